What follows belongs to an exercise in optimizing a design on an open flow for small area and a short achievable clock period; a production flow would make more cautious choices. Where RTL was checked, it was by simulation tests only, not by an equivalence proof against the original. Order is by start time. A run may have started before the one above it ended, and the first run may already hold edits. Not every run is shown, and edits may drop behaviour that the tests do not exercise. The RTL of runs 3, 4, 12 to 15, 17, 19, 20, 22 to 24 and 38 was laid out without a check of its function.

==> design.v <==
module my_fir
#(parameter F=10)
(
input logic                clk,
input logic                rst,
input logic signed  [15:0] filter_in,
output logic signed [31:0] filter_out
    );
logic signed [15:0] shift_regs [0:16];
logic signed [15:0] coes       [0:16];
logic signed [31:0] mults      [0:16];
logic signed [31:0] psum       [0: 3];
logic signed [31:0] sum;
logic signed [31:0] mult16_d;    
always@(posedge clk,posedge rst)
  if(rst)
    for(int i=0;i<=16;i++)
     shift_regs[i]<=0;
  else
  begin
     shift_regs[0]<=filter_in;
     for(int i=0;i<16;i++)
       shift_regs[i+1]<=shift_regs[i];
  end
assign coes[0]= -17;
assign coes[1]=  62;
assign coes[2]=  456;
assign coes[3]=  1482;
assign coes[4]=  3367;
assign coes[5]=  6013;
assign coes[6]=  8880;
assign coes[7]=  11129;
assign coes[8]=  11983;
assign coes[9]=  11129;
assign coes[10]= 8880;
assign coes[11]= 6013;
assign coes[12]= 3367;
assign coes[13]= 1482;
assign coes[14]= 456;
assign coes[15]= 62;
assign coes[16]= -17;
always@(posedge clk,posedge rst)
  if(rst)
    for(int i=0;i<=16;i++)
      mults[i]<=0;
  else
  begin
    for(int i=0;i<=16;i++)
      mults[i]<=coes[i]*shift_regs[i]; 
  end
always@(posedge clk,posedge rst)
  if(rst)
     for(int i=0;i<4;i++)
       psum[i]<=0;
  else
       for(int i=0;i<4;i++)
        psum[i]<=mults[4*i]+mults[4*i+1]+mults[4*i+2]+mults[4*i+3];
always@(posedge clk,posedge rst)
  if(rst)
     mult16_d<=0;
  else
     mult16_d<=mults[16];
always@(posedge clk,posedge rst)
  if(rst)
     sum<=0;
  else
    sum<=psum[0]+psum[1]+psum[2]+psum[3]+mult16_d;
assign filter_out=(sum>>>F);
endmodule
==> run.sh <==
#!/bin/bash
# synth_recipe.tcl (not shown) runs the flow's synth.tcl, then flattens the netlist and writes it again
# the make line also repeats each setting of config.mk as NAME=value (left out here)
make -C /OpenROAD-flow-scripts/flow DESIGN_CONFIG=/design/flow/config.mk WORK_HOME=/design/flow/orfs CLKGATE_MAP_FILE= SYNTH_SCRIPT=/design/flow/synth_recipe.tcl finish
==> config.mk <==
export PLATFORM = sky130hd
export DESIGN_NAME = my_fir
export DESIGN_NICKNAME = my_fir
export VERILOG_FILES = /design/flow/design.v
export SDC_FILE = /design/flow/constraint.sdc
export NUM_CORES = 4
export LEC_CHECK = 0
export CAP_MARGIN = 20
export CORE_MARGIN = 2
export CORE_UTILIZATION = 40
export PLACE_DENSITY = 0.6
export SLEW_MARGIN = 20
==> constraint.sdc <==
create_clock -name core_clock -period 6.5 [get_ports {clk}]
set_input_delay 1.3000 -clock core_clock [delete_from_list [all_inputs] [get_ports {clk}]]
set_output_delay 1.3000 -clock core_clock [all_outputs]
set_load 0.01 [all_outputs]
==> out/results.ini, run 1 <==
[run_status]
status=no timing/DRC/antenna violations

[synthesis]
synth_ff_type=dfrtp_1
synth_edf_count=0
synth_cell_types=77
yosys_warnings=5
syn_area_um2=94000
postSynthAreaPerCell_um2=10.8
async_flop_share_pct=100
synth-seq-cells=867
syn_inst=8668
yosysSeqAreaShare_pct=23.1

[sta]
period_minus_slack_ps=6230
hold_viol_final=0
clock.fmax_mhz=160
slew_headroom_pct=39.6
grt_setup_unrepaired=yes
worst_pin_slew_ps=883
drv_slew=0
fin_crit_sh_pct=95.9
finalSetupViolCount=0
fin_skew_ps=46.1

[critical_path]
reg2reg_slack_ps=270
critPathKind=reg -> reg
path_max_fanout=6
endpoint_kind=register
crit_arrival_ps=6860
rr_worst_depth=19
r2r_start=shift_regs[11][4]$_DFF_PP0_
startpoint_type=register
required_ps=7120
r2r_end=mults[11][28]$_DFF_PP0_

[cells_and_area]
nNetsFinal=11843
area_delta_synth_final_pct=9.51
drive_gt1_share_pct=4.07
stdcell_count=12130
fill_cells=21690
layout_commonest_cell=inv_1
mostFrequentLayoutCells=inv_1, ha_1, fa_1

[die]
die_area_um2=239000
die_w_um=489
die_h_um=489
coreArea_um2=233000
top_level_ports=50
rows=177
start_util_pct=40.3

[grt]
grt_pass1_wl_um=361000
grt_antenna_before_repair=12
grt_start_max_net_pins=156
grt_pass1_vias=63466
grt_usage_pct=19.5
grt-ovfl-total=0

[place]
place.port_buffers=49
gp_congestion=0.894
place.detailed.hpwl_um=190000
dpl.cell_count=11930

[clock_tree]
cts_tree=done
cts_buffer_depth=3
h-tree-depth=3
cts_root_buf=clkbuf_16
numCtsBuffers=106
clk_transition_reported_paths_ps=60
clk_latency_ps=750
cts.sinks=867

[detailed_routing]
ant_nets=0
via_per_inst=4.82
num_vias=58508
wirelength_um=225000
drtIter0Drc=3339
drt-wirelength-per-cell_um=18.5
firstDrtPassIters=6
drc=0

[flow_run]
cap_violations=0

[min_path]
min_to=mult16_d[4]$_DFF_PP0_
hold_path_depth=0
min_from=mults[16][4]$_DFF_PP0_
hold_class=reg -> reg

cells in the mapped netlist (7+ instances only):
cell | n | share of area (%)
inv_1 | 2221 | 8.9
ha_1 | 1524 | 20
fa_1 | 1392 | 30
dfrtp_1 | 867 | 23
xnor2_1 | 435 | 4.1
a21oi_1 | 405 | 2.2
nor2_1 | 269 | 1.1
o21ai_0 | 198 | 1.1
nand2_1 | 182 | 0.73
a21o_1 | 174 | 1.4
xor2_1 | 156 | 1.5
o21bai_1 | 82 | 0.65
nand3_1 | 73 | 0.39
nor3_1 | 70 | 0.37
o21a_1 | 63 | 0.50
nand2b_1 | 55 | 0.37
nor2b_1 | 45 | 0.30
and3_1 | 41 | 0.27
a211oi_1 | 38 | 0.30
a31oi_1 | 37 | 0.25
or2_2 | 34 | 0.23
or3_1 | 24 | 0.16
o211ai_1 | 20 | 0.16
nand4_1 | 19 | 0.13
a21boi_0 | 16 | 0.13
and2_1 | 15 | 0.10
mux2i_1 | 15 | 0.16
o31a_1 | 14 | 0.13
a31o_2 | 12 | 0.11
clkbuf_1 | 12 | 0.048
o31ai_1 | 11 | 0.088
buf_4 | 10 | 0.080
a2111oi_0 | 9 | 0.084
a221oi_1 | 7 | 0.065
a311oi_1 | 7 | 0.065
a41oi_1 | 7 | 0.065
o2111ai_1 | 7 | 0.065
metrics by stage:
stage               setup slack, ps  hold WS [ps]  area, um2  util [%]  setup TNS [ps]
floorplan                     -6720           331      94000         -        -5824420
global placement                140           335      99100      42.5               0
detailed placement              105           336      99200      42.5               0
CTS                            62.1           338     103000      44.1               0
global route                  -29.4           334     103000      44.1           -29.4
finish                          266           337     103000      44.1               0
how the worst max path moves through the flow:
stage	start	endpoint	cells after the start
floorplan	rst	mult16_d[0]$_DFF_PP0_	1
global placement	shift_regs[11][5]$_DFF_PP0_	mults[11][28]$_DFF_PP0_	22
detailed placement	shift_regs[11][5]$_DFF_PP0_	mults[11][28]$_DFF_PP0_	24
CTS	shift_regs[11][5]$_DFF_PP0_	mults[11][28]$_DFF_PP0_	24
global route	shift_regs[11][4]$_DFF_PP0_	mults[11][28]$_DFF_PP0_	22
finish	shift_regs[11][4]$_DFF_PP0_	mults[11][28]$_DFF_PP0_	19
registers in the layout (all words and copies together) (netlist names):
name and cells:
mults 425, shift_regs 272, psum 126, mult16_d 22, sum 22
worst max-delay path: stages, from the launching register on:
cell and delay (ps):
dfrtp_2 480, fa_1 480, buf_4 160, fa_1 500
fa_1 580, fa_1 450, fa_1 490, inv_1 50
fa_1 470, inv_1 40, ha_1 330, and3_1 200
a21boi_1 150, o41a_1 400, o31a_1 290, a311o_1 360
a21o_1 200, and4_1 210, mux2i_1 140, o211ai_1 100
timing repair:
action                                  in CTS  in global routing
hold buffers                                 0                  0
setup buffers                                0                  3
resized for setup                            0                 23
endpoints found under the setup margin       0                  7
routing by layer:
layer	routed length, um	GRT usage [%]
met2	109000	33.2
met1	104000	27.3
met3	6290	1.62
met4	4620	3.85
met5	13	0
final cells by class:
cell class	count	area, um2	share of cell area [%]
antenna	3	7.51	0.00729
clock buffer	135	2910	2.83
multi-input combinational	5556	63900	62.1
clock inverter	59	764	0.743
sequential	867	21700	21.1
tap	3132	3920	3.81
timing repair buffer	156	1390	1.35
inverter	2222	8340	8.11
cells by family (layout without fill, tap and decap cells):
| kind of cell | after synthesis | after routing | share of synthesized area, % |
|---|---|---|---|
| DFF | 867 | 867 | 23.1 |
| xor gates and xnor gates | 591 | 591 | 5.51 |
| buffers and inverters | 2245 | 2572 | 9.01 |
| AOI/OAI and AO/OA | 1174 | 1174 | 7.91 |
| other | 0 | 3 | 0 |
| and+or+nand+nor | 858 | 858 | 4.38 |
| muxes | 17 | 17 | 0.184 |
| adders and majority gates | 2916 | 2916 | 49.9 |
Power of run 1 is left out: the tool's default activity adds up to more than one toggle a clock period on the data nets, which glitch-free logic cannot reach.
==> run 2, diff against run 1 <==
==> design.v (replaced) <==
module my_fir
#(parameter F=10)
(
input logic                clk,
input logic                rst,
input logic signed  [15:0] filter_in,
output logic signed [31:0] filter_out
    );
logic signed [15:0] d [0:16];
logic r1_2670;
logic r1_2671;
logic r1_2672;
logic r1_2673;
logic r1_2674;
logic r1_2675;
logic r1_2676;
logic r1_2677;
logic r1_2678;
logic r1_2679;
logic r1_2680;
logic r1_2681;
logic r1_2682;
logic r1_2683;
logic r1_2684;
logic r1_2685;
logic r1_2686;
logic r1_2687;
logic r1_2688;
logic r1_2689;
logic r1_2690;
logic r1_2691;
logic r1_2692;
logic r1_2693;
logic r1_2694;
logic r1_2695;
logic r1_2696;
logic r1_2697;
logic r1_2698;
logic r1_2699;
logic r1_2700;
logic r1_2701;
logic r1_2702;
logic r1_2703;
logic r1_2704;
logic r1_2705;
logic r1_2706;
logic r1_2707;
logic r1_2708;
logic r1_2709;
logic r1_2710;
logic r1_2711;
logic r1_2712;
logic r1_2713;
logic r1_2714;
logic r1_2715;
logic r1_2716;
logic r1_2717;
logic r1_2718;
logic r1_2719;
logic r1_2720;
logic r1_2721;
logic r1_2722;
logic r1_2723;
logic r1_2724;
logic r1_2725;
logic r1_2726;
logic r1_2727;
logic r1_2728;
logic r1_2729;
logic r1_2730;
logic r1_2731;
logic r1_2732;
logic r1_2733;
logic r1_2734;
logic r1_2735;
logic r1_2736;
logic r1_2737;
logic r1_2738;
logic r1_2739;
logic r1_2740;
logic r1_2741;
logic r1_2742;
logic r1_2743;
logic r1_2744;
logic r1_2745;
logic r1_2746;
logic r1_2747;
logic r1_2748;
logic r1_2749;
logic r1_2750;
logic r1_2751;
logic r1_2752;
logic r1_2753;
logic r1_2754;
logic r1_2755;
logic r1_2756;
logic r1_2757;
logic r1_2758;
logic r1_2759;
logic r1_2760;
logic r1_2761;
logic r1_2762;
logic r1_2763;
logic r1_2764;
logic r1_2765;
logic r1_2766;
logic r1_2767;
logic r1_2768;
logic r1_2769;
logic r1_2770;
logic r1_2771;
logic r1_2772;
logic r1_2773;
logic r1_2774;
logic r1_2775;
logic r1_2776;
logic r1_2777;
logic r1_2778;
logic r1_2779;
logic r1_2780;
logic r1_2781;
logic r1_2782;
logic r1_2783;
logic r1_2784;
logic r1_2785;
logic r1_2786;
logic r1_2787;
logic r1_2788;
logic r1_2789;
logic r1_2790;
logic r1_2791;
logic r1_2792;
logic r1_2793;
logic r1_2794;
logic r1_2795;
logic r1_2796;
logic r1_2797;
logic r1_2798;
logic r1_2799;
logic r1_2800;
logic r1_2801;
logic r1_2802;
logic r1_2803;
logic r1_2804;
logic r1_2805;
logic r1_2806;
logic r1_2807;
logic r1_2808;
logic r1_2809;
logic r1_2810;
logic r1_2811;
logic r1_2812;
logic r1_2813;
logic r1_2814;
logic r1_2815;
logic r1_2816;
logic r1_2817;
logic r1_2818;
logic r1_2819;
logic r1_2820;
logic r1_2821;
logic h_3641;
logic h_3642;
logic h_3643;
logic h_3644;
logic h_3645;
logic h_3646;
logic h_3647;
logic h_3648;
logic h_3649;
logic h_3650;
logic h_3651;
logic h_3652;
logic h_3653;
logic h_3654;
logic h_3655;
logic h_3656;
logic h_3657;
logic h_3658;
logic h_3659;
logic h_3660;
logic h_3661;
logic h_3662;
logic h_3663;
logic h_3664;
logic h_3665;
logic h_3666;
logic h_3667;
logic h_3668;
logic h_3669;
logic h_3670;
logic h_3671;
logic h_3672;
logic h_3673;
logic h_3674;
logic h_3675;
logic h_3676;
logic h_3677;
logic h_3678;
logic h_3679;
logic h_3680;
logic h_3681;
logic h_3682;
logic h_3683;
logic h_3684;
logic h_3685;
logic h_3686;
logic h_3687;
logic h_3688;
logic h_3689;
logic h_3690;
logic h_3691;
logic h_3692;
logic h_3693;
logic h_3694;
logic h_3695;
logic h_3696;
logic h_3697;
logic h_3698;
logic h_3699;
logic h_3700;
logic h_3701;
logic h_3702;
logic h_3703;
logic h_3704;
logic [21:0] q;
always @(posedge clk, posedge rst)
  if (rst) begin
    for (int i = 0; i < 17; i++) d[i] <= '0;
    pr0 <= 17'd0;
    pr1 <= 17'd0;
    pr2 <= 17'd0;
    pr3 <= 17'd0;
    pr4 <= 17'd0;
    pr5 <= 17'd0;
    pr6 <= 17'd0;
    r1_2670 <= 1'b0;
    r1_2671 <= 1'b1;
    r1_2672 <= 1'b1;
    r1_2673 <= 1'b0;
    r1_2674 <= 1'b0;
    r1_2675 <= 1'b1;
    r1_2676 <= 1'b0;
    r1_2677 <= 1'b0;
    r1_2678 <= 1'b0;
    r1_2679 <= 1'b0;
    r1_2680 <= 1'b1;
    r1_2681 <= 1'b0;
    r1_2682 <= 1'b0;
    r1_2683 <= 1'b0;
    r1_2684 <= 1'b1;
    r1_2685 <= 1'b0;
    r1_2686 <= 1'b1;
    r1_2687 <= 1'b0;
    r1_2688 <= 1'b1;
    r1_2689 <= 1'b0;
    r1_2690 <= 1'b0;
    r1_2691 <= 1'b1;
    r1_2692 <= 1'b0;
    r1_2693 <= 1'b0;
    r1_2694 <= 1'b1;
    r1_2695 <= 1'b0;
    r1_2696 <= 1'b0;
    r1_2697 <= 1'b0;
    r1_2698 <= 1'b1;
    r1_2699 <= 1'b0;
    r1_2700 <= 1'b1;
    r1_2701 <= 1'b0;
    r1_2702 <= 1'b1;
    r1_2703 <= 1'b0;
    r1_2704 <= 1'b0;
    r1_2705 <= 1'b0;
    r1_2706 <= 1'b1;
    r1_2707 <= 1'b1;
    r1_2708 <= 1'b1;
    r1_2709 <= 1'b0;
    r1_2710 <= 1'b0;
    r1_2711 <= 1'b0;
    r1_2712 <= 1'b0;
    r1_2713 <= 1'b0;
    r1_2714 <= 1'b0;
    r1_2715 <= 1'b1;
    r1_2716 <= 1'b0;
    r1_2717 <= 1'b0;
    r1_2718 <= 1'b0;
    r1_2719 <= 1'b0;
    r1_2720 <= 1'b0;
    r1_2721 <= 1'b1;
    r1_2722 <= 1'b1;
    r1_2723 <= 1'b1;
    r1_2724 <= 1'b0;
    r1_2725 <= 1'b0;
    r1_2726 <= 1'b0;
    r1_2727 <= 1'b0;
    r1_2728 <= 1'b0;
    r1_2729 <= 1'b1;
    r1_2730 <= 1'b0;
    r1_2731 <= 1'b1;
    r1_2732 <= 1'b0;
    r1_2733 <= 1'b0;
    r1_2734 <= 1'b0;
    r1_2735 <= 1'b0;
    r1_2736 <= 1'b1;
    r1_2737 <= 1'b0;
    r1_2738 <= 1'b0;
    r1_2739 <= 1'b0;
    r1_2740 <= 1'b0;
    r1_2741 <= 1'b1;
    r1_2742 <= 1'b0;
    r1_2743 <= 1'b0;
    r1_2744 <= 1'b0;
    r1_2745 <= 1'b0;
    r1_2746 <= 1'b0;
    r1_2747 <= 1'b0;
    r1_2748 <= 1'b0;
    r1_2749 <= 1'b0;
    r1_2750 <= 1'b0;
    r1_2751 <= 1'b0;
    r1_2752 <= 1'b0;
    r1_2753 <= 1'b1;
    r1_2754 <= 1'b1;
    r1_2755 <= 1'b0;
    r1_2756 <= 1'b0;
    r1_2757 <= 1'b0;
    r1_2758 <= 1'b0;
    r1_2759 <= 1'b0;
    r1_2760 <= 1'b1;
    r1_2761 <= 1'b0;
    r1_2762 <= 1'b1;
    r1_2763 <= 1'b0;
    r1_2764 <= 1'b0;
    r1_2765 <= 1'b0;
    r1_2766 <= 1'b0;
    r1_2767 <= 1'b1;
    r1_2768 <= 1'b0;
    r1_2769 <= 1'b1;
    r1_2770 <= 1'b0;
    r1_2771 <= 1'b1;
    r1_2772 <= 1'b0;
    r1_2773 <= 1'b0;
    r1_2774 <= 1'b0;
    r1_2775 <= 1'b0;
    r1_2776 <= 1'b1;
    r1_2777 <= 1'b1;
    r1_2778 <= 1'b0;
    r1_2779 <= 1'b0;
    r1_2780 <= 1'b0;
    r1_2781 <= 1'b1;
    r1_2782 <= 1'b0;
    r1_2783 <= 1'b0;
    r1_2784 <= 1'b0;
    r1_2785 <= 1'b1;
    r1_2786 <= 1'b0;
    r1_2787 <= 1'b0;
    r1_2788 <= 1'b0;
    r1_2789 <= 1'b1;
    r1_2790 <= 1'b0;
    r1_2791 <= 1'b0;
    r1_2792 <= 1'b0;
    r1_2793 <= 1'b0;
    r1_2794 <= 1'b0;
    r1_2795 <= 1'b0;
    r1_2796 <= 1'b0;
    r1_2797 <= 1'b0;
    r1_2798 <= 1'b1;
    r1_2799 <= 1'b0;
    r1_2800 <= 1'b1;
    r1_2801 <= 1'b0;
    r1_2802 <= 1'b1;
    r1_2803 <= 1'b1;
    r1_2804 <= 1'b0;
    r1_2805 <= 1'b0;
    r1_2806 <= 1'b0;
    r1_2807 <= 1'b0;
    r1_2808 <= 1'b0;
    r1_2809 <= 1'b1;
    r1_2810 <= 1'b0;
    r1_2811 <= 1'b0;
    r1_2812 <= 1'b0;
    r1_2813 <= 1'b1;
    r1_2814 <= 1'b0;
    r1_2815 <= 1'b1;
    r1_2816 <= 1'b0;
    r1_2817 <= 1'b0;
    r1_2818 <= 1'b1;
    r1_2819 <= 1'b1;
    r1_2820 <= 1'b0;
    r1_2821 <= 1'b0;
    pr2822 <= 17'd0;
    h_3641 <= 1'b0;
    h_3642 <= 1'b1;
    h_3643 <= 1'b0;
    h_3644 <= 1'b1;
    h_3645 <= 1'b1;
    h_3646 <= 1'b1;
    h_3647 <= 1'b0;
    h_3648 <= 1'b0;
    h_3649 <= 1'b0;
    h_3650 <= 1'b0;
    h_3651 <= 1'b0;
    h_3652 <= 1'b0;
    h_3653 <= 1'b1;
    h_3654 <= 1'b1;
    h_3655 <= 1'b0;
    h_3656 <= 1'b0;
    h_3657 <= 1'b1;
    h_3658 <= 1'b1;
    h_3659 <= 1'b0;
    h_3660 <= 1'b1;
    h_3661 <= 1'b0;
    h_3662 <= 1'b1;
    h_3663 <= 1'b1;
    h_3664 <= 1'b1;
    h_3665 <= 1'b0;
    h_3666 <= 1'b1;
    h_3667 <= 1'b0;
    h_3668 <= 1'b1;
    h_3669 <= 1'b0;
    h_3670 <= 1'b1;
    h_3671 <= 1'b1;
    h_3672 <= 1'b1;
    h_3673 <= 1'b0;
    h_3674 <= 1'b0;
    h_3675 <= 1'b0;
    h_3676 <= 1'b1;
    h_3677 <= 1'b0;
    h_3678 <= 1'b1;
    h_3679 <= 1'b0;
    h_3680 <= 1'b0;
    h_3681 <= 1'b1;
    h_3682 <= 1'b1;
    h_3683 <= 1'b1;
    h_3684 <= 1'b1;
    h_3685 <= 1'b0;
    h_3686 <= 1'b1;
    h_3687 <= 1'b0;
    h_3688 <= 1'b1;
    h_3689 <= 1'b0;
    h_3690 <= 1'b1;
    h_3691 <= 1'b1;
    h_3692 <= 1'b0;
    h_3693 <= 1'b0;
    h_3694 <= 1'b1;
    h_3695 <= 1'b0;
    h_3696 <= 1'b1;
    h_3697 <= 1'b0;
    h_3698 <= 1'b1;
    h_3699 <= 1'b1;
    h_3700 <= 1'b0;
    h_3701 <= 1'b0;
    h_3702 <= 1'b1;
    h_3703 <= 1'b0;
    h_3704 <= 1'b1;
    q <= '0;
  end else begin
    d[0] <= filter_in;
    for (int i = 1; i < 17; i++) d[i] <= d[i-1];
    pr0 <= pr0_d;
    pr1 <= pr1_d;
    pr2 <= pr2_d;
    pr3 <= pr3_d;
    pr4 <= pr4_d;
    pr5 <= pr5_d;
    pr6 <= pr6_d;
    r1_2670 <= x7[0];
    r1_2671 <= s662;
    r1_2672 <= s674;
    r1_2673 <= s686;
    r1_2674 <= s690;
    r1_2675 <= s718;
    r1_2676 <= c719;
    r1_2677 <= s754;
    r1_2678 <= c747;
    r1_2679 <= s790;
    r1_2680 <= c755;
    r1_2681 <= s794;
    r1_2682 <= s838;
    r1_2683 <= c795;
    r1_2684 <= s846;
    r1_2685 <= s898;
    r1_2686 <= s902;
    r1_2687 <= c847;
    r1_2688 <= s906;
    r1_2689 <= c907;
    r1_2690 <= s974;
    r1_2691 <= s978;
    r1_2692 <= s1046;
    r1_2693 <= c975;
    r1_2694 <= s1054;
    r1_2695 <= c979;
    r1_2696 <= s1058;
    r1_2697 <= s1134;
    r1_2698 <= s1138;
    r1_2699 <= c1055;
    r1_2700 <= s1146;
    r1_2701 <= c1059;
    r1_2702 <= s1142;
    r1_2703 <= c1147;
    r1_2704 <= c1143;
    r1_2705 <= s1234;
    r1_2706 <= s1238;
    r1_2707 <= s1242;
    r1_2708 <= s1334;
    r1_2709 <= c1235;
    r1_2710 <= s1338;
    r1_2711 <= c1239;
    r1_2712 <= s1342;
    r1_2713 <= c1243;
    r1_2714 <= s1346;
    r1_2715 <= s1442;
    r1_2716 <= c1339;
    r1_2717 <= c1343;
    r1_2718 <= c1347;
    r1_2719 <= s1450;
    r1_2720 <= s1454;
    r1_2721 <= s1458;
    r1_2722 <= s1558;
    r1_2723 <= s1562;
    r1_2724 <= c1451;
    r1_2725 <= c1455;
    r1_2726 <= s1566;
    r1_2727 <= s1570;
    r1_2728 <= c1459;
    r1_2729 <= s1574;
    r1_2730 <= c1563;
    r1_2731 <= s1682;
    r1_2732 <= c1567;
    r1_2733 <= c1571;
    r1_2734 <= c1575;
    r1_2735 <= s1686;
    r1_2736 <= s1690;
    r1_2737 <= s1694;
    r1_2738 <= c1687;
    r1_2739 <= c1691;
    r1_2740 <= s1802;
    r1_2741 <= s1806;
    r1_2742 <= c1695;
    r1_2743 <= s1810;
    r1_2744 <= s1814;
    r1_2745 <= c1803;
    r1_2746 <= c1807;
    r1_2747 <= s1914;
    r1_2748 <= c1811;
    r1_2749 <= s1918;
    r1_2750 <= s1922;
    r1_2751 <= s1926;
    r1_2752 <= c1815;
    r1_2753 <= s2010;
    r1_2754 <= s2018;
    r1_2755 <= c1915;
    r1_2756 <= c1919;
    r1_2757 <= c1923;
    r1_2758 <= s2022;
    r1_2759 <= s2026;
    r1_2760 <= s2030;
    r1_2761 <= c1927;
    r1_2762 <= s2114;
    r1_2763 <= s2118;
    r1_2764 <= c2023;
    r1_2765 <= c2027;
    r1_2766 <= c2031;
    r1_2767 <= s2122;
    r1_2768 <= s2126;
    r1_2769 <= s2130;
    r1_2770 <= s2198;
    r1_2771 <= s2206;
    r1_2772 <= c2123;
    r1_2773 <= c2127;
    r1_2774 <= s2210;
    r1_2775 <= c2131;
    r1_2776 <= s2214;
    r1_2777 <= s2218;
    r1_2778 <= c2211;
    r1_2779 <= c2215;
    r1_2780 <= c2219;
    r1_2781 <= s2294;
    r1_2782 <= s2298;
    r1_2783 <= s2302;
    r1_2784 <= s2366;
    r1_2785 <= s2370;
    r1_2786 <= c2295;
    r1_2787 <= c2299;
    r1_2788 <= s2374;
    r1_2789 <= s2378;
    r1_2790 <= c2303;
    r1_2791 <= c2375;
    r1_2792 <= c2379;
    r1_2793 <= s2438;
    r1_2794 <= s2442;
    r1_2795 <= s2446;
    r1_2796 <= c2439;
    r1_2797 <= c2443;
    r1_2798 <= c2447;
    r1_2799 <= s2498;
    r1_2800 <= s2502;
    r1_2801 <= c2495;
    r1_2802 <= c2499;
    r1_2803 <= s2550;
    r1_2804 <= s2546;
    r1_2805 <= c2503;
    r1_2806 <= s2586;
    r1_2807 <= c2551;
    r1_2808 <= c2547;
    r1_2809 <= s2590;
    r1_2810 <= c2587;
    r1_2811 <= c2591;
    r1_2812 <= s2622;
    r1_2813 <= s2642;
    r1_2814 <= s2646;
    r1_2815 <= c2623;
    r1_2816 <= c2647;
    r1_2817 <= s2662;
    r1_2818 <= c2659;
    r1_2819 <= s2666;
    r1_2820 <= c2663;
    r1_2821 <= c2667;
    pr2822 <= pr2822_d;
    h_3641 <= pr2822[0];
    h_3642 <= s3026;
    h_3643 <= s3030;
    h_3644 <= c3027;
    h_3645 <= c3031;
    h_3646 <= s3034;
    h_3647 <= s3038;
    h_3648 <= c3035;
    h_3649 <= s3042;
    h_3650 <= s3046;
    h_3651 <= c3047;
    h_3652 <= s3058;
    h_3653 <= c3059;
    h_3654 <= s3070;
    h_3655 <= c3071;
    h_3656 <= s3086;
    h_3657 <= s3098;
    h_3658 <= s3102;
    h_3659 <= c3103;
    h_3660 <= s3122;
    h_3661 <= c3123;
    h_3662 <= s3146;
    h_3663 <= s3166;
    h_3664 <= s3170;
    h_3665 <= c3171;
    h_3666 <= s3198;
    h_3667 <= c3199;
    h_3668 <= s3226;
    h_3669 <= s3258;
    h_3670 <= c3227;
    h_3671 <= c3259;
    h_3672 <= s3290;
    h_3673 <= c3291;
    h_3674 <= s3322;
    h_3675 <= c3323;
    h_3676 <= s3354;
    h_3677 <= s3390;
    h_3678 <= c3355;
    h_3679 <= s3422;
    h_3680 <= s3426;
    h_3681 <= c3427;
    h_3682 <= s3458;
    h_3683 <= s3486;
    h_3684 <= c3459;
    h_3685 <= c3487;
    h_3686 <= s3514;
    h_3687 <= c3515;
    h_3688 <= s3538;
    h_3689 <= c3539;
    h_3690 <= s3558;
    h_3691 <= s3578;
    h_3692 <= c3559;
    h_3693 <= c3579;
    h_3694 <= s3594;
    h_3695 <= c3595;
    h_3696 <= s3606;
    h_3697 <= s3618;
    h_3698 <= c3607;
    h_3699 <= c3619;
    h_3700 <= s3626;
    h_3701 <= s3634;
    h_3702 <= c3627;
    h_3703 <= c3635;
    h_3704 <= s3638;
    q <= acc_[31:10];
  end
wire [16:0] pr0_d = {d[0][15], d[0]} + {d[14][15], d[14]};
logic [16:0] pr0;
wire [16:0] pr1_d = {d[1][15], d[1]} + {d[13][15], d[13]};
logic [16:0] pr1;
wire [16:0] pr2_d = {d[2][15], d[2]} + {d[12][15], d[12]};
logic [16:0] pr2;
wire [16:0] pr3_d = {d[3][15], d[3]} + {d[11][15], d[11]};
logic [16:0] pr3;
wire [16:0] pr4_d = {d[4][15], d[4]} + {d[10][15], d[10]};
logic [16:0] pr4;
wire [16:0] pr5_d = {d[5][15], d[5]} + {d[9][15], d[9]};
logic [16:0] pr5;
wire [16:0] pr6_d = {d[6][15], d[6]} + {d[8][15], d[8]};
logic [16:0] pr6;
wire [15:0] x7 = d[8];
wire s662, c663;
fa_ us662 (~pr3[0], pr4[0], pr6[0], s662, c663);
wire s666, c667;
fa_ us666 (pr0[0], pr3[1], x7[1], s666, c667);
wire s670, c671;
fa_ us670 (pr2[0], pr4[1], pr6[1], s670, c671);
wire s674, c675;
fa_ us674 (c663, ~s666, s670, s674, c675);
wire s678, c679;
fa_ us678 (pr0[1], pr3[2], pr4[0], s678, c679);
wire s682, c683;
fa_ us682 (pr2[1], pr4[2], pr6[2], s682, c683);
wire s686, c687;
fa_ us686 (x7[2], c667, s678, s686, c687);
wire s690, c691;
fa_ us690 (c671, s682, c675, s690, c691);
wire s694, c695;
fa_ us694 (pr0[2], pr3[3], pr4[1], s694, c695);
wire s698, c699;
fa_ us698 (pr1[0], pr2[2], pr2[0], s698, c699);
wire s702, c703;
fa_ us702 (pr3[0], pr4[3], pr6[3], s702, c703);
wire s706, c707;
fa_ us706 (pr6[0], x7[3], c679, s706, c707);
wire s710, c711;
fa_ us710 (c683, s698, s702, s710, c711);
wire s714, c715;
fa_ us714 (s694, c687, s706, s714, c715);
wire s718, c719;
fa_ us718 (s710, c691, ~s714, s718, c719);
wire s722, c723;
fa_ us722 (pr0[3], pr3[4], pr4[2], s722, c723);
wire s726, c727;
fa_ us726 (pr1[1], pr2[3], pr2[1], s726, c727);
wire s730, c731;
fa_ us730 (pr3[1], pr4[4], pr6[4], s730, c731);
wire s734, c735;
fa_ us734 (pr5[0], pr6[1], x7[4], s734, c735);
wire s738, c739;
fa_ us738 (x7[0], c699, c703, s738, c739);
wire s742, c743;
fa_ us742 (c695, s722, s734, s742, c743);
wire s746, c747;
fa_ us746 (s726, s730, c711, s746, c747);
wire s750, c751;
fa_ us750 (c707, ~s738, s742, s750, c751);
wire s754, c755;
fa_ us754 (c715, ~s746, s750, s754, c755);
wire s758, c759;
fa_ us758 (1'b1, pr1[2], pr2[4], s758, c759);
wire s762, c763;
fa_ us762 (pr0[4], pr3[5], pr4[3], s762, c763);
wire s766, c767;
fa_ us766 (pr2[2], pr3[2], pr3[0], s766, c767);
wire s770, c771;
fa_ us770 (pr4[5], pr6[5], x7[1], s770, c771);
wire s774, c775;
fa_ us774 (pr5[1], pr6[2], x7[5], s774, c775);
wire s778, c779;
fa_ us778 (c723, c735, s762, s778, c779);
wire s782, c783;
fa_ us782 (c727, c731, s758, s782, c783);
wire s786, c787;
fa_ us786 (s766, s770, ~s774, s786, c787);
wire s790, c791;
fa_ us790 (c739, s782, s786, s790, c791);
wire s794, c795;
fa_ us794 (c743, s778, c751, s794, c795);
wire s798, c799;
fa_ us798 (pr0[5], pr1[0], pr2[0], s798, c799);
wire s802, c803;
fa_ us802 (pr0[0], pr1[3], pr2[5], s802, c803);
wire s806, c807;
fa_ us806 (pr2[3], pr3[3], pr3[1], s806, c807);
wire s810, c811;
fa_ us810 (pr3[6], pr4[4], pr5[2], s810, c811);
wire s814, c815;
fa_ us814 (pr4[6], pr6[6], x7[2], s814, c815);
wire s818, c819;
fa_ us818 (pr5[0], pr6[3], x7[6], s818, c819);
wire s822, c823;
fa_ us822 (x7[0], c763, c775, s822, c823);
wire s826, c827;
fa_ us826 (c759, c767, c771, s826, c827);
wire s830, c831;
fa_ us830 (s798, s810, s818, s830, c831);
wire s834, c835;
fa_ us834 (s802, s806, s814, s834, c835);
wire s838, c839;
fa_ us838 (c779, s822, s830, s838, c839);
wire s842, c843;
fa_ us842 (c783, s826, c787, s842, c843);
wire s846, c847;
fa_ us846 (s834, c791, s842, s846, c847);
wire s850, c851;
fa_ us850 (pr0[6], pr1[1], pr2[1], s850, c851);
wire s854, c855;
fa_ us854 (pr0[1], pr1[4], pr2[6], s854, c855);
wire s858, c859;
fa_ us858 (pr2[4], pr3[4], pr3[2], s858, c859);
wire s862, c863;
fa_ us862 (pr3[7], pr4[5], pr4[0], s862, c863);
wire s866, c867;
fa_ us866 (pr4[7], pr6[7], x7[3], s866, c867);
wire s870, c871;
fa_ us870 (pr5[3], pr5[1], pr6[4], s870, c871);
wire s874, c875;
fa_ us874 (pr6[0], x7[7], x7[1], s874, c875);
wire s878, c879;
fa_ us878 (c799, c811, c819, s878, c879);
wire s882, c883;
fa_ us882 (c803, c807, c815, s882, c883);
wire s886, c887;
fa_ us886 (s850, s862, s870, s886, c887);
wire s890, c891;
fa_ us890 (s854, s858, s866, s890, c891);
wire s894, c895;
fa_ us894 (s874, c823, c831, s894, c895);
wire s898, c899;
fa_ us898 (c827, c835, s882, s898, c899);
wire s902, c903;
fa_ us902 (s878, s886, ~s890, s902, c903);
wire s906, c907;
fa_ us906 (~c843, c839, s894, s906, c907);
wire s910, c911;
fa_ us910 (pr0[7], pr1[2], pr2[2], s910, c911);
wire s914, c915;
fa_ us914 (pr0[2], pr1[5], pr2[7], s914, c915);
wire s918, c919;
fa_ us918 (pr2[5], pr3[5], pr3[3], s918, c919);
wire s922, c923;
fa_ us922 (pr3[8], pr4[6], pr4[1], s922, c923);
wire s926, c927;
fa_ us926 (pr3[0], pr4[8], pr6[8], s926, c927);
wire s930, c931;
fa_ us930 (pr5[4], pr5[2], pr5[0], s930, c931);
wire s934, c935;
fa_ us934 (pr6[5], pr6[1], x7[8], s934, c935);
wire s938, c939;
fa_ us938 (~x7[4], x7[2], x7[0], s938, c939);
wire s942, c943;
fa_ us942 (c851, c863, c871, s942, c943);
wire s946, c947;
fa_ us946 (c855, c859, c867, s946, c947);
wire s950, c951;
fa_ us950 (c875, s910, s922, s950, c951);
wire s954, c955;
fa_ us954 (s914, s918, s926, s954, c955);
wire s958, c959;
fa_ us958 (s930, s934, s938, s958, c959);
wire s962, c963;
fa_ us962 (c879, c887, s942, s962, c963);
wire s966, c967;
fa_ us966 (c883, c891, s946, s966, c967);
wire s970, c971;
fa_ us970 (s950, ~s954, s958, s970, c971);
wire s974, c975;
fa_ us974 (c895, s962, c903, s974, c975);
wire s978, c979;
fa_ us978 (c899, s966, ~s970, s978, c979);
wire s982, c983;
fa_ us982 (1'b1, pr0[3], pr1[6], s982, c983);
wire s986, c987;
fa_ us986 (pr0[8], pr1[3], pr2[3], s986, c987);
wire s990, c991;
fa_ us990 (pr1[0], pr2[8], pr2[6], s990, c991);
wire s994, c995;
fa_ us994 (pr2[0], pr3[9], pr4[7], s994, c995);
wire s998, c999;
fa_ us998 (pr3[6], pr3[4], pr3[1], s998, c999);
wire s1002, c1003;
fa_ us1002 (pr4[9], pr6[9], x7[5], s1002, c1003);
wire s1006, c1007;
fa_ us1006 (pr4[2], pr5[5], pr5[3], s1006, c1007);
wire s1010, c1011;
fa_ us1010 (pr5[1], pr6[6], pr6[2], s1010, c1011);
wire s1014, c1015;
fa_ us1014 (x7[9], x7[3], x7[1], s1014, c1015);
wire s1018, c1019;
fa_ us1018 (c911, c923, c931, s1018, c1019);
wire s1022, c1023;
fa_ us1022 (c915, c919, c927, s1022, c1023);
wire s1026, c1027;
fa_ us1026 (c935, c939, s986, s1026, c1027);
wire s1030, c1031;
fa_ us1030 (s982, s990, s998, s1030, c1031);
wire s1034, c1035;
fa_ us1034 (s994, s1006, s1010, s1034, c1035);
wire s1038, c1039;
fa_ us1038 (s1002, c947, c955, s1038, c1039);
wire s1042, c1043;
fa_ us1042 (s1014, c943, c951, s1042, c1043);
wire s1046, c1047;
fa_ us1046 (s1018, c959, s1026, s1046, c1047);
wire s1050, c1051;
fa_ us1050 (s1022, s1030, ~s1034, s1050, c1051);
wire s1054, c1055;
fa_ us1054 (c963, s1042, c971, s1054, c1055);
wire s1058, c1059;
fa_ us1058 (c967, s1038, s1050, s1058, c1059);
wire s1062, c1063;
fa_ us1062 (1'b1, pr0[4], pr1[7], s1062, c1063);
wire s1066, c1067;
fa_ us1066 (pr0[9], pr1[4], pr2[4], s1066, c1067);
wire s1070, c1071;
fa_ us1070 (pr1[1], pr2[9], pr2[7], s1070, c1071);
wire s1074, c1075;
fa_ us1074 (pr2[1], pr3[10], pr3[0], s1074, c1075);
wire s1078, c1079;
fa_ us1078 (pr3[7], pr3[5], pr3[2], s1078, c1079);
wire s1082, c1083;
fa_ us1082 (pr4[10], pr5[0], pr6[10], s1082, c1083);
wire s1086, c1087;
fa_ us1086 (pr4[8], pr4[3], pr5[6], s1086, c1087);
wire s1090, c1091;
fa_ us1090 (pr5[4], pr5[2], pr6[7], s1090, c1091);
wire s1094, c1095;
fa_ us1094 (pr6[3], pr6[0], x7[10], s1094, c1095);
wire s1098, c1099;
fa_ us1098 (~x7[6], x7[4], x7[2], s1098, c1099);
wire s1102, c1103;
fa_ us1102 (c983, c991, c999, s1102, c1103);
wire s1106, c1107;
fa_ us1106 (c987, c995, c1007, s1106, c1107);
wire s1110, c1111;
fa_ us1110 (c1003, s1062, s1070, s1110, c1111);
wire s1114, c1115;
fa_ us1114 (c1011, c1015, s1066, s1114, c1115);
wire s1118, c1119;
fa_ us1118 (s1074, s1086, s1090, s1118, c1119);
wire s1122, c1123;
fa_ us1122 (s1078, s1082, ~s1094, s1122, c1123);
wire s1126, c1127;
fa_ us1126 (s1098, c1019, c1027, s1126, c1127);
wire s1130, c1131;
fa_ us1130 (c1023, c1031, s1102, s1130, c1131);
wire s1134, c1135;
fa_ us1134 (c1035, s1106, s1114, s1134, c1135);
wire s1138, c1139;
fa_ us1138 (s1110, ~s1118, s1122, s1138, c1139);
wire s1142, c1143;
fa_ us1142 (c1039, s1130, c1051, s1142, c1143);
wire s1146, c1147;
fa_ us1146 (c1043, c1047, s1126, s1146, c1147);
wire s1150, c1151;
fa_ us1150 (pr0[10], pr1[5], pr2[5], s1150, c1151);
wire s1154, c1155;
fa_ us1154 (pr0[5], pr1[8], pr1[2], s1154, c1155);
wire s1158, c1159;
fa_ us1158 (pr2[10], pr2[8], pr2[0], s1158, c1159);
wire s1162, c1163;
fa_ us1162 (pr2[2], pr3[11], pr3[1], s1162, c1163);
wire s1166, c1167;
fa_ us1166 (pr3[8], pr3[6], pr3[3], s1166, c1167);
wire s1170, c1171;
fa_ us1170 (pr4[11], pr5[1], pr6[11], s1170, c1171);
wire s1174, c1175;
fa_ us1174 (pr4[9], pr4[4], pr4[0], s1174, c1175);
wire s1178, c1179;
fa_ us1178 (pr5[7], pr5[5], pr5[3], s1178, c1179);
wire s1182, c1183;
fa_ us1182 (pr6[8], pr6[4], pr6[1], s1182, c1183);
wire s1186, c1187;
fa_ us1186 (x7[11], x7[5], x7[3], s1186, c1187);
wire s1190, c1191;
fa_ us1190 (x7[7], c1063, c1071, s1190, c1191);
wire s1194, c1195;
fa_ us1194 (c1067, c1075, c1087, s1194, c1195);
wire s1198, c1199;
fa_ us1198 (c1079, c1083, s1154, s1198, c1199);
wire s1202, c1203;
fa_ us1202 (c1091, c1095, c1099, s1202, c1203);
wire s1206, c1207;
fa_ us1206 (s1150, s1162, s1174, s1206, c1207);
wire s1210, c1211;
fa_ us1210 (s1158, s1166, s1170, s1210, c1211);
wire s1214, c1215;
fa_ us1214 (s1178, s1182, s1186, s1214, c1215);
wire s1218, c1219;
fa_ us1218 (c1103, c1111, s1190, s1218, c1219);
wire s1222, c1223;
fa_ us1222 (c1107, c1115, c1119, s1222, c1223);
wire s1226, c1227;
fa_ us1226 (s1194, s1202, s1206, s1226, c1227);
wire s1230, c1231;
fa_ us1230 (c1123, s1198, s1210, s1230, c1231);
wire s1234, c1235;
fa_ us1234 (s1214, c1127, c1135, s1234, c1235);
wire s1238, c1239;
fa_ us1238 (c1131, s1218, c1139, s1238, c1239);
wire s1242, c1243;
fa_ us1242 (s1222, s1226, ~s1230, s1242, c1243);
wire s1246, c1247;
fa_ us1246 (1'b1, pr0[6], pr1[9], s1246, c1247);
wire s1250, c1251;
fa_ us1250 (pr0[11], pr1[6], pr2[6], s1250, c1251);
wire s1254, c1255;
fa_ us1254 (pr1[3], pr2[11], pr2[9], s1254, c1255);
wire s1258, c1259;
fa_ us1258 (pr2[3], pr3[12], pr3[2], s1258, c1259);
wire s1262, c1263;
fa_ us1262 (pr2[1], pr3[9], pr3[7], s1262, c1263);
wire s1266, c1267;
fa_ us1266 (pr3[4], pr3[0], pr4[12], s1266, c1267);
wire s1270, c1271;
fa_ us1270 (pr4[10], pr4[5], pr4[1], s1270, c1271);
wire s1274, c1275;
fa_ us1274 (pr5[8], pr5[6], pr5[4], s1274, c1275);
wire s1278, c1279;
fa_ us1278 (pr5[2], pr6[12], x7[8], s1278, c1279);
wire s1282, c1283;
fa_ us1282 (pr6[9], pr6[5], pr6[2], s1282, c1283);
wire s1286, c1287;
fa_ us1286 (pr6[0], x7[12], x7[6], s1286, c1287);
wire s1290, c1291;
fa_ us1290 (x7[4], x7[0], c1151, s1290, c1291);
wire s1294, c1295;
fa_ us1294 (c1155, c1159, c1167, s1294, c1295);
wire s1298, c1299;
fa_ us1298 (c1163, c1175, c1179, s1298, c1299);
wire s1302, c1303;
fa_ us1302 (c1171, s1246, s1254, s1302, c1303);
wire s1306, c1307;
fa_ us1306 (c1183, c1187, s1250, s1306, c1307);
wire s1310, c1311;
fa_ us1310 (s1258, s1270, s1274, s1310, c1311);
wire s1314, c1315;
fa_ us1314 (s1262, s1266, s1278, s1314, c1315);
wire s1318, c1319;
fa_ us1318 (s1282, s1286, c1195, s1318, c1319);
wire s1322, c1323;
fa_ us1322 (c1191, c1199, c1211, s1322, c1323);
wire s1326, c1327;
fa_ us1326 (c1203, c1207, c1215, s1326, c1327);
wire s1330, c1331;
fa_ us1330 (s1290, s1298, s1306, s1330, c1331);
wire s1334, c1335;
fa_ us1334 (s1294, s1302, s1314, s1334, c1335);
wire s1338, c1339;
fa_ us1338 (s1310, c1223, s1318, s1338, c1339);
wire s1342, c1343;
fa_ us1342 (c1219, c1231, s1322, s1342, c1343);
wire s1346, c1347;
fa_ us1346 (c1227, s1326, s1330, s1346, c1347);
wire s1350, c1351;
fa_ us1350 (1'b1, pr0[7], pr1[10], s1350, c1351);
wire s1354, c1355;
fa_ us1354 (pr0[12], pr1[7], pr2[7], s1354, c1355);
wire s1358, c1359;
fa_ us1358 (pr1[4], pr2[12], pr2[10], s1358, c1359);
wire s1362, c1363;
fa_ us1362 (pr2[4], pr3[13], pr3[3], s1362, c1363);
wire s1366, c1367;
fa_ us1366 (pr2[2], pr3[10], pr3[8], s1366, c1367);
wire s1370, c1371;
fa_ us1370 (pr3[5], pr3[1], pr4[13], s1370, c1371);
wire s1374, c1375;
fa_ us1374 (pr4[11], pr4[6], pr4[2], s1374, c1375);
wire s1378, c1379;
fa_ us1378 (pr4[0], pr5[3], pr5[0], s1378, c1379);
wire s1382, c1383;
fa_ us1382 (pr5[9], pr5[7], pr5[5], s1382, c1383);
wire s1386, c1387;
fa_ us1386 (~pr6[13], pr6[10], pr6[6], s1386, c1387);
wire s1390, c1391;
fa_ us1390 (pr6[3], pr6[1], x7[13], s1390, c1391);
wire s1394, c1395;
fa_ us1394 (~x7[9], x7[7], x7[5], s1394, c1395);
wire s1398, c1399;
fa_ us1398 (x7[1], c1251, c1259, s1398, c1399);
wire s1402, c1403;
fa_ us1402 (c1247, c1255, c1263, s1402, c1403);
wire s1406, c1407;
fa_ us1406 (c1267, c1279, s1350, s1406, c1407);
wire s1410, c1411;
fa_ us1410 (c1271, c1275, c1283, s1410, c1411);
wire s1414, c1415;
fa_ us1414 (c1287, s1354, s1362, s1414, c1415);
wire s1418, c1419;
fa_ us1418 (s1358, s1366, s1370, s1418, c1419);
wire s1422, c1423;
fa_ us1422 (s1374, s1382, s1390, s1422, c1423);
wire s1426, c1427;
fa_ us1426 (~s1378, s1386, s1394, s1426, c1427);
wire s1430, c1431;
fa_ us1430 (c1291, c1299, c1307, s1430, c1431);
wire s1434, c1435;
fa_ us1434 (c1295, c1303, c1315, s1434, c1435);
wire s1438, c1439;
fa_ us1438 (c1311, s1398, s1410, s1438, c1439);
wire s1442, c1443;
fa_ us1442 (s1402, s1406, s1418, s1442, c1443);
wire s1446, c1447;
fa_ us1446 (s1414, s1422, s1426, s1446, c1447);
wire s1450, c1451;
fa_ us1450 (c1319, c1327, c1331, s1450, c1451);
wire s1454, c1455;
fa_ us1454 (c1323, c1335, s1434, s1454, c1455);
wire s1458, c1459;
fa_ us1458 (s1430, s1438, s1446, s1458, c1459);
wire s1462, c1463;
fa_ us1462 (pr0[13], pr1[8], pr2[8], s1462, c1463);
wire s1466, c1467;
fa_ us1466 (pr0[8], pr1[11], pr1[5], s1466, c1467);
wire s1470, c1471;
fa_ us1470 (pr2[13], pr2[11], pr2[3], s1470, c1471);
wire s1474, c1475;
fa_ us1474 (pr2[5], pr3[14], pr3[4], s1474, c1475);
wire s1478, c1479;
fa_ us1478 (pr3[11], pr3[9], pr3[6], s1478, c1479);
wire s1482, c1483;
fa_ us1482 (pr3[2], pr4[14], pr4[1], s1482, c1483);
wire s1486, c1487;
fa_ us1486 (pr4[12], pr4[7], pr4[3], s1486, c1487);
wire s1490, c1491;
fa_ us1490 (pr5[10], pr5[8], pr5[6], s1490, c1491);
wire s1494, c1495;
fa_ us1494 (pr5[4], pr5[1], pr6[14], s1494, c1495);
wire s1498, c1499;
fa_ us1498 (pr6[11], pr6[7], pr6[4], s1498, c1499);
wire s1502, c1503;
fa_ us1502 (pr6[2], x7[14], x7[8], s1502, c1503);
wire s1506, c1507;
fa_ us1506 (pr6[0], x7[10], x7[0], s1506, c1507);
wire s1510, c1511;
fa_ us1510 (x7[6], x7[2], c1355, s1510, c1511);
wire s1514, c1515;
fa_ us1514 (c1351, c1359, c1367, s1514, c1515);
wire s1518, c1519;
fa_ us1518 (c1363, c1375, c1383, s1518, c1519);
wire s1522, c1523;
fa_ us1522 (c1371, c1379, s1466, s1522, c1523);
wire s1526, c1527;
fa_ us1526 (c1391, c1387, c1395, s1526, c1527);
wire s1530, c1531;
fa_ us1530 (s1462, s1474, s1486, s1530, c1531);
wire s1534, c1535;
fa_ us1534 (s1470, s1478, s1482, s1534, c1535);
wire s1538, c1539;
fa_ us1538 (s1490, s1498, s1502, s1538, c1539);
wire s1542, c1543;
fa_ us1542 (s1494, s1506, c1403, s1542, c1543);
wire s1546, c1547;
fa_ us1546 (c1399, c1411, c1415, s1546, c1547);
wire s1550, c1551;
fa_ us1550 (c1407, c1419, s1514, s1550, c1551);
wire s1554, c1555;
fa_ us1554 (c1423, s1510, s1518, s1554, c1555);
wire s1558, c1559;
fa_ us1558 (c1427, s1526, s1530, s1558, c1559);
wire s1562, c1563;
fa_ us1562 (s1522, s1534, ~s1538, s1562, c1563);
wire s1566, c1567;
fa_ us1566 (c1431, c1439, s1546, s1566, c1567);
wire s1570, c1571;
fa_ us1570 (c1435, s1542, c1443, s1570, c1571);
wire s1574, c1575;
fa_ us1574 (~s1550, s1554, c1447, s1574, c1575);
wire s1578, c1579;
fa_ us1578 (1'b1, pr0[9], pr1[12], s1578, c1579);
wire s1582, c1583;
fa_ us1582 (pr0[14], pr1[9], pr2[9], s1582, c1583);
wire s1586, c1587;
fa_ us1586 (pr1[6], pr2[14], pr2[12], s1586, c1587);
wire s1590, c1591;
fa_ us1590 (pr2[6], pr3[15], pr3[5], s1590, c1591);
wire s1594, c1595;
fa_ us1594 (pr2[4], pr3[12], pr3[10], s1594, c1595);
wire s1598, c1599;
fa_ us1598 (pr3[7], pr3[3], pr4[15], s1598, c1599);
wire s1602, c1603;
fa_ us1602 (pr4[13], pr4[8], pr4[4], s1602, c1603);
wire s1606, c1607;
fa_ us1606 (pr4[2], pr5[5], pr5[2], s1606, c1607);
wire s1610, c1611;
fa_ us1610 (pr5[11], pr5[9], pr5[7], s1610, c1611);
wire s1614, c1615;
fa_ us1614 (pr6[15], pr6[1], x7[15], s1614, c1615);
wire s1618, c1619;
fa_ us1618 (pr6[12], pr6[8], pr6[5], s1618, c1619);
wire s1622, c1623;
fa_ us1622 (pr6[3], x7[9], x7[7], s1622, c1623);
wire s1626, c1627;
fa_ us1626 (x7[11], ~x7[3], x7[1], s1626, c1627);
wire s1630, c1631;
fa_ us1630 (c1463, c1475, c1487, s1630, c1631);
wire s1634, c1635;
fa_ us1634 (c1467, c1471, c1479, s1634, c1635);
wire s1638, c1639;
fa_ us1638 (c1483, c1495, c1507, s1638, c1639);
wire s1642, c1643;
fa_ us1642 (c1491, c1499, c1503, s1642, c1643);
wire s1646, c1647;
fa_ us1646 (s1578, s1586, s1594, s1646, c1647);
wire s1650, c1651;
fa_ us1650 (s1582, s1590, s1602, s1650, c1651);
wire s1654, c1655;
fa_ us1654 (s1598, s1606, s1614, s1654, c1655);
wire s1658, c1659;
fa_ us1658 (s1610, s1618, s1622, s1658, c1659);
wire s1662, c1663;
fa_ us1662 (s1626, c1515, c1523, s1662, c1663);
wire s1666, c1667;
fa_ us1666 (c1511, c1519, c1527, s1666, c1667);
wire s1670, c1671;
fa_ us1670 (c1531, c1539, s1630, s1670, c1671);
wire s1674, c1675;
fa_ us1674 (c1535, s1634, s1638, s1674, c1675);
wire s1678, c1679;
fa_ us1678 (s1642, s1650, s1658, s1678, c1679);
wire s1682, c1683;
fa_ us1682 (s1646, s1654, c1543, s1682, c1683);
wire s1686, c1687;
fa_ us1686 (c1547, c1555, c1559, s1686, c1687);
wire s1690, c1691;
fa_ us1690 (c1551, s1662, s1674, s1690, c1691);
wire s1694, c1695;
fa_ us1694 (s1666, s1670, s1678, s1694, c1695);
wire s1698, c1699;
fa_ us1698 (pr0[15], pr1[10], pr2[10], s1698, c1699);
wire s1702, c1703;
fa_ us1702 (pr0[10], pr1[13], pr1[7], s1702, c1703);
wire s1706, c1707;
fa_ us1706 (pr2[15], pr2[13], pr2[5], s1706, c1707);
wire s1710, c1711;
fa_ us1710 (pr2[7], pr3[6], pr4[16], s1710, c1711);
wire s1714, c1715;
fa_ us1714 (pr3[16], pr3[13], pr3[11], s1714, c1715);
wire s1718, c1719;
fa_ us1718 (pr3[8], pr3[4], pr4[3], s1718, c1719);
wire s1722, c1723;
fa_ us1722 (pr4[14], pr4[9], pr4[5], s1722, c1723);
wire s1726, c1727;
fa_ us1726 (pr5[12], pr5[10], pr5[8], s1726, c1727);
wire s1730, c1731;
fa_ us1730 (pr5[6], pr5[3], pr6[2], s1730, c1731);
wire s1734, c1735;
fa_ us1734 (pr6[16], pr6[13], pr6[9], s1734, c1735);
wire s1738, c1739;
fa_ us1738 (pr6[6], pr6[4], x7[10], s1738, c1739);
wire s1742, c1743;
fa_ us1742 (~x7[12], x7[8], x7[4], s1742, c1743);
wire s1746, c1747;
fa_ us1746 (x7[2], c1579, c1587, s1746, c1747);
wire s1750, c1751;
fa_ us1750 (c1583, c1591, c1603, s1750, c1751);
wire s1754, c1755;
fa_ us1754 (c1595, c1599, c1607, s1754, c1755);
wire s1758, c1759;
fa_ us1758 (c1611, c1619, c1623, s1758, c1759);
wire s1762, c1763;
fa_ us1762 (c1615, c1627, s1702, s1762, c1763);
wire s1766, c1767;
fa_ us1766 (s1698, s1710, s1722, s1766, c1767);
wire s1770, c1771;
fa_ us1770 (s1706, s1714, s1718, s1770, c1771);
wire s1774, c1775;
fa_ us1774 (s1726, s1734, s1738, s1774, c1775);
wire s1778, c1779;
fa_ us1778 (s1730, c1635, c1639, s1778, c1779);
wire s1782, c1783;
fa_ us1782 (s1742, c1631, c1643, s1782, c1783);
wire s1786, c1787;
fa_ us1786 (c1647, c1655, s1746, s1786, c1787);
wire s1790, c1791;
fa_ us1790 (c1651, c1659, s1750, s1790, c1791);
wire s1794, c1795;
fa_ us1794 (s1754, s1762, s1770, s1794, c1795);
wire s1798, c1799;
fa_ us1798 (s1758, s1766, s1774, s1798, c1799);
wire s1802, c1803;
fa_ us1802 (c1663, c1675, s1778, s1802, c1803);
wire s1806, c1807;
fa_ us1806 (c1667, c1671, s1782, s1806, c1807);
wire s1810, c1811;
fa_ us1810 (c1679, s1790, s1798, s1810, c1811);
wire s1814, c1815;
fa_ us1814 (s1786, s1794, c1683, s1814, c1815);
wire s1818, c1819;
fa_ us1818 (pr0[16], pr0[11], pr1[14], s1818, c1819);
wire s1822, c1823;
fa_ us1822 (pr1[11], pr2[16], pr2[11], s1822, c1823);
wire s1826, c1827;
fa_ us1826 (pr1[8], pr2[14], pr2[6], s1826, c1827);
wire s1830, c1831;
fa_ us1830 (pr2[8], pr3[7], pr4[15], s1830, c1831);
wire s1834, c1835;
fa_ us1834 (pr3[14], pr3[12], pr3[9], s1834, c1835);
wire s1838, c1839;
fa_ us1838 (pr3[5], pr4[4], pr5[7], s1838, c1839);
wire s1842, c1843;
fa_ us1842 (pr4[10], pr4[6], pr5[13], s1842, c1843);
wire s1846, c1847;
fa_ us1846 (pr5[11], pr5[9], pr6[14], s1846, c1847);
wire s1850, c1851;
fa_ us1850 (pr5[4], pr6[3], x7[13], s1850, c1851);
wire s1854, c1855;
fa_ us1854 (pr6[10], pr6[7], pr6[5], s1854, c1855);
wire s1858, c1859;
fa_ us1858 (x7[11], x7[9], x7[5], s1858, c1859);
wire s1862, c1863;
fa_ us1862 (x7[3], c1703, c1707, s1862, c1863);
wire s1866, c1867;
fa_ us1866 (c1699, c1711, c1723, s1866, c1867);
wire s1870, c1871;
fa_ us1870 (c1715, c1719, c1731, s1870, c1871);
wire s1874, c1875;
fa_ us1874 (c1727, c1735, c1739, s1874, c1875);
wire s1878, c1879;
fa_ us1878 (c1743, s1822, s1830, s1878, c1879);
wire s1882, c1883;
fa_ us1882 (s1818, s1826, s1834, s1882, c1883);
wire s1886, c1887;
fa_ us1886 (~s1838, s1842, s1846, s1886, c1887);
wire s1890, c1891;
fa_ us1890 (~s1850, s1854, s1858, s1890, c1891);
wire s1894, c1895;
fa_ us1894 (c1747, c1755, c1763, s1894, c1895);
wire s1898, c1899;
fa_ us1898 (c1751, c1759, c1767, s1898, c1899);
wire s1902, c1903;
fa_ us1902 (c1771, s1862, s1870, s1902, c1903);
wire s1906, c1907;
fa_ us1906 (c1775, s1866, s1874, s1906, c1907);
wire s1910, c1911;
fa_ us1910 (s1878, s1886, s1890, s1910, c1911);
wire s1914, c1915;
fa_ us1914 (s1882, c1779, c1787, s1914, c1915);
wire s1918, c1919;
fa_ us1918 (c1783, c1791, c1799, s1918, c1919);
wire s1922, c1923;
fa_ us1922 (c1795, s1894, s1902, s1922, c1923);
wire s1926, c1927;
fa_ us1926 (s1898, s1906, s1910, s1926, c1927);
wire s1930, c1931;
fa_ us1930 (1'b1, pr0[12], pr1[15], s1930, c1931);
wire s1934, c1935;
fa_ us1934 (pr1[12], pr2[12], pr2[9], s1934, c1935);
wire s1938, c1939;
fa_ us1938 (pr1[9], pr2[15], pr2[7], s1938, c1939);
wire s1942, c1943;
fa_ us1942 (pr3[15], pr3[13], pr3[10], s1942, c1943);
wire s1946, c1947;
fa_ us1946 (pr3[8], pr4[11], pr4[7], s1946, c1947);
wire s1950, c1951;
fa_ us1950 (pr3[6], pr4[16], pr4[5], s1950, c1951);
wire s1954, c1955;
fa_ us1954 (pr5[14], pr5[12], pr5[10], s1954, c1955);
wire s1958, c1959;
fa_ us1958 (pr5[8], pr5[5], pr6[4], s1958, c1959);
wire s1962, c1963;
fa_ us1962 (pr6[15], pr6[11], pr6[8], s1962, c1963);
wire s1966, c1967;
fa_ us1966 (pr6[6], x7[12], x7[10], s1966, c1967);
wire s1970, c1971;
fa_ us1970 (x7[14], ~x7[6], x7[4], s1970, c1971);
wire s1974, c1975;
fa_ us1974 (c1819, c1827, c1835, s1974, c1975);
wire s1978, c1979;
fa_ us1978 (c1823, c1831, c1843, s1978, c1979);
wire s1982, c1983;
fa_ us1982 (c1839, c1851, s1930, s1982, c1983);
wire s1986, c1987;
fa_ us1986 (c1847, c1855, c1859, s1986, c1987);
wire s1990, c1991;
fa_ us1990 (s1934, s1946, s1954, s1990, c1991);
wire s1994, c1995;
fa_ us1994 (s1938, s1942, s1950, s1994, c1995);
wire s1998, c1999;
fa_ us1998 (~s1958, s1962, s1966, s1998, c1999);
wire s2002, c2003;
fa_ us2002 (s1970, c1863, c1871, s2002, c2003);
wire s2006, c2007;
fa_ us2006 (c1867, c1875, c1879, s2006, c2007);
wire s2010, c2011;
fa_ us2010 (c1883, s1974, s1982, s2010, c2011);
wire s2014, c2015;
fa_ us2014 (s1978, s1986, c1887, s2014, c2015);
wire s2018, c2019;
fa_ us2018 (c1891, s1990, s1998, s2018, c2019);
wire s2022, c2023;
fa_ us2022 (s1994, c1895, c1903, s2022, c2023);
wire s2026, c2027;
fa_ us2026 (c1899, c1907, s2006, s2026, c2027);
wire s2030, c2031;
fa_ us2030 (~s2002, c1911, s2014, s2030, c2031);
wire s2034, c2035;
fa_ us2034 (1'b1, pr0[13], pr1[10], s2034, c2035);
wire s2038, c2039;
fa_ us2038 (pr1[16], pr1[13], pr2[16], s2038, c2039);
wire s2042, c2043;
fa_ us2042 (pr2[13], pr2[10], pr3[16], s2042, c2043);
wire s2046, c2047;
fa_ us2046 (pr2[8], pr3[14], pr3[11], s2046, c2047);
wire s2050, c2051;
fa_ us2050 (pr3[9], pr4[12], pr4[8], s2050, c2051);
wire s2054, c2055;
fa_ us2054 (pr3[7], pr4[6], pr5[9], s2054, c2055);
wire s2058, c2059;
fa_ us2058 (pr5[15], pr5[13], pr5[11], s2058, c2059);
wire s2062, c2063;
fa_ us2062 (pr5[6], pr6[16], pr6[5], s2062, c2063);
wire s2066, c2067;
fa_ us2066 (pr6[12], pr6[9], pr6[7], s2066, c2067);
wire s2070, c2071;
fa_ us2070 (x7[15], x7[13], x7[11], s2070, c2071);
wire s2074, c2075;
fa_ us2074 (x7[7], c1935, c1947, s2074, c2075);
wire s2078, c2079;
fa_ us2078 (x7[5], c1931, c1939, s2078, c2079);
wire s2082, c2083;
fa_ us2082 (c1943, c1951, c1959, s2082, c2083);
wire s2086, c2087;
fa_ us2086 (c1955, c1963, c1967, s2086, c2087);
wire s2090, c2091;
fa_ us2090 (c1971, s2034, s2046, s2090, c2091);
wire s2094, c2095;
fa_ us2094 (s2038, s2042, s2050, s2094, c2095);
wire s2098, c2099;
fa_ us2098 (s2054, ~s2058, s2062, s2098, c2099);
wire s2102, c2103;
fa_ us2102 (s2066, s2070, c1979, s2102, c2103);
wire s2106, c2107;
fa_ us2106 (c1975, c1983, c1995, s2106, c2107);
wire s2110, c2111;
fa_ us2110 (c1987, c1991, s2074, s2110, c2111);
wire s2114, c2115;
fa_ us2114 (s2078, s2082, s2090, s2114, c2115);
wire s2118, c2119;
fa_ us2118 (s2086, c1999, s2094, s2118, c2119);
wire s2122, c2123;
fa_ us2122 (s2098, c2003, c2011, s2122, c2123);
wire s2126, c2127;
fa_ us2126 (c2007, s2102, c2015, s2126, c2127);
wire s2130, c2131;
fa_ us2130 (~s2106, s2110, c2019, s2130, c2131);
wire s2134, c2135;
fa_ us2134 (1'b1, pr0[14], pr1[11], s2134, c2135);
wire s2138, c2139;
fa_ us2138 (pr1[14], pr2[14], pr2[11], s2138, c2139);
wire s2142, c2143;
fa_ us2142 (pr2[9], pr3[15], pr3[12], s2142, c2143);
wire s2146, c2147;
fa_ us2146 (pr3[10], pr4[13], pr4[9], s2146, c2147);
wire s2150, c2151;
fa_ us2150 (pr3[8], pr4[7], pr5[16], s2150, c2151);
wire s2154, c2155;
fa_ us2154 (pr5[14], pr5[12], pr6[13], s2154, c2155);
wire s2158, c2159;
fa_ us2158 (pr5[10], pr5[7], pr6[6], s2158, c2159);
wire s2162, c2163;
fa_ us2162 (pr6[10], pr6[8], x7[14], s2162, c2163);
wire s2166, c2167;
fa_ us2166 (x7[12], x7[8], ~x7[6], s2166, c2167);
wire s2170, c2171;
fa_ us2170 (c2035, c2047, c2055, s2170, c2171);
wire s2174, c2175;
fa_ us2174 (c2039, c2043, c2051, s2174, c2175);
wire s2178, c2179;
fa_ us2178 (c2059, c2067, c2071, s2178, c2179);
wire s2182, c2183;
fa_ us2182 (c2063, s2134, s2142, s2182, c2183);
wire s2186, c2187;
fa_ us2186 (s2138, s2146, s2154, s2186, c2187);
wire s2190, c2191;
fa_ us2190 (s2150, s2158, ~s2162, s2190, c2191);
wire s2194, c2195;
fa_ us2194 (s2166, c2075, c2087, s2194, c2195);
wire s2198, c2199;
fa_ us2198 (c2079, c2083, c2091, s2198, c2199);
wire s2202, c2203;
fa_ us2202 (c2095, s2174, s2178, s2202, c2203);
wire s2206, c2207;
fa_ us2206 (s2170, c2099, s2182, s2206, c2207);
wire s2210, c2211;
fa_ us2210 (s2186, c2103, c2111, s2210, c2211);
wire s2214, c2215;
fa_ us2214 (s2190, c2107, c2115, s2214, c2215);
wire s2218, c2219;
fa_ us2218 (s2194, c2119, s2202, s2218, c2219);
wire s2222, c2223;
fa_ us2222 (1'b1, pr0[15], pr1[12], s2222, c2223);
wire s2226, c2227;
fa_ us2226 (pr1[15], pr2[15], pr2[12], s2226, c2227);
wire s2230, c2231;
fa_ us2230 (pr2[10], pr3[13], pr3[9], s2230, c2231);
wire s2234, c2235;
fa_ us2234 (pr3[16], pr3[11], pr4[14], s2234, c2235);
wire s2238, c2239;
fa_ us2238 (pr4[10], pr5[15], pr5[13], s2238, c2239);
wire s2242, c2243;
fa_ us2242 (pr4[8], pr5[11], pr5[8], s2242, c2243);
wire s2246, c2247;
fa_ us2246 (pr6[14], pr6[11], pr6[9], s2246, c2247);
wire s2250, c2251;
fa_ us2250 (pr6[7], x7[15], x7[7], s2250, c2251);
wire s2254, c2255;
fa_ us2254 (x7[13], x7[9], c2139, s2254, c2255);
wire s2258, c2259;
fa_ us2258 (c2135, c2143, c2151, s2258, c2259);
wire s2262, c2263;
fa_ us2262 (c2147, c2155, c2163, s2262, c2263);
wire s2266, c2267;
fa_ us2266 (c2159, s2222, s2230, s2266, c2267);
wire s2270, c2271;
fa_ us2270 (c2167, s2226, s2234, s2270, c2271);
wire s2274, c2275;
fa_ us2274 (s2238, ~s2242, s2246, s2274, c2275);
wire s2278, c2279;
fa_ us2278 (s2250, c2171, c2183, s2278, c2279);
wire s2282, c2283;
fa_ us2282 (c2175, c2179, c2187, s2282, c2283);
wire s2286, c2287;
fa_ us2286 (s2254, s2262, s2270, s2286, c2287);
wire s2290, c2291;
fa_ us2290 (s2258, c2191, s2266, s2290, c2291);
wire s2294, c2295;
fa_ us2294 (s2274, c2195, c2203, s2294, c2295);
wire s2298, c2299;
fa_ us2298 (c2199, c2207, s2278, s2298, c2299);
wire s2302, c2303;
fa_ us2302 (s2282, s2286, ~s2290, s2302, c2303);
wire s2306, c2307;
fa_ us2306 (1'b1, pr1[16], pr1[13], s2306, c2307);
wire s2310, c2311;
fa_ us2310 (pr0[16], pr2[13], pr3[12], s2310, c2311);
wire s2314, c2315;
fa_ us2314 (pr2[16], pr2[11], pr3[14], s2314, c2315);
wire s2318, c2319;
fa_ us2318 (pr3[10], pr4[9], pr5[16], s2318, c2319);
wire s2322, c2323;
fa_ us2322 (pr4[15], pr4[11], pr5[14], s2322, c2323);
wire s2326, c2327;
fa_ us2326 (pr5[12], pr5[9], pr6[8], s2326, c2327);
wire s2330, c2331;
fa_ us2330 (pr6[15], pr6[12], pr6[10], s2330, c2331);
wire s2334, c2335;
fa_ us2334 (x7[14], x7[10], ~x7[8], s2334, c2335);
wire s2338, c2339;
fa_ us2338 (c2223, c2231, c2243, s2338, c2339);
wire s2342, c2343;
fa_ us2342 (c2227, c2235, c2239, s2342, c2343);
wire s2346, c2347;
fa_ us2346 (c2247, s2310, s2322, s2346, c2347);
wire s2350, c2351;
fa_ us2350 (c2251, s2306, s2314, s2350, c2351);
wire s2354, c2355;
fa_ us2354 (s2318, s2326, ~s2330, s2354, c2355);
wire s2358, c2359;
fa_ us2358 (s2334, c2255, c2263, s2358, c2359);
wire s2362, c2363;
fa_ us2362 (c2259, c2267, s2338, s2362, c2363);
wire s2366, c2367;
fa_ us2366 (c2271, s2342, c2275, s2366, c2367);
wire s2370, c2371;
fa_ us2370 (~s2346, s2350, s2354, s2370, c2371);
wire s2374, c2375;
fa_ us2374 (c2279, c2291, s2362, s2374, c2375);
wire s2378, c2379;
fa_ us2378 (c2283, s2358, c2287, s2378, c2379);
wire s2382, c2383;
fa_ us2382 (1'b1, pr1[14], pr2[12], s2382, c2383);
wire s2386, c2387;
fa_ us2386 (pr2[14], pr3[13], pr4[12], s2386, c2387);
wire s2390, c2391;
fa_ us2390 (pr3[15], pr3[11], pr4[16], s2390, c2391);
wire s2394, c2395;
fa_ us2394 (pr4[10], pr5[13], pr5[10], s2394, c2395);
wire s2398, c2399;
fa_ us2398 (pr5[15], pr6[13], pr6[11], s2398, c2399);
wire s2402, c2403;
fa_ us2402 (pr6[16], pr6[9], x7[15], s2402, c2403);
wire s2406, c2407;
fa_ us2406 (x7[11], c2311, c2323, s2406, c2407);
wire s2410, c2411;
fa_ us2410 (x7[9], c2307, c2315, s2410, c2411);
wire s2414, c2415;
fa_ us2414 (c2319, c2327, s2382, s2414, c2415);
wire s2418, c2419;
fa_ us2418 (c2331, c2335, s2386, s2418, c2419);
wire s2422, c2423;
fa_ us2422 (s2390, s2394, s2402, s2422, c2423);
wire s2426, c2427;
fa_ us2426 (s2398, c2343, c2347, s2426, c2427);
wire s2430, c2431;
fa_ us2430 (c2339, c2351, s2410, s2430, c2431);
wire s2434, c2435;
fa_ us2434 (~s2406, c2355, s2414, s2434, c2435);
wire s2438, c2439;
fa_ us2438 (s2418, c2359, c2367, s2438, c2439);
wire s2442, c2443;
fa_ us2442 (s2422, c2363, s2430, s2442, c2443);
wire s2446, c2447;
fa_ us2446 (~s2426, c2371, s2434, s2446, c2447);
wire s2450, c2451;
fa_ us2450 (pr1[15], pr2[13], pr3[12], s2450, c2451);
wire s2454, c2455;
fa_ us2454 (pr2[15], pr3[16], pr3[14], s2454, c2455);
wire s2458, c2459;
fa_ us2458 (pr4[13], pr6[14], pr6[12], s2458, c2459);
wire s2462, c2463;
fa_ us2462 (pr4[11], pr5[16], pr5[14], s2462, c2463);
wire s2466, c2467;
fa_ us2466 (pr5[11], pr6[10], x7[10], s2466, c2467);
wire s2470, c2471;
fa_ us2470 (x7[12], c2387, c2399, s2470, c2471);
wire s2474, c2475;
fa_ us2474 (c2383, c2391, c2395, s2474, c2475);
wire s2478, c2479;
fa_ us2478 (c2403, s2450, s2462, s2478, c2479);
wire s2482, c2483;
fa_ us2482 (s2454, s2458, ~s2466, s2482, c2483);
wire s2486, c2487;
fa_ us2486 (c2407, c2419, s2470, s2486, c2487);
wire s2490, c2491;
fa_ us2490 (c2411, c2415, c2423, s2490, c2491);
wire s2494, c2495;
fa_ us2494 (s2474, s2478, ~s2482, s2494, c2495);
wire s2498, c2499;
fa_ us2498 (~c2427, c2431, c2435, s2498, c2499);
wire s2502, c2503;
fa_ us2502 (~s2486, s2490, s2494, s2502, c2503);
wire s2506, c2507;
fa_ us2506 (1'b1, pr2[16], pr2[14], s2506, c2507);
wire s2510, c2511;
fa_ us2510 (pr1[16], pr3[15], pr4[14], s2510, c2511);
wire s2514, c2515;
fa_ us2514 (pr3[13], pr4[12], pr5[15], s2514, c2515);
wire s2518, c2519;
fa_ us2518 (pr5[12], pr6[11], x7[11], s2518, c2519);
wire s2522, c2523;
fa_ us2522 (pr6[15], pr6[13], x7[13], s2522, c2523);
wire s2526, c2527;
fa_ us2526 (c2451, c2463, c2467, s2526, c2527);
wire s2530, c2531;
fa_ us2530 (c2455, c2459, s2510, s2530, c2531);
wire s2534, c2535;
fa_ us2534 (s2506, s2514, s2518, s2534, c2535);
wire s2538, c2539;
fa_ us2538 (s2522, c2471, c2483, s2538, c2539);
wire s2542, c2543;
fa_ us2542 (c2475, c2479, s2526, s2542, c2543);
wire s2546, c2547;
fa_ us2546 (s2530, c2487, s2538, s2546, c2547);
wire s2550, c2551;
fa_ us2550 (s2534, c2491, s2542, s2550, c2551);
wire s2554, c2555;
fa_ us2554 (pr2[15], pr3[16], pr3[14], s2554, c2555);
wire s2558, c2559;
fa_ us2558 (pr4[15], pr5[16], pr6[14], s2558, c2559);
wire s2562, c2563;
fa_ us2562 (pr4[13], pr5[13], pr6[16], s2562, c2563);
wire s2566, c2567;
fa_ us2566 (pr6[12], ~x7[14], x7[12], s2566, c2567);
wire s2570, c2571;
fa_ us2570 (c2507, c2515, c2519, s2570, c2571);
wire s2574, c2575;
fa_ us2574 (c2511, c2523, s2558, s2574, c2575);
wire s2578, c2579;
fa_ us2578 (s2554, s2562, s2566, s2578, c2579);
wire s2582, c2583;
fa_ us2582 (c2527, c2535, s2570, s2582, c2583);
wire s2586, c2587;
fa_ us2586 (c2531, s2574, ~s2578, s2586, c2587);
wire s2590, c2591;
fa_ us2590 (c2543, ~c2539, s2582, s2590, c2591);
wire s2594, c2595;
fa_ us2594 (~pr2[16], pr3[15], pr4[16], s2594, c2595);
wire s2598, c2599;
fa_ us2598 (pr4[14], pr5[14], pr6[13], s2598, c2599);
wire s2602, c2603;
fa_ us2602 (~pr6[15], x7[15], x7[13], s2602, c2603);
wire s2606, c2607;
fa_ us2606 (c2555, c2563, c2567, s2606, c2607);
wire s2610, c2611;
fa_ us2610 (~c2559, s2598, s2594, s2610, c2611);
wire s2614, c2615;
fa_ us2614 (s2602, c2571, c2579, s2614, c2615);
wire s2618, c2619;
fa_ us2618 (~c2575, s2606, s2610, s2618, c2619);
wire s2622, c2623;
fa_ us2622 (c2583, s2614, s2618, s2622, c2623);
wire s2626, c2627;
fa_ us2626 (1'b1, pr4[15], pr5[15], s2626, c2627);
wire s2630, c2631;
fa_ us2630 (~pr3[16], pr6[16], pr6[14], s2630, c2631);
wire s2634, c2635;
fa_ us2634 (x7[14], c2599, c2595, s2634, c2635);
wire s2638, c2639;
fa_ us2638 (c2603, s2626, s2630, s2638, c2639);
wire s2642, c2643;
fa_ us2642 (c2607, c2611, s2634, s2642, c2643);
wire s2646, c2647;
fa_ us2646 (s2638, c2615, c2619, s2646, c2647);
wire s2650, c2651;
fa_ us2650 (pr4[16], pr5[16], x7[15], s2650, c2651);
wire s2654, c2655;
fa_ us2654 (pr6[15], c2627, c2631, s2654, c2655);
wire s2658, c2659;
fa_ us2658 (~s2650, c2635, c2639, s2658, c2659);
wire s2662, c2663;
fa_ us2662 (s2654, c2643, s2658, s2662, c2663);
wire s2666, c2667;
fa_ us2666 (pr6[16], c2651, ~c2655, s2666, c2667);
wire [16:0] pr2822_d = {d[0][15], d[0]} + {d[16][15], d[16]};
logic [16:0] pr2822;
wire s3026, c3027;
fa_ us3026 (1'b1, ~r1_2670, r1_2671, s3026, c3027);
wire s3030 = r1_2672 ^ ~pr2822[1];
wire c3031 = r1_2672 & ~pr2822[1];
wire s3034, c3035;
fa_ us3034 (r1_2673, ~r1_2674, pr2822[2], s3034, c3035);
wire s3038 = r1_2675 ^ ~pr2822[3];
wire c3039 = r1_2675 & ~pr2822[3];
wire s3042, c3043;
fa_ us3042 (1'b1, r1_2676, ~r1_2677, s3042, c3043);
wire s3046, c3047;
fa_ us3046 (pr2822[4], pr2822[0], ~c3039, s3046, c3047);
wire s3050, c3051;
fa_ us3050 (r1_2678, r1_2679, ~r1_2680, s3050, c3051);
wire s3054, c3055;
fa_ us3054 (r1_2681, pr2822[5], pr2822[1], s3054, c3055);
wire s3058, c3059;
fa_ us3058 (c3043, ~s3054, s3050, s3058, c3059);
wire s3062, c3063;
fa_ us3062 (r1_2682, r1_2683, pr2822[6], s3062, c3063);
wire s3066, c3067;
fa_ us3066 (~r1_2684, pr2822[2], c3055, s3066, c3067);
wire s3070, c3071;
fa_ us3070 (~c3051, s3062, s3066, s3070, c3071);
wire s3074, c3075;
fa_ us3074 (r1_2685, ~r1_2686, r1_2687, s3074, c3075);
wire s3078, c3079;
fa_ us3078 (r1_2688, pr2822[7], pr2822[3], s3078, c3079);
wire s3082, c3083;
fa_ us3082 (c3063, s3078, ~s3074, s3082, c3083);
wire s3086 = ~c3067 ^ ~s3082;
wire c3087 = ~c3067 & ~s3082;
wire s3090, c3091;
fa_ us3090 (r1_2689, r1_2690, pr2822[8], s3090, c3091);
wire s3094, c3095;
fa_ us3094 (~r1_2691, pr2822[4], c3079, s3094, c3095);
wire s3098, c3099;
fa_ us3098 (~c3075, s3090, s3094, s3098, c3099);
wire s3102 = ~c3083 ^ c3087;
wire c3103 = ~c3083 & c3087;
wire s3106, c3107;
fa_ us3106 (r1_2692, r1_2693, r1_2694, s3106, c3107);
wire s3110, c3111;
fa_ us3110 (r1_2695, r1_2696, ~pr2822[9], s3110, c3111);
wire s3114, c3115;
fa_ us3114 (pr2822[5], c3091, s3106, s3114, c3115);
wire s3118, c3119;
fa_ us3118 (~s3110, c3095, s3114, s3118, c3119);
wire s3122 = ~c3099 ^ ~s3118;
wire c3123 = ~c3099 & ~s3118;
wire s3126, c3127;
fa_ us3126 (r1_2697, r1_2699, r1_2700, s3126, c3127);
wire s3130, c3131;
fa_ us3130 (r1_2698, r1_2701, r1_2702, s3130, c3131);
wire s3134, c3135;
fa_ us3134 (pr2822[10], pr2822[6], c3107, s3134, c3135);
wire s3138, c3139;
fa_ us3138 (c3111, ~s3126, s3130, s3138, c3139);
wire s3142, c3143;
fa_ us3142 (c3115, s3134, ~s3138, s3142, c3143);
wire s3146 = ~c3119 ^ ~s3142;
wire c3147 = ~c3119 & ~s3142;
wire s3150, c3151;
fa_ us3150 (r1_2703, r1_2705, r1_2707, s3150, c3151);
wire s3154, c3155;
fa_ us3154 (r1_2704, r1_2706, ~pr2822[11], s3154, c3155);
wire s3158, c3159;
fa_ us3158 (pr2822[7], c3127, s3150, s3158, c3159);
wire s3162, c3163;
fa_ us3162 (c3131, s3154, c3139, s3162, c3163);
wire s3166, c3167;
fa_ us3166 (c3135, s3158, c3143, s3166, c3167);
wire s3170 = s3162 ^ c3147;
wire c3171 = s3162 & c3147;
wire s3174, c3175;
fa_ us3174 (r1_2708, r1_2711, r1_2712, s3174, c3175);
wire s3178, c3179;
fa_ us3178 (r1_2709, r1_2710, r1_2713, s3178, c3179);
wire s3182, c3183;
fa_ us3182 (r1_2714, pr2822[12], pr2822[8], s3182, c3183);
wire s3186, c3187;
fa_ us3186 (c3151, s3178, s3182, s3186, c3187);
wire s3190, c3191;
fa_ us3190 (c3155, s3174, ~c3159, s3190, c3191);
wire s3194, c3195;
fa_ us3194 (~s3186, c3163, s3190, s3194, c3195);
wire s3198 = ~c3167 ^ s3194;
wire c3199 = ~c3167 & s3194;
wire s3202, c3203;
fa_ us3202 (r1_2715, r1_2717, r1_2720, s3202, c3203);
wire s3206, c3207;
fa_ us3206 (r1_2716, r1_2718, r1_2719, s3206, c3207);
wire s3210, c3211;
fa_ us3210 (r1_2721, pr2822[13], pr2822[9], s3210, c3211);
wire s3214, c3215;
fa_ us3214 (~c3175, c3179, c3183, s3214, c3215);
wire s3218, c3219;
fa_ us3218 (~s3202, s3206, s3210, s3218, c3219);
wire s3222, c3223;
fa_ us3222 (c3187, s3214, s3218, s3222, c3223);
wire s3226, c3227;
fa_ us3226 (c3191, ~s3222, c3195, s3226, c3227);
wire s3230, c3231;
fa_ us3230 (r1_2722, r1_2724, r1_2726, s3230, c3231);
wire s3234, c3235;
fa_ us3234 (r1_2723, r1_2725, r1_2727, s3234, c3235);
wire s3238, c3239;
fa_ us3238 (r1_2728, r1_2729, pr2822[14], s3238, c3239);
wire s3242, c3243;
fa_ us3242 (pr2822[10], c3207, c3211, s3242, c3243);
wire s3246, c3247;
fa_ us3246 (c3203, ~s3230, s3234, s3246, c3247);
wire s3250, c3251;
fa_ us3250 (s3238, c3215, s3242, s3250, c3251);
wire s3254, c3255;
fa_ us3254 (c3219, s3250, c3223, s3254, c3255);
wire s3258 = s3246 ^ ~s3254;
wire c3259 = s3246 & ~s3254;
wire s3262, c3263;
fa_ us3262 (r1_2730, r1_2731, r1_2733, s3262, c3263);
wire s3266, c3267;
fa_ us3266 (r1_2732, r1_2734, r1_2735, s3266, c3267);
wire s3270, c3271;
fa_ us3270 (~r1_2736, r1_2737, pr2822[15], s3270, c3271);
wire s3274, c3275;
fa_ us3274 (pr2822[11], c3231, c3239, s3274, c3275);
wire s3278, c3279;
fa_ us3278 (c3235, s3262, ~s3266, s3278, c3279);
wire s3282, c3283;
fa_ us3282 (s3270, c3243, s3274, s3282, c3283);
wire s3286, c3287;
fa_ us3286 (c3247, s3278, ~c3251, s3286, c3287);
wire s3290, c3291;
fa_ us3290 (s3282, c3255, ~s3286, s3290, c3291);
wire s3294, c3295;
fa_ us3294 (1'b1, r1_2739, r1_2740, s3294, c3295);
wire s3298, c3299;
fa_ us3298 (r1_2738, r1_2741, r1_2742, s3298, c3299);
wire s3302, c3303;
fa_ us3302 (~r1_2743, r1_2744, pr2822[16], s3302, c3303);
wire s3306, c3307;
fa_ us3306 (pr2822[12], c3267, c3271, s3306, c3307);
wire s3310, c3311;
fa_ us3310 (c3263, s3294, s3302, s3310, c3311);
wire s3314, c3315;
fa_ us3314 (s3298, c3275, s3306, s3314, c3315);
wire s3318, c3319;
fa_ us3318 (c3279, s3310, ~c3283, s3318, c3319);
wire s3322, c3323;
fa_ us3322 (~s3314, c3287, s3318, s3322, c3323);
wire s3326, c3327;
fa_ us3326 (1'b1, r1_2745, r1_2747, s3326, c3327);
wire s3330, c3331;
fa_ us3330 (r1_2746, r1_2748, r1_2749, s3330, c3331);
wire s3334, c3335;
fa_ us3334 (r1_2750, ~r1_2751, r1_2752, s3334, c3335);
wire s3338, c3339;
fa_ us3338 (pr2822[13], c3299, s3330, s3338, c3339);
wire s3342, c3343;
fa_ us3342 (c3295, c3303, s3326, s3342, c3343);
wire s3346, c3347;
fa_ us3346 (s3334, c3311, s3342, s3346, c3347);
wire s3350, c3351;
fa_ us3350 (c3307, s3338, c3315, s3350, c3351);
wire s3354, c3355;
fa_ us3354 (s3346, c3319, ~s3350, s3354, c3355);
wire s3358, c3359;
fa_ us3358 (1'b1, r1_2753, r1_2755, s3358, c3359);
wire s3362, c3363;
fa_ us3362 (r1_2754, r1_2756, r1_2759, s3362, c3363);
wire s3366, c3367;
fa_ us3366 (r1_2757, r1_2758, ~r1_2760, s3366, c3367);
wire s3370, c3371;
fa_ us3370 (r1_2761, pr2822[14], c3331, s3370, c3371);
wire s3374, c3375;
fa_ us3374 (c3327, c3335, s3358, s3374, c3375);
wire s3378, c3379;
fa_ us3378 (s3362, c3339, s3370, s3378, c3379);
wire s3382, c3383;
fa_ us3382 (s3366, c3343, s3374, s3382, c3383);
wire s3386, c3387;
fa_ us3386 (c3347, ~s3378, s3382, s3386, c3387);
wire s3390 = ~c3351 ^ s3386;
wire c3391 = ~c3351 & s3386;
wire s3394, c3395;
fa_ us3394 (1'b1, r1_2762, r1_2764, s3394, c3395);
wire s3398, c3399;
fa_ us3398 (r1_2763, r1_2765, r1_2766, s3398, c3399);
wire s3402, c3403;
fa_ us3402 (~r1_2767, r1_2768, r1_2769, s3402, c3403);
wire s3406, c3407;
fa_ us3406 (pr2822[15], c3363, s3398, s3406, c3407);
wire s3410, c3411;
fa_ us3410 (c3359, c3367, s3394, s3410, c3411);
wire s3414, c3415;
fa_ us3414 (s3402, c3371, s3406, s3414, c3415);
wire s3418, c3419;
fa_ us3418 (c3375, s3410, c3383, s3418, c3419);
wire s3422, c3423;
fa_ us3422 (c3379, s3414, ~c3387, s3422, c3423);
wire s3426 = s3418 ^ c3391;
wire c3427 = s3418 & c3391;
wire s3430, c3431;
fa_ us3430 (r1_2770, r1_2771, r1_2772, s3430, c3431);
wire s3434, c3435;
fa_ us3434 (r1_2773, r1_2774, r1_2775, s3434, c3435);
wire s3438, c3439;
fa_ us3438 (r1_2776, ~r1_2777, pr2822[16], s3438, c3439);
wire s3442, c3443;
fa_ us3442 (c3395, s3430, s3438, s3442, c3443);
wire s3446, c3447;
fa_ us3446 (c3399, c3403, s3434, s3446, c3447);
wire s3450, c3451;
fa_ us3450 (c3407, ~c3411, s3446, s3450, c3451);
wire s3454, c3455;
fa_ us3454 (~s3442, c3415, s3450, s3454, c3455);
wire s3458, c3459;
fa_ us3458 (~c3419, s3454, c3423, s3458, c3459);
wire s3462, c3463;
fa_ us3462 (1'b1, r1_2779, r1_2782, s3462, c3463);
wire s3466, c3467;
fa_ us3466 (r1_2778, r1_2780, r1_2781, s3466, c3467);
wire s3470, c3471;
fa_ us3470 (r1_2783, c3435, s3466, s3470, c3471);
wire s3474, c3475;
fa_ us3474 (c3431, c3439, s3462, s3474, c3475);
wire s3478, c3479;
fa_ us3478 (c3447, ~c3443, s3470, s3478, c3479);
wire s3482, c3483;
fa_ us3482 (~s3474, c3451, s3478, s3482, c3483);
wire s3486 = ~c3455 ^ ~s3482;
wire c3487 = ~c3455 & ~s3482;
wire s3490, c3491;
fa_ us3490 (1'b1, r1_2785, r1_2787, s3490, c3491);
wire s3494, c3495;
fa_ us3494 (r1_2784, r1_2786, r1_2789, s3494, c3495);
wire s3498, c3499;
fa_ us3498 (r1_2788, c3463, s3490, s3498, c3499);
wire s3502, c3503;
fa_ us3502 (r1_2790, c3467, s3494, s3502, c3503);
wire s3506, c3507;
fa_ us3506 (~c3471, c3475, s3498, s3506, c3507);
wire s3510, c3511;
fa_ us3510 (s3502, c3479, ~s3506, s3510, c3511);
wire s3514 = ~c3483 ^ ~s3510;
wire c3515 = ~c3483 & ~s3510;
wire s3518, c3519;
fa_ us3518 (1'b1, r1_2791, r1_2794, s3518, c3519);
wire s3522, c3523;
fa_ us3522 (r1_2792, r1_2793, ~r1_2795, s3522, c3523);
wire s3526, c3527;
fa_ us3526 (c3491, ~c3495, s3518, s3526, c3527);
wire s3530, c3531;
fa_ us3530 (s3522, ~c3499, c3503, s3530, c3531);
wire s3534, c3535;
fa_ us3534 (s3526, c3507, ~s3530, s3534, c3535);
wire s3538 = ~c3511 ^ s3534;
wire c3539 = ~c3511 & s3534;
wire s3542, c3543;
fa_ us3542 (1'b1, r1_2797, r1_2798, s3542, c3543);
wire s3546, c3547;
fa_ us3546 (~r1_2796, r1_2799, r1_2800, s3546, c3547);
wire s3550, c3551;
fa_ us3550 (c3519, s3542, s3546, s3550, c3551);
wire s3554, c3555;
fa_ us3554 (~c3523, c3527, s3550, s3554, c3555);
wire s3558, c3559;
fa_ us3558 (~c3531, s3554, c3535, s3558, c3559);
wire s3562, c3563;
fa_ us3562 (1'b1, r1_2801, r1_2802, s3562, c3563);
wire s3566, c3567;
fa_ us3566 (r1_2803, ~r1_2804, r1_2805, s3566, c3567);
wire s3570, c3571;
fa_ us3570 (c3543, c3547, s3562, s3570, c3571);
wire s3574, c3575;
fa_ us3574 (s3566, c3551, s3570, s3574, c3575);
wire s3578 = c3555 ^ s3574;
wire c3579 = c3555 & s3574;
wire s3582, c3583;
fa_ us3582 (1'b1, r1_2807, r1_2809, s3582, c3583);
wire s3586, c3587;
fa_ us3586 (r1_2806, r1_2808, ~c3563, s3586, c3587);
wire s3590, c3591;
fa_ us3590 (c3567, s3582, c3571, s3590, c3591);
wire s3594, c3595;
fa_ us3594 (~s3586, c3575, s3590, s3594, c3595);
wire s3598, c3599;
fa_ us3598 (1'b1, r1_2811, r1_2812, s3598, c3599);
wire s3602, c3603;
fa_ us3602 (~r1_2810, c3583, s3598, s3602, c3603);
wire s3606, c3607;
fa_ us3606 (~c3587, s3602, c3591, s3606, c3607);
wire s3610, c3611;
fa_ us3610 (1'b1, r1_2813, r1_2814, s3610, c3611);
wire s3614, c3615;
fa_ us3614 (r1_2815, c3599, s3610, s3614, c3615);
wire s3618 = c3603 ^ s3614;
wire c3619 = c3603 & s3614;
wire s3622, c3623;
fa_ us3622 (1'b1, r1_2816, r1_2817, s3622, c3623);
wire s3626, c3627;
fa_ us3626 (c3611, s3622, c3615, s3626, c3627);
wire s3630, c3631;
fa_ us3630 (1'b1, r1_2818, r1_2820, s3630, c3631);
wire s3634, c3635;
fa_ us3634 (~r1_2819, c3623, s3630, s3634, c3635);
wire s3638, c3639;
fa_ us3638 (1'b1, ~r1_2821, c3631, s3638, c3639);
wire [31:0] acc_ = {h_3703, h_3701, h_3699, h_3697, h_3695, h_3693, h_3691, h_3689, h_3687, h_3685, h_3683, h_3681, ~h_3679, h_3677, h_3675, ~h_3673, h_3671, h_3669, h_3667, h_3665, ~h_3663, h_3661, h_3659, ~h_3657, ~h_3655, h_3653, ~h_3651, h_3649, h_3647, h_3645, h_3643, ~h_3641} + {h_3704, h_3702, h_3700, h_3698, h_3696, h_3694, h_3692, h_3690, h_3688, h_3686, ~h_3684, ~h_3682, h_3680, h_3678, h_3676, h_3674, ~h_3672, h_3670, h_3668, h_3666, h_3664, h_3662, h_3660, h_3658, h_3656, ~h_3654, h_3652, ~h_3650, ~h_3648, ~h_3646, h_3644, h_3642};
assign filter_out = {{10{q[21]}}, q};
endmodule
module fa_ (input logic a, input logic b, input logic c, output logic s, output logic co);
assign s = a ^ b ^ c;
assign co = (a & b) | (a & c) | (b & c);
endmodule
--- a/config.mk
+++ b/config.mk
@@ -10,3 +10,4 @@
 export CORE_UTILIZATION = 40
 export PLACE_DENSITY = 0.6
 export SLEW_MARGIN = 20
+export SYNTH_HIERARCHICAL = 1
==> out/results.ini, run 2 <==
[cells_and_area]
layout_commonest_cell=fa_1
regMostFlops=d
drive_gt1_share_pct=8.81
mostFrequentLayoutCells=fa_1, dfrtp_1, inv_1, ha_1, a21oi_1
nNetsFinal=3383
fill_cells=7882
final_core_util_pct=45.4
top_regs=d x272, q x22
largest_register_ffs=272
area_delta_synth_final_pct=12.6

[synthesis]
yosys-top-cells-count=fa_1, dfrtp_1, inv_1, ha_1, a21oi_1
synthTopCellsByArea=dfrtp_1, fa_1, ha_1
synth_cell_types=74
yosys_warnings=8
syn_inst=2400
async_flop_share_pct=100
synth_edf_count=0
synth_ff_type=dfrtp_1
yosys.area.top_type_share_pct=38.5
yosysSeqAreaShare_pct=44.0
syn_area_um2=36900
yosys.area.top_type=dfrtp_1
synth-seq-cells=645
yosysMostFrequentCell=fa_1
postSynthAreaPerCell_um2=15.4

[place]
place.port_buffers=49
gp_congestion=0.955
post-place-ws_ps=3110
place.detailed.hpwl_um=80200

[sta]
period_minus_slack_ps=3340
fin_skew_ps=40.7
fin_setup_tns_ps=0
clock.fmax_mhz=300
fin_crit_sh_pct=51.3
slew_headroom_pct=37.3
hold_ws_ps=346
finalSetupViolCount=0
setup_slack_ps=3160
hold_viol_final=0
grt_setup_unrepaired=no
worst_pin_slew_ps=940
drv_slew=0

[detailed_routing]
drt-wirelength-per-cell_um=26.4
firstDrtPassIters=7
drc=0
wirelength_um=100000
via_per_inst=5.20
ant_nets=0
drtIter0Drc=1569
num_vias=19699

[die]
die_h_um=308
start_util_pct=40.3
rows=111
coreArea_um2=91500
die_area_um2=94700
top_level_ports=50
die_w_um=308

[clock_tree]
clk_transition_reported_paths_ps=60
h-tree-depth=3
cts.sinks=645
clk_latency_ps=650
cts_resized=0
cts_hold_buf=0
cts_tree=done
cts_buffer_depth=3
cts_root_buf=clkbuf_16
cts_setup_buffers=0
numCtsBuffers=71

[grt]
grt_pass1_vias=22559
grt-ovfl-total=0
grt_pass1_wl_um=150000
grt_start_max_net_pins=163
grt_usage_pct=22.2
grt_antenna_before_repair=4

[run_status]
status=no timing/DRC/antenna violations

[critical_path]
crit_arrival_ps=3830
path_max_fanout=7
critPathKind=reg -> reg
endpoint_kind=register
required_ps=6990
startpoint_type=register

[min_path]
hold_class=reg -> reg

[flow_run]
cap_violations=0

run 2: cell types whose count changed after synthesis, sizes merged, moves of 197 or more:
cell,delta
inv,-2046
ha,-1350
fa,-744
xnor2,-351
a21oi,-303
dfrtp,-299
nor2,-197
run 2: per-layer routing:
metal	routed length [um]	part of all wire, %	track usage [%]	vias to the layer above
met5	0	0	0	-
met2	46500	46	35.1	712
met3	6640	6.6	4.26	182
li1	-	-	-	8183
met4	3500	3.5	7.86	0
met1	43400	43	30.8	10622
run 2: cell families after synthesis:
family                     share of synthesized area, %
adders and majority gates                          41.1
DFF                                                44.0
AOI/OAI and AO/OA                                  6.57
and+or+nand+nor                                    3.44
buffers and inverters                              2.11
xor gates and xnor gates                           2.78
other                                            0.0102
muxes                                            0.0271
run 2: stage by stage:
| step | cell area, um2 | cells |
|---|---|---|
| 6_report | 41500 | 3787 |
| 3_5_place_dp | 39000 | 3656 |
| 3_3_place_gp | 39000 | 3656 |
| 4_1_cts | 41500 | 3786 |
| 5_1_grt | 41500 | 3786 |
| 2_1_floorplan | 37000 | 2430 |
run 2: path summary, 6_finish.rpt:
kind	from	to	slack [ps]	cells past startpoint
worst max register to register	d[8][0]$_DFF_PP0_	pr6[14]$_DFF_PP0_	3160	9
worst min register to register	d[7][11]$_DFF_PP0_	d[8][11]$_DFF_PP0_	350	0
worst max-delay path	d[8][0]$_DFF_PP0_	pr6[14]$_DFF_PP0_	3160	9
max in group asynchronous	rst	d[8][15]$_DFF_PP0_	3950	3
min in group asynchronous	rst	q[0]$_DFF_PP0_	1180	2
worst min-delay path	d[7][11]$_DFF_PP0_	d[8][11]$_DFF_PP0_	350	0
run 2: modules after synthesis (local to each module, per instance):
| module | times used | cells | flip-flops and latches | cell area, um2 |
|---|---|---|---|---|
| fa_ | 640 | 1 | 0 | 20.0 |
| my_fir | 1 | 1760 | 645 | 24100 |
run 2: layout make-up:
cell class | count | area [um2] | area share [%]
well taps | 1186 | 1480 | 3.57
inverters | 175 | 661 | 1.59
diodes | 1 | 2.50 | 0.00602
clock buffers | 106 | 2050 | 4.93
multi-input cells | 1590 | 20000 | 48.1
clock inverters | 24 | 488 | 1.17
repair buffers | 60 | 623 | 1.50
flip-flops and latches | 645 | 16200 | 39.1
run 2: critical path: stages, from the launching register on:
cell	delay, ps
dfrtp_1	610
ha_1	330
fa_1	400
a21o_1	200
a21o_1	190
a21oi_1	510
o21ba_2	230
o21ai_0	120
a2111oi_0	460
nor3_1	120
Power of run 2 is not shown: the default activity estimate is doubtful for this run.
--- run 3: outline of the changes from run 2 ---
design.v: 2019 -> 2180 lines; modules unchanged: 1
  my_fir: edited, 2015 -> 2176 lines, shown in part
==> module my_fir as of run 3, first 114 of 2176 lines <==
module my_fir
#(parameter F=10)
(
input logic                clk,
input logic                rst,
input logic signed  [15:0] filter_in,
output logic signed [31:0] filter_out
    );
logic signed [15:0] d [0:16];
logic r1_2935;
logic r1_2936;
logic r1_2937;
logic r1_2938;
logic r1_2939;
logic r1_2940;
logic r1_2941;
logic r1_2942;
logic r1_2943;
logic r1_2944;
logic r1_2945;
logic r1_2946;
logic r1_2947;
logic r1_2948;
logic r1_2949;
logic r1_2950;
logic r1_2951;
logic r1_2952;
logic r1_2953;
logic r1_2954;
logic r1_2955;
logic r1_2956;
logic r1_2957;
logic r1_2958;
logic r1_2959;
logic r1_2960;
logic r1_2961;
logic r1_2962;
logic r1_2963;
logic r1_2964;
logic r1_2965;
logic r1_2966;
logic r1_2967;
logic r1_2968;
logic r1_2969;
logic r1_2970;
logic r1_2971;
logic r1_2972;
logic r1_2973;
logic r1_2974;
logic r1_2975;
logic r1_2976;
logic r1_2977;
logic r1_2978;
logic r1_2979;
logic r1_2980;
logic r1_2981;
logic r1_2982;
logic r1_2983;
logic r1_2984;
logic r1_2985;
logic r1_2986;
logic r1_2987;
logic r1_2988;
logic r1_2989;
logic r1_2990;
logic r1_2991;
logic r1_2992;
logic r1_2993;
logic r1_2994;
logic r1_2995;
logic r1_2996;
logic r1_2997;
logic r1_2998;
logic r1_2999;
logic r1_3000;
logic r1_3001;
logic r1_3002;
logic r1_3003;
logic r1_3004;
logic r1_3005;
logic r1_3006;
logic r1_3007;
logic r1_3008;
logic r1_3009;
logic r1_3010;
logic r1_3011;
logic r1_3012;
logic r1_3013;
logic r1_3014;
logic r1_3015;
logic r1_3016;
logic r1_3017;
logic r1_3018;
logic r1_3019;
logic r1_3020;
logic r1_3021;
logic r1_3022;
logic r1_3023;
logic r1_3024;
logic r1_3025;
logic r1_3026;
logic r1_3027;
logic r1_3028;
logic r1_3029;
logic r1_3030;
logic r1_3031;
logic r1_3032;
logic r1_3033;
logic r1_3034;
logic r1_3035;
logic r1_3036;
logic r1_3037;
logic r1_3038;
logic r1_3039;
--- a/config.mk
+++ b/config.mk
@@ -5,6 +5,7 @@
 export SDC_FILE = /design/flow/constraint.sdc
 export NUM_CORES = 4
 export LEC_CHECK = 0
+export ABC_CLOCK_PERIOD_IN_PS = 2700
 export CAP_MARGIN = 20
 export CORE_MARGIN = 2
 export CORE_UTILIZATION = 40
==> out/results.ini, run 3 <==
[clock_tree]
numCtsBuffers=70
cts_resized=0
cts.sinks=624
h-tree-depth=3
clk_transition_reported_paths_ps=60
cts_root_buf=clkbuf_16
cts_hold_buf=0
cts_buffer_depth=3
cts_setup_buffers=0
clk_latency_ps=660
cts_tree=done

[run_status]
status=no timing/DRC/antenna violations

[synthesis]
synth_cell_types=67
synth_ff_type=dfrtp_1
yosys_warnings=8
synth_edf_count=0
yosysSeqAreaShare_pct=42.8
postSynthAreaPerCell_um2=15.6
yosys.area.top_type_share_pct=42.8
syn_area_um2=36500
async_flop_share_pct=100
synthTopCellsByArea=dfrtp_1, fa_1, ha_1
yosys-top-cells-count=fa_1, dfrtp_1, inv_1, ha_1, a21oi_1
synth-seq-cells=624
yosysMostFrequentCell=fa_1
yosys.area.top_type=dfrtp_1
syn_inst=2336

[critical_path]
required_ps=7000
reg2reg_slack_ps=3080
r2r_start=d[1][15]$_DFF_PP0_
cp_common_cell=fa_1
rr_worst_depth=8
critPathKind=reg -> reg
max_stage_delay_ps=680
path_max_fanout=6
startpoint_type=register
crit_arrival_ps=3920
cp-startpoint=d[1][15]$_DFF_PP0_
endpoint=h_4020$_DFF_PP0_
endpoint_kind=register
crit_chain=fa_1 -> fa_1 -> fa_1 -> fa_1 -> inv_1 -> fa_1 -> inv_1 -> ha_1
cpMaxStageDelayCell=dfrtp_1
r2r_end=h_4020$_DFF_PP0_

[grt]
grt_antenna_before_repair=3
grt-ovfl-total=0
grt_usage_pct=22.6
grt_pass1_wl_um=150000
grt_start_max_net_pins=143
grt_pass1_vias=22069

[min_path]
min_from=d[14][4]$_DFF_PP0_
hold_class=reg -> reg

[detailed_routing]
drc=0
drt-wirelength-per-cell_um=27.3
firstDrtPassIters=5
ant_nets=0
via_per_inst=5.18
num_vias=19230
drtIter0Drc=1554
wirelength_um=101000

[sta]
drv_slew=0
hold_viol_final=0
fin_skew_ps=49.0
slew_headroom_pct=29.8
finalSetupViolCount=0
fin_crit_sh_pct=52.6
fin_setup_tns_ps=0
period_minus_slack_ps=3420
grt_setup_unrepaired=no
worst_pin_slew_ps=1050
clock.fmax_mhz=292

[cells_and_area]
nNetsFinal=3353
top_regs=d x272, q x22
largest_register_ffs=272
fill_cells=7781
stdcell_count=3714
antenna_cells=0
drive_gt1_share_pct=6.23
layout_commonest_cell=fa_1
area_delta_synth_final_pct=12.7
regMostFlops=d
mostFrequentLayoutCells=fa_1, dfrtp_1, inv_1

[die]
coreArea_um2=90100
die_area_um2=93600
top_level_ports=50
rows=110
start_util_pct=40.5
die_w_um=306
die_h_um=306

[place]
dpl.cell_count=3588
place.detailed.hpwl_um=79000
gp_congestion=0.966
place.port_buffers=49

[flow_run]
cap_violations=0

## run 3: cell types whose count changed after synthesis, sizes merged, moves of 10 or more
cell,change
nor3,-10
o211ai,-10
dfrtp,+56
xor2,-11
nand2,-12
fa,+60
inv,+80
o21ai,-19
a21oi,-18
ha,-31
dfstp,-77
xnor2,-10
a21o,-10
## run 3: worst min-delay path by stage
| stage | endpoint | slack [ps] | depth (start not counted) |
|---|---|---|---|
| floorplan | d[15][0]$_DFF_PP0_ | 330 | 0 |
| global placement | d[8][5]$_DFF_PP0_ | 330 | 0 |
| detailed placement | d[15][5]$_DFF_PP0_ | 330 | 0 |
| CTS | d[15][12]$_DFF_PP0_ | 330 | 0 |
| global route | d[15][4]$_DFF_PP0_ | 340 | 0 |
| finish | d[15][4]$_DFF_PP0_ | 330 | 0 |
## run 3: layout make-up
class                   instances  area, um2  area share (%)
multi-input cells            1470      19900            48.4
flip-flops and latches        624      15600            38.0
clock buffers                  88       1920            4.67
well taps                    1176       1470            3.58
inverters                     255        961            2.34
repair buffers                 63        658            1.60
clock inverters                38        573            1.39
## run 3: per-layer routing
| metal | track usage, % | vias up | part of all wire [%] |
|---|---|---|---|
| met5 | 0 | - | 0 |
| met4 | 7.76 | 0 | 3.5 |
| met3 | 4.11 | 154 | 6.2 |
| met2 | 35.8 | 658 | 48 |
| met1 | 31.7 | 10676 | 43 |
| li1 | - | 7742 | - |
## run 3: kinds of logic after synthesis
| group | share of synthesized area, % |
|---|---|
| multiplexers | 0.110 |
| buffers and inverters | 2.94 |
| AO/OA/AOI/OAI | 5.50 |
| XOR/XNOR | 2.31 |
| other | 0.0206 |
| adder cells (fa/ha/maj) | 43.8 |
| AND/OR/NAND/NOR | 2.53 |
| flip-flops | 42.8 |
## run 3: critical path: cells and delay by family (launching register included)
kind	cells	cell delay [ps]
DFF	1	680
adders and majority gates	6	2470
buffers and inverters	2	120
## run 3: stage by stage
step	setup WS (ps)	cell area (um2)	hold WS, ps	utilization [%]
floorplan	-3320	36600	331	-
global placement	3110	38600	332	42.8
detailed placement	3120	38600	335	42.8
CTS	3050	41100	332	45.6
global route	2970	41100	337	45.6
finish	3080	41100	334	45.6
## run 3: modules after synthesis, one instance, submodules excluded
module	flops+latches	cells	times used	area [um2]
my_fir	624	1634	1	22400
fa_	0	1	702	20.0
Power of run 3 is not shown: the default activity estimate is doubtful for this run.
==> run 4, diff against run 3 <==
--- a/config.mk
+++ b/config.mk
@@ -10,5 +10,6 @@
 export CORE_MARGIN = 2
 export CORE_UTILIZATION = 40
 export PLACE_DENSITY = 0.6
+export SETUP_SLACK_MARGIN = 3.8
 export SLEW_MARGIN = 20
 export SYNTH_HIERARCHICAL = 1
==> out/results.ini, run 4 <==
[sta]
hold_viol_final=0
period_minus_slack_ps=3150
drv_slew=0
finalSetupViolCount=0
grt_setup_unrepaired=yes
fin_skew_ps=32.7
fin_crit_sh_pct=48.5
clock.fmax_mhz=317
worst_pin_slew_ps=835
slew_headroom_pct=44.3

[clock_tree]
clk_transition_reported_paths_ps=60
cts_buffer_depth=3
clk_latency_ps=660
cts_tree=done
h-tree-depth=3
cts_root_buf=clkbuf_16
cts.sinks=624
cts_hold_buf=0
numCtsBuffers=72

[synthesis]
yosys.area.top_type=dfrtp_1
yosysMostFrequentCell=fa_1
syn_inst=2336
synth_edf_count=0
synthTopCellsByArea=dfrtp_1, fa_1, ha_1
synth_ff_type=dfrtp_1
yosysSeqAreaShare_pct=42.8
syn_area_um2=36500
yosys.area.top_type_share_pct=42.8
yosys-top-cells-count=fa_1, dfrtp_1, inv_1, ha_1, a21oi_1
synth_cell_types=67
synth-seq-cells=624
yosys_warnings=8
postSynthAreaPerCell_um2=15.6
async_flop_share_pct=100

[run_status]
status=no timing/DRC/antenna violations

[critical_path]
crit_arrival_ps=3720
required_ps=7070
cpMaxStageDelayCell=fa_1
path_max_fanout=1
rr_worst_depth=7
endpoint_kind=register
startpoint_type=register
critPathKind=reg -> reg
crit_chain=fa_1 -> fa_1 -> fa_2 -> inv_2 -> fa_1 -> fa_2 -> fa_2
max_stage_delay_ps=560

[detailed_routing]
drtIter0Drc=1621
drc=0
num_vias=19719
ant_nets=0
drt-wirelength-per-cell_um=27.0
firstDrtPassIters=7
wl_met1_um=42700
via_per_inst=5.08
wirelength_um=105000
wl_met3_um=7640
dr_wl_met2_um=49300
top_layer=met5

[min_path]
hold_path_depth=0
hold_class=reg -> reg

[die]
die_area_um2=93600
start_util_pct=40.5
rows=110
coreArea_um2=90100
die_h_um=306
top_level_ports=50
die_w_um=306

[cells_and_area]
antenna_cells=0
area_delta_synth_final_pct=21.4
drive_gt1_share_pct=31.0
mostFrequentLayoutCells=dfrtp_1, fa_1, fa_2
largest_register_ffs=272
multiInputGateArea_um2=21200
top_regs=d x272, q x22
nNetsFinal=3519
seq_area_um2=15900
regMostFlops=d
fill_cells=7466
layout_commonest_cell=dfrtp_1
stdcell_count=3879

[flow_run]
cap_violations=0

[grt]
grt_usage_pct=23.3
grt_pass1_wl_um=154000
grt_antenna_before_repair=4
grt_start_max_net_pins=155
grt-ovfl-total=0
grt_pass1_vias=22715

[place]
place.port_buffers=49
place.detailed.hpwl_um=78500
gp_congestion=0.981
dpl.cell_count=3583

## run 4: cells by family after synthesis
family	synth area share, %
buffers and inverters	2.94
multiplexers	0.110
AND/OR/NAND/NOR	2.53
AO/OA/AOI/OAI	5.50
other	0.0206
adder cells (fa/ha/maj)	43.8
XOR/XNOR	2.31
flip-flops	42.8
## run 4: worst max-delay path: cells and delay by family (launching register included)
| family | cells | cell delay, ps |
|---|---|---|
| buffers and inverters | 1 | 60 |
| DFF | 1 | 390 |
| adders and majority gates | 6 | 2640 |
## run 4: area by class of cell
type,instances,share of cell area (%)
Inverter,255,2.17
Timing Repair Buffer,227,4.91
Tap cell,1176,3.32
Multi-Input combinational cell,1470,47.8
Clock inverter,31,1.11
Sequential cell,624,36.0
Clock buffer,96,4.61
## run 4: per-module statistics from Yosys (local to each module, per instance)
module,cell area [um2],times used,cells,flip-flops and latches
fa_,20.0,702,1,0
my_fir,22400,1,1634,624
## run 4: repair_timing
action | CTS | global route
setup endpoints to repair | 246 | 212
gates resized for setup | 571 | 153
pin swaps | 163 | 115
gates cloned | 0 | 0
buffers inserted | 116 | 53
hold endpoints to repair | 0 | 0
## run 4: final timing paths
kind	start	endpoint	slack, ps
worst max-delay path	r1_3032$_DFF_PP0_	h_4024$_DFF_PP0_	3350
worst min-delay path	d[14][14]$_DFF_PP0_	d[15][14]$_DFF_PP0_	340
worst max register to register	r1_3032$_DFF_PP0_	h_4024$_DFF_PP0_	3350
worst min register to register	d[14][14]$_DFF_PP0_	d[15][14]$_DFF_PP0_	340
max in group asynchronous	rst	d[8][0]$_DFF_PP0_	3980
min in group asynchronous	rst	d[16][13]$_DFF_PP0_	1160
## run 4: per-layer routing
metal  track usage (%)  vias to the layer above
met5                 0                        -
li1                  -                     8068
met4              11.2                        2
met3              6.01                      217
met1              30.7                    10712
met2              36.3                      720
## run 4: metrics by stage
step | hold WS [ps] | util, % | setup TNS [ps] | setup WS, ps | instance area [um2]
2_1_floorplan | 331 | - | -2071010 | -3320 | 36600
3_3_place_gp | 331 | 42.8 | 0 | 3080 | 38500
3_5_place_dp | 335 | 42.8 | 0 | 3100 | 38500
4_1_cts | 329 | 48.1 | 0 | 3340 | 43300
5_1_grt | 352 | 49.1 | 0 | 3270 | 44300
6_report | 340 | 49.1 | 0 | 3350 | 44300
Power of run 4 is not shown: the default activity estimate is doubtful for this run.
--- run 5: outline of the changes from run 4 ---
design.v: 2180 -> 2465 lines; modules unchanged: 1
  my_fir: edited, 2176 -> 2461 lines, shown in part
==> module my_fir as of run 5, first 114 of 2461 lines <==
module my_fir
#(parameter F=10)
(
input logic                clk,
input logic                rst,
input logic signed  [15:0] filter_in,
output logic signed [31:0] filter_out
    );
logic signed [15:0] d [0:15];
logic r0_2971;
logic r0_2972;
logic r0_2973;
logic r0_2974;
logic r0_2975;
logic r0_2976;
logic r0_2977;
logic r0_2978;
logic r0_2979;
logic r0_2980;
logic r0_2981;
logic r0_2982;
logic r0_2983;
logic r0_2984;
logic r0_2985;
logic r0_2986;
logic r0_2987;
logic r0_2988;
logic r0_2989;
logic r0_2990;
logic r0_2991;
logic r0_2992;
logic r0_2993;
logic r0_2994;
logic r0_2995;
logic r0_2996;
logic r0_2997;
logic r0_2998;
logic r0_2999;
logic r0_3000;
logic r0_3001;
logic r0_3002;
logic r0_3003;
logic r0_3004;
logic r0_3005;
logic r0_3006;
logic r0_3007;
logic r0_3008;
logic r0_3009;
logic r0_3010;
logic r0_3011;
logic r0_3012;
logic r0_3013;
logic r0_3014;
logic r0_3015;
logic r0_3016;
logic r0_3017;
logic r0_3018;
logic r0_3019;
logic r0_3020;
logic r0_3021;
logic r0_3022;
logic r0_3023;
logic r0_3024;
logic r0_3025;
logic r0_3026;
logic r0_3027;
logic r0_3028;
logic r0_3029;
logic r0_3030;
logic r0_3031;
logic r0_3032;
logic r0_3033;
logic r0_3034;
logic r0_3035;
logic r0_3036;
logic r0_3037;
logic r0_3038;
logic r0_3039;
logic r0_3040;
logic r0_3041;
logic r0_3042;
logic r0_3043;
logic r0_3044;
logic r0_3045;
logic r0_3046;
logic r0_3047;
logic r0_3048;
logic r0_3049;
logic r0_3050;
logic r0_3051;
logic r0_3052;
logic r0_3053;
logic r0_3054;
logic r0_3055;
logic r0_3056;
logic r0_3057;
logic r0_3058;
logic r0_3059;
logic r0_3060;
logic r0_3061;
logic r0_3062;
logic r0_3063;
logic r0_3064;
logic r0_3065;
logic r0_3066;
logic r0_3067;
logic r0_3068;
logic r0_3069;
logic r0_3070;
logic r0_3071;
logic r0_3072;
logic r0_3073;
logic r0_3074;
logic r0_3075;
--- a/config.mk
+++ b/config.mk
@@ -5,11 +5,10 @@
 export SDC_FILE = /design/flow/constraint.sdc
 export NUM_CORES = 4
 export LEC_CHECK = 0
-export ABC_CLOCK_PERIOD_IN_PS = 2700
+export ABC_CLOCK_PERIOD_IN_PS = 2600
 export CAP_MARGIN = 20
 export CORE_MARGIN = 2
 export CORE_UTILIZATION = 40
 export PLACE_DENSITY = 0.6
-export SETUP_SLACK_MARGIN = 3.8
 export SLEW_MARGIN = 20
 export SYNTH_HIERARCHICAL = 1
==> out/results.ini, run 5 <==
[die]
coreArea_um2=93300
rows=112
die_h_um=311
die_area_um2=96600
top_level_ports=50
start_util_pct=40.3
die_w_um=311

[clock_tree]
cts_buffer_depth=3
cts.sinks=659
clk_latency_ps=640
cts_setup_buffers=0
cts_tree=done
cts_hold_buf=0
clk_transition_reported_paths_ps=80
h-tree-depth=3
numCtsBuffers=73
cts_root_buf=clkbuf_16
cts_resized=0

[grt]
use_met1_pct=30.8
use_met3_pct=5.33
grt_antenna_before_repair=5
grt_start_max_net_pins=189
use_met2_pct=36.5
grt_usage_pct=22.6
grt_pass1_vias=22473
grt-ovfl-total=0
grt_pass1_wl_um=154000
busiest_layer=met2

[detailed_routing]
via_per_inst=5.06
drtIter0Drc=1583
drc=0
ant_nets=0
num_vias=19296
wirelength_um=105000
drt-wirelength-per-cell_um=27.5
firstDrtPassIters=6

[sta]
hold_viol_final=0
slew_headroom_pct=30.1
finalSetupViolCount=0
drv_slew=0
fin_crit_sh_pct=50.5
period_minus_slack_ps=3280
fin_skew_ps=25.7
hold_ws_ps=326
setup_slack_ps=3220
worst_pin_slew_ps=1050
clock.fmax_mhz=305
grt_setup_unrepaired=no

[synthesis]
yosysSeqAreaShare_pct=43.8
synth-seq-cells=659
yosys_warnings=8
syn_area_um2=37600
yosys.area.top_type=dfrtp_1
synth_cell_types=67
synthTopCellsByArea=dfrtp_1, fa_1, ha_1
synth_edf_count=0
yosys.area.top_type_share_pct=43.8
postSynthAreaPerCell_um2=16.0
synth_ff_type=dfrtp_1
yosys-top-cells-count=fa_1, dfrtp_1, inv_1, ha_1, a21oi_1
syn_inst=2357
async_flop_share_pct=100
yosysMostFrequentCell=fa_1

[cells_and_area]
fill_cells=8149
layout_commonest_cell=fa_1
mostFrequentLayoutCells=fa_1, dfrtp_1, inv_1
nNetsFinal=3391
seq_area_um2=16500
top_regs=d x256, q x22
multiInputGateArea_um2=20100
drive_gt1_share_pct=5.71
area_delta_synth_final_pct=12.3
largest_register_ffs=256
regMostFlops=d

[critical_path]
crit_arrival_ps=3800
crit_chain=fa_1 -> fa_1 -> fa_1 -> fa_1 -> inv_1
critPathKind=reg -> reg
cpMaxStageDelayCell=dfrtp_1
critPathTopFamily=adder cells
endpoint_kind=register
path_max_fanout=8
cp-startpoint=d[7][7]$_DFF_PP0_
max_stage_delay_ps=1030
critPathBufInv=1
r2r_start=d[7][7]$_DFF_PP0_
required_ps=7020
cp_common_cell=fa_1
startpoint_type=register

[min_path]
hold_class=reg -> reg
min_from=d[12][4]$_DFF_PP0_

[place]
place.port_buffers=49
place.detailed.hpwl_um=82700
post-place-ws_ps=3260
gp_congestion=0.978

[flow_run]
cap_violations=0

[run_status]
status=no timing/DRC/antenna violations

run 5: cell count changes after synthesis, moves of 6 or more:
cell | before | now
fa_1 | 708 | 750
dfrtp_1 | 624 | 659
inv_1 | 255 | 284
nor2_1 | 70 | 48
ha_1 | 143 | 123
o21ai_0 | 42 | 23
xnor2_1 | 74 | 58
o21ai_1 | 7 | 15
a211oi_1 | 10 | 4
run 5: cell families after synthesis:
family | after synthesis | synth area share (%)
AO/OA/AOI/OAI | 258 | 4.75
XOR/XNOR | 83 | 1.93
adder cells (fa/ha/maj) | 873 | 44.0
buffers and inverters | 305 | 3.17
flip-flops | 659 | 43.8
multiplexers | 1 | 0.0266
other | 2 | 0.0199
AND/OR/NAND/NOR | 176 | 2.33
run 5: final timing paths:
kind | slack [ps] | cells after the start | to
worst max-delay path | 3220 | 5 | r0_3043$_DFF_PP0_
worst min-delay path | 330 | 0 | d[13][4]$_DFF_PP0_
worst max register to register | 3220 | 5 | r0_3043$_DFF_PP0_
worst min register to register | 330 | 0 | d[13][4]$_DFF_PP0_
max in group asynchronous | 3950 | 4 | d[13][2]$_DFF_PP0_
min in group asynchronous | 1140 | 2 | q[11]$_DFF_PP0_
run 5: through the flow:
stage | instances | instance area, um2 | util (%) | TNS, ps
2_1_floorplan | 2385 | 37800 | - | -2509800
3_3_place_gp | 3678 | 39800 | 42.7 | 0
3_5_place_dp | 3678 | 39800 | 42.7 | 0
4_1_cts | 3808 | 42300 | 45.3 | 0
5_1_grt | 3809 | 42300 | 45.3 | 0
6_report | 3810 | 42300 | 45.3 | 0
run 5: layer usage:
metal	vias up	wire, um
met5	-	0
met4	0	2610
met3	136	7380
met2	664	50700
met1	10768	44300
li1	7728	-
run 5: area by class of cell:
cell class / count / area share (%)
antenna: 1 / 0.00592
clock buffer: 106 / 5.02
clock inverter: 24 / 0.761
inverter: 284 / 2.53
multi-input combinational: 1421 / 47.5
sequential: 659 / 39.0
tap: 1254 / 3.71
timing repair buffer: 61 / 1.51
run 5: per-module statistics from Yosys (local to each module, per instance):
module	flops+latches	copies in the design	cell area, um2	cells
my_fir	659	1	22700	1612
fa_	0	745	20.0	1
Power of run 5 is not shown: the default activity estimate is doubtful for this run.
==> run 6, diff against run 5 <==
--- a/config.mk
+++ b/config.mk
@@ -10,5 +10,6 @@
 export CORE_MARGIN = 2
 export CORE_UTILIZATION = 40
 export PLACE_DENSITY = 0.6
+export SETUP_SLACK_MARGIN = 3.9
 export SLEW_MARGIN = 20
 export SYNTH_HIERARCHICAL = 1
==> out/results.ini, run 6 <==
[clock_tree]
cts.sinks=659
cts_hold_buf=0
cts_buffer_depth=3
cts_root_buf=clkbuf_16
clk_latency_ps=650
cts_tree=done
clk_transition_reported_paths_ps=70
numCtsBuffers=76
h-tree-depth=3

[cells_and_area]
drive_gt1_share_pct=31.7
nNetsFinal=3581
final_core_util_pct=49.3
regMostFlops=d
top_regs=d x256, q x22
area_delta_synth_final_pct=22.3
layout_commonest_cell=dfrtp_1
mostFrequentLayoutCells=dfrtp_1, fa_1, fa_2
largest_register_ffs=256

[grt]
busiest_layer=met2
grt_antenna_before_repair=7
grt_start_max_net_pins=193
grt_usage_pct=23.6
grt_pass1_wl_um=161000
grt-ovfl-total=0
use_met2_pct=38.2
grt_pass1_vias=22974
use_met1_pct=33.0
use_met3_pct=3.70

[sta]
fin_crit_sh_pct=44.3
period_minus_slack_ps=2880
setup_slack_ps=3620
finalSetupViolCount=0
clock.fmax_mhz=347
drv_slew=0
hold_ws_ps=346
worst_pin_slew_ps=897
slew_headroom_pct=40.2
grt_setup_unrepaired=yes
hold_viol_final=0
fin_skew_ps=34.1

[synthesis]
syn_inst=2357
yosys_warnings=8
synth_cell_types=67
yosys-top-cells-count=fa_1, dfrtp_1, inv_1, ha_1, a21oi_1
synthTopCellsByArea=dfrtp_1, fa_1, ha_1
postSynthAreaPerCell_um2=16.0
synth_edf_count=0
yosys.area.top_type=dfrtp_1
synth-seq-cells=659
synth_ff_type=dfrtp_1
syn_area_um2=37600
yosysMostFrequentCell=fa_1
async_flop_share_pct=100
yosys.area.top_type_share_pct=43.8
yosysSeqAreaShare_pct=43.8

[run_status]
status=no timing/DRC/antenna violations

[min_path]
hold_class=reg -> reg

[detailed_routing]
num_vias=20182
drc=0
wirelength_um=111000
ant_nets=0
drt-wirelength-per-cell_um=27.7
drtIter0Drc=1601
via_per_inst=5.04
firstDrtPassIters=5

[die]
top_level_ports=50
rows=112
coreArea_um2=93300
start_util_pct=40.3
die_w_um=311
die_h_um=311
die_area_um2=96600

[critical_path]
required_ps=7020
cp_common_cell=fa_2
crit_arrival_ps=3400
max_stage_delay_ps=570
endpoint_kind=register
cpMaxStageDelayCell=dfrtp_4
crit_chain=buf_12 -> fa_2 -> fa_2 -> fa_2 -> fa_2
startpoint_type=register
path_max_fanout=5
critPathKind=reg -> reg

[place]
gp_congestion=0.975
post-place-ws_ps=2970
place.port_buffers=49
place.detailed.hpwl_um=85100

[flow_run]
cap_violations=0

run 6: critical path: cells and delay by family, from the launching register on:
| family | cells | cell delay, ps |
|---|---|---|
| fa+ha+maj | 4 | 2000 |
| flops | 1 | 570 |
| buf+inv | 1 | 170 |
run 6: path summary, 6_finish.rpt:
path                                     from            endpoint  slack [ps]  cells past startpoint
max reg2reg                  pr8[8]$_DFF_PP0_   r0_3095$_DFF_PP0_        3620                      5
max                          pr8[8]$_DFF_PP0_   r0_3095$_DFF_PP0_        3620                      5
min                        d[12][5]$_DFF_PP0_  d[13][5]$_DFF_PP0_         350                      0
max in group asynchronous                 rst   d[1][3]$_DFF_PP0_        4080                      3
min reg2reg                d[12][5]$_DFF_PP0_  d[13][5]$_DFF_PP0_         350                      0
min in group asynchronous                 rst    h_4361$_DFF_PP0_        1120                      2
run 6: final cells by class:
type,count,area [um2]
timing repair buffer,247,2630
clock inverter,37,576
clock buffer,104,2130
timing repair inverter,1,5.00
fill,7894,47300
inverter,284,1070
multi-input combinational,1421,21200
tap,1254,1570
antenna,1,2.50
sequential,659,16900
run 6: stage by stage:
stage / TNS [ps] / std cells / area (um2)
after CTS: 0 / 3940 / 44900
after global routing: 0 / 4007 / 46000
after floorplan: -2509800 / 2385 / 37800
final: 0 / 4008 / 46000
after global placement: 0 / 3677 / 39800
after detailed placement: 0 / 3677 / 39800
run 6: timing repair:
action,in CTS,in global routing
endpoints found under the setup margin,295,422
gates resized for setup,593,171
cloned,0,2
setup buffers,122,64
pin swaps,112,142
run 6: cells by family after synthesis:
| group | count (synthesis) | synth area share, % |
|---|---|---|
| fa+ha+maj | 873 | 44.0 |
| flops | 659 | 43.8 |
| buf+inv | 305 | 3.17 |
| compound gates | 258 | 4.75 |
| simple gates | 176 | 2.33 |
| xor+xnor | 83 | 1.93 |
| other cells | 2 | 0.0199 |
| mux | 1 | 0.0266 |
run 6: per-layer routing:
| layer | routed length, um | up-vias |
|---|---|---|
| met5 | 0 | - |
| met4 | 3840 | 0 |
| met2 | 53800 | 632 |
| met1 | 47400 | 11285 |
| li1 | - | 8093 |
| met3 | 5950 | 172 |
run 6: Yosys stat by module (local to each module, per instance):
module / times used / flops+latches / cells inside
my_fir: 1 / 659 / 1612
fa_: 745 / 0 / 1
Power of run 6 is not shown: the default activity estimate is doubtful for this run.
==> run 7, diff against run 6 <==
--- a/config.mk
+++ b/config.mk
@@ -10,6 +10,6 @@
 export CORE_MARGIN = 2
 export CORE_UTILIZATION = 40
 export PLACE_DENSITY = 0.6
-export SETUP_SLACK_MARGIN = 3.9
+export SETUP_SLACK_MARGIN = 3.6
 export SLEW_MARGIN = 20
 export SYNTH_HIERARCHICAL = 1
==> out/results.ini, run 7 <==
[run_status]
status=no timing/DRC/antenna violations

[detailed_routing]
drc=0
drtIter0Drc=1527
ant_nets=0
num_vias=19483
drt-wirelength-per-cell_um=27.3
wirelength_um=105000
firstDrtPassIters=5
via_per_inst=5.05

[critical_path]
startpoint_type=register
critPathTopFamily=buffers and inverters
path_max_fanout=11
reg2reg_slack_ps=3600
max_stage_delay_ps=570
required_ps=5200
critPathKind=reg -> out
cpMaxStageDelayCell=clkdlybuf4s50_1
crit_arrival_ps=1640
critPathBufInv=1
endpoint_kind=output port
crit_chain=clkdlybuf4s50_1

[place]
place.port_buffers=49
place.detailed.hpwl_um=82700
gp_congestion=0.978

[synthesis]
syn_inst=2357
synthSimpleGateAreaFrac_pct=2.33
synthTopCellsByArea=dfrtp_1, fa_1, ha_1
synthMuxAreaShare_pct=0.0266
yosys_warnings=8
yosys-top-cells-count=fa_1, dfrtp_1, inv_1, ha_1, a21oi_1
synth_top_family_by_area=adder cells
synth_compound_area_share_pct=4.75
yosys.area.top_type_share_pct=43.8
syn_area_um2=37600
synth-seq-cells=659
yosysMostFrequentCell=fa_1
synth_cell_types=67
synth_ff_type=dfrtp_1
synth_xor_area_share_pct=1.93
yosysSeqAreaShare_pct=43.8
synthAdderAreaFrac_pct=44.0
yosys.area.top_type=dfrtp_1
async_flop_share_pct=100
postSynthAreaPerCell_um2=16.0
synth_edf_count=0

[die]
die_w_um=311
die_area_um2=96600
top_level_ports=50
coreArea_um2=93300
start_util_pct=40.3
die_h_um=311
rows=112

[clock_tree]
cts_buffer_depth=3
clk_latency_ps=640
clk_transition_reported_paths_ps=80
cts.sinks=659
cts_root_buf=clkbuf_16
h-tree-depth=3
numCtsBuffers=73
cts_tree=done

[cells_and_area]
layout_commonest_cell=fa_1
area_delta_synth_final_pct=14.2
drive_gt1_share_pct=12.6
top_regs=d x256, q x22
regMostFlops=d
mostFrequentLayoutCells=fa_1, dfrtp_1, inv_1
nNetsFinal=3439
largest_register_ffs=256

[grt]
grt_pass1_vias=22501
grt_pass1_wl_um=155000
grt_antenna_before_repair=5
grt-ovfl-total=0
grt_start_max_net_pins=189
grt_usage_pct=22.6

[sta]
period_minus_slack_ps=2940
hold_viol_final=0
worst_pin_slew_ps=811
finalSetupViolCount=0
clock.fmax_mhz=341
fin_skew_ps=26.0
grt_setup_unrepaired=yes
fin_crit_sh_pct=45.2
hold_ws_ps=326
slew_headroom_pct=45.9
drv_slew=0

[min_path]
hold_class=reg -> reg

[flow_run]
cap_violations=0

==> run 7: final timing paths <==
path,from,to,depth (start not counted)
worst min-delay path,d[12][4]$_DFF_PP0_,d[13][4]$_DFF_PP0_,0
min in group asynchronous,rst,q[11]$_DFF_PP0_,2
worst max register to register,pr6[5]$_DFF_PP0_,r0_3032$_DFF_PP0_,5
worst max-delay path,q[21]$_DFF_PP0_,filter_out[28],1
worst min register to register,d[12][4]$_DFF_PP0_,d[13][4]$_DFF_PP0_,0
max in group asynchronous,rst,d[1][6]$_DFF_PP0_,4
==> run 7: area by class of cell <==
class | count | area (um2)
diodes | 1 | 2.50
clock buffers | 106 | 2120
clock inverters | 24 | 322
fillers | 8094 | 50300
inverters | 284 | 1070
multi-input cells | 1421 | 20100
flip-flops and latches | 659 | 16700
well taps | 1254 | 1570
repair buffers | 109 | 1070
==> run 7: per-stage QoR <==
step	area (um2)	instances	setup slack, ps	TNS [ps]	util [%]
6_report	43000	3858	3560	0	46.1
5_1_grt	43000	3857	3490	0	46.1
4_1_cts	42500	3812	3510	0	45.5
3_5_place_dp	39800	3678	3260	0	42.7
3_3_place_gp	39800	3678	3180	0	42.7
2_1_floorplan	37800	2385	-3810	-2509800	-
==> run 7: timing repair <==
| item | 4_1_cts | 5_1_grt |
|---|---|---|
| setup endpoints to repair | 137 | 38 |
| pin swaps | 0 | 9 |
| resized for setup | 118 | 49 |
| cloned | 0 | 0 |
| hold buffers | 0 | 0 |
| setup buffers | 4 | 44 |
==> run 7: Yosys stat by module (local to each module, per instance) <==
module | cells inside | times used
my_fir | 1612 | 1
fa_ | 1 | 745
==> run 7: per-layer routing <==
layer	vias up	GRT usage (%)	wire (um)
li1	7824	-	-
met1	10860	30.8	44000
met2	664	36.6	51000
met3	135	5.45	7990
met4	0	5.85	2460
met5	-	0	0
==> run 7: kinds of logic (layout without fill, tap and decap cells) <==
family / count (synthesis) / count (layout)
multiplexers: 1 / 1
AO/OA/AOI/OAI: 258 / 258
XOR/XNOR: 83 / 83
other: 2 / 31
adder cells (fa/ha/maj): 873 / 873
flip-flops: 659 / 659
AND/OR/NAND/NOR: 176 / 176
buffers and inverters: 305 / 523
Power of run 7 is not shown: the default activity estimate is doubtful for this run.
==> run 8, diff against run 7 <==
--- a/config.mk
+++ b/config.mk
@@ -9,6 +9,7 @@
 export CAP_MARGIN = 20
 export CORE_MARGIN = 2
 export CORE_UTILIZATION = 40
+export CTS_BUF_LIST = sky130_fd_sc_hd__clkbuf_4 sky130_fd_sc_hd__clkbuf_8
 export PLACE_DENSITY = 0.6
 export SETUP_SLACK_MARGIN = 3.6
 export SLEW_MARGIN = 20
==> out/results.ini, run 8 <==
[sta]
fin_crit_sh_pct=44.4
drv_slew=0
hold_viol_final=0
period_minus_slack_ps=2880
clock.fmax_mhz=347
worst_pin_slew_ps=809
hold_ws_ps=325
slew_headroom_pct=46.0
setup_slack_ps=3620
finalSetupViolCount=0
grt_setup_unrepaired=yes
fin_skew_ps=51.9

[critical_path]
crit_chain=fa_1 -> inv_1 -> fa_1 -> fa_1 -> fa_1 -> inv_1
required_ps=7150
critPathKind=reg -> reg
path_max_fanout=6
reg2reg_slack_ps=3620
critPathBufInv=2
crit_arrival_ps=3530
cpMaxStageDelayCell=fa_1
max_stage_delay_ps=610
startpoint_type=register
cp_common_cell=fa_1
critPathTopFamily=adder cells
endpoint_kind=register

[synthesis]
synth_compound_area_share_pct=4.75
yosysSeqAreaShare_pct=43.8
yosys-top-cells-count=fa_1, dfrtp_1, inv_1, ha_1, a21oi_1
yosys.area.top_type_share_pct=43.8
async_flop_share_pct=100
synth-seq-cells=659
postSynthAreaPerCell_um2=16.0
yosysMostFrequentCell=fa_1
yosys.area.top_type=dfrtp_1
syn_area_um2=37600
syn_inst=2357
synth_edf_count=0
yosys_warnings=8
synthAdderAreaFrac_pct=44.0
synth_ff_type=dfrtp_1
synth_cell_types=67
synthMuxAreaShare_pct=0.0266
synth_xor_area_share_pct=1.93
synth_top_family_by_area=adder cells
synthSimpleGateAreaFrac_pct=2.33
synthTopCellsByArea=dfrtp_1, fa_1, ha_1

[cells_and_area]
largest_register_ffs=256
stdcell_count=3929
final_core_util_pct=46.1
drive_gt1_share_pct=15.5
nNetsFinal=3479
mostFrequentLayoutCells=fa_1, dfrtp_1, inv_1
layout_commonest_cell=fa_1
regMostFlops=d
area_delta_synth_final_pct=14.4
top_regs=d x256, q x22

[grt]
grt_pass1_wl_um=155000
grt_pass1_vias=22838
grt_usage_pct=22.7
grt_antenna_before_repair=8
grt_start_max_net_pins=189
grt-ovfl-total=0

[detailed_routing]
num_vias=19871
wirelength_um=106000
ant_nets=0
drt-wirelength-per-cell_um=26.9
firstDrtPassIters=5
drtIter0Drc=1616
drc=0
via_per_inst=5.06

[clock_tree]
cts_hold_buf=0
numCtsBuffers=109
h-tree-depth=3
clk_transition_reported_paths_ps=80
cts_root_buf=clkbuf_8
cts.sinks=659
cts_tree=done
cts_buffer_depth=3
clk_latency_ps=770

[die]
die_area_um2=96600
coreArea_um2=93300
rows=112
top_level_ports=50
die_w_um=311
die_h_um=311
start_util_pct=40.3

[place]
place.port_buffers=49
post-place-ws_ps=3260
dpl.cell_count=3678
gp_congestion=0.978
place.detailed.hpwl_um=82700

[min_path]
hold_class=reg -> reg

[flow_run]
cap_violations=0

[run_status]
status=no timing/DRC/antenna violations

==> run 8: final cells by class <==
type	count	area, um2
fill	8163	50300
multi-input combinational	1421	20100
sequential	659	16700
clock buffer	165	2070
tap	1254	1570
timing repair buffer	113	1100
inverter	284	1070
clock inverter	31	388
antenna	2	5.00
==> run 8: final timing paths <==
check | start | end | depth (start not counted)
hold / removal | d[12][4]$_DFF_PP0_ | d[13][4]$_DFF_PP0_ | 0
hold reg to reg | d[12][4]$_DFF_PP0_ | d[13][4]$_DFF_PP0_ | 0
min in group asynchronous | rst | q[17]$_DFF_PP0_ | 2
setup reg to reg | pr8[9]$_DFF_PP0_ | r0_3069$_DFF_PP0_ | 6
max in group asynchronous | rst | pr6[4]$_DFF_PP0_ | 4
setup / recovery | pr8[9]$_DFF_PP0_ | r0_3069$_DFF_PP0_ | 6
==> run 8: stage by stage <==
stage | cell area [um2] | TNS [ps]
floorplan | 37800 | -2509800
global route | 43100 | 0
CTS | 42500 | 0
detailed placement | 39800 | 0
global placement | 39800 | 0
finish | 43100 | 0
==> run 8: repair_timing <==
item	4_1_cts	5_1_grt
pin swaps	0	5
endpoints found under the setup margin	162	29
hold endpoints to repair	0	0
resized for setup	167	42
buffers inserted	6	46
==> run 8: logic make-up after synthesis <==
logic type,after synthesis
adder cells (fa/ha/maj),873
flip-flops,659
buffers and inverters,305
AO/OA/AOI/OAI,258
AND/OR/NAND/NOR,176
XOR/XNOR,83
other,2
multiplexers,1
==> run 8: per-module statistics from Yosys, one instance, submodules excluded <==
module  copies in the design  cells inside
fa_                      745             1
my_fir                     1          1612
==> run 8: layer usage <==
metal	global-route usage, %	wire, um
met5	0	0
met4	7.37	3240
met3	5.88	8180
met2	36.2	50700
met1	30.5	43700
Power of run 8 is not shown: the default activity estimate is doubtful for this run.
==> run 9, diff against run 8 <==
--- a/config.mk
+++ b/config.mk
@@ -8,9 +8,8 @@
 export ABC_CLOCK_PERIOD_IN_PS = 2600
 export CAP_MARGIN = 20
 export CORE_MARGIN = 2
-export CORE_UTILIZATION = 40
-export CTS_BUF_LIST = sky130_fd_sc_hd__clkbuf_4 sky130_fd_sc_hd__clkbuf_8
-export PLACE_DENSITY = 0.6
+export CORE_UTILIZATION = 60
+export PLACE_DENSITY = 0.75
 export SETUP_SLACK_MARGIN = 3.6
 export SLEW_MARGIN = 20
 export SYNTH_HIERARCHICAL = 1
==> out/results.ini, run 9 <==
[critical_path]
max_stage_delay_ps=570
crit_arrival_ps=1630
cpMaxStageDelayCell=clkdlybuf4s50_1
required_ps=5200
critPathTopFamily=buffers and inverters
path_max_fanout=11
critPathBufInv=1
startpoint_type=register
critPathKind=reg -> out
crit_chain=clkdlybuf4s50_1
endpoint_kind=output port

[clock_tree]
numCtsBuffers=71
clk_latency_ps=620
cts_buffer_depth=3
h-tree-depth=3
cts_root_buf=clkbuf_16
cts_hold_buf=0
cts_tree=done
clk_transition_reported_paths_ps=60
cts.sinks=659

[sta]
worst_pin_slew_ps=939
clock.fmax_mhz=341
setup_slack_ps=3570
period_minus_slack_ps=2930
drv_slew=0
grt_setup_unrepaired=yes
finalSetupViolCount=0
fin_skew_ps=34.5
slew_headroom_pct=37.2
fin_crit_sh_pct=45.1
hold_viol_final=0

[die]
top_level_ports=50
start_util_pct=60.9
die_w_um=254
die_h_um=254
coreArea_um2=61800
rows=91
die_area_um2=64800

[synthesis]
postSynthAreaPerCell_um2=16.0
syn_inst=2357
yosysMostFrequentCell=fa_1
yosys_warnings=8
syn_area_um2=37600
synth_edf_count=0
yosys.area.top_type=dfrtp_1
synth-seq-cells=659
yosys.area.top_type_share_pct=43.8
synth_ff_type=dfrtp_1
synthTopCellsByArea=dfrtp_1, fa_1, ha_1
yosysSeqAreaShare_pct=43.8
synth_cell_types=67
yosys-top-cells-count=fa_1, dfrtp_1, inv_1, ha_1, a21oi_1
async_flop_share_pct=100

[grt]
grt_usage_pct=33.7
grt_pass1_vias=22300
grt-ovfl-total=0
grt_antenna_before_repair=2
grt_start_max_net_pins=166
grt_pass1_wl_um=149000

[cells_and_area]
layout_commonest_cell=fa_1
multiInputGateArea_um2=20100
nNetsFinal=3400
area_delta_synth_final_pct=11.7
regMostFlops=d
seq_area_um2=16700
largest_register_ffs=256
drive_gt1_share_pct=11.1
top_regs=d x256, q x22
fill_cells=4121
mostFrequentLayoutCells=fa_1, dfrtp_1, inv_1

[run_status]
status=no timing/DRC/antenna violations

[detailed_routing]
via_per_inst=5.74
firstDrtPassIters=7
ant_nets=0
wirelength_um=101000
drc=0
drtIter0Drc=1785
num_vias=19528
drt-wirelength-per-cell_um=29.7

[min_path]
hold_class=reg -> reg

[place]
place.detailed.hpwl_um=78100
post-place-ws_ps=3230
gp_congestion=1.02
place.port_buffers=49

[flow_run]
cap_violations=0

==> run 9: cell counts after synthesis <==
Identical to the previous run, type by type.
==> run 9: area by class of cell <==
type | count | area share (%)
multi-input cells | 1421 | 47.8
flip-flops and latches | 659 | 39.6
clock buffers | 96 | 4.78
inverters | 284 | 2.54
well taps | 837 | 2.49
repair buffers | 72 | 1.80
clock inverters | 31 | 0.952
diodes | 2 | 0.0119
==> run 9: kinds of logic after synthesis <==
group,count (synthesis),share of synthesized area [%]
buffers and inverters,305,3.17
other,2,0.0199
adders and majority gates,873,44.0
xor gates and xnor gates,83,1.93
muxes,1,0.0266
DFF,659,43.8
and+or+nand+nor,176,2.33
AOI/OAI and AO/OA,258,4.75
==> run 9: worst paths after layout <==
path                                     end         startpoint  depth (start not counted)  slack (ps)
min reg2reg                d[7][2]$_DFF_PP0_  d[6][2]$_DFF_PP0_                          0         350
min in group asynchronous    q[17]$_DFF_PP0_                rst                          2        1240
max in group asynchronous   pr8[5]$_DFF_PP0_                rst                          3        3860
max                           filter_out[22]    q[21]$_DFF_PP0_                          1        3570
min                        d[7][2]$_DFF_PP0_  d[6][2]$_DFF_PP0_                          0         350
max reg2reg                r0_3069$_DFF_PP0_   pr8[9]$_DFF_PP0_                          6        3630
==> run 9: per-module statistics from Yosys (local to each module, per instance) <==
module | area [um2] | cells inside | flip-flops and latches | copies in the design
my_fir | 22700 | 1612 | 659 | 1
fa_ | 20.0 | 1 | 0 | 745
==> run 9: timing repair <==
| item | CTS | global route |
|---|---|---|
| gates resized for setup | 104 | 37 |
| setup buffers | 6 | 9 |
| endpoints found under the setup margin | 126 | 45 |
| pin swaps | 0 | 2 |
| hold endpoints to repair | 0 | 0 |
==> run 9: stage by stage <==
stage                     hold slack, ps  setup TNS, ps  instances  utilization, %  cell area [um2]
final                                346              0       3402            68.0            42100
after global routing                 356              0       3400            68.0            42100
after CTS                            348              0       3391            67.7            41900
after detailed placement             335              0       3258            63.5            39300
after global placement               331              0       3258            63.5            39300
after floorplan                      331       -2509800       2385               -            37800
==> run 9: metal layers <==
layer / global-route usage, % / routed length, um / vias up
met5: 0 / 0 / -
met4: 12.1 / 3770 / 0
met3: 10.3 / 10400 / 194
met2: 51.0 / 47000 / 911
met1: 47.3 / 40100 / 10694
li1: - / - / 7729
Power of run 9 is not shown: the default activity estimate is doubtful for this run.
==> run 10, diff against run 9 <==
--- a/config.mk
+++ b/config.mk
@@ -9,6 +9,8 @@
 export CAP_MARGIN = 20
 export CORE_MARGIN = 2
 export CORE_UTILIZATION = 60
+export CTS_CLUSTER_DIAMETER = 100
+export CTS_CLUSTER_SIZE = 22
 export PLACE_DENSITY = 0.75
 export SETUP_SLACK_MARGIN = 3.6
 export SLEW_MARGIN = 20
==> out/results.ini, run 10 <==
[run_status]
status=no timing/DRC/antenna violations

[grt]
grt-ovfl-total=0
grt_start_max_net_pins=166
grt_pass1_wl_um=146000
grt_pass1_vias=21734
grt_usage_pct=33.1
grt_antenna_before_repair=2

[sta]
hold_viol_final=0
worst_pin_slew_ps=997
grt_setup_unrepaired=yes
drv_slew=0
slew_headroom_pct=33.5
finalSetupViolCount=0
period_minus_slack_ps=2920
clock.fmax_mhz=342
hold_ws_ps=349
fin_crit_sh_pct=44.9
fin_skew_ps=23.1

[critical_path]
crit_chain=fa_1 -> fa_1 -> fa_1 -> fa_1 -> inv_1
cpMaxStageDelayCell=dfrtp_1
startpoint_type=register
max_stage_delay_ps=630
crit_arrival_ps=3410
path_max_fanout=4
required_ps=6990
endpoint_kind=register
reg2reg_slack_ps=3580
critPathKind=reg -> reg
cp_common_cell=fa_1

[cells_and_area]
nNetsFinal=3366
top_regs=d x256, q x22
largest_register_ffs=256
layout_commonest_cell=fa_1
antenna_cells=0
area_delta_synth_final_pct=8.18
regMostFlops=d
mostFrequentLayoutCells=fa_1, dfrtp_1, inv_1
drive_gt1_share_pct=8.77
fill_cells=4287

[synthesis]
yosysMostFrequentCell=fa_1
synth_ff_type=dfrtp_1
yosys-top-cells-count=fa_1, dfrtp_1, inv_1, ha_1, a21oi_1
async_flop_share_pct=100
syn_area_um2=37600
synth_edf_count=0
syn_inst=2357
postSynthAreaPerCell_um2=16.0
synthTopCellsByArea=dfrtp_1, fa_1, ha_1
synth_cell_types=67
yosys.area.top_type=dfrtp_1
synth-seq-cells=659
yosysSeqAreaShare_pct=43.8
yosys.area.top_type_share_pct=43.8
yosys_warnings=8

[detailed_routing]
drc=0
wl_met1_um=39900
top_layer=met5
num_vias=19316
dr_wl_met2_um=45800
drt-wirelength-per-cell_um=30.0
drtIter0Drc=1776
firstDrtPassIters=5
via_per_inst=5.81
wirelength_um=99600
wl_met3_um=10000
ant_nets=0

[clock_tree]
h-tree-depth=2
numCtsBuffers=38
cts.sinks=659
clk_transition_reported_paths_ps=90
cts_hold_buf=0
clk_latency_ps=600
cts_root_buf=clkbuf_16
cts_tree=done
cts_buffer_depth=3

[place]
place.port_buffers=49
place.detailed.hpwl_um=78100
gp_congestion=1.02

[die]
start_util_pct=60.9
die_area_um2=64800
die_h_um=254
die_w_um=254
top_level_ports=50
coreArea_um2=61800
rows=91

[min_path]
hold_class=reg -> reg

[flow_run]
cap_violations=0

[run 10: path summary, 6_finish.rpt]
path,startpoint,endpoint,cells past startpoint
max,d[13][6]$_DFF_PP0_,r0_3041$_DFF_PP0_,5
min,r0_2976$_DFF_PP0_,r1_3750$_DFF_PP0_,0
max reg2reg,d[13][6]$_DFF_PP0_,r0_3041$_DFF_PP0_,5
min reg2reg,r0_2976$_DFF_PP0_,r1_3750$_DFF_PP0_,0
max in group asynchronous,rst,pr7[5]$_DFF_PP0_,3
min in group asynchronous,rst,q[17]$_DFF_PP0_,2
[run 10: cell families (layout without fill, tap and decap cells)]
family / count (synthesis) / after routing / synth area share (%)
adders and majority gates: 873 / 873 / 44.0
DFF: 659 / 659 / 43.8
buffers and inverters: 305 / 406 / 3.17
AOI/OAI and AO/OA: 258 / 258 / 4.75
and+or+nand+nor: 176 / 176 / 2.33
xor gates and xnor gates: 83 / 83 / 1.93
other: 2 / 30 / 0.0199
muxes: 1 / 1 / 0.0266
[run 10: routing by layer]
metal  up-vias  GRT usage [%]
li1       7639              -
met3       203           10.2
met1     10573           47.1
met2       899           49.8
met5         -              0
met4         2           10.8
[run 10: layout make-up]
cell class	instances	area, um2	area share (%)
Multi-Input combinational cell	1421	20100	49.4
Sequential cell	659	16700	40.9
Inverter	284	1070	2.63
Tap cell	837	1050	2.57
Clock buffer	42	996	2.45
Timing Repair Buffer	71	724	1.78
Clock inverter	9	114	0.280
[run 10: per-module statistics from Yosys (local to each module, per instance)]
| module | cells | times used | cell area (um2) |
|---|---|---|---|
| my_fir | 1612 | 1 | 22700 |
| fa_ | 1 | 745 | 20.0 |
[run 10: what timing repair did]
item / in CTS / in global routing
resized for setup: 112 / 38
pin swaps: 0 / 1
endpoints found under the setup margin: 132 / 34
setup buffers: 8 / 6
gates cloned: 0 / 0
[run 10: stage by stage]
stage	instances	setup TNS, ps	setup WS, ps	utilization [%]	instance area (um2)
finish	3323	0	3580	65.9	40700
floorplan	2385	-2509800	-3810	-	37800
global route	3323	0	3570	65.9	40700
CTS	3317	0	3550	65.7	40600
global placement	3258	0	3280	63.5	39300
detailed placement	3258	0	3230	63.5	39300
[run 10: critical path, delay by kind of cell (launching register included)]
family,cells,cell delay (ps)
buffers and inverters,1,50
flip-flops,1,630
adder cells (fa/ha/maj),4,2110
Power of run 10 is not shown: the default activity estimate is doubtful for this run.
==> run 11, diff against run 10 <==
--- a/config.mk
+++ b/config.mk
@@ -9,8 +9,8 @@
 export CAP_MARGIN = 20
 export CORE_MARGIN = 2
 export CORE_UTILIZATION = 60
-export CTS_CLUSTER_DIAMETER = 100
-export CTS_CLUSTER_SIZE = 22
+export CTS_CLUSTER_DIAMETER = 80
+export CTS_CLUSTER_SIZE = 18
 export PLACE_DENSITY = 0.75
 export SETUP_SLACK_MARGIN = 3.6
 export SLEW_MARGIN = 20
==> out/results.ini, run 11 <==
[sta]
fin_crit_sh_pct=44.4
worst_pin_slew_ps=953
fin_skew_ps=21.8
hold_viol_final=0
period_minus_slack_ps=2890
drv_slew=0
clock.fmax_mhz=346
hold_ws_ps=345
finalSetupViolCount=0
slew_headroom_pct=36.5
grt_setup_unrepaired=yes

[synthesis]
syn_inst=2357
synth_ff_type=dfrtp_1
yosys-top-cells-count=fa_1, dfrtp_1, inv_1, ha_1, a21oi_1
synthAdderAreaFrac_pct=44.0
synth_compound_area_share_pct=4.75
synth_xor_area_share_pct=1.93
synthSimpleGateAreaFrac_pct=2.33
yosys.area.top_type_share_pct=43.8
synthTopCellsByArea=dfrtp_1, fa_1, ha_1
yosys.area.top_type=dfrtp_1
postSynthAreaPerCell_um2=16.0
syn_area_um2=37600
yosysMostFrequentCell=fa_1
synth-seq-cells=659
synthMuxAreaShare_pct=0.0266
yosysSeqAreaShare_pct=43.8
synth_cell_types=67
yosys_warnings=8
async_flop_share_pct=100
synth_edf_count=0
synth_top_family_by_area=adder cells

[cells_and_area]
largest_register_ffs=256
seq_area_um2=16700
area_delta_synth_final_pct=8.66
mostFrequentLayoutCells=fa_1, dfrtp_1, inv_1
antenna_cells=0
regMostFlops=d
final_core_util_pct=66.2
layout_commonest_cell=fa_1
drive_gt1_share_pct=8.90
multiInputGateArea_um2=20100
fill_cells=4278
nNetsFinal=3373
top_regs=d x256, q x22
post-route-cell-area_um2=40900

[clock_tree]
cts_tree=done
clk_latency_ps=620
cts_root_buf=clkbuf_16
cts_buffer_depth=3
cts.sinks=659
cts_hold_buf=0
numCtsBuffers=45
clk_transition_reported_paths_ps=80
h-tree-depth=2

[detailed_routing]
ant_nets=0
drc=0
num_vias=19247
firstDrtPassIters=7
drt-wirelength-per-cell_um=29.9
drtIter0Drc=1725
via_per_inst=5.78
wirelength_um=99500

[critical_path]
rr_worst_depth=5
crit_chain=fa_1 -> fa_1 -> fa_1 -> fa_1 -> inv_1
crit_arrival_ps=3390
endpoint_kind=register
startpoint_type=register
max_stage_delay_ps=590
path_max_fanout=7
required_ps=7000
cp_common_cell=fa_1
cpMaxStageDelayCell=fa_1
critPathKind=reg -> reg

[min_path]
hold_path_depth=0
hold_class=reg -> reg

[flow_run]
cap_violations=0

[die]
coreArea_um2=61800
rows=91
die_h_um=254
die_w_um=254
start_util_pct=60.9
top_level_ports=50
die_area_um2=64800

[place]
place.detailed.hpwl_um=78100
dpl_cell_area_um2=39300
place.port_buffers=49
gp_congestion=1.02

[grt]
grt_usage_pct=33.1
grt_start_max_net_pins=166
grt_pass1_vias=21786
grt-ovfl-total=0
grt_antenna_before_repair=1
grt_pass1_wl_um=146000

[run_status]
status=no timing/DRC/antenna violations

## run 11: what timing repair did
action / in CTS / in global routing
endpoints found under the hold margin: 0 / 0
gates resized for setup: 112 / 35
pin swaps: 0 / 2
setup buffers: 8 / 6
setup endpoints to repair: 128 / 30
## run 11: cell families after synthesis
| logic type | after synthesis |
|---|---|
| compound gates | 258 |
| xor+xnor | 83 |
| fa+ha+maj | 873 |
| buf+inv | 305 |
| flops | 659 |
| mux | 1 |
| other cells | 2 |
| simple gates | 176 |
## run 11: final timing paths
| path | startpoint | end | slack, ps |
|---|---|---|---|
| max reg2reg | d[1][6]$_DFF_PP0_ | r0_3041$_DFF_PP0_ | 3610 |
| min reg2reg | r0_2977$_DFF_PP0_ | r1_3751$_DFF_PP0_ | 350 |
| min in group asynchronous | rst | q[17]$_DFF_PP0_ | 1230 |
| max in group asynchronous | rst | d[7][4]$_DFF_PP0_ | 3770 |
| min | r0_2977$_DFF_PP0_ | r1_3751$_DFF_PP0_ | 350 |
| max | d[1][6]$_DFF_PP0_ | r0_3041$_DFF_PP0_ | 3610 |
## run 11: layer usage
layer / GRT usage, % / routed length [um] / up-vias
met5: 0 / 0 / -
met4: 10.6 / 3520 / 0
met3: 10.3 / 9670 / 174
met2: 49.6 / 46100 / 809
met1: 47.1 / 40200 / 10619
li1: - / - / 7645
## run 11: per-module statistics from Yosys, one instance, submodules excluded
| module | cells | flip-flops and latches | copies in the design |
|---|---|---|---|
| fa_ | 1 | 0 | 745 |
| my_fir | 1612 | 659 | 1 |
## run 11: worst max-delay path: cells and delay by family, from the launching register on
family	cells	cell delay [ps]
adders and majority gates	4	2140
DFF	1	570
buffers and inverters	1	50
## run 11: metrics by stage
step	TNS (ps)	instances	setup slack, ps
after floorplan	-2509800	2385	-3810
after global placement	0	3258	3280
after detailed placement	0	3258	3230
after CTS	0	3326	3540
after global routing	0	3332	3560
final	0	3332	3610
## run 11: final cells by class
type	instances	share of cell area, %
sequential	659	40.7
tap	837	2.56
clock buffer	51	2.86
multi-input combinational	1421	49.1
timing repair buffer	71	1.77
clock inverter	9	0.324
inverter	284	2.62
Power of run 11 is not shown: the default activity estimate is doubtful for this run.
--- run 12: outline of the changes from run 11 ---
design.v: 2465 -> 2564 lines; modules unchanged: 1
  my_fir: edited, 2461 -> 2560 lines, shown in part
==> module my_fir as of run 12, first 114 of 2560 lines <==
module my_fir
#(parameter F=10)
(
input logic                clk,
input logic                rst,
input logic signed  [15:0] filter_in,
output logic signed [31:0] filter_out
    );
logic signed [15:0] d [0:15];
logic r0_1971;
logic r0_1972;
logic r0_1973;
logic r0_1974;
logic r0_1975;
logic r0_1976;
logic r0_1977;
logic r0_1978;
logic r0_1979;
logic r0_1980;
logic r0_1981;
logic r0_1982;
logic r0_1983;
logic r0_1984;
logic r0_1985;
logic r0_1986;
logic r0_1987;
logic r0_1988;
logic r0_1989;
logic r0_1990;
logic r0_1991;
logic r0_1992;
logic r0_1993;
logic r0_1994;
logic r0_1995;
logic r0_1996;
logic r0_1997;
logic r0_1998;
logic r0_1999;
logic r0_2000;
logic r0_2001;
logic r0_2002;
logic r0_2003;
logic r0_2004;
logic r0_2005;
logic r0_2006;
logic r0_2007;
logic r0_2008;
logic r0_2009;
logic r0_2010;
logic r0_2011;
logic r0_2012;
logic r0_2013;
logic r0_2014;
logic r0_2015;
logic r0_2016;
logic r0_2017;
logic r0_2018;
logic r0_2019;
logic r0_2020;
logic r0_2021;
logic r0_2022;
logic r0_2023;
logic r0_2024;
logic r0_2025;
logic r0_2026;
logic r0_2027;
logic r0_2028;
logic r0_2029;
logic r0_2030;
logic r0_2031;
logic r0_2032;
logic r0_2033;
logic r0_2034;
logic r0_2035;
logic r0_2036;
logic r0_2037;
logic r0_2038;
logic r0_2039;
logic r0_2040;
logic r0_2041;
logic r0_2042;
logic r0_2043;
logic r0_2044;
logic r0_2045;
logic r0_2046;
logic r0_2047;
logic r0_2048;
logic r0_2049;
logic r0_2050;
logic r0_2051;
logic r0_2052;
logic r0_2053;
logic r0_2054;
logic r0_2055;
logic r0_2056;
logic r0_2057;
logic r0_2058;
logic r0_2059;
logic r0_2060;
logic r0_2061;
logic r0_2062;
logic r0_2063;
logic r0_2064;
logic r0_2065;
logic r0_2066;
logic r0_2067;
logic r0_2068;
logic r0_2069;
logic r0_2070;
logic r0_2071;
logic r0_2072;
logic r0_2073;
logic r0_2074;
logic r0_2075;
==> config.mk (replaced) <==
export PLATFORM = sky130hd
export DESIGN_NAME = my_fir
export DESIGN_NICKNAME = my_fir
export VERILOG_FILES = /design/flow/design.v
export SDC_FILE = /design/flow/constraint.sdc
export NUM_CORES = 4
export LEC_CHECK = 0
export CAP_MARGIN = 20
export CORE_MARGIN = 2
export CORE_UTILIZATION = 60
export CTS_CLUSTER_DIAMETER = 80
export CTS_CLUSTER_SIZE = 18
export PLACE_DENSITY = 0.75
export SETUP_SLACK_MARGIN = 3.7
export SLEW_MARGIN = 20
export SYNTH_HIERARCHICAL = 1
==> out/results.ini, run 12 <==
[sta]
fin_skew_ps=19.9
finalSetupViolCount=0
worst_pin_slew_ps=917
drv_slew=0
slew_headroom_pct=38.9
setup_slack_ps=3670
hold_viol_final=0
fin_crit_sh_pct=43.6
clock.fmax_mhz=353
period_minus_slack_ps=2830
grt_setup_unrepaired=yes

[synthesis]
synthMuxAreaShare_pct=0.0258
yosysSeqAreaShare_pct=47.7
synth_ff_type=dfrtp_1
yosys_warnings=8
synth_compound_area_share_pct=3.63
syn_inst=2455
yosysMostFrequentCell=dfrtp_1
synth_cell_types=61
yosys-top-cells-count=dfrtp_1, fa_1, inv_1, ha_1, a21oi_1
postSynthAreaPerCell_um2=15.8
synth_edf_count=0
yosys.area.top_type=dfrtp_1
synthTopCellsByArea=dfrtp_1, fa_1, ha_1
synthSimpleGateAreaFrac_pct=2.41
syn_area_um2=38800
synth_top_family_by_area=adder cells
yosys.area.top_type_share_pct=47.7
synthAdderAreaFrac_pct=40.2
synth-seq-cells=739
async_flop_share_pct=100
synth_xor_area_share_pct=2.08

[run_status]
status=no timing/DRC/antenna violations

[critical_path]
rr_worst_depth=12
endpoint_kind=register
crit_arrival_ps=3360
reg2reg_slack_ps=3670
cpMaxStageDelayCell=dfrtp_1
r2r_start=h_4247$_DFF_PP0_
startpoint_type=register
crit_chain=ha_4 -> nor4b_4 -> o41ai_4 -> or3_4 -> a211oi_4 -> buf_6 -> nor2_4 -> o22ai_4 -> o41ai_4 -> buf_6 -> o31ai_4 -> xnor2_1
required_ps=7030
critPathTopFamily=compound AO/OA/AOI/OAI gates
critPathKind=reg -> reg
path_max_fanout=4
r2r_end=q[21]$_DFF_PP0_
critPathBufInv=2
max_stage_delay_ps=400

[place]
dpl_cell_area_um2=40400
dpl.cell_count=3358
place.detailed.hpwl_um=73700
post-place-ws_ps=3000
gp_congestion=0.972
place.port_buffers=49

[clock_tree]
numCtsBuffers=49
cts.sinks=739
clk_latency_ps=610
clk_transition_reported_paths_ps=80
h-tree-depth=2
cts_tree=done
cts_buffer_depth=3
cts_hold_buf=0
cts_root_buf=clkbuf_16

[min_path]
hold_path_depth=0
min_from=d[6][5]$_DFF_PP0_
hold_class=reg -> reg
min_to=d[7][5]$_DFF_PP0_

[grt]
grt_pass1_vias=22559
grt_start_max_net_pins=146
grt_usage_pct=29.8
grt-ovfl-total=0
grt_antenna_before_repair=5
grt_pass1_wl_um=142000

[detailed_routing]
firstDrtPassIters=5
ant_nets=0
drt-wirelength-per-cell_um=27.1
drtIter0Drc=1530
drc=0
via_per_inst=5.63
num_vias=19443
wirelength_um=93600

[cells_and_area]
fill_cells=4443
regMostFlops=d
largest_register_ffs=256
top_regs=d x256, q x22
final_core_util_pct=66.2
nNetsFinal=3442
layout_commonest_cell=dfrtp_1
mostFrequentLayoutCells=dfrtp_1, fa_1, inv_1
drive_gt1_share_pct=7.78
area_delta_synth_final_pct=9.52
post-route-cell-area_um2=42500
stdcell_count=3453

[die]
start_util_pct=60.5
top_level_ports=50
coreArea_um2=64100
die_area_um2=66700
die_h_um=258
rows=93
die_w_um=258

[flow_run]
cap_violations=0

run 12: cell types whose count changed after synthesis, sizes merged, moves of 7 or more:
cell,change
inv,+103
dfrtp,+80
fa,-67
ha,+30
nand2,-15
nand3,+13
o21ai,-12
a21o,-11
o211ai,-9
clkbuf,-7
run 12: what timing repair did:
action                     4_1_cts  5_1_grt
resized for setup               95       36
setup buffers                   25        8
pin swaps                       32       27
setup endpoints to repair       66       38
run 12: metal layers:
metal	GRT usage [%]	up-vias	part of all wire (%)
met5	0	-	0
met4	10.9	0	4.3
met3	5.82	209	6.7
met2	46.1	701	47
met1	43.4	10690	42
li1	-	7843	-
run 12: modules after synthesis, one instance, submodules excluded:
module,area (um2),cells inside,copies in the design,flops+latches
fa_,20.0,1,677,0
my_fir,25200,1778,1,739
run 12: kinds of logic (layout without fill, tap and decap cells):
kind of cell | after synthesis | in the layout
flip-flops | 739 | 739
AO/OA/AOI/OAI | 211 | 211
AND/OR/NAND/NOR | 177 | 177
multiplexers | 1 | 1
other | 0 | 1
XOR/XNOR | 92 | 92
adder cells (fa/ha/maj) | 836 | 836
buffers and inverters | 399 | 541
run 12: layout make-up:
class | instances | area, um2 | area share (%)
timing repair buffer | 94 | 891 | 2.10
sequential | 739 | 18500 | 43.6
clock inverter | 8 | 98.8 | 0.233
clock buffer | 52 | 1280 | 3.01
multi-input combinational | 1317 | 19100 | 45.1
antenna | 1 | 2.50 | 0.00589
inverter | 387 | 1460 | 3.43
tap | 855 | 1070 | 2.52
run 12: through the flow:
step,TNS (ps),hold WS [ps]
2_1_floorplan,-3641420,331
3_3_place_gp,0,332
3_5_place_dp,0,335
4_1_cts,0,331
5_1_grt,0,331
6_report,0,333
run 12: how the worst max path moves through the flow:
stage / endpoint / depth (start not counted) / startpoint / slack, ps
3_5_place_dp: pr6[14]$_DFF_PP0_ / 11 / d[5][0]$_DFF_PP0_ / 3000
4_1_cts: pr6[14]$_DFF_PP0_ / 12 / d[7][0]$_DFF_PP0_ / 3690
5_1_grt: q[21]$_DFF_PP0_ / 12 / h_4247$_DFF_PP0_ / 3570
6_report: q[21]$_DFF_PP0_ / 12 / h_4247$_DFF_PP0_ / 3670
2_1_floorplan: d[0][0]$_DFF_PP0_ / 1 / rst / -4930
3_3_place_gp: pr6[16]$_DFF_PP0_ / 11 / d[5][0]$_DFF_PP0_ / 3120
Power of run 12 is not shown: the default activity estimate is doubtful for this run.
==> run 13, diff against run 12 <==
--- a/config.mk
+++ b/config.mk
@@ -11,6 +11,6 @@
 export CTS_CLUSTER_DIAMETER = 80
 export CTS_CLUSTER_SIZE = 18
 export PLACE_DENSITY = 0.75
-export SETUP_SLACK_MARGIN = 3.7
+export SETUP_SLACK_MARGIN = 3.85
 export SLEW_MARGIN = 20
 export SYNTH_HIERARCHICAL = 1
==> out/results.ini, run 13 <==
[cells_and_area]
top_regs=d x256, q x22
largest_register_ffs=256
area_delta_synth_final_pct=10.4
drive_gt1_share_pct=10.3
mostFrequentLayoutCells=dfrtp_1, fa_1, inv_1
layout_commonest_cell=dfrtp_1
fill_cells=4341
multiInputGateArea_um2=19300
regMostFlops=d
nNetsFinal=3458
final_core_util_pct=66.7
seq_area_um2=18500

[sta]
grt_setup_unrepaired=yes
slew_headroom_pct=39.4
fin_crit_sh_pct=42.8
worst_pin_slew_ps=908
period_minus_slack_ps=2780
clock.fmax_mhz=359
drv_slew=0
fin_skew_ps=23.6
finalSetupViolCount=0
hold_viol_final=0

[synthesis]
synth_edf_count=0
synth_compound_area_share_pct=3.63
synthMuxAreaShare_pct=0.0258
yosys_warnings=8
postSynthAreaPerCell_um2=15.8
synth_ff_type=dfrtp_1
synthSimpleGateAreaFrac_pct=2.41
synth_top_family_by_area=adder cells
yosys.area.top_type=dfrtp_1
yosys-top-cells-count=dfrtp_1, fa_1, inv_1, ha_1, a21oi_1
syn_inst=2455
synth_xor_area_share_pct=2.08
synth-seq-cells=739
yosys.area.top_type_share_pct=47.7
synth_cell_types=61
synthTopCellsByArea=dfrtp_1, fa_1, ha_1
syn_area_um2=38800
async_flop_share_pct=100
yosysMostFrequentCell=dfrtp_1
yosysSeqAreaShare_pct=47.7
synthAdderAreaFrac_pct=40.2

[critical_path]
crit_chain=ha_1 -> a21o_1 -> a21oi_2 -> o21bai_2 -> a2111oi_4 -> buf_4 -> o31ai_4 -> nor4_2 -> nor4b_2 -> o21ai_1 -> a31o_2
cpMaxStageDelayCell=dfrtp_4
critPathKind=reg -> reg
path_max_fanout=3
required_ps=7010
crit_arrival_ps=3290
max_stage_delay_ps=480
endpoint_kind=register
startpoint_type=register

[clock_tree]
cts.sinks=739
numCtsBuffers=48
cts_buffer_depth=3
h-tree-depth=2
cts_root_buf=clkbuf_16
clk_transition_reported_paths_ps=80
clk_latency_ps=630
cts_tree=done

[grt]
grt_pass1_wl_um=143000
grt_usage_pct=30.1
grt_antenna_before_repair=1
grt_pass1_vias=22349
grt_start_max_net_pins=185
grt-ovfl-total=0

[run_status]
status=no timing/DRC/antenna violations

[flow_run]
cap_violations=0

[place]
gp_congestion=0.986
place.detailed.hpwl_um=73600
place.port_buffers=49

[die]
start_util_pct=60.5
die_h_um=258
rows=93
die_area_um2=66700
die_w_um=258
coreArea_um2=64100
top_level_ports=50

[detailed_routing]
wirelength_um=94800
firstDrtPassIters=5
num_vias=19440
drt-wirelength-per-cell_um=27.3
drtIter0Drc=1625
via_per_inst=5.60
ant_nets=0
drc=0

[min_path]
hold_class=reg -> reg

==> run 13: cell counts after synthesis <==
Identical to the previous run, type by type.
==> run 13: worst max-delay path: cells and delay by family (launching register included) <==
kind	cells	cell delay, ps
compound gates	7	1190
fa+ha+maj	1	380
buf+inv	1	170
flops	1	480
simple gates	2	430
==> run 13: area by class of cell <==
cell class / count / area share [%]
inverter: 387 / 3.40
tap: 855 / 2.50
antenna: 1 / 0.00585
clock inverter: 8 / 0.325
multi-input combinational: 1317 / 45.2
clock buffer: 51 / 2.88
timing repair buffer: 111 / 2.35
sequential: 739 / 43.3
==> run 13: metal layers <==
layer | track usage (%) | up-vias | routed length, um
met3 | 6.72 | 195 | 6870
met1 | 43.9 | 10670 | 39700
met5 | 0 | - | 0
li1 | - | 7881 | -
met2 | 46.6 | 694 | 44600
met4 | 9.41 | 0 | 3620
==> run 13: cell families after synthesis <==
group           Yosys count
simple gates            177
mux                       1
flops                   739
compound gates          211
fa+ha+maj               836
buf+inv                 399
xor+xnor                 92
==> run 13: path summary, 6_finish.rpt <==
kind	start	to	slack, ps	depth (start not counted)
min reg2reg	d[6][3]$_DFF_PP0_	d[7][3]$_DFF_PP0_	350	0
min in group asynchronous	rst	d[1][14]$_DFF_PP0_	1230	2
max reg2reg	d[8][2]$_DFF_PP0_	pr5[16]$_DFF_PP0_	3720	11
max in group asynchronous	rst	d[1][0]$_DFF_PP0_	3880	3
min	d[6][3]$_DFF_PP0_	d[7][3]$_DFF_PP0_	350	0
max	d[8][2]$_DFF_PP0_	pr5[16]$_DFF_PP0_	3720	11
==> run 13: timing repair <==
item | 4_1_cts | 5_1_grt
cloned | 0 | 2
gates resized for setup | 173 | 58
hold buffers | 0 | 0
endpoints found under the setup margin | 103 | 196
pin swaps | 55 | 36
setup buffers | 41 | 11
==> run 13: per-stage QoR <==
stage | cells | TNS, ps | hold slack [ps] | area [um2] | setup slack, ps
after floorplan | 2455 | -3641420 | 331 | 38800 | -4930
after global placement | 3355 | 0 | 333 | 40400 | 3030
after detailed placement | 3355 | 0 | 335 | 40400 | 3000
after CTS | 3455 | 0 | 348 | 42400 | 3700
after global routing | 3468 | 0 | 355 | 42800 | 3600
final | 3469 | 0 | 349 | 42800 | 3720
==> run 13: modules after synthesis (local to each module, per instance) <==
module  area (um2)  cells  flops+latches  times used
fa_           20.0      1              0         677
my_fir       25200   1778            739           1
Power of run 13 is not shown: the default activity estimate is doubtful for this run.
==> run 14, diff against run 13 <==
--- a/config.mk
+++ b/config.mk
@@ -5,12 +5,13 @@
 export SDC_FILE = /design/flow/constraint.sdc
 export NUM_CORES = 4
 export LEC_CHECK = 0
+export ABC_CLOCK_PERIOD_IN_PS = 2400
 export CAP_MARGIN = 20
 export CORE_MARGIN = 2
 export CORE_UTILIZATION = 60
 export CTS_CLUSTER_DIAMETER = 80
 export CTS_CLUSTER_SIZE = 18
 export PLACE_DENSITY = 0.75
-export SETUP_SLACK_MARGIN = 3.85
+export SETUP_SLACK_MARGIN = 3.95
 export SLEW_MARGIN = 20
 export SYNTH_HIERARCHICAL = 1
==> out/results.ini, run 14 <==
[grt]
grt_pass1_vias=22696
use_met2_pct=47.5
use_met1_pct=43.8
grt_usage_pct=30.4
grt_start_max_net_pins=166
use_met3_pct=5.40
grt_pass1_wl_um=144000
grt_antenna_before_repair=2
busiest_layer=met2
grt-ovfl-total=0

[clock_tree]
numCtsBuffers=48
clk_transition_reported_paths_ps=80
cts_root_buf=clkbuf_16
clk_latency_ps=620
cts_tree=done
cts_hold_buf=0
cts.sinks=739
h-tree-depth=2
cts_buffer_depth=3

[critical_path]
endpoint_kind=register
crit_chain=ha_1 -> a21o_1 -> a21oi_2 -> o21bai_2 -> a2111oi_4 -> o31ai_4 -> buf_4 -> buf_6 -> o21a_1 -> nor2_2 -> xnor2_1
cpMaxStageDelayCell=dfrtp_2
crit_arrival_ps=3340
critPathKind=reg -> reg
critPathTopFamily=compound AO/OA/AOI/OAI gates
required_ps=7040
path_max_fanout=8
max_stage_delay_ps=600
startpoint_type=register
critPathBufInv=2

[synthesis]
synth_cell_types=61
yosys_warnings=8
yosysSeqAreaShare_pct=47.7
async_flop_share_pct=100
yosysMostFrequentCell=dfrtp_1
postSynthAreaPerCell_um2=15.8
yosys.area.top_type=dfrtp_1
synth-seq-cells=739
synth_edf_count=0
syn_inst=2455
synth_ff_type=dfrtp_1
synthTopCellsByArea=dfrtp_1, fa_1, ha_1
yosys.area.top_type_share_pct=47.7
yosys-top-cells-count=dfrtp_1, fa_1, inv_1, ha_1, a21oi_1
syn_area_um2=38800

[sta]
drv_slew=0
slew_headroom_pct=46.2
worst_pin_slew_ps=807
hold_viol_final=0
fin_skew_ps=23.3
clock.fmax_mhz=357
grt_setup_unrepaired=yes
setup_slack_ps=3700
period_minus_slack_ps=2800
fin_crit_sh_pct=43.1
finalSetupViolCount=0
fin_setup_tns_ps=0

[cells_and_area]
nNetsFinal=3478
area_delta_synth_final_pct=11.4
top_regs=d x256, q x22
largest_register_ffs=256
fill_cells=4253
final_core_util_pct=67.4
regMostFlops=d
layout_commonest_cell=dfrtp_1
mostFrequentLayoutCells=dfrtp_1, fa_1, inv_1
drive_gt1_share_pct=13.5

[die]
top_level_ports=50
die_area_um2=66700
coreArea_um2=64100
start_util_pct=60.5
die_h_um=258
die_w_um=258
rows=93

[detailed_routing]
num_vias=19759
wirelength_um=95800
firstDrtPassIters=7
drc=0
ant_nets=0
drt-wirelength-per-cell_um=27.4
drtIter0Drc=1543
via_per_inst=5.66

[flow_run]
cap_violations=0

[place]
post-place-ws_ps=2820
gp_congestion=0.963
place.detailed.hpwl_um=74400
place.port_buffers=49

[min_path]
hold_class=reg -> reg

[run_status]
status=no timing/DRC/antenna violations

==> run 14: cell counts after synthesis <==
No cell type changed its count.
==> run 14: cells by family (layout without fill, tap and decap cells) <==
group                    count (synthesis)  after routing  synth area share [%]
buffers and inverters                  399            577                  3.96
other                                    0              2                     0
AND/OR/NAND/NOR                        177            177                  2.41
XOR/XNOR                                92             92                  2.08
adder cells (fa/ha/maj)                836            836                  40.2
flip-flops                             739            739                  47.7
multiplexers                             1              1                0.0258
AO/OA/AOI/OAI                          211            211                  3.63
==> run 14: worst reg2reg max path, stage by stage, from the launching register on <==
cell and delay [ps]:
dfrtp_2 600, ha_1 350, a21o_1 230, a21oi_2 170, o21bai_2 110, a2111oi_4 450
o31ai_4 140, buf_4 180, buf_6 120, o21a_1 170, nor2_2 100, xnor2_1 120
==> run 14: worst paths after layout <==
check / slack, ps / endpoint / startpoint / depth (start not counted)
worst min-delay path: 340 / d[13][15]$_DFF_PP0_ / d[12][15]$_DFF_PP0_ / 0
max in group asynchronous: 4200 / pr5[2]$_DFF_PP0_ / rst / 5
worst max register to register: 3700 / pr5[12]$_DFF_PP0_ / d[8][2]$_DFF_PP0_ / 11
worst min register to register: 340 / d[13][15]$_DFF_PP0_ / d[12][15]$_DFF_PP0_ / 0
min in group asynchronous: 1310 / r0_2076$_DFF_PP0_ / rst / 2
worst max-delay path: 3700 / pr5[12]$_DFF_PP0_ / d[8][2]$_DFF_PP0_ / 11
==> run 14: final cells by class <==
class	instances	area, um2	area share [%]
timing repair buffer	130	1250	2.90
clock inverter	6	80.1	0.185
antenna	2	5.00	0.0116
sequential	739	18600	43.0
clock buffer	53	1260	2.92
timing repair inverter	1	5.00	0.0116
multi-input combinational	1317	19500	45.1
inverter	387	1460	3.37
tap	855	1070	2.48
==> run 14: what timing repair did <==
| action | CTS | global route |
|---|---|---|
| buffers inserted | 36 | 32 |
| resized for setup | 254 | 84 |
| cloned | 0 | 2 |
| hold endpoints to repair | 0 | 0 |
| pin swaps | 85 | 65 |
| endpoints found under the setup margin | 191 | 492 |
==> run 14: through the flow <==
step / hold slack, ps / instance area [um2] / std cells
global route: 356 / 43200 / 3488
finish: 344 / 43200 / 3490
CTS: 346 / 42600 / 3454
global placement: 334 / 40400 / 3359
floorplan: 331 / 38800 / 2455
detailed placement: 335 / 40400 / 3359
==> run 14: per-module statistics from Yosys, one instance, submodules excluded <==
module | copies in the design | cell area [um2] | flops+latches
my_fir | 1 | 25200 | 739
fa_ | 677 | 20.0 | 0
==> run 14: layer usage <==
| metal | vias to the layer above | wire (um) | part of all wire (%) |
|---|---|---|---|
| met5 | - | 0 | 0 |
| met4 | 0 | 4240 | 4.4 |
| met3 | 218 | 6270 | 6.5 |
| met2 | 669 | 45500 | 48 |
| met1 | 10960 | 39700 | 41 |
| li1 | 7912 | - | - |
Power of run 14 is not shown: the default activity estimate is doubtful for this run.
==> run 15, diff against run 14 <==
--- a/config.mk
+++ b/config.mk
@@ -12,6 +12,6 @@
 export CTS_CLUSTER_DIAMETER = 80
 export CTS_CLUSTER_SIZE = 18
 export PLACE_DENSITY = 0.75
-export SETUP_SLACK_MARGIN = 3.95
+export SETUP_SLACK_MARGIN = 3.85
 export SLEW_MARGIN = 20
 export SYNTH_HIERARCHICAL = 1
==> out/results.ini, run 15 <==
[die]
rows=93
start_util_pct=60.5
top_level_ports=50
coreArea_um2=64100
die_w_um=258
die_h_um=258
die_area_um2=66700

[critical_path]
startpoint_type=register
required_ps=7010
r2r_start=d[8][2]$_DFF_PP0_
path_max_fanout=3
critPathKind=reg -> reg
reg2reg_slack_ps=3720
r2r_end=pr5[16]$_DFF_PP0_
rr_worst_depth=11
crit_arrival_ps=3290
endpoint_kind=register

[clock_tree]
cts_hold_buf=0
numCtsBuffers=48
cts_buffer_depth=3
h-tree-depth=2
cts.sinks=739
clk_latency_ps=630
clk_transition_reported_paths_ps=80
cts_root_buf=clkbuf_16
cts_tree=done

[synthesis]
async_flop_share_pct=100
yosys_warnings=8
yosys.area.top_type_share_pct=47.7
synth_ff_type=dfrtp_1
yosysSeqAreaShare_pct=47.7
yosys-top-cells-count=dfrtp_1, fa_1, inv_1, ha_1, a21oi_1
synth-seq-cells=739
synth_cell_types=61
yosys.area.top_type=dfrtp_1
yosysMostFrequentCell=dfrtp_1
syn_area_um2=38800
synth_edf_count=0
postSynthAreaPerCell_um2=15.8
syn_inst=2455
synthTopCellsByArea=dfrtp_1, fa_1, ha_1

[grt]
grt_pass1_wl_um=143000
grt_antenna_before_repair=1
grt_start_max_net_pins=185
grt_pass1_vias=22349
grt-ovfl-total=0
grt_usage_pct=30.1

[sta]
fin_crit_sh_pct=42.8
hold_ws_ps=349
worst_pin_slew_ps=908
clock.fmax_mhz=359
drv_slew=0
hold_viol_final=0
grt_setup_unrepaired=yes
finalSetupViolCount=0
slew_headroom_pct=39.4
period_minus_slack_ps=2780
fin_skew_ps=23.6

[cells_and_area]
layout_commonest_cell=dfrtp_1
top_regs=d x256, q x22
mostFrequentLayoutCells=dfrtp_1, fa_1, inv_1
nNetsFinal=3458
area_delta_synth_final_pct=10.4
largest_register_ffs=256
regMostFlops=d
drive_gt1_share_pct=10.3

[min_path]
hold_path_depth=0
min_to=d[7][3]$_DFF_PP0_
min_from=d[6][3]$_DFF_PP0_
hold_class=reg -> reg

[run_status]
status=no timing/DRC/antenna violations

[detailed_routing]
drtIter0Drc=1625
firstDrtPassIters=5
drc=0
num_vias=19440
wirelength_um=94800
drt-wirelength-per-cell_um=27.3
via_per_inst=5.60
ant_nets=0

[place]
gp_congestion=0.986
place.detailed.hpwl_um=73600
place.port_buffers=49

[flow_run]
cap_violations=0

run 15: cell counts after synthesis:
No cell type changed its count.
run 15: per-module statistics from Yosys (local to each module, per instance):
module / flops+latches / times used / cells inside / cell area (um2)
fa_: 0 / 677 / 1 / 20.0
my_fir: 739 / 1 / 1778 / 25200
run 15: cells by family after synthesis:
logic type,count (synthesis),share of synthesized area [%]
muxes,1,0.0258
DFF,739,47.7
and+or+nand+nor,177,2.41
AOI/OAI and AO/OA,211,3.63
adders and majority gates,836,40.2
buffers and inverters,399,3.96
xor gates and xnor gates,92,2.08
run 15: worst max path at each step:
| stage | start | endpoint | slack, ps |
|---|---|---|---|
| final | d[8][2]$_DFF_PP0_ | pr5[16]$_DFF_PP0_ | 3720 |
| after global routing | h_4237$_DFF_PP0_ | q[15]$_DFF_PP0_ | 3600 |
| after CTS | h_4247$_DFF_PP0_ | q[21]$_DFF_PP0_ | 3700 |
| after detailed placement | d[8][0]$_DFF_PP0_ | pr5[14]$_DFF_PP0_ | 3000 |
| after global placement | d[8][0]$_DFF_PP0_ | pr5[16]$_DFF_PP0_ | 3030 |
| after floorplan | rst | d[0][0]$_DFF_PP0_ | -4930 |
run 15: layout make-up:
type                       count  area (um2)
clock inverter                 8         139
tap                          855        1070
antenna                        1        2.50
inverter                     387        1460
sequential                   739       18500
timing repair buffer         111        1010
clock buffer                  51        1230
multi-input combinational   1317       19300
fill                        4341       21300
run 15: metrics by stage:
stage	std cells	TNS (ps)	utilization, %	setup WS (ps)	area (um2)
after floorplan	2455	-3641420	-	-4930	38800
after global placement	3355	0	63.0	3030	40400
after detailed placement	3355	0	63.0	3000	40400
after CTS	3455	0	66.2	3700	42400
after global routing	3468	0	66.7	3600	42800
final	3469	0	66.7	3720	42800
run 15: what timing repair did:
action / 4_1_cts / 5_1_grt
gates resized for setup: 173 / 58
pin swaps: 55 / 36
setup endpoints to repair: 103 / 196
setup buffers: 41 / 11
cloned: 0 / 2
run 15: metal layers:
| metal | routed length (um) | GRT usage (%) |
|---|---|---|
| met3 | 6870 | 6.72 |
| met2 | 44600 | 46.6 |
| met4 | 3620 | 9.41 |
| met5 | 0 | 0 |
| met1 | 39700 | 43.9 |
run 15: critical path: stages (launching register included):
cell       delay [ps]
dfrtp_4           480
ha_1              380
a21o_1            190
a21oi_2            70
o21bai_2          190
a2111oi_4         100
buf_4             170
o31ai_4           270
nor4_2             80
nor4b_2           350
o21ai_1           130
a31o_2            240
Power of run 15 is not shown: the default activity estimate is doubtful for this run.
==> run 16, diff against run 15 <==
==> design.v: back to that of run 5 <==
==> config.mk (replaced) <==
export PLATFORM = sky130hd
export DESIGN_NAME = my_fir
export DESIGN_NICKNAME = my_fir
export VERILOG_FILES = /design/flow/design.v
export SDC_FILE = /design/flow/constraint.sdc
export NUM_CORES = 4
export LEC_CHECK = 0
export ABC_CLOCK_PERIOD_IN_PS = 2600
export CAP_MARGIN = 20
export CORE_MARGIN = 2
export CORE_UTILIZATION = 60
export CTS_CLUSTER_DIAMETER = 80
export CTS_CLUSTER_SIZE = 18
export PLACE_DENSITY = 0.75
export SETUP_SLACK_MARGIN = 3.7
export SLEW_MARGIN = 20
export SYNTH_HIERARCHICAL = 1
==> out/results.ini, run 16 <==
[synthesis]
synthTopCellsByArea=dfrtp_1, fa_1, ha_1
syn_area_um2=37600
synth_ff_type=dfrtp_1
yosysSeqAreaShare_pct=43.8
synth-seq-cells=659
yosys_warnings=8
syn_inst=2357
yosysMostFrequentCell=fa_1
postSynthAreaPerCell_um2=16.0
synth_cell_types=67
yosys.area.top_type_share_pct=43.8
yosys.area.top_type=dfrtp_1
async_flop_share_pct=100
yosys-top-cells-count=fa_1, dfrtp_1, inv_1, ha_1, a21oi_1
synth_edf_count=0

[clock_tree]
cts_root_buf=clkbuf_16
cts_tree=done
h-tree-depth=2
cts.sinks=659
numCtsBuffers=45
clk_latency_ps=620
cts_buffer_depth=3
clk_transition_reported_paths_ps=70

[critical_path]
startpoint_type=register
crit_chain=clkdlybuf4s50_1
required_ps=5200
cpMaxStageDelayCell=clkdlybuf4s50_1
critPathBufInv=1
crit_arrival_ps=1630
path_max_fanout=11
critPathKind=reg -> out
max_stage_delay_ps=580
endpoint_kind=output port
critPathTopFamily=buffers and inverters

[die]
die_w_um=254
die_h_um=254
rows=91
coreArea_um2=61800
start_util_pct=60.9
top_level_ports=50
die_area_um2=64800

[flow_run]
cap_violations=0

[grt]
use_met2_pct=49.7
busiest_layer=met2
grt_pass1_wl_um=147000
use_met1_pct=47.4
use_met3_pct=9.78
grt_start_max_net_pins=166
grt_pass1_vias=22034
grt_antenna_before_repair=1
grt-ovfl-total=0
grt_usage_pct=33.2

[sta]
fin_crit_sh_pct=45.0
clock.fmax_mhz=342
drv_slew=0
setup_slack_ps=3570
finalSetupViolCount=0
grt_setup_unrepaired=yes
fin_skew_ps=24.8
slew_headroom_pct=40.4
hold_viol_final=0
hold_ws_ps=346
worst_pin_slew_ps=894
period_minus_slack_ps=2930

[detailed_routing]
wirelength_um=100000
via_per_inst=5.75
firstDrtPassIters=5
num_vias=19608
ant_nets=0
drt-wirelength-per-cell_um=29.4
drtIter0Drc=1718
drc=0

[cells_and_area]
mostFrequentLayoutCells=fa_1, dfrtp_1, inv_1
layout_commonest_cell=fa_1
top_regs=d x256, q x22
fill_cells=4176
regMostFlops=d
area_delta_synth_final_pct=11.6
seq_area_um2=16800
largest_register_ffs=256
multiInputGateArea_um2=20300
nNetsFinal=3452
drive_gt1_share_pct=14.5

[place]
post-place-ws_ps=3230
place.detailed.hpwl_um=78100
gp_congestion=1.02
place.port_buffers=49

[run_status]
status=no timing/DRC/antenna violations

[min_path]
hold_class=reg -> reg

[run 16: cell count changes after synthesis, moves of 5 or more]
cell      previous run  this run
dfrtp_1            739       659
nand2_1             22        37
a31oi_1              6        11
ha_1               153       123
inv_1              387       284
nand3_1             26        13
and3_1               4        10
o21ai_1              1        15
o211ai_1             0         9
fa_1               683       750
xor2_1              31        25
clkbuf_1             1         8
a21o_1              31        43
[run 16: cells by family after synthesis]
family	synth area share, %
fa+ha+maj	44.0
flops	43.8
buf+inv	3.17
compound gates	4.75
simple gates	2.33
xor+xnor	1.93
other cells	0.0199
mux	0.0266
[run 16: stage by stage]
stage | utilization (%) | cells | instance area [um2] | TNS, ps
after floorplan | - | 2385 | 37800 | -2509800
after global placement | 63.5 | 3258 | 39300 | 0
after detailed placement | 63.5 | 3258 | 39300 | 0
after CTS | 66.8 | 3361 | 41300 | 0
after global routing | 67.9 | 3411 | 42000 | 0
final | 67.9 | 3412 | 42000 | 0
[run 16: cell type report]
cell class                      instances  area share, %
Multi-Input combinational cell       1421           48.2
Sequential cell                       659           40.0
Timing Repair Buffer                  149           3.66
Clock buffer                           51           2.78
Inverter                              284           2.55
Tap cell                              837           2.49
Clock inverter                          9          0.316
Timing Repair inverter                  1         0.0119
Antenna cell                            1        0.00596
[run 16: per-module statistics from Yosys, one instance, submodules excluded]
module / flip-flops and latches / cells inside
my_fir: 659 / 1612
fa_: 0 / 1
[run 16: what timing repair did]
item                                    4_1_cts  5_1_grt
pin swaps                                    21       36
gates cloned                                  0        1
hold buffers                                  0        0
endpoints found under the setup margin      168      173
resized for setup                           186       83
buffers inserted                             43       49
[run 16: metal layers]
layer,part of all wire [%],vias up
met3,10,199
met2,46,859
met5,0.0080,-
met1,40,10753
li1,-,7795
met4,3.8,2
[run 16: path summary, 6_finish.rpt]
path | slack, ps | depth (start not counted) | from | to
min in group asynchronous | 1210 | 2 | rst | q[13]$_DFF_PP0_
setup reg to reg | 3650 | 6 | pr4[9]$_DFF_PP0_ | r0_3026$_DFF_PP0_
hold / removal | 350 | 0 | r0_2977$_DFF_PP0_ | r1_3751$_DFF_PP0_
hold reg to reg | 350 | 0 | r0_2977$_DFF_PP0_ | r1_3751$_DFF_PP0_
setup / recovery | 3570 | 1 | q[21]$_DFF_PP0_ | filter_out[24]
max in group asynchronous | 3930 | 3 | rst | pr8[6]$_DFF_PP0_
Power of run 16 is not shown: the default activity estimate is doubtful for this run.
--- run 17: outline of the changes from run 16 ---
design.v: 2465 -> 2525 lines; modules unchanged: 1
  my_fir: edited, 2461 -> 2505 lines, shown in part
  anb_: new, 3 lines
  ha_: new, 4 lines
  or2_: new, 3 lines
  orn_: new, 3 lines
  x2_: new, 3 lines
==> module my_fir, changes in run 17, first 85 of 1938 lines <==
@@ -297,14 +297,6 @@
 logic h_4378;
 logic h_4379;
 logic h_4380;
-logic h_4381;
-logic h_4382;
-logic h_4383;
-logic h_4384;
-logic h_4385;
-logic h_4386;
-logic h_4387;
-logic h_4388;
 logic [21:0] q;
 always @(posedge clk, posedge rst)
   if (rst) begin
@@ -604,14 +596,6 @@
     h_4378 <= 1'b0;
     h_4379 <= 1'b0;
     h_4380 <= 1'b0;
-    h_4381 <= 1'b0;
-    h_4382 <= 1'b0;
-    h_4383 <= 1'b0;
-    h_4384 <= 1'b0;
-    h_4385 <= 1'b0;
-    h_4386 <= 1'b0;
-    h_4387 <= 1'b0;
-    h_4388 <= 1'b0;
     q <= '0;
   end else begin
     d[0] <= filter_in;
@@ -621,7 +605,7 @@
     pr6 <= pr6_d;
     pr7 <= pr7_d;
     pr8 <= pr8_d;
-    r0_2971 <= ~s739;
+    r0_2971 <= g739;
     r0_2972 <= s743;
     r0_2973 <= ~s759;
     r0_2974 <= c760;
@@ -629,24 +613,24 @@
     r0_2976 <= s807;
     r0_2977 <= s811;
     r0_2978 <= s851;
-    r0_2979 <= ~s855;
-    r0_2980 <= c812;
-    r0_2981 <= c856;
-    r0_2982 <= ~s903;
+    r0_2979 <= c812;
+    r0_2980 <= ~s855;
+    r0_2981 <= ~s903;
+    r0_2982 <= c856;
     r0_2983 <= s907;
-    r0_2984 <= s959;
-    r0_2985 <= s967;
+    r0_2984 <= s967;
+    r0_2985 <= ~s963;
     r0_2986 <= c904;
-    r0_2987 <= ~c908;
-    r0_2988 <= s971;
-    r0_2989 <= s1031;
-    r0_2990 <= ~c968;
-    r0_2991 <= ~c972;
-    r0_2992 <= ~s1039;
+    r0_2987 <= ~s971;
+    r0_2988 <= ~c908;
+    r0_2989 <= c964;
+    r0_2990 <= s1031;
+    r0_2991 <= s1039;
+    r0_2992 <= c972;
     r0_2993 <= s1043;
     r0_2994 <= c1036;
     r0_2995 <= s1111;
-    r0_2996 <= c1040;
+    r0_2996 <= ~c1040;
     r0_2997 <= s1119;
     r0_2998 <= c1044;
     r0_2999 <= ~s1123;
@@ -656,88 +640,88 @@
     r0_3003 <= s1211;
     r0_3004 <= ~s1215;
     r0_3005 <= c1124;
-    r0_3006 <= s1303;
+    r0_3006 <= c1208;
     r0_3007 <= c1212;
-    r0_3008 <= c1216;
==> module anb_ as of run 17 <==
module anb_ (input logic a, input logic b, output logic y);
assign y = ~a & b;
endmodule
==> module ha_ as of run 17 <==
module ha_ (input logic a, input logic b, output logic s, output logic co);
assign s = a ^ b;
assign co = a & b;
endmodule
==> module or2_ as of run 17 <==
module or2_ (input logic a, input logic b, output logic y);
assign y = a | b;
endmodule
==> module orn_ as of run 17 <==
module orn_ (input logic a, input logic b, output logic y);
assign y = ~a | b;
endmodule
==> module x2_ as of run 17 <==
module x2_ (input logic a, input logic b, output logic y);
assign y = a ^ b;
endmodule
--- a/config.mk
+++ b/config.mk
@@ -12,6 +12,6 @@
 export CTS_CLUSTER_DIAMETER = 80
 export CTS_CLUSTER_SIZE = 18
 export PLACE_DENSITY = 0.75
-export SETUP_SLACK_MARGIN = 3.7
+export SETUP_SLACK_MARGIN = 3.6
 export SLEW_MARGIN = 20
 export SYNTH_HIERARCHICAL = 1
==> out/results.ini, run 17 <==
[clock_tree]
cts_hold_buf=0
cts_tree=done
cts_root_buf=clkbuf_16
clk_transition_reported_paths_ps=80
cts_buffer_depth=3
clk_latency_ps=640
h-tree-depth=2
cts.sinks=652
numCtsBuffers=47

[critical_path]
path_max_fanout=2
required_ps=7060
critPathKind=reg -> reg
crit_chain=ha_2 -> fa_2 -> a21o_1 -> a21oi_2 -> nor2_1 -> o21a_1 -> o41ai_4 -> buf_4 -> o31ai_1 -> a2111oi_1 -> a21o_1
max_stage_delay_ps=450
critPathBufInv=1
endpoint_kind=register
crit_arrival_ps=3490
cp_common_cell=a21o_1
critPathTopFamily=compound AO/OA/AOI/OAI gates
startpoint_type=register
cpMaxStageDelayCell=dfrtp_2

[cells_and_area]
layout_commonest_cell=fa_1
seq_area_um2=16600
drive_gt1_share_pct=12.4
nNetsFinal=3271
regMostFlops=d
fill_cells=4115
largest_register_ffs=256
antenna_cells=0
multiInputGateArea_um2=19300
final_core_util_pct=67.2
stdcell_count=3219
area_delta_synth_final_pct=11.0
post-route-cell-area_um2=40600
top_regs=d x256, q x22
mostFrequentLayoutCells=fa_1, dfrtp_1, inv_1

[detailed_routing]
wirelength_um=103000
drc=0
drtIter0Drc=1465
firstDrtPassIters=6
ant_nets=0
drt-wirelength-per-cell_um=31.9
via_per_inst=5.83
num_vias=18780

[sta]
clock.fmax_mhz=342
finalSetupViolCount=0
fin_crit_sh_pct=45.0
fin_skew_ps=33.1
worst_pin_slew_ps=958
period_minus_slack_ps=2930
grt_setup_unrepaired=yes
slew_headroom_pct=36.1
fin_setup_tns_ps=0
hold_viol_final=0
drv_slew=0

[run_status]
status=no timing/DRC/antenna violations

[synthesis]
syn_area_um2=36600
yosysSeqAreaShare_pct=44.6
synthTopCellsByArea=dfrtp_1, fa_1, ha_1
yosys.area.top_type_share_pct=44.6
yosys-top-cells-count=fa_1, dfrtp_1, inv_1, ha_1, xor2_1
async_flop_share_pct=100
synth_ff_type=dfrtp_1
syn_inst=2250
yosysMostFrequentCell=fa_1
yosys_warnings=8
synth_cell_types=56
synth_edf_count=0
synth-seq-cells=652
postSynthAreaPerCell_um2=16.3
yosys.area.top_type=dfrtp_1

[grt]
grt_usage_pct=34.9
grt_pass1_vias=21406
grt_pass1_wl_um=149000
grt_antenna_before_repair=5
grt_start_max_net_pins=129
grt-ovfl-total=0

[place]
gp_congestion=0.994
place.detailed.hpwl_um=79600
dpl_cell_area_um2=38100
place.port_buffers=49
dpl.cell_count=3082

[die]
coreArea_um2=60400
die_h_um=251
rows=90
start_util_pct=60.6
top_level_ports=50
die_w_um=251
die_area_um2=62900

[min_path]
hold_class=reg -> reg

[flow_run]
cap_violations=0

-- run 17: cell count changes in the layout (fill, tap and decap cells not counted), sizes merged, moves of 16 or more --
cell / delta
xor2: +42
conb: -30
fa: -23
inv: -22
or2: +20
buf: -18
ha: -18
nand2: -16
o21ai: -16
-- run 17: cell type report --
type | instances | area share (%)
multi-input cells | 1327 | 47.6
flip-flops and latches | 652 | 40.8
repair buffers | 131 | 3.12
clock buffers | 52 | 2.97
inverters | 261 | 2.42
well taps | 782 | 2.41
clock inverters | 13 | 0.626
repair inverters | 1 | 0.0123
-- run 17: path summary, 6_finish.rpt --
path                                    start  slack [ps]  depth (start not counted)                 end
setup / recovery            d[2][0]$_DFF_PP0_        3570                         11   pr5[16]$_DFF_PP0_
hold / removal             d[6][13]$_DFF_PP0_         340                          0  d[7][13]$_DFF_PP0_
setup reg to reg            d[2][0]$_DFF_PP0_        3570                         11   pr5[16]$_DFF_PP0_
hold reg to reg            d[6][13]$_DFF_PP0_         340                          0  d[7][13]$_DFF_PP0_
max in group asynchronous                 rst        3860                          4  d[1][15]$_DFF_PP0_
min in group asynchronous                 rst        1110                          2      q[7]$_DFF_PP0_
-- run 17: Yosys stat by module, one instance, submodules excluded --
module | cell area, um2 | copies in the design | flip-flops and latches
fa_ | 20.0 | 722 | 0
ha_ | 12.5 | 3 | 0
my_fir | 21600 | 1 | 652
x2_ | 8.76 | 34 | 0
anb_ | 13.8 | 1 | 0
or2_ | 6.26 | 25 | 0
orn_ | 6.26 | 7 | 0
-- run 17: layer usage --
layer / global-route usage [%] / wire [um] / vias up
met5: 0 / 13 / -
met4: 9.91 / 3370 / 2
met3: 9.92 / 9930 / 176
met2: 51.6 / 46700 / 818
met1: 51.9 / 42800 / 10449
li1: - / - / 7335
-- run 17: logic make-up after synthesis --
| group | count (synthesis) | synth area share [%] |
|---|---|---|
| adders and majority gates | 832 | 43.4 |
| DFF | 652 | 44.6 |
| buffers and inverters | 271 | 2.88 |
| AOI/OAI and AO/OA | 201 | 3.69 |
| and+or+nand+nor | 170 | 2.44 |
| xor gates and xnor gates | 124 | 2.97 |
-- run 17: per-stage QoR --
stage	hold slack (ps)	worst slack [ps]
floorplan	331	-3710
global placement	332	3160
finish	338	3570
detailed placement	335	3040
CTS	342	3520
global route	356	3480
-- run 17: what timing repair did --
action | 4_1_cts | 5_1_grt
cloned | 0 | 1
hold endpoints to repair | 0 | 0
setup buffers | 20 | 51
pin swaps | 12 | 21
endpoints found under the setup margin | 151 | 87
resized for setup | 142 | 65
Power of run 17 is not shown: the default activity estimate is doubtful for this run.
==> run 18, diff against run 17 <==
--- a/design.v
+++ b/design.v
@@ -895,21 +895,26 @@
     h_4378 <= g4318;
     h_4379 <= ~g4319;
     h_4380 <= g4322;
-    q <= acc_[31:10];
+    q <= acc_[21:0];
   end
 wire [15:0] x0 = d[15];
 wire [15:0] x1 = d[14];
 wire [15:0] x2 = d[1];
 wire [15:0] x3 = d[13];
-wire [16:0] pr4_d = {d[1][15], d[1]} + {d[11][15], d[11]};
+wire [16:0] pr4_d;
+padd_ upr4_d (d[1], d[11], pr4_d);
 logic [16:0] pr4;
-wire [16:0] pr5_d = {d[2][15], d[2]} + {d[10][15], d[10]};
+wire [16:0] pr5_d;
+padd_ upr5_d (d[2], d[10], pr5_d);
 logic [16:0] pr5;
-wire [16:0] pr6_d = {d[3][15], d[3]} + {d[9][15], d[9]};
+wire [16:0] pr6_d;
+padd_ upr6_d (d[3], d[9], pr6_d);
 logic [16:0] pr6;
-wire [16:0] pr7_d = {d[4][15], d[4]} + {d[8][15], d[8]};
+wire [16:0] pr7_d;
+padd_ upr7_d (d[4], d[8], pr7_d);
 logic [16:0] pr7;
-wire [16:0] pr8_d = {d[5][15], d[5]} + {d[7][15], d[7]};
+wire [16:0] pr8_d;
+padd_ upr8_d (d[5], d[7], pr8_d);
 logic [16:0] pr8;
 wire [15:0] x9 = d[7];
 wire g739;
@@ -2500,7 +2505,8 @@
 x2_ ug4322 (r1_3806, r1_3807, g4322);
 wire g4323;
 orn_ ug4323 (r1_3806, r1_3807, g4323);
-wire [31:0] acc_ = {~h_4379, ~h_4377, h_4375, ~h_4374, h_4372, ~h_4370, ~h_4369, h_4367, ~h_4365, ~h_4364, ~h_4362, ~h_4360, ~h_4359, ~h_4357, h_4355, h_4353, h_4351, ~h_4349, ~h_4348, h_4346, ~h_4344, h_4342, h_4340, ~h_4338, ~h_4336, ~h_4335, h_4333, ~h_4332, ~h_4330, ~h_4328, ~h_4327, ~h_4325} + {h_4380, h_4378, ~h_4376, 1'b0, ~h_4373, h_4371, 1'b0, ~h_4368, h_4366, 1'b0, h_4363, h_4361, 1'b0, h_4358, ~h_4356, ~h_4354, ~h_4352, h_4350, 1'b0, ~h_4347, h_4345, ~h_4343, ~h_4341, h_4339, h_4337, 1'b0, ~h_4334, 1'b0, h_4331, h_4329, 1'b0, ~h_4326};
+wire [21:0] acc_;
+cpa_ ucpa_ ({h_4380, h_4378, h_4376, h_4373, h_4371, h_4368, h_4366, h_4363, h_4361, h_4358, h_4356, h_4354, h_4352, h_4350, h_4347, h_4345, h_4343, h_4341, h_4339, h_4337, h_4334, h_4331, h_4329, h_4326, h_4379, h_4377, h_4375, h_4374, h_4372, h_4370, h_4369, h_4367, h_4365, h_4364, h_4362, h_4360, h_4359, h_4357, h_4355, h_4353, h_4351, h_4349, h_4348, h_4346, h_4344, h_4342, h_4340, h_4338, h_4336, h_4335, h_4333, h_4332, h_4330, h_4328, h_4327, h_4325}, acc_);
 assign filter_out = {{10{q[21]}}, q};
 endmodule
 module fa_ (input logic a, input logic b, input logic c, output logic s, output logic co);
@@ -2520,6 +2526,231 @@
 module orn_ (input logic a, input logic b, output logic y);
 assign y = ~a | b;
 endmodule
+module padd_ (input logic [15:0] a, input logic [15:0] b, output logic [16:0] p);
+wire p__g0_0 = a[0] & b[0];
+wire p__p0_0 = a[0] ^ b[0];
+wire p__g1_1 = a[1] & b[1];
+wire p__p1_1 = a[1] ^ b[1];
+wire p__g2_2 = a[2] & b[2];
+wire p__p2_2 = a[2] ^ b[2];
+wire p__g3_3 = a[3] & b[3];
+wire p__p3_3 = a[3] ^ b[3];
+wire p__g4_4 = a[4] & b[4];
+wire p__p4_4 = a[4] ^ b[4];
+wire p__g5_5 = a[5] & b[5];
+wire p__p5_5 = a[5] ^ b[5];
+wire p__g6_6 = a[6] & b[6];
+wire p__p6_6 = a[6] ^ b[6];
+wire p__g7_7 = a[7] & b[7];
+wire p__p7_7 = a[7] ^ b[7];
+wire p__g8_8 = a[8] & b[8];
+wire p__p8_8 = a[8] ^ b[8];
+wire p__g9_9 = a[9] & b[9];
+wire p__p9_9 = a[9] ^ b[9];
+wire p__g10_10 = a[10] & b[10];
+wire p__p10_10 = a[10] ^ b[10];
+wire p__g11_11 = a[11] & b[11];
+wire p__p11_11 = a[11] ^ b[11];
+wire p__g12_12 = a[12] & b[12];
+wire p__p12_12 = a[12] ^ b[12];
+wire p__g13_13 = a[13] & b[13];
+wire p__p13_13 = a[13] ^ b[13];
+wire p__g14_14 = a[14] & b[14];
+wire p__p14_14 = a[14] ^ b[14];
+wire p__g15_15 = a[15] & b[15];
+wire p__p15_15 = a[15] ^ b[15];
+wire p__g16_16 = a[15] & b[15];
+wire p__p16_16 = a[15] ^ b[15];
+wire p__g1_0 = p__g1_1 | (p__p1_1 & p__g0_0);
+wire p__g3_2 = p__g3_3 | (p__p3_3 & p__g2_2);
+wire p__p3_2 = p__p3_3 & p__p2_2;
+wire p__g5_4 = p__g5_5 | (p__p5_5 & p__g4_4);
+wire p__p5_4 = p__p5_5 & p__p4_4;
+wire p__g7_6 = p__g7_7 | (p__p7_7 & p__g6_6);
+wire p__p7_6 = p__p7_7 & p__p6_6;
+wire p__g9_8 = p__g9_9 | (p__p9_9 & p__g8_8);
+wire p__p9_8 = p__p9_9 & p__p8_8;
+wire p__g11_10 = p__g11_11 | (p__p11_11 & p__g10_10);
+wire p__p11_10 = p__p11_11 & p__p10_10;
+wire p__g13_12 = p__g13_13 | (p__p13_13 & p__g12_12);
+wire p__p13_12 = p__p13_13 & p__p12_12;
+wire p__g15_14 = p__g15_15 | (p__p15_15 & p__g14_14);
+wire p__p15_14 = p__p15_15 & p__p14_14;
+wire p__g3_0 = p__g3_2 | (p__p3_2 & p__g1_0);
+wire p__g7_4 = p__g7_6 | (p__p7_6 & p__g5_4);
+wire p__p7_4 = p__p7_6 & p__p5_4;
+wire p__g11_8 = p__g11_10 | (p__p11_10 & p__g9_8);
+wire p__p11_8 = p__p11_10 & p__p9_8;
+wire p__g15_12 = p__g15_14 | (p__p15_14 & p__g13_12);
+wire p__p15_12 = p__p15_14 & p__p13_12;
+wire p__g7_0 = p__g7_4 | (p__p7_4 & p__g3_0);
+wire p__g15_8 = p__g15_12 | (p__p15_12 & p__g11_8);
+wire p__p15_8 = p__p15_12 & p__p11_8;
+wire p__g15_0 = p__g15_8 | (p__p15_8 & p__g7_0);
+wire p__g11_0 = p__g11_8 | (p__p11_8 & p__g7_0);
+wire p__g5_0 = p__g5_4 | (p__p5_4 & p__g3_0);
+wire p__g9_0 = p__g9_8 | (p__p9_8 & p__g7_0);
+wire p__g13_0 = p__g13_12 | (p__p13_12 & p__g11_0);
+wire p__g2_0 = p__g2_2 | (p__p2_2 & p__g1_0);
+wire p__g4_0 = p__g4_4 | (p__p4_4 & p__g3_0);
+wire p__g6_0 = p__g6_6 | (p__p6_6 & p__g5_0);
+wire p__g8_0 = p__g8_8 | (p__p8_8 & p__g7_0);
+wire p__g10_0 = p__g10_10 | (p__p10_10 & p__g9_0);
+wire p__g12_0 = p__g12_12 | (p__p12_12 & p__g11_0);
+wire p__g14_0 = p__g14_14 | (p__p14_14 & p__g13_0);
+wire p__g16_0 = p__g16_16 | (p__p16_16 & p__g15_0);
+assign p = {p__p16_16 ^ p__g15_0, p__p15_15 ^ p__g14_0, p__p14_14 ^ p__g13_0, p__p13_13 ^ p__g12_0, p__p12_12 ^ p__g11_0, p__p11_11 ^ p__g10_0, p__p10_10 ^ p__g9_0, p__p9_9 ^ p__g8_0, p__p8_8 ^ p__g7_0, p__p7_7 ^ p__g6_0, p__p6_6 ^ p__g5_0, p__p5_5 ^ p__g4_0, p__p4_4 ^ p__g3_0, p__p3_3 ^ p__g2_0, p__p2_2 ^ p__g1_0, p__p1_1 ^ p__g0_0, p__p0_0};
+endmodule
 module x2_ (input logic a, input logic b, output logic y);
 assign y = a ^ b;
 endmodule
+module cpa_ (input logic [55:0] i, output logic [21:0] y);
+wire g0_0 = ~i[0] & ~i[32];
+wire p0_0 = ~i[0] ^ ~i[32];
+wire g1_1 = ~i[1] & 1'b0;
+wire p1_1 = ~i[1] ^ 1'b0;
+wire g2_2 = ~i[2] & i[33];
+wire p2_2 = ~i[2] ^ i[33];
+wire g3_3 = ~i[3] & i[34];
+wire p3_3 = ~i[3] ^ i[34];
+wire g4_4 = ~i[4] & 1'b0;
+wire p4_4 = ~i[4] ^ 1'b0;
+wire g5_5 = i[5] & ~i[35];
+wire p5_5 = i[5] ^ ~i[35];
+wire g6_6 = ~i[6] & 1'b0;
+wire p6_6 = ~i[6] ^ 1'b0;
+wire g7_7 = ~i[7] & i[36];
+wire p7_7 = ~i[7] ^ i[36];
+wire g8_8 = ~i[8] & i[37];
+wire p8_8 = ~i[8] ^ i[37];
+wire g9_9 = i[9] & ~i[38];
+wire p9_9 = i[9] ^ ~i[38];
+wire g10_10 = i[10] & ~i[39];
+wire p10_10 = i[10] ^ ~i[39];
+wire g11_11 = ~i[11] & i[40];
+wire p11_11 = ~i[11] ^ i[40];
+wire g12_12 = i[12] & ~i[41];
+wire p12_12 = i[12] ^ ~i[41];
+wire g13_13 = ~i[13] & 1'b0;
+wire p13_13 = ~i[13] ^ 1'b0;
+wire g14_14 = ~i[14] & i[42];
+wire p14_14 = ~i[14] ^ i[42];
+wire g15_15 = i[15] & ~i[43];
+wire p15_15 = i[15] ^ ~i[43];
+wire g16_16 = i[16] & ~i[44];
+wire p16_16 = i[16] ^ ~i[44];
+wire g17_17 = i[17] & ~i[45];
+wire p17_17 = i[17] ^ ~i[45];
+wire g18_18 = ~i[18] & i[46];
+wire p18_18 = ~i[18] ^ i[46];
+wire g19_19 = ~i[19] & 1'b0;
+wire p19_19 = ~i[19] ^ 1'b0;
+wire g20_20 = ~i[20] & i[47];
+wire p20_20 = ~i[20] ^ i[47];
+wire g21_21 = ~i[21] & i[48];
+wire p21_21 = ~i[21] ^ i[48];
+wire g22_22 = ~i[22] & 1'b0;
+wire p22_22 = ~i[22] ^ 1'b0;
+wire g23_23 = ~i[23] & i[49];
+wire p23_23 = ~i[23] ^ i[49];
+wire g24_24 = i[24] & ~i[50];
+wire p24_24 = i[24] ^ ~i[50];
+wire g25_25 = ~i[25] & 1'b0;
+wire p25_25 = ~i[25] ^ 1'b0;
+wire g26_26 = ~i[26] & i[51];
+wire p26_26 = ~i[26] ^ i[51];
+wire g27_27 = i[27] & ~i[52];
+wire p27_27 = i[27] ^ ~i[52];
+wire g28_28 = ~i[28] & 1'b0;
+wire p28_28 = ~i[28] ^ 1'b0;
+wire g29_29 = i[29] & ~i[53];
+wire p29_29 = i[29] ^ ~i[53];
+wire g30_30 = ~i[30] & i[54];
+wire p30_30 = ~i[30] ^ i[54];
+wire g31_31 = ~i[31] & i[55];
+wire p31_31 = ~i[31] ^ i[55];
+wire g1_0 = g1_1 | (p1_1 & g0_0);
+wire g3_2 = g3_3 | (p3_3 & g2_2);
+wire p3_2 = p3_3 & p2_2;
+wire g5_4 = g5_5 | (p5_5 & g4_4);
+wire p5_4 = p5_5 & p4_4;
+wire g7_6 = g7_7 | (p7_7 & g6_6);
+wire p7_6 = p7_7 & p6_6;
+wire g9_8 = g9_9 | (p9_9 & g8_8);
+wire p9_8 = p9_9 & p8_8;
+wire g11_10 = g11_11 | (p11_11 & g10_10);
+wire p11_10 = p11_11 & p10_10;
+wire g13_12 = g13_13 | (p13_13 & g12_12);
+wire p13_12 = p13_13 & p12_12;
+wire g15_14 = g15_15 | (p15_15 & g14_14);
+wire p15_14 = p15_15 & p14_14;
+wire g17_16 = g17_17 | (p17_17 & g16_16);
+wire p17_16 = p17_17 & p16_16;
+wire g19_18 = g19_19 | (p19_19 & g18_18);
+wire p19_18 = p19_19 & p18_18;
+wire g21_20 = g21_21 | (p21_21 & g20_20);
+wire p21_20 = p21_21 & p20_20;
+wire g23_22 = g23_23 | (p23_23 & g22_22);
+wire p23_22 = p23_23 & p22_22;
+wire g25_24 = g25_25 | (p25_25 & g24_24);
+wire p25_24 = p25_25 & p24_24;
+wire g27_26 = g27_27 | (p27_27 & g26_26);
+wire p27_26 = p27_27 & p26_26;
+wire g29_28 = g29_29 | (p29_29 & g28_28);
+wire p29_28 = p29_29 & p28_28;
+wire g31_30 = g31_31 | (p31_31 & g30_30);
+wire p31_30 = p31_31 & p30_30;
+wire g3_0 = g3_2 | (p3_2 & g1_0);
+wire g7_4 = g7_6 | (p7_6 & g5_4);
+wire p7_4 = p7_6 & p5_4;
+wire g11_8 = g11_10 | (p11_10 & g9_8);
+wire p11_8 = p11_10 & p9_8;
+wire g15_12 = g15_14 | (p15_14 & g13_12);
+wire p15_12 = p15_14 & p13_12;
+wire g19_16 = g19_18 | (p19_18 & g17_16);
+wire p19_16 = p19_18 & p17_16;
+wire g23_20 = g23_22 | (p23_22 & g21_20);
+wire p23_20 = p23_22 & p21_20;
+wire g27_24 = g27_26 | (p27_26 & g25_24);
+wire p27_24 = p27_26 & p25_24;
+wire g31_28 = g31_30 | (p31_30 & g29_28);
+wire p31_28 = p31_30 & p29_28;
+wire g7_0 = g7_4 | (p7_4 & g3_0);
+wire g15_8 = g15_12 | (p15_12 & g11_8);
+wire p15_8 = p15_12 & p11_8;
+wire g23_16 = g23_20 | (p23_20 & g19_16);
+wire p23_16 = p23_20 & p19_16;
+wire g31_24 = g31_28 | (p31_28 & g27_24);
+wire p31_24 = p31_28 & p27_24;
+wire g15_0 = g15_8 | (p15_8 & g7_0);
+wire g31_16 = g31_24 | (p31_24 & g23_16);
+wire p31_16 = p31_24 & p23_16;
+wire g31_0 = g31_16 | (p31_16 & g15_0);
+wire g23_0 = g23_16 | (p23_16 & g15_0);
+wire g11_0 = g11_8 | (p11_8 & g7_0);
+wire g19_0 = g19_16 | (p19_16 & g15_0);
+wire g27_0 = g27_24 | (p27_24 & g23_0);
+wire g5_0 = g5_4 | (p5_4 & g3_0);
+wire g9_0 = g9_8 | (p9_8 & g7_0);
+wire g13_0 = g13_12 | (p13_12 & g11_0);
+wire g17_0 = g17_16 | (p17_16 & g15_0);
+wire g21_0 = g21_20 | (p21_20 & g19_0);
+wire g25_0 = g25_24 | (p25_24 & g23_0);
+wire g29_0 = g29_28 | (p29_28 & g27_0);
+wire g2_0 = g2_2 | (p2_2 & g1_0);
+wire g4_0 = g4_4 | (p4_4 & g3_0);
+wire g6_0 = g6_6 | (p6_6 & g5_0);
+wire g8_0 = g8_8 | (p8_8 & g7_0);
+wire g10_0 = g10_10 | (p10_10 & g9_0);
+wire g12_0 = g12_12 | (p12_12 & g11_0);
+wire g14_0 = g14_14 | (p14_14 & g13_0);
+wire g16_0 = g16_16 | (p16_16 & g15_0);
+wire g18_0 = g18_18 | (p18_18 & g17_0);
+wire g20_0 = g20_20 | (p20_20 & g19_0);
+wire g22_0 = g22_22 | (p22_22 & g21_0);
+wire g24_0 = g24_24 | (p24_24 & g23_0);
+wire g26_0 = g26_26 | (p26_26 & g25_0);
+wire g28_0 = g28_28 | (p28_28 & g27_0);
+wire g30_0 = g30_30 | (p30_30 & g29_0);
+assign y = {p31_31 ^ g30_0, p30_30 ^ g29_0, p29_29 ^ g28_0, p28_28 ^ g27_0, p27_27 ^ g26_0, p26_26 ^ g25_0, p25_25 ^ g24_0, p24_24 ^ g23_0, p23_23 ^ g22_0, p22_22 ^ g21_0, p21_21 ^ g20_0, p20_20 ^ g19_0, p19_19 ^ g18_0, p18_18 ^ g17_0, p17_17 ^ g16_0, p16_16 ^ g15_0, p15_15 ^ g14_0, p14_14 ^ g13_0, p13_13 ^ g12_0, p12_12 ^ g11_0, p11_11 ^ g10_0, p10_10 ^ g9_0};
+endmodule
--- a/config.mk
+++ b/config.mk
@@ -12,6 +12,6 @@
 export CTS_CLUSTER_DIAMETER = 80
 export CTS_CLUSTER_SIZE = 18
 export PLACE_DENSITY = 0.75
-export SETUP_SLACK_MARGIN = 3.6
+export SETUP_SLACK_MARGIN = 3.7
 export SLEW_MARGIN = 20
 export SYNTH_HIERARCHICAL = 1
==> out/results.ini, run 18 <==
[synthesis]
yosysSeqAreaShare_pct=44.6
yosys-top-cells-count=fa_1, dfrtp_1, inv_1, ha_1, xor2_1
synthTopCellsByArea=dfrtp_1, fa_1, ha_1
synth_ff_type=dfrtp_1
yosysMostFrequentCell=fa_1
synth_edf_count=0
syn_inst=2184
yosys.area.top_type=dfrtp_1
syn_area_um2=36600
postSynthAreaPerCell_um2=16.7
async_flop_share_pct=100
yosys.area.top_type_share_pct=44.6
yosys_warnings=9
synth_cell_types=44
synth-seq-cells=652

[cells_and_area]
mostFrequentLayoutCells=fa_1, dfrtp_1, inv_1
drive_gt1_share_pct=17.6
antenna_cells=0
largest_register_ffs=256
area_delta_synth_final_pct=12.2
fill_cells=4029
regMostFlops=d
multiInputGateArea_um2=19200
seq_area_um2=16600
layout_commonest_cell=fa_1
top_regs=d x256, q x22
final_core_util_pct=68.0
nNetsFinal=3287

[min_path]
hold_class=reg -> reg
min_from=d[12][10]$_DFF_PP0_
min_to=d[13][10]$_DFF_PP0_
hold_path_depth=0

[die]
die_h_um=251
top_level_ports=50
die_area_um2=62900
rows=90
coreArea_um2=60400
start_util_pct=60.6
die_w_um=251

[grt]
grt_pass1_vias=21174
grt_usage_pct=33.9
grt-ovfl-total=0
grt_start_max_net_pins=163
grt_pass1_wl_um=146000
grt_antenna_before_repair=3

[critical_path]
crit_arrival_ps=3350
critPathKind=reg -> reg
reg2reg_slack_ps=3650
r2r_end=r0_3070$_DFF_PP0_
required_ps=7000
path_max_fanout=3
endpoint_kind=register
rr_worst_depth=7
r2r_start=pr7[7]$_DFF_PP0_
startpoint_type=register

[clock_tree]
cts_root_buf=clkbuf_16
cts_tree=done
clk_latency_ps=620
h-tree-depth=2
cts.sinks=652
cts_buffer_depth=3
numCtsBuffers=46
clk_transition_reported_paths_ps=80

[sta]
fin_setup_tns_ps=0
worst_pin_slew_ps=888
setup_slack_ps=3650
hold_viol_final=0
drv_slew=0
slew_headroom_pct=40.8
fin_skew_ps=30.2
grt_setup_unrepaired=yes
finalSetupViolCount=0
period_minus_slack_ps=2850
clock.fmax_mhz=351
fin_crit_sh_pct=43.9

[detailed_routing]
via_per_inst=5.74
drc=0
wirelength_um=99600
num_vias=18329
ant_nets=0
drtIter0Drc=1893
drt-wirelength-per-cell_um=31.2
firstDrtPassIters=5

[place]
place.detailed.hpwl_um=78200
place.port_buffers=49
post-place-ws_ps=3310
gp_congestion=1.04

[run_status]
status=no timing/DRC/antenna violations

[flow_run]
cap_violations=0

## run 18: how the worst max path moves through the flow
| stage | startpoint | end | slack [ps] | depth (start not counted) |
|---|---|---|---|---|
| 2_1_floorplan | rst | d[0][0]$_DFF_PP0_ | -3710 | 1 |
| 3_3_place_gp | rst | r0_3138$_DFF_PP0_ | 3350 | 3 |
| 3_5_place_dp | rst | r0_3141$_DFF_PP0_ | 3310 | 3 |
| 4_1_cts | pr5[9]$_DFF_PP0_ | r0_3070$_DFF_PP0_ | 3660 | 5 |
| 5_1_grt | pr7[7]$_DFF_PP0_ | r0_3070$_DFF_PP0_ | 3600 | 7 |
| 6_report | pr7[7]$_DFF_PP0_ | r0_3070$_DFF_PP0_ | 3650 | 7 |
## run 18: critical path, cell delays in order (launching register included)
cell and delay [ps]:
dfrtp_2 480, fa_1 560, inv_1 60, fa_1 550, inv_1 80, fa_1 480, fa_1 490, inv_1 30
## run 18: per-stage QoR
stage          std cells  hold slack, ps  cell area [um2]
2_1_floorplan       2184             331            36600
4_1_cts             3137             346            40300
3_5_place_dp        3010             335            38100
3_3_place_gp        3010             332            38100
6_report            3193             343            41000
5_1_grt             3193             352            41000
## run 18: kinds of logic after synthesis
logic type	Yosys count	share of synthesized area, %
xor gates and xnor gates	81	1.94
and+or+nand+nor	124	1.95
buffers and inverters	339	3.63
DFF	652	44.6
adders and majority gates	872	45.7
AOI/OAI and AO/OA	116	2.21
## run 18: metal layers
| layer | routed length, um | track usage, % | part of all wire (%) | up-vias |
|---|---|---|---|---|
| met3 | 11300 | 11.4 | 11 | 162 |
| met4 | 2730 | 8.59 | 2.7 | 0 |
| met5 | 0 | 0 | 0 | - |
| met1 | 39800 | 49.7 | 40 | 10268 |
| met2 | 45800 | 50.3 | 46 | 886 |
| li1 | - | - | - | 7013 |
## run 18: timing repair
action | 4_1_cts | 5_1_grt
buffers inserted | 65 | 56
gates resized for setup | 198 | 89
pin swaps | 19 | 36
hold buffers | 0 | 0
hold endpoints to repair | 0 | 0
setup endpoints to repair | 175 | 66
## run 18: layout make-up
class | count | share of cell area (%)
Multi-Input combinational cell | 1193 | 46.7
Sequential cell | 652 | 40.4
Timing Repair Buffer | 180 | 4.24
Inverter | 324 | 2.97
Clock buffer | 50 | 2.94
Tap cell | 782 | 2.38
Clock inverter | 12 | 0.326
## run 18: Yosys stat by module, one instance, submodules excluded
| module | times used | flops+latches | cell area [um2] |
|---|---|---|---|
| my_fir | 1 | 652 | 17200 |
| cpa_ | 1 | 0 | 1030 |
| padd_ | 5 | 0 | 669 |
| fa_ | 722 | 0 | 20.0 |
| anb_ | 1 | 0 | 13.8 |
| ha_ | 3 | 0 | 12.5 |
| x2_ | 34 | 0 | 8.76 |
| or2_ | 25 | 0 | 6.26 |
| orn_ | 7 | 0 | 6.26 |
Power of run 18 is not shown: the default activity estimate is doubtful for this run.
==> run 19: too many edits to list; what changed since run 18 <==
design.v: 2756 -> 2882 lines; modules unchanged: 7
  my_fir: edited, 2511 -> 2637 lines, shown in part
  cpa_: edited, 150 -> 150 lines, not shown
==> module my_fir as of run 19, first 114 of 2637 lines <==
module my_fir
#(parameter F=10)
(
input logic                clk,
input logic                rst,
input logic signed  [15:0] filter_in,
output logic signed [31:0] filter_out
    );
logic signed [15:0] d [0:15];
logic r0_1971;
logic r0_1972;
logic r0_1973;
logic r0_1974;
logic r0_1975;
logic r0_1976;
logic r0_1977;
logic r0_1978;
logic r0_1979;
logic r0_1980;
logic r0_1981;
logic r0_1982;
logic r0_1983;
logic r0_1984;
logic r0_1985;
logic r0_1986;
logic r0_1987;
logic r0_1988;
logic r0_1989;
logic r0_1990;
logic r0_1991;
logic r0_1992;
logic r0_1993;
logic r0_1994;
logic r0_1995;
logic r0_1996;
logic r0_1997;
logic r0_1998;
logic r0_1999;
logic r0_2000;
logic r0_2001;
logic r0_2002;
logic r0_2003;
logic r0_2004;
logic r0_2005;
logic r0_2006;
logic r0_2007;
logic r0_2008;
logic r0_2009;
logic r0_2010;
logic r0_2011;
logic r0_2012;
logic r0_2013;
logic r0_2014;
logic r0_2015;
logic r0_2016;
logic r0_2017;
logic r0_2018;
logic r0_2019;
logic r0_2020;
logic r0_2021;
logic r0_2022;
logic r0_2023;
logic r0_2024;
logic r0_2025;
logic r0_2026;
logic r0_2027;
logic r0_2028;
logic r0_2029;
logic r0_2030;
logic r0_2031;
logic r0_2032;
logic r0_2033;
logic r0_2034;
logic r0_2035;
logic r0_2036;
logic r0_2037;
logic r0_2038;
logic r0_2039;
logic r0_2040;
logic r0_2041;
logic r0_2042;
logic r0_2043;
logic r0_2044;
logic r0_2045;
logic r0_2046;
logic r0_2047;
logic r0_2048;
logic r0_2049;
logic r0_2050;
logic r0_2051;
logic r0_2052;
logic r0_2053;
logic r0_2054;
logic r0_2055;
logic r0_2056;
logic r0_2057;
logic r0_2058;
logic r0_2059;
logic r0_2060;
logic r0_2061;
logic r0_2062;
logic r0_2063;
logic r0_2064;
logic r0_2065;
logic r0_2066;
logic r0_2067;
logic r0_2068;
logic r0_2069;
logic r0_2070;
logic r0_2071;
logic r0_2072;
logic r0_2073;
logic r0_2074;
logic r0_2075;
--- a/config.mk
+++ b/config.mk
@@ -12,6 +12,6 @@
 export CTS_CLUSTER_DIAMETER = 80
 export CTS_CLUSTER_SIZE = 18
 export PLACE_DENSITY = 0.75
-export SETUP_SLACK_MARGIN = 3.7
+export SETUP_SLACK_MARGIN = 3.75
 export SLEW_MARGIN = 20
 export SYNTH_HIERARCHICAL = 1
==> out/results.ini, run 19 <==
[run_status]
status=no timing/DRC/antenna violations

[synthesis]
synth-seq-cells=739
synth_cell_types=39
yosysSeqAreaShare_pct=47.8
async_flop_share_pct=100
yosys-top-cells-count=dfrtp_1, fa_1, inv_1, ha_1, xor2_1
syn_inst=2332
yosys.area.top_type=dfrtp_1
yosys_warnings=9
synthTopCellsByArea=dfrtp_1, fa_1, ha_1
synth_edf_count=0
yosysMostFrequentCell=dfrtp_1
synth_ff_type=dfrtp_1
yosys.area.top_type_share_pct=47.8
syn_area_um2=38700
postSynthAreaPerCell_um2=16.6

[clock_tree]
cts_buffer_depth=3
clk_transition_reported_paths_ps=80
cts.sinks=739
h-tree-depth=2
numCtsBuffers=48
clk_latency_ps=600
cts_root_buf=clkbuf_16
cts_tree=done
cts_hold_buf=0

[die]
die_h_um=258
top_level_ports=50
die_area_um2=66600
start_util_pct=60.4
die_w_um=258
coreArea_um2=64100
rows=93

[place]
place.port_buffers=49
gp_congestion=0.963
dpl_cell_area_um2=40300
place.detailed.hpwl_um=72900

[cells_and_area]
top_regs=d x256, q x22
mostFrequentLayoutCells=fa_1, dfrtp_1, inv_1
regMostFlops=d
area_delta_synth_final_pct=8.07
fill_cells=4428
nNetsFinal=3307
antenna_cells=0
layout_commonest_cell=fa_1
drive_gt1_share_pct=6.10
post-route-cell-area_um2=41800
largest_register_ffs=256

[sta]
fin_skew_ps=23.7
hold_viol_final=0
period_minus_slack_ps=2840
slew_headroom_pct=37.8
fin_crit_sh_pct=43.6
worst_pin_slew_ps=933
clock.fmax_mhz=353
grt_setup_unrepaired=yes
drv_slew=0
finalSetupViolCount=0

[critical_path]
required_ps=6990
max_stage_delay_ps=400
critPathBufInv=1
crit_arrival_ps=3320
cpMaxStageDelayCell=dfrtp_1
crit_chain=ha_4 -> nor2b_1 -> a221oi_4 -> nor4_4 -> buf_6 -> o21ai_4 -> a41oi_4 -> a31oi_4 -> fa_2 -> xnor2_2 -> xnor2_1
critPathKind=reg -> reg
endpoint_kind=register
path_max_fanout=3
critPathTopFamily=compound AO/OA/AOI/OAI gates
startpoint_type=register

[detailed_routing]
drtIter0Drc=1498
via_per_inst=5.60
firstDrtPassIters=5
drc=0
wirelength_um=91700
num_vias=18461
drt-wirelength-per-cell_um=27.8
ant_nets=0

[min_path]
hold_class=reg -> reg

[grt]
grt_pass1_vias=21494
grt_pass1_wl_um=138000
grt-ovfl-total=0
grt_usage_pct=29.5
grt_antenna_before_repair=1
grt_start_max_net_pins=142

[flow_run]
cap_violations=0

run 19: cell types whose count changed in the layout (fill, tap and decap cells not counted), sizes merged, moves of 5 or more:
cell           previous run  this run
buf                     131        24
dfrtp                   652       739
fa                      771       733
inv                     329       366
ha                      101       116
clkdlybuf4s15             3        11
nand2                    18        25
dlymetal6s2s              6         0
a21oi                    39        44
run 19: cell families after synthesis:
| group | share of synthesized area, % |
|---|---|
| adder cells (fa/ha/maj) | 41.7 |
| AND/OR/NAND/NOR | 2.21 |
| AO/OA/AOI/OAI | 2.49 |
| flip-flops | 47.8 |
| buffers and inverters | 3.85 |
| XOR/XNOR | 2.01 |
run 19: layout make-up:
class,count,area [um2],area share (%)
clock inverters,4,43.8,0.105
clock buffers,50,1230,2.94
repair inverters,1,5.00,0.0120
flip-flops and latches,739,18500,44.3
inverters,365,1370,3.28
repair buffers,73,733,1.75
well taps,855,1070,2.56
multi-input cells,1212,18900,45.1
run 19: final timing paths:
kind	slack, ps	cells after the start	startpoint	end
min in group asynchronous	1270	3	rst	q[13]$_DFF_PP0_
min reg2reg	350	0	d[12][11]$_DFF_PP0_	d[13][11]$_DFF_PP0_
max in group asynchronous	4250	4	rst	d[8][12]$_DFF_PP0_
max	3660	11	h_4239$_DFF_PP0_	q[21]$_DFF_PP0_
max reg2reg	3660	11	h_4239$_DFF_PP0_	q[21]$_DFF_PP0_
min	350	0	d[12][11]$_DFF_PP0_	d[13][11]$_DFF_PP0_
run 19: per-layer routing:
layer / GRT usage [%] / part of all wire (%)
met2: 46.2 / 48
met1: 42.6 / 41
met5: 0 / 0
met3: 5.43 / 6.6
met4: 10.5 / 4.1
run 19: per-module statistics from Yosys (local to each module, per instance):
module  times used  cells inside  cell area, um2
my_fir           1           989           19500
anb_             8             1            13.8
padd_            6            77             669
cpa_             1           134            1090
ha_              2             1            12.5
or2_            26             1            6.26
fa_            676             1            20.0
x2_             35             1            8.76
run 19: through the flow:
| stage | util (%) | worst slack (ps) | hold WS (ps) | TNS (ps) | instances |
|---|---|---|---|---|---|
| after global routing | 65.2 | 3530 | 352 | 0 | 3299 |
| after floorplan | - | -4930 | 331 | -3641420 | 2332 |
| final | 65.2 | 3660 | 347 | 0 | 3299 |
| after global placement | 62.9 | 3330 | 332 | 0 | 3233 |
| after detailed placement | 62.9 | 3270 | 335 | 0 | 3233 |
| after CTS | 65.0 | 3620 | 344 | 0 | 3291 |
run 19: repair_timing:
item | CTS | global route
gates cloned | 0 | 1
pin swaps | 6 | 8
endpoints found under the setup margin | 59 | 115
resized for setup | 57 | 29
buffers inserted | 4 | 7
run 19: worst register-to-register path: stages (launching register included):
cell      delay (ps)
dfrtp_1          400
ha_4             290
nor2b_1          250
a221oi_4         120
nor4_4           240
buf_6            160
o21ai_4          100
a41oi_4          350
a31oi_4          150
fa_2             390
xnor2_2          150
xnor2_1          120
Power of run 19 is not shown: the default activity estimate is doubtful for this run.
==> run 20, diff against run 19 <==
--- a/config.mk
+++ b/config.mk
@@ -12,6 +12,6 @@
 export CTS_CLUSTER_DIAMETER = 80
 export CTS_CLUSTER_SIZE = 18
 export PLACE_DENSITY = 0.75
-export SETUP_SLACK_MARGIN = 3.75
+export SETUP_SLACK_MARGIN = 3.85
 export SLEW_MARGIN = 20
 export SYNTH_HIERARCHICAL = 1
==> out/results.ini, run 20 <==
[detailed_routing]
drtIter0Drc=1579
ant_nets=0
drc=0
drt-wirelength-per-cell_um=27.8
wirelength_um=92300
num_vias=18481
via_per_inst=5.56
firstDrtPassIters=5

[critical_path]
max_stage_delay_ps=510
critPathKind=reg -> reg
rr_worst_depth=9
path_max_fanout=4
crit_arrival_ps=3280
startpoint_type=register
critPathBufInv=0
r2r_end=q[21]$_DFF_PP0_
reg2reg_slack_ps=3700
endpoint_kind=register
critPathTopFamily=adder cells
crit_chain=ha_1 -> nand2_1 -> nor4_1 -> o21ai_4 -> a41oi_4 -> a31oi_4 -> fa_2 -> xnor2_2 -> xnor2_1
endpoint=q[21]$_DFF_PP0_
cp-startpoint=h_4263$_DFF_PP0_
cp.depth=9
cpMaxStageDelayCell=nor4_1
required_ps=6990
r2r_start=h_4263$_DFF_PP0_

[cells_and_area]
mostFrequentLayoutCells=fa_1, dfrtp_1, inv_1
drive_gt1_share_pct=8.92
nNetsFinal=3330
area_delta_synth_final_pct=8.72
layout_commonest_cell=fa_1
regMostFlops=d
top_regs=d x256, q x22
fill_cells=4410
antenna_cells=0
multiInputGateArea_um2=18900
largest_register_ffs=256
seq_area_um2=18600

[grt]
grt_antenna_before_repair=0
grt_pass1_wl_um=138000
grt_usage_pct=29.5
grt_pass1_vias=21528
grt-ovfl-total=0
grt_start_max_net_pins=142

[synthesis]
synth-seq-cells=739
yosys.area.top_type=dfrtp_1
syn_area_um2=38700
yosys-top-cells-count=dfrtp_1, fa_1, inv_1, ha_1, xor2_1
yosys.area.top_type_share_pct=47.8
yosys_warnings=9
synthTopCellsByArea=dfrtp_1, fa_1, ha_1
synth_ff_type=dfrtp_1
synth_edf_count=0
async_flop_share_pct=100
yosysMostFrequentCell=dfrtp_1
postSynthAreaPerCell_um2=16.6
syn_inst=2332
yosysSeqAreaShare_pct=47.8
synth_cell_types=39

[clock_tree]
clk_latency_ps=600
cts_root_buf=clkbuf_16
cts_tree=done
clk_transition_reported_paths_ps=80
numCtsBuffers=48
h-tree-depth=2
cts.sinks=739
cts_buffer_depth=3

[die]
die_area_um2=66600
die_w_um=258
start_util_pct=60.4
top_level_ports=50
die_h_um=258
rows=93
coreArea_um2=64100

[sta]
clock.fmax_mhz=358
grt_setup_unrepaired=yes
fin_skew_ps=23.4
worst_pin_slew_ps=886
period_minus_slack_ps=2800
hold_ws_ps=349
slew_headroom_pct=40.6
fin_crit_sh_pct=43.0
finalSetupViolCount=0
drv_slew=0
hold_viol_final=0

[min_path]
hold_class=reg -> reg
min_from=d[12][11]$_DFF_PP0_
hold_path_depth=0

[place]
place.port_buffers=49
place.detailed.hpwl_um=72900
gp_congestion=0.963

[flow_run]
cap_violations=0

[run_status]
status=no timing/DRC/antenna violations

-- run 20: cell counts after synthesis --
Identical to the previous run, type by type.
-- run 20: worst register-to-register path, stage by stage (launching register included) --
cell and delay, ps:
dfrtp_1 370, ha_1 370, nand2_1 90, nor4_1 510, o21ai_4 200, a41oi_4 350
a31oi_4 150, fa_2 390, xnor2_2 140, xnor2_1 130
-- run 20: kinds of logic after synthesis --
| logic type | count (synthesis) | synth area share [%] |
|---|---|---|
| adders and majority gates | 849 | 41.7 |
| DFF | 739 | 47.8 |
| buffers and inverters | 381 | 3.85 |
| AOI/OAI and AO/OA | 137 | 2.49 |
| and+or+nand+nor | 137 | 2.21 |
| xor gates and xnor gates | 89 | 2.01 |
-- run 20: metrics by stage --
| stage | cells | instance area, um2 | util, % | setup TNS [ps] | setup slack, ps |
|---|---|---|---|---|---|
| after floorplan | 2332 | 38700 | - | -3641420 | -4930 |
| after global placement | 3233 | 40300 | 62.9 | 0 | 3330 |
| after detailed placement | 3233 | 40300 | 62.9 | 0 | 3270 |
| after CTS | 3293 | 41700 | 65.1 | 0 | 3690 |
| after global routing | 3322 | 42100 | 65.6 | 0 | 3530 |
| final | 3322 | 42100 | 65.6 | 0 | 3700 |
-- run 20: metal layers --
layer / up-vias / global-route usage (%) / part of all wire [%] / routed length (um)
met2: 632 / 46.5 / 48 / 44400
met1: 10358 / 42.6 / 42 / 38400
li1: 7296 / - / - / -
met5: - / 0 / 0 / 0
met4: 0 / 10.1 / 4.1 / 3780
met3: 195 / 5.44 / 6.2 / 5760
-- run 20: how the worst min path moves through the flow --
stage | endpoint
floorplan | d[13][0]$_DFF_PP0_
global placement | d[13][6]$_DFF_PP0_
detailed placement | d[13][11]$_DFF_PP0_
CTS | d[13][11]$_DFF_PP0_
global route | d[13][11]$_DFF_PP0_
finish | d[13][11]$_DFF_PP0_
-- run 20: modules after synthesis, one instance, submodules excluded --
| module | copies in the design | area (um2) | flops+latches |
|---|---|---|---|
| padd_ | 6 | 669 | 0 |
| cpa_ | 1 | 1090 | 0 |
| anb_ | 8 | 13.8 | 0 |
| x2_ | 35 | 8.76 | 0 |
| fa_ | 676 | 20.0 | 0 |
| my_fir | 1 | 19500 | 739 |
| ha_ | 2 | 12.5 | 0 |
| or2_ | 26 | 6.26 | 0 |
-- run 20: layout make-up --
class	count	share of cell area (%)
sequential	739	44.1
inverter	365	3.26
clock inverter	4	0.104
timing repair buffer	96	2.05
tap	855	2.54
clock buffer	50	2.92
timing repair inverter	1	0.0119
multi-input combinational	1212	45.0
-- run 20: repair_timing --
action	4_1_cts	5_1_grt
gates resized for setup	111	40
endpoints found under the hold margin	0	0
hold buffers	0	0
gates cloned	0	1
setup endpoints to repair	93	295
setup buffers	6	28
pin swaps	7	13
Power of run 20 is not shown: the default activity estimate is doubtful for this run.
==> run 21, diff against run 20 <==
==> design.v: back to that of run 18 <==
--- a/config.mk
+++ b/config.mk
@@ -12,6 +12,6 @@
 export CTS_CLUSTER_DIAMETER = 80
 export CTS_CLUSTER_SIZE = 18
 export PLACE_DENSITY = 0.75
-export SETUP_SLACK_MARGIN = 3.85
+export SETUP_SLACK_MARGIN = 3.6
 export SLEW_MARGIN = 20
 export SYNTH_HIERARCHICAL = 1
==> out/results.ini, run 21 <==
[critical_path]
reg2reg_slack_ps=3620
crit_chain=fa_1 -> fa_1 -> fa_1 -> fa_1
rr_worst_depth=4
required_ps=6970
r2r_start=pr6[1]$_DFF_PP0_
cp_common_cell=fa_1
critPathKind=reg -> reg
crit_arrival_ps=3340
path_max_fanout=5
cp-startpoint=pr6[1]$_DFF_PP0_
startpoint_type=register
r2r_end=r0_3016$_DFF_PP0_
critPathBufInv=0
endpoint_kind=register
endpoint=r0_3016$_DFF_PP0_
cp.depth=4
max_stage_delay_ps=720
critPathTopFamily=adder cells
cpMaxStageDelayCell=dfrtp_1

[synthesis]
synth_cell_types=44
synth_ff_type=dfrtp_1
async_flop_share_pct=100
yosys-top-cells-count=fa_1, dfrtp_1, inv_1, ha_1, xor2_1
synth-seq-cells=652
yosysMostFrequentCell=fa_1
yosysSeqAreaShare_pct=44.6
syn_area_um2=36600
synth_edf_count=0
syn_inst=2184
yosys_warnings=9
yosys.area.top_type=dfrtp_1
yosys.area.top_type_share_pct=44.6
synthTopCellsByArea=dfrtp_1, fa_1, ha_1
postSynthAreaPerCell_um2=16.7

[die]
die_h_um=251
start_util_pct=60.6
top_level_ports=50
die_area_um2=62900
coreArea_um2=60400
rows=90
die_w_um=251

[cells_and_area]
area_delta_synth_final_pct=9.87
top_regs=d x256, q x22
mostFrequentLayoutCells=fa_1, dfrtp_1, inv_1
fill_cells=4101
drive_gt1_share_pct=12.2
layout_commonest_cell=fa_1
nNetsFinal=3226
regMostFlops=d
largest_register_ffs=256

[clock_tree]
clk_latency_ps=620
cts_root_buf=clkbuf_16
cts_tree=done
cts_hold_buf=0
cts_buffer_depth=3
clk_transition_reported_paths_ps=80
cts.sinks=652
h-tree-depth=2
numCtsBuffers=46

[detailed_routing]
drc=0
firstDrtPassIters=5
via_per_inst=5.77
wirelength_um=98500
drtIter0Drc=1908
drt-wirelength-per-cell_um=31.4
num_vias=18073
ant_nets=0

[grt]
grt_usage_pct=33.6
grt_pass1_vias=20886
grt_antenna_before_repair=6
grt_pass1_wl_um=145000
grt_start_max_net_pins=163
grt-ovfl-total=0

[sta]
worst_pin_slew_ps=889
fin_crit_sh_pct=44.3
drv_slew=0
grt_setup_unrepaired=yes
finalSetupViolCount=0
hold_viol_final=0
slew_headroom_pct=40.7
clock.fmax_mhz=348
period_minus_slack_ps=2880
fin_skew_ps=26.2
fin_setup_tns_ps=0

[place]
place.detailed.hpwl_um=78200
gp_congestion=1.04
place.port_buffers=49

[min_path]
min_from=d[12][12]$_DFF_PP0_
hold_class=reg -> reg

[run_status]
status=no timing/DRC/antenna violations

[flow_run]
cap_violations=0

==> run 21: cell types whose count changed after synthesis, sizes merged, moves of 5 or more <==
cell	before	now
a21oi	44	39
dfrtp	739	652
fa	733	771
ha	116	101
inv	365	324
nand2	25	18
==> run 21: layout make-up <==
class	instances	area, um2	share of cell area, %
clock inverter	12	134	0.333
inverter	324	1220	3.04
tap	782	978	2.43
antenna	2	5.00	0.0125
sequential	652	16500	41.1
clock buffer	50	1210	3.00
multi-input combinational	1193	19000	47.2
timing repair buffer	119	1160	2.89
==> run 21: cell families (layout without fill, tap and decap cells) <==
logic type      after synthesis  after routing  synth area share (%)
xor+xnor                     81             81                  1.94
simple gates                124            124                  1.95
other cells                   0              2                     0
fa+ha+maj                   872            872                  45.7
flops                       652            652                  44.6
compound gates              116            116                  2.21
buf+inv                     339            505                  3.63
==> run 21: modules after synthesis (local to each module, per instance), excerpt <==
module	cells inside	flops+latches	copies in the design	cell area, um2
cpa_	131	0	1	1030
padd_	77	0	5	669
ha_	1	0	3	12.5
anb_	1	0	1	13.8
orn_	1	0	7	6.26
or2_	1	0	25	6.26
==> run 21: worst min path at each step <==
stage	cells after the start	slack, ps	end
after global routing	0	350	d[13][11]$_DFF_PP0_
final	0	340	d[13][12]$_DFF_PP0_
after global placement	0	330	d[7][5]$_DFF_PP0_
after detailed placement	0	330	d[13][12]$_DFF_PP0_
after CTS	0	350	d[13][12]$_DFF_PP0_
after floorplan	0	330	d[13][0]$_DFF_PP0_
==> run 21: stage by stage <==
stage | instance area, um2 | worst slack [ps] | hold WS (ps) | instances | utilization, %
2_1_floorplan | 36600 | -3710 | 331 | 2184 | -
6_report | 40200 | 3620 | 344 | 3134 | 66.6
3_3_place_gp | 38100 | 3350 | 332 | 3010 | 63.1
3_5_place_dp | 38100 | 3310 | 335 | 3010 | 63.1
4_1_cts | 39600 | 3500 | 346 | 3077 | 65.6
5_1_grt | 40200 | 3560 | 352 | 3132 | 66.6
==> run 21: metal layers <==
| layer | vias to the layer above | global-route usage, % | wire length (um) |
|---|---|---|---|
| li1 | 6901 | - | - |
| met1 | 10148 | 49.5 | 39800 |
| met2 | 845 | 49.6 | 45300 |
| met3 | 175 | 11.3 | 10700 |
| met4 | 4 | 8.76 | 2640 |
| met5 | - | 0 | 22 |
==> run 21: timing repair <==
action / 4_1_cts / 5_1_grt
endpoints found under the hold margin: 0 / 0
buffers inserted: 5 / 55
pin swaps: 2 / 8
resized for setup: 115 / 47
setup endpoints to repair: 135 / 40
==> run 21: worst reg2reg max path, stage by stage (launching register included) <==
cell and delay (ps):
dfrtp_1 720, fa_1 570, fa_1 440, fa_1 500, fa_1 500
Power of run 21 is not shown: the default activity estimate is doubtful for this run.
==> run 22: too many edits to list; what changed since run 21 <==
design.v: 2756 -> 2893 lines; modules unchanged: 7
  my_fir: edited, 2511 -> 2648 lines, shown in part
  cpa_: edited, 150 -> 150 lines, not shown
==> module my_fir, changes in run 22, first 110 of 4159 lines <==
@@ -7,6 +7,166 @@
 output logic signed [31:0] filter_out
     );
 logic signed [15:0] d [0:15];
+logic r0_2811;
+logic r0_2812;
+logic r0_2813;
+logic r0_2814;
+logic r0_2815;
+logic r0_2816;
+logic r0_2817;
+logic r0_2818;
+logic r0_2819;
+logic r0_2820;
+logic r0_2821;
+logic r0_2822;
+logic r0_2823;
+logic r0_2824;
+logic r0_2825;
+logic r0_2826;
+logic r0_2827;
+logic r0_2828;
+logic r0_2829;
+logic r0_2830;
+logic r0_2831;
+logic r0_2832;
+logic r0_2833;
+logic r0_2834;
+logic r0_2835;
+logic r0_2836;
+logic r0_2837;
+logic r0_2838;
+logic r0_2839;
+logic r0_2840;
+logic r0_2841;
+logic r0_2842;
+logic r0_2843;
+logic r0_2844;
+logic r0_2845;
+logic r0_2846;
+logic r0_2847;
+logic r0_2848;
+logic r0_2849;
+logic r0_2850;
+logic r0_2851;
+logic r0_2852;
+logic r0_2853;
+logic r0_2854;
+logic r0_2855;
+logic r0_2856;
+logic r0_2857;
+logic r0_2858;
+logic r0_2859;
+logic r0_2860;
+logic r0_2861;
+logic r0_2862;
+logic r0_2863;
+logic r0_2864;
+logic r0_2865;
+logic r0_2866;
+logic r0_2867;
+logic r0_2868;
+logic r0_2869;
+logic r0_2870;
+logic r0_2871;
+logic r0_2872;
+logic r0_2873;
+logic r0_2874;
+logic r0_2875;
+logic r0_2876;
+logic r0_2877;
+logic r0_2878;
+logic r0_2879;
+logic r0_2880;
+logic r0_2881;
+logic r0_2882;
+logic r0_2883;
+logic r0_2884;
+logic r0_2885;
+logic r0_2886;
+logic r0_2887;
+logic r0_2888;
+logic r0_2889;
+logic r0_2890;
+logic r0_2891;
+logic r0_2892;
+logic r0_2893;
+logic r0_2894;
+logic r0_2895;
+logic r0_2896;
+logic r0_2897;
+logic r0_2898;
+logic r0_2899;
+logic r0_2900;
+logic r0_2901;
+logic r0_2902;
+logic r0_2903;
+logic r0_2904;
+logic r0_2905;
+logic r0_2906;
+logic r0_2907;
+logic r0_2908;
+logic r0_2909;
+logic r0_2910;
+logic r0_2911;
+logic r0_2912;
+logic r0_2913;
+logic r0_2914;
+logic r0_2915;
+logic r0_2916;
--- a/config.mk
+++ b/config.mk
@@ -12,6 +12,6 @@
 export CTS_CLUSTER_DIAMETER = 80
 export CTS_CLUSTER_SIZE = 18
 export PLACE_DENSITY = 0.75
-export SETUP_SLACK_MARGIN = 3.6
+export SETUP_SLACK_MARGIN = 3.75
 export SLEW_MARGIN = 20
 export SYNTH_HIERARCHICAL = 1
==> out/results.ini, run 22 <==
[synthesis]
synth_cell_types=54
synthMuxAreaShare_pct=0
yosysMostFrequentCell=fa_1
synth-seq-cells=699
yosysSeqAreaShare_pct=46.1
postSynthAreaPerCell_um2=17.0
synth_compound_area_share_pct=2.34
synth_edf_count=0
synthSimpleGateAreaFrac_pct=2.15
yosys.area.top_type=dfrtp_1
async_flop_share_pct=100
synth_ff_type=dfrtp_1
syn_inst=2236
synth_top_family_by_area=adder cells
synth_xor_area_share_pct=1.82
synthAdderAreaFrac_pct=44.1
yosys.area.top_type_share_pct=46.1
syn_area_um2=37900
yosys-top-cells-count=fa_1, dfrtp_1, inv_1, ha_1, xor2_1
synthTopCellsByArea=dfrtp_1, fa_1, ha_1
yosys_warnings=9

[sta]
setup_slack_ps=3700
grt_setup_unrepaired=yes
worst_pin_slew_ps=843
fin_skew_ps=29.6
clock.fmax_mhz=357
finalSetupViolCount=0
fin_crit_sh_pct=43.1
drv_slew=0
hold_ws_ps=350
period_minus_slack_ps=2800
fin_setup_tns_ps=0
hold_viol_final=0
slew_headroom_pct=43.8

[die]
top_level_ports=50
start_util_pct=60.4
coreArea_um2=62700
rows=92
die_w_um=255
die_h_um=255
die_area_um2=65200

[place]
place.port_buffers=49
place.detailed.hpwl_um=78700
post-place-ws_ps=3380
gp_congestion=0.985
dpl_cell_area_um2=39500

[critical_path]
cp_common_cell=inv_1
reg2reg_slack_ps=3700
required_ps=7010
max_stage_delay_ps=540
critPathBufInv=4
endpoint_kind=register
cpMaxStageDelayCell=fa_2
critPathTopFamily=adder cells
crit_arrival_ps=3310
path_max_fanout=4
crit_chain=inv_1 -> ha_1 -> and4bb_4 -> nand4_1 -> a2111oi_4 -> or2_4 -> buf_4 -> buf_6 -> a31oi_4 -> fa_2 -> inv_1
critPathKind=reg -> reg
startpoint_type=register

[clock_tree]
numCtsBuffers=48
clk_transition_reported_paths_ps=70
clk_latency_ps=640
cts_hold_buf=0
cts.sinks=699
cts_root_buf=clkbuf_16
cts_buffer_depth=3
cts_tree=done
h-tree-depth=2

[detailed_routing]
drc=0
wirelength_um=101000
drtIter0Drc=1493
num_vias=18397
via_per_inst=5.69
firstDrtPassIters=5
drt-wirelength-per-cell_um=31.1
wl_met3_um=9240
top_layer=met4
ant_nets=0
dr_wl_met2_um=47400
wl_met1_um=40900

[grt]
grt-ovfl-total=0
grt_start_max_net_pins=151
grt_usage_pct=33.0
grt_antenna_before_repair=5
grt_pass1_vias=21879
grt_pass1_wl_um=149000

[cells_and_area]
nNetsFinal=3264
post-route-cell-area_um2=41600
drive_gt1_share_pct=12.8
mostFrequentLayoutCells=fa_1, dfrtp_1, inv_1
area_delta_synth_final_pct=9.65
largest_register_ffs=256
top_regs=d x256, q x22
regMostFlops=d
layout_commonest_cell=fa_1

[run_status]
status=no timing/DRC/antenna violations

[min_path]
hold_class=reg -> reg

[flow_run]
cap_violations=0

==> run 22: routing by layer <==
metal,vias up,track usage (%)
met4,0,9.23
met3,170,9.99
met1,10437,47.1
met5,-,0
li1,7057,-
met2,733,50.5
==> run 22: cells by family after synthesis <==
kind of cell	count (synthesis)
adders and majority gates	875
and+or+nand+nor	130
xor gates and xnor gates	79
buffers and inverters	332
AOI/OAI and AO/OA	121
DFF	699
==> run 22: per-module statistics from Yosys (local to each module, per instance) <==
module	cell area, um2	cells
anb_	13.8	1
padd_	669	77
x2_	8.76	1
fa_	20.0	1
my_fir	18300	916
ha_	12.5	1
orn_	6.26	1
or2_	6.26	1
cpa_	1200	145
==> run 22: per-stage QoR <==
step	utilization (%)	std cells
6_report	66.3	3232
5_1_grt	66.3	3228
4_1_cts	65.8	3203
3_5_place_dp	63.0	3129
3_3_place_gp	63.0	3129
2_1_floorplan	-	2236
==> run 22: area by class of cell <==
cell class,count,area (um2)
Tap cell,846,1060
Clock buffer,49,1210
Sequential cell,699,17700
Multi-Input combinational cell,1205,19300
Clock inverter,12,193
Antenna cell,4,10.0
Timing Repair Buffer,100,872
Fill cell,4233,21200
Inverter,317,1190
==> run 22: repair_timing <==
item,CTS,global route
buffers inserted,13,25
resized for setup,163,64
endpoints found under the hold margin,0,0
pin swaps,5,6
setup endpoints to repair,126,57
cloned,0,0
==> run 22: path summary, 6_finish.rpt <==
kind                                        start                end  cells past startpoint
min in group asynchronous                     rst    q[13]$_DFF_PP0_                      2
max in group asynchronous                     rst  d[1][5]$_DFF_PP0_                      3
worst min register to register  d[6][5]$_DFF_PP0_  d[7][5]$_DFF_PP0_                      0
worst min-delay path            d[6][5]$_DFF_PP0_  d[7][5]$_DFF_PP0_                      0
worst max-delay path             h_4428$_DFF_PP0_     q[8]$_DFF_PP0_                     11
worst max register to register   h_4428$_DFF_PP0_     q[8]$_DFF_PP0_                     11
Power of run 22 is not shown: the default activity estimate is doubtful for this run.
==> run 23: too many edits to list; what changed since run 22 <==
design.v: 2893 -> 2846 lines; modules unchanged: 7
  my_fir: edited, 2648 -> 2630 lines, shown in part
  cpa_: edited, 150 -> 121 lines, not shown
==> module my_fir, changes in run 23, first 88 of 1379 lines <==
@@ -287,6 +287,7 @@
 logic r1_3867;
 logic r1_3868;
 logic r1_3869;
+logic lc_;
 logic h_4417;
 logic h_4418;
 logic h_4419;
@@ -334,16 +335,6 @@
 logic h_4461;
 logic h_4462;
 logic h_4463;
-logic h_4464;
-logic h_4465;
-logic h_4466;
-logic h_4467;
-logic h_4468;
-logic h_4469;
-logic h_4470;
-logic h_4471;
-logic h_4472;
-logic h_4473;
 logic [21:0] q;
 always @(posedge clk, posedge rst)
   if (rst) begin
@@ -355,7 +346,7 @@
     pr8 <= 17'd0;
     r0_2811 <= 1'b0;
     r0_2812 <= 1'b0;
-    r0_2813 <= 1'b0;
+    r0_2813 <= 1'b1;
     r0_2814 <= 1'b0;
     r0_2815 <= 1'b0;
     r0_2816 <= 1'b0;
@@ -368,13 +359,13 @@
     r0_2823 <= 1'b0;
     r0_2824 <= 1'b0;
     r0_2825 <= 1'b0;
-    r0_2826 <= 1'b0;
-    r0_2827 <= 1'b0;
+    r0_2826 <= 1'b1;
+    r0_2827 <= 1'b1;
     r0_2828 <= 1'b0;
     r0_2829 <= 1'b0;
     r0_2830 <= 1'b0;
     r0_2831 <= 1'b0;
-    r0_2832 <= 1'b0;
+    r0_2832 <= 1'b1;
     r0_2833 <= 1'b0;
     r0_2834 <= 1'b0;
     r0_2835 <= 1'b0;
@@ -386,12 +377,12 @@
     r0_2841 <= 1'b0;
     r0_2842 <= 1'b0;
     r0_2843 <= 1'b0;
-    r0_2844 <= 1'b0;
-    r0_2845 <= 1'b0;
+    r0_2844 <= 1'b1;
+    r0_2845 <= 1'b1;
     r0_2846 <= 1'b0;
     r0_2847 <= 1'b0;
     r0_2848 <= 1'b0;
-    r0_2849 <= 1'b0;
+    r0_2849 <= 1'b1;
     r0_2850 <= 1'b0;
     r0_2851 <= 1'b0;
     r0_2852 <= 1'b0;
@@ -402,7 +393,7 @@
     r0_2857 <= 1'b0;
     r0_2858 <= 1'b0;
     r0_2859 <= 1'b0;
-    r0_2860 <= 1'b0;
+    r0_2860 <= 1'b1;
     r0_2861 <= 1'b0;
     r0_2862 <= 1'b0;
     r0_2863 <= 1'b0;
@@ -413,7 +404,7 @@
     r0_2868 <= 1'b0;
     r0_2869 <= 1'b0;
     r0_2870 <= 1'b0;
-    r0_2871 <= 1'b0;
+    r0_2871 <= 1'b1;
     r0_2872 <= 1'b0;
     r0_2873 <= 1'b0;
     r0_2874 <= 1'b0;
@@ -428,17 +419,17 @@
     r0_2883 <= 1'b0;
     r0_2884 <= 1'b0;
==> out/results.ini, run 23 <==
[run_status]
status=no timing/DRC/antenna violations

[sta]
grt_setup_unrepaired=no
fin_crit_sh_pct=42.1
finalSetupViolCount=0
hold_viol_final=0
hold_ws_ps=350
worst_pin_slew_ps=737
drv_slew=0
fin_skew_ps=27.7
clock.fmax_mhz=365
slew_headroom_pct=50.9
period_minus_slack_ps=2740

[critical_path]
reg2reg_slack_ps=3760
endpoint_kind=register
path_max_fanout=6
startpoint_type=register
required_ps=7000
crit_arrival_ps=3240
critPathKind=reg -> reg

[clock_tree]
h-tree-depth=2
clk_transition_reported_paths_ps=80
numCtsBuffers=48
cts_tree=done
cts_buffer_depth=3
cts.sinks=691
cts_root_buf=clkbuf_16
cts_hold_buf=0
clk_latency_ps=630

[cells_and_area]
top_regs=d x256, q x22
nNetsFinal=3190
mostFrequentLayoutCells=fa_1, dfrtp_1, inv_1
layout_commonest_cell=fa_1
drive_gt1_share_pct=12.8
area_delta_synth_final_pct=8.87
largest_register_ffs=256
stdcell_count=3167
regMostFlops=d

[synthesis]
yosys_warnings=9
synthSimpleGateAreaFrac_pct=2.14
async_flop_share_pct=100
synth_top_family_by_area=adder cells
postSynthAreaPerCell_um2=17.2
synthMuxAreaShare_pct=0
synth_ff_type=dfrtp_1
synthTopCellsByArea=dfrtp_1, fa_1, dfstp_2
synth-seq-cells=691
synth_xor_area_share_pct=1.94
yosys-top-cells-count=fa_1, dfrtp_1, inv_1, ha_1, xor2_1
yosysMostFrequentCell=fa_1
yosysSeqAreaShare_pct=46.3
syn_area_um2=37500
synth_cell_types=44
synth_compound_area_share_pct=2.22
yosys.area.top_type=dfrtp_1
yosys.area.top_type_share_pct=42.3
synth_edf_count=0
synthAdderAreaFrac_pct=44.4
syn_inst=2183

[grt]
grt_pass1_vias=21079
grt_start_max_net_pins=133
grt_antenna_before_repair=2
grt-ovfl-total=0
grt_usage_pct=31.0
grt_pass1_wl_um=138000

[die]
coreArea_um2=61700
die_h_um=254
top_level_ports=50
rows=91
die_w_um=254
start_util_pct=60.8
die_area_um2=64500

[detailed_routing]
drc=0
wirelength_um=92000
via_per_inst=5.72
drt-wirelength-per-cell_um=29.1
drtIter0Drc=1514
ant_nets=0
num_vias=18108
firstDrtPassIters=7

[place]
gp_congestion=1.02
place.port_buffers=49
dpl.cell_count=3065
place.detailed.hpwl_um=71600

[flow_run]
cap_violations=0

[min_path]
hold_class=reg -> reg

[run 23: per-module statistics from Yosys (local to each module, per instance), a selection]
module / times used / cells
anb_: 2 / 1
cpa_: 1 / 135
fa_: 721 / 1
ha_: 2 / 1
my_fir: 1 / 869
or2_: 27 / 1
padd_: 5 / 77
x2_: 36 / 1
[run 23: area by class of cell]
type                       count  area [um2]
tap                          837        1050
multi-input combinational   1208       19100
sequential                   691       17500
antenna                        2        5.00
inverter                     269        1010
fill                        4215       20900
timing repair buffer          83         751
clock inverter                13         176
clock buffer                  64        1260
[run 23: path summary, 6_finish.rpt]
check	startpoint	end	cells past startpoint
min in group asynchronous	rst	q[9]$_DFF_PP0_	2
max reg2reg	pr4[16]$_DFF_PP0_	r0_2945$_DFF_PP0_	4
min	r0_2811$_DFF_PP0_	r1_3801$_DFF_PP0_	0
max	pr4[16]$_DFF_PP0_	r0_2945$_DFF_PP0_	4
min reg2reg	r0_2811$_DFF_PP0_	r1_3801$_DFF_PP0_	0
max in group asynchronous	rst	d[7][0]$_DFF_PP0_	4
[run 23: cells by family (layout without fill, tap and decap cells)]
family	after synthesis	count (layout)
simple gates	136	136
compound gates	118	118
buf+inv	284	429
flops	691	691
xor+xnor	83	83
other cells	0	2
fa+ha+maj	871	871
[run 23: worst max-delay path, cell delays in order, from the launching register on]
cell	delay, ps
dfrtp_1	580
fa_1	680
fa_1	460
fa_1	440
fa_1	440
[run 23: what timing repair did]
item	in CTS	in global routing
hold endpoints to repair	0	0
resized for setup	135	39
endpoints found under the setup margin	153	45
pin swaps	0	2
buffers inserted	10	13
[run 23: metal layers]
layer / vias up / share of wire, % / GRT usage [%]
met5: - / 0.014 / 0
met4: 2 / 4.2 / 10.3
met3: 235 / 11 / 10.9
met2: 933 / 46 / 46.7
met1: 10027 / 38 / 43.2
li1: 6911 / - / -
[run 23: stage by stage]
stage	utilization [%]	cell area (um2)	setup TNS [ps]	setup slack, ps
after floorplan	-	37500	-2756870	-4210
after global placement	63.3	39100	0	3130
after detailed placement	63.3	39100	0	3090
after CTS	66.0	40700	0	3710
after global routing	66.2	40800	0	3750
final	66.2	40800	0	3760
Power of run 23 is not shown: the default activity estimate is doubtful for this run.
==> run 24, diff against run 23 <==
--- a/config.mk
+++ b/config.mk
@@ -12,6 +12,6 @@
 export CTS_CLUSTER_DIAMETER = 80
 export CTS_CLUSTER_SIZE = 18
 export PLACE_DENSITY = 0.75
-export SETUP_SLACK_MARGIN = 3.75
+export SETUP_SLACK_MARGIN = 3.85
 export SLEW_MARGIN = 20
 export SYNTH_HIERARCHICAL = 1
==> out/results.ini, run 24 <==
[detailed_routing]
firstDrtPassIters=5
via_per_inst=5.65
drtIter0Drc=1567
ant_nets=0
num_vias=18180
wirelength_um=93200
drt-wirelength-per-cell_um=28.9
drc=0

[sta]
grt_setup_unrepaired=yes
fin_skew_ps=26.0
worst_pin_slew_ps=734
clock.fmax_mhz=370
hold_viol_final=0
slew_headroom_pct=51.1
period_minus_slack_ps=2700
finalSetupViolCount=0
fin_crit_sh_pct=41.5
drv_slew=0

[grt]
grt_antenna_before_repair=3
grt-ovfl-total=0
grt_pass1_vias=21269
grt_usage_pct=31.3
grt_start_max_net_pins=133
grt_pass1_wl_um=139000

[critical_path]
r2r_end=lc_$_DFF_PP1_
critPathKind=reg -> reg
crit_arrival_ps=3230
reg2reg_slack_ps=3800
endpoint_kind=register
cp-startpoint=d[1][4]$_DFF_PP0_
rr_worst_depth=7
r2r_start=d[1][4]$_DFF_PP0_
required_ps=7030
path_max_fanout=6
endpoint=lc_$_DFF_PP1_
startpoint_type=register

[clock_tree]
cts_tree=done
cts_buffer_depth=3
cts_hold_buf=0
clk_transition_reported_paths_ps=70
cts_root_buf=clkbuf_16
cts.sinks=691
h-tree-depth=2
numCtsBuffers=48
clk_latency_ps=630

[die]
die_w_um=254
coreArea_um2=61700
top_level_ports=50
die_area_um2=64500
start_util_pct=60.8
die_h_um=254
rows=91

[synthesis]
synth_edf_count=0
yosysSeqAreaShare_pct=46.3
synth-seq-cells=691
syn_area_um2=37500
async_flop_share_pct=100
synth_ff_type=dfrtp_1
syn_inst=2183
postSynthAreaPerCell_um2=17.2
yosys.area.top_type=dfrtp_1
yosys-top-cells-count=fa_1, dfrtp_1, inv_1, ha_1, xor2_1
synth_cell_types=44
yosys_warnings=9
synthTopCellsByArea=dfrtp_1, fa_1, dfstp_2
yosysMostFrequentCell=fa_1
yosys.area.top_type_share_pct=42.3

[min_path]
hold_class=reg -> reg

[flow_run]
cap_violations=0

[place]
gp_congestion=1.02
place.detailed.hpwl_um=71600
place.port_buffers=49

[cells_and_area]
final_core_util_pct=67.5
fill_cells=4133
top_regs=d x256, q x22
area_delta_synth_final_pct=11.0
regMostFlops=d
nNetsFinal=3242
largest_register_ffs=256
mostFrequentLayoutCells=fa_1, dfrtp_1, inv_1
drive_gt1_share_pct=18.2
layout_commonest_cell=fa_1

[run_status]
status=no timing/DRC/antenna violations

==> run 24: cell count changes in the layout (fill, tap and decap cells not counted), sizes merged <==
cell           before  now
buf                34   96
clkbuf             72   65
clkdlybuf4s15       3    0
diode               2    1
==> run 24: modules after synthesis (local to each module, per instance), a selection <==
| module | copies in the design | flip-flops and latches | cells | cell area, um2 |
|---|---|---|---|---|
| my_fir | 1 | 691 | 869 | 18100 |
| cpa_ | 1 | 0 | 135 | 1040 |
| padd_ | 5 | 0 | 77 | 669 |
| fa_ | 721 | 0 | 1 | 20.0 |
| ha_ | 2 | 0 | 1 | 12.5 |
| or2_ | 27 | 0 | 1 | 6.26 |
==> run 24: through the flow <==
stage               area, um2  hold WS (ps)  TNS [ps]  worst slack [ps]  cells
floorplan               37500           331  -2756870             -4210   2183
global placement        39100           331         0              3130   3065
detailed placement      39100           335         0              3090   3065
CTS                     41100           352         0              3710   3180
global route            41700           356         0              3740   3217
finish                  41700           350         0              3800   3218
==> run 24: how the worst min path moves through the flow <==
| stage | from | end | slack (ps) | depth (start not counted) |
|---|---|---|---|---|
| finish | r0_2811$_DFF_PP0_ | r1_3801$_DFF_PP0_ | 350 | 0 |
| floorplan | d[12][0]$_DFF_PP0_ | d[13][0]$_DFF_PP0_ | 330 | 0 |
| detailed placement | d[12][12]$_DFF_PP0_ | d[13][12]$_DFF_PP0_ | 330 | 0 |
| global placement | d[0][0]$_DFF_PP0_ | d[1][0]$_DFF_PP0_ | 330 | 0 |
| global route | d[6][6]$_DFF_PP0_ | d[7][6]$_DFF_PP0_ | 360 | 0 |
| CTS | d[12][6]$_DFF_PP0_ | d[13][6]$_DFF_PP0_ | 350 | 0 |
==> run 24: cell type report <==
class | instances | area, um2 | share of cell area [%]
clock buffer | 64 | 1260 | 3.03
tap | 837 | 1050 | 2.51
timing repair buffer | 135 | 1300 | 3.11
clock inverter | 13 | 176 | 0.423
sequential | 691 | 17600 | 42.3
inverter | 269 | 1010 | 2.43
multi-input combinational | 1208 | 19200 | 46.2
antenna | 1 | 2.50 | 0.00601
==> run 24: layer usage <==
layer	wire length, um	global-route usage, %
met1	35600	43.1
met2	43000	47.0
met3	10100	10.8
met4	4400	11.7
met5	42	0
==> run 24: what timing repair did <==
action,4_1_cts,5_1_grt
gates resized for setup,231,85
pin swaps,13,16
setup buffers,38,37
endpoints found under the setup margin,198,228
==> run 24: worst max-delay path, cell delays in order, from the launching register on <==
cell	delay (ps)
dfrtp_4	590
ha_4	200
fa_1	440
fa_1	500
inv_1	50
ha_1	290
and4bb_1	210
a221o_1	320
==> run 24: logic make-up (layout without fill, tap and decap cells) <==
group,after synthesis,after routing,synth area share (%)
other,0,1,0
AND/OR/NAND/NOR,136,136,2.14
AO/OA/AOI/OAI,118,118,2.22
buffers and inverters,284,481,2.99
adder cells (fa/ha/maj),871,871,44.4
flip-flops,691,691,46.3
XOR/XNOR,83,83,1.94
Power of run 24 is not shown: the default activity estimate is doubtful for this run.
## Run 25: large edit since run 24, in outline
design.v: 2846 -> 2828 lines; modules unchanged: 7
  my_fir: edited, 2630 -> 2620 lines, shown in part
  cpa_: edited, 121 -> 113 lines, not shown
==> module my_fir as of run 25, first 114 of 2620 lines <==
module my_fir
#(parameter F=10)
(
input logic                clk,
input logic                rst,
input logic signed  [15:0] filter_in,
output logic signed [31:0] filter_out
    );
logic signed [15:0] d [0:15];
logic r0_1971;
logic r0_1972;
logic r0_1973;
logic r0_1974;
logic r0_1975;
logic r0_1976;
logic r0_1977;
logic r0_1978;
logic r0_1979;
logic r0_1980;
logic r0_1981;
logic r0_1982;
logic r0_1983;
logic r0_1984;
logic r0_1985;
logic r0_1986;
logic r0_1987;
logic r0_1988;
logic r0_1989;
logic r0_1990;
logic r0_1991;
logic r0_1992;
logic r0_1993;
logic r0_1994;
logic r0_1995;
logic r0_1996;
logic r0_1997;
logic r0_1998;
logic r0_1999;
logic r0_2000;
logic r0_2001;
logic r0_2002;
logic r0_2003;
logic r0_2004;
logic r0_2005;
logic r0_2006;
logic r0_2007;
logic r0_2008;
logic r0_2009;
logic r0_2010;
logic r0_2011;
logic r0_2012;
logic r0_2013;
logic r0_2014;
logic r0_2015;
logic r0_2016;
logic r0_2017;
logic r0_2018;
logic r0_2019;
logic r0_2020;
logic r0_2021;
logic r0_2022;
logic r0_2023;
logic r0_2024;
logic r0_2025;
logic r0_2026;
logic r0_2027;
logic r0_2028;
logic r0_2029;
logic r0_2030;
logic r0_2031;
logic r0_2032;
logic r0_2033;
logic r0_2034;
logic r0_2035;
logic r0_2036;
logic r0_2037;
logic r0_2038;
logic r0_2039;
logic r0_2040;
logic r0_2041;
logic r0_2042;
logic r0_2043;
logic r0_2044;
logic r0_2045;
logic r0_2046;
logic r0_2047;
logic r0_2048;
logic r0_2049;
logic r0_2050;
logic r0_2051;
logic r0_2052;
logic r0_2053;
logic r0_2054;
logic r0_2055;
logic r0_2056;
logic r0_2057;
logic r0_2058;
logic r0_2059;
logic r0_2060;
logic r0_2061;
logic r0_2062;
logic r0_2063;
logic r0_2064;
logic r0_2065;
logic r0_2066;
logic r0_2067;
logic r0_2068;
logic r0_2069;
logic r0_2070;
logic r0_2071;
logic r0_2072;
logic r0_2073;
logic r0_2074;
logic r0_2075;
==> out/results.ini, run 25 <==
[run_status]
status=no timing/DRC/antenna violations

[min_path]
hold_class=reg -> reg

[flow_run]
cap_violations=0

[cells_and_area]
top_regs=d x256, q x22
largest_register_ffs=256
regMostFlops=d
area_delta_synth_final_pct=7.89
nNetsFinal=3234
layout_commonest_cell=fa_1
mostFrequentLayoutCells=fa_1, dfrtp_1, inv_1
drive_gt1_share_pct=9.56
final_core_util_pct=65.7

[detailed_routing]
firstDrtPassIters=5
wirelength_um=91500
num_vias=18185
via_per_inst=5.61
drc=0
drtIter0Drc=1511
drt-wirelength-per-cell_um=28.2
ant_nets=0

[synthesis]
postSynthAreaPerCell_um2=17.0
yosys_warnings=9
yosys.area.top_type_share_pct=42.7
synthTopCellsByArea=dfrtp_1, fa_1, dfstp_2
yosysMostFrequentCell=fa_1
syn_area_um2=38500
synth_ff_type=dfrtp_1
syn_inst=2268
yosys-top-cells-count=fa_1, dfrtp_1, inv_1, ha_1, dfstp_2
synth-seq-cells=734
yosys.area.top_type=dfrtp_1
synth_cell_types=46
yosysSeqAreaShare_pct=48.0
async_flop_share_pct=100
synth_edf_count=0

[sta]
drv_slew=0
fin_skew_ps=17.3
finalSetupViolCount=0
grt_setup_unrepaired=yes
hold_viol_final=0
worst_pin_slew_ps=977
clock.fmax_mhz=370
period_minus_slack_ps=2700
fin_crit_sh_pct=41.6
slew_headroom_pct=34.9

[critical_path]
crit_chain=buf_12 -> clkdlybuf4s15_1
max_stage_delay_ps=430
path_max_fanout=6
crit_arrival_ps=1400
required_ps=5200
critPathKind=reg -> out
endpoint_kind=output port
cpMaxStageDelayCell=dfrtp_2
startpoint_type=register

[place]
place.detailed.hpwl_um=71200
gp_congestion=0.948
place.port_buffers=49

[grt]
grt_start_max_net_pins=190
grt_pass1_wl_um=138000
grt_pass1_vias=21205
grt-ovfl-total=0
grt_antenna_before_repair=4
grt_usage_pct=29.5

[clock_tree]
cts_root_buf=clkbuf_16
cts_tree=done
h-tree-depth=2
cts_buffer_depth=3
numCtsBuffers=48
cts.sinks=734
cts_hold_buf=0
clk_latency_ps=620
clk_transition_reported_paths_ps=70

[die]
die_h_um=257
die_w_um=257
start_util_pct=60.9
rows=92
top_level_ports=50
die_area_um2=66200
coreArea_um2=63200

## run 25: cell count changes after synthesis, moves of 5 or more
cell,change
fa_1,-35
inv_1,+23
dfrtp_1,+22
dfstp_2,+21
ha_1,+13
a21oi_1,+5
xor2_1,+5
## run 25: worst paths after layout
check / slack [ps] / from / endpoint / cells after the start
min in group asynchronous: 1150 / rst / r0_2064$_DFF_PP0_ / 2
worst min register to register: 350 / d[12][5]$_DFF_PP0_ / d[13][5]$_DFF_PP0_ / 0
max in group asynchronous: 3950 / rst / d[8][7]$_DFF_PP0_ / 3
worst max register to register: 3860 / pr4[4]$_DFF_PP0_ / r0_2056$_DFF_PP1_ / 3
worst min-delay path: 350 / d[12][5]$_DFF_PP0_ / d[13][5]$_DFF_PP0_ / 0
worst max-delay path: 3800 / q[21]$_DFF_PP0_ / filter_out[27] / 2
## run 25: what timing repair did
action                                  in CTS  in global routing
endpoints found under the setup margin      54                176
resized for setup                           78                 19
pin swaps                                    1                  0
buffers inserted                             4                  1
cloned                                       0                  1
## run 25: kinds of logic (layout without fill, tap and decap cells)
group                      count (synthesis)  count (layout)  synth area share, %
and+or+nand+nor                          151             151                 2.31
adders and majority gates                849             849                 41.9
xor gates and xnor gates                  89              89                 2.03
AOI/OAI and AO/OA                        136             136                 2.55
buffers and inverters                    309             437                 3.17
DFF                                      734             734                 48.0
other                                      0               1                    0
## run 25: modules after synthesis (local to each module, per instance)
module	flops+latches	cells	copies in the design
anb_	0	1	6
ha_	0	1	2
padd_	0	77	6
or2_	0	1	25
x2_	0	1	35
cpa_	0	137	1
my_fir	734	922	1
orn_	0	1	3
fa_	0	1	676
## run 25: final cells by class
cell class	instances	area, um2
fillers	4276	21700
multi-input cells	1225	18800
flip-flops and latches	734	18500
clock buffers	73	1330
inverters	293	1100
well taps	846	1060
repair buffers	65	636
clock inverters	6	58.8
diodes	1	2.50
## run 25: per-stage QoR
step	instances	hold slack (ps)	setup WS (ps)	area, um2	TNS [ps]
floorplan	2268	331	-4790	38500	-3297380
global route	3242	356	3750	41500	0
finish	3243	351	3800	41500	0
global placement	3156	332	3330	40000	0
detailed placement	3156	335	3280	40000	0
CTS	3239	352	3720	41400	0
## run 25: metal layers
layer | share of wire, % | track usage (%)
met5 | 0 | 0
met2 | 47 | 45.0
met1 | 42 | 43.8
met3 | 6.8 | 5.81
met4 | 4.0 | 10.1
## run 25: worst max-delay path, delay by kind of cell (launching register included)
family / cells / cell delay [ps]
buf+inv: 2 / 360
flops: 1 / 430
Power of run 25 is not shown: the default activity estimate is doubtful for this run.
==> run 26, diff against run 25 <==
--- a/config.mk
+++ b/config.mk
@@ -12,6 +12,6 @@
 export CTS_CLUSTER_DIAMETER = 80
 export CTS_CLUSTER_SIZE = 18
 export PLACE_DENSITY = 0.75
-export SETUP_SLACK_MARGIN = 3.85
+export SETUP_SLACK_MARGIN = 3.95
 export SLEW_MARGIN = 20
 export SYNTH_HIERARCHICAL = 1
==> out/results.ini, run 26 <==
[place]
place.detailed.hpwl_um=71200
gp_congestion=0.948
post-place-ws_ps=3280
place.port_buffers=49

[sta]
clock.fmax_mhz=383
drv_slew=0
fin_crit_sh_pct=40.2
hold_viol_final=0
worst_pin_slew_ps=899
fin_skew_ps=15.4
finalSetupViolCount=0
grt_setup_unrepaired=yes
slew_headroom_pct=40.1
setup_slack_ps=3890
hold_ws_ps=351
period_minus_slack_ps=2610

[detailed_routing]
drt-wirelength-per-cell_um=28.3
num_vias=18201
ant_nets=0
drtIter0Drc=1433
via_per_inst=5.61
drc=0
wirelength_um=91800
firstDrtPassIters=7

[grt]
grt_start_max_net_pins=156
grt_antenna_before_repair=6
grt-ovfl-total=0
grt_pass1_wl_um=138000
grt_pass1_vias=21177
grt_usage_pct=29.7

[synthesis]
postSynthAreaPerCell_um2=17.0
synth_ff_type=dfrtp_1
synth-seq-cells=734
synth_edf_count=0
yosys_warnings=9
yosysMostFrequentCell=fa_1
synth_cell_types=46
yosys-top-cells-count=fa_1, dfrtp_1, inv_1, ha_1, dfstp_2
yosysSeqAreaShare_pct=48.0
syn_area_um2=38500
async_flop_share_pct=100
synthTopCellsByArea=dfrtp_1, fa_1, dfstp_2
syn_inst=2268
yosys.area.top_type=dfrtp_1
yosys.area.top_type_share_pct=42.7

[critical_path]
r2r_end=r0_2047$_DFF_PP1_
reg2reg_slack_ps=3950
required_ps=5200
r2r_start=pr2[5]$_DFF_PP0_
path_max_fanout=5
endpoint_kind=output port
rr_worst_depth=4
critPathKind=reg -> out
startpoint_type=register
crit_arrival_ps=1310

[die]
rows=92
coreArea_um2=63200
die_w_um=257
top_level_ports=50
die_h_um=257
start_util_pct=60.9
die_area_um2=66200

[clock_tree]
cts_root_buf=clkbuf_16
clk_transition_reported_paths_ps=80
h-tree-depth=2
numCtsBuffers=48
cts_tree=done
cts_buffer_depth=3
cts.sinks=734
cts_hold_buf=0
clk_latency_ps=620

[cells_and_area]
regMostFlops=d
area_delta_synth_final_pct=8.44
layout_commonest_cell=fa_1
drive_gt1_share_pct=11.8
mostFrequentLayoutCells=fa_1, dfrtp_1, inv_1
nNetsFinal=3237
final_core_util_pct=66.0
top_regs=d x256, q x22
largest_register_ffs=256

[min_path]
min_to=h_4282$_DFF_PP0_
hold_class=reg -> reg
min_from=r1_3776$_DFF_PP0_
hold_path_depth=0

[flow_run]
cap_violations=0

[run_status]
status=no timing/DRC/antenna violations

## run 26: worst max-delay path by stage
stage	cells past startpoint	startpoint	end	slack, ps
CTS	2	q[21]$_DFF_PP0_	filter_out[27]	3870
global placement	3	rst	d[13][1]$_DFF_PP0_	3330
finish	2	q[21]$_DFF_PP0_	filter_out[23]	3890
global route	3	rst	d[1][0]$_DFF_PP0_	3840
floorplan	1	rst	d[0][0]$_DFF_PP0_	-4790
detailed placement	3	rst	d[5][3]$_DFF_PP0_	3280
## run 26: area by class of cell
| cell class | count | area (um2) |
|---|---|---|
| fillers | 4242 | 21500 |
| multi-input cells | 1225 | 18900 |
| flip-flops and latches | 734 | 18500 |
| clock buffers | 73 | 1330 |
| inverters | 293 | 1100 |
| well taps | 846 | 1060 |
| repair buffers | 68 | 708 |
| clock inverters | 6 | 58.8 |
| diodes | 1 | 2.50 |
## run 26: cell families after synthesis
| family | synth area share (%) |
|---|---|
| AND/OR/NAND/NOR | 2.31 |
| adder cells (fa/ha/maj) | 41.9 |
| AO/OA/AOI/OAI | 2.55 |
| flip-flops | 48.0 |
| buffers and inverters | 3.17 |
| XOR/XNOR | 2.03 |
## run 26: Yosys stat by module, one instance, submodules excluded, excerpt
module / copies in the design / area [um2] / cells
my_fir: 1 / 19300 / 922
anb_: 6 / 13.8 / 1
padd_: 6 / 669 / 77
or2_: 25 / 6.26 / 1
x2_: 35 / 8.76 / 1
orn_: 3 / 6.26 / 1
ha_: 2 / 12.5 / 1
## run 26: worst max-delay path, cell delays in order (launching register included)
cell	delay [ps]
dfrtp_2	440
buf_6	130
buf_2	130
## run 26: repair_timing
item                                    4_1_cts  5_1_grt
buffers inserted                              5        4
pin swaps                                     1        4
resized for setup                           144       48
endpoints found under the setup margin      215      332
gates cloned                                  1        0
## run 26: per-stage QoR
step / std cells / area, um2 / TNS, ps
2_1_floorplan: 2268 / 38500 / -3297380
3_3_place_gp: 3156 / 40000 / 0
3_5_place_dp: 3156 / 40000 / 0
4_1_cts: 3241 / 41600 / 0
5_1_grt: 3245 / 41700 / 0
6_report: 3246 / 41700 / 0
## run 26: metal layers
layer / wire (um) / track usage [%]
met4: 3420 / 9.66
met3: 6320 / 5.99
met2: 43400 / 45.6
met1: 38600 / 43.8
met5: 12 / 0
Power of run 26 is not shown: the default activity estimate is doubtful for this run.
==> run 27, diff against run 26 <==
==> flow/run.sh (new file) <==
#!/bin/bash
# Standard layout, but the port buffers inserted before placement are plain
# buffers (buf_2) instead of the resizer's default delay cell; everything
# else is the standard flow (standard.sh).
export BUFFER_PORTS_ARGS="-buffer_cell sky130_fd_sc_hd__buf_2"
bash standard.sh > standard.log 2>&1
status=$?
cp standard.sh my_standard_copy.sh.txt 2>/dev/null
exit $status
==> standard.sh (new file) <==
#!/bin/bash
# synth_recipe.tcl (not shown) runs the flow's synth.tcl, then flattens the netlist and writes it again
# the make line also repeats each setting of config.mk as NAME=value (left out here)
make -C /OpenROAD-flow-scripts/flow DESIGN_CONFIG=/design/flow/config.mk WORK_HOME=/design/flow/orfs CLKGATE_MAP_FILE= SYNTH_SCRIPT=/design/flow/synth_recipe.tcl "${@:-finish}"
removed: run.sh
==> out/results.ini, run 27 <==
[sta]
worst_pin_slew_ps=963
drv_slew=0
fin_setup_tns_ps=0
grt_setup_unrepaired=yes
fin_crit_sh_pct=39.5
slew_headroom_pct=35.8
clock.fmax_mhz=390
setup_slack_ps=3930
hold_viol_final=0
fin_skew_ps=32.2
period_minus_slack_ps=2570
finalSetupViolCount=0

[synthesis]
synth_cell_types=46
synth-seq-cells=734
yosys-top-cells-count=fa_1, dfrtp_1, inv_1, ha_1, dfstp_2
syn_inst=2268
syn_area_um2=38500
synth_ff_type=dfrtp_1
async_flop_share_pct=100
yosys_warnings=9
yosysMostFrequentCell=fa_1
yosys.area.top_type_share_pct=42.7
synth_edf_count=0
postSynthAreaPerCell_um2=17.0
yosysSeqAreaShare_pct=48.0
synthTopCellsByArea=dfrtp_1, fa_1, dfstp_2
yosys.area.top_type=dfrtp_1

[grt]
grt_pass1_wl_um=136000
grt_antenna_before_repair=5
grt_usage_pct=29.2
grt_start_max_net_pins=175
grt_pass1_vias=21266
grt-ovfl-total=0

[cells_and_area]
top_regs=d x256, q x22
area_delta_synth_final_pct=7.87
layout_commonest_cell=fa_1
drive_gt1_share_pct=12.8
antenna_cells=0
largest_register_ffs=256
regMostFlops=d
final_core_util_pct=65.7
fill_cells=4305
mostFrequentLayoutCells=fa_1, dfrtp_1, inv_1
nNetsFinal=3238
stdcell_count=3246

[clock_tree]
clk_transition_reported_paths_ps=80
h-tree-depth=2
numCtsBuffers=48
cts_tree=done
cts_root_buf=clkbuf_16
cts.sinks=734
clk_latency_ps=620
cts_buffer_depth=3

[detailed_routing]
drtIter0Drc=1576
ant_nets=0
via_per_inst=5.57
num_vias=18094
drt-wirelength-per-cell_um=27.7
drc=0
firstDrtPassIters=5
wirelength_um=89900

[die]
die_area_um2=66200
rows=92
die_w_um=257
coreArea_um2=63200
die_h_um=257
top_level_ports=50
start_util_pct=60.9

[critical_path]
crit_arrival_ps=3040
startpoint_type=register
path_max_fanout=1
required_ps=6980
endpoint_kind=register
critPathKind=reg -> reg

[flow_run]
cap_violations=0

[place]
gp_congestion=0.950
place.port_buffers=49
dpl.cell_count=3157
post-place-ws_ps=3350
place.detailed.hpwl_um=71100

[min_path]
hold_class=reg -> reg

[run_status]
status=no timing/DRC/antenna violations

[run 27: cell count changes in the layout (fill, tap and decap cells not counted), sizes merged, moves of 3 or more]
cell,before,now
buf,29,68
clkbuf,79,74
clkdlybuf4s15,15,0
clkdlybuf4s50,17,0
clkinv,1,4
inv,297,293
[run 27: repair_timing]
item	in CTS	in global routing
hold buffers	0	0
pin swaps	1	8
endpoints found under the hold margin	0	0
buffers inserted	2	7
gates cloned	0	1
setup endpoints to repair	74	246
gates resized for setup	31	45
[run 27: modules after synthesis, one instance, submodules excluded, excerpt]
| module | area (um2) | cells inside | flip-flops and latches | times used |
|---|---|---|---|---|
| my_fir | 19300 | 922 | 734 | 1 |
| or2_ | 6.26 | 1 | 0 | 25 |
| padd_ | 669 | 77 | 0 | 6 |
| fa_ | 20.0 | 1 | 0 | 676 |
| orn_ | 6.26 | 1 | 0 | 3 |
| cpa_ | 1070 | 137 | 0 | 1 |
[run 27: worst paths after layout]
check / startpoint / endpoint / slack (ps) / depth (start not counted)
setup / recovery: r0_2060$_DFF_PP0_ / r1_3717$_DFF_PP0_ / 3930 / 5
hold / removal: d[6][14]$_DFF_PP0_ / d[7][14]$_DFF_PP0_ / 350 / 0
setup reg to reg: r0_2060$_DFF_PP0_ / r1_3717$_DFF_PP0_ / 3930 / 5
hold reg to reg: d[6][14]$_DFF_PP0_ / d[7][14]$_DFF_PP0_ / 350 / 0
max in group asynchronous: rst / d[8][7]$_DFF_PP0_ / 4230 / 4
min in group asynchronous: rst / r1_3747$_DFF_PP0_ / 690 / 2
[run 27: critical path: stages, from the launching register on]
cell and delay (ps):
dfrtp_1 390, fa_1 590, fa_1 480, fa_1 500, inv_1 50, fa_1 440
[run 27: per-layer routing]
| metal | GRT usage [%] | vias up | wire length, um |
|---|---|---|---|
| met5 | 0 | - | 13 |
| met4 | 10.4 | 2 | 3820 |
| met3 | 8.13 | 182 | 7290 |
| met2 | 44.7 | 632 | 42600 |
| met1 | 41.0 | 10127 | 36200 |
| li1 | - | 7151 | - |
[run 27: layout make-up]
class                   instances  area [um2]  area share, %
clock buffers                  73        1340           3.22
well taps                     846        1060           2.55
repair buffers                 69         465           1.12
flip-flops and latches        734       18500           44.6
clock inverters                 6        65.1          0.157
multi-input cells            1225       18900           45.6
inverters                     293        1100           2.66
[run 27: logic make-up after synthesis]
group	Yosys count	synth area share, %
adder cells (fa/ha/maj)	849	41.9
flip-flops	734	48.0
buffers and inverters	309	3.17
AND/OR/NAND/NOR	151	2.31
AO/OA/AOI/OAI	136	2.55
XOR/XNOR	89	2.03
[run 27: metrics by stage]
step           hold slack [ps]  cell area (um2)
2_1_floorplan              331            38500
3_3_place_gp               331            39800
3_5_place_dp               335            39800
4_1_cts                    353            41200
5_1_grt                    358            41500
6_report                   350            41500
Power of run 27 is not shown: the default activity estimate is doubtful for this run.
==> run 28, diff against run 27 <==
--- a/config.mk
+++ b/config.mk
@@ -12,6 +12,6 @@
 export CTS_CLUSTER_DIAMETER = 80
 export CTS_CLUSTER_SIZE = 18
 export PLACE_DENSITY = 0.75
-export SETUP_SLACK_MARGIN = 3.95
+export SETUP_SLACK_MARGIN = 4.05
 export SLEW_MARGIN = 20
 export SYNTH_HIERARCHICAL = 1
==> out/results.ini, run 28 <==
[min_path]
hold_path_depth=0
min_to=d[7][14]$_DFF_PP0_
min_from=d[6][14]$_DFF_PP0_
hold_class=reg -> reg

[synthesis]
yosysMostFrequentCell=fa_1
yosys-top-cells-count=fa_1, dfrtp_1, inv_1, ha_1, dfstp_2
synth-seq-cells=734
syn_inst=2268
synthTopCellsByArea=dfrtp_1, fa_1, dfstp_2
synth_ff_type=dfrtp_1
yosys.area.top_type_share_pct=42.7
async_flop_share_pct=100
yosys.area.top_type=dfrtp_1
yosys_warnings=9
syn_area_um2=38500
yosysSeqAreaShare_pct=48.0
synth_cell_types=46
postSynthAreaPerCell_um2=17.0
synth_edf_count=0

[grt]
grt_usage_pct=29.2
grt-ovfl-total=0
grt_antenna_before_repair=3
grt_pass1_wl_um=136000
grt_pass1_vias=21320
grt_start_max_net_pins=175

[detailed_routing]
firstDrtPassIters=5
drt-wirelength-per-cell_um=27.7
drtIter0Drc=1647
via_per_inst=5.54
wirelength_um=90200
dr_wl_met2_um=42400
ant_nets=0
wl_met1_um=36200
num_vias=18040
top_layer=met5
drc=0
wl_met3_um=7570

[die]
die_w_um=257
top_level_ports=50
die_area_um2=66200
start_util_pct=60.9
die_h_um=257
rows=92
coreArea_um2=63200

[sta]
slew_headroom_pct=38.6
clock.fmax_mhz=385
fin_crit_sh_pct=40.0
worst_pin_slew_ps=921
period_minus_slack_ps=2600
drv_slew=0
fin_setup_tns_ps=0
grt_setup_unrepaired=yes
finalSetupViolCount=0
fin_skew_ps=35.1
hold_viol_final=0

[flow_run]
cap_violations=0

[cells_and_area]
largest_register_ffs=256
top_regs=d x256, q x22
antenna_cells=0
drive_gt1_share_pct=16.2
nNetsFinal=3247
regMostFlops=d
stdcell_count=3255
multiInputGateArea_um2=19100
post-route-cell-area_um2=41800
mostFrequentLayoutCells=fa_1, dfrtp_1, inv_1
area_delta_synth_final_pct=8.60
layout_commonest_cell=fa_1
seq_area_um2=18600
fill_cells=4278
final_core_util_pct=66.1

[clock_tree]
cts_root_buf=clkbuf_16
cts_hold_buf=0
clk_latency_ps=620
cts_tree=done
numCtsBuffers=48
cts.sinks=734
clk_transition_reported_paths_ps=80
h-tree-depth=2
cts_buffer_depth=3

[critical_path]
critPathKind=reg -> reg
rr_worst_depth=5
r2r_end=r1_3717$_DFF_PP0_
endpoint_kind=register
r2r_start=r0_2060$_DFF_PP0_
startpoint_type=register
crit_chain=fa_1 -> fa_2 -> fa_1 -> inv_2 -> fa_2
required_ps=7040
path_max_fanout=1
max_stage_delay_ps=600
crit_arrival_ps=3130
cpMaxStageDelayCell=fa_1
reg2reg_slack_ps=3900

[place]
place.detailed.hpwl_um=71100
gp_congestion=0.950
dpl_cell_area_um2=39800
dpl.cell_count=3157
place.port_buffers=49

[run_status]
status=no timing/DRC/antenna violations

## run 28: through the flow
stage	setup slack, ps	hold slack [ps]
after floorplan	-4790	331
after global placement	3410	331
after detailed placement	3350	335
after CTS	3920	353
after global routing	3860	358
final	3900	350
## run 28: modules after synthesis, one instance, submodules excluded
module	flops+latches	times used	area (um2)
or2_	0	25	6.26
orn_	0	3	6.26
x2_	0	35	8.76
padd_	0	6	669
fa_	0	676	20.0
ha_	0	2	12.5
anb_	0	6	13.8
my_fir	734	1	19300
cpa_	0	1	1070
## run 28: how the worst max path moves through the flow
stage | start | to | slack, ps | cells past startpoint
2_1_floorplan | rst | d[0][0]$_DFF_PP0_ | -4790 | 1
3_3_place_gp | rst | d[6][8]$_DFF_PP0_ | 3410 | 4
3_5_place_dp | rst | d[6][8]$_DFF_PP0_ | 3350 | 4
4_1_cts | r0_2060$_DFF_PP0_ | r1_3717$_DFF_PP0_ | 3920 | 5
5_1_grt | r0_2060$_DFF_PP0_ | r1_3717$_DFF_PP0_ | 3860 | 5
6_report | r0_2060$_DFF_PP0_ | r1_3717$_DFF_PP0_ | 3900 | 5
## run 28: cell type report
cell class                 instances  share of cell area, %
tap                              846                   2.53
clock buffer                      73                   3.20
multi-input combinational       1225                   45.7
clock inverter                     6                  0.156
sequential                       734                   44.5
timing repair buffer              78                   1.28
inverter                         293                   2.64
## run 28: cells by family (layout without fill, tap and decap cells)
kind of cell | after synthesis | after routing | synth area share, %
buffers and inverters | 309 | 450 | 3.17
DFF | 734 | 734 | 48.0
xor gates and xnor gates | 89 | 89 | 2.03
adders and majority gates | 849 | 849 | 41.9
and+or+nand+nor | 151 | 151 | 2.31
AOI/OAI and AO/OA | 136 | 136 | 2.55
## run 28: metal layers
metal / up-vias / global-route usage, %
met4: 2 / 10.3
met2: 634 / 44.9
met3: 195 / 7.75
met5: - / 0
li1: 7170 / -
met1: 10039 / 41.3
## run 28: worst max-delay path, delay by kind of cell, from the launching register on
kind | cells | cell delay [ps]
buffers and inverters | 1 | 40
adders and majority gates | 4 | 2110
DFF | 1 | 390
## run 28: repair_timing
item	CTS	global route
pin swaps	8	15
setup endpoints to repair	232	260
buffers inserted	8	10
gates cloned	0	1
gates resized for setup	94	68
Power of run 28 is not shown: the default activity estimate is doubtful for this run.
==> run 29, diff against run 28 <==
--- a/config.mk
+++ b/config.mk
@@ -9,9 +9,9 @@
 export CAP_MARGIN = 20
 export CORE_MARGIN = 2
 export CORE_UTILIZATION = 60
-export CTS_CLUSTER_DIAMETER = 80
-export CTS_CLUSTER_SIZE = 18
+export CTS_CLUSTER_DIAMETER = 100
+export CTS_CLUSTER_SIZE = 24
 export PLACE_DENSITY = 0.75
-export SETUP_SLACK_MARGIN = 4.05
+export SETUP_SLACK_MARGIN = 3.95
 export SLEW_MARGIN = 20
 export SYNTH_HIERARCHICAL = 1
==> out/results.ini, run 29 <==
[sta]
slew_headroom_pct=36.5
grt_setup_unrepaired=yes
fin_skew_ps=26.4
fin_crit_sh_pct=39.6
finalSetupViolCount=0
hold_viol_final=0
drv_slew=0
clock.fmax_mhz=388
worst_pin_slew_ps=953
period_minus_slack_ps=2580

[synthesis]
yosys-top-cells-count=fa_1, dfrtp_1, inv_1, ha_1, dfstp_2
synth_cell_types=46
yosys.area.top_type_share_pct=42.7
syn_area_um2=38500
async_flop_share_pct=100
synthTopCellsByArea=dfrtp_1, fa_1, dfstp_2
yosys_warnings=9
postSynthAreaPerCell_um2=17.0
synth_edf_count=0
yosys.area.top_type=dfrtp_1
syn_inst=2268
yosysMostFrequentCell=fa_1
synth-seq-cells=734
yosysSeqAreaShare_pct=48.0
synth_ff_type=dfrtp_1

[die]
rows=92
die_area_um2=66200
die_h_um=257
top_level_ports=50
die_w_um=257
coreArea_um2=63200
start_util_pct=60.9

[grt]
grt_pass1_vias=21130
grt-ovfl-total=0
grt_usage_pct=29.1
grt_pass1_wl_um=135000
use_met2_pct=44.6
use_met3_pct=8.21
grt_start_max_net_pins=175
use_met1_pct=40.8
grt_antenna_before_repair=3
busiest_layer=met2

[detailed_routing]
via_per_inst=5.60
drt-wirelength-per-cell_um=27.8
num_vias=18048
drc=0
drtIter0Drc=1534
wirelength_um=89600
ant_nets=0
firstDrtPassIters=5

[place]
place.detailed.hpwl_um=71100
place.port_buffers=49
gp_congestion=0.950

[critical_path]
startpoint_type=register
path_max_fanout=1
required_ps=6960
critPathKind=reg -> reg
crit_arrival_ps=3030
endpoint_kind=register

[clock_tree]
cts_hold_buf=0
cts_tree=done
numCtsBuffers=37
h-tree-depth=2
cts_root_buf=clkbuf_16
clk_latency_ps=600
clk_transition_reported_paths_ps=90
cts.sinks=734
cts_buffer_depth=3

[cells_and_area]
mostFrequentLayoutCells=fa_1, dfrtp_1, inv_1
layout_commonest_cell=fa_1
antenna_cells=0
area_delta_synth_final_pct=6.99
seq_area_um2=18500
fill_cells=4353
top_regs=d x256, q x22
final_core_util_pct=65.1
drive_gt1_share_pct=12.4
multiInputGateArea_um2=18900
regMostFlops=d
nNetsFinal=3224
largest_register_ffs=256

[min_path]
hold_class=reg -> reg

[flow_run]
cap_violations=0

[run_status]
status=no timing/DRC/antenna violations

[run 29: worst paths after layout]
path | startpoint | slack (ps) | depth (start not counted) | endpoint
max | r0_2060$_DFF_PP0_ | 3920 | 5 | r1_3717$_DFF_PP0_
min | d[12][6]$_DFF_PP0_ | 350 | 0 | d[13][6]$_DFF_PP0_
max reg2reg | r0_2060$_DFF_PP0_ | 3920 | 5 | r1_3717$_DFF_PP0_
min reg2reg | d[12][6]$_DFF_PP0_ | 350 | 0 | d[13][6]$_DFF_PP0_
max in group asynchronous | rst | 4220 | 4 | d[8][7]$_DFF_PP0_
min in group asynchronous | rst | 710 | 2 | r1_3731$_DFF_PP0_
[run 29: routing by layer]
metal,vias to the layer above,share of wire (%)
met3,171,8.5
met5,-,0
met4,0,4.2
met2,633,47
met1,10124,40
li1,7120,-
[run 29: kinds of logic (layout without fill, tap and decap cells)]
family,after synthesis,in the layout,share of synthesized area (%)
DFF,734,734,48.0
AOI/OAI and AO/OA,136,136,2.55
buffers and inverters,309,419,3.17
xor gates and xnor gates,89,89,2.03
adders and majority gates,849,849,41.9
and+or+nand+nor,151,151,2.31
[run 29: modules after synthesis, one instance, submodules excluded]
module | cells inside | times used | flip-flops and latches
anb_ | 1 | 6 | 0
cpa_ | 137 | 1 | 0
fa_ | 1 | 676 | 0
ha_ | 1 | 2 | 0
my_fir | 922 | 1 | 734
or2_ | 1 | 25 | 0
orn_ | 1 | 3 | 0
padd_ | 77 | 6 | 0
x2_ | 1 | 35 | 0
[run 29: layout make-up]
class	instances	share of cell area (%)
Multi-Input combinational cell	1225	46.0
Inverter	293	2.68
Timing Repair Buffer	66	1.08
Sequential cell	734	45.0
Clock buffer	54	2.51
Tap cell	846	2.57
Clock inverter	6	0.134
[run 29: what timing repair did]
action,4_1_cts,5_1_grt
setup buffers,2,4
cloned,0,1
gates resized for setup,37,44
pin swaps,1,7
endpoints found under the setup margin,80,256
[run 29: stage by stage]
| step | setup TNS [ps] | setup WS [ps] | instance area [um2] | instances | hold WS (ps) |
|---|---|---|---|---|---|
| 6_report | 0 | 3920 | 41200 | 3224 | 353 |
| 5_1_grt | 0 | 3850 | 41200 | 3224 | 362 |
| 4_1_cts | 0 | 3890 | 40900 | 3219 | 355 |
| 3_5_place_dp | 0 | 3350 | 39800 | 3157 | 335 |
| 3_3_place_gp | 0 | 3410 | 39800 | 3157 | 331 |
| 2_1_floorplan | -3297380 | -4790 | 38500 | 2268 | 331 |
[run 29: worst max-delay path, stage by stage (launching register included)]
cell and delay, ps:
dfrtp_1 390, fa_1 600, fa_1 480, fa_1 500, inv_1 50, fa_1 440
Power of run 29 is not shown: the default activity estimate is doubtful for this run.
==> run 30, diff against run 29 <==
--- a/config.mk
+++ b/config.mk
@@ -9,8 +9,8 @@
 export CAP_MARGIN = 20
 export CORE_MARGIN = 2
 export CORE_UTILIZATION = 60
-export CTS_CLUSTER_DIAMETER = 100
-export CTS_CLUSTER_SIZE = 24
+export CTS_CLUSTER_DIAMETER = 110
+export CTS_CLUSTER_SIZE = 28
 export PLACE_DENSITY = 0.75
 export SETUP_SLACK_MARGIN = 3.95
 export SLEW_MARGIN = 20
==> out/results.ini, run 30 <==
[grt]
grt_antenna_before_repair=3
grt_pass1_wl_um=135000
grt-ovfl-total=0
grt_start_max_net_pins=175
grt_pass1_vias=21161
grt_usage_pct=28.8

[critical_path]
cpMaxStageDelayCell=fa_1
max_stage_delay_ps=600
endpoint_kind=register
r2r_end=r1_3717$_DFF_PP0_
required_ps=7020
endpoint=r1_3717$_DFF_PP0_
startpoint_type=register
rr_worst_depth=5
critPathKind=reg -> reg
reg2reg_slack_ps=3920
path_max_fanout=1
crit_arrival_ps=3110
cp_common_cell=fa_1
crit_chain=fa_1 -> fa_1 -> fa_1 -> inv_1 -> fa_1
r2r_start=r0_2060$_DFF_PP0_
cp-startpoint=r0_2060$_DFF_PP0_

[synthesis]
yosysMostFrequentCell=fa_1
synth_cell_types=46
yosys_warnings=9
synthMuxAreaShare_pct=0
yosys.area.top_type_share_pct=42.7
synth_xor_area_share_pct=2.03
synth_edf_count=0
synthTopCellsByArea=dfrtp_1, fa_1, dfstp_2
yosys-top-cells-count=fa_1, dfrtp_1, inv_1, ha_1, dfstp_2
syn_area_um2=38500
synth-seq-cells=734
yosysSeqAreaShare_pct=48.0
synth_ff_type=dfrtp_1
postSynthAreaPerCell_um2=17.0
syn_inst=2268
async_flop_share_pct=100
synthSimpleGateAreaFrac_pct=2.31
yosys.area.top_type=dfrtp_1
synthAdderAreaFrac_pct=41.9
synth_compound_area_share_pct=2.55
synth_top_family_by_area=adder cells

[sta]
period_minus_slack_ps=2580
clock.fmax_mhz=387
grt_setup_unrepaired=yes
worst_pin_slew_ps=938
finalSetupViolCount=0
fin_crit_sh_pct=39.7
fin_skew_ps=15.4
hold_viol_final=0
drv_slew=0
slew_headroom_pct=37.5

[detailed_routing]
via_per_inst=5.53
num_vias=17817
wirelength_um=89200
drt-wirelength-per-cell_um=27.7
drtIter0Drc=1526
ant_nets=0
drc=0
firstDrtPassIters=5

[clock_tree]
h-tree-depth=1
cts_tree=done
cts_hold_buf=0
clk_transition_reported_paths_ps=110
cts.sinks=734
cts_root_buf=clkbuf_16
numCtsBuffers=30
cts_buffer_depth=3
clk_latency_ps=650

[cells_and_area]
layout_commonest_cell=fa_1
top_regs=d x256, q x22
nNetsFinal=3217
stdcell_count=3220
area_delta_synth_final_pct=6.49
antenna_cells=0
largest_register_ffs=256
drive_gt1_share_pct=11.9
mostFrequentLayoutCells=fa_1, dfrtp_1, inv_1
regMostFlops=d

[place]
gp_congestion=0.950
place.detailed.hpwl_um=71100
place.port_buffers=49
dpl.cell_count=3157

[flow_run]
cap_violations=0

[die]
die_area_um2=66200
coreArea_um2=63200
start_util_pct=60.9
die_h_um=257
top_level_ports=50
die_w_um=257
rows=92

[run_status]
status=no timing/DRC/antenna violations

[min_path]
hold_class=reg -> reg

run 30: per-layer routing:
metal / track usage [%] / vias to the layer above / part of all wire, %
li1: - / 7102 / -
met1: 40.8 / 9927 / 40
met2: 44.6 / 615 / 47
met3: 7.35 / 173 / 8.4
met4: 9.84 / 0 / 4.3
met5: 0 / - / 0
run 30: cell type report:
type	count	area [um2]
Inverter	293	1100
Multi-Input combinational cell	1225	18900
Clock inverter	3	26.3
Clock buffer	53	868
Fill cell	4398	22200
Timing Repair Buffer	66	443
Tap cell	846	1060
Sequential cell	734	18500
run 30: worst min path at each step:
stage                        startpoint  cells past startpoint                   to  slack, ps
floorplan            d[12][0]$_DFF_PP0_                      0   d[13][0]$_DFF_PP0_        330
global placement    d[12][14]$_DFF_PP0_                      0  d[13][14]$_DFF_PP0_        330
detailed placement   d[12][1]$_DFF_PP0_                      0   d[13][1]$_DFF_PP0_        330
CTS                  d[12][9]$_DFF_PP0_                      0   d[13][9]$_DFF_PP0_        350
global route         d[12][1]$_DFF_PP0_                      0   d[13][1]$_DFF_PP0_        370
finish              d[12][13]$_DFF_PP0_                      0  d[13][13]$_DFF_PP0_        360
run 30: what timing repair did:
action / 4_1_cts / 5_1_grt
gates cloned: 0 / 1
endpoints found under the setup margin: 75 / 169
setup buffers: 2 / 4
resized for setup: 38 / 39
hold endpoints to repair: 0 / 0
pin swaps: 1 / 5
run 30: cell families after synthesis:
logic type                 count (synthesis)
DFF                                      734
xor gates and xnor gates                  89
buffers and inverters                    309
adders and majority gates                849
and+or+nand+nor                          151
AOI/OAI and AO/OA                        136
run 30: modules after synthesis (local to each module, per instance), excerpt:
module,area (um2),cells inside,flops+latches,copies in the design
orn_,6.26,1,0,3
anb_,13.8,1,0,6
ha_,12.5,1,0,2
padd_,669,77,0,6
my_fir,19300,922,734,1
x2_,8.76,1,0,35
or2_,6.26,1,0,25
run 30: through the flow:
stage	setup slack (ps)	util (%)	area, um2	setup TNS (ps)	hold WS [ps]
4_1_cts	3900	64.5	40800	0	355
2_1_floorplan	-4790	-	38500	-3297380	331
3_5_place_dp	3350	62.9	39800	0	335
3_3_place_gp	3410	62.9	39800	0	331
6_report	3920	64.8	41000	0	356
5_1_grt	3860	64.8	41000	0	366
run 30: worst max-delay path, delay by kind of cell, from the launching register on:
family / cells / cell delay, ps
buffers and inverters: 1 / 50
DFF: 1 / 400
adders and majority gates: 4 / 2020
Power of run 30 is not shown: the default activity estimate is doubtful for this run.
==> run 31, diff against run 30 <==
--- a/config.mk
+++ b/config.mk
@@ -8,10 +8,10 @@
 export ABC_CLOCK_PERIOD_IN_PS = 2600
 export CAP_MARGIN = 20
 export CORE_MARGIN = 2
-export CORE_UTILIZATION = 60
-export CTS_CLUSTER_DIAMETER = 110
-export CTS_CLUSTER_SIZE = 28
-export PLACE_DENSITY = 0.75
+export CORE_UTILIZATION = 70
+export CTS_CLUSTER_DIAMETER = 100
+export CTS_CLUSTER_SIZE = 24
+export PLACE_DENSITY = 0.82
 export SETUP_SLACK_MARGIN = 3.95
 export SLEW_MARGIN = 20
 export SYNTH_HIERARCHICAL = 1
==> out/results.ini, run 31 <==
[min_path]
hold_class=reg -> reg
hold_path_depth=0
min_from=d[12][12]$_DFF_PP0_
min_to=d[13][12]$_DFF_PP0_

[detailed_routing]
via_per_inst=5.90
drtIter0Drc=1471
drc=0
num_vias=18156
wirelength_um=90900
firstDrtPassIters=5
drt-wirelength-per-cell_um=29.6
ant_nets=0

[critical_path]
cp.depth=4
max_stage_delay_ps=570
cp-startpoint=r0_2062$_DFF_PP1_
critPathBufInv=0
endpoint_kind=register
r2r_end=r1_3717$_DFF_PP0_
crit_chain=fa_1 -> fa_1 -> fa_1 -> fa_1
crit_arrival_ps=3040
startpoint_type=register
critPathKind=reg -> reg
required_ps=6960
critPathTopFamily=adder cells
cp_common_cell=fa_1
cpMaxStageDelayCell=fa_1
r2r_start=r0_2062$_DFF_PP1_
reg2reg_slack_ps=3920
path_max_fanout=1
rr_worst_depth=4

[grt]
grt_start_max_net_pins=144
grt_antenna_before_repair=3
grt_pass1_vias=21228
grt_pass1_wl_um=135000
grt_usage_pct=34.7
grt-ovfl-total=0

[sta]
fin_setup_tns_ps=0
fin_crit_sh_pct=39.7
period_minus_slack_ps=2580
drv_slew=0
finalSetupViolCount=0
grt_setup_unrepaired=yes
slew_headroom_pct=44.5
clock.fmax_mhz=388
worst_pin_slew_ps=833
hold_viol_final=0
setup_slack_ps=3920
fin_skew_ps=23.3

[synthesis]
yosys_warnings=9
postSynthAreaPerCell_um2=17.0
yosys.area.top_type_share_pct=42.7
synth_cell_types=46
synthAdderAreaFrac_pct=41.9
yosys-top-cells-count=fa_1, dfrtp_1, inv_1, ha_1, dfstp_2
synth_edf_count=0
syn_inst=2268
synthTopCellsByArea=dfrtp_1, fa_1, dfstp_2
synthMuxAreaShare_pct=0
synth_compound_area_share_pct=2.55
yosys.area.top_type=dfrtp_1
synthSimpleGateAreaFrac_pct=2.31
yosysSeqAreaShare_pct=48.0
yosysMostFrequentCell=fa_1
syn_area_um2=38500
synth-seq-cells=734
synth_top_family_by_area=adder cells
async_flop_share_pct=100
synth_ff_type=dfrtp_1
synth_xor_area_share_pct=2.03

[place]
place.detailed.hpwl_um=71000
gp_congestion=0.987
post-place-ws_ps=3290
place.port_buffers=49
dpl_cell_area_um2=39600

[die]
die_area_um2=56800
top_level_ports=50
start_util_pct=71.2
die_h_um=238
rows=85
coreArea_um2=54000
die_w_um=238

[clock_tree]
clk_transition_reported_paths_ps=100
cts_root_buf=clkbuf_16
clk_latency_ps=590
numCtsBuffers=36
cts_tree=done
h-tree-depth=2
cts_buffer_depth=3
cts.sinks=734

[cells_and_area]
layout_commonest_cell=fa_1
largest_register_ffs=256
seq_area_um2=18500
multiInputGateArea_um2=19000
nNetsFinal=3228
regMostFlops=d
final_core_util_pct=76.0
area_delta_synth_final_pct=6.71
top_regs=d x256, q x22
antenna_cells=0
mostFrequentLayoutCells=fa_1, dfrtp_1, inv_1
fill_cells=3057
drive_gt1_share_pct=12.8
post-route-cell-area_um2=41000

[run_status]
status=no timing/DRC/antenna violations

[flow_run]
cap_violations=0

## run 31: cell count changes in the layout (fill, tap and decap cells not counted), sizes merged
cell / before / now
clkinvlp: 3 / 2
buf: 65 / 70
inv: 293 / 294
clkbuf: 54 / 53
bufinv: 0 / 2
## run 31: metrics by stage
step	hold slack [ps]	std cells
6_report	354	3076
3_5_place_dp	335	3005
3_3_place_gp	332	3005
5_1_grt	343	3076
4_1_cts	348	3069
2_1_floorplan	331	2268
## run 31: cell type report
cell class	instances	share of cell area [%]
clock buffer	53	2.43
clock inverter	4	0.189
inverter	293	2.69
multi-input combinational	1225	46.2
sequential	734	45.2
tap	696	2.12
timing repair buffer	70	1.15
timing repair inverter	1	0.0183
## run 31: worst max path at each step
stage	endpoint	slack, ps
2_1_floorplan	d[0][0]$_DFF_PP0_	-4790
3_3_place_gp	r1_3679$_DFF_PP0_	3400
3_5_place_dp	r1_3677$_DFF_PP0_	3290
4_1_cts	q[11]$_DFF_PP0_	3940
5_1_grt	q[19]$_DFF_PP0_	3890
6_report	r1_3717$_DFF_PP0_	3920
## run 31: per-layer routing
layer	vias to the layer above	share of wire [%]	track usage (%)
met2	791	47	52.7
met3	203	10	11.2
met5	-	0.014	0
met4	2	4.3	12.8
li1	7109	-	-
met1	10051	39	48.6
## run 31: worst register-to-register path, cell delays in order, from the launching register on
cell	delay (ps)
dfstp_2	540
fa_1	440
fa_1	570
fa_1	450
fa_1	440
## run 31: per-module statistics from Yosys (local to each module, per instance)
module  cells inside  area, um2
anb_               1       13.8
cpa_             137       1070
fa_                1       20.0
ha_                1       12.5
my_fir           922      19300
or2_               1       6.26
orn_               1       6.26
padd_             77        669
x2_                1       8.76
## run 31: what timing repair did
action | 4_1_cts | 5_1_grt
pin swaps | 10 | 9
endpoints found under the setup margin | 127 | 75
setup buffers | 6 | 7
hold buffers | 0 | 0
gates cloned | 1 | 0
gates resized for setup | 46 | 46
## run 31: cell families after synthesis
group | Yosys count
flops | 734
xor+xnor | 89
buf+inv | 309
compound gates | 136
simple gates | 151
fa+ha+maj | 849
Power of run 31 is not shown: the default activity estimate is doubtful for this run.
## Run 32: large edit since run 31, in outline
design.v: 2828 -> 2868 lines; modules unchanged: 7
  my_fir: edited, 2620 -> 2660 lines, shown in part
  cpa_: edited, 113 -> 113 lines, not shown
==> module my_fir as of run 32, first 114 of 2660 lines <==
module my_fir
#(parameter F=10)
(
input logic                clk,
input logic                rst,
input logic signed  [15:0] filter_in,
output logic signed [31:0] filter_out
    );
logic signed [15:0] d [0:15];
logic r0_2540;
logic r0_2541;
logic r0_2542;
logic r0_2543;
logic r0_2544;
logic r0_2545;
logic r0_2546;
logic r0_2547;
logic r0_2548;
logic r0_2549;
logic r0_2550;
logic r0_2551;
logic r0_2552;
logic r0_2553;
logic r0_2554;
logic r0_2555;
logic r0_2556;
logic r0_2557;
logic r0_2558;
logic r0_2559;
logic r0_2560;
logic r0_2561;
logic r0_2562;
logic r0_2563;
logic r0_2564;
logic r0_2565;
logic r0_2566;
logic r0_2567;
logic r0_2568;
logic r0_2569;
logic r0_2570;
logic r0_2571;
logic r0_2572;
logic r0_2573;
logic r0_2574;
logic r0_2575;
logic r0_2576;
logic r0_2577;
logic r0_2578;
logic r0_2579;
logic r0_2580;
logic r0_2581;
logic r0_2582;
logic r0_2583;
logic r0_2584;
logic r0_2585;
logic r0_2586;
logic r0_2587;
logic r0_2588;
logic r0_2589;
logic r0_2590;
logic r0_2591;
logic r0_2592;
logic r0_2593;
logic r0_2594;
logic r0_2595;
logic r0_2596;
logic r0_2597;
logic r0_2598;
logic r0_2599;
logic r0_2600;
logic r0_2601;
logic r0_2602;
logic r0_2603;
logic r0_2604;
logic r0_2605;
logic r0_2606;
logic r0_2607;
logic r0_2608;
logic r0_2609;
logic r0_2610;
logic r0_2611;
logic r0_2612;
logic r0_2613;
logic r0_2614;
logic r0_2615;
logic r0_2616;
logic r0_2617;
logic r0_2618;
logic r0_2619;
logic r0_2620;
logic r0_2621;
logic r0_2622;
logic r0_2623;
logic r0_2624;
logic r0_2625;
logic r0_2626;
logic r0_2627;
logic r0_2628;
logic r0_2629;
logic r0_2630;
logic r0_2631;
logic r0_2632;
logic r0_2633;
logic r0_2634;
logic r0_2635;
logic r0_2636;
logic r0_2637;
logic r0_2638;
logic r0_2639;
logic r0_2640;
logic r0_2641;
logic r0_2642;
logic r0_2643;
logic r0_2644;
--- a/config.mk
+++ b/config.mk
@@ -8,10 +8,10 @@
 export ABC_CLOCK_PERIOD_IN_PS = 2600
 export CAP_MARGIN = 20
 export CORE_MARGIN = 2
-export CORE_UTILIZATION = 70
+export CORE_UTILIZATION = 60
 export CTS_CLUSTER_DIAMETER = 100
 export CTS_CLUSTER_SIZE = 24
-export PLACE_DENSITY = 0.82
-export SETUP_SLACK_MARGIN = 3.95
+export PLACE_DENSITY = 0.75
+export SETUP_SLACK_MARGIN = 4.1
 export SLEW_MARGIN = 20
 export SYNTH_HIERARCHICAL = 1
==> out/results.ini, run 32 <==
[synthesis]
synthMuxAreaShare_pct=0
yosys-top-cells-count=fa_1, dfrtp_1, inv_1, ha_1, dfstp_2
yosysMostFrequentCell=fa_1
synth_ff_type=dfrtp_1
synth_xor_area_share_pct=2.02
synth_compound_area_share_pct=2.31
synth_edf_count=0
synthTopCellsByArea=dfrtp_1, fa_1, dfstp_2
postSynthAreaPerCell_um2=17.1
synthSimpleGateAreaFrac_pct=2.16
yosysSeqAreaShare_pct=48.7
syn_area_um2=38500
synth-seq-cells=746
synth_cell_types=45
syn_inst=2249
synthAdderAreaFrac_pct=41.9
async_flop_share_pct=100
yosys.area.top_type=dfrtp_1
yosys_warnings=9
synth_top_family_by_area=adder cells
yosys.area.top_type_share_pct=43.8

[sta]
period_minus_slack_ps=2510
drv_slew=0
finalSetupViolCount=0
hold_ws_ps=348
setup_slack_ps=3990
grt_setup_unrepaired=yes
fin_crit_sh_pct=38.6
fin_skew_ps=39.2
worst_pin_slew_ps=882
clock.fmax_mhz=398
hold_viol_final=0
slew_headroom_pct=41.2

[critical_path]
max_stage_delay_ps=460
r2r_end=r0_2671$_DFF_PP0_
critPathKind=reg -> out
required_ps=5200
rr_worst_depth=3
path_max_fanout=11
startpoint_type=register
cpMaxStageDelayCell=dfrtp_2
r2r_start=pr5[9]$_DFF_PP0_
critPathTopFamily=flip-flops
crit_arrival_ps=1210
crit_chain=buf_2
cp.depth=1
endpoint_kind=output port
reg2reg_slack_ps=4100
critPathBufInv=1

[die]
die_h_um=257
coreArea_um2=63300
rows=92
top_level_ports=50
die_area_um2=66300
start_util_pct=60.9
die_w_um=257

[clock_tree]
cts_tree=done
clk_transition_reported_paths_ps=90
clk_latency_ps=610
cts_root_buf=clkbuf_16
cts_buffer_depth=3
cts_hold_buf=0
cts.sinks=746
h-tree-depth=2
numCtsBuffers=38

[cells_and_area]
antenna_cells=0
top_regs=d x256, q x22
area_delta_synth_final_pct=8.08
drive_gt1_share_pct=15.9
largest_register_ffs=256
mostFrequentLayoutCells=fa_1, dfrtp_1, inv_1
nNetsFinal=3231
regMostFlops=d
layout_commonest_cell=fa_1

[flow_run]
cap_violations=0

[detailed_routing]
drtIter0Drc=1622
ant_nets=0
num_vias=18374
drt-wirelength-per-cell_um=29.7
drc=0
firstDrtPassIters=5
via_per_inst=5.69
wirelength_um=95900

[place]
post-place-ws_ps=3570
place.port_buffers=49
gp_congestion=0.991
place.detailed.hpwl_um=75800

[grt]
grt-ovfl-total=0
grt_pass1_wl_um=142000
grt_usage_pct=30.9
grt_start_max_net_pins=174
grt_antenna_before_repair=5
grt_pass1_vias=21495

[min_path]
min_to=d[14][14]$_DFF_PP0_
hold_class=reg -> reg
min_from=d[13][14]$_DFF_PP0_
hold_path_depth=0

[run_status]
status=no timing/DRC/antenna violations

==> run 32: routing by layer <==
layer	GRT usage [%]	up-vias	part of all wire (%)	routed length, um
met1	43.5	10250	40	38200
li1	-	7121	-	-
met2	46.1	794	46	44100
met3	11.6	205	11	10300
met5	0	-	0.028	27
met4	9.07	4	3.4	3300
==> run 32: per-stage QoR <==
step / instance area [um2] / TNS, ps / instances / util [%]
CTS: 41300 / 0 / 3214 / 65.3
finish: 41600 / 0 / 3232 / 65.8
global placement: 39900 / 0 / 3139 / 63.0
global route: 41600 / 0 / 3232 / 65.8
detailed placement: 39900 / 0 / 3139 / 63.0
floorplan: 38500 / -3497150 / 2249 / -
==> run 32: how the worst max path moves through the flow <==
stage | start | to | slack (ps)
after floorplan | rst | d[0][0]$_DFF_PP0_ | -4970
after CTS | q[21]$_DFF_PP0_ | filter_out[21] | 3950
after global routing | q[21]$_DFF_PP0_ | filter_out[30] | 3920
final | q[21]$_DFF_PP0_ | filter_out[21] | 3990
after detailed placement | rst | d[6][2]$_DFF_PP0_ | 3570
after global placement | rst | d[5][2]$_DFF_PP0_ | 3620
==> run 32: what timing repair did <==
action / in CTS / in global routing
resized for setup: 127 / 57
endpoints found under the setup margin: 214 / 435
pin swaps: 7 / 16
gates cloned: 0 / 1
setup buffers: 13 / 17
==> run 32: kinds of logic after synthesis <==
kind of cell	after synthesis
AOI/OAI and AO/OA	132
buffers and inverters	285
DFF	746
adders and majority gates	849
xor gates and xnor gates	89
and+or+nand+nor	148
==> run 32: cell type report <==
cell class	count	area [um2]
timing repair buffer	90	643
clock buffer	55	1020
multi-input combinational	1218	18900
clock inverter	7	82.6
sequential	746	18900
tap	846	1060
inverter	269	1010
fill	4326	21700
timing repair inverter	1	5.00
==> run 32: Yosys stat by module, one instance, submodules excluded <==
module	area (um2)	cells inside	times used	flip-flops and latches
x2_	8.76	1	34	0
anb_	13.8	1	2	0
fa_	20.0	1	680	0
my_fir	19500	912	1	746
padd_	661	78	6	0
or2_	6.26	1	28	0
cpa_	948	120	1	0
orn_	6.26	1	3	0
ha_	12.5	1	2	0
Power of run 32 is not shown: the default activity estimate is doubtful for this run.
==> run 33, diff against run 32 <==
--- a/config.mk
+++ b/config.mk
@@ -12,6 +12,6 @@
 export CTS_CLUSTER_DIAMETER = 100
 export CTS_CLUSTER_SIZE = 24
 export PLACE_DENSITY = 0.75
-export SETUP_SLACK_MARGIN = 4.1
+export SETUP_SLACK_MARGIN = 4.0
 export SLEW_MARGIN = 20
 export SYNTH_HIERARCHICAL = 1
==> out/results.ini, run 33 <==
[run_status]
status=no timing/DRC/antenna violations

[detailed_routing]
drt-wirelength-per-cell_um=29.6
ant_nets=0
num_vias=18157
drtIter0Drc=1659
via_per_inst=5.65
wirelength_um=95000
firstDrtPassIters=5
drc=0

[synthesis]
yosys.area.top_type_share_pct=43.8
yosysSeqAreaShare_pct=48.7
postSynthAreaPerCell_um2=17.1
yosysMostFrequentCell=fa_1
yosys.area.top_type=dfrtp_1
synth_ff_type=dfrtp_1
synthTopCellsByArea=dfrtp_1, fa_1, dfstp_2
yosys_warnings=9
yosys-top-cells-count=fa_1, dfrtp_1, inv_1, ha_1, dfstp_2
async_flop_share_pct=100
synth-seq-cells=746
synth_edf_count=0
syn_area_um2=38500
synth_cell_types=45
syn_inst=2249

[sta]
hold_viol_final=0
period_minus_slack_ps=2510
grt_setup_unrepaired=yes
fin_crit_sh_pct=38.6
finalSetupViolCount=0
worst_pin_slew_ps=864
clock.fmax_mhz=399
fin_skew_ps=38.9
slew_headroom_pct=42.1
drv_slew=0
setup_slack_ps=3990

[grt]
grt_pass1_vias=21399
grt-ovfl-total=0
grt_start_max_net_pins=174
grt_usage_pct=30.8
grt_antenna_before_repair=7
grt_pass1_wl_um=142000

[die]
die_h_um=257
rows=92
die_w_um=257
coreArea_um2=63300
start_util_pct=60.9
top_level_ports=50
die_area_um2=66300

[cells_and_area]
nNetsFinal=3211
area_delta_synth_final_pct=7.20
regMostFlops=d
top_regs=d x256, q x22
fill_cells=4352
largest_register_ffs=256
mostFrequentLayoutCells=fa_1, dfrtp_1, inv_1
layout_commonest_cell=fa_1
drive_gt1_share_pct=12.8

[critical_path]
cpMaxStageDelayCell=dfrtp_2
max_stage_delay_ps=460
endpoint=filter_out[21]
reg2reg_slack_ps=4020
required_ps=5200
path_max_fanout=11
r2r_start=d[7][13]$_DFF_PP0_
cp.depth=1
endpoint_kind=output port
critPathBufInv=1
crit_chain=buf_2
r2r_end=r0_2633$_DFF_PP0_
critPathTopFamily=flip-flops
crit_arrival_ps=1210
rr_worst_depth=3
cp-startpoint=q[21]$_DFF_PP0_
startpoint_type=register
critPathKind=reg -> out

[clock_tree]
cts_root_buf=clkbuf_16
h-tree-depth=2
cts_tree=done
cts.sinks=746
clk_latency_ps=610
numCtsBuffers=38
cts_hold_buf=0
clk_transition_reported_paths_ps=90
cts_buffer_depth=3

[place]
post-place-ws_ps=3570
place.port_buffers=49
place.detailed.hpwl_um=75800
gp_congestion=0.991

[flow_run]
cap_violations=0

[min_path]
hold_path_depth=0
hold_class=reg -> reg
min_from=d[13][14]$_DFF_PP0_

==> run 33: cell count changes in the layout (fill, tap and decap cells not counted), sizes merged <==
cell and delta:
buf -20, diode +2
==> run 33: per-module statistics from Yosys (local to each module, per instance), excerpt <==
module,flip-flops and latches,times used,area [um2]
cpa_,0,1,948
ha_,0,2,12.5
my_fir,746,1,19500
or2_,0,28,6.26
orn_,0,3,6.26
x2_,0,34,8.76
==> run 33: per-stage QoR <==
step                cells  instance area (um2)  hold slack [ps]  util (%)  TNS (ps)
floorplan            2249                38500              331         -  -3497150
global placement     3139                39900              331      63.0         0
detailed placement   3139                39900              335      63.0         0
CTS                  3204                41100              349      64.9         0
global route         3212                41300              357      65.2         0
finish               3214                41300              351      65.2         0
==> run 33: kinds of logic after synthesis <==
family          share of synthesized area (%)
fa+ha+maj                                41.9
flops                                    48.7
buf+inv                                  2.93
simple gates                             2.16
compound gates                           2.31
xor+xnor                                 2.02
==> run 33: worst register-to-register path: cells and delay by family, from the launching register on <==
| kind | cells | cell delay (ps) |
|---|---|---|
| adder cells (fa/ha/maj) | 3 | 1510 |
| flip-flops | 1 | 830 |
==> run 33: worst min-delay path by stage <==
stage	to	slack [ps]
after global routing	d[14][13]$_DFF_PP0_	360
after global placement	d[7][3]$_DFF_PP0_	330
after floorplan	d[14][0]$_DFF_PP0_	330
after CTS	d[14][14]$_DFF_PP0_	350
final	d[14][14]$_DFF_PP0_	350
after detailed placement	d[14][11]$_DFF_PP0_	330
==> run 33: area by class of cell <==
class                           count  area [um2]  share of cell area (%)
Sequential cell                   746       18900                    45.7
Clock buffer                       55        1020                    2.48
Clock inverter                      7        82.6                   0.200
Tap cell                          846        1060                    2.56
Multi-Input combinational cell   1218       18800                    45.4
Antenna cell                        2        5.00                  0.0121
Timing Repair Buffer               70         477                    1.15
Inverter                          269        1010                    2.45
Timing Repair inverter              1        5.00                  0.0121
==> run 33: repair_timing <==
item / CTS / global route
gates resized for setup: 60 / 57
setup buffers: 3 / 7
endpoints found under the setup margin: 103 / 126
cloned: 0 / 1
pin swaps: 1 / 5
==> run 33: layer usage <==
| metal | up-vias | track usage, % | routed length [um] |
|---|---|---|---|
| met5 | - | 0 | 27 |
| met4 | 4 | 8.54 | 3270 |
| met3 | 194 | 11.0 | 9390 |
| met2 | 745 | 46.2 | 43700 |
| met1 | 10132 | 43.6 | 38600 |
| li1 | 7082 | - | - |
Power of run 33 is not shown: the default activity estimate is doubtful for this run.
==> run 34, diff against run 33 <==
--- a/design.v
+++ b/design.v
@@ -375,6 +375,7 @@
 logic h_4327;
 logic h_4328;
 logic [21:0] q;
+logic qs;    
 always @(posedge clk, posedge rst)
   if (rst) begin
     for (int i = 0; i < 16; i++) d[i] <= '0;
@@ -752,8 +753,10 @@
     h_4327 <= 1'b0;
     h_4328 <= 1'b0;
     q <= '0;
+    qs <= 1'b0;
   end else begin
     d[0] <= filter_in;
+    qs <= sdup_;
     for (int i = 1; i < 16; i++) d[i] <= d[i-1];
     pr2 <= pr2_d;
     pr3 <= pr3_d;
@@ -2655,8 +2658,10 @@
 fa_ us4284 (r1_3949, ~r1_3950, c4281, s4284, c4285);
 wire [8:0] lsum_ = {1'b0, ~s4068, ~s4060, ~r1_3860, ~r1_3858, ~r1_3857, ~r1_3855, ~r1_3854, ~r1_3852} + {1'b0, 1'b0, 1'b0, ~r1_3861, ~r1_3859, 1'b0, ~r1_3856, 1'b0, ~r1_3853};
 wire [21:0] acc_;
-cpa_ ucpa_ ({lc_, h_4328, h_4326, h_4324, h_4321, h_4319, h_4316, h_4314, h_4311, h_4309, h_4307, h_4304, h_4302, h_4300, h_4298, h_4296, h_4294, h_4290, h_4327, h_4325, h_4323, h_4322, h_4320, h_4318, h_4317, h_4315, h_4313, h_4312, h_4310, h_4308, h_4306, h_4305, h_4303, h_4301, h_4299, h_4297, h_4295, h_4293, h_4292, h_4291, h_4289, h_4288}, acc_);
-assign filter_out = {{10{q[21]}}, q};
+wire pt_, gt_, sdup_;
+cpa_ ucpa_ ({lc_, h_4328, h_4326, h_4324, h_4321, h_4319, h_4316, h_4314, h_4311, h_4309, h_4307, h_4304, h_4302, h_4300, h_4298, h_4296, h_4294, h_4290, h_4327, h_4325, h_4323, h_4322, h_4320, h_4318, h_4317, h_4315, h_4313, h_4312, h_4310, h_4308, h_4306, h_4305, h_4303, h_4301, h_4299, h_4297, h_4295, h_4293, h_4292, h_4291, h_4289, h_4288}, acc_, pt_, gt_);
+x2_ usdup_ (pt_, gt_, sdup_);
+assign filter_out = {{5{qs}}, {5{q[21]}}, q};
 endmodule
 module fa_ (input logic a, input logic b, input logic c, output logic s, output logic co);
 assign s = a ^ b ^ c;
@@ -2753,7 +2758,7 @@
 module x2_ (input logic a, input logic b, output logic y);
 assign y = a ^ b;
 endmodule
-module cpa_ (input logic [41:0] i, output logic [21:0] y);
+module cpa_ (input logic [41:0] i, output logic [21:0] y, output logic pt, output logic gt);
 wire g0_0 = i[41];
 wire p0_0 = 1'b0;
 wire g1_1 = ~i[0] & 1'b0;
@@ -2865,4 +2870,6 @@
 wire g22_0 = g22_22 | (p22_22 & g21_0);
 wire g24_0 = g24_24 | (p24_24 & g23_0);
 assign y = {p24_24 ^ g23_0, p23_23 ^ g22_0, p22_22 ^ g21_0, p21_21 ^ g20_0, p20_20 ^ g19_0, p19_19 ^ g18_0, p18_18 ^ g17_0, p17_17 ^ g16_0, p16_16 ^ g15_0, p15_15 ^ g14_0, p14_14 ^ g13_0, p13_13 ^ g12_0, p12_12 ^ g11_0, p11_11 ^ g10_0, p10_10 ^ g9_0, p9_9 ^ g8_0, p8_8 ^ g7_0, p7_7 ^ g6_0, p6_6 ^ g5_0, p5_5 ^ g4_0, p4_4 ^ g3_0, p3_3 ^ g2_0};
+assign pt = p24_24;
+assign gt = g23_0;
 endmodule
==> out/results.ini, run 34 <==
[synthesis]
syn_area_um2=38500
syn_inst=2242
synth_cell_types=43
yosys.area.top_type=dfrtp_1
yosys_warnings=9
yosys-top-cells-count=fa_1, dfrtp_1, inv_1, ha_1, dfstp_2
yosys.area.top_type_share_pct=43.8
synth_edf_count=0
yosysMostFrequentCell=fa_1
synth_ff_type=dfrtp_1
yosysSeqAreaShare_pct=48.7
synth-seq-cells=747
synthTopCellsByArea=dfrtp_1, fa_1, dfstp_2
postSynthAreaPerCell_um2=17.2
async_flop_share_pct=100

[sta]
worst_pin_slew_ps=912
clock.fmax_mhz=398
grt_setup_unrepaired=yes
period_minus_slack_ps=2510
slew_headroom_pct=39.2
drv_slew=0
finalSetupViolCount=0
fin_crit_sh_pct=38.6
hold_viol_final=0
fin_skew_ps=26.8

[cells_and_area]
area_delta_synth_final_pct=7.13
nNetsFinal=3206
largest_register_ffs=256
mostFrequentLayoutCells=fa_1, dfrtp_1, inv_1
antenna_cells=0
layout_commonest_cell=fa_1
final_core_util_pct=65.2
regMostFlops=d
top_regs=d x256, q x22
stdcell_count=3207
drive_gt1_share_pct=12.3

[clock_tree]
cts_root_buf=clkbuf_16
cts.sinks=747
numCtsBuffers=38
cts_hold_buf=0
clk_transition_reported_paths_ps=90
h-tree-depth=2
cts_buffer_depth=3
clk_latency_ps=600
cts_tree=done

[die]
rows=92
die_area_um2=66300
top_level_ports=50
start_util_pct=60.9
die_w_um=257
die_h_um=257
coreArea_um2=63300

[critical_path]
rr_worst_depth=7
endpoint_kind=register
reg2reg_slack_ps=3990
critPathKind=reg -> reg
startpoint_type=register
r2r_end=pr7[15]$_DFF_PP0_
cp-startpoint=d[7][13]$_DFF_PP0_
crit_arrival_ps=2990
path_max_fanout=8
r2r_start=d[7][13]$_DFF_PP0_
required_ps=6980

[min_path]
hold_class=reg -> reg
min_to=h_4328$_DFF_PP0_
min_from=r1_3955$_DFF_PP0_
hold_path_depth=0

[place]
dpl.cell_count=3132
gp_congestion=0.973
place.port_buffers=49
place.detailed.hpwl_um=72900

[flow_run]
cap_violations=0

[grt]
busiest_layer=met2
grt_pass1_wl_um=139000
grt_pass1_vias=21250
use_met2_pct=46.2
grt_usage_pct=30.0
use_met3_pct=8.95
grt_antenna_before_repair=4
use_met1_pct=42.1
grt_start_max_net_pins=181
grt-ovfl-total=0

[detailed_routing]
firstDrtPassIters=5
ant_nets=0
drc=0
via_per_inst=5.57
drtIter0Drc=1617
drt-wirelength-per-cell_um=28.8
num_vias=17877
wirelength_um=92500

[run_status]
status=no timing/DRC/antenna violations

## run 34: worst max-delay path by stage
stage,end,slack (ps),cells after the start
3_3_place_gp,pr6[13]$_DFF_PP0_,3430,3
3_5_place_dp,d[3][13]$_DFF_PP0_,3390,3
6_report,pr7[15]$_DFF_PP0_,3990,7
4_1_cts,pr7[15]$_DFF_PP0_,3910,7
5_1_grt,pr7[15]$_DFF_PP0_,3950,7
2_1_floorplan,d[0][0]$_DFF_PP0_,-4980,1
## run 34: critical path, cell delays in order, from the launching register on
cell and delay [ps]:
dfrtp_1 820, ha_1 420, nand2_1 160, nor4_1 70, o21ai_1 180, o211ai_1 160, fa_1 400, xor2_1 170
## run 34: cells by family (layout without fill, tap and decap cells)
family,after synthesis,after routing,synth area share (%)
AO/OA/AOI/OAI,135,135,2.43
XOR/XNOR,90,90,2.05
adder cells (fa/ha/maj),849,849,41.9
buffers and inverters,280,399,2.88
flip-flops,747,747,48.7
AND/OR/NAND/NOR,141,141,2.02
## run 34: final cells by class
cell class	instances	area, um2
clock buffers	57	1050
repair buffers	72	480
clock inverters	5	83.8
well taps	846	1060
repair inverters	1	5.00
flip-flops and latches	747	18900
fillers	4372	22000
multi-input cells	1215	18700
inverters	264	995
## run 34: Yosys stat by module, one instance, submodules excluded
module | cell area [um2] | cells inside | flops+latches | copies in the design
orn_ | 6.26 | 1 | 0 | 3
padd_ | 661 | 78 | 0 | 6
fa_ | 20.0 | 1 | 0 | 680
anb_ | 13.8 | 1 | 0 | 2
or2_ | 6.26 | 1 | 0 | 28
my_fir | 19500 | 913 | 747 | 1
ha_ | 12.5 | 1 | 0 | 2
x2_ | 8.76 | 1 | 0 | 35
cpa_ | 925 | 111 | 0 | 1
## run 34: per-stage QoR
stage                     hold slack [ps]  setup WS (ps)  cell area [um2]  TNS (ps)
after floorplan                       331          -4980            38500  -3512260
after global placement                331           3430            39900         0
after detailed placement              335           3390            39900         0
after CTS                             345           3910            41100         0
after global routing                  363           3950            41300         0
final                                 348           3990            41300         0
## run 34: what timing repair did
action,CTS,global route
gates cloned,0,1
setup buffers,3,9
pin swaps,1,4
resized for setup,46,47
endpoints found under the setup margin,89,193
## run 34: layer usage
layer,vias to the layer above,part of all wire [%]
met3,178,9.3
met5,-,0.038
met1,9955,39
li1,7065,-
met4,6,3.7
met2,673,47
Power of run 34 is not shown: the default activity estimate is doubtful for this run.
==> run 35, diff against run 34 <==
--- a/config.mk
+++ b/config.mk
@@ -9,9 +9,9 @@
 export CAP_MARGIN = 20
 export CORE_MARGIN = 2
 export CORE_UTILIZATION = 60
-export CTS_CLUSTER_DIAMETER = 100
-export CTS_CLUSTER_SIZE = 24
+export CTS_CLUSTER_DIAMETER = 110
+export CTS_CLUSTER_SIZE = 28
 export PLACE_DENSITY = 0.75
-export SETUP_SLACK_MARGIN = 4.0
+export SETUP_SLACK_MARGIN = 4.1
 export SLEW_MARGIN = 20
 export SYNTH_HIERARCHICAL = 1
==> out/results.ini, run 35 <==
[synthesis]
syn_area_um2=38500
yosys_warnings=9
postSynthAreaPerCell_um2=17.2
synth_ff_type=dfrtp_1
async_flop_share_pct=100
syn_inst=2242
yosys-top-cells-count=fa_1, dfrtp_1, inv_1, ha_1, dfstp_2
synth_cell_types=43
yosysMostFrequentCell=fa_1
yosysSeqAreaShare_pct=48.7
yosys.area.top_type=dfrtp_1
synthTopCellsByArea=dfrtp_1, fa_1, dfstp_2
synth-seq-cells=747
synth_edf_count=0
yosys.area.top_type_share_pct=43.8

[flow_run]
cap_violations=0

[sta]
fin_crit_sh_pct=38.5
fin_setup_tns_ps=0
hold_viol_final=0
slew_headroom_pct=39.7
grt_setup_unrepaired=yes
finalSetupViolCount=0
drv_slew=0
period_minus_slack_ps=2500
clock.fmax_mhz=399
fin_skew_ps=21.6
worst_pin_slew_ps=904

[die]
coreArea_um2=63300
die_w_um=257
die_area_um2=66300
top_level_ports=50
die_h_um=257
rows=92
start_util_pct=60.9

[critical_path]
r2r_end=pr4[15]$_DFF_PP0_
crit_chain=buf_2
critPathTopFamily=flip-flops
required_ps=5200
r2r_start=d[2][5]$_DFF_PP0_
reg2reg_slack_ps=4090
critPathBufInv=1
cpMaxStageDelayCell=dfrtp_1
rr_worst_depth=7
endpoint_kind=output port
path_max_fanout=5
max_stage_delay_ps=420
startpoint_type=register
critPathKind=reg -> out
crit_arrival_ps=1200

[cells_and_area]
area_delta_synth_final_pct=7.96
mostFrequentLayoutCells=fa_1, dfrtp_1, inv_1
largest_register_ffs=256
fill_cells=4339
regMostFlops=d
drive_gt1_share_pct=16.0
nNetsFinal=3227
layout_commonest_cell=fa_1
top_regs=d x256, q x22

[detailed_routing]
drc=0
drt-wirelength-per-cell_um=28.7
wirelength_um=92600
num_vias=17974
drtIter0Drc=1630
via_per_inst=5.56
firstDrtPassIters=5
ant_nets=0

[clock_tree]
cts_buffer_depth=3
clk_transition_reported_paths_ps=110
h-tree-depth=1
clk_latency_ps=650
numCtsBuffers=31
cts.sinks=747
cts_tree=done
cts_hold_buf=0
cts_root_buf=clkbuf_16

[grt]
grt-ovfl-total=0
grt_start_max_net_pins=181
grt_usage_pct=29.8
grt_pass1_vias=21196
grt_antenna_before_repair=5
grt_pass1_wl_um=139000

[place]
place.detailed.hpwl_um=72900
place.port_buffers=49
gp_congestion=0.973

[min_path]
hold_path_depth=0
min_from=d[6][9]$_DFF_PP0_
min_to=d[7][9]$_DFF_PP0_
hold_class=reg -> reg

[run_status]
status=no timing/DRC/antenna violations

==> run 35: cells by family after synthesis <==
| kind of cell | synth area share [%] |
|---|---|
| DFF | 48.7 |
| adders and majority gates | 41.9 |
| xor gates and xnor gates | 2.05 |
| buffers and inverters | 2.88 |
| AOI/OAI and AO/OA | 2.43 |
| and+or+nand+nor | 2.02 |
==> run 35: worst max path at each step <==
stage	from	slack [ps]	to	cells past startpoint
6_report	qs$_DFF_PP0_	4000	filter_out[30]	1
5_1_grt	q[21]$_DFF_PP0_	3930	filter_out[24]	1
4_1_cts	qs$_DFF_PP0_	3950	filter_out[30]	1
3_5_place_dp	rst	3390	d[3][13]$_DFF_PP0_	3
3_3_place_gp	rst	3430	pr6[13]$_DFF_PP0_	3
2_1_floorplan	rst	-4980	d[0][0]$_DFF_PP0_	1
==> run 35: final cells by class <==
class / count / area [um2] / area share [%]
Timing Repair inverter: 1 / 5.00 / 0.0120
Clock inverter: 4 / 50.0 / 0.120
Clock buffer: 53 / 858 / 2.06
Inverter: 264 / 998 / 2.40
Tap cell: 846 / 1060 / 2.54
Multi-Input combinational cell: 1215 / 19000 / 45.6
Sequential cell: 747 / 18900 / 45.5
Timing Repair Buffer: 100 / 742 / 1.78
Antenna cell: 1 / 2.50 / 0.00601
==> run 35: per-layer routing <==
layer	track usage [%]	vias to the layer above	share of wire (%)
met5	0	-	0.038
met1	42.1	9981	39
li1	-	7101	-
met3	8.57	194	9.4
met4	9.22	6	3.9
met2	46.0	692	47
==> run 35: modules after synthesis, one instance, submodules excluded <==
module | copies in the design | cell area (um2) | cells
or2_ | 28 | 6.26 | 1
x2_ | 35 | 8.76 | 1
my_fir | 1 | 19500 | 913
ha_ | 2 | 12.5 | 1
anb_ | 2 | 13.8 | 1
orn_ | 3 | 6.26 | 1
padd_ | 6 | 661 | 78
fa_ | 680 | 20.0 | 1
cpa_ | 1 | 925 | 111
==> run 35: through the flow <==
step / util, % / hold slack (ps) / setup WS, ps / cells / area, um2
after detailed placement: 62.9 / 335 / 3390 / 3132 / 39900
after floorplan: - / 331 / -4980 / 2242 / 38500
after CTS: 64.9 / 352 / 3950 / 3199 / 41100
after global placement: 62.9 / 331 / 3430 / 3132 / 39900
final: 65.7 / 349 / 4000 / 3231 / 41600
after global routing: 65.7 / 365 / 3930 / 3230 / 41600
==> run 35: repair_timing <==
item | 4_1_cts | 5_1_grt
pin swaps | 9 | 24
cloned | 0 | 1
setup buffers | 10 | 30
resized for setup | 111 | 75
endpoints found under the setup margin | 229 | 398
Power of run 35 is not shown: the default activity estimate is doubtful for this run.
==> run 36, diff against run 35 <==
--- a/config.mk
+++ b/config.mk
@@ -9,8 +9,8 @@
 export CAP_MARGIN = 20
 export CORE_MARGIN = 2
 export CORE_UTILIZATION = 60
-export CTS_CLUSTER_DIAMETER = 110
-export CTS_CLUSTER_SIZE = 28
+export CTS_CLUSTER_DIAMETER = 100
+export CTS_CLUSTER_SIZE = 24
 export PLACE_DENSITY = 0.75
 export SETUP_SLACK_MARGIN = 4.1
 export SLEW_MARGIN = 20
==> out/results.ini, run 36 <==
[detailed_routing]
drc=0
drt-wirelength-per-cell_um=28.9
ant_nets=0
wirelength_um=93200
via_per_inst=5.59
firstDrtPassIters=4
num_vias=18055
drtIter0Drc=1539

[clock_tree]
cts_buffer_depth=3
cts_hold_buf=0
h-tree-depth=2
cts.sinks=747
numCtsBuffers=38
clk_transition_reported_paths_ps=90
cts_tree=done
cts_root_buf=clkbuf_16
clk_latency_ps=600

[grt]
grt_usage_pct=30.2
grt_start_max_net_pins=181
grt_pass1_wl_um=140000
grt_antenna_before_repair=4
grt_pass1_vias=21373
grt-ovfl-total=0

[critical_path]
required_ps=5200
critPathKind=reg -> out
critPathBufInv=1
max_stage_delay_ps=420
critPathTopFamily=flip-flops
endpoint_kind=output port
r2r_start=pr7[0]$_DFF_PP0_
path_max_fanout=5
startpoint_type=register
cp-startpoint=qs$_DFF_PP0_
crit_chain=buf_2
crit_arrival_ps=1170
cpMaxStageDelayCell=dfrtp_1

[die]
top_level_ports=50
die_w_um=257
start_util_pct=60.9
rows=92
coreArea_um2=63300
die_h_um=257
die_area_um2=66300

[place]
place.detailed.hpwl_um=72900
dpl_cell_area_um2=39900
place.port_buffers=49
gp_congestion=0.973

[synthesis]
postSynthAreaPerCell_um2=17.2
yosysMostFrequentCell=fa_1
synth_cell_types=43
yosysSeqAreaShare_pct=48.7
syn_inst=2242
async_flop_share_pct=100
synth_edf_count=0
yosys.area.top_type_share_pct=43.8
synthTopCellsByArea=dfrtp_1, fa_1, dfstp_2
synth_ff_type=dfrtp_1
synth-seq-cells=747
yosys_warnings=9
yosys.area.top_type=dfrtp_1
yosys-top-cells-count=fa_1, dfrtp_1, inv_1, ha_1, dfstp_2
syn_area_um2=38500

[sta]
fin_setup_tns_ps=0
period_minus_slack_ps=2470
slew_headroom_pct=40.5
fin_skew_ps=26.4
worst_pin_slew_ps=892
fin_crit_sh_pct=37.9
drv_slew=0
finalSetupViolCount=0
grt_setup_unrepaired=yes
clock.fmax_mhz=406
hold_viol_final=0

[cells_and_area]
top_regs=d x256, q x22
nNetsFinal=3228
largest_register_ffs=256
post-route-cell-area_um2=41800
regMostFlops=d
antenna_cells=0
layout_commonest_cell=fa_1
mostFrequentLayoutCells=fa_1, dfrtp_1, inv_1
drive_gt1_share_pct=16.0
area_delta_synth_final_pct=8.36

[run_status]
status=no timing/DRC/antenna violations

[flow_run]
cap_violations=0

[min_path]
min_from=r1_3955$_DFF_PP0_
hold_class=reg -> reg

-- run 36: layout make-up --
cell class / instances / area (um2)
clock buffers: 57 / 1050
well taps: 846 / 1060
clock inverters: 5 / 83.8
flip-flops and latches: 747 / 18900
inverters: 264 / 998
fillers: 4289 / 21500
multi-input cells: 1215 / 18900
repair buffers: 94 / 722
repair inverters: 1 / 5.00
-- run 36: per-stage QoR --
stage	util (%)	instances	hold slack [ps]	setup slack, ps
floorplan	-	2242	331	-4980
global placement	62.9	3132	331	3430
detailed placement	62.9	3132	335	3390
CTS	65.2	3206	345	3990
global route	66.0	3229	363	3970
finish	66.0	3229	348	4030
-- run 36: metal layers --
| layer | up-vias | wire length [um] | global-route usage [%] |
|---|---|---|---|
| li1 | 7104 | - | - |
| met1 | 10108 | 37300 | 42.2 |
| met2 | 654 | 43900 | 46.4 |
| met3 | 183 | 8320 | 9.29 |
| met4 | 6 | 3650 | 9.52 |
| met5 | - | 35 | 0 |
-- run 36: cells by family after synthesis --
group / Yosys count / synth area share [%]
buf+inv: 280 / 2.88
fa+ha+maj: 849 / 41.9
simple gates: 141 / 2.02
flops: 747 / 48.7
xor+xnor: 90 / 2.05
compound gates: 135 / 2.43
-- run 36: repair_timing --
action,CTS,global route
cloned,0,1
gates resized for setup,109,67
pin swaps,5,21
buffers inserted,12,22
setup endpoints to repair,283,454
endpoints found under the hold margin,0,0
-- run 36: path summary, 6_finish.rpt --
check                                          to  slack [ps]  depth (start not counted)
worst max-delay path               filter_out[30]        4030                          1
worst min-delay path             h_4328$_DFF_PP0_         350                          0
worst max register to register  r0_2645$_DFF_PP1_        4100                          3
worst min register to register   h_4328$_DFF_PP0_         350                          0
max in group asynchronous       d[7][1]$_DFF_PP0_        4310                          3
min in group asynchronous        h_4309$_DFF_PP0_         840                          2
-- run 36: Yosys stat by module, one instance, submodules excluded --
module | flip-flops and latches | cells
fa_ | 0 | 1
x2_ | 0 | 1
anb_ | 0 | 1
or2_ | 0 | 1
cpa_ | 0 | 111
orn_ | 0 | 1
padd_ | 0 | 78
my_fir | 747 | 913
ha_ | 0 | 1
Power of run 36 is not shown: the default activity estimate is doubtful for this run.
==> run 37, diff against run 36 <==
--- a/config.mk
+++ b/config.mk
@@ -12,6 +12,6 @@
 export CTS_CLUSTER_DIAMETER = 100
 export CTS_CLUSTER_SIZE = 24
 export PLACE_DENSITY = 0.75
-export SETUP_SLACK_MARGIN = 4.1
+export SETUP_SLACK_MARGIN = 4.2
 export SLEW_MARGIN = 20
 export SYNTH_HIERARCHICAL = 1
==> out/results.ini, run 37 <==
[critical_path]
required_ps=5200
startpoint_type=register
critPathBufInv=1
r2r_start=r1_3934$_DFF_PP0_
critPathKind=reg -> out
critPathTopFamily=flip-flops
cp-startpoint=qs$_DFF_PP0_
rr_worst_depth=6
endpoint_kind=output port
crit_arrival_ps=1170
cp.depth=1
path_max_fanout=5
max_stage_delay_ps=420
crit_chain=buf_2
reg2reg_slack_ps=4130
cpMaxStageDelayCell=dfrtp_1

[sta]
hold_viol_final=0
drv_slew=0
fin_crit_sh_pct=37.9
worst_pin_slew_ps=801
grt_setup_unrepaired=yes
period_minus_slack_ps=2470
fin_skew_ps=24.5
clock.fmax_mhz=406
slew_headroom_pct=46.3
fin_setup_tns_ps=0
setup_slack_ps=4030
finalSetupViolCount=0

[detailed_routing]
ant_nets=0
firstDrtPassIters=4
drtIter0Drc=1564
top_layer=met5
wl_met1_um=37300
wirelength_um=95400
via_per_inst=5.59
drt-wirelength-per-cell_um=29.1
drc=0
dr_wl_met2_um=45000
wl_met3_um=9290
num_vias=18348

[die]
die_h_um=257
start_util_pct=60.9
top_level_ports=50
coreArea_um2=63300
rows=92
die_w_um=257
die_area_um2=66300

[clock_tree]
numCtsBuffers=38
h-tree-depth=2
clk_transition_reported_paths_ps=90
clk_latency_ps=600
cts_buffer_depth=3
cts_tree=done
cts_root_buf=clkbuf_16
cts.sinks=747

[synthesis]
synth-seq-cells=747
synth_cell_types=43
syn_area_um2=38500
yosys_warnings=9
yosys.area.top_type_share_pct=43.8
synth_ff_type=dfrtp_1
synth_edf_count=0
yosysSeqAreaShare_pct=48.7
yosysMostFrequentCell=fa_1
yosys.area.top_type=dfrtp_1
yosys-top-cells-count=fa_1, dfrtp_1, inv_1, ha_1, dfstp_2
synthTopCellsByArea=dfrtp_1, fa_1, dfstp_2
async_flop_share_pct=100
syn_inst=2242
postSynthAreaPerCell_um2=17.2

[grt]
grt_pass1_wl_um=141000
grt_usage_pct=30.5
grt_antenna_before_repair=5
grt_start_max_net_pins=181
grt-ovfl-total=0
grt_pass1_vias=21507

[place]
place.port_buffers=49
place.detailed.hpwl_um=72900
gp_congestion=0.973
post-place-ws_ps=3390
dpl_cell_area_um2=39900

[cells_and_area]
largest_register_ffs=256
nNetsFinal=3281
drive_gt1_share_pct=22.3
layout_commonest_cell=fa_1
regMostFlops=d
antenna_cells=0
post-route-cell-area_um2=42700
mostFrequentLayoutCells=fa_1, dfrtp_1, inv_1
area_delta_synth_final_pct=10.9
top_regs=d x256, q x22

[min_path]
min_from=r1_3955$_DFF_PP0_
hold_path_depth=0
hold_class=reg -> reg

[run_status]
status=no timing/DRC/antenna violations

[flow_run]
cap_violations=0

## run 37: kinds of logic (layout without fill, tap and decap cells)
logic type	after synthesis	after routing	synth area share (%)
compound gates	135	135	2.43
xor+xnor	90	90	2.05
fa+ha+maj	849	849	41.9
buf+inv	280	474	2.88
flops	747	747	48.7
simple gates	141	141	2.02
## run 37: layout make-up
cell class / instances / area [um2]
Fill cell: 4176 / 20600
Timing Repair Buffer: 147 / 1200
Sequential cell: 747 / 19000
Multi-Input combinational cell: 1215 / 19300
Timing Repair inverter: 1 / 5.00
Clock buffer: 57 / 1050
Inverter: 264 / 998
Tap cell: 846 / 1060
Clock inverter: 5 / 83.8
## run 37: final timing paths
path                                 endpoint
setup reg to reg             h_4317$_DFF_PP0_
max in group asynchronous  d[7][13]$_DFF_PP0_
hold reg to reg              h_4328$_DFF_PP0_
setup / recovery               filter_out[30]
min in group asynchronous     q[10]$_DFF_PP0_
hold / removal               h_4328$_DFF_PP0_
## run 37: timing repair
item	in CTS	in global routing
endpoints found under the setup margin	412	402
gates cloned	1	2
resized for setup	204	130
pin swaps	28	57
endpoints found under the hold margin	0	0
buffers inserted	41	44
hold buffers	0	0
## run 37: Yosys stat by module, one instance, submodules excluded
| module | flops+latches | copies in the design |
|---|---|---|
| padd_ | 0 | 6 |
| cpa_ | 0 | 1 |
| orn_ | 0 | 3 |
| my_fir | 747 | 1 |
| anb_ | 0 | 2 |
| fa_ | 0 | 680 |
| x2_ | 0 | 35 |
| ha_ | 0 | 2 |
| or2_ | 0 | 28 |
## run 37: metrics by stage
stage	util, %	hold slack [ps]	cells
5_1_grt	67.5	360	3282
6_report	67.5	348	3282
3_3_place_gp	62.9	331	3132
4_1_cts	66.1	345	3236
3_5_place_dp	62.9	335	3132
2_1_floorplan	-	331	2242
## run 37: layer usage
metal  global-route usage [%]  vias to the layer above
met2                     46.9                      725
li1                         -                     7217
met4                     9.38                        6
met1                     42.8                    10213
met3                     9.28                      187
met5                        0                        -
Power of run 37 is not shown: the default activity estimate is doubtful for this run.
==> run 38, diff against run 37 <==
--- a/design.v
+++ b/design.v
@@ -376,6 +376,7 @@
 logic h_4328;
 logic [21:0] q;
 logic qs;    
+logic qs2;   
 always @(posedge clk, posedge rst)
   if (rst) begin
     for (int i = 0; i < 16; i++) d[i] <= '0;
@@ -754,9 +755,11 @@
     h_4328 <= 1'b0;
     q <= '0;
     qs <= 1'b0;
+    qs2 <= 1'b0;
   end else begin
     d[0] <= filter_in;
     qs <= sdup_;
+    qs2 <= sdup2_;
     for (int i = 1; i < 16; i++) d[i] <= d[i-1];
     pr2 <= pr2_d;
     pr3 <= pr3_d;
@@ -2658,10 +2661,11 @@
 fa_ us4284 (r1_3949, ~r1_3950, c4281, s4284, c4285);
 wire [8:0] lsum_ = {1'b0, ~s4068, ~s4060, ~r1_3860, ~r1_3858, ~r1_3857, ~r1_3855, ~r1_3854, ~r1_3852} + {1'b0, 1'b0, 1'b0, ~r1_3861, ~r1_3859, 1'b0, ~r1_3856, 1'b0, ~r1_3853};
 wire [21:0] acc_;
-wire pt_, gt_, sdup_;
+wire pt_, gt_, sdup_, sdup2_;
 cpa_ ucpa_ ({lc_, h_4328, h_4326, h_4324, h_4321, h_4319, h_4316, h_4314, h_4311, h_4309, h_4307, h_4304, h_4302, h_4300, h_4298, h_4296, h_4294, h_4290, h_4327, h_4325, h_4323, h_4322, h_4320, h_4318, h_4317, h_4315, h_4313, h_4312, h_4310, h_4308, h_4306, h_4305, h_4303, h_4301, h_4299, h_4297, h_4295, h_4293, h_4292, h_4291, h_4289, h_4288}, acc_, pt_, gt_);
 x2_ usdup_ (pt_, gt_, sdup_);
-assign filter_out = {{5{qs}}, {5{q[21]}}, q};
+x2_ usdup2_ (pt_, gt_, sdup2_);
+assign filter_out = {{4{qs2}}, {3{qs}}, {3{q[21]}}, q};
 endmodule
 module fa_ (input logic a, input logic b, input logic c, output logic s, output logic co);
 assign s = a ^ b ^ c;
--- a/config.mk
+++ b/config.mk
@@ -12,6 +12,6 @@
 export CTS_CLUSTER_DIAMETER = 100
 export CTS_CLUSTER_SIZE = 24
 export PLACE_DENSITY = 0.75
-export SETUP_SLACK_MARGIN = 4.2
+export SETUP_SLACK_MARGIN = 4.1
 export SLEW_MARGIN = 20
 export SYNTH_HIERARCHICAL = 1
==> out/results.ini, run 38 <==
[cells_and_area]
area_delta_synth_final_pct=8.28
drive_gt1_share_pct=15.5
mostFrequentLayoutCells=fa_1, dfrtp_1, inv_1
largest_register_ffs=256
nNetsFinal=3229
top_regs=d x256, q x22
post-route-cell-area_um2=41800
fill_cells=4293
regMostFlops=d
layout_commonest_cell=fa_1
multiInputGateArea_um2=18900
seq_area_um2=19000

[die]
rows=92
die_h_um=258
top_level_ports=50
start_util_pct=60.9
coreArea_um2=63300
die_area_um2=66300
die_w_um=258

[clock_tree]
clk_latency_ps=620
cts_root_buf=clkbuf_16
cts_buffer_depth=3
h-tree-depth=2
cts_tree=done
cts_hold_buf=0
cts.sinks=748
numCtsBuffers=39
clk_transition_reported_paths_ps=90

[synthesis]
yosys_warnings=9
syn_inst=2244
synthTopCellsByArea=dfrtp_1, fa_1, dfstp_2
postSynthAreaPerCell_um2=17.2
syn_area_um2=38600
synth_cell_types=43
async_flop_share_pct=100
yosys-top-cells-count=fa_1, dfrtp_1, inv_1, ha_1, dfstp_2
yosys.area.top_type_share_pct=43.8
synth-seq-cells=748
synth_edf_count=0
yosysMostFrequentCell=fa_1
yosys.area.top_type=dfrtp_1
yosysSeqAreaShare_pct=48.8
synth_ff_type=dfrtp_1

[critical_path]
cpMaxStageDelayCell=dfrtp_1
crit_chain=buf_2
critPathKind=reg -> out
path_max_fanout=4
critPathTopFamily=flip-flops
endpoint_kind=output port
startpoint_type=register
required_ps=5200
max_stage_delay_ps=410
crit_arrival_ps=1180
critPathBufInv=1

[detailed_routing]
drtIter0Drc=1456
via_per_inst=5.59
drc=0
drt-wirelength-per-cell_um=29.0
num_vias=18103
firstDrtPassIters=5
ant_nets=0
wirelength_um=94000

[sta]
fin_setup_tns_ps=0
finalSetupViolCount=0
fin_crit_sh_pct=38.1
hold_ws_ps=334
fin_skew_ps=39.8
drv_slew=0
period_minus_slack_ps=2480
hold_viol_final=0
setup_slack_ps=4020
slew_headroom_pct=39.1
clock.fmax_mhz=404
grt_setup_unrepaired=yes
worst_pin_slew_ps=914

[grt]
grt-ovfl-total=0
grt_usage_pct=30.2
grt_antenna_before_repair=2
grt_start_max_net_pins=157
grt_pass1_wl_um=140000
grt_pass1_vias=21139

[flow_run]
cap_violations=0

[place]
place.port_buffers=49
place.detailed.hpwl_um=74000
post-place-ws_ps=3500
dpl_cell_area_um2=39900
gp_congestion=0.967

[run_status]
status=no timing/DRC/antenna violations

[min_path]
hold_class=reg -> reg

run 38: cell types whose count changed in the layout (fill, tap and decap cells not counted), moves of 8 or more:
cell,change
fa_1,+46
fa_2,-46
buf_4,-44
dfrtp_4,-30
dfrtp_1,+23
ha_1,+11
ha_4,-9
a21oi_1,+8
dfrtp_2,+8
run 38: routing by layer:
| metal | wire length (um) | GRT usage, % | up-vias | part of all wire (%) |
|---|---|---|---|---|
| li1 | - | - | 7127 | - |
| met2 | 45800 | 47.6 | 611 | 49 |
| met4 | 2600 | 7.55 | 0 | 2.8 |
| met5 | 0 | 0 | - | 0 |
| met1 | 38400 | 43.9 | 10230 | 41 |
| met3 | 7110 | 6.76 | 135 | 7.6 |
run 38: path summary, 6_finish.rpt:
kind                                        start                end  slack [ps]  cells after the start
worst min-delay path            r1_3952$_DFF_PP0_   h_4325$_DFF_PP0_         330                      0
worst min register to register  r1_3952$_DFF_PP0_   h_4325$_DFF_PP0_         330                      0
worst max-delay path              q[21]$_DFF_PP0_     filter_out[23]        4020                      1
worst max register to register  d[7][0]$_DFF_PP0_   pr7[9]$_DFF_PP0_        4080                      9
min in group asynchronous                     rst   h_4304$_DFF_PP0_         730                      2
max in group asynchronous                     rst  d[1][3]$_DFF_PP0_        4350                      4
run 38: kinds of logic (layout without fill, tap and decap cells):
kind of cell / after synthesis / after routing / synth area share [%]
compound gates: 135 / 135 / 2.43
xor+xnor: 91 / 91 / 2.07
fa+ha+maj: 849 / 849 / 41.9
buf+inv: 280 / 425 / 2.88
flops: 748 / 748 / 48.8
other cells: 0 / 1 / 0
simple gates: 141 / 141 / 2.02
run 38: per-stage QoR:
step / instances / util [%]
2_1_floorplan: 2244 / -
3_3_place_gp: 3134 / 63.1
3_5_place_dp: 3134 / 63.1
4_1_cts: 3217 / 65.4
5_1_grt: 3235 / 66.0
6_report: 3236 / 66.0
run 38: Yosys stat by module, one instance, submodules excluded:
| module | flip-flops and latches | times used | area [um2] | cells inside |
|---|---|---|---|---|
| ha_ | 0 | 2 | 12.5 | 1 |
| padd_ | 0 | 6 | 661 | 78 |
| or2_ | 0 | 28 | 6.26 | 1 |
| orn_ | 0 | 3 | 6.26 | 1 |
| my_fir | 748 | 1 | 19500 | 914 |
| x2_ | 0 | 36 | 8.76 | 1 |
| fa_ | 0 | 680 | 20.0 | 1 |
| cpa_ | 0 | 1 | 925 | 111 |
| anb_ | 0 | 2 | 13.8 | 1 |
run 38: repair_timing:
item                                    4_1_cts  5_1_grt
cloned                                        0        1
gates resized for setup                     109       55
buffers inserted                             15       17
pin swaps                                     5       15
endpoints found under the setup margin      204      388
run 38: layout make-up:
| type | count | area share (%) |
|---|---|---|
| multi-input combinational | 1216 | 45.1 |
| tap | 846 | 2.53 |
| clock inverter | 7 | 0.291 |
| sequential | 748 | 45.4 |
| timing repair buffer | 93 | 1.71 |
| antenna | 1 | 0.00599 |
| clock buffer | 61 | 2.53 |
| inverter | 264 | 2.39 |
Power of run 38 is not shown: the default activity estimate is doubtful for this run.
==> run 39, diff against run 38 <==
--- a/design.v
+++ b/design.v
@@ -376,7 +376,6 @@
 logic h_4328;
 logic [21:0] q;
 logic qs;    
-logic qs2;   
 always @(posedge clk, posedge rst)
   if (rst) begin
     for (int i = 0; i < 16; i++) d[i] <= '0;
@@ -755,11 +754,9 @@
     h_4328 <= 1'b0;
     q <= '0;
     qs <= 1'b0;
-    qs2 <= 1'b0;
   end else begin
     d[0] <= filter_in;
     qs <= sdup_;
-    qs2 <= sdup2_;
     for (int i = 1; i < 16; i++) d[i] <= d[i-1];
     pr2 <= pr2_d;
     pr3 <= pr3_d;
@@ -2661,11 +2658,10 @@
 fa_ us4284 (r1_3949, ~r1_3950, c4281, s4284, c4285);
 wire [8:0] lsum_ = {1'b0, ~s4068, ~s4060, ~r1_3860, ~r1_3858, ~r1_3857, ~r1_3855, ~r1_3854, ~r1_3852} + {1'b0, 1'b0, 1'b0, ~r1_3861, ~r1_3859, 1'b0, ~r1_3856, 1'b0, ~r1_3853};
 wire [21:0] acc_;
-wire pt_, gt_, sdup_, sdup2_;
+wire pt_, gt_, sdup_;
 cpa_ ucpa_ ({lc_, h_4328, h_4326, h_4324, h_4321, h_4319, h_4316, h_4314, h_4311, h_4309, h_4307, h_4304, h_4302, h_4300, h_4298, h_4296, h_4294, h_4290, h_4327, h_4325, h_4323, h_4322, h_4320, h_4318, h_4317, h_4315, h_4313, h_4312, h_4310, h_4308, h_4306, h_4305, h_4303, h_4301, h_4299, h_4297, h_4295, h_4293, h_4292, h_4291, h_4289, h_4288}, acc_, pt_, gt_);
 x2_ usdup_ (pt_, gt_, sdup_);
-x2_ usdup2_ (pt_, gt_, sdup2_);
-assign filter_out = {{4{qs2}}, {3{qs}}, {3{q[21]}}, q};
+assign filter_out = {{5{qs}}, {5{q[21]}}, q};
 endmodule
 module fa_ (input logic a, input logic b, input logic c, output logic s, output logic co);
 assign s = a ^ b ^ c;
--- a/config.mk
+++ b/config.mk
@@ -8,10 +8,10 @@
 export ABC_CLOCK_PERIOD_IN_PS = 2600
 export CAP_MARGIN = 20
 export CORE_MARGIN = 2
-export CORE_UTILIZATION = 60
+export CORE_UTILIZATION = 66
 export CTS_CLUSTER_DIAMETER = 100
 export CTS_CLUSTER_SIZE = 24
-export PLACE_DENSITY = 0.75
+export PLACE_DENSITY = 0.8
 export SETUP_SLACK_MARGIN = 4.1
 export SLEW_MARGIN = 20
 export SYNTH_HIERARCHICAL = 1
==> out/results.ini, run 39 <==
[run_status]
status=no timing/DRC/antenna violations

[cells_and_area]
layout_commonest_cell=fa_1
nNetsFinal=3232
area_delta_synth_final_pct=8.21
mostFrequentLayoutCells=fa_1, dfrtp_1, inv_1
top_regs=d x256, q x22
largest_register_ffs=256
regMostFlops=d
post-route-cell-area_um2=41700
drive_gt1_share_pct=16.6

[die]
die_area_um2=60400
start_util_pct=66.8
top_level_ports=50
die_h_um=246
coreArea_um2=57700
rows=88
die_w_um=246

[sta]
setup_slack_ps=4030
worst_pin_slew_ps=1020
hold_viol_final=0
fin_crit_sh_pct=38.0
period_minus_slack_ps=2470
clock.fmax_mhz=404
drv_slew=0
finalSetupViolCount=0
slew_headroom_pct=32.1
fin_skew_ps=27.1
grt_setup_unrepaired=yes

[flow_run]
cap_violations=0

[place]
place.port_buffers=49
post-place-ws_ps=3440
place.detailed.hpwl_um=74300
gp_congestion=1.00
dpl_cell_area_um2=39800

[critical_path]
critPathTopFamily=flip-flops
max_stage_delay_ps=440
cp.depth=1
required_ps=5200
endpoint=filter_out[26]
critPathKind=reg -> out
reg2reg_slack_ps=4050
r2r_end=pr4[15]$_DFF_PP0_
startpoint_type=register
crit_chain=buf_2
endpoint_kind=output port
r2r_start=d[2][5]$_DFF_PP0_
cpMaxStageDelayCell=dfrtp_2
cp-startpoint=q[21]$_DFF_PP0_
critPathBufInv=1
rr_worst_depth=7
path_max_fanout=6
crit_arrival_ps=1170

[clock_tree]
clk_transition_reported_paths_ps=110
cts_buffer_depth=3
h-tree-depth=2
cts.sinks=747
numCtsBuffers=38
cts_root_buf=clkbuf_16
clk_latency_ps=610
cts_hold_buf=0
cts_tree=done

[detailed_routing]
ant_nets=0
via_per_inst=5.82
drc=0
firstDrtPassIters=5
drtIter0Drc=1884
num_vias=18329
wirelength_um=95800
drt-wirelength-per-cell_um=30.4

[synthesis]
postSynthAreaPerCell_um2=17.2
synth_ff_type=dfrtp_1
yosys.area.top_type=dfrtp_1
syn_inst=2242
yosys-top-cells-count=fa_1, dfrtp_1, inv_1, ha_1, dfstp_2
syn_area_um2=38500
synth-seq-cells=747
synth_edf_count=0
yosys_warnings=9
yosysMostFrequentCell=fa_1
yosys.area.top_type_share_pct=43.8
yosysSeqAreaShare_pct=48.7
synth_cell_types=43
synthTopCellsByArea=dfrtp_1, fa_1, dfstp_2
async_flop_share_pct=100

[min_path]
min_from=d[13][13]$_DFF_PP0_
hold_class=reg -> reg

[grt]
grt_pass1_vias=21373
grt_start_max_net_pins=169
grt_antenna_before_repair=5
grt_pass1_wl_um=141000
grt_usage_pct=34.2
grt-ovfl-total=0

-- run 39: kinds of logic (layout without fill, tap and decap cells) --
kind of cell | Yosys count | count (layout) | synth area share, %
compound gates | 135 | 135 | 2.43
xor+xnor | 90 | 90 | 2.05
buf+inv | 280 | 422 | 2.88
other cells | 0 | 3 | 0
flops | 747 | 747 | 48.7
simple gates | 141 | 141 | 2.02
fa+ha+maj | 849 | 849 | 41.9
-- run 39: cell type report --
class	instances	area, um2
flip-flops and latches	747	19000
multi-input cells	1215	18900
fillers	3479	16000
clock buffers	51	1010
inverters	264	998
well taps	765	957
repair buffers	98	772
clock inverters	8	113
diodes	3	7.51
repair inverters	1	5.00
-- run 39: through the flow --
step / hold slack (ps) / TNS (ps) / utilization, % / std cells
after global routing: 354 / 0 / 72.3 / 3149
after detailed placement: 335 / 0 / 69.0 / 3052
after global placement: 332 / 0 / 69.0 / 3052
after floorplan: 331 / -3512260 / - / 2242
after CTS: 342 / 0 / 71.6 / 3125
final: 335 / 0 / 72.3 / 3152
-- run 39: metal layers --
layer	routed length [um]	track usage [%]
met4	4470	12.9
met1	36600	46.9
met5	12	0
met3	10400	13.4
met2	44300	50.8
-- run 39: what timing repair did --
item	4_1_cts	5_1_grt
resized for setup	130	59
gates cloned	1	0
setup endpoints to repair	292	187
pin swaps	10	17
setup buffers	13	24
-- run 39: worst min path at each step --
stage	end	slack, ps	cells past startpoint
5_1_grt	d[14][13]$_DFF_PP0_	350	0
6_report	d[14][13]$_DFF_PP0_	340	0
3_3_place_gp	d[7][10]$_DFF_PP0_	330	0
3_5_place_dp	d[14][10]$_DFF_PP0_	330	0
2_1_floorplan	d[14][0]$_DFF_PP0_	330	0
4_1_cts	d[14][13]$_DFF_PP0_	340	0
-- run 39: modules after synthesis, one instance, submodules excluded, excerpt --
| module | flip-flops and latches | area (um2) |
|---|---|---|
| anb_ | 0 | 13.8 |
| or2_ | 0 | 6.26 |
| ha_ | 0 | 12.5 |
| padd_ | 0 | 661 |
| orn_ | 0 | 6.26 |
| x2_ | 0 | 8.76 |
| cpa_ | 0 | 925 |
| fa_ | 0 | 20.0 |
Power of run 39 is not shown: the default activity estimate is doubtful for this run.

[static timing again, ports no longer ideal]
Ports are ideal in the flow. The routed layouts listed here were re-timed in OpenROAD. Step 1 sets driving cells, clkbuf_16 on the clock port and buf_2 on the other inputs (assumed; they add their load-dependent delay and slew). Step 2 also shifts input and output timing later by t, the mid clock arrival at the registers, as if the neighbouring blocks saw the same clock. Three values: ideal ports, drivers, drivers and shift; two values: the first two.
run | t, ns | slack for setup (ns) | worst slew at a driven data input, ns
run 1 | 0.822 | 0.266 / 0.266 / 0.266 | 0.07
run 2 | 0.701 | 3.164 / 3.164 / 3.164 | 0.03
run 3 | 0.706 | 3.080 / 3.080 / 3.080 | 0.03
run 4 | 0.708 | 3.346 / 3.346 / 3.324 | 0.03
run 5 | 0.692 | 3.217 / 3.217 / 3.217 | 0.04
run 6 | 0.705 | 3.620 / 3.620 / 3.421 | 0.03
run 7 | 0.695 | 3.565 / 3.499 / 3.267 | 0.04
run 8 | 0.801 | 3.617 / 3.617 / 3.243 | 0.04
run 9 | 0.667 | 3.570 / 3.508 / 3.227 | 0.04
run 10 | 0.654 | 3.579 / 3.579 / 3.148 | 0.03
run 11 | 0.671 | 3.611 / 3.611 / 3.140 | 0.04
run 12 | 0.668 | 3.666 / 3.666 / 3.401 | 0.04
run 13 | 0.678 | 3.717 / 3.717 / 3.238 | 0.04
run 14 | 0.671 | 3.698 / 3.698 / 3.572 | 0.04
run 15 | 0.678 | 3.717 / 3.717 / 3.238 | 0.04
run 16 | 0.666 | 3.573 / 3.511 / 3.301 | 0.04
run 17 | 0.692 | 3.573 / 3.573 / 3.216 | 0.04
run 18 | 0.664 | 3.647 / 3.647 / 3.358 | 0.04
run 19 | 0.651 | 3.664 / 3.664 / 3.641 | 0.04
run 20 | 0.652 | 3.705 / 3.705 / 3.628 | 0.04
run 21 | 0.665 | 3.624 / 3.617 / 3.356 | 0.04
run 22 | 0.688 | 3.697 / 3.697 / 3.370 | 0.04
run 23 | 0.673 | 3.761 / 3.750 / 3.350 | 0.05
run 24 | 0.675 | 3.801 / 3.801 / 3.538 | 0.05
run 25 | 0.671 | 3.799 / 3.736 / 3.316 | 0.04
run 26 | 0.669 | 3.889 / 3.826 / 3.313 | 0.04
run 27 | 0.667 | 3.933 / 3.918 / 3.600 | 0.04
run 28 | 0.667 | 3.903 / 3.903 / 3.737 | 0.04
run 29 | 0.645 | 3.923 / 3.923 / 3.604 | 0.03
run 30 | 0.698 | 3.917 / 3.879 / 3.608 | 0.03
run 31 | 0.642 | 3.921 / 3.921 / 3.580 | 0.04
run 32 | 0.651 | 3.990 / 3.928 / 3.767 | 0.03
run 33 | 0.655 | 3.993 / 3.928 / 3.764 | 0.03
run 34 | 0.645 | 3.990 / 3.965 / 3.683 | 0.03
run 35 | 0.697 | 3.997 / 3.937 / 3.653 | 0.03
run 36 | 0.648 | 4.035 / 3.978 / 3.697 | 0.03
run 37 | 0.647 | 4.034 / 3.978 / 3.750 | 0.03
run 38 | 0.665 | 4.024 / 3.963 / 3.722 | 0.04
run 39 | 0.662 | 4.027 / 3.963 / 3.700 | 0.04
After both steps setup and hold are still met in every run listed. The setup slack of run 26, which loses most, moves by -0.063 ns with the drivers and by -0.576 ns with both steps. The worst setup slack also covers recovery checks on asynchronous resets.
